This design comes from an exercise in tuning for small area and a short achievable clock period on the open sky130 flow, not from production work.
RTL that was checked went through simulation tests only; none was proved equivalent to the original.
Runs are listed by start time; runs that overlapped did not see each other's results, and the first one shown may already differ from the original design.
Not every run is shown, and edits may drop behaviour that the tests do not exercise.
The RTL of runs 3 to 9, 13, 15, 18 to 22, 24 and 27 was laid out without a check of its function.
No activity file was given, so power comes from the tool's default toggle rates.

==> flow/design.v <==
module pc_main(clk,rst,j_sele,pc_sele,adr_in,funct,neg,zer,ovf,car,label,pc_out);
 input clk,rst,j_sele,pc_sele;
 input [8:0] adr_in,label;
 input [2:0] funct;
 input neg,zer,ovf,car;
 reg [7:0] pc;
 output [7:0] pc_out;
 wire [7:0] incr;
 always@(posedge clk, posedge rst)
 begin
 if(rst==1)
 	pc<=0;
 else if(j_sele==0 & pc_sele==0)
 	pc<=incr;
 else if(j_sele==1 & pc_sele==0)
 	pc<=pc+adr_in;
 else if(j_sele==0 & pc_sele==1)
	if (funct==1 && neg==1)
 	pc<=label;
	else if (funct==2 && zer==1)
 	pc<=label;
	else if (funct==3 && ovf==1)
 	pc<=label;
	else if (funct==4 && car==1)
 	pc<=label;
	else
 	pc<=incr;
 end
 assign incr=pc+1;
 assign pc_out=pc;
 endmodule
module intruc_memory (clk,rst,pc_in,instr_in,instruction_out);
 input clk,rst;
 input [7:0] pc_in;
 input [15:0] instr_in;
 reg [15:0] instruction;
 output [15:0] instruction_out;
 assign instruction_out=instruction;
 always @(posedge clk, posedge rst)
 begin
if(rst==1)
instruction<=0;
else
 instruction<=instr_in;
 end
 endmodule
module signextend(clk,const_in,const_out);
 input clk;
 input [5:0] const_in;
 reg [15:0] const_internal;
 output [15:0] const_out;
 always@(*)
 begin
 if(const_in[5]==0)
 const_internal=const_in|16'h0000;
 else
 const_internal=const_in|32704;
 end
 assign const_out=const_internal;
 endmodule
module data_mem(clk,rst,wr_en,read_en,data_in,address,data_out);
 input clk,rst;
 input wr_en,read_en;
 input [15:0] data_in,address;
 reg [15:0] data_internal;
 output [15:0] data_out;
 reg [15:0] ram [9:0];
 integer k;
always@(posedge clk, posedge rst)
begin
if (rst==1)
for(k=0; k<10;k=k+1)
 begin
 ram[k]<=k+16384;
 end
 else if(wr_en==1 && address<10)
 ram[address]<=data_in;
end
always@(*)
begin
if(read_en==1 && address<10)
 data_internal=ram[address];
else
 data_internal=0;
end
 assign data_out=data_internal;
 endmodule
module alu(clk,rst,var_1,rt_in,constant_in,shamtt,funct,opco,zer,neg,car,ovf,constant_en,result_out,hi_out,lo_out);
 input clk,rst;
 input [15:0] var_1,rt_in;
 input [15:0] constant_in;
 input constant_en;
 input [2:0] shamtt,funct;
 input zer,neg,car,ovf;
 input [3:0] opco;
 reg [16:0] result,hi,lo;
 output [16:0] result_out,hi_out,lo_out;
 reg [15:0] var_2;
 assign result_out=result; assign hi_out=hi; assign lo_out=lo; 
always@(*)
 begin
 if(constant_en==0)
 	var_2=rt_in;
 else
 	var_2=constant_in;
 end
 always@(*)
 begin
 result=0;
 {hi,lo}=var_1*var_2;
 if (opco==0 && funct==0)
 	result=var_1+var_2;
 else if (opco==0 && funct==1 && neg==1)
 	result=var_1+var_2;
 else if (opco==0 && funct==2 && zer==1)
 	result=var_1+var_2;
 else if(opco==1)
 	result=var_1<<shamtt;
 else if(opco==2)
 	result=var_1>>shamtt;
 else if(opco==3)
 	result=var_1|var_2;
 else if(opco==4)
 	result=var_1&var_2;
 else if(opco==5)
 	result=var_1+var_2;
 else if(opco==7)
 	result=var_1+var_2;
 else if(opco==8)
 	result=var_1+var_2;
 end
 endmodule
module decoder (clk,instruction,neg,zer,opcode_d,rs_d,rt_d,rd_d,shamt_d,funct_d,constant_d,address_d,const_en_d, write_en_d,read_en_d,write_en2_d,j_sel_d,pc_sel_d,output_sel_d,hilo_en_d);
 input clk;
 input [15:0] instruction;
 input neg,zer;
 wire [3:0] opcode; wire [3:0] opcodee;
 output [3:0] opcode_d;
 wire [2:0] rs,rd,shamt,funct;
 reg [2:0] rt;
 output [2:0] rs_d,rt_d,rd_d,shamt_d,funct_d;
 wire [5:0] constant;
 output [5:0] constant_d;
 wire [8:0] address;
 output [8:0] address_d;
 reg const_en, write_en, write_en2,j_sel,pc_sel,read_en,hilo_en;
 output const_en_d, write_en_d, write_en2_d,read_en_d,j_sel_d,pc_sel_d,hilo_en_d;
 reg [3:0] output_sel;
 output [3:0] output_sel_d;
 assign opcode_d=opcodee;
 assign rs_d=rs; assign rt_d=rt; assign rd_d=rd; assign shamt_d=shamt;
 assign constant_d=constant;
 assign address_d=address;
 assign const_en_d=const_en; assign write_en_d=write_en; assign write_en2_d=write_en2; assign j_sel_d=j_sel; assign pc_sel_d=pc_sel;
 assign output_sel_d=output_sel;
 assign read_en_d=read_en;
 assign hilo_en_d=hilo_en;
 assign funct_d=funct;
 assign opcode=instruction[3:0];
 always @(*)
 	begin 
 	output_sel=-1;
 	const_en=0;
 	write_en=0;
 	write_en2=0;
 	j_sel=0;
 	pc_sel=0;
	read_en=0;
	hilo_en=0;
 	if ((opcode==0 && funct==0) || (opcode==0 && funct==1 && neg==1) || (opcode==0 && funct==2 && zer==1))
 		begin 
 		output_sel=1;
 		write_en2=1;
 		end 
 	else if (opcode==1| opcode==2| opcode==3 |opcode==4)
 		begin 
 		output_sel=1;
 		write_en2=1;
 		end 
	else if (opcode==10)
		begin
		hilo_en=1;
		end
 	else if (opcode==11)
 		begin 
 		output_sel=3;
 		write_en2=1;
 		end
 	else if (opcode==12)
 		begin
 		output_sel=2;
 		write_en2=1;
 		end
	else if (opcode==5)
		begin
 		output_sel=1;
 		const_en=1;
 		write_en2=1;
		end
	else if (opcode==6)
		begin
 		output_sel=4;
 		write_en2=1;
		end
	else if (opcode==7)
		begin
 		output_sel=0;
 		const_en=1;
 		write_en2=1;
		read_en=1;
		end
	else if (opcode==8)
		begin
 		const_en=1;
 		write_en=1;
		end
	else if (opcode==9 && funct==0)
		begin
 		j_sel=1;
		end
	else if (opcode==9 && funct>0)
		begin
 		pc_sel=1;
		end
 end
assign opcodee=instruction[3:0];
assign rd=instruction[6:4];
assign rs=instruction[9:7];
always@(*)
begin
if (opcode==8)
 rt=rd;
else
 rt=instruction[12:10];
end
assign shamt=instruction[15:13];
assign constant=instruction[15:10];
assign address=instruction[12:4];
assign funct=instruction[15:13];
 endmodule
module regfile(clk,rst,rs_loc,rt_loc,rd_loc,alu_data,hi_data,lo_data,constant_data,ram_data,out_sel,writesignal,hilo_en,rs_out,rt_out,rd_out); 
input [2:0] rs_loc,rt_loc,rd_loc;
 input clk,rst,hilo_en;
 input [16:0] alu_data,hi_data,lo_data;
 input [15:0] constant_data,ram_data;
 input [3:0] out_sel;
 input writesignal;
 output [15:0] rs_out,rt_out,rd_out;
 reg [15:0] rs_internal,rt_internal;
 reg [15:0] hi_r,lo_r;
 reg [15:0] rd_data;
 reg [15:0] registers[7:0];
 integer i;
 always@(posedge clk,posedge rst)
 begin
 	if(rst==1)
 	for(i=0; i<8;i=i+1)
 	begin
 	registers[i]<=0;
 	end
	else if(writesignal==1)
 	registers[rd_loc]<=rd_data;
 end
 always@(posedge clk,posedge rst)
 begin
 	if(rst==1)
 	begin
	hi_r<=0;
	lo_r<=0;
	end
	else if (hilo_en==1)
	begin
	hi_r<=hi_data[15:0];
	lo_r<=lo_data[15:0];
	end
 end
always@(*)
begin
rs_internal=registers[rs_loc];
rt_internal=registers[rt_loc];
end
 assign rs_out=rs_internal;
 assign rt_out=rt_internal;
 assign rd_out=rd_data;
 always@(*)
 begin
 if(out_sel==0)
 	rd_data=ram_data;
 else if(out_sel==1)
 	rd_data=alu_data[15:0];
 else if(out_sel==2)
 	rd_data=hi_r;
 else if(out_sel==3)
 	rd_data=lo_r;
 else if(out_sel==4)
 	rd_data=constant_data;
 else
 	rd_data=0;
 end
 endmodule
module statusr(clock,reset,opc,funct,alu_ans,hi_ans,lo_ans,sr_out);
input clock,reset;
input [16:0] alu_ans,hi_ans,lo_ans;
input [3:0] opc;
input [2:0] funct;
reg [3:0] flags;
reg z_out,n_out,ca_out,of_out,upd;
output [15:0] sr_out;
assign sr_out={12'b0,flags};
always@(*)
begin
upd=0; z_out=0; n_out=0; ca_out=0; of_out=0;
if((opc==0 && (funct==0 || (funct==1 && flags[2]==1) || (funct==2 && flags[3]==1))) || opc==1 || opc==2 || opc==3 || opc==4 || opc==5)
begin
upd=1;
z_out=(alu_ans==0);
n_out=(alu_ans[16:15]==1);
ca_out=(opc==0 && alu_ans[16]==1);
of_out=alu_ans[16];
end
else if(opc==10)
begin
upd=1;
z_out=(hi_ans==0 && lo_ans==0);
n_out=(hi_ans[16:15]==1) || (hi_ans==0 && lo_ans[16:15]==1);
ca_out=0;
of_out=hi_ans[16];
end
end
always@(posedge clock,posedge reset)
begin
if(reset==1)
flags<=0;
else if(upd==1)
flags<={z_out,n_out,ca_out,of_out};
end
endmodule
module processor(clock,reset,imem_addr,imem_data,wb_en,wb_addr,wb_data,flags);
input clock,reset;
output [7:0] imem_addr;
input [15:0] imem_data;
output wb_en;
output [2:0] wb_addr;
output [15:0] wb_data;
output [3:0] flags;
wire jumpselect,pcselect; wire [8:0] adrsin; wire [7:0] counter; wire [15:0] srout; wire [2:0] functd;
pc_main progrmcountr(clock,reset,jumpselect,pcselect,adrsin,functd,srout[2],srout[3],srout[0],srout[1],adrsin,counter);
wire [15:0] instructionout;
intruc_memory instructionsmemory(clock,reset,counter,imem_data,instructionout);
wire [3:0] opc; wire [2:0] rss,rtt,rdd,shamtd; wire [5:0] cons;
wire consten,writeen,writeen2,readen,hiloen; wire [3:0] outputselect;
decoder decoding(clock,instructionout,srout[2],srout[3],opc,rss,rtt,rdd,shamtd,functd,cons,adrsin,consten,writeen,readen,writeen2,jumpselect,pcselect,outputselect,hiloen);
wire [15:0] constout;
signextend signextension(clock,cons,constout);
wire [16:0] arithlu,hid,lod; wire [15:0] memdata,oper1,oper2,rddata;
regfile registerfilee(clock,reset,rss,rtt,rdd,arithlu,hid,lod,constout,memdata,outputselect,writeen2,hiloen,oper1,oper2,rddata);
alu mathlogic(clock,reset,oper1,oper2,constout,shamtd,functd,opc,srout[3],srout[2],srout[1],srout[0],consten,arithlu,hid,lod);
data_mem datasmemory(clock,reset,writeen,readen,oper2,arithlu[15:0],memdata);
statusr statusregister(clock,reset,opc,functd,arithlu,hid,lod,srout);
assign imem_addr=counter;
assign wb_en=writeen2;
assign wb_addr=rdd;
assign wb_data=rddata;
assign flags=srout[3:0];
endmodule
==> flow/constraint.sdc <==
create_clock -name core_clock -period 11.0 [get_ports {clock}]
set_input_delay 2.2000 -clock core_clock [delete_from_list [all_inputs] [get_ports {clock}]]
set_output_delay 2.2000 -clock core_clock [all_outputs]
set_load 0.01 [all_outputs]
==> flow/run.sh <==
#!/bin/bash
# synth_recipe.tcl (not shown) runs the flow's synth.tcl, then flattens the netlist and writes it again
# the make line also repeats each setting of config.mk as NAME=value (left out here)
make -C /OpenROAD-flow-scripts/flow DESIGN_CONFIG=/design/flow/config.mk WORK_HOME=/design/flow/orfs CLKGATE_MAP_FILE= SYNTH_SCRIPT=/design/flow/synth_recipe.tcl finish
==> flow/config.mk <==
export PLATFORM = sky130hd
export DESIGN_NAME = processor
export DESIGN_NICKNAME = processor
export VERILOG_FILES = /design/flow/design.v
export SDC_FILE = /design/flow/constraint.sdc
export NUM_CORES = 4
export LEC_CHECK = 0
export CAP_MARGIN = 20
export CORE_MARGIN = 2
export CORE_UTILIZATION = 35
export SLEW_MARGIN = 20
==> results of run 1 <==
==> power breakdown <==
part           switching (W)  internal, W  total [W]
logic                0.00312      0.00170    0.00482
clock network       0.000540     0.000802    0.00134
registers           0.000160      0.00143    0.00159
total                0.00382      0.00393    0.00775
==> final cells by class <==
cell class | count | area (sq um)
inverters | 315 | 1200
clock inverters | 12 | 174
flip-flops and latches | 347 | 8720
multi-input cells | 2366 | 19300
clock buffers | 56 | 1120
well taps | 1144 | 1430
diodes | 2 | 5.00
repair buffers | 168 | 1440
fillers | 8616 | 51800
==> state kept, by name (all words and copies together), names as in the netlist <==
register	count
statusregister.flags	4
registerfilee.lo_r	16
registerfilee.hi_r	15
progrmcountr.pc	8
datasmemory.ram	160
instructionsmemory.instruction	16
registerfilee.registers	128
==> Yosys cell counts (15+ instances only) <==
library cell	instances	area (sq um)
nand2_1	371	1390
dfrtp_1	322	8060
nor2_1	303	1140
inv_1	295	1110
mux2_2	238	2680
fa_1	196	3920
a21oi_1	174	871
ha_1	144	1800
clkbuf_1	109	409
o21ai_0	107	536
mux2i_1	65	651
nand3_1	58	290
o22ai_1	46	288
nor3_1	36	180
a21o_1	35	263
buf_2	35	175
nand2b_1	28	175
xnor2_1	26	228
buf_4	25	188
dfstp_2	25	657
a22oi_1	24	180
a211oi_1	22	165
o211ai_1	21	158
a221oi_1	20	175
o31ai_1	18	135
o21a_1	17	128
o221ai_1	17	149
xor2_1	17	149
a22o_1	16	140
buf_1	16	60.1
nand4_1	16	100
a31oi_1	15	93.8
nor2b_1	15	93.8
==> what timing repair did <==
action	in CTS	in global routing
setup endpoints to repair	0	15
gates resized for setup	0	11
buffers inserted	0	3
==> worst paths after layout <==
| kind | startpoint | endpoint | slack, ps |
|---|---|---|---|
| min in group asynchronous | reset | registerfilee.registers[2][13]$_DFFE_PP0P_ | 2230 |
| hold reg to reg | registerfilee.hi_r[12]$_DFFE_PP0P_ | registerfilee.hi_r[12]$_DFFE_PP0P_ | 480 |
| max in group asynchronous | reset | datasmemory.ram[5][7]$_DFFE_PP0P_ | 7270 |
| setup / recovery | instructionsmemory.instruction[2]$_DFF_PP0_ | wb_data[10] | 340 |
| setup reg to reg | instructionsmemory.instruction[2]$_DFF_PP0_ | statusregister.flags[2]$_DFFE_PP0P_ | 390 |
| hold / removal | registerfilee.hi_r[12]$_DFFE_PP0P_ | registerfilee.hi_r[12]$_DFFE_PP0P_ | 480 |
==> logic make-up after synthesis <==
group | after synthesis | share of synthesized area, %
fa+ha+maj | 340 | 19.1
mux | 324 | 12.1
compound gates | 715 | 16.8
flops | 347 | 29.0
simple gates | 944 | 14.4
xor+xnor | 43 | 1.25
buf+inv | 515 | 7.29
==> worst max-delay path, delay by kind of cell, from the launching register on <==
family	cells	cell delay, ps
simple gates	8	2660
compound gates	10	2270
buf+inv	5	1180
fa+ha+maj	2	910
mux	1	440
flops	1	400
==> routing by layer <==
metal	global-route usage [%]	part of all wire [%]
met4	13.0	5.5
met1	35.2	42
met3	4.24	8.4
met2	40.2	44
met5	0	0.011
==> per-stage QoR <==
stage / instances / area, sq um / hold WS [ps] / setup WS [ps] / total power, W
2_1_floorplan: 3228 / 30000 / 445 / 1890 / 0.00454
3_3_place_gp: 4336 / 31900 / 462 / 436 / 0.00634
3_5_place_dp: 4336 / 31900 / 472 / 604 / 0.00632
4_1_cts: 4404 / 33200 / 485 / 90.9 / 0.00770
5_1_grt: 4408 / 33400 / 505 / 24.2 / 0.00828
6_report: 4410 / 33400 / 485 / 341 / 0.00775
==> impl_metrics.ini, run 1 <==
[setup_path]
crit_type = reg2out
critPathRequiredTime_ps = 8800
cpMaxStageDelayCell = or4_1
rr_worst_depth = 33
cp_max_fo = 19
crit_path_end_kind = output pin
start_kind = flop
cpPeakStageDelay_ps = 630
cp_data_arrival_time_ps = 8460

[final_layout]
nNetsFinal = 3593
drive_above_1_share_pct = 16.9
final_core_util_pct = 39.2
syn2layout_area_growth_pct = 11.1
final_cell_mix = 371 x nand2_1, 319 x dfrtp_1, 303 x nor2_1, 294 x inv_1, 238 x mux2_2
final_common_cell = nand2_1

[sta]
maxSlewViolCount = 0
rsz0062_at_grt = false
fmax_mhz = 93.8
setup_viol_count_final = 0
finalCriticalPeriod_ps = 10660
hold_viol = 0
tns_ps = 0
fin_crit_sh_pct = 96.9
worst_slew_pin_slew_ps = 1150
slew_headroom_pct = 23.5
fin_skew_ps = 22.5

[route]
drt_iter0_drc = 2783
wl_per_cell_microns = 26.4
num_vias = 26100
viasPerCell = 5.93
drt.antenna.violating_nets = 0
drc = 0
wl_microns = 117000
drtPass1Iterations = 8

[cts]
cts_hold_buffers = 0
clockRootBuffer = clkbuf_16
tritoncts = yes
clock_path_buffers = 3
cts-buffers-inserted = 37
htreeDepth = 2
insertion_delay_ps = 560
clk_pin_slew_ps = 60
cts_sinks = 347

[placed_design]
dp.final_hpwl_microns = 87300
io_buffers = 49
gp_congestion = 1.03

[flow_run]
max-cap-violations = 0

[power]
power.density_cell_area_nw_per_um2 = 232
ir_drop_mv = 0.438
leakagePower_nw = 15.2

[global_route]
grt-ovfl-total = 0
grt_usage_pct = 26.0
grt_max_degree = 140
first_global_vias = 26100
antenna_found_initial = 2
grt_pass1_wl_microns = 173000

[min_path]
whs_path_depth = 2
hp-class = reg2reg

[yosys]
syn_nets = 3586
synth_seq_cells = 347
syn_area_sq_um = 30000
synth_edf_count = 0
synth_cells = 3228
ys_warn_count = 10
ys.flop_type = dfrtp_1
ys_types = 119
avgSynthCellArea_sq_um = 9.30
async_reset_ff_share_pct = 100
synth-seq-area-share_pct = 29.0

[die]
ios = 50
fp.dieArea_sq_um = 88200
die_h_microns = 297
rows = 107
core_region_area_sq_um = 85100
start_util_pct = 35.3
die_width_microns = 297

[status]
status = no timing/DRC/antenna violations
==> run 2: changes to the inputs <==
==> flow/design.v (replaced) <==
module processor(clock,reset,imem_addr,imem_data,wb_en,wb_addr,wb_data,flags);
input clock,reset;
output [7:0] imem_addr;
input [15:0] imem_data;
output wb_en;
output [2:0] wb_addr;
output [15:0] wb_data;
output [3:0] flags;
reg [7:0] pc;
reg [15:0] ir;
reg [3:0] fl;             
reg [15:0] rf [0:7];
reg [7:0] rv;
reg [15:0] dm [0:9];
reg [9:0] dv;
reg [14:0] hi;
reg [15:0] lo;
reg hlv;
wire [3:0] op = ir[3:0];
wire [2:0] rd = ir[6:4];
wire [2:0] rs = ir[9:7];
wire [2:0] rt = (op == 4'd8) ? rd : ir[12:10];
wire [2:0] f  = ir[15:13];
wire [5:0] c6 = ir[15:10];
wire [15:0] sx = {1'b0, {9{c6[5]}}, c6};
wire fZ = fl[3], fN = fl[2], fC = fl[1], fV = fl[0];
wire [15:0] A  = rv[rs] ? rf[rs] : 16'd0;
wire [15:0] Bt = rv[rt] ? rf[rt] : 16'd0;
wire isimm = (op == 4'd5) | (op == 4'd7) | (op == 4'd8);
wire [15:0] B = isimm ? sx : Bt;
wire [16:0] sum = {1'b0, A} + {1'b0, B};
wire [16:0] shl = {1'b0, A} << f;
wire [15:0] shr = A >> f;
wire addok = (op == 4'd0) & ((f == 3'd0) | ((f == 3'd1) & fN) | ((f == 3'd2) & fZ));
reg [16:0] res;
always @* begin
  case (op)
    4'd1: res = shl;
    4'd2: res = {1'b0, shr};
    4'd3: res = {1'b0, A | Bt};
    4'd4: res = {1'b0, A & Bt};
    default: res = sum;
  endcase
end
wire [15:0] addr = sum[15:0];
wire inr = (addr < 16'd10);
wire [3:0] a4 = addr[3:0];
wire [15:0] mword = dv[a4] ? dm[a4] : {12'h400, a4};
wire [15:0] mdata = inr ? mword : 16'd0;
wire [31:0] P = A * Bt;
reg [15:0] wd;
always @* begin
  case (op)
    4'd6:  wd = sx;
    4'd7:  wd = mdata;
    4'd11: wd = hlv ? lo : 16'd0;
    4'd12: wd = hlv ? {1'b0, hi} : 16'd0;
    default: wd = res[15:0];
  endcase
end
wire we = addok | (op == 4'd1) | (op == 4'd2) | (op == 4'd3) | (op == 4'd4) |
          (op == 4'd5) | (op == 4'd6) | (op == 4'd7) | (op == 4'd11) | (op == 4'd12);
wire setfl = addok | (op == 4'd1) | (op == 4'd2) | (op == 4'd3) | (op == 4'd4) | (op == 4'd5);
integer k;
always @(posedge clock) begin
  if (we) rf[rd] <= wd;
  if ((op == 4'd8) & inr) dm[a4] <= Bt;
  if (op == 4'd10) begin
    hi <= P[31:17];
    lo <= P[15:0];
  end
end
always @(posedge clock, posedge reset) begin
  if (reset) begin
    rv <= 8'd0;
    dv <= 10'd0;
    hlv <= 1'b0;
  end else begin
    if (we) rv[rd] <= 1'b1;
    if ((op == 4'd8) & inr) dv[a4] <= 1'b1;
    if (op == 4'd10) hlv <= 1'b1;
  end
end
always @(posedge clock, posedge reset) begin
  if (reset)
    fl <= 4'd0;
  else if (setfl)
    fl <= {res == 17'd0, res[16:15] == 2'b01, (op == 4'd0) & res[16], res[16]};
  else if (op == 4'd10)
    fl <= {P == 32'd0, (P[31:16] == 16'd0) & P[15], 2'b00};
end
wire brc = (op == 4'd9) & (((f == 3'd1) & fN) | ((f == 3'd2) & fZ) | ((f == 3'd3) & fV) | ((f == 3'd4) & fC));
wire jmp = (op == 4'd9) & (f == 3'd0);
always @(posedge clock, posedge reset) begin
  if (reset) begin
    pc <= 8'd0;
    ir <= 16'd0;
  end else begin
    ir <= imem_data;
    if (jmp) pc <= pc + ir[11:4];
    else if (brc) pc <= ir[11:4];
    else pc <= pc + 8'd1;
  end
end
assign imem_addr = pc;
assign wb_en = we;
assign wb_addr = rd;
assign wb_data = wd;
assign flags = fl;
endmodule
==> impl_metrics.ini, run 2 <==
[setup_path]
rrSetupSlack_ps = 840
cp_data_arrival_time_ps = 8330
crit_path_end_kind = output pin
start_kind = flop
critPathRequiredTime_ps = 8800
crit_type = reg2out
cp_max_fo = 15

[sta]
fin_crit_sh_pct = 95.7
finalCriticalPeriod_ps = 10530
fin_skew_ps = 31.8
slew_headroom_pct = 27.1
hold_viol = 0
maxSlewViolCount = 0
worst_slew_pin_slew_ps = 1090
rsz0062_at_grt = false
fmax_mhz = 95.0
whs_ps = 468
tns_ps = 0
setup_viol_count_final = 0

[final_layout]
register_area_sq_um = 10800
syn2layout_area_growth_pct = 12.5
drive_above_1_share_pct = 11.1
diodes = 0
final_cell_mix = 375 x nand2_1, 319 x edfxtp_1, 265 x inv_1, 235 x nor2_1, 195 x fa_1
largest_reg_flops = 160
multi_input_area_sq_um = 15000
reg_top3 = dm (160), rf (128)
nFillCells = 7475
max_flop_register = dm
fin_cells = 3705
final_common_cell = nand2_1
nNetsFinal = 2985

[die]
rows = 102
die_width_microns = 283
ios = 50
die_h_microns = 283
fp.dieArea_sq_um = 80300
start_util_pct = 35.3
core_region_area_sq_um = 77300

[yosys]
yosysTopAreaCell = edfxtp_1
synth_top_cell_area_share_pct = 35.1
ys.flop_type = edfxtp_1
ys_warn_count = 1
ys_types = 85
synth_edf_count = 319
synth_cells = 2566
async_reset_ff_share_pct = 12.8
synth-seq-area-share_pct = 39.4
yosysMostFrequentCell = nand2_1
syn_nets = 2916
synth.area.top_cells = edfxtp_1 35%, fa_1 14%, ha_1 6.2%, nand2_1 5.2%, mux4_2 4.9%
avgSynthCellArea_sq_um = 10.6
synthTopCellsByCount = 375 x nand2_1, 319 x edfxtp_1, 266 x inv_1, 240 x nor2_1, 196 x fa_1
syn_area_sq_um = 27300
synth_seq_cells = 366

[route]
wl_per_cell_microns = 26.0
num_vias = 21000
drt_iter0_drc = 2041
drc = 0
drtPass1Iterations = 8
drt.antenna.violating_nets = 0
viasPerCell = 5.68
wl_microns = 96400

[global_route]
grt_usage_pct = 23.9
antenna_found_initial = 2
grt-ovfl-total = 0
first_global_vias = 21400
grt_pass1_wl_microns = 144000
grt_max_degree = 55

[cts]
htreeDepth = 2
tritoncts = yes
clock_path_buffers = 3
clk_pin_slew_ps = 60
insertion_delay_ps = 570
cts_sinks = 366
cts-buffers-inserted = 40
clockRootBuffer = clkbuf_16

[status]
status = no timing/DRC/antenna violations

[placed_design]
io_buffers = 49
dp.final_hpwl_microns = 71800
placed_cells = 3632
gp_congestion = 1.04

[flow_run]
max-cap-violations = 0

[min_path]
hp-class = reg2reg
run 2: cell types whose count changed after synthesis, moves of 16 or more:
cell / previous run / this run
a21oi_1: 174 / 74
a32oi_1: 6 / 27
clkbuf_1: 109 / 79
dfrtp_1: 322 / 47
dfstp_2: 25 / 0
edfxtp_1: 0 / 319
inv_1: 295 / 266
mux2_2: 238 / 23
mux4_2: 7 / 59
nand2b_1: 28 / 11
nor2_1: 303 / 240
o21ai_0: 107 / 86
o221ai_1: 17 / 1
o22ai_1: 46 / 6
run 2: critical path, stage by stage (launching register included):
cell	delay, ps
dfrtp_1	560
nor4b_4	380
buf_12	170
mux2_2	470
mux2_2	340
a211oi_2	220
buf_4	280
nand3_1	370
o21ai_0	620
ha_1	430
a21o_1	190
a22oi_1	310
a211oi_1	190
o21bai_1	240
a211o_1	160
o311ai_0	220
nor4_1	390
and4_1	400
nor2b_1	240
buf_4	240
a221oi_1	120
a21oi_1	380
buf_4	260
clkdlybuf4s50_1	560
run 2: cell type report:
type,count,area share (%)
Tap cell,1040,4.23
Clock inverter,16,0.472
Clock buffer,56,3.62
Sequential cell,366,35.0
Multi-Input combinational cell,1790,48.9
Timing Repair Buffer,157,4.31
Inverter,280,3.42
run 2: routing by layer:
layer / up-vias / GRT usage (%) / routed length, microns
met2: 999 / 37.9 / 44300
li1: 9176 / - / -
met1: 10600 / 32.2 / 39700
met4: 4 / 10.9 / 4850
met3: 226 / 4.07 / 7500
met5: - / 0 / 28
run 2: kinds of logic (layout without fill, tap and decap cells):
logic type      count (synthesis)  count (layout)  synth area share, %
mux                           149             149                 8.29
fa+ha+maj                     332             332                 20.6
buf+inv                       410             509                 5.96
simple gates                  818             818                 13.0
xor+xnor                       56              56                 1.80
compound gates                435             435                 11.0
flops                         366             366                 39.4
run 2: final timing paths:
check | start | to | cells past startpoint
max in group asynchronous | reset | ir[9]$_DFF_PP0_ | 3
worst min register to register | dv[0]$_DFFE_PP0P_ | dv[0]$_DFFE_PP0P_ | 1
min in group asynchronous | reset | ir[4]$_DFF_PP0_ | 3
worst max register to register | ir[1]$_DFF_PP0_ | fl[3]$_DFFE_PP0P_ | 32
worst min-delay path | dv[0]$_DFFE_PP0P_ | dv[0]$_DFFE_PP0P_ | 1
worst max-delay path | ir[1]$_DFF_PP0_ | wb_data[7] | 23
run 2: through the flow:
step | worst slack (ps) | util, % | area, sq um
after global placement | 867 | 38.0 | 29400
after floorplan | 1850 | - | 27300
after CTS | 77.5 | 39.7 | 30700
after detailed placement | 709 | 38.1 | 29400
final | 470 | 39.7 | 30700
after global routing | 91.2 | 39.7 | 30700
run 2: what timing repair did:
item / 4_1_cts / 5_1_grt
setup endpoints to repair: 0 / 12
buffers inserted: 0 / 1
hold buffers: 0 / 0
resized for setup: 0 / 7
Power of run 2 is not shown: the default activity estimate is doubtful for this run.
==> run 3: changes to the inputs <==
==> flow/design.v (replaced) <==
module mul16(a, b, p);
input [15:0] a, b;
output [31:0] p;
wire pp0_0 = a[0] & b[0];
wire pp0_1 = a[0] & b[1];
wire pp0_2 = a[0] & b[2];
wire pp0_3 = a[0] & b[3];
wire pp0_4 = a[0] & b[4];
wire pp0_5 = a[0] & b[5];
wire pp0_6 = a[0] & b[6];
wire pp0_7 = a[0] & b[7];
wire pp0_8 = a[0] & b[8];
wire pp0_9 = a[0] & b[9];
wire pp0_10 = a[0] & b[10];
wire pp0_11 = a[0] & b[11];
wire pp0_12 = a[0] & b[12];
wire pp0_13 = a[0] & b[13];
wire pp0_14 = a[0] & b[14];
wire pp0_15 = a[0] & b[15];
wire pp1_0 = a[1] & b[0];
wire pp1_1 = a[1] & b[1];
wire pp1_2 = a[1] & b[2];
wire pp1_3 = a[1] & b[3];
wire pp1_4 = a[1] & b[4];
wire pp1_5 = a[1] & b[5];
wire pp1_6 = a[1] & b[6];
wire pp1_7 = a[1] & b[7];
wire pp1_8 = a[1] & b[8];
wire pp1_9 = a[1] & b[9];
wire pp1_10 = a[1] & b[10];
wire pp1_11 = a[1] & b[11];
wire pp1_12 = a[1] & b[12];
wire pp1_13 = a[1] & b[13];
wire pp1_14 = a[1] & b[14];
wire pp1_15 = a[1] & b[15];
wire pp2_0 = a[2] & b[0];
wire pp2_1 = a[2] & b[1];
wire pp2_2 = a[2] & b[2];
wire pp2_3 = a[2] & b[3];
wire pp2_4 = a[2] & b[4];
wire pp2_5 = a[2] & b[5];
wire pp2_6 = a[2] & b[6];
wire pp2_7 = a[2] & b[7];
wire pp2_8 = a[2] & b[8];
wire pp2_9 = a[2] & b[9];
wire pp2_10 = a[2] & b[10];
wire pp2_11 = a[2] & b[11];
wire pp2_12 = a[2] & b[12];
wire pp2_13 = a[2] & b[13];
wire pp2_14 = a[2] & b[14];
wire pp2_15 = a[2] & b[15];
wire pp3_0 = a[3] & b[0];
wire pp3_1 = a[3] & b[1];
wire pp3_2 = a[3] & b[2];
wire pp3_3 = a[3] & b[3];
wire pp3_4 = a[3] & b[4];
wire pp3_5 = a[3] & b[5];
wire pp3_6 = a[3] & b[6];
wire pp3_7 = a[3] & b[7];
wire pp3_8 = a[3] & b[8];
wire pp3_9 = a[3] & b[9];
wire pp3_10 = a[3] & b[10];
wire pp3_11 = a[3] & b[11];
wire pp3_12 = a[3] & b[12];
wire pp3_13 = a[3] & b[13];
wire pp3_14 = a[3] & b[14];
wire pp3_15 = a[3] & b[15];
wire pp4_0 = a[4] & b[0];
wire pp4_1 = a[4] & b[1];
wire pp4_2 = a[4] & b[2];
wire pp4_3 = a[4] & b[3];
wire pp4_4 = a[4] & b[4];
wire pp4_5 = a[4] & b[5];
wire pp4_6 = a[4] & b[6];
wire pp4_7 = a[4] & b[7];
wire pp4_8 = a[4] & b[8];
wire pp4_9 = a[4] & b[9];
wire pp4_10 = a[4] & b[10];
wire pp4_11 = a[4] & b[11];
wire pp4_12 = a[4] & b[12];
wire pp4_13 = a[4] & b[13];
wire pp4_14 = a[4] & b[14];
wire pp4_15 = a[4] & b[15];
wire pp5_0 = a[5] & b[0];
wire pp5_1 = a[5] & b[1];
wire pp5_2 = a[5] & b[2];
wire pp5_3 = a[5] & b[3];
wire pp5_4 = a[5] & b[4];
wire pp5_5 = a[5] & b[5];
wire pp5_6 = a[5] & b[6];
wire pp5_7 = a[5] & b[7];
wire pp5_8 = a[5] & b[8];
wire pp5_9 = a[5] & b[9];
wire pp5_10 = a[5] & b[10];
wire pp5_11 = a[5] & b[11];
wire pp5_12 = a[5] & b[12];
wire pp5_13 = a[5] & b[13];
wire pp5_14 = a[5] & b[14];
wire pp5_15 = a[5] & b[15];
wire pp6_0 = a[6] & b[0];
wire pp6_1 = a[6] & b[1];
wire pp6_2 = a[6] & b[2];
wire pp6_3 = a[6] & b[3];
wire pp6_4 = a[6] & b[4];
wire pp6_5 = a[6] & b[5];
wire pp6_6 = a[6] & b[6];
wire pp6_7 = a[6] & b[7];
wire pp6_8 = a[6] & b[8];
wire pp6_9 = a[6] & b[9];
wire pp6_10 = a[6] & b[10];
wire pp6_11 = a[6] & b[11];
wire pp6_12 = a[6] & b[12];
wire pp6_13 = a[6] & b[13];
wire pp6_14 = a[6] & b[14];
wire pp6_15 = a[6] & b[15];
wire pp7_0 = a[7] & b[0];
wire pp7_1 = a[7] & b[1];
wire pp7_2 = a[7] & b[2];
wire pp7_3 = a[7] & b[3];
wire pp7_4 = a[7] & b[4];
wire pp7_5 = a[7] & b[5];
wire pp7_6 = a[7] & b[6];
wire pp7_7 = a[7] & b[7];
wire pp7_8 = a[7] & b[8];
wire pp7_9 = a[7] & b[9];
wire pp7_10 = a[7] & b[10];
wire pp7_11 = a[7] & b[11];
wire pp7_12 = a[7] & b[12];
wire pp7_13 = a[7] & b[13];
wire pp7_14 = a[7] & b[14];
wire pp7_15 = a[7] & b[15];
wire pp8_0 = a[8] & b[0];
wire pp8_1 = a[8] & b[1];
wire pp8_2 = a[8] & b[2];
wire pp8_3 = a[8] & b[3];
wire pp8_4 = a[8] & b[4];
wire pp8_5 = a[8] & b[5];
wire pp8_6 = a[8] & b[6];
wire pp8_7 = a[8] & b[7];
wire pp8_8 = a[8] & b[8];
wire pp8_9 = a[8] & b[9];
wire pp8_10 = a[8] & b[10];
wire pp8_11 = a[8] & b[11];
wire pp8_12 = a[8] & b[12];
wire pp8_13 = a[8] & b[13];
wire pp8_14 = a[8] & b[14];
wire pp8_15 = a[8] & b[15];
wire pp9_0 = a[9] & b[0];
wire pp9_1 = a[9] & b[1];
wire pp9_2 = a[9] & b[2];
wire pp9_3 = a[9] & b[3];
wire pp9_4 = a[9] & b[4];
wire pp9_5 = a[9] & b[5];
wire pp9_6 = a[9] & b[6];
wire pp9_7 = a[9] & b[7];
wire pp9_8 = a[9] & b[8];
wire pp9_9 = a[9] & b[9];
wire pp9_10 = a[9] & b[10];
wire pp9_11 = a[9] & b[11];
wire pp9_12 = a[9] & b[12];
wire pp9_13 = a[9] & b[13];
wire pp9_14 = a[9] & b[14];
wire pp9_15 = a[9] & b[15];
wire pp10_0 = a[10] & b[0];
wire pp10_1 = a[10] & b[1];
wire pp10_2 = a[10] & b[2];
wire pp10_3 = a[10] & b[3];
wire pp10_4 = a[10] & b[4];
wire pp10_5 = a[10] & b[5];
wire pp10_6 = a[10] & b[6];
wire pp10_7 = a[10] & b[7];
wire pp10_8 = a[10] & b[8];
wire pp10_9 = a[10] & b[9];
wire pp10_10 = a[10] & b[10];
wire pp10_11 = a[10] & b[11];
wire pp10_12 = a[10] & b[12];
wire pp10_13 = a[10] & b[13];
wire pp10_14 = a[10] & b[14];
wire pp10_15 = a[10] & b[15];
wire pp11_0 = a[11] & b[0];
wire pp11_1 = a[11] & b[1];
wire pp11_2 = a[11] & b[2];
wire pp11_3 = a[11] & b[3];
wire pp11_4 = a[11] & b[4];
wire pp11_5 = a[11] & b[5];
wire pp11_6 = a[11] & b[6];
wire pp11_7 = a[11] & b[7];
wire pp11_8 = a[11] & b[8];
wire pp11_9 = a[11] & b[9];
wire pp11_10 = a[11] & b[10];
wire pp11_11 = a[11] & b[11];
wire pp11_12 = a[11] & b[12];
wire pp11_13 = a[11] & b[13];
wire pp11_14 = a[11] & b[14];
wire pp11_15 = a[11] & b[15];
wire pp12_0 = a[12] & b[0];
wire pp12_1 = a[12] & b[1];
wire pp12_2 = a[12] & b[2];
wire pp12_3 = a[12] & b[3];
wire pp12_4 = a[12] & b[4];
wire pp12_5 = a[12] & b[5];
wire pp12_6 = a[12] & b[6];
wire pp12_7 = a[12] & b[7];
wire pp12_8 = a[12] & b[8];
wire pp12_9 = a[12] & b[9];
wire pp12_10 = a[12] & b[10];
wire pp12_11 = a[12] & b[11];
wire pp12_12 = a[12] & b[12];
wire pp12_13 = a[12] & b[13];
wire pp12_14 = a[12] & b[14];
wire pp12_15 = a[12] & b[15];
wire pp13_0 = a[13] & b[0];
wire pp13_1 = a[13] & b[1];
wire pp13_2 = a[13] & b[2];
wire pp13_3 = a[13] & b[3];
wire pp13_4 = a[13] & b[4];
wire pp13_5 = a[13] & b[5];
wire pp13_6 = a[13] & b[6];
wire pp13_7 = a[13] & b[7];
wire pp13_8 = a[13] & b[8];
wire pp13_9 = a[13] & b[9];
wire pp13_10 = a[13] & b[10];
wire pp13_11 = a[13] & b[11];
wire pp13_12 = a[13] & b[12];
wire pp13_13 = a[13] & b[13];
wire pp13_14 = a[13] & b[14];
wire pp13_15 = a[13] & b[15];
wire pp14_0 = a[14] & b[0];
wire pp14_1 = a[14] & b[1];
wire pp14_2 = a[14] & b[2];
wire pp14_3 = a[14] & b[3];
wire pp14_4 = a[14] & b[4];
wire pp14_5 = a[14] & b[5];
wire pp14_6 = a[14] & b[6];
wire pp14_7 = a[14] & b[7];
wire pp14_8 = a[14] & b[8];
wire pp14_9 = a[14] & b[9];
wire pp14_10 = a[14] & b[10];
wire pp14_11 = a[14] & b[11];
wire pp14_12 = a[14] & b[12];
wire pp14_13 = a[14] & b[13];
wire pp14_14 = a[14] & b[14];
wire pp14_15 = a[14] & b[15];
wire pp15_0 = a[15] & b[0];
wire pp15_1 = a[15] & b[1];
wire pp15_2 = a[15] & b[2];
wire pp15_3 = a[15] & b[3];
wire pp15_4 = a[15] & b[4];
wire pp15_5 = a[15] & b[5];
wire pp15_6 = a[15] & b[6];
wire pp15_7 = a[15] & b[7];
wire pp15_8 = a[15] & b[8];
wire pp15_9 = a[15] & b[9];
wire pp15_10 = a[15] & b[10];
wire pp15_11 = a[15] & b[11];
wire pp15_12 = a[15] & b[12];
wire pp15_13 = a[15] & b[13];
wire pp15_14 = a[15] & b[14];
wire pp15_15 = a[15] & b[15];
wire s0 = pp0_13 ^ pp1_12;
wire c0 = pp0_13 & pp1_12;
wire s1 = pp0_14 ^ pp1_13 ^ pp2_12;
wire c1 = (pp0_14 & pp1_13) | (pp0_14 & pp2_12) | (pp1_13 & pp2_12);
wire s2 = pp3_11 ^ pp4_10;
wire c2 = pp3_11 & pp4_10;
wire s3 = pp0_15 ^ pp1_14 ^ pp2_13;
wire c3 = (pp0_15 & pp1_14) | (pp0_15 & pp2_13) | (pp1_14 & pp2_13);
wire s4 = pp3_12 ^ pp4_11 ^ pp5_10;
wire c4 = (pp3_12 & pp4_11) | (pp3_12 & pp5_10) | (pp4_11 & pp5_10);
wire s5 = pp6_9 ^ pp7_8;
wire c5 = pp6_9 & pp7_8;
wire s6 = pp1_15 ^ pp2_14 ^ pp3_13;
wire c6 = (pp1_15 & pp2_14) | (pp1_15 & pp3_13) | (pp2_14 & pp3_13);
wire s7 = pp4_12 ^ pp5_11 ^ pp6_10;
wire c7 = (pp4_12 & pp5_11) | (pp4_12 & pp6_10) | (pp5_11 & pp6_10);
wire s8 = pp7_9 ^ pp8_8;
wire c8 = pp7_9 & pp8_8;
wire s9 = pp2_15 ^ pp3_14 ^ pp4_13;
wire c9 = (pp2_15 & pp3_14) | (pp2_15 & pp4_13) | (pp3_14 & pp4_13);
wire s10 = pp5_12 ^ pp6_11 ^ pp7_10;
wire c10 = (pp5_12 & pp6_11) | (pp5_12 & pp7_10) | (pp6_11 & pp7_10);
wire s11 = pp3_15 ^ pp4_14 ^ pp5_13;
wire c11 = (pp3_15 & pp4_14) | (pp3_15 & pp5_13) | (pp4_14 & pp5_13);
wire s12 = pp0_9 ^ pp1_8;
wire c12 = pp0_9 & pp1_8;
wire s13 = pp0_10 ^ pp1_9 ^ pp2_8;
wire c13 = (pp0_10 & pp1_9) | (pp0_10 & pp2_8) | (pp1_9 & pp2_8);
wire s14 = pp3_7 ^ pp4_6;
wire c14 = pp3_7 & pp4_6;
wire s15 = pp0_11 ^ pp1_10 ^ pp2_9;
wire c15 = (pp0_11 & pp1_10) | (pp0_11 & pp2_9) | (pp1_10 & pp2_9);
wire s16 = pp3_8 ^ pp4_7 ^ pp5_6;
wire c16 = (pp3_8 & pp4_7) | (pp3_8 & pp5_6) | (pp4_7 & pp5_6);
wire s17 = pp6_5 ^ pp7_4;
wire c17 = pp6_5 & pp7_4;
wire s18 = pp0_12 ^ pp1_11 ^ pp2_10;
wire c18 = (pp0_12 & pp1_11) | (pp0_12 & pp2_10) | (pp1_11 & pp2_10);
wire s19 = pp3_9 ^ pp4_8 ^ pp5_7;
wire c19 = (pp3_9 & pp4_8) | (pp3_9 & pp5_7) | (pp4_8 & pp5_7);
wire s20 = pp6_6 ^ pp7_5 ^ pp8_4;
wire c20 = (pp6_6 & pp7_5) | (pp6_6 & pp8_4) | (pp7_5 & pp8_4);
wire s21 = pp9_3 ^ pp10_2;
wire c21 = pp9_3 & pp10_2;
wire s22 = pp2_11 ^ pp3_10 ^ pp4_9;
wire c22 = (pp2_11 & pp3_10) | (pp2_11 & pp4_9) | (pp3_10 & pp4_9);
wire s23 = pp5_8 ^ pp6_7 ^ pp7_6;
wire c23 = (pp5_8 & pp6_7) | (pp5_8 & pp7_6) | (pp6_7 & pp7_6);
wire s24 = pp8_5 ^ pp9_4 ^ pp10_3;
wire c24 = (pp8_5 & pp9_4) | (pp8_5 & pp10_3) | (pp9_4 & pp10_3);
wire s25 = pp11_2 ^ pp12_1 ^ pp13_0;
wire c25 = (pp11_2 & pp12_1) | (pp11_2 & pp13_0) | (pp12_1 & pp13_0);
wire s26 = pp5_9 ^ pp6_8 ^ pp7_7;
wire c26 = (pp5_9 & pp6_8) | (pp5_9 & pp7_7) | (pp6_8 & pp7_7);
wire s27 = pp8_6 ^ pp9_5 ^ pp10_4;
wire c27 = (pp8_6 & pp9_5) | (pp8_6 & pp10_4) | (pp9_5 & pp10_4);
wire s28 = pp11_3 ^ pp12_2 ^ pp13_1;
wire c28 = (pp11_3 & pp12_2) | (pp11_3 & pp13_1) | (pp12_2 & pp13_1);
wire s29 = pp14_0 ^ s1 ^ s2;
wire c29 = (pp14_0 & s1) | (pp14_0 & s2) | (s1 & s2);
wire s30 = pp8_7 ^ pp9_6 ^ pp10_5;
wire c30 = (pp8_7 & pp9_6) | (pp8_7 & pp10_5) | (pp9_6 & pp10_5);
wire s31 = pp11_4 ^ pp12_3 ^ pp13_2;
wire c31 = (pp11_4 & pp12_3) | (pp11_4 & pp13_2) | (pp12_3 & pp13_2);
wire s32 = pp14_1 ^ pp15_0 ^ s3;
wire c32 = (pp14_1 & pp15_0) | (pp14_1 & s3) | (pp15_0 & s3);
wire s33 = s4 ^ s5 ^ c1;
wire c33 = (s4 & s5) | (s4 & c1) | (s5 & c1);
wire s34 = pp9_7 ^ pp10_6 ^ pp11_5;
wire c34 = (pp9_7 & pp10_6) | (pp9_7 & pp11_5) | (pp10_6 & pp11_5);
wire s35 = pp12_4 ^ pp13_3 ^ pp14_2;
wire c35 = (pp12_4 & pp13_3) | (pp12_4 & pp14_2) | (pp13_3 & pp14_2);
wire s36 = pp15_1 ^ s6 ^ s7;
wire c36 = (pp15_1 & s6) | (pp15_1 & s7) | (s6 & s7);
wire s37 = s8 ^ c3 ^ c4;
wire c37 = (s8 & c3) | (s8 & c4) | (c3 & c4);
wire s38 = pp8_9 ^ pp9_8 ^ pp10_7;
wire c38 = (pp8_9 & pp9_8) | (pp8_9 & pp10_7) | (pp9_8 & pp10_7);
wire s39 = pp11_6 ^ pp12_5 ^ pp13_4;
wire c39 = (pp11_6 & pp12_5) | (pp11_6 & pp13_4) | (pp12_5 & pp13_4);
wire s40 = pp14_3 ^ pp15_2 ^ s9;
wire c40 = (pp14_3 & pp15_2) | (pp14_3 & s9) | (pp15_2 & s9);
wire s41 = s10 ^ c6 ^ c7;
wire c41 = (s10 & c6) | (s10 & c7) | (c6 & c7);
wire s42 = pp6_12 ^ pp7_11 ^ pp8_10;
wire c42 = (pp6_12 & pp7_11) | (pp6_12 & pp8_10) | (pp7_11 & pp8_10);
wire s43 = pp9_9 ^ pp10_8 ^ pp11_7;
wire c43 = (pp9_9 & pp10_8) | (pp9_9 & pp11_7) | (pp10_8 & pp11_7);
wire s44 = pp12_6 ^ pp13_5 ^ pp14_4;
wire c44 = (pp12_6 & pp13_5) | (pp12_6 & pp14_4) | (pp13_5 & pp14_4);
wire s45 = pp15_3 ^ s11 ^ c9;
wire c45 = (pp15_3 & s11) | (pp15_3 & c9) | (s11 & c9);
wire s46 = pp4_15 ^ pp5_14 ^ pp6_13;
wire c46 = (pp4_15 & pp5_14) | (pp4_15 & pp6_13) | (pp5_14 & pp6_13);
wire s47 = pp7_12 ^ pp8_11 ^ pp9_10;
wire c47 = (pp7_12 & pp8_11) | (pp7_12 & pp9_10) | (pp8_11 & pp9_10);
wire s48 = pp10_9 ^ pp11_8 ^ pp12_7;
wire c48 = (pp10_9 & pp11_8) | (pp10_9 & pp12_7) | (pp11_8 & pp12_7);
wire s49 = pp13_6 ^ pp14_5 ^ pp15_4;
wire c49 = (pp13_6 & pp14_5) | (pp13_6 & pp15_4) | (pp14_5 & pp15_4);
wire s50 = pp5_15 ^ pp6_14 ^ pp7_13;
wire c50 = (pp5_15 & pp6_14) | (pp5_15 & pp7_13) | (pp6_14 & pp7_13);
wire s51 = pp8_12 ^ pp9_11 ^ pp10_10;
wire c51 = (pp8_12 & pp9_11) | (pp8_12 & pp10_10) | (pp9_11 & pp10_10);
wire s52 = pp11_9 ^ pp12_8 ^ pp13_7;
wire c52 = (pp11_9 & pp12_8) | (pp11_9 & pp13_7) | (pp12_8 & pp13_7);
wire s53 = pp6_15 ^ pp7_14 ^ pp8_13;
wire c53 = (pp6_15 & pp7_14) | (pp6_15 & pp8_13) | (pp7_14 & pp8_13);
wire s54 = pp9_12 ^ pp10_11 ^ pp11_10;
wire c54 = (pp9_12 & pp10_11) | (pp9_12 & pp11_10) | (pp10_11 & pp11_10);
wire s55 = pp7_15 ^ pp8_14 ^ pp9_13;
wire c55 = (pp7_15 & pp8_14) | (pp7_15 & pp9_13) | (pp8_14 & pp9_13);
wire s56 = pp0_6 ^ pp1_5;
wire c56 = pp0_6 & pp1_5;
wire s57 = pp0_7 ^ pp1_6 ^ pp2_5;
wire c57 = (pp0_7 & pp1_6) | (pp0_7 & pp2_5) | (pp1_6 & pp2_5);
wire s58 = pp3_4 ^ pp4_3;
wire c58 = pp3_4 & pp4_3;
wire s59 = pp0_8 ^ pp1_7 ^ pp2_6;
wire c59 = (pp0_8 & pp1_7) | (pp0_8 & pp2_6) | (pp1_7 & pp2_6);
wire s60 = pp3_5 ^ pp4_4 ^ pp5_3;
wire c60 = (pp3_5 & pp4_4) | (pp3_5 & pp5_3) | (pp4_4 & pp5_3);
wire s61 = pp6_2 ^ pp7_1;
wire c61 = pp6_2 & pp7_1;
wire s62 = pp2_7 ^ pp3_6 ^ pp4_5;
wire c62 = (pp2_7 & pp3_6) | (pp2_7 & pp4_5) | (pp3_6 & pp4_5);
wire s63 = pp5_4 ^ pp6_3 ^ pp7_2;
wire c63 = (pp5_4 & pp6_3) | (pp5_4 & pp7_2) | (pp6_3 & pp7_2);
wire s64 = pp8_1 ^ pp9_0 ^ s12;
wire c64 = (pp8_1 & pp9_0) | (pp8_1 & s12) | (pp9_0 & s12);
wire s65 = pp5_5 ^ pp6_4 ^ pp7_3;
wire c65 = (pp5_5 & pp6_4) | (pp5_5 & pp7_3) | (pp6_4 & pp7_3);
wire s66 = pp8_2 ^ pp9_1 ^ pp10_0;
wire c66 = (pp8_2 & pp9_1) | (pp8_2 & pp10_0) | (pp9_1 & pp10_0);
wire s67 = s13 ^ s14 ^ c12;
wire c67 = (s13 & s14) | (s13 & c12) | (s14 & c12);
wire s68 = pp8_3 ^ pp9_2 ^ pp10_1;
wire c68 = (pp8_3 & pp9_2) | (pp8_3 & pp10_1) | (pp9_2 & pp10_1);
wire s69 = pp11_0 ^ s15 ^ s16;
wire c69 = (pp11_0 & s15) | (pp11_0 & s16) | (s15 & s16);
wire s70 = s17 ^ c13 ^ c14;
wire c70 = (s17 & c13) | (s17 & c14) | (c13 & c14);
wire s71 = pp11_1 ^ pp12_0 ^ s18;
wire c71 = (pp11_1 & pp12_0) | (pp11_1 & s18) | (pp12_0 & s18);
wire s72 = s19 ^ s20 ^ s21;
wire c72 = (s19 & s20) | (s19 & s21) | (s20 & s21);
wire s73 = c15 ^ c16 ^ c17;
wire c73 = (c15 & c16) | (c15 & c17) | (c16 & c17);
wire s74 = s0 ^ s22 ^ s23;
wire c74 = (s0 & s22) | (s0 & s23) | (s22 & s23);
wire s75 = s24 ^ s25 ^ c18;
wire c75 = (s24 & s25) | (s24 & c18) | (s25 & c18);
wire s76 = c19 ^ c20 ^ c21;
wire c76 = (c19 & c20) | (c19 & c21) | (c20 & c21);
wire s77 = c0 ^ s26 ^ s27;
wire c77 = (c0 & s26) | (c0 & s27) | (s26 & s27);
wire s78 = s28 ^ s29 ^ c22;
wire c78 = (s28 & s29) | (s28 & c22) | (s29 & c22);
wire s79 = c23 ^ c24 ^ c25;
wire c79 = (c23 & c24) | (c23 & c25) | (c24 & c25);
wire s80 = c2 ^ s30 ^ s31;
wire c80 = (c2 & s30) | (c2 & s31) | (s30 & s31);
wire s81 = s32 ^ s33 ^ c26;
wire c81 = (s32 & s33) | (s32 & c26) | (s33 & c26);
wire s82 = c27 ^ c28 ^ c29;
wire c82 = (c27 & c28) | (c27 & c29) | (c28 & c29);
wire s83 = c5 ^ s34 ^ s35;
wire c83 = (c5 & s34) | (c5 & s35) | (s34 & s35);
wire s84 = s36 ^ s37 ^ c30;
wire c84 = (s36 & s37) | (s36 & c30) | (s37 & c30);
wire s85 = c31 ^ c32 ^ c33;
wire c85 = (c31 & c32) | (c31 & c33) | (c32 & c33);
wire s86 = c8 ^ s38 ^ s39;
wire c86 = (c8 & s38) | (c8 & s39) | (s38 & s39);
wire s87 = s40 ^ s41 ^ c34;
wire c87 = (s40 & s41) | (s40 & c34) | (s41 & c34);
wire s88 = c35 ^ c36 ^ c37;
wire c88 = (c35 & c36) | (c35 & c37) | (c36 & c37);
wire s89 = c10 ^ s42 ^ s43;
wire c89 = (c10 & s42) | (c10 & s43) | (s42 & s43);
wire s90 = s44 ^ s45 ^ c38;
wire c90 = (s44 & s45) | (s44 & c38) | (s45 & c38);
wire s91 = c39 ^ c40 ^ c41;
wire c91 = (c39 & c40) | (c39 & c41) | (c40 & c41);
wire s92 = c11 ^ s46 ^ s47;
wire c92 = (c11 & s46) | (c11 & s47) | (s46 & s47);
wire s93 = s48 ^ s49 ^ c42;
wire c93 = (s48 & s49) | (s48 & c42) | (s49 & c42);
wire s94 = c43 ^ c44 ^ c45;
wire c94 = (c43 & c44) | (c43 & c45) | (c44 & c45);
wire s95 = pp14_6 ^ pp15_5 ^ s50;
wire c95 = (pp14_6 & pp15_5) | (pp14_6 & s50) | (pp15_5 & s50);
wire s96 = s51 ^ s52 ^ c46;
wire c96 = (s51 & s52) | (s51 & c46) | (s52 & c46);
wire s97 = c47 ^ c48 ^ c49;
wire c97 = (c47 & c48) | (c47 & c49) | (c48 & c49);
wire s98 = pp12_9 ^ pp13_8 ^ pp14_7;
wire c98 = (pp12_9 & pp13_8) | (pp12_9 & pp14_7) | (pp13_8 & pp14_7);
wire s99 = pp15_6 ^ s53 ^ s54;
wire c99 = (pp15_6 & s53) | (pp15_6 & s54) | (s53 & s54);
wire s100 = c50 ^ c51 ^ c52;
wire c100 = (c50 & c51) | (c50 & c52) | (c51 & c52);
wire s101 = pp10_12 ^ pp11_11 ^ pp12_10;
wire c101 = (pp10_12 & pp11_11) | (pp10_12 & pp12_10) | (pp11_11 & pp12_10);
wire s102 = pp13_9 ^ pp14_8 ^ pp15_7;
wire c102 = (pp13_9 & pp14_8) | (pp13_9 & pp15_7) | (pp14_8 & pp15_7);
wire s103 = s55 ^ c53 ^ c54;
wire c103 = (s55 & c53) | (s55 & c54) | (c53 & c54);
wire s104 = pp8_15 ^ pp9_14 ^ pp10_13;
wire c104 = (pp8_15 & pp9_14) | (pp8_15 & pp10_13) | (pp9_14 & pp10_13);
wire s105 = pp11_12 ^ pp12_11 ^ pp13_10;
wire c105 = (pp11_12 & pp12_11) | (pp11_12 & pp13_10) | (pp12_11 & pp13_10);
wire s106 = pp14_9 ^ pp15_8 ^ c55;
wire c106 = (pp14_9 & pp15_8) | (pp14_9 & c55) | (pp15_8 & c55);
wire s107 = pp9_15 ^ pp10_14 ^ pp11_13;
wire c107 = (pp9_15 & pp10_14) | (pp9_15 & pp11_13) | (pp10_14 & pp11_13);
wire s108 = pp12_12 ^ pp13_11 ^ pp14_10;
wire c108 = (pp12_12 & pp13_11) | (pp12_12 & pp14_10) | (pp13_11 & pp14_10);
wire s109 = pp10_15 ^ pp11_14 ^ pp12_13;
wire c109 = (pp10_15 & pp11_14) | (pp10_15 & pp12_13) | (pp11_14 & pp12_13);
wire s110 = pp0_4 ^ pp1_3;
wire c110 = pp0_4 & pp1_3;
wire s111 = pp0_5 ^ pp1_4 ^ pp2_3;
wire c111 = (pp0_5 & pp1_4) | (pp0_5 & pp2_3) | (pp1_4 & pp2_3);
wire s112 = pp3_2 ^ pp4_1;
wire c112 = pp3_2 & pp4_1;
wire s113 = pp2_4 ^ pp3_3 ^ pp4_2;
wire c113 = (pp2_4 & pp3_3) | (pp2_4 & pp4_2) | (pp3_3 & pp4_2);
wire s114 = pp5_1 ^ pp6_0 ^ s56;
wire c114 = (pp5_1 & pp6_0) | (pp5_1 & s56) | (pp6_0 & s56);
wire s115 = pp5_2 ^ pp6_1 ^ pp7_0;
wire c115 = (pp5_2 & pp6_1) | (pp5_2 & pp7_0) | (pp6_1 & pp7_0);
wire s116 = s57 ^ s58 ^ c56;
wire c116 = (s57 & s58) | (s57 & c56) | (s58 & c56);
wire s117 = pp8_0 ^ s59 ^ s60;
wire c117 = (pp8_0 & s59) | (pp8_0 & s60) | (s59 & s60);
wire s118 = s61 ^ c57 ^ c58;
wire c118 = (s61 & c57) | (s61 & c58) | (c57 & c58);
wire s119 = s62 ^ s63 ^ s64;
wire c119 = (s62 & s63) | (s62 & s64) | (s63 & s64);
wire s120 = c59 ^ c60 ^ c61;
wire c120 = (c59 & c60) | (c59 & c61) | (c60 & c61);
wire s121 = s65 ^ s66 ^ s67;
wire c121 = (s65 & s66) | (s65 & s67) | (s66 & s67);
wire s122 = c62 ^ c63 ^ c64;
wire c122 = (c62 & c63) | (c62 & c64) | (c63 & c64);
wire s123 = s68 ^ s69 ^ s70;
wire c123 = (s68 & s69) | (s68 & s70) | (s69 & s70);
wire s124 = c65 ^ c66 ^ c67;
wire c124 = (c65 & c66) | (c65 & c67) | (c66 & c67);
wire s125 = s71 ^ s72 ^ s73;
wire c125 = (s71 & s72) | (s71 & s73) | (s72 & s73);
wire s126 = c68 ^ c69 ^ c70;
wire c126 = (c68 & c69) | (c68 & c70) | (c69 & c70);
wire s127 = s74 ^ s75 ^ s76;
wire c127 = (s74 & s75) | (s74 & s76) | (s75 & s76);
wire s128 = c71 ^ c72 ^ c73;
wire c128 = (c71 & c72) | (c71 & c73) | (c72 & c73);
wire s129 = s77 ^ s78 ^ s79;
wire c129 = (s77 & s78) | (s77 & s79) | (s78 & s79);
wire s130 = c74 ^ c75 ^ c76;
wire c130 = (c74 & c75) | (c74 & c76) | (c75 & c76);
wire s131 = s80 ^ s81 ^ s82;
wire c131 = (s80 & s81) | (s80 & s82) | (s81 & s82);
wire s132 = c77 ^ c78 ^ c79;
wire c132 = (c77 & c78) | (c77 & c79) | (c78 & c79);
wire s133 = s83 ^ s84 ^ s85;
wire c133 = (s83 & s84) | (s83 & s85) | (s84 & s85);
wire s134 = c80 ^ c81 ^ c82;
wire c134 = (c80 & c81) | (c80 & c82) | (c81 & c82);
wire s135 = s86 ^ s87 ^ s88;
wire c135 = (s86 & s87) | (s86 & s88) | (s87 & s88);
wire s136 = c83 ^ c84 ^ c85;
wire c136 = (c83 & c84) | (c83 & c85) | (c84 & c85);
wire s137 = s89 ^ s90 ^ s91;
wire c137 = (s89 & s90) | (s89 & s91) | (s90 & s91);
wire s138 = c86 ^ c87 ^ c88;
wire c138 = (c86 & c87) | (c86 & c88) | (c87 & c88);
wire s139 = s92 ^ s93 ^ s94;
wire c139 = (s92 & s93) | (s92 & s94) | (s93 & s94);
wire s140 = c89 ^ c90 ^ c91;
wire c140 = (c89 & c90) | (c89 & c91) | (c90 & c91);
wire s141 = s95 ^ s96 ^ s97;
wire c141 = (s95 & s96) | (s95 & s97) | (s96 & s97);
wire s142 = c92 ^ c93 ^ c94;
wire c142 = (c92 & c93) | (c92 & c94) | (c93 & c94);
wire s143 = s98 ^ s99 ^ s100;
wire c143 = (s98 & s99) | (s98 & s100) | (s99 & s100);
wire s144 = c95 ^ c96 ^ c97;
wire c144 = (c95 & c96) | (c95 & c97) | (c96 & c97);
wire s145 = s101 ^ s102 ^ s103;
wire c145 = (s101 & s102) | (s101 & s103) | (s102 & s103);
wire s146 = c98 ^ c99 ^ c100;
wire c146 = (c98 & c99) | (c98 & c100) | (c99 & c100);
wire s147 = s104 ^ s105 ^ s106;
wire c147 = (s104 & s105) | (s104 & s106) | (s105 & s106);
wire s148 = c101 ^ c102 ^ c103;
wire c148 = (c101 & c102) | (c101 & c103) | (c102 & c103);
wire s149 = pp15_9 ^ s107 ^ s108;
wire c149 = (pp15_9 & s107) | (pp15_9 & s108) | (s107 & s108);
wire s150 = c104 ^ c105 ^ c106;
wire c150 = (c104 & c105) | (c104 & c106) | (c105 & c106);
wire s151 = pp13_12 ^ pp14_11 ^ pp15_10;
wire c151 = (pp13_12 & pp14_11) | (pp13_12 & pp15_10) | (pp14_11 & pp15_10);
wire s152 = s109 ^ c107 ^ c108;
wire c152 = (s109 & c107) | (s109 & c108) | (c107 & c108);
wire s153 = pp11_15 ^ pp12_14 ^ pp13_13;
wire c153 = (pp11_15 & pp12_14) | (pp11_15 & pp13_13) | (pp12_14 & pp13_13);
wire s154 = pp14_12 ^ pp15_11 ^ c109;
wire c154 = (pp14_12 & pp15_11) | (pp14_12 & c109) | (pp15_11 & c109);
wire s155 = pp12_15 ^ pp13_14 ^ pp14_13;
wire c155 = (pp12_15 & pp13_14) | (pp12_15 & pp14_13) | (pp13_14 & pp14_13);
wire s156 = pp0_3 ^ pp1_2;
wire c156 = pp0_3 & pp1_2;
wire s157 = pp2_2 ^ pp3_1 ^ pp4_0;
wire c157 = (pp2_2 & pp3_1) | (pp2_2 & pp4_0) | (pp3_1 & pp4_0);
wire s158 = pp5_0 ^ s111 ^ s112;
wire c158 = (pp5_0 & s111) | (pp5_0 & s112) | (s111 & s112);
wire s159 = s113 ^ s114 ^ c111;
wire c159 = (s113 & s114) | (s113 & c111) | (s114 & c111);
wire s160 = s115 ^ s116 ^ c113;
wire c160 = (s115 & s116) | (s115 & c113) | (s116 & c113);
wire s161 = s117 ^ s118 ^ c115;
wire c161 = (s117 & s118) | (s117 & c115) | (s118 & c115);
wire s162 = s119 ^ s120 ^ c117;
wire c162 = (s119 & s120) | (s119 & c117) | (s120 & c117);
wire s163 = s121 ^ s122 ^ c119;
wire c163 = (s121 & s122) | (s121 & c119) | (s122 & c119);
wire s164 = s123 ^ s124 ^ c121;
wire c164 = (s123 & s124) | (s123 & c121) | (s124 & c121);
wire s165 = s125 ^ s126 ^ c123;
wire c165 = (s125 & s126) | (s125 & c123) | (s126 & c123);
wire s166 = s127 ^ s128 ^ c125;
wire c166 = (s127 & s128) | (s127 & c125) | (s128 & c125);
wire s167 = s129 ^ s130 ^ c127;
wire c167 = (s129 & s130) | (s129 & c127) | (s130 & c127);
wire s168 = s131 ^ s132 ^ c129;
wire c168 = (s131 & s132) | (s131 & c129) | (s132 & c129);
wire s169 = s133 ^ s134 ^ c131;
wire c169 = (s133 & s134) | (s133 & c131) | (s134 & c131);
wire s170 = s135 ^ s136 ^ c133;
wire c170 = (s135 & s136) | (s135 & c133) | (s136 & c133);
wire s171 = s137 ^ s138 ^ c135;
wire c171 = (s137 & s138) | (s137 & c135) | (s138 & c135);
wire s172 = s139 ^ s140 ^ c137;
wire c172 = (s139 & s140) | (s139 & c137) | (s140 & c137);
wire s173 = s141 ^ s142 ^ c139;
wire c173 = (s141 & s142) | (s141 & c139) | (s142 & c139);
wire s174 = s143 ^ s144 ^ c141;
wire c174 = (s143 & s144) | (s143 & c141) | (s144 & c141);
wire s175 = s145 ^ s146 ^ c143;
wire c175 = (s145 & s146) | (s145 & c143) | (s146 & c143);
wire s176 = s147 ^ s148 ^ c145;
wire c176 = (s147 & s148) | (s147 & c145) | (s148 & c145);
wire s177 = s149 ^ s150 ^ c147;
wire c177 = (s149 & s150) | (s149 & c147) | (s150 & c147);
wire s178 = s151 ^ s152 ^ c149;
wire c178 = (s151 & s152) | (s151 & c149) | (s152 & c149);
wire s179 = s153 ^ s154 ^ c151;
wire c179 = (s153 & s154) | (s153 & c151) | (s154 & c151);
wire s180 = pp15_12 ^ s155 ^ c153;
wire c180 = (pp15_12 & s155) | (pp15_12 & c153) | (s155 & c153);
wire s181 = pp13_15 ^ pp14_14 ^ pp15_13;
wire c181 = (pp13_15 & pp14_14) | (pp13_15 & pp15_13) | (pp14_14 & pp15_13);
wire s182 = pp0_2 ^ pp1_1;
wire c182 = pp0_2 & pp1_1;
wire s183 = pp2_1 ^ pp3_0 ^ s156;
wire c183 = (pp2_1 & pp3_0) | (pp2_1 & s156) | (pp3_0 & s156);
wire s184 = s110 ^ s157 ^ c156;
wire c184 = (s110 & s157) | (s110 & c156) | (s157 & c156);
wire s185 = c110 ^ s158 ^ c157;
wire c185 = (c110 & s158) | (c110 & c157) | (s158 & c157);
wire s186 = c112 ^ s159 ^ c158;
wire c186 = (c112 & s159) | (c112 & c158) | (s159 & c158);
wire s187 = c114 ^ s160 ^ c159;
wire c187 = (c114 & s160) | (c114 & c159) | (s160 & c159);
wire s188 = c116 ^ s161 ^ c160;
wire c188 = (c116 & s161) | (c116 & c160) | (s161 & c160);
wire s189 = c118 ^ s162 ^ c161;
wire c189 = (c118 & s162) | (c118 & c161) | (s162 & c161);
wire s190 = c120 ^ s163 ^ c162;
wire c190 = (c120 & s163) | (c120 & c162) | (s163 & c162);
wire s191 = c122 ^ s164 ^ c163;
wire c191 = (c122 & s164) | (c122 & c163) | (s164 & c163);
wire s192 = c124 ^ s165 ^ c164;
wire c192 = (c124 & s165) | (c124 & c164) | (s165 & c164);
wire s193 = c126 ^ s166 ^ c165;
wire c193 = (c126 & s166) | (c126 & c165) | (s166 & c165);
wire s194 = c128 ^ s167 ^ c166;
wire c194 = (c128 & s167) | (c128 & c166) | (s167 & c166);
wire s195 = c130 ^ s168 ^ c167;
wire c195 = (c130 & s168) | (c130 & c167) | (s168 & c167);
wire s196 = c132 ^ s169 ^ c168;
wire c196 = (c132 & s169) | (c132 & c168) | (s169 & c168);
wire s197 = c134 ^ s170 ^ c169;
wire c197 = (c134 & s170) | (c134 & c169) | (s170 & c169);
wire s198 = c136 ^ s171 ^ c170;
wire c198 = (c136 & s171) | (c136 & c170) | (s171 & c170);
wire s199 = c138 ^ s172 ^ c171;
wire c199 = (c138 & s172) | (c138 & c171) | (s172 & c171);
wire s200 = c140 ^ s173 ^ c172;
wire c200 = (c140 & s173) | (c140 & c172) | (s173 & c172);
wire s201 = c142 ^ s174 ^ c173;
wire c201 = (c142 & s174) | (c142 & c173) | (s174 & c173);
wire s202 = c144 ^ s175 ^ c174;
wire c202 = (c144 & s175) | (c144 & c174) | (s175 & c174);
wire s203 = c146 ^ s176 ^ c175;
wire c203 = (c146 & s176) | (c146 & c175) | (s176 & c175);
wire s204 = c148 ^ s177 ^ c176;
wire c204 = (c148 & s177) | (c148 & c176) | (s177 & c176);
wire s205 = c150 ^ s178 ^ c177;
wire c205 = (c150 & s178) | (c150 & c177) | (s178 & c177);
wire s206 = c152 ^ s179 ^ c178;
wire c206 = (c152 & s179) | (c152 & c178) | (s179 & c178);
wire s207 = c154 ^ s180 ^ c179;
wire c207 = (c154 & s180) | (c154 & c179) | (s180 & c179);
wire s208 = c155 ^ s181 ^ c180;
wire c208 = (c155 & s181) | (c155 & c180) | (s181 & c180);
wire s209 = pp14_15 ^ pp15_14 ^ c181;
wire c209 = (pp14_15 & pp15_14) | (pp14_15 & c181) | (pp15_14 & c181);
wire [31:0] x = {1'b0, pp15_15, s209, s208, s207, s206, s205, s204, s203, s202, s201, s200, s199, s198, s197, s196, s195, s194, s193, s192, s191, s190, s189, s188, s187, s186, s185, s184, s183, pp2_0, pp0_1, pp0_0};
wire [31:0] y = {1'b0, c209, c208, c207, c206, c205, c204, c203, c202, c201, c200, c199, c198, c197, c196, c195, c194, c193, c192, c191, c190, c189, c188, c187, c186, c185, c184, c183, c182, s182, pp1_0, 1'b0};
assign p = x + y;
endmodule
module processor(clock,reset,imem_addr,imem_data,wb_en,wb_addr,wb_data,flags);
input clock,reset;
output [7:0] imem_addr;
input [15:0] imem_data;
output wb_en;
output [2:0] wb_addr;
output [15:0] wb_data;
output [3:0] flags;
reg [7:0] pc;
reg [15:0] ir;
reg [3:0] fl;             
reg [15:0] rf [0:7];
reg [7:0] rv;
reg [15:0] dm [0:9];
reg [9:0] dv;
reg [14:0] hi;
reg [15:0] lo;
reg hlv;
reg [15:0] opa, opb;      
wire [3:0] op = ir[3:0];
wire [2:0] rd = ir[6:4];
wire [2:0] f  = ir[15:13];
wire [5:0] c6 = ir[15:10];
wire [15:0] sx = {1'b0, {9{c6[5]}}, c6};
wire fZ = fl[3], fN = fl[2], fC = fl[1], fV = fl[0];
wire [15:0] A  = opa;
wire [15:0] Bt = opb;
wire [15:0] B = (op == 4'd5) ? sx : Bt;
wire [16:0] sum = {1'b0, A} + {1'b0, B};
wire [16:0] shl = {1'b0, A} << f;
wire [15:0] shr = A >> f;
wire addok = (op == 4'd0) & ((f == 3'd0) | ((f == 3'd1) & fN) | ((f == 3'd2) & fZ));
reg [16:0] res;
always @* begin
  case (op)
    4'd1: res = shl;
    4'd2: res = {1'b0, shr};
    4'd3: res = {1'b0, A | Bt};
    4'd4: res = {1'b0, A & Bt};
    default: res = sum;
  endcase
end
wire [9:0] hit;
genvar k;
generate
  for (k = 0; k < 10; k = k + 1) begin : g_hit
    wire [15:0] kk = k;
    wire [15:0] t = A ^ sx ^ kk;
    wire [15:1] g = (A[14:0] & sx[14:0]) | (A[14:0] & t[14:0]) | (sx[14:0] & t[14:0]);
    assign hit[k] = ~t[0] & ~|(t[15:1] ^ g);
  end
endgenerate
reg [15:0] mdata;
integer j;
always @* begin
  mdata = 16'd0;
  for (j = 0; j < 10; j = j + 1)
    if (hit[j]) mdata = mdata | (dv[j] ? dm[j] : (16'h4000 | j));
end
wire [31:0] P;
mul16 u_mul(.a(A), .b(Bt), .p(P));
reg [15:0] wd;
always @* begin
  case (op)
    4'd6:  wd = sx;
    4'd7:  wd = mdata;
    4'd11: wd = hlv ? lo : 16'd0;
    4'd12: wd = hlv ? {1'b0, hi} : 16'd0;
    default: wd = res[15:0];
  endcase
end
wire we = addok | (op == 4'd1) | (op == 4'd2) | (op == 4'd3) | (op == 4'd4) |
          (op == 4'd5) | (op == 4'd6) | (op == 4'd7) | (op == 4'd11) | (op == 4'd12);
wire setfl = addok | (op == 4'd1) | (op == 4'd2) | (op == 4'd3) | (op == 4'd4) | (op == 4'd5);
wire st = (op == 4'd8);
always @(posedge clock) begin
  if (we) rf[rd] <= wd;
  for (j = 0; j < 10; j = j + 1)
    if (st & hit[j]) dm[j] <= Bt;
  if (op == 4'd10) begin
    hi <= P[31:17];
    lo <= P[15:0];
  end
end
always @(posedge clock, posedge reset) begin
  if (reset) begin
    rv <= 8'd0;
    dv <= 10'd0;
    hlv <= 1'b0;
  end else begin
    if (we) rv[rd] <= 1'b1;
    for (j = 0; j < 10; j = j + 1)
      if (st & hit[j]) dv[j] <= 1'b1;
    if (op == 4'd10) hlv <= 1'b1;
  end
end
always @(posedge clock, posedge reset) begin
  if (reset)
    fl <= 4'd0;
  else if (setfl)
    fl <= {res == 17'd0, res[16:15] == 2'b01, (op == 4'd0) & res[16], res[16]};
  else if (op == 4'd10)
    fl <= {(A == 16'd0) | (Bt == 16'd0), (P[31:16] == 16'd0) & P[15], 2'b00};
end
wire [3:0] nop = imem_data[3:0];
wire [2:0] nrs = imem_data[9:7];
wire [2:0] nrt = (nop == 4'd8) ? imem_data[6:4] : imem_data[12:10];
wire [15:0] rA = rv[nrs] ? rf[nrs] : 16'd0;
wire [15:0] rB = rv[nrt] ? rf[nrt] : 16'd0;
wire brc = (op == 4'd9) & (((f == 3'd1) & fN) | ((f == 3'd2) & fZ) | ((f == 3'd3) & fV) | ((f == 3'd4) & fC));
wire jmp = (op == 4'd9) & (f == 3'd0);
always @(posedge clock, posedge reset) begin
  if (reset) begin
    pc <= 8'd0;
    ir <= 16'd0;
    opa <= 16'd0;
    opb <= 16'd0;
  end else begin
    ir <= imem_data;
    opa <= (we & (rd == nrs)) ? wd : rA;
    opb <= (we & (rd == nrt)) ? wd : rB;
    if (jmp) pc <= pc + ir[11:4];
    else if (brc) pc <= ir[11:4];
    else pc <= pc + 8'd1;
  end
end
assign imem_addr = pc;
assign wb_en = we;
assign wb_addr = rd;
assign wb_data = wd;
assign flags = fl;
endmodule
==> impl_metrics.ini, run 3 <==
[cts]
tritoncts = yes
postCtsSetupBuffers = 0
cts-buffers-inserted = 44
cts_sinks = 398
insertion_delay_ps = 610
clock_path_buffers = 3
htreeDepth = 2
clockRootBuffer = clkbuf_16
cts_resized = 0
clk_pin_slew_ps = 60
cts_hold_buffers = 0

[sta]
whs_ps = 485
fmax_mhz = 118
worst_slew_pin_slew_ps = 1190
fin_skew_ps = 41.8
hold_viol = 0
setup_viol_count_final = 0
tns_ps = 0
fin_crit_sh_pct = 76.8
slew_headroom_pct = 20.1
finalCriticalPeriod_ps = 8440
maxSlewViolCount = 0
rsz0062_at_grt = false

[final_layout]
drive_above_1_share_pct = 9.56
final_common_cell = nand2_1
reg_top3 = dm (160), rf (128)
final_cell_mix = 345 x nand2_1, 319 x edfxtp_1, 253 x inv_1, 198 x fa_1, 171 x and2_1
syn2layout_area_growth_pct = 10.8
finalInstanceArea_sq_um = 31400
max_flop_register = dm
largest_reg_flops = 160
nNetsFinal = 2888

[yosys]
synth.area.mux_share_pct = 5.62
ys_warn_count = 2
yosysTopAreaCell = edfxtp_1
synth_xor_xnor_area_share_pct = 2.22
avgSynthCellArea_sq_um = 10.9
synth-compound-area-share_pct = 11.7
synth_adder_area_share_pct = 18.0
syn_nets = 2899
synth_top_cell_area_share_pct = 33.8
synth_cells = 2592
synthTopCellsByCount = 345 x nand2_1, 319 x edfxtp_1, 254 x inv_1, 198 x fa_1, 171 x and2_1
yosysMostFrequentCell = nand2_1
synth.area.top_cells = edfxtp_1 34%, fa_1 14%, dfrtp_1 7.0%, nand2_1 4.6%, mux4_2 4.3%
synth_top_family_by_area = adder cells
ys.flop_type = edfxtp_1
syn_area_sq_um = 28400
async_reset_ff_share_pct = 19.8
synth_edf_count = 319
synthSimpleGateAreaFrac_pct = 15.7
synth-seq-area-share_pct = 40.8
ys_types = 93
synth_seq_cells = 398

[setup_path]
r2r_start = opa[2]$_DFF_PP0_
crit_top_cell = nand2_1
crit_path_end_kind = output pin
start_kind = flop
rrSetupSlack_ps = 3870
crit_chain = nor2b_1 > nand2_1 > nand2_1 > o21ai_0 > ha_1 > fa_1 > a211oi_1 > o21ai_0 > nand2_1 > a21oi_1 > a31o_2 > xor2_1 > a211o_1 > o221ai_1 > inv_1 > clkdlybuf4s50_1
critPathRequiredTime_ps = 8800
r2r_end = fl[2]$_DFFE_PP0P_
cpMaxStageDelayCell = dfrtp_1
cpPeakStageDelay_ps = 700
cp_max_fo = 21
crit_type = reg2out
cp_data_arrival_time_ps = 6240
rr_worst_depth = 21

[die]
core_region_area_sq_um = 80400
ios = 50
start_util_pct = 35.3
die_h_microns = 289
die_width_microns = 289
rows = 104
fp.dieArea_sq_um = 83300

[route]
drt.antenna.violating_nets = 0
wl_microns = 91700
drtPass1Iterations = 8
wl_per_cell_microns = 24.9
drc = 0
drt_iter0_drc = 2340
num_vias = 21300
viasPerCell = 5.79

[global_route]
antenna_found_initial = 4
grt-ovfl-total = 0
first_global_vias = 21500
grt_max_degree = 70
grt_pass1_wl_microns = 137000
grt_usage_pct = 22.1

[status]
status = no timing/DRC/antenna violations

[power]
ir_drop_mv = 0.239
leakagePower_nw = 12.3
power.density_cell_area_nw_per_um2 = 247

[placed_design]
dpl_cell_area_sq_um = 30000
gp_congestion = 0.967
dp.final_hpwl_microns = 61000
io_buffers = 49

[flow_run]
max-cap-violations = 0

[min_path]
whs_path_depth = 1
holdPathEnd = hlv$_DFFE_PP0P_
hp-class = reg2reg
hold_start = hlv$_DFFE_PP0P_
[run 3: layout make-up]
| type | instances | area (sq um) |
|---|---|---|
| inverters | 256 | 977 |
| well taps | 1060 | 1330 |
| repair buffers | 109 | 935 |
| fillers | 7747 | 49000 |
| diodes | 2 | 5.00 |
| clock inverters | 22 | 267 |
| flip-flops and latches | 398 | 11600 |
| clock buffers | 59 | 1180 |
| multi-input cells | 1772 | 15200 |
[run 3: worst max path at each step]
stage / from / to / slack (ps) / cells after the start
global placement: ir[2]$_DFF_PP0_ / wb_data[14] / 3450 / 16
CTS: ir[2]$_DFF_PP0_ / wb_data[14] / 2700 / 16
global route: ir[2]$_DFF_PP0_ / wb_data[14] / 2270 / 16
detailed placement: ir[2]$_DFF_PP0_ / wb_data[14] / 3340 / 16
finish: ir[2]$_DFF_PP0_ / wb_data[14] / 2560 / 16
floorplan: opb[10]$_DFF_PP0_ / fl[2]$_DFFE_PP0P_ / 4600 / 22
[run 3: per-layer routing]
| metal | vias to the layer above | GRT usage, % | share of wire, % |
|---|---|---|---|
| met5 | - | 0 | 0.029 |
| met4 | 4 | 7.73 | 3.6 |
| met3 | 192 | 4.37 | 8.9 |
| met2 | 1063 | 35.9 | 47 |
| met1 | 10900 | 29.4 | 40 |
| li1 | 9157 | - | - |
[run 3: kinds of logic after synthesis]
logic type	Yosys count
XOR/XNOR	72
flip-flops	398
adder cells (fa/ha/maj)	289
AO/OA/AOI/OAI	463
AND/OR/NAND/NOR	857
buffers and inverters	422
multiplexers	91
[run 3: worst max-delay path: cells and delay by family (launching register included)]
family / cells / cell delay [ps]
AO/OA/AOI/OAI: 7 / 1870
XOR/XNOR: 1 / 150
adder cells (fa/ha/maj): 2 / 730
buffers and inverters: 2 / 850
flip-flops: 1 / 700
AND/OR/NAND/NOR: 4 / 1340
[run 3: metrics by stage]
| step | utilization (%) | setup slack (ps) | cells | power, W |
|---|---|---|---|---|
| floorplan | - | 4600 | 2592 | 0.00488 |
| global placement | 37.3 | 3450 | 3594 | 0.00618 |
| detailed placement | 37.3 | 3340 | 3595 | 0.00621 |
| CTS | 39.1 | 2700 | 3676 | 0.00773 |
| global route | 39.1 | 2270 | 3676 | 0.00829 |
| finish | 39.1 | 2560 | 3678 | 0.00776 |
[run 3: power breakdown]
part           internal [W]  total, W  switching, W
combinational       0.00157   0.00428       0.00271
clock              0.000856   0.00148      0.000626
sequential          0.00189   0.00199      0.000102
total               0.00432   0.00776       0.00344
==> run 4: changes to the inputs <==
--- a/flow/config.mk
+++ b/flow/config.mk
@@ -5,7 +5,9 @@
 export SDC_FILE = /design/flow/constraint.sdc
 export NUM_CORES = 4
 export LEC_CHECK = 0
+export ABC_CLOCK_PERIOD_IN_PS = 5000
 export CAP_MARGIN = 20
 export CORE_MARGIN = 2
 export CORE_UTILIZATION = 35
+export SETUP_SLACK_MARGIN = 5
 export SLEW_MARGIN = 20
==> impl_metrics.ini, run 4 <==
[yosys]
yosysMostFrequentCell = nand2_1
synth_edf_count = 319
syn_area_sq_um = 28400
ys_types = 93
async_reset_ff_share_pct = 19.8
synthTopCellsByCount = 345 x nand2_1, 319 x edfxtp_1, 254 x inv_1, 198 x fa_1, 171 x and2_1
synth-seq-area-share_pct = 40.8
synth_seq_cells = 398
ys_warn_count = 2
synth_top_cell_area_share_pct = 33.8
yosysTopAreaCell = edfxtp_1
synth_cells = 2592
avgSynthCellArea_sq_um = 10.9
ys.flop_type = edfxtp_1
syn_nets = 2899
synth.area.top_cells = edfxtp_1 34%, fa_1 14%, dfrtp_1 7.0%, nand2_1 4.6%, mux4_2 4.3%

[sta]
fin_crit_sh_pct = 57.5
slew_headroom_pct = 24.5
worst_slew_pin_slew_ps = 1130
hold_viol = 0
whs_ps = 505
finalCriticalPeriod_ps = 6330
setup_viol_count_final = 0
tns_ps = 0
maxSlewViolCount = 0
rsz0062_at_grt = true
fin_skew_ps = 25.6
fmax_mhz = 158

[route]
wl_per_cell_microns = 25.8
drt.antenna.violating_nets = 0
viasPerCell = 5.80
num_vias = 22300
drt_iter0_drc = 2516
drc = 0
drtPass1Iterations = 8
wl_microns = 99400

[setup_path]
rrSetupSlack_ps = 4920
cpMaxStageDelayCell = dfrtp_2
cp_max_fo = 10
cpPeakStageDelay_ps = 440
crit_path_end_kind = output pin
cpLargestDelayFamily = compound AO/OA/AOI/OAI gates
crit_path_start = ir[1]$_DFF_PP0_
crit_chain = nor2b_4 > buf_12 > nand2_4 > nand2_1 > o21ai_0 > ha_1 > o21ai_0 > o21ai_1 > nand2_1 > a21oi_1 > a31o_2 > xor2_1 > a211o_1 > o221ai_4 > inv_4 > buf_6
critPathRequiredTime_ps = 8800
start_kind = flop
cp_data_arrival_time_ps = 4130
crit_buf_inv = 3
r2r_start = opa[5]$_DFF_PP0_
crit_type = reg2out

[final_layout]
finalInstanceArea_sq_um = 34300
syn2layout_area_growth_pct = 21.1
final_cell_mix = 343 x nand2_1, 319 x edfxtp_1, 238 x inv_1, 192 x fa_1, 173 x buf_4
max_flop_register = dm
nNetsFinal = 3061
drive_above_1_share_pct = 21.4
final_core_util_pct = 42.7
largest_reg_flops = 160
final_common_cell = nand2_1
reg_top3 = dm (160), rf (128)

[cts]
tritoncts = yes
htreeDepth = 2
cts_sinks = 398
clock_path_buffers = 3
clk_pin_slew_ps = 70
cts-buffers-inserted = 43
insertion_delay_ps = 600
clockRootBuffer = clkbuf_16

[global_route]
grt_usage_pct = 23.5
grt-ovfl-total = 0
first_global_vias = 22700
grt_max_degree = 70
grt_pass1_wl_microns = 146000
antenna_found_initial = 4

[die]
rows = 104
ios = 50
start_util_pct = 35.3
die_width_microns = 289
core_region_area_sq_um = 80400
die_h_microns = 289
fp.dieArea_sq_um = 83300

[power]
ir_drop_mv = 0.507
power_frac_seq_pct = 22.9
p_sw_w = 0.00389
clkPwrFrac_pct = 16.5
leakagePower_nw = 13.6
pwr-share-comb_pct = 60.5
switching_share_pct = 44.4
power.density_cell_area_nw_per_um2 = 255
power_w = 0.00877
p_int_w = 0.00488

[placed_design]
dp.final_hpwl_microns = 60900
dpl_cell_area_sq_um = 30000
io_buffers = 49
gp_congestion = 0.991

[flow_run]
max-cap-violations = 0

[min_path]
hp-class = reg2reg
hold_start = hlv$_DFFE_PP0P_

[status]
status = no timing/DRC/antenna violations
## run 4: cell types whose count changed in the layout (fill, tap and decap cells not counted), sizes merged, moves of 2 or more
cell	change
buf	+177
clkdlybuf4s50	-16
bufbuf	+8
clkinvlp	+4
clkbuf	+3
bufinv	-2
inv	-2
## run 4: metal layers
| layer | up-vias | global-route usage [%] | routed length [microns] | share of wire (%) |
|---|---|---|---|---|
| li1 | 9500 | - | - | - |
| met2 | 1268 | 37.1 | 45100 | 45 |
| met1 | 11300 | 31.5 | 39400 | 40 |
| met5 | - | 0 | 27 | 0.027 |
| met4 | 4 | 10.5 | 5290 | 5.3 |
| met3 | 261 | 4.52 | 9620 | 9.7 |
## run 4: cell families (layout without fill, tap and decap cells)
kind of cell | count (synthesis) | count (layout) | share of synthesized area, %
other cells | 0 | 1 | 0
simple gates | 857 | 858 | 15.7
mux | 91 | 91 | 5.62
buf+inv | 422 | 617 | 6.05
flops | 398 | 398 | 40.8
fa+ha+maj | 289 | 289 | 18.0
xor+xnor | 72 | 72 | 2.22
compound gates | 463 | 463 | 11.7
## run 4: path summary, 6_finish.rpt
check / end / depth (start not counted)
max: wb_data[14] / 16
min: hlv$_DFFE_PP0P_ / 1
max in group asynchronous: opa[15]$_DFF_PP0_ / 3
min reg2reg: hlv$_DFFE_PP0P_ / 1
max reg2reg: fl[2]$_DFFE_PP0P_ / 20
min in group asynchronous: dv[5]$_DFFE_PP0P_ / 2
## run 4: power by group through the flow
stage                     logic [W]  registers [W]  clock network (W)
after floorplan             0.00304        0.00201                  0
after global placement      0.00424        0.00206                  0
after detailed placement    0.00428        0.00206                  0
after CTS                   0.00507        0.00201            0.00147
after global routing        0.00574        0.00202            0.00153
final                       0.00531        0.00201            0.00145
## run 4: repair_timing
| item | in CTS | in global routing |
|---|---|---|
| pin swaps | 81 | 42 |
| gates resized for setup | 293 | 81 |
| endpoints found under the hold margin | 0 | 0 |
| setup buffers | 150 | 21 |
| endpoints found under the setup margin | 30 | 22 |
| hold buffers | 0 | 0 |
| gates cloned | 10 | 2 |
## run 4: layout make-up
class                           instances  area [sq um]
Fill cell                            7463         46100
Clock inverter                         20           214
Antenna cell                            1          2.50
Multi-Input combinational cell       1773         16100
Timing Repair inverter                  1          7.51
Tap cell                             1060          1330
Sequential cell                       398         11600
Clock buffer                           59          1200
Inverter                              256          1000
Timing Repair Buffer                  281          2860
## run 4: metrics by stage
| stage | setup slack, ps | cells |
|---|---|---|
| 2_1_floorplan | 5000 | 2592 |
| 3_3_place_gp | 3340 | 3586 |
| 3_5_place_dp | 3310 | 3586 |
| 4_1_cts | 4690 | 3825 |
| 5_1_grt | 4620 | 3848 |
| 6_report | 4670 | 3849 |
==> run 5: changes to the inputs <==
--- a/flow/design.v
+++ b/flow/design.v
@@ -700,29 +700,21 @@
 reg [15:0] lo;
 reg hlv;
 reg [15:0] opa, opb;      
+reg s_sum, s_shl, s_shr, s_or, s_and, s_mem, s_lo, s_hi;
 wire [3:0] op = ir[3:0];
 wire [2:0] rd = ir[6:4];
 wire [2:0] f  = ir[15:13];
 wire [5:0] c6 = ir[15:10];
 wire [15:0] sx = {1'b0, {9{c6[5]}}, c6};
 wire fZ = fl[3], fN = fl[2], fC = fl[1], fV = fl[0];
-wire [15:0] A  = opa;
-wire [15:0] Bt = opb;
-wire [15:0] B = (op == 4'd5) ? sx : Bt;
+wire [15:0] A = opa;
+wire [15:0] B = opb;
 wire [16:0] sum = {1'b0, A} + {1'b0, B};
 wire [16:0] shl = {1'b0, A} << f;
 wire [15:0] shr = A >> f;
 wire addok = (op == 4'd0) & ((f == 3'd0) | ((f == 3'd1) & fN) | ((f == 3'd2) & fZ));
-reg [16:0] res;
-always @* begin
-  case (op)
-    4'd1: res = shl;
-    4'd2: res = {1'b0, shr};
-    4'd3: res = {1'b0, A | Bt};
-    4'd4: res = {1'b0, A & Bt};
-    default: res = sum;
-  endcase
-end
+wire [16:0] res = ({17{s_sum}} & sum) | ({17{s_shl}} & shl) | ({17{s_shr}} & {1'b0, shr}) |
+                  ({17{s_or}} & {1'b0, A | B}) | ({17{s_and}} & {1'b0, A & B});
 wire [9:0] hit;
 genvar k;
 generate
@@ -741,26 +733,19 @@
     if (hit[j]) mdata = mdata | (dv[j] ? dm[j] : (16'h4000 | j));
 end
 wire [31:0] P;
-mul16 u_mul(.a(A), .b(Bt), .p(P));
-reg [15:0] wd;
-always @* begin
-  case (op)
-    4'd6:  wd = sx;
-    4'd7:  wd = mdata;
-    4'd11: wd = hlv ? lo : 16'd0;
-    4'd12: wd = hlv ? {1'b0, hi} : 16'd0;
-    default: wd = res[15:0];
-  endcase
-end
+mul16 u_mul(.a(A), .b(B), .p(P));
+wire [15:0] wd = res[15:0] | ({16{s_mem}} & mdata) | ({16{s_lo & hlv}} & lo) |
+                 ({16{s_hi & hlv}} & {1'b0, hi});
 wire we = addok | (op == 4'd1) | (op == 4'd2) | (op == 4'd3) | (op == 4'd4) |
           (op == 4'd5) | (op == 4'd6) | (op == 4'd7) | (op == 4'd11) | (op == 4'd12);
 wire setfl = addok | (op == 4'd1) | (op == 4'd2) | (op == 4'd3) | (op == 4'd4) | (op == 4'd5);
 wire st = (op == 4'd8);
+wire mul = (op == 4'd10);
 always @(posedge clock) begin
   if (we) rf[rd] <= wd;
   for (j = 0; j < 10; j = j + 1)
-    if (st & hit[j]) dm[j] <= Bt;
-  if (op == 4'd10) begin
+    if (st & hit[j]) dm[j] <= B;
+  if (mul) begin
     hi <= P[31:17];
     lo <= P[15:0];
   end
@@ -774,7 +759,7 @@
     if (we) rv[rd] <= 1'b1;
     for (j = 0; j < 10; j = j + 1)
       if (st & hit[j]) dv[j] <= 1'b1;
-    if (op == 4'd10) hlv <= 1'b1;
+    if (mul) hlv <= 1'b1;
   end
 end
 always @(posedge clock, posedge reset) begin
@@ -782,14 +767,20 @@
     fl <= 4'd0;
   else if (setfl)
     fl <= {res == 17'd0, res[16:15] == 2'b01, (op == 4'd0) & res[16], res[16]};
-  else if (op == 4'd10)
-    fl <= {(A == 16'd0) | (Bt == 16'd0), (P[31:16] == 16'd0) & P[15], 2'b00};
+  else if (mul)
+    fl <= {(A == 16'd0) | (B == 16'd0), (P[31:16] == 16'd0) & P[15], 2'b00};
 end
 wire [3:0] nop = imem_data[3:0];
 wire [2:0] nrs = imem_data[9:7];
 wire [2:0] nrt = (nop == 4'd8) ? imem_data[6:4] : imem_data[12:10];
-wire [15:0] rA = rv[nrs] ? rf[nrs] : 16'd0;
+wire [5:0] nc6 = imem_data[15:10];
+wire [15:0] nsx = {1'b0, {9{nc6[5]}}, nc6};
+wire nimm = (nop == 4'd5) | (nop == 4'd6);
+wire nli = (nop == 4'd6);
+wire [15:0] rA = (rv[nrs] & ~nli) ? rf[nrs] : 16'd0;
 wire [15:0] rB = rv[nrt] ? rf[nrt] : 16'd0;
+wire fwa = we & (rd == nrs) & ~nli;
+wire fwb = we & (rd == nrt);
 wire brc = (op == 4'd9) & (((f == 3'd1) & fN) | ((f == 3'd2) & fZ) | ((f == 3'd3) & fV) | ((f == 3'd4) & fC));
 wire jmp = (op == 4'd9) & (f == 3'd0);
 always @(posedge clock, posedge reset) begin
@@ -798,10 +789,26 @@
     ir <= 16'd0;
     opa <= 16'd0;
     opb <= 16'd0;
+    s_sum <= 1'b1;
+    s_shl <= 1'b0;
+    s_shr <= 1'b0;
+    s_or <= 1'b0;
+    s_and <= 1'b0;
+    s_mem <= 1'b0;
+    s_lo <= 1'b0;
+    s_hi <= 1'b0;
   end else begin
     ir <= imem_data;
-    opa <= (we & (rd == nrs)) ? wd : rA;
-    opb <= (we & (rd == nrt)) ? wd : rB;
+    opa <= fwa ? wd : rA;
+    opb <= nimm ? nsx : fwb ? wd : rB;
+    s_sum <= (nop == 4'd0) | (nop == 4'd5) | (nop == 4'd6);
+    s_shl <= (nop == 4'd1);
+    s_shr <= (nop == 4'd2);
+    s_or <= (nop == 4'd3);
+    s_and <= (nop == 4'd4);
+    s_mem <= (nop == 4'd7);
+    s_lo <= (nop == 4'd11);
+    s_hi <= (nop == 4'd12);
     if (jmp) pc <= pc + ir[11:4];
     else if (brc) pc <= ir[11:4];
     else pc <= pc + 8'd1;
==> impl_metrics.ini, run 5 <==
[status]
status = no timing/DRC/antenna violations

[cts]
cts_hold_buffers = 0
htreeDepth = 2
cts-buffers-inserted = 45
tritoncts = yes
clk_pin_slew_ps = 70
clock_path_buffers = 3
insertion_delay_ps = 610
clockRootBuffer = clkbuf_16
cts_sinks = 406

[setup_path]
crit_type = reg2reg
critPathRequiredTime_ps = 11530
crit_buf_inv = 4
cpLargestDelayFamily = adder cells
crit_chain = clkinvlp_4 > buf_12 > nor2_4 > fa_1 > inv_1 > fa_1 > fa_1 > fa_2 > fa_2 > inv_2 > fa_2 > ha_4 > a21oi_4 > o211ai_1 > or4_4 > nor3_4 > nor4_2 > or4_1 > or4_4 > or4_1 > o21ai_1
cp_data_arrival_time_ps = 7330
cpPeakStageDelay_ps = 560
r2r_end = fl[2]$_DFFE_PP0P_
cpMaxStageDelayCell = or4_4
cp_max_fo = 4
start_kind = flop
r2r_start = opa[4]$_DFF_PP0_
crit_path_end_kind = flop
rrSetupSlack_ps = 4200
rr_worst_depth = 21

[sta]
worst_slew_pin_slew_ps = 1180
slew_headroom_pct = 21.1
setup_viol_count_final = 0
tns_ps = 0
fin_crit_sh_pct = 61.8
fmax_mhz = 147
rsz0062_at_grt = true
finalCriticalPeriod_ps = 6800
maxSlewViolCount = 0
setup_ws_ps = 4200
hold_viol = 0
fin_skew_ps = 31.1

[route]
num_vias = 22100
drt.antenna.violating_nets = 0
wl_per_cell_microns = 26.8
wl_microns = 101000
viasPerCell = 5.86
drt_iter0_drc = 2598
drc = 0
drtPass1Iterations = 6

[yosys]
ys_warn_count = 2
synth.area.top_cells = edfxtp_1 34%, fa_1 14%, dfrtp_1 7.6%, mux4_2 7.3%, ha_1 4.7%
synth_edf_count = 319
yosysTopAreaCell = edfxtp_1
ys_types = 96
yosysMostFrequentCell = edfxtp_1
synthTopCellsByCount = 319 x edfxtp_1, 255 x nor2_1, 250 x inv_1, 215 x nand2_1, 198 x fa_1
synth_cells = 2464
async_reset_ff_share_pct = 21.4
syn_nets = 2787
ys.flop_type = edfxtp_1
synth_seq_cells = 406
avgSynthCellArea_sq_um = 11.4
syn_area_sq_um = 28200
synth_top_cell_area_share_pct = 34.0
synth-seq-area-share_pct = 41.7

[final_layout]
final_common_cell = edfxtp_1
largest_reg_flops = 160
max_flop_register = dm
diodes = 0
reg_top3 = dm (160), rf (128)
drive_above_1_share_pct = 26.9
syn2layout_area_growth_pct = 24.0
nNetsFinal = 2992
final_cell_mix = 319 x edfxtp_1, 238 x nor2_1, 228 x inv_1, 207 x nand2_1, 191 x fa_1

[min_path]
hp-class = reg2reg
hold_start = hlv$_DFFE_PP0P_
whs_path_depth = 1
holdPathEnd = hlv$_DFFE_PP0P_

[global_route]
grt_max_degree = 69
first_global_vias = 23000
grt-ovfl-total = 0
antenna_found_initial = 3
grt_usage_pct = 24.3
grt_pass1_wl_microns = 149000

[flow_run]
max-cap-violations = 0

[placed_design]
gp_congestion = 0.961
io_buffers = 49
dp.final_hpwl_microns = 67900
place_worst_setup_slack_ps = 3030

[die]
rows = 104
die_h_microns = 288
ios = 50
core_region_area_sq_um = 80200
fp.dieArea_sq_um = 82800
die_width_microns = 288
start_util_pct = 35.2
-- run 5: cell types whose count changed after synthesis, sizes merged, moves of 19 or more --
cell    previous run  this run
and3              42        19
and2             175        10
mux4              54        91
clkbuf           115        95
nand2            346       216
nor2              69       255
a31oi             24         5
-- run 5: area by class of cell --
class	instances	area, sq um
Tap cell	1060	1330
Sequential cell	406	11800
Clock buffer	61	1240
Multi-Input combinational cell	1661	16300
Fill cell	7409	45200
Inverter	270	1200
Timing Repair Buffer	285	2710
Clock inverter	23	360
-- run 5: kinds of logic after synthesis --
kind of cell | after synthesis | share of synthesized area (%)
compound gates | 414 | 10.6
buf+inv | 398 | 5.55
fa+ha+maj | 305 | 18.8
mux | 154 | 9.62
xor+xnor | 71 | 2.21
flops | 406 | 41.7
simple gates | 716 | 11.5
-- run 5: worst max path at each step --
stage                     startpoint                 to  cells after the start
finish              opa[4]$_DFF_PP0_  fl[2]$_DFFE_PP0P_                     21
global route        opa[4]$_DFF_PP0_  fl[2]$_DFFE_PP0P_                     24
CTS                 opa[4]$_DFF_PP0_  fl[2]$_DFFE_PP0P_                     21
detailed placement  opa[2]$_DFF_PP0_  fl[2]$_DFFE_PP0P_                     20
global placement    opa[2]$_DFF_PP0_  fl[2]$_DFFE_PP0P_                     20
floorplan           opa[3]$_DFF_PP0_  fl[2]$_DFFE_PP0P_                     23
-- run 5: per-stage QoR --
step	utilization [%]	instance area [sq um]	hold slack, ps	cells
after global routing	43.6	34900	508	3766
final	43.6	34900	482	3766
after global placement	37.5	30100	459	3501
after floorplan	-	28400	440	2464
after CTS	43.0	34500	480	3734
after detailed placement	37.5	30100	465	3501
-- run 5: routing by layer --
layer	vias up	track usage, %	wire length (microns)
met4	4	12.6	5970
met5	-	0	28
met2	1203	38.2	46600
met1	11300	30.4	38300
li1	9246	-	-
met3	324	6.97	10100
-- run 5: what timing repair did --
item,CTS,global route
hold endpoints to repair,0,0
setup endpoints to repair,39,33
cloned,5,0
resized for setup,399,61
setup buffers,144,32
pin swaps,110,64
Power of run 5 is not shown: the default activity estimate is doubtful for this run.
==> run 6: changes to the inputs <==
--- a/flow/design.v
+++ b/flow/design.v
@@ -1,6 +1,6 @@
-module mul16(a, b, p);
+module mul16(a, b, x, y);
 input [15:0] a, b;
-output [31:0] p;
+output [31:0] x, y;
 wire pp0_0 = a[0] & b[0];
 wire pp0_1 = a[0] & b[1];
 wire pp0_2 = a[0] & b[2];
@@ -677,9 +677,8 @@
 wire c208 = (c155 & s181) | (c155 & c180) | (s181 & c180);
 wire s209 = pp14_15 ^ pp15_14 ^ c181;
 wire c209 = (pp14_15 & pp15_14) | (pp14_15 & c181) | (pp15_14 & c181);
-wire [31:0] x = {1'b0, pp15_15, s209, s208, s207, s206, s205, s204, s203, s202, s201, s200, s199, s198, s197, s196, s195, s194, s193, s192, s191, s190, s189, s188, s187, s186, s185, s184, s183, pp2_0, pp0_1, pp0_0};
-wire [31:0] y = {1'b0, c209, c208, c207, c206, c205, c204, c203, c202, c201, c200, c199, c198, c197, c196, c195, c194, c193, c192, c191, c190, c189, c188, c187, c186, c185, c184, c183, c182, s182, pp1_0, 1'b0};
-assign p = x + y;
+assign x = {1'b0, pp15_15, s209, s208, s207, s206, s205, s204, s203, s202, s201, s200, s199, s198, s197, s196, s195, s194, s193, s192, s191, s190, s189, s188, s187, s186, s185, s184, s183, pp2_0, pp0_1, pp0_0};
+assign y = {1'b0, c209, c208, c207, c206, c205, c204, c203, c202, c201, c200, c199, c198, c197, c196, c195, c194, c193, c192, c191, c190, c189, c188, c187, c186, c185, c184, c183, c182, s182, pp1_0, 1'b0};
 endmodule
 module processor(clock,reset,imem_addr,imem_data,wb_en,wb_addr,wb_data,flags);
 input clock,reset;
@@ -732,8 +731,10 @@
   for (j = 0; j < 10; j = j + 1)
     if (hit[j]) mdata = mdata | (dv[j] ? dm[j] : (16'h4000 | j));
 end
-wire [31:0] P;
-mul16 u_mul(.a(A), .b(B), .p(P));
+wire [31:0] mx, my;
+mul16 u_mul(.a(A), .b(B), .x(mx), .y(my));
+wire [31:0] P = mx + my;
+wire pz_hi = &((mx[31:17] ^ my[31:17]) ~^ (mx[30:16] | my[30:16])) & ~P[16];
 wire [15:0] wd = res[15:0] | ({16{s_mem}} & mdata) | ({16{s_lo & hlv}} & lo) |
                  ({16{s_hi & hlv}} & {1'b0, hi});
 wire we = addok | (op == 4'd1) | (op == 4'd2) | (op == 4'd3) | (op == 4'd4) |
@@ -768,7 +769,7 @@
   else if (setfl)
     fl <= {res == 17'd0, res[16:15] == 2'b01, (op == 4'd0) & res[16], res[16]};
   else if (mul)
-    fl <= {(A == 16'd0) | (B == 16'd0), (P[31:16] == 16'd0) & P[15], 2'b00};
+    fl <= {(A == 16'd0) | (B == 16'd0), pz_hi & P[15], 2'b00};
 end
 wire [3:0] nop = imem_data[3:0];
 wire [2:0] nrs = imem_data[9:7];
==> impl_metrics.ini, run 6 <==
[yosys]
synth_top_cell_area_share_pct = 33.2
ys.flop_type = edfxtp_1
ys_types = 97
synth_cells = 2672
yosysMostFrequentCell = edfxtp_1
synthTopCellsByCount = 319 x edfxtp_1, 306 x inv_1, 288 x nor2_1, 247 x nand2_1, 198 x fa_1
synth-seq-area-share_pct = 40.8
syn_nets = 3010
synth.area.top_cells = edfxtp_1 33%, fa_1 14%, dfrtp_1 7.5%, ha_1 5.3%, mux4_2 4.5%
syn_area_sq_um = 28800
synth_edf_count = 319
ys_warn_count = 2
async_reset_ff_share_pct = 21.4
yosysTopAreaCell = edfxtp_1
synth_seq_cells = 406
avgSynthCellArea_sq_um = 10.8

[final_layout]
reg_top3 = dm (160), rf (128)
final_common_cell = edfxtp_1
multi_input_area_sq_um = 16700
final_cell_mix = 319 x edfxtp_1, 267 x inv_1, 262 x nor2_1, 241 x nand2_1, 208 x buf_4
nFillCells = 7540
syn2layout_area_growth_pct = 23.2
diodes = 0
nNetsFinal = 3214
final_core_util_pct = 43.4
largest_reg_flops = 160
register_area_sq_um = 11800
max_flop_register = dm
drive_above_1_share_pct = 23.7

[setup_path]
crit_buf_inv = 4
r2r_start = opb[14]$_DFF_PP0_
rr_worst_depth = 19
critical_path_cell_count = 12
crit_top_cell = buf_6
cpMaxStageDelayCell = dfrtp_4
cp_max_fo = 2
critPathRequiredTime_ps = 8800
crit_chain = buf_6 > ha_4 > fa_2 > buf_6 > xor2_1 > a222oi_1 > and4_1 > nand3_2 > a221o_1 > o32ai_4 > inv_4 > buf_6
crit_path_start = opb[0]$_DFF_PP0_
cpPeakStageDelay_ps = 500
cp_data_arrival_time_ps = 3850
cpLargestDelayFamily = compound AO/OA/AOI/OAI gates
crit_type = reg2out
start_kind = flop
crit_path_end_kind = output pin

[route]
drt_iter0_drc = 2740
drtPass1Iterations = 9
routed.top_layer = met4
wl_met3_microns = 10300
drc = 0
wl_met2_microns = 46000
wl_met1_microns = 39600
wl_microns = 103000
wl_per_cell_microns = 25.8
num_vias = 23300
viasPerCell = 5.85
drt.antenna.violating_nets = 0

[global_route]
grt_pass1_wl_microns = 150000
first_global_vias = 22700
grt_max_degree = 67
grt_usage_pct = 23.6
antenna_found_initial = 0
grt-ovfl-total = 0

[cts]
cts_hold_buffers = 0
insertion_delay_ps = 630
htreeDepth = 2
cts_sinks = 406
clock_path_buffers = 3
tritoncts = yes
clockRootBuffer = clkbuf_16
clk_pin_slew_ps = 60
cts-buffers-inserted = 45

[sta]
fin_skew_ps = 31.1
fin_crit_sh_pct = 55.0
whs_ps = 496
setup_ws_ps = 4950
hold_viol = 0
fmax_mhz = 165
maxSlewViolCount = 0
finalCriticalPeriod_ps = 6050
tns_ps = 0
slew_headroom_pct = 25.5
setup_viol_count_final = 0
worst_slew_pin_slew_ps = 1120
rsz0062_at_grt = true

[power]
pwr-share-comb_pct = 66.3
leakagePower_nw = 13.7
power_frac_seq_pct = 19.3
p_int_w = 0.00591
ir_drop_mv = 0.537
p_sw_w = 0.00507
clkPwrFrac_pct = 14.4
power.density_cell_area_nw_per_um2 = 309
power_w = 0.0110
switching_share_pct = 46.1

[placed_design]
place_worst_setup_slack_ps = 3710
gp_congestion = 0.940
io_buffers = 49
dp.final_hpwl_microns = 68400

[min_path]
hp-class = reg2reg
hold_start = rv[4]$_DFFE_PP0P_
whs_path_depth = 1

[die]
die_width_microns = 291
rows = 105
ios = 50
fp.dieArea_sq_um = 84700
die_h_microns = 291
start_util_pct = 35.2
core_region_area_sq_um = 81800

[flow_run]
max-cap-violations = 0

[status]
status = no timing/DRC/antenna violations
run 6: cell types whose count changed after synthesis, sizes merged, moves of 16 or more:
cell and change:
nor2 +33, inv +52, buf +16, and3 +31
mux4 -32, a31oi +19, nand3 +30, nor3 -20
nand2 +31
run 6: what timing repair did:
action / in CTS / in global routing
cloned: 5 / 5
buffers inserted: 152 / 40
resized for setup: 317 / 126
setup endpoints to repair: 34 / 29
pin swaps: 62 / 69
run 6: worst paths after layout:
kind                                     end  slack, ps
setup / recovery                  wb_data[2]       4950
hold / removal             rv[4]$_DFFE_PP0P_        500
setup reg to reg            hi[10]$_DFFE_PP_       5030
hold reg to reg            rv[4]$_DFFE_PP0P_        500
max in group asynchronous   ir[15]$_DFF_PP0_       7710
min in group asynchronous    ir[4]$_DFF_PP0_       1970
run 6: power groups by stage:
stage | Clock [W] | Combinational (W) | Sequential (W)
after floorplan | 0 | 0.00402 | 0.00210
after global placement | 0 | 0.00563 | 0.00218
after detailed placement | 0 | 0.00568 | 0.00218
after CTS | 0.00160 | 0.00653 | 0.00212
after global routing | 0.00166 | 0.00790 | 0.00213
final | 0.00158 | 0.00728 | 0.00212
run 6: final cells by class:
type | count | area share, %
clock buffer | 53 | 3.26
clock inverter | 30 | 1.02
inverter | 309 | 3.65
multi-input combinational | 1809 | 47.1
sequential | 406 | 33.2
tap | 1070 | 3.77
timing repair buffer | 304 | 7.90
timing repair inverter | 1 | 0.0247
run 6: kinds of logic (layout without fill, tap and decap cells):
group	after synthesis	count (layout)	synth area share, %
DFF	406	406	40.8
adders and majority gates	320	320	19.0
AOI/OAI and AO/OA	429	429	10.8
buffers and inverters	458	697	6.27
and+or+nand+nor	867	868	14.1
muxes	111	111	6.52
xor gates and xnor gates	81	81	2.46
run 6: per-layer routing:
metal / global-route usage, % / vias up
met3: 4.13 / 325
li1: - / 9844
met2: 36.7 / 1493
met1: 31.6 / 11600
met4: 12.4 / 0
met5: 0 / -
run 6: metrics by stage:
| stage | instance area, sq um | instances |
|---|---|---|
| after CTS | 34500 | 3937 |
| after floorplan | 28800 | 2672 |
| final | 35500 | 3982 |
| after global routing | 35500 | 3982 |
| after detailed placement | 30500 | 3697 |
| after global placement | 30500 | 3697 |
run 6: worst reg2reg max path, cell delays in order (launching register included):
cell and delay, ps:
dfrtp_1 380, buf_12 120, clkinvlp_4 200, buf_6 200, nor2_4 100, fa_2 440
inv_1 80, fa_2 470, fa_2 590, fa_2 440, fa_1 490, inv_1 50
fa_2 560, ha_4 240, and2_1 190, o21bai_2 210, or2_4 300, a311oi_4 370
buf_4 190, xnor2_2 80
==> run 7: changes to the inputs <==
--- a/flow/design.v
+++ b/flow/design.v
@@ -710,7 +710,9 @@
 wire [15:0] B = opb;
 wire [16:0] sum = {1'b0, A} + {1'b0, B};
 wire [16:0] shl = {1'b0, A} << f;
-wire [15:0] shr = A >> f;
+reg [15:0] shr;
+integer b;
+always @* for (b = 0; b < 16; b = b + 1) shr[b] = shl[15 - b];
 wire addok = (op == 4'd0) & ((f == 3'd0) | ((f == 3'd1) & fN) | ((f == 3'd2) & fZ));
 wire [16:0] res = ({17{s_sum}} & sum) | ({17{s_shl}} & shl) | ({17{s_shr}} & {1'b0, shr}) |
                   ({17{s_or}} & {1'b0, A | B}) | ({17{s_and}} & {1'b0, A & B});
@@ -781,6 +783,10 @@
 wire [15:0] rA = (rv[nrs] & ~nli) ? rf[nrs] : 16'd0;
 wire [15:0] rB = rv[nrt] ? rf[nrt] : 16'd0;
 wire fwa = we & (rd == nrs) & ~nli;
+wire nsr = (nop == 4'd2);
+wire [15:0] ra_in = fwa ? wd : rA;
+reg [15:0] ra_rev;
+always @* for (b = 0; b < 16; b = b + 1) ra_rev[b] = ra_in[15 - b];
 wire fwb = we & (rd == nrt);
 wire brc = (op == 4'd9) & (((f == 3'd1) & fN) | ((f == 3'd2) & fZ) | ((f == 3'd3) & fV) | ((f == 3'd4) & fC));
 wire jmp = (op == 4'd9) & (f == 3'd0);
@@ -800,7 +806,7 @@
     s_hi <= 1'b0;
   end else begin
     ir <= imem_data;
-    opa <= fwa ? wd : rA;
+    opa <= nsr ? ra_rev : ra_in;
     opb <= nimm ? nsx : fwb ? wd : rB;
     s_sum <= (nop == 4'd0) | (nop == 4'd5) | (nop == 4'd6);
     s_shl <= (nop == 4'd1);
--- a/flow/config.mk
+++ b/flow/config.mk
@@ -5,9 +5,8 @@
 export SDC_FILE = /design/flow/constraint.sdc
 export NUM_CORES = 4
 export LEC_CHECK = 0
-export ABC_CLOCK_PERIOD_IN_PS = 5000
 export CAP_MARGIN = 20
 export CORE_MARGIN = 2
-export CORE_UTILIZATION = 35
+export CORE_UTILIZATION = 60
 export SETUP_SLACK_MARGIN = 5
 export SLEW_MARGIN = 20
==> impl_metrics.ini, run 7 <==
[setup_path]
cpMaxStageDelayCell = fa_1
cp_data_arrival_time_ps = 6560
critPathRequiredTime_ps = 11330
crit_path_end_kind = flop
crit_buf_inv = 5
r2r_start = opb[6]$_DFF_PP0_
cpPeakStageDelay_ps = 600
rr_worst_depth = 20
crit_top_cell = fa_1
cpLargestDelayFamily = adder cells
rrSetupSlack_ps = 4770
critical_path_cell_count = 20
crit_chain = buf_12 > clkinvlp_4 > buf_6 > nor2_2 > fa_2 > fa_1 > inv_1 > fa_1 > fa_1 > inv_1 > fa_2 > ha_4 > and4_1 > a21oi_1 > o211ai_1 > a221o_1 > a21o_1 > o221ai_4 > a21oi_1 > xor2_1
crit_type = reg2reg
critPathCapture = hi[13]$_DFFE_PP_
r2r_end = hi[13]$_DFFE_PP_
cp_max_fo = 16
crit_path_start = opb[6]$_DFF_PP0_
start_kind = flop

[yosys]
avgSynthCellArea_sq_um = 10.9
syn_area_sq_um = 28300
yosysTopAreaCell = edfxtp_1
syn_nets = 2943
ys_warn_count = 2
async_reset_ff_share_pct = 21.4
synth_seq_cells = 406
ys.flop_type = edfxtp_1
synth.area.top_cells = edfxtp_1 34%, fa_1 14%, dfrtp_1 7.6%, ha_1 5.4%, inv_1 4.0%
synth-seq-area-share_pct = 41.6
synth_edf_count = 319
synthTopCellsByCount = 319 x edfxtp_1, 300 x inv_1, 267 x nor2_1, 256 x nand2_1, 198 x fa_1
synth_top_cell_area_share_pct = 33.9
ys_types = 89
synth_cells = 2605
yosysMostFrequentCell = edfxtp_1

[status]
status = no timing/DRC/antenna violations

[sta]
rsz0062_at_grt = true
fin_crit_sh_pct = 56.6
finalCriticalPeriod_ps = 6230
slew_headroom_pct = 21.7
setup_viol_count_final = 0
maxSlewViolCount = 0
hold_viol = 0
worst_slew_pin_slew_ps = 1170
tns_ps = 0
fmax_mhz = 161
fin_skew_ps = 48.1

[global_route]
first_global_vias = 22400
antenna_found_initial = 1
grt_pass1_wl_microns = 143000
grt_usage_pct = 39.4
grt_max_degree = 70
grt-ovfl-total = 0

[route]
wl_per_cell_microns = 28.7
viasPerCell = 6.69
drt.antenna.violating_nets = 0
drtPass1Iterations = 7
num_vias = 23300
drc = 0
wl_microns = 99900
drt_iter0_drc = 3101

[final_layout]
nNetsFinal = 3174
nFillCells = 3138
syn2layout_area_growth_pct = 22.2
largest_reg_flops = 160
final_common_cell = edfxtp_1
drive_above_1_share_pct = 24.6
max_flop_register = dm
final_cell_mix = 319 x edfxtp_1, 267 x inv_1, 252 x nand2_1, 243 x nor2_1, 234 x buf_4
reg_top3 = dm (160), rf (128)
fin_cells = 3478

[cts]
clk_pin_slew_ps = 70
tritoncts = yes
cts_sinks = 406
insertion_delay_ps = 620
cts-buffers-inserted = 43
clockRootBuffer = clkbuf_16
clock_path_buffers = 3
htreeDepth = 2

[power]
p_int_w = 0.00503
ir_drop_mv = 1.20
power_frac_seq_pct = 21.7
pwr-share-comb_pct = 61.8
p_sw_w = 0.00412
clkPwrFrac_pct = 16.4
leakagePower_nw = 13.8
power.density_cell_area_nw_per_um2 = 265
switching_share_pct = 45.0

[placed_design]
gp_congestion = 1.01
io_buffers = 49
dp.final_hpwl_microns = 63300
placed_cells = 3165

[die]
fp.dieArea_sq_um = 48900
core_region_area_sq_um = 46600
start_util_pct = 60.8
die_width_microns = 221
die_h_microns = 221
ios = 50
rows = 79

[flow_run]
max-cap-violations = 0

[min_path]
hp-class = reg2reg
==> run 7: through the flow <==
stage | hold WS, ps | util, % | cell area, sq um | setup slack, ps | power (W)
2_1_floorplan | 440 | - | 28300 | 5010 | 0.00464
3_3_place_gp | 461 | 63.1 | 29400 | 3270 | 0.00601
3_5_place_dp | 464 | 63.1 | 29400 | 3110 | 0.00604
4_1_cts | 477 | 71.8 | 33400 | 4880 | 0.00838
5_1_grt | 502 | 74.3 | 34600 | 4670 | 0.00952
6_report | 474 | 74.3 | 34600 | 4770 | 0.00915
==> run 7: per-layer routing <==
metal / track usage, % / vias to the layer above / part of all wire [%]
li1: - / 9594 / -
met1: 53.9 / 11600 / 37
met2: 59.2 / 1747 / 44
met3: 10.7 / 376 / 13
met4: 18.0 / 2 / 5.9
met5: 0 / - / 0.032
==> run 7: worst min-delay path by stage <==
| stage | startpoint | endpoint | slack [ps] | depth (start not counted) |
|---|---|---|---|---|
| 5_1_grt | hlv$_DFFE_PP0P_ | hlv$_DFFE_PP0P_ | 500 | 1 |
| 3_3_place_gp | rv[2]$_DFFE_PP0P_ | rv[2]$_DFFE_PP0P_ | 460 | 2 |
| 3_5_place_dp | hlv$_DFFE_PP0P_ | hlv$_DFFE_PP0P_ | 460 | 1 |
| 4_1_cts | hlv$_DFFE_PP0P_ | hlv$_DFFE_PP0P_ | 480 | 1 |
| 2_1_floorplan | hlv$_DFFE_PP0P_ | hlv$_DFFE_PP0P_ | 440 | 1 |
| 6_report | hlv$_DFFE_PP0P_ | hlv$_DFFE_PP0P_ | 470 | 1 |
==> run 7: area by class of cell <==
cell class / count / area (sq um) / share of cell area, %
diodes: 2 / 5.00 / 0.0145
well taps: 607 / 759 / 2.20
multi-input cells: 1750 / 16300 / 47.0
clock buffers: 54 / 1190 / 3.43
inverters: 302 / 1270 / 3.66
clock inverters: 24 / 263 / 0.760
flip-flops and latches: 406 / 11800 / 34.1
repair buffers: 333 / 3040 / 8.78
==> run 7: kinds of logic (layout without fill, tap and decap cells) <==
kind of cell / after synthesis / in the layout / synth area share [%]
buf+inv: 450 / 713 / 6.27
xor+xnor: 84 / 84 / 2.60
fa+ha+maj: 320 / 320 / 19.4
compound gates: 432 / 432 / 10.9
mux: 109 / 109 / 6.02
other cells: 0 / 2 / 0
simple gates: 804 / 805 / 13.2
flops: 406 / 406 / 41.6
==> run 7: power by group through the flow <==
stage / sequential (W) / combinational [W] / clock, W
CTS: 0.00198 / 0.00489 / 0.00151
finish: 0.00199 / 0.00566 / 0.00150
global placement: 0.00203 / 0.00398 / 0
detailed placement: 0.00203 / 0.00401 / 0
global route: 0.00199 / 0.00596 / 0.00156
floorplan: 0.00199 / 0.00265 / 0
==> run 7: repair_timing <==
item,4_1_cts,5_1_grt
pin swaps,73,72
gates cloned,5,0
setup endpoints to repair,44,35
hold buffers,0,0
setup buffers,145,83
resized for setup,334,134
hold endpoints to repair,0,0
==> run 8: changes to the inputs <==
--- a/flow/config.mk
+++ b/flow/config.mk
@@ -7,6 +7,6 @@
 export LEC_CHECK = 0
 export CAP_MARGIN = 20
 export CORE_MARGIN = 2
-export CORE_UTILIZATION = 60
-export SETUP_SLACK_MARGIN = 5
+export CORE_UTILIZATION = 35
+export SETUP_SLACK_MARGIN = 4
 export SLEW_MARGIN = 20
==> impl_metrics.ini, run 8 <==
[sta]
rsz0062_at_grt = true
fin_crit_sh_pct = 63.5
slew_headroom_pct = 30.8
fin_skew_ps = 14.8
hold_viol = 0
setup_viol_count_final = 0
tns_ps = 0
worst_slew_pin_slew_ps = 1040
finalCriticalPeriod_ps = 6990
fmax_mhz = 143
maxSlewViolCount = 0

[final_layout]
nFillCells = 7665
final_core_util_pct = 39.9
drive_above_1_share_pct = 12.5
reg_top3 = dm (160), rf (128)
max_flop_register = dm
final_common_cell = edfxtp_1
final_cell_mix = 319 x edfxtp_1, 284 x inv_1, 263 x nor2_1, 256 x nand2_1, 198 x fa_1
nNetsFinal = 2983
largest_reg_flops = 160
register_area_sq_um = 11800
syn2layout_area_growth_pct = 13.4
multi_input_area_sq_um = 15100

[status]
status = no timing/DRC/antenna violations

[power]
switching_share_pct = 43.3
pwr-share-comb_pct = 53.6
p_int_w = 0.00436
leakagePower_nw = 12.6
power_frac_seq_pct = 26.1
ir_drop_mv = 0.243
clkPwrFrac_pct = 20.3
p_sw_w = 0.00332
power.density_cell_area_nw_per_um2 = 239

[route]
drtPass1Iterations = 6
drt.antenna.violating_nets = 0
num_vias = 21500
wl_per_cell_microns = 25.4
wl_microns = 94900
viasPerCell = 5.76
drc = 0
drt_iter0_drc = 2609

[yosys]
syn_area_sq_um = 28300
synth_cells = 2605
syn_nets = 2943
synth_edf_count = 319
yosysTopAreaCell = edfxtp_1
synth_top_cell_area_share_pct = 33.9
ys.flop_type = edfxtp_1
avgSynthCellArea_sq_um = 10.9
async_reset_ff_share_pct = 21.4
synth-seq-area-share_pct = 41.6
yosysMostFrequentCell = edfxtp_1
synth_seq_cells = 406
synth.area.top_cells = edfxtp_1 34%, fa_1 14%, dfrtp_1 7.6%, ha_1 5.4%, inv_1 4.0%
synthTopCellsByCount = 319 x edfxtp_1, 300 x inv_1, 267 x nor2_1, 256 x nand2_1, 198 x fa_1
ys_types = 89
ys_warn_count = 2

[placed_design]
io_buffers = 49
dp.final_hpwl_microns = 66400
gp_congestion = 0.993

[cts]
htreeDepth = 2
cts_sinks = 406
cts_hold_buffers = 0
clock_path_buffers = 3
insertion_delay_ps = 590
tritoncts = yes
clockRootBuffer = clkbuf_16
clk_pin_slew_ps = 60
cts-buffers-inserted = 45

[global_route]
use_met1_pct = 30.9
grt_usage_pct = 22.8
grt_util_met3_pct = 4.42
first_global_vias = 21800
grt_busiest_layer = met2
grt_util_met2_pct = 34.6
grt_max_degree = 70
antenna_found_initial = 1
grt_pass1_wl_microns = 141000
grt-ovfl-total = 0

[min_path]
hp-class = reg2reg

[setup_path]
crit_path_end_kind = output pin
cp_max_fo = 13
crit_type = reg2out
start_kind = flop
cp_data_arrival_time_ps = 4790
critPathRequiredTime_ps = 8800
cpMaxStageDelayCell = clkdlybuf4s50_1
crit_top_cell = a211o_1
cpLargestDelayFamily = compound AO/OA/AOI/OAI gates
rrSetupSlack_ps = 4310
cpPeakStageDelay_ps = 610
crit_buf_inv = 2
crit_chain = inv_1 > ha_1 > a211o_1 > a211o_1 > a2111o_1 > nand3_1 > a21oi_1 > o21ai_1 > nand3_2 > clkdlybuf4s50_1

[die]
ios = 50
fp.dieArea_sq_um = 83100
die_h_microns = 288
core_region_area_sq_um = 80300
start_util_pct = 35.2
die_width_microns = 288
rows = 104

[flow_run]
max-cap-violations = 0
## run 8: cell counts after synthesis
Identical to the previous run, type by type.
## run 8: worst paths after layout
path                            cells past startpoint                 to             start
worst max-delay path                               10        wb_data[15]  opb[6]$_DFF_PP0_
worst min-delay path                                1    hlv$_DFFE_PP0P_   hlv$_DFFE_PP0P_
worst max register to register                     22   hi[12]$_DFFE_PP_  opa[3]$_DFF_PP0_
worst min register to register                      1    hlv$_DFFE_PP0P_   hlv$_DFFE_PP0P_
max in group asynchronous                           3   opa[3]$_DFF_PP0_             reset
min in group asynchronous                           2  rv[2]$_DFFE_PP0P_             reset
## run 8: what timing repair did
item                                    CTS  global route
setup buffers                            28             6
pin swaps                                 2             1
endpoints found under the setup margin   18            20
gates resized for setup                  61            30
endpoints found under the hold margin     0             0
## run 8: area by class of cell
class                   count  area share [%]
diodes                      1         0.00780
inverters                 302            3.73
multi-input cells        1749            47.0
clock inverters            21           0.780
clock buffers              60            3.92
repair buffers            141            3.68
well taps                1060            4.14
flip-flops and latches    406            36.7
## run 8: per-stage QoR
stage               cells  hold WS (ps)  power, W  setup WS [ps]  instance area [sq um]
floorplan            2605           440   0.00463           4750                  28300
global placement     3624           468   0.00593           3340                  30000
detailed placement   3624           465   0.00597           3080                  30000
CTS                  3733           479   0.00762           3960                  31900
global route         3739           503   0.00814           3930                  32100
finish               3740           472   0.00768           4010                  32100
## run 8: power by group through the flow
stage / logic, W / clock network, W / registers [W]
6_report: 0.00412 / 0.00156 / 0.00201
5_1_grt: 0.00449 / 0.00164 / 0.00201
4_1_cts: 0.00404 / 0.00158 / 0.00200
3_3_place_gp: 0.00391 / 0 / 0.00202
2_1_floorplan: 0.00264 / 0 / 0.00199
3_5_place_dp: 0.00394 / 0 / 0.00203
## run 8: cells by family after synthesis
logic type	count (synthesis)	synth area share, %
multiplexers	109	6.02
adder cells (fa/ha/maj)	320	19.4
AND/OR/NAND/NOR	804	13.2
buffers and inverters	450	6.27
AO/OA/AOI/OAI	432	10.9
XOR/XNOR	84	2.60
flip-flops	406	41.6
## run 8: layer usage
layer	vias up	part of all wire, %
li1	9196	-
met1	10900	40
met2	1198	45
met3	254	9.2
met4	0	6.1
met5	-	0
## run 8: worst register-to-register path, delay by kind of cell, from the launching register on
kind | cells | cell delay (ps)
AOI/OAI and AO/OA | 6 | 1170
xor gates and xnor gates | 1 | 150
adders and majority gates | 7 | 3530
buffers and inverters | 5 | 610
DFF | 1 | 560
and+or+nand+nor | 3 | 390
==> run 9: changes to the inputs <==
--- a/flow/config.mk
+++ b/flow/config.mk
@@ -8,5 +8,7 @@
 export CAP_MARGIN = 20
 export CORE_MARGIN = 2
 export CORE_UTILIZATION = 35
-export SETUP_SLACK_MARGIN = 4
+export CTS_BUF_LIST = sky130_fd_sc_hd__clkbuf_4 sky130_fd_sc_hd__clkbuf_8
+export CTS_CLUSTER_SIZE = 30
+export SETUP_SLACK_MARGIN = 5
 export SLEW_MARGIN = 20
==> impl_metrics.ini, run 9 <==
[status]
status = no timing/DRC/antenna violations

[power]
power_frac_seq_pct = 23.5
p_int_w = 0.00474
leakagePower_nw = 13.6
pwr-share-comb_pct = 59.4
switching_share_pct = 43.9
power_w = 0.00846
p_sw_w = 0.00372
power.density_cell_area_nw_per_um2 = 244
clkPwrFrac_pct = 17.1
ir_drop_mv = 0.296

[min_path]
whs_path_depth = 1
holdPathEnd = hlv$_DFFE_PP0P_
hp-class = reg2reg
hold_start = hlv$_DFFE_PP0P_

[sta]
finalCriticalPeriod_ps = 6140
hold_viol = 0
setup_viol_count_final = 0
maxSlewViolCount = 0
setup_ws_ps = 4860
rsz0062_at_grt = true
fin_skew_ps = 38.6
tns_ps = 0
slew_headroom_pct = 23.3
fin_crit_sh_pct = 55.9
fmax_mhz = 163
worst_slew_pin_slew_ps = 1150

[global_route]
grt_pass1_wl_microns = 148000
grt_max_degree = 70
grt-ovfl-total = 0
first_global_vias = 22900
grt_usage_pct = 24.1
antenna_found_initial = 4

[cts]
clock_path_buffers = 3
cts-buffers-inserted = 72
htreeDepth = 3
cts_sinks = 406
insertion_delay_ps = 670
clockRootBuffer = clkbuf_8
tritoncts = yes
clk_pin_slew_ps = 60
cts_hold_buffers = 0

[route]
num_vias = 22600
drtPass1Iterations = 6
drt.antenna.violating_nets = 0
wl_per_cell_microns = 25.4
drt_iter0_drc = 2621
drc = 0
viasPerCell = 5.72
wl_microns = 100000

[final_layout]
syn2layout_area_growth_pct = 22.8
nFillCells = 7350
fin_cells = 3946
multi_input_area_sq_um = 16200
reg_top3 = dm (160), rf (128)
nNetsFinal = 3166
final_cell_mix = 319 x edfxtp_1, 269 x inv_1, 253 x nand2_1, 249 x nor2_1, 200 x buf_4
largest_reg_flops = 160
final_common_cell = edfxtp_1
register_area_sq_um = 11800
max_flop_register = dm
drive_above_1_share_pct = 24.5

[yosys]
ys_warn_count = 2
async_reset_ff_share_pct = 21.4
yosysTopAreaCell = edfxtp_1
synth_top_cell_area_share_pct = 33.9
synth-seq-area-share_pct = 41.6
yosysMostFrequentCell = edfxtp_1
synth.area.top_cells = edfxtp_1 34%, fa_1 14%, dfrtp_1 7.6%, ha_1 5.4%, inv_1 4.0%
avgSynthCellArea_sq_um = 10.9
synthTopCellsByCount = 319 x edfxtp_1, 300 x inv_1, 267 x nor2_1, 256 x nand2_1, 198 x fa_1
syn_nets = 2943
syn_area_sq_um = 28300
ys_types = 89
synth_cells = 2605
synth_seq_cells = 406
synth_edf_count = 319
ys.flop_type = edfxtp_1

[setup_path]
r2r_end = hi[10]$_DFFE_PP_
cp_data_arrival_time_ps = 6550
crit_top_cell = fa_1
cpLargestDelayFamily = adder cells
cp_max_fo = 6
crit_type = reg2reg
cpMaxStageDelayCell = fa_2
cpPeakStageDelay_ps = 610
critPathRequiredTime_ps = 11400
rr_worst_depth = 21
start_kind = flop
crit_buf_inv = 5
rrSetupSlack_ps = 4860
r2r_start = opb[13]$_DFF_PP0_
crit_chain = clkinvlp_4 > nor2_2 > fa_1 > fa_1 > inv_1 > fa_1 > fa_2 > fa_1 > inv_1 > fa_2 > ha_4 > a21o_1 > a21oi_2 > nor2_1 > a21oi_1 > o31a_1 > o211ai_1 > nor2_1 > buf_4 > buf_6 > xnor2_2
crit_path_end_kind = flop

[placed_design]
placed_cells = 3620
place_worst_setup_slack_ps = 3290
dp.final_hpwl_microns = 65500
gp_congestion = 0.968
io_buffers = 49

[die]
core_region_area_sq_um = 80300
rows = 104
fp.dieArea_sq_um = 83100
ios = 50
die_h_microns = 288
die_width_microns = 288
start_util_pct = 35.2

[flow_run]
max-cap-violations = 0
## run 9: cell types whose count changed in the layout (fill, tap and decap cells not counted), sizes merged
cell           before  now
bufbuf              0    2
bufinv              5    2
clkinv             13   22
and3               50   51
clkinvlp           16   29
diode               1    2
clkdlybuf4s15       0    1
buf                94  257
inv               289  279
clkdlybuf4s50      47   31
clkbuf             60  105
## run 9: area by class of cell
class                      count  share of cell area [%]
clock buffer                 100                    3.55
antenna                        2                  0.0144
sequential                   406                    34.0
clock inverter                30                   0.674
timing repair buffer         296                    7.82
tap                         1060                    3.82
multi-input combinational   1750                    46.5
inverter                     302                    3.64
## run 9: power groups by stage
stage / clock (W) / sequential, W / combinational (W)
global placement: 0 / 0.00203 / 0.00389
CTS: 0.00147 / 0.00198 / 0.00478
global route: 0.00154 / 0.00199 / 0.00545
floorplan: 0 / 0.00199 / 0.00265
finish: 0.00145 / 0.00199 / 0.00503
detailed placement: 0 / 0.00203 / 0.00397
## run 9: worst max path at each step
stage	from	endpoint	cells after the start
after floorplan	opa[3]$_DFF_PP0_	hi[14]$_DFFE_PP_	23
after global placement	ir[15]$_DFF_PP0_	wb_data[7]	11
after detailed placement	ir[15]$_DFF_PP0_	wb_data[7]	11
after CTS	opa[1]$_DFF_PP0_	wb_data[7]	13
after global routing	opa[3]$_DFF_PP0_	wb_data[7]	15
final	opb[13]$_DFF_PP0_	hi[10]$_DFFE_PP_	21
## run 9: per-stage QoR
stage / util (%) / hold WS, ps / area, sq um
detailed placement: 37.3 / 473 / 29900
finish: 43.3 / 484 / 34700
floorplan: - / 440 / 28300
global route: 43.3 / 497 / 34700
global placement: 37.3 / 462 / 29900
CTS: 42.5 / 488 / 34100
## run 9: what timing repair did
action	CTS	global route
pin swaps	75	62
gates cloned	4	2
setup buffers	152	36
resized for setup	346	99
setup endpoints to repair	34	37
hold endpoints to repair	0	0
## run 9: cells by family after synthesis
family | after synthesis | share of synthesized area, %
compound gates | 432 | 10.9
xor+xnor | 84 | 2.60
fa+ha+maj | 320 | 19.4
buf+inv | 450 | 6.27
flops | 406 | 41.6
mux | 109 | 6.02
simple gates | 804 | 13.2
## run 9: per-layer routing
metal / GRT usage (%) / part of all wire (%)
met1: 31.8 / 39
met2: 37.2 / 45
met3: 5.00 / 9.5
met4: 12.8 / 6.1
met5: 0 / 0
==> run 10: changes to the inputs <==
--- a/flow/design.v
+++ b/flow/design.v
@@ -695,7 +695,8 @@
 reg [7:0] rv;
 reg [15:0] dm [0:9];
 reg [9:0] dv;
-reg [14:0] hi;
+reg [14:0] hx, hy;       
+reg hc;
 reg [15:0] lo;
 reg hlv;
 reg [15:0] opa, opb;      
@@ -726,19 +727,33 @@
     assign hit[k] = ~t[0] & ~|(t[15:1] ^ g);
   end
 endgenerate
-reg [15:0] mdata;
-integer j;
+wire ahi0 = &((A[15:5] ^ sx[15:5]) ~^ (A[14:4] | sx[14:4])) & ~sum[4];
+reg [15:0] mword;
 always @* begin
-  mdata = 16'd0;
-  for (j = 0; j < 10; j = j + 1)
-    if (hit[j]) mdata = mdata | (dv[j] ? dm[j] : (16'h4000 | j));
+  case (sum[3:0])
+    4'd0: mword = dv[0] ? dm[0] : 16'h4000;
+    4'd1: mword = dv[1] ? dm[1] : 16'h4001;
+    4'd2: mword = dv[2] ? dm[2] : 16'h4002;
+    4'd3: mword = dv[3] ? dm[3] : 16'h4003;
+    4'd4: mword = dv[4] ? dm[4] : 16'h4004;
+    4'd5: mword = dv[5] ? dm[5] : 16'h4005;
+    4'd6: mword = dv[6] ? dm[6] : 16'h4006;
+    4'd7: mword = dv[7] ? dm[7] : 16'h4007;
+    4'd8: mword = dv[8] ? dm[8] : 16'h4008;
+    4'd9: mword = dv[9] ? dm[9] : 16'h4009;
+    default: mword = 16'd0;
+  endcase
 end
+wire [15:0] mdata = ahi0 ? mword : 16'd0;
+integer j;
 wire [31:0] mx, my;
 mul16 u_mul(.a(A), .b(B), .x(mx), .y(my));
-wire [31:0] P = mx + my;
-wire pz_hi = &((mx[31:17] ^ my[31:17]) ~^ (mx[30:16] | my[30:16])) & ~P[16];
+wire [16:0] P = {1'b0, mx[15:0]} + {1'b0, my[15:0]};    
+wire p16 = P[16] ^ mx[16] ^ my[16];                     
+wire [15:0] hsum = {1'b0, hx} + {1'b0, hy} + hc;
+wire pz_hi = &((mx[31:17] ^ my[31:17]) ~^ (mx[30:16] | my[30:16])) & ~p16;
 wire [15:0] wd = res[15:0] | ({16{s_mem}} & mdata) | ({16{s_lo & hlv}} & lo) |
-                 ({16{s_hi & hlv}} & {1'b0, hi});
+                 ({16{s_hi & hlv}} & {1'b0, hsum[15:1]});
 wire we = addok | (op == 4'd1) | (op == 4'd2) | (op == 4'd3) | (op == 4'd4) |
           (op == 4'd5) | (op == 4'd6) | (op == 4'd7) | (op == 4'd11) | (op == 4'd12);
 wire setfl = addok | (op == 4'd1) | (op == 4'd2) | (op == 4'd3) | (op == 4'd4) | (op == 4'd5);
@@ -749,7 +764,9 @@
   for (j = 0; j < 10; j = j + 1)
     if (st & hit[j]) dm[j] <= B;
   if (mul) begin
-    hi <= P[31:17];
+    hx <= mx[30:16];
+    hy <= my[30:16];
+    hc <= P[16];
     lo <= P[15:0];
   end
 end
@@ -778,7 +795,7 @@
 wire [2:0] nrt = (nop == 4'd8) ? imem_data[6:4] : imem_data[12:10];
 wire [5:0] nc6 = imem_data[15:10];
 wire [15:0] nsx = {1'b0, {9{nc6[5]}}, nc6};
-wire nimm = (nop == 4'd5) | (nop == 4'd6);
+wire nimm = (nop == 4'd5) | (nop == 4'd6) | (nop == 4'd7);
 wire nli = (nop == 4'd6);
 wire [15:0] rA = (rv[nrs] & ~nli) ? rf[nrs] : 16'd0;
 wire [15:0] rB = rv[nrt] ? rf[nrt] : 16'd0;
==> flow/config.mk (replaced) <==
export PLATFORM = sky130hd
export DESIGN_NAME = processor
export DESIGN_NICKNAME = processor
export VERILOG_FILES = /design/flow/design.v
export SDC_FILE = /design/flow/constraint.sdc
export NUM_CORES = 4
export LEC_CHECK = 0
export CAP_MARGIN = 0
export CORE_MARGIN = 2
export CORE_UTILIZATION = 35
export SETUP_SLACK_MARGIN = 5
export SLEW_MARGIN = 0
export TNS_END_PERCENT = 5
==> impl_metrics.ini, run 10 <==
[status]
status = no timing/DRC/antenna violations

[die]
ios = 50
fp.dieArea_sq_um = 83200
start_util_pct = 35.3
core_region_area_sq_um = 80300
die_h_microns = 288
rows = 104
die_width_microns = 288

[final_layout]
syn2layout_area_growth_pct = 18.5
diodes = 0
largest_reg_flops = 160
final_cell_mix = 335 x edfxtp_1, 257 x inv_1, 219 x nand2_1, 203 x nor2_1, 198 x fa_1
drive_above_1_share_pct = 19.9
reg_top3 = dm (160), rf (128)
finalInstanceArea_sq_um = 33600
max_flop_register = dm
final_common_cell = edfxtp_1
nNetsFinal = 2906

[cts]
cts-buffers-inserted = 45
cts_sinks = 422
tritoncts = yes
clock_path_buffers = 3
cts_hold_buffers = 0
clk_pin_slew_ps = 60
insertion_delay_ps = 600
clockRootBuffer = clkbuf_16
htreeDepth = 2

[yosys]
yosysTopAreaCell = edfxtp_1
synth_seq_cells = 422
synth_top_cell_area_share_pct = 35.5
ys_warn_count = 2
synth.area.top_cells = edfxtp_1 36%, fa_1 14%, dfrtp_1 7.6%, mux4_2 6.4%, ha_1 5.3%
syn_nets = 2756
synth-seq-area-share_pct = 43.2
async_reset_ff_share_pct = 20.6
synth_top_family_by_area = adder cells
ys.flop_type = edfxtp_1
synthSimpleGateAreaFrac_pct = 10.7
synth_adder_area_share_pct = 19.4
synth_xor_xnor_area_share_pct = 2.57
synth_edf_count = 335
synth_cells = 2418
synth-compound-area-share_pct = 9.56
synth.area.mux_share_pct = 8.95
ys_types = 89
yosysMostFrequentCell = edfxtp_1
avgSynthCellArea_sq_um = 11.7
synthTopCellsByCount = 335 x edfxtp_1, 273 x inv_1, 221 x nand2_1, 209 x nor2_1, 199 x fa_1
syn_area_sq_um = 28300

[sta]
fmax_mhz = 162
slew_headroom_pct = 15.9
tns_ps = 0
fin_skew_ps = 21.2
fin_crit_sh_pct = 56.1
worst_slew_pin_slew_ps = 1260
finalCriticalPeriod_ps = 6170
whs_ps = 496
hold_viol = 0
setup_viol_count_final = 0
rsz0062_at_grt = true
maxSlewViolCount = 0

[global_route]
first_global_vias = 21500
antenna_found_initial = 2
grt_pass1_wl_microns = 148000
grt_max_degree = 71
grt_usage_pct = 24.5
grt-ovfl-total = 0

[setup_path]
crit_path_end_kind = output pin
cp_max_fo = 15
cpPeakStageDelay_ps = 550
critical_path_cell_count = 13
crit_buf_inv = 6
cp_data_arrival_time_ps = 3970
rrSetupSlack_ps = 4960
rr_worst_depth = 19
crit_chain = buf_4 > clkinv_4 > ha_1 > xnor2_1 > nor3_2 > nand3_2 > buf_4 > nor4b_2 > buf_4 > nand3_1 > nand4b_1 > buf_6 > clkdlybuf4s50_1
crit_type = reg2out
crit_top_cell = buf_4
critPathRequiredTime_ps = 8800
start_kind = flop
cpLargestDelayFamily = buffers and inverters
cpMaxStageDelayCell = clkdlybuf4s50_1

[route]
wl_per_cell_microns = 27.6
viasPerCell = 5.78
num_vias = 21200
drtPass1Iterations = 6
wl_microns = 101000
drc = 0
drt.antenna.violating_nets = 0
drt_iter0_drc = 2238

[placed_design]
io_buffers = 49
gp_congestion = 0.968
dpl_cell_area_sq_um = 30200
dp.final_hpwl_microns = 71100

[min_path]
hp-class = reg2reg
whs_path_depth = 1

[flow_run]
max-cap-violations = 0

[power]
power.density_cell_area_nw_per_um2 = 229
ir_drop_mv = 0.213
leakagePower_nw = 12.7
==> run 10: cell types whose count changed after synthesis, sizes merged, moves of 17 or more <==
| cell | before | now |
|---|---|---|
| a22oi | 41 | 24 |
| inv | 301 | 281 |
| nand3 | 73 | 38 |
| a21o | 48 | 20 |
| buf | 57 | 30 |
| and3 | 50 | 15 |
| mux4 | 47 | 81 |
| nand2 | 256 | 221 |
| nor2 | 267 | 209 |
==> run 10: kinds of logic (layout without fill, tap and decap cells) <==
family / Yosys count / count (layout)
compound gates: 377 / 377
mux: 149 / 149
flops: 422 / 422
fa+ha+maj: 320 / 320
simple gates: 658 / 658
buf+inv: 409 / 596
xor+xnor: 83 / 83
==> run 10: final cells by class <==
type	instances	area, sq um
inverters	291	1200
flip-flops and latches	422	12300
well taps	1060	1330
multi-input cells	1587	15200
repair buffers	221	2000
clock buffers	65	1300
fillers	7503	46700
clock inverters	19	267
==> run 10: stage by stage <==
| stage | cells | utilization [%] | setup slack [ps] | total power, W |
|---|---|---|---|---|
| after CTS | 3652 | 41.5 | 4800 | 0.00763 |
| after global routing | 3665 | 41.8 | 4770 | 0.00816 |
| final | 3665 | 41.8 | 4830 | 0.00768 |
| after floorplan | 2418 | - | 5470 | 0.00451 |
| after global placement | 3477 | 37.6 | 3450 | 0.00567 |
| after detailed placement | 3477 | 37.6 | 3100 | 0.00572 |
==> run 10: timing repair <==
action                     4_1_cts  5_1_grt
cloned                           3        1
pin swaps                       33       14
buffers inserted                88       12
setup endpoints to repair       17       17
resized for setup              209       37
==> run 10: report_power, final <==
part / switching, W / total (W) / internal [W]
logic: 0.00241 / 0.00399 / 0.00157
registers: 0.000108 / 0.00208 / 0.00197
clock network: 0.000680 / 0.00161 / 0.000933
==> run 10: layer usage <==
metal | track usage (%) | share of wire (%)
met2 | 37.6 | 45
met4 | 11.5 | 5.5
met5 | 0 | 0.013
met1 | 33.2 | 40
met3 | 5.09 | 9.4
==> run 10: path summary, 6_finish.rpt <==
| check | to | startpoint |
|---|---|---|
| hold / removal | rv[2]$_DFFE_PP0P_ | rv[2]$_DFFE_PP0P_ |
| setup / recovery | wb_data[14] | opa[8]$_DFF_PP0_ |
| setup reg to reg | fl[2]$_DFFE_PP0P_ | opb[12]$_DFF_PP0_ |
| min in group asynchronous | rv[7]$_DFFE_PP0P_ | reset |
| hold reg to reg | rv[2]$_DFFE_PP0P_ | rv[2]$_DFFE_PP0P_ |
| max in group asynchronous | opb[0]$_DFF_PP0_ | reset |
==> run 11: changes to the inputs <==
==> flow/config.mk (replaced) <==
export PLATFORM = sky130hd
export DESIGN_NAME = processor
export DESIGN_NICKNAME = processor
export VERILOG_FILES = /design/flow/design.v
export SDC_FILE = /design/flow/constraint.sdc
export NUM_CORES = 4
export LEC_CHECK = 0
export ABC_CLOCK_PERIOD_IN_PS = 5000
export CAP_MARGIN = 20
export CORE_MARGIN = 2
export CORE_UTILIZATION = 35
export SETUP_SLACK_MARGIN = 5
export SLEW_MARGIN = 20
==> impl_metrics.ini, run 11 <==
[status]
status = no timing/DRC/antenna violations

[sta]
fin_crit_sh_pct = 54.6
setup_viol_count_final = 0
worst_slew_pin_slew_ps = 1050
fin_skew_ps = 26.8
hold_viol = 0
fmax_mhz = 166
rsz0062_at_grt = true
finalCriticalPeriod_ps = 6010
setup_ws_ps = 4990
maxSlewViolCount = 0
slew_headroom_pct = 29.3
tns_ps = 0

[global_route]
grt_max_degree = 71
grt_pass1_wl_microns = 149000
first_global_vias = 21700
antenna_found_initial = 7
grt-ovfl-total = 0
grt_usage_pct = 24.5

[die]
start_util_pct = 35.3
rows = 104
fp.dieArea_sq_um = 83200
ios = 50
die_h_microns = 288
core_region_area_sq_um = 80300
die_width_microns = 288

[placed_design]
place_worst_setup_slack_ps = 3090
io_buffers = 49
dp.final_hpwl_microns = 71100
gp_congestion = 0.968
placed_cells = 3477

[cts]
clk_pin_slew_ps = 60
clock_path_buffers = 3
clockRootBuffer = clkbuf_16
cts-buffers-inserted = 46
cts_sinks = 422
cts_hold_buffers = 0
insertion_delay_ps = 620
htreeDepth = 2
tritoncts = yes

[yosys]
ys.flop_type = edfxtp_1
async_reset_ff_share_pct = 20.6
yosysTopAreaCell = edfxtp_1
ys_warn_count = 2
synth_edf_count = 335
syn_area_sq_um = 28300
synth_top_cell_area_share_pct = 35.5
synth_cells = 2418
synth_seq_cells = 422
ys_types = 89
synth-seq-area-share_pct = 43.2
yosysMostFrequentCell = edfxtp_1
avgSynthCellArea_sq_um = 11.7
syn_nets = 2756
synthTopCellsByCount = 335 x edfxtp_1, 273 x inv_1, 221 x nand2_1, 209 x nor2_1, 199 x fa_1
synth.area.top_cells = edfxtp_1 36%, fa_1 14%, dfrtp_1 7.6%, mux4_2 6.4%, ha_1 5.3%

[setup_path]
cp_data_arrival_time_ps = 3810
critPathRequiredTime_ps = 8800
cpMaxStageDelayCell = a2111o_2
crit_path_end_kind = output pin
cp_max_fo = 11
start_kind = flop
crit_top_cell = buf_4
r2r_end = fl[2]$_DFFE_PP0P_
crit_chain = buf_4 > ha_1 > a211o_4 > nand3_4 > buf_12 > a2111oi_2 > buf_4 > buf_4 > a222oi_1 > a31oi_1 > a2111o_2 > buf_2
cpPeakStageDelay_ps = 530
rrSetupSlack_ps = 5170
r2r_start = opb[15]$_DFF_PP0_
crit_type = reg2out
rr_worst_depth = 16

[final_layout]
max_flop_register = dm
largest_reg_flops = 160
final_common_cell = edfxtp_1
syn2layout_area_growth_pct = 19.7
reg_top3 = dm (160), rf (128)
drive_above_1_share_pct = 21.3
nNetsFinal = 2925
fin_cells = 3686
final_cell_mix = 335 x edfxtp_1, 257 x inv_1, 219 x nand2_1, 202 x nor2_1, 198 x fa_1

[route]
num_vias = 21500
drtPass1Iterations = 8
wl_per_cell_microns = 27.6
drc = 0
drt.antenna.violating_nets = 0
drt_iter0_drc = 2456
wl_microns = 102000
viasPerCell = 5.84

[min_path]
holdPathEnd = rv[5]$_DFFE_PP0P_
hold_start = rv[5]$_DFFE_PP0P_
hp-class = reg2reg
whs_path_depth = 1

[flow_run]
max-cap-violations = 0

[power]
power_w = 0.00779
leakagePower_nw = 12.9
power.density_cell_area_nw_per_um2 = 230
ir_drop_mv = 0.223
==> run 11: what timing repair did <==
| action | in CTS | in global routing |
|---|---|---|
| cloned | 4 | 1 |
| gates resized for setup | 246 | 65 |
| setup buffers | 103 | 14 |
| pin swaps | 43 | 31 |
| setup endpoints to repair | 17 | 17 |
==> run 11: power by group <==
| part | internal [W] | switching [W] | total (W) |
|---|---|---|---|
| Combinational | 0.00162 | 0.00248 | 0.00411 |
| Sequential | 0.00197 | 0.000110 | 0.00208 |
| Clock | 0.000927 | 0.000675 | 0.00160 |
==> run 11: worst max path at each step <==
stage                           from           to  slack [ps]
detailed placement  opb[0]$_DFF_PP0_   wb_data[7]        3090
global route        opa[2]$_DFF_PP0_  wb_data[12]        4920
finish              opa[2]$_DFF_PP0_  wb_data[12]        4990
floorplan           opa[1]$_DFF_PP0_   wb_data[7]        5470
global placement    opb[0]$_DFF_PP0_   wb_data[7]        3450
CTS                  hx[0]$_DFFE_PP_   wb_data[7]        4800
==> run 11: kinds of logic (layout without fill, tap and decap cells) <==
logic type | Yosys count | count (layout) | share of synthesized area (%)
buf+inv | 409 | 615 | 5.59
flops | 422 | 422 | 43.2
fa+ha+maj | 320 | 320 | 19.4
other cells | 0 | 1 | 0
simple gates | 658 | 659 | 10.7
compound gates | 377 | 377 | 9.56
mux | 149 | 149 | 8.95
xor+xnor | 83 | 83 | 2.57
==> run 11: cell type report <==
cell class                      count  area, sq um
Timing Repair inverter              1         7.51
Multi-Input combinational cell   1588        15300
Antenna cell                        1         2.50
Clock buffer                       66         1300
Clock inverter                     20          274
Inverter                          291         1200
Fill cell                        7446        46400
Timing Repair Buffer              237         2200
Tap cell                         1060         1330
Sequential cell                   422        12300
==> run 11: per-layer routing <==
layer / part of all wire [%] / GRT usage [%] / wire length [microns]
met1: 41 / 33.5 / 41300
met2: 45 / 37.9 / 45700
met3: 8.6 / 4.22 / 8770
met4: 5.7 / 11.6 / 5780
met5: 0.041 / 0 / 42
==> run 11: through the flow <==
| stage | instance area, sq um | hold WS [ps] | utilization (%) |
|---|---|---|---|
| 3_3_place_gp | 30200 | 473 | 37.6 |
| 3_5_place_dp | 30200 | 479 | 37.6 |
| 2_1_floorplan | 28300 | 439 | - |
| 5_1_grt | 33900 | 517 | 42.2 |
| 6_report | 33900 | 488 | 42.2 |
| 4_1_cts | 33500 | 492 | 41.8 |
==> run 11: worst max-delay path, delay by kind of cell, from the launching register on <==
| kind | cells | cell delay [ps] |
|---|---|---|
| compound gates | 5 | 1470 |
| fa+ha+maj | 1 | 360 |
| buf+inv | 5 | 800 |
| flops | 1 | 440 |
| simple gates | 1 | 120 |
==> run 12: changes to the inputs <==
--- a/flow/config.mk
+++ b/flow/config.mk
@@ -5,9 +5,9 @@
 export SDC_FILE = /design/flow/constraint.sdc
 export NUM_CORES = 4
 export LEC_CHECK = 0
-export ABC_CLOCK_PERIOD_IN_PS = 5000
 export CAP_MARGIN = 20
 export CORE_MARGIN = 2
 export CORE_UTILIZATION = 35
+export PLACE_DENSITY = 0.8
 export SETUP_SLACK_MARGIN = 5
 export SLEW_MARGIN = 20
==> impl_metrics.ini, run 12 <==
[final_layout]
syn2layout_area_growth_pct = 18.3
nNetsFinal = 2911
finalInstanceArea_sq_um = 33500
final_cell_mix = 335 x edfxtp_1, 258 x inv_1, 218 x nand2_1, 206 x nor2_1, 198 x fa_1
final_common_cell = edfxtp_1
final_core_util_pct = 41.7
reg_top3 = dm (160), rf (128)
max_flop_register = dm
largest_reg_flops = 160
fin_cells = 3667
drive_above_1_share_pct = 20.9
diodes = 0

[route]
drt.antenna.violating_nets = 0
drt_iter0_drc = 3364
wl_microns = 94800
drtPass1Iterations = 8
wl_per_cell_microns = 25.9
num_vias = 21700
drc = 0
viasPerCell = 5.93

[yosys]
synth_top_cell_area_share_pct = 35.5
synth_seq_cells = 422
avgSynthCellArea_sq_um = 11.7
synth_edf_count = 335
synth_cells = 2418
ys.flop_type = edfxtp_1
synth-seq-area-share_pct = 43.2
async_reset_ff_share_pct = 20.6
synth.area.top_cells = edfxtp_1 36%, fa_1 14%, dfrtp_1 7.6%, mux4_2 6.4%, ha_1 5.3%
yosysTopAreaCell = edfxtp_1
synthTopCellsByCount = 335 x edfxtp_1, 273 x inv_1, 221 x nand2_1, 209 x nor2_1, 199 x fa_1
ys_types = 89
syn_area_sq_um = 28300
ys_warn_count = 2
yosysMostFrequentCell = edfxtp_1
syn_nets = 2756

[power]
power.density_cell_area_nw_per_um2 = 228
leakagePower_nw = 12.7
ir_drop_mv = 0.162

[global_route]
grt_max_degree = 73
antenna_found_initial = 3
grt-ovfl-total = 0
first_global_vias = 21900
grt_usage_pct = 22.7
grt_pass1_wl_microns = 140000

[setup_path]
cpMaxStageDelayCell = ha_1
crit_type = reg2out
crit_buf_inv = 3
crit_chain = buf_4 > clkinvlp_4 > ha_1 > nand2_1 > nor2_1 > a21oi_1 > o31ai_4 > o2111ai_1 > o211ai_1 > nand4b_1 > buf_4
cp_max_fo = 18
rr_worst_depth = 16
crit_path_end_kind = output pin
r2r_start = opb[15]$_DFF_PP0_
r2r_end = fl[2]$_DFFE_PP0P_
start_kind = flop
critPathRequiredTime_ps = 8800
cpLargestDelayFamily = compound AO/OA/AOI/OAI gates
cp_data_arrival_time_ps = 3830
rrSetupSlack_ps = 5190
cpPeakStageDelay_ps = 470
crit_top_cell = buf_4

[cts]
clk_pin_slew_ps = 70
insertion_delay_ps = 600
clockRootBuffer = clkbuf_16
cts-buffers-inserted = 42
tritoncts = yes
htreeDepth = 2
clock_path_buffers = 3
cts_sinks = 422
cts_hold_buffers = 0

[sta]
setup_ws_ps = 4970
tns_ps = 0
setup_viol_count_final = 0
fin_crit_sh_pct = 54.8
fin_skew_ps = 37.4
worst_slew_pin_slew_ps = 1050
rsz0062_at_grt = true
hold_viol = 0
fmax_mhz = 166
slew_headroom_pct = 30.1
maxSlewViolCount = 0
finalCriticalPeriod_ps = 6030

[die]
core_region_area_sq_um = 80300
start_util_pct = 35.3
fp.dieArea_sq_um = 83200
ios = 50
rows = 104
die_width_microns = 288
die_h_microns = 288

[min_path]
whs_path_depth = 1
hp-class = reg2reg
holdPathEnd = rv[5]$_DFFE_PP0P_
hold_start = rv[5]$_DFFE_PP0P_

[placed_design]
dp.final_hpwl_microns = 65000
dpl_cell_area_sq_um = 30200
gp_congestion = 0.993
io_buffers = 49
place_worst_setup_slack_ps = 3140
placed_cells = 3471

[status]
status = no timing/DRC/antenna violations

[flow_run]
max-cap-violations = 0
-- run 12: layout make-up --
class | instances | area (sq um)
Clock buffer | 53 | 1160
Clock inverter | 25 | 265
Fill cell | 7244 | 46800
Inverter | 291 | 1180
Multi-Input combinational cell | 1589 | 15300
Sequential cell | 422 | 12300
Tap cell | 1060 | 1330
Timing Repair Buffer | 226 | 1970
Timing Repair inverter | 1 | 7.51
-- run 12: where the power goes --
| part | internal (W) | switching, W | leakage [nW] |
|---|---|---|---|
| clock | 0.000834 | 0.000651 | 0.696 |
| sequential | 0.00197 | 0.000112 | 4.13 |
| combinational | 0.00160 | 0.00246 | 7.85 |
-- run 12: what timing repair did --
action                                  CTS  global route
endpoints found under the hold margin     0             0
gates resized for setup                 221            67
setup buffers                            90            21
pin swaps                                40            32
cloned                                    6             1
endpoints found under the setup margin   17            17
-- run 12: logic make-up (layout without fill, tap and decap cells) --
group	after synthesis	count (layout)	share of synthesized area [%]
xor gates and xnor gates	83	83	2.57
muxes	149	149	8.95
and+or+nand+nor	658	659	10.7
buffers and inverters	409	596	5.59
adders and majority gates	320	320	19.4
DFF	422	422	43.2
AOI/OAI and AO/OA	377	378	9.56
-- run 12: layer usage --
| layer | up-vias | wire, microns | GRT usage, % |
|---|---|---|---|
| met5 | - | 31 | 0 |
| met4 | 4 | 7190 | 14.6 |
| met3 | 425 | 11600 | 6.21 |
| met2 | 1706 | 42700 | 35.2 |
| met1 | 10700 | 33300 | 28.0 |
| li1 | 8925 | - | - |
-- run 12: how the worst max path moves through the flow --
stage	cells past startpoint	slack (ps)	startpoint	to
final	11	4970	opb[11]$_DFF_PP0_	wb_data[14]
after global routing	11	4890	opb[1]$_DFF_PP0_	wb_data[7]
after CTS	13	4920	ir[15]$_DFF_PP0_	wb_data[9]
after detailed placement	9	3140	opb[0]$_DFF_PP0_	wb_data[7]
after global placement	9	3400	opb[0]$_DFF_PP0_	wb_data[7]
after floorplan	11	5470	opa[1]$_DFF_PP0_	wb_data[7]
-- run 12: metrics by stage --
step / total power [W] / hold WS, ps
2_1_floorplan: 0.00451 / 439
3_3_place_gp: 0.00559 / 470
3_5_place_dp: 0.00571 / 481
4_1_cts: 0.00748 / 498
5_1_grt: 0.00808 / 516
6_report: 0.00763 / 508
==> run 13: changes to the inputs <==
--- a/flow/design.v
+++ b/flow/design.v
@@ -706,7 +706,9 @@
 wire [2:0] f  = ir[15:13];
 wire [5:0] c6 = ir[15:10];
 wire [15:0] sx = {1'b0, {9{c6[5]}}, c6};
-wire fZ = fl[3], fN = fl[2], fC = fl[1], fV = fl[0];
+reg nm;                   
+wire mulN;
+wire fZ = fl[3], fN = nm ? mulN : fl[2], fC = fl[1], fV = fl[0];
 wire [15:0] A = opa;
 wire [15:0] B = opb;
 wire [16:0] sum = {1'b0, A} + {1'b0, B};
@@ -749,9 +751,10 @@
 wire [31:0] mx, my;
 mul16 u_mul(.a(A), .b(B), .x(mx), .y(my));
 wire [16:0] P = {1'b0, mx[15:0]} + {1'b0, my[15:0]};    
-wire p16 = P[16] ^ mx[16] ^ my[16];                     
 wire [15:0] hsum = {1'b0, hx} + {1'b0, hy} + hc;
-wire pz_hi = &((mx[31:17] ^ my[31:17]) ~^ (mx[30:16] | my[30:16])) & ~p16;
+wire mp16 = hc ^ hx[0] ^ hy[0];                         
+wire mpz = &((hx[14:1] ^ hy[14:1]) ~^ (hx[13:0] | hy[13:0])) & ~(hx[14] | hy[14]) & ~mp16;
+assign mulN = mpz & lo[15];
 wire [15:0] wd = res[15:0] | ({16{s_mem}} & mdata) | ({16{s_lo & hlv}} & lo) |
                  ({16{s_hi & hlv}} & {1'b0, hsum[15:1]});
 wire we = addok | (op == 4'd1) | (op == 4'd2) | (op == 4'd3) | (op == 4'd4) |
@@ -783,12 +786,16 @@
   end
 end
 always @(posedge clock, posedge reset) begin
-  if (reset)
+  if (reset) begin
     fl <= 4'd0;
-  else if (setfl)
+    nm <= 1'b0;
+  end else if (setfl) begin
     fl <= {res == 17'd0, res[16:15] == 2'b01, (op == 4'd0) & res[16], res[16]};
-  else if (mul)
-    fl <= {(A == 16'd0) | (B == 16'd0), pz_hi & P[15], 2'b00};
+    nm <= 1'b0;
+  end else if (mul) begin
+    fl <= {(A == 16'd0) | (B == 16'd0), 3'b000};
+    nm <= 1'b1;
+  end
 end
 wire [3:0] nop = imem_data[3:0];
 wire [2:0] nrs = imem_data[9:7];
@@ -842,5 +849,5 @@
 assign wb_en = we;
 assign wb_addr = rd;
 assign wb_data = wd;
-assign flags = fl;
+assign flags = {fZ, fN, fC, fV};
 endmodule
--- a/flow/config.mk
+++ b/flow/config.mk
@@ -5,9 +5,9 @@
 export SDC_FILE = /design/flow/constraint.sdc
 export NUM_CORES = 4
 export LEC_CHECK = 0
+export ABC_CLOCK_PERIOD_IN_PS = 5000
 export CAP_MARGIN = 20
 export CORE_MARGIN = 2
 export CORE_UTILIZATION = 35
-export PLACE_DENSITY = 0.8
 export SETUP_SLACK_MARGIN = 5
 export SLEW_MARGIN = 20
==> impl_metrics.ini, run 13 <==
[status]
status = no timing/DRC/antenna violations

[final_layout]
diodes = 0
nFillCells = 7462
reg_top3 = dm (160), rf (128)
largest_reg_flops = 160
drive_above_1_share_pct = 22.3
multi_input_area_sq_um = 15800
register_area_sq_um = 12300
fin_cells = 3794
max_flop_register = dm
final_cell_mix = 335 x edfxtp_1, 284 x inv_1, 278 x nor2_1, 197 x fa_1, 185 x buf_4
final_common_cell = edfxtp_1
nNetsFinal = 3027
finalInstanceArea_sq_um = 34900
syn2layout_area_growth_pct = 20.7

[setup_path]
critPathRequiredTime_ps = 8800
crit_type = reg2out
cp_max_fo = 5
start_kind = flop
crit_path_end_kind = output pin
cp_data_arrival_time_ps = 4040

[yosys]
synthTopCellsByCount = 335 x edfxtp_1, 312 x inv_1, 281 x nor2_1, 200 x fa_1, 163 x nand2_1
synth_top_cell_area_share_pct = 34.8
synth_cells = 2510
syn_nets = 2849
ys.flop_type = edfxtp_1
synth_top_family_by_area = adder cells
synthSimpleGateAreaFrac_pct = 11.2
syn_area_sq_um = 28900
synth-compound-area-share_pct = 9.76
synth.area.top_cells = edfxtp_1 35%, fa_1 14%, dfrtp_1 7.5%, mux4_2 6.3%, ha_1 5.2%
yosysMostFrequentCell = edfxtp_1
synth_seq_cells = 423
synth_xor_xnor_area_share_pct = 2.39
synth_adder_area_share_pct = 19.1
synth.area.mux_share_pct = 8.86
avgSynthCellArea_sq_um = 11.5
ys_warn_count = 2
synth-seq-area-share_pct = 42.4
ys_types = 87
yosysTopAreaCell = edfxtp_1
async_reset_ff_share_pct = 20.8
synth_edf_count = 335

[sta]
hold_viol = 0
fmax_mhz = 160
setup_ws_ps = 4760
worst_slew_pin_slew_ps = 1040
finalCriticalPeriod_ps = 6240
fin_skew_ps = 41.5
setup_viol_count_final = 0
fin_crit_sh_pct = 56.7
rsz0062_at_grt = true
tns_ps = 0
slew_headroom_pct = 30.6
maxSlewViolCount = 0

[global_route]
grt_max_degree = 62
first_global_vias = 22100
antenna_found_initial = 0
grt_busiest_layer = met2
use_met1_pct = 30.2
grt_usage_pct = 23.1
grt_pass1_wl_microns = 146000
grt-ovfl-total = 0
grt_util_met2_pct = 37.5
grt_util_met3_pct = 3.70

[flow_run]
max-cap-violations = 0

[die]
fp.dieArea_sq_um = 84900
rows = 105
die_width_microns = 291
die_h_microns = 291
start_util_pct = 35.3
ios = 50
core_region_area_sq_um = 81800

[power]
leakagePower_nw = 13.5
ir_drop_mv = 0.297
power.density_cell_area_nw_per_um2 = 242

[placed_design]
gp_congestion = 0.979
io_buffers = 49
place_worst_setup_slack_ps = 3080
dpl_cell_area_sq_um = 30700
placed_cells = 3557
dp.final_hpwl_microns = 69300

[route]
drt_iter0_drc = 2481
wl_per_cell_microns = 26.1
drc = 0
viasPerCell = 5.79
drtPass1Iterations = 6
wl_microns = 98900
num_vias = 22000
drt.antenna.violating_nets = 0

[cts]
tritoncts = yes
clk_pin_slew_ps = 70
clockRootBuffer = clkbuf_16
htreeDepth = 2
cts_sinks = 423
insertion_delay_ps = 610
cts-buffers-inserted = 47
clock_path_buffers = 3

[min_path]
hp-class = reg2reg
run 13: cell count changes after synthesis, moves of 10 or more:
cell       previous run  this run
nor2_1              209       281
a31oi_1               7        35
or3_1                 7        27
nand2_1             221       163
buf_2                12        22
inv_1               273       312
xnor2_1              51        39
a21oi_1              67        49
o211ai_1             23        35
o2111ai_1             9        26
run 13: worst paths after layout:
check	endpoint	from	cells after the start	slack, ps
min in group asynchronous	pc[0]$_DFF_PP0_	reset	2	1930
setup reg to reg	lo[14]$_DFFE_PN_	opb[10]$_DFF_PP0_	15	5260
hold / removal	fl[2]$_DFFE_PP0P_	fl[2]$_DFFE_PP0P_	2	500
max in group asynchronous	opb[3]$_DFF_PP0_	reset	3	7700
setup / recovery	wb_data[8]	opb[0]$_DFF_PP0_	12	4760
hold reg to reg	fl[2]$_DFFE_PP0P_	fl[2]$_DFFE_PP0P_	2	500
run 13: where the power goes:
part / internal (W) / total (W) / switching, W
registers: 0.00206 / 0.00219 / 0.000130
clock network: 0.000961 / 0.00164 / 0.000676
logic: 0.00186 / 0.00460 / 0.00274
total: 0.00488 / 0.00843 / 0.00354
run 13: cell families after synthesis:
kind of cell | after synthesis
and+or+nand+nor | 689
buffers and inverters | 461
DFF | 423
AOI/OAI and AO/OA | 387
adders and majority gates | 321
muxes | 151
xor gates and xnor gates | 78
run 13: metal layers:
metal,vias to the layer above,wire [microns]
met4,0,5430
met5,-,0
met2,1197,46000
met3,264,8180
li1,9254,-
met1,11300,39300
run 13: metrics by stage:
step / total power [W] / utilization [%] / hold slack [ps]
after floorplan: 0.00483 / - / 449
after global placement: 0.00613 / 37.5 / 469
after detailed placement: 0.00619 / 37.5 / 483
after CTS: 0.00838 / 42.2 / 497
after global routing: 0.00898 / 42.6 / 540
final: 0.00843 / 42.6 / 496
run 13: repair_timing:
item                       in CTS  in global routing
setup endpoints to repair      19                 22
resized for setup             291                 38
setup buffers                 123                 21
hold buffers                    0                  0
cloned                          7                  0
pin swaps                      71                 49
run 13: cell type report:
type	count	share of cell area, %
Clock buffer	62	3.86
Clock inverter	23	0.743
Inverter	315	3.67
Multi-Input combinational cell	1626	45.3
Sequential cell	423	35.2
Tap cell	1070	3.84
Timing Repair Buffer	275	7.34
run 13: worst max-delay path: stages (launching register included):
cell and delay [ps]:
dfrtp_4 520, ha_4 180, fa_2 490, buf_12 170, nor2b_4 130, and3_4 200
buf_6 110, a222oi_1 610, mux2_4 300, a31o_4 180, nand3_4 100, or2_4 300
buf_6 130
==> run 14: changes to the inputs <==
--- a/flow/design.v
+++ b/flow/design.v
@@ -697,6 +697,8 @@
 reg [9:0] dv;
 reg [14:0] hx, hy;       
 reg hc;
+reg [3:0] alo;            
+reg ac4;                  
 reg [15:0] lo;
 reg hlv;
 reg [15:0] opa, opb;      
@@ -729,10 +731,10 @@
     assign hit[k] = ~t[0] & ~|(t[15:1] ^ g);
   end
 endgenerate
-wire ahi0 = &((A[15:5] ^ sx[15:5]) ~^ (A[14:4] | sx[14:4])) & ~sum[4];
+wire ahi0 = &((A[15:5] ^ sx[15:5]) ~^ (A[14:4] | sx[14:4])) & ~(A[4] ^ sx[4] ^ ac4);
 reg [15:0] mword;
 always @* begin
-  case (sum[3:0])
+  case (alo)
     4'd0: mword = dv[0] ? dm[0] : 16'h4000;
     4'd1: mword = dv[1] ? dm[1] : 16'h4001;
     4'd2: mword = dv[2] ? dm[2] : 16'h4002;
@@ -802,7 +804,7 @@
 wire [2:0] nrt = (nop == 4'd8) ? imem_data[6:4] : imem_data[12:10];
 wire [5:0] nc6 = imem_data[15:10];
 wire [15:0] nsx = {1'b0, {9{nc6[5]}}, nc6};
-wire nimm = (nop == 4'd5) | (nop == 4'd6) | (nop == 4'd7);
+wire nimm = (nop == 4'd5) | (nop == 4'd6);
 wire nli = (nop == 4'd6);
 wire [15:0] rA = (rv[nrs] & ~nli) ? rf[nrs] : 16'd0;
 wire [15:0] rB = rv[nrt] ? rf[nrt] : 16'd0;
@@ -845,6 +847,8 @@
     else pc <= pc + 8'd1;
   end
 end
+always @(posedge clock)
+  {ac4, alo} <= ra_in[3:0] + nsx[3:0];
 assign imem_addr = pc;
 assign wb_en = we;
 assign wb_addr = rd;
==> impl_metrics.ini, run 14 <==
[sta]
rsz0062_at_grt = true
tns_ps = 0
worst_slew_pin_slew_ps = 1010
fmax_mhz = 167
setup_viol_count_final = 0
finalCriticalPeriod_ps = 5970
hold_viol = 0
slew_headroom_pct = 32.8
fin_skew_ps = 47.4
maxSlewViolCount = 0
fin_crit_sh_pct = 54.3
setup_ws_ps = 5030

[die]
ios = 50
die_width_microns = 291
core_region_area_sq_um = 81700
rows = 105
start_util_pct = 35.2
die_h_microns = 291
fp.dieArea_sq_um = 84400

[route]
routed.top_layer = met5
drt_iter0_drc = 2062
wl_microns = 99600
num_vias = 21200
drt.antenna.violating_nets = 0
wl_per_cell_microns = 26.8
wl_met2_microns = 46000
drc = 0
viasPerCell = 5.72
drtPass1Iterations = 7
wl_met3_microns = 9050
wl_met1_microns = 39900

[cts]
tritoncts = yes
clockRootBuffer = clkbuf_16
insertion_delay_ps = 640
cts-buffers-inserted = 48
htreeDepth = 2
cts_sinks = 428
clock_path_buffers = 3
clk_pin_slew_ps = 70

[yosys]
syn_area_sq_um = 28700
avgSynthCellArea_sq_um = 11.7
async_reset_ff_share_pct = 20.6
ys_warn_count = 2
synth_seq_cells = 428
synth-seq-area-share_pct = 43.0
synth_cells = 2464
synth.area.top_cells = edfxtp_1 35%, fa_1 14%, dfrtp_1 7.6%, mux4_2 6.3%, ha_1 5.4%
syn_nets = 2808
ys_types = 92
synth_edf_count = 335
synth_top_cell_area_share_pct = 35.0
ys.flop_type = edfxtp_1
synthTopCellsByCount = 335 x edfxtp_1, 301 x inv_1, 283 x nor2_1, 201 x fa_1, 136 x nand2_1
yosysTopAreaCell = edfxtp_1
yosysMostFrequentCell = edfxtp_1

[global_route]
first_global_vias = 21500
grt_max_degree = 65
grt-ovfl-total = 0
grt_pass1_wl_microns = 146000
antenna_found_initial = 3
grt_usage_pct = 23.4

[final_layout]
nNetsFinal = 2944
final_common_cell = edfxtp_1
fin_cells = 3710
largest_reg_flops = 160
drive_above_1_share_pct = 20.7
syn2layout_area_growth_pct = 17.9
nFillCells = 7695
reg_top3 = dm (160), rf (128)
diodes = 0
final_cell_mix = 335 x edfxtp_1, 281 x nor2_1, 272 x inv_1, 198 x fa_1, 145 x buf_4
max_flop_register = dm
final_core_util_pct = 41.5

[setup_path]
crit_type = reg2out
cp_data_arrival_time_ps = 3770
crit_path_end_kind = output pin
critPathRequiredTime_ps = 8800
cpPeakStageDelay_ps = 510
start_kind = flop
crit_chain = buf_4 > mux4_2 > mux2_4 > a221o_1 > a221o_1 > a2111oi_4 > buf_6 > inv_2 > clkdlybuf4s50_1
cp_max_fo = 8
crit_top_cell = a221o_1
cpMaxStageDelayCell = mux4_2

[power]
power_w = 0.00792
ir_drop_mv = 0.207
power.density_cell_area_nw_per_um2 = 234
leakagePower_nw = 13.0

[placed_design]
gp_congestion = 0.962
placed_cells = 3511
dp.final_hpwl_microns = 70600
place_worst_setup_slack_ps = 3980
io_buffers = 49

[flow_run]
max-cap-violations = 0

[min_path]
hp-class = reg2reg

[status]
status = no timing/DRC/antenna violations
-- run 14: changes by cell type after synthesis, moves of 15 or more --
cell       change
a21oi_1       +20
a22oi_1       +30
a31oi_1       -31
clkbuf_1      -15
mux2i_1       -25
nand2_1       -27
o2111ai_1     -21
o211ai_1      -24
o21ai_0       +24
-- run 14: power breakdown --
part	total [W]	switching (W)	internal [W]
registers	0.00230	0.000204	0.00209
logic	0.00396	0.00235	0.00161
clock network	0.00167	0.000717	0.000948
-- run 14: what timing repair did --
action	CTS	global route
hold buffers	0	0
cloned	3	1
gates resized for setup	210	40
setup buffers	88	17
pin swaps	34	24
setup endpoints to repair	18	15
-- run 14: area by class of cell --
cell class                      count  area (sq um)  area share [%]
Multi-Input combinational cell   1608         15400            45.6
Sequential cell                   428         12400            36.7
Timing Repair Buffer              210          1790            5.29
Tap cell                         1070          1340            3.95
Clock buffer                       63          1310            3.86
Inverter                          303          1230            3.62
Clock inverter                     27           323           0.953
Timing Repair inverter              1          5.00          0.0148
-- run 14: kinds of logic (layout without fill, tap and decap cells) --
family	after synthesis	in the layout	share of synthesized area, %
fa+ha+maj	326	326	19.4
xor+xnor	76	76	2.32
flops	428	428	43.0
compound gates	398	398	9.80
simple gates	666	668	10.9
buf+inv	430	604	5.91
mux	140	140	8.59
-- run 14: per-layer routing --
metal | vias to the layer above | track usage [%]
li1 | 8990 | -
met1 | 11000 | 31.0
met2 | 1044 | 37.2
met3 | 201 | 4.93
met4 | 2 | 9.67
met5 | - | 0
-- run 14: worst max-delay path: cells and delay by family (launching register included) --
kind | cells | cell delay (ps)
AOI/OAI and AO/OA | 3 | 950
buffers and inverters | 4 | 880
DFF | 1 | 490
muxes | 2 | 810
-- run 14: per-stage QoR --
step,area [sq um],hold slack [ps]
finish,33900,479
global route,33900,495
CTS,33500,481
detailed placement,30500,467
global placement,30400,460
floorplan,28700,439
-- run 14: worst paths after layout --
kind	to	startpoint	cells past startpoint	slack, ps
max in group asynchronous	opb[0]$_DFF_PP0_	reset	3	7780
hold reg to reg	rv[2]$_DFFE_PP0P_	rv[2]$_DFFE_PP0P_	1	480
setup / recovery	wb_data[4]	opa[6]$_DFF_PP0_	9	5030
setup reg to reg	lo[15]$_DFFE_PN_	opb[12]$_DFF_PP0_	16	5600
hold / removal	rv[2]$_DFFE_PP0P_	rv[2]$_DFFE_PP0P_	1	480
min in group asynchronous	pc[4]$_DFF_PP0_	reset	2	1910
==> run 15: changes to the inputs <==
--- a/flow/design.v
+++ b/flow/design.v
@@ -721,17 +721,8 @@
 wire addok = (op == 4'd0) & ((f == 3'd0) | ((f == 3'd1) & fN) | ((f == 3'd2) & fZ));
 wire [16:0] res = ({17{s_sum}} & sum) | ({17{s_shl}} & shl) | ({17{s_shr}} & {1'b0, shr}) |
                   ({17{s_or}} & {1'b0, A | B}) | ({17{s_and}} & {1'b0, A & B});
-wire [9:0] hit;
-genvar k;
-generate
-  for (k = 0; k < 10; k = k + 1) begin : g_hit
-    wire [15:0] kk = k;
-    wire [15:0] t = A ^ sx ^ kk;
-    wire [15:1] g = (A[14:0] & sx[14:0]) | (A[14:0] & t[14:0]) | (sx[14:0] & t[14:0]);
-    assign hit[k] = ~t[0] & ~|(t[15:1] ^ g);
-  end
-endgenerate
 wire ahi0 = &((A[15:5] ^ sx[15:5]) ~^ (A[14:4] | sx[14:4])) & ~(A[4] ^ sx[4] ^ ac4);
+wire [9:0] hit = {10{ahi0}} & (10'd1 << alo);
 reg [15:0] mword;
 always @* begin
   case (alo)
@@ -820,9 +811,7 @@
   if (reset) begin
     pc <= 8'd0;
     ir <= 16'd0;
-    opa <= 16'd0;
-    opb <= 16'd0;
-    s_sum <= 1'b1;
+    s_sum <= 1'b0;            
     s_shl <= 1'b0;
     s_shr <= 1'b0;
     s_or <= 1'b0;
@@ -832,8 +821,6 @@
     s_hi <= 1'b0;
   end else begin
     ir <= imem_data;
-    opa <= nsr ? ra_rev : ra_in;
-    opb <= nimm ? nsx : fwb ? wd : rB;
     s_sum <= (nop == 4'd0) | (nop == 4'd5) | (nop == 4'd6);
     s_shl <= (nop == 4'd1);
     s_shr <= (nop == 4'd2);
@@ -847,8 +834,11 @@
     else pc <= pc + 8'd1;
   end
 end
-always @(posedge clock)
+always @(posedge clock) begin
+  opa <= nsr ? ra_rev : ra_in;
+  opb <= nimm ? nsx : fwb ? wd : rB;
   {ac4, alo} <= ra_in[3:0] + nsx[3:0];
+end
 assign imem_addr = pc;
 assign wb_en = we;
 assign wb_addr = rd;
==> impl_metrics.ini, run 15 <==
[status]
status = no timing/DRC/antenna violations

[setup_path]
critPathRequiredTime_ps = 8800
cp_data_arrival_time_ps = 3940
cpPeakStageDelay_ps = 460
cp_max_fo = 9
start_kind = flop
rrSetupSlack_ps = 5400
crit_type = reg2out
r2r_start = opa[0]$_DFF_P_
crit_chain = clkinvlp_4 > ha_1 > o21a_1 > o22a_1 > a32o_2 > o21ai_0 > o31ai_1 > a221o_1 > a211oi_4 > inv_2 > dlygate4sd2_1
r2r_end = hc$_DFFE_PP_
cpMaxStageDelayCell = a211oi_4
rr_worst_depth = 16
crit_path_end_kind = output pin

[min_path]
whs_path_depth = 1
holdPathEnd = rv[0]$_DFFE_PP0P_
hp-class = reg2reg
hold_start = rv[0]$_DFFE_PP0P_

[placed_design]
io_buffers = 49
dp.final_hpwl_microns = 68600
dpl_cell_area_sq_um = 29900
gp_congestion = 0.998
place_worst_setup_slack_ps = 3940

[final_layout]
nNetsFinal = 2834
syn2layout_area_growth_pct = 16.0
drive_above_1_share_pct = 20.0
reg_top3 = dm (160), rf (128)
max_flop_register = dm
final_common_cell = edfxtp_1
nFillCells = 7472
final_core_util_pct = 40.9
final_cell_mix = 335 x edfxtp_1, 263 x inv_1, 262 x nor2_1, 198 x fa_1, 122 x nand2_1
finalInstanceArea_sq_um = 32800
largest_reg_flops = 160

[cts]
htreeDepth = 2
clockRootBuffer = clkbuf_16
tritoncts = yes
clock_path_buffers = 3
cts-buffers-inserted = 48
cts_sinks = 427
clk_pin_slew_ps = 60
insertion_delay_ps = 630

[yosys]
avgSynthCellArea_sq_um = 11.8
syn_area_sq_um = 28300
synthTopCellsByCount = 335 x edfxtp_1, 304 x inv_1, 262 x nor2_1, 201 x fa_1, 122 x nand2_1
synth_cells = 2397
synth.area.mux_share_pct = 9.52
synthSimpleGateAreaFrac_pct = 10.8
syn_nets = 2733
synth_edf_count = 335
synth_xor_xnor_area_share_pct = 2.20
ys.flop_type = edfxtp_1
synth_seq_cells = 427
ys_warn_count = 2
ys_types = 88
async_reset_ff_share_pct = 12.9
synth.area.top_cells = edfxtp_1 36%, fa_1 14%, mux4_2 6.1%, ha_1 5.2%, dfrtp_1 4.9%
synth-compound-area-share_pct = 8.94
yosysTopAreaCell = edfxtp_1
synth_top_cell_area_share_pct = 35.6
yosysMostFrequentCell = edfxtp_1
synth_top_family_by_area = adder cells
synth-seq-area-share_pct = 43.1
synth_adder_area_share_pct = 19.4

[global_route]
first_global_vias = 20600
grt_usage_pct = 23.0
grt-ovfl-total = 0
grt_pass1_wl_microns = 141000
antenna_found_initial = 4
grt_max_degree = 56

[power]
p_int_w = 0.00472
p_sw_w = 0.00339
pwr-share-comb_pct = 51.8
leakagePower_nw = 12.5
ir_drop_mv = 0.185
power.density_cell_area_nw_per_um2 = 247
power_frac_seq_pct = 28.8
clkPwrFrac_pct = 19.4
switching_share_pct = 41.8

[route]
drtPass1Iterations = 6
wl_microns = 95100
drt.antenna.violating_nets = 0
wl_per_cell_microns = 26.4
drt_iter0_drc = 2313
num_vias = 20400
viasPerCell = 5.68
drc = 0

[flow_run]
max-cap-violations = 0

[sta]
maxSlewViolCount = 0
fin_crit_sh_pct = 55.8
hold_viol = 0
setup_viol_count_final = 0
tns_ps = 0
slew_headroom_pct = 24.3
fin_skew_ps = 55.5
setup_ws_ps = 4860
rsz0062_at_grt = true
finalCriticalPeriod_ps = 6140
fmax_mhz = 163
worst_slew_pin_slew_ps = 1140

[die]
fp.dieArea_sq_um = 83100
ios = 50
core_region_area_sq_um = 80300
rows = 104
die_h_microns = 288
start_util_pct = 35.2
die_width_microns = 288
==> run 15: changes by cell type in the layout (fill, tap and decap cells not counted), moves of 14 or more <==
cell     delta
a22o_1     +16
or3_1      -14
a22oi_1    -26
dfxtp_4    +22
nand3_1    +30
a21oi_1    -14
mux2_2     +16
buf_4      -31
dfrtp_2    -18
nor2_1     -19
==> run 15: worst max-delay path: cells and delay by family (launching register included) <==
family / cells / cell delay [ps]
AO/OA/AOI/OAI: 7 / 1930
buffers and inverters: 3 / 570
flip-flops: 1 / 430
adder cells (fa/ha/maj): 1 / 390
==> run 15: worst max path at each step <==
| stage | from | to | slack [ps] | cells after the start |
|---|---|---|---|---|
| 4_1_cts | opb[8]$_DFF_P_ | wb_data[13] | 4830 | 11 |
| 5_1_grt | opb[1]$_DFF_P_ | wb_data[13] | 4780 | 12 |
| 3_3_place_gp | opb[9]$_DFF_P_ | wb_data[13] | 4140 | 11 |
| 6_report | opa[5]$_DFF_P_ | wb_data[13] | 4860 | 11 |
| 3_5_place_dp | opb[10]$_DFF_P_ | wb_data[13] | 3940 | 11 |
| 2_1_floorplan | opa[10]$_DFF_P_ | wb_data[13] | 5820 | 12 |
==> run 15: routing by layer <==
metal	GRT usage, %	vias up	part of all wire, %
li1	-	8657	-
met1	31.4	10600	41
met2	35.6	1003	45
met3	4.91	196	9.4
met4	9.17	4	4.3
met5	0	-	0.028
==> run 15: cell type report <==
cell class	instances	area, sq um	area share [%]
tap	1060	1330	4.04
inverter	308	1260	3.84
clock buffer	61	1270	3.87
sequential	427	12300	37.4
antenna	2	5.00	0.0153
clock inverter	28	264	0.805
timing repair buffer	174	1480	4.52
multi-input combinational	1539	14900	45.5
==> run 15: cell families (layout without fill, tap and decap cells) <==
kind of cell,count (synthesis),in the layout
buffers and inverters,431,571
muxes,157,157
AOI/OAI and AO/OA,351,351
and+or+nand+nor,642,642
adders and majority gates,318,318
xor gates and xnor gates,71,71
other,0,2
DFF,427,427
==> run 15: power by group through the flow <==
| stage | clock network (W) | logic [W] | registers (W) |
|---|---|---|---|
| after global routing | 0.00166 | 0.00473 | 0.00235 |
| after detailed placement | 0 | 0.00393 | 0.00235 |
| after global placement | 0 | 0.00388 | 0.00233 |
| final | 0.00157 | 0.00420 | 0.00234 |
| after CTS | 0.00159 | 0.00414 | 0.00234 |
| after floorplan | 0 | 0.00271 | 0.00224 |
==> run 15: repair_timing <==
action,in CTS,in global routing
endpoints found under the setup margin,17,18
setup buffers,49,31
gates cloned,0,2
gates resized for setup,158,57
hold endpoints to repair,0,0
pin swaps,18,19
hold buffers,0,0
==> run 15: per-stage QoR <==
stage	std cells	power, W	hold WS (ps)
6_report	3599	0.00811	502
5_1_grt	3597	0.00874	502
4_1_cts	3564	0.00807	496
2_1_floorplan	2397	0.00495	439
3_5_place_dp	3426	0.00628	474
3_3_place_gp	3426	0.00622	473
==> run 16: changes to the inputs <==
--- a/flow/design.v
+++ b/flow/design.v
@@ -701,6 +701,7 @@
 reg ac4;                  
 reg [15:0] lo;
 reg hlv;
+integer j;
 reg [15:0] opa, opb;      
 reg s_sum, s_shl, s_shr, s_or, s_and, s_mem, s_lo, s_hi;
 wire [3:0] op = ir[3:0];
@@ -716,31 +717,21 @@
 wire [16:0] sum = {1'b0, A} + {1'b0, B};
 wire [16:0] shl = {1'b0, A} << f;
 reg [15:0] shr;
-integer b;
-always @* for (b = 0; b < 16; b = b + 1) shr[b] = shl[15 - b];
+integer bi;
+always @* for (bi = 0; bi < 16; bi = bi + 1) shr[bi] = shl[15 - bi];
 wire addok = (op == 4'd0) & ((f == 3'd0) | ((f == 3'd1) & fN) | ((f == 3'd2) & fZ));
 wire [16:0] res = ({17{s_sum}} & sum) | ({17{s_shl}} & shl) | ({17{s_shr}} & {1'b0, shr}) |
                   ({17{s_or}} & {1'b0, A | B}) | ({17{s_and}} & {1'b0, A & B});
 wire ahi0 = &((A[15:5] ^ sx[15:5]) ~^ (A[14:4] | sx[14:4])) & ~(A[4] ^ sx[4] ^ ac4);
 wire [9:0] hit = {10{ahi0}} & (10'd1 << alo);
+wire [9:0] msel = 10'd1 << alo;
 reg [15:0] mword;
 always @* begin
-  case (alo)
-    4'd0: mword = dv[0] ? dm[0] : 16'h4000;
-    4'd1: mword = dv[1] ? dm[1] : 16'h4001;
-    4'd2: mword = dv[2] ? dm[2] : 16'h4002;
-    4'd3: mword = dv[3] ? dm[3] : 16'h4003;
-    4'd4: mword = dv[4] ? dm[4] : 16'h4004;
-    4'd5: mword = dv[5] ? dm[5] : 16'h4005;
-    4'd6: mword = dv[6] ? dm[6] : 16'h4006;
-    4'd7: mword = dv[7] ? dm[7] : 16'h4007;
-    4'd8: mword = dv[8] ? dm[8] : 16'h4008;
-    4'd9: mword = dv[9] ? dm[9] : 16'h4009;
-    default: mword = 16'd0;
-  endcase
+  mword = 16'd0;
+  for (j = 0; j < 10; j = j + 1)
+    mword = mword | ({16{msel[j] & dv[j]}} & dm[j]) | ({16{msel[j] & ~dv[j]}} & (16'h4000 | j));
 end
 wire [15:0] mdata = ahi0 ? mword : 16'd0;
-integer j;
 wire [31:0] mx, my;
 mul16 u_mul(.a(A), .b(B), .x(mx), .y(my));
 wire [16:0] P = {1'b0, mx[15:0]} + {1'b0, my[15:0]};    
@@ -797,13 +788,22 @@
 wire [15:0] nsx = {1'b0, {9{nc6[5]}}, nc6};
 wire nimm = (nop == 4'd5) | (nop == 4'd6);
 wire nli = (nop == 4'd6);
-wire [15:0] rA = (rv[nrs] & ~nli) ? rf[nrs] : 16'd0;
-wire [15:0] rB = rv[nrt] ? rf[nrt] : 16'd0;
+wire [7:0] sela = {8{~nli}} & rv & (8'd1 << nrs);
+wire [7:0] selb = rv & (8'd1 << nrt);
+reg [15:0] rA, rB;
+always @* begin
+  rA = 16'd0;
+  rB = 16'd0;
+  for (j = 0; j < 8; j = j + 1) begin
+    rA = rA | ({16{sela[j]}} & rf[j]);
+    rB = rB | ({16{selb[j]}} & rf[j]);
+  end
+end
 wire fwa = we & (rd == nrs) & ~nli;
 wire nsr = (nop == 4'd2);
 wire [15:0] ra_in = fwa ? wd : rA;
 reg [15:0] ra_rev;
-always @* for (b = 0; b < 16; b = b + 1) ra_rev[b] = ra_in[15 - b];
+always @* for (bi = 0; bi < 16; bi = bi + 1) ra_rev[bi] = ra_in[15 - bi];
 wire fwb = we & (rd == nrt);
 wire brc = (op == 4'd9) & (((f == 3'd1) & fN) | ((f == 3'd2) & fZ) | ((f == 3'd3) & fV) | ((f == 3'd4) & fC));
 wire jmp = (op == 4'd9) & (f == 3'd0);
--- a/flow/config.mk
+++ b/flow/config.mk
@@ -9,5 +9,5 @@
 export CAP_MARGIN = 20
 export CORE_MARGIN = 2
 export CORE_UTILIZATION = 35
-export SETUP_SLACK_MARGIN = 5
+export SETUP_SLACK_MARGIN = 4.5
 export SLEW_MARGIN = 20
==> impl_metrics.ini, run 16 <==
[die]
rows = 103
die_width_microns = 286
die_h_microns = 286
fp.dieArea_sq_um = 81900
ios = 50
core_region_area_sq_um = 78900
start_util_pct = 35.3

[final_layout]
reg_top3 = dm (160), rf (128)
syn2layout_area_growth_pct = 14.3
final_common_cell = edfxtp_1
drive_above_1_share_pct = 14.0
largest_reg_flops = 160
nNetsFinal = 2861
final_cell_mix = 335 x edfxtp_1, 264 x inv_1, 247 x nor2_1, 200 x fa_1, 137 x a22oi_1
nFillCells = 7529
max_flop_register = dm

[sta]
worst_slew_pin_slew_ps = 1080
rsz0062_at_grt = true
hold_viol = 0
finalCriticalPeriod_ps = 6430
fin_crit_sh_pct = 58.5
fin_skew_ps = 27.4
maxSlewViolCount = 0
setup_viol_count_final = 0
tns_ps = 0
fmax_mhz = 155
slew_headroom_pct = 27.7

[route]
num_vias = 20900
viasPerCell = 5.79
wl_per_cell_microns = 26.2
drtPass1Iterations = 6
drt.antenna.violating_nets = 0
drc = 0
wl_microns = 94600
drt_iter0_drc = 2602

[cts]
tritoncts = yes
cts_hold_buffers = 0
clock_path_buffers = 3
htreeDepth = 2
cts-buffers-inserted = 46
clockRootBuffer = clkbuf_16
cts_sinks = 427
clk_pin_slew_ps = 70
insertion_delay_ps = 600

[setup_path]
start_kind = flop
crit_type = reg2out
cp_max_fo = 26
critPathRequiredTime_ps = 8800
cpMaxStageDelayCell = a221oi_1
cp_data_arrival_time_ps = 4230
crit_path_end_kind = output pin
crit_chain = buf_4 > mux4_2 > mux2_2 > a221oi_1 > nand3_1 > clkdlybuf4s50_1
cpPeakStageDelay_ps = 840

[global_route]
grt_pass1_wl_microns = 139000
first_global_vias = 21200
grt_max_degree = 56
antenna_found_initial = 1
grt-ovfl-total = 0
grt_usage_pct = 22.8

[power]
ir_drop_mv = 0.150
power.density_cell_area_nw_per_um2 = 209
power_w = 0.00665
leakagePower_nw = 12.1

[yosys]
syn_nets = 2813
synth_edf_count = 335
avgSynthCellArea_sq_um = 11.2
yosysTopAreaCell = edfxtp_1
synth_cells = 2477
yosysMostFrequentCell = edfxtp_1
synth.area.top_cells = edfxtp_1 36%, fa_1 14%, ha_1 5.3%, dfrtp_1 4.9%, inv_1 3.9%
synth_top_cell_area_share_pct = 36.1
async_reset_ff_share_pct = 12.9
synth-seq-area-share_pct = 43.7
synth_seq_cells = 427
ys_types = 96
syn_area_sq_um = 27900
ys_warn_count = 2
ys.flop_type = edfxtp_1
synthTopCellsByCount = 335 x edfxtp_1, 290 x inv_1, 247 x nor2_1, 201 x fa_1, 137 x a22oi_1

[placed_design]
dp.final_hpwl_microns = 67200
gp_congestion = 0.947
io_buffers = 49

[flow_run]
max-cap-violations = 0

[status]
status = no timing/DRC/antenna violations

[min_path]
hp-class = reg2reg
-- run 16: per-layer routing --
layer / track usage [%] / part of all wire (%) / vias to the layer above
met5: 0 / 0.014 / -
met4: 11.2 / 5.2 / 2
met3: 4.24 / 8.9 / 234
met2: 35.0 / 45 / 1141
met1: 31.2 / 41 / 10600
li1: - / - / 8920
-- run 16: report_power, final --
group          leakage, nW  switching [W]  total, W  internal [W]
registers             4.06       0.000185   0.00219       0.00200
logic                 7.30        0.00170   0.00282       0.00112
clock network        0.779       0.000694   0.00165      0.000957
total                 12.1        0.00257   0.00665       0.00408
-- run 16: final cells by class --
type / count / area, sq um / area share (%)
tap: 1050 / 1310 / 4.12
multi-input combinational: 1614 / 14300 / 45.0
antenna: 1 / 2.50 / 0.00786
inverter: 295 / 1190 / 3.75
clock inverter: 32 / 385 / 1.21
timing repair buffer: 141 / 1180 / 3.72
sequential: 427 / 12200 / 38.3
clock buffer: 54 / 1230 / 3.87
-- run 16: repair_timing --
action,4_1_cts,5_1_grt
resized for setup,74,40
pin swaps,8,5
setup buffers,40,2
setup endpoints to repair,17,14
-- run 16: worst paths after layout --
check	cells past startpoint	endpoint	slack (ps)	from
min in group asynchronous	3	dv[9]$_DFFE_PP0P_	2150	reset
max in group asynchronous	3	ir[15]$_DFF_PP0_	8190	reset
min	1	rv[5]$_DFFE_PP0P_	490	rv[5]$_DFFE_PP0P_
min reg2reg	1	rv[5]$_DFFE_PP0P_	490	rv[5]$_DFFE_PP0P_
max reg2reg	16	lo[15]$_DFFE_PP_	5610	opb[8]$_DFF_P_
max	6	wb_data[3]	4570	ir[14]$_DFF_PP0_
-- run 16: logic make-up (layout without fill, tap and decap cells) --
kind of cell	Yosys count	after routing	synth area share, %
and+or+nand+nor	667	667	11.9
buffers and inverters	436	522	6.15
other	0	1	0
AOI/OAI and AO/OA	497	497	13.3
xor gates and xnor gates	71	71	2.23
adders and majority gates	318	318	19.7
muxes	61	61	3.08
DFF	427	427	43.7
-- run 16: worst max-delay path, delay by kind of cell (launching register included) --
kind | cells | cell delay [ps]
muxes | 2 | 920
DFF | 1 | 320
and+or+nand+nor | 1 | 530
AOI/OAI and AO/OA | 1 | 840
buffers and inverters | 2 | 1000
-- run 16: metrics by stage --
| stage | worst slack [ps] | instances | util (%) | area [sq um] | hold slack (ps) |
|---|---|---|---|---|---|
| 4_1_cts | 4490 | 3611 | 40.1 | 31700 | 487 |
| 5_1_grt | 4470 | 3613 | 40.4 | 31800 | 515 |
| 2_1_floorplan | 5860 | 2477 | - | 27900 | 433 |
| 6_report | 4570 | 3614 | 40.4 | 31900 | 493 |
| 3_3_place_gp | 3830 | 3485 | 37.4 | 29500 | 457 |
| 3_5_place_dp | 3760 | 3485 | 37.4 | 29500 | 465 |
==> run 17: changes to the inputs <==
--- a/flow/config.mk
+++ b/flow/config.mk
@@ -9,5 +9,5 @@
 export CAP_MARGIN = 20
 export CORE_MARGIN = 2
 export CORE_UTILIZATION = 35
-export SETUP_SLACK_MARGIN = 4.5
+export SETUP_SLACK_MARGIN = 5
 export SLEW_MARGIN = 20
==> impl_metrics.ini, run 17 <==
[status]
status = no timing/DRC/antenna violations

[global_route]
first_global_vias = 21400
grt-ovfl-total = 0
grt_pass1_wl_microns = 141000
antenna_found_initial = 3
grt_usage_pct = 23.1
grt_max_degree = 56

[power]
power_frac_seq_pct = 32.5
switching_share_pct = 38.8
ir_drop_mv = 0.150
p_sw_w = 0.00261
pwr-share-comb_pct = 43.0
leakagePower_nw = 12.5
p_int_w = 0.00413
power.density_cell_area_nw_per_um2 = 207
clkPwrFrac_pct = 24.5

[yosys]
avgSynthCellArea_sq_um = 11.2
yosysTopAreaCell = edfxtp_1
yosysMostFrequentCell = edfxtp_1
async_reset_ff_share_pct = 12.9
synth_top_cell_area_share_pct = 36.1
synth.area.top_cells = edfxtp_1 36%, fa_1 14%, ha_1 5.3%, dfrtp_1 4.9%, inv_1 3.9%
syn_nets = 2813
synth_seq_cells = 427
synthTopCellsByCount = 335 x edfxtp_1, 290 x inv_1, 247 x nor2_1, 201 x fa_1, 137 x a22oi_1
syn_area_sq_um = 27900
ys_types = 96
ys_warn_count = 2
synth_edf_count = 335
ys.flop_type = edfxtp_1
synth_cells = 2477
synth-seq-area-share_pct = 43.7

[die]
ios = 50
start_util_pct = 35.3
core_region_area_sq_um = 78900
die_width_microns = 286
rows = 103
die_h_microns = 286
fp.dieArea_sq_um = 81900

[min_path]
holdPathEnd = rv[5]$_DFFE_PP0P_
hold_start = rv[5]$_DFFE_PP0P_
whs_path_depth = 1
hp-class = reg2reg

[sta]
worst_slew_pin_slew_ps = 1120
finalCriticalPeriod_ps = 5960
tns_ps = 0
whs_ps = 493
hold_viol = 0
fin_skew_ps = 27.8
setup_viol_count_final = 0
slew_headroom_pct = 25.4
fmax_mhz = 168
rsz0062_at_grt = true
fin_crit_sh_pct = 54.2
maxSlewViolCount = 0

[cts]
clockRootBuffer = clkbuf_16
tritoncts = yes
cts_hold_buffers = 0
htreeDepth = 2
clk_pin_slew_ps = 70
cts_sinks = 427
insertion_delay_ps = 610
clock_path_buffers = 3
cts-buffers-inserted = 46

[placed_design]
dp.final_hpwl_microns = 67200
placed_cells = 3485
gp_congestion = 0.947
dpl_cell_area_sq_um = 29500
io_buffers = 49

[route]
viasPerCell = 5.81
wl_microns = 95800
drt.antenna.violating_nets = 0
num_vias = 21200
wl_per_cell_microns = 26.2
drc = 0
drtPass1Iterations = 6
drt_iter0_drc = 2863

[setup_path]
crit_chain = inv_1 > fa_1 > fa_2 > nor2b_2 > o31a_1 > o31a_1 > o21ai_1 > xnor2_2 > a211oi_2 > buf_4 > clkinvlp_4 > dlygate4sd2_1
crit_type = reg2out
cpMaxStageDelayCell = fa_1
r2r_end = hc$_DFFE_PP_
crit_path_end_kind = output pin
rr_worst_depth = 15
start_kind = flop
critPathRequiredTime_ps = 8800
cp_data_arrival_time_ps = 3760
r2r_start = opb[13]$_DFF_P_
crit_top_cell = o31a_1
rrSetupSlack_ps = 5660
cp_max_fo = 3
cpPeakStageDelay_ps = 470

[final_layout]
syn2layout_area_growth_pct = 16.6
nFillCells = 7492
max_flop_register = dm
largest_reg_flops = 160
reg_top3 = dm (160), rf (128)
fin_cells = 3653
drive_above_1_share_pct = 17.3
finalInstanceArea_sq_um = 32500
nNetsFinal = 2898
final_common_cell = edfxtp_1
final_cell_mix = 335 x edfxtp_1, 257 x inv_1, 247 x nor2_1, 199 x fa_1, 137 x a22oi_1

[flow_run]
max-cap-violations = 0
-- run 17: cell count changes in the layout (fill, tap and decap cells not counted), sizes merged --
cell	before	now
buf	92	127
clkdlybuf4s50	49	37
dlygate4sd2	0	5
dlymetal6s2s	0	5
clkinvlp	27	30
diode	1	3
inv	275	273
clkbuf	54	55
clkdlybuf4s15	0	1
nand2	136	137
-- run 17: logic make-up (layout without fill, tap and decap cells) --
logic type | Yosys count | after routing | synth area share, %
muxes | 61 | 61 | 3.08
and+or+nand+nor | 667 | 668 | 11.9
adders and majority gates | 318 | 318 | 19.7
buffers and inverters | 436 | 558 | 6.15
xor gates and xnor gates | 71 | 71 | 2.23
AOI/OAI and AO/OA | 497 | 497 | 13.3
DFF | 427 | 427 | 43.7
other | 0 | 3 | 0
-- run 17: metrics by stage --
| step | setup WS, ps | power (W) | utilization [%] |
|---|---|---|---|
| finish | 5040 | 0.00674 | 41.2 |
| global route | 4980 | 0.00716 | 41.2 |
| CTS | 4850 | 0.00672 | 40.8 |
| detailed placement | 3760 | 0.00490 | 37.4 |
| global placement | 3830 | 0.00483 | 37.4 |
| floorplan | 5860 | 0.00399 | - |
-- run 17: routing by layer --
layer	wire (microns)	global-route usage (%)
met5	41	0
met4	4980	10.9
met3	8430	4.16
met1	39700	31.5
met2	42700	35.9
-- run 17: final cells by class --
type,count,area (sq um),area share [%]
Multi-Input combinational cell,1615,14600,44.9
Sequential cell,427,12200,37.7
Timing Repair Buffer,176,1510,4.65
Tap cell,1050,1310,4.04
Clock buffer,54,1230,3.79
Inverter,295,1200,3.70
Clock inverter,32,385,1.19
Antenna cell,3,7.51,0.0231
Timing Repair inverter,1,5.00,0.0154
-- run 17: how the worst max path moves through the flow --
stage,start,to,slack [ps],cells past startpoint
2_1_floorplan,opb[1]$_DFF_P_,wb_data[11],5860,10
3_3_place_gp,ir[15]$_DFF_PP0_,wb_data[1],3830,8
3_5_place_dp,ir[15]$_DFF_PP0_,wb_data[1],3760,8
4_1_cts,opb[0]$_DFF_P_,wb_data[1],4850,9
5_1_grt,hy[1]$_DFFE_PP_,wb_data[2],4980,9
6_report,hx[0]$_DFFE_PP_,wb_data[11],5040,12
-- run 17: power groups by stage --
stage / sequential (W) / combinational [W] / clock (W)
CTS: 0.00218 / 0.00286 / 0.00168
floorplan: 0.00212 / 0.00187 / 0
finish: 0.00219 / 0.00290 / 0.00165
detailed placement: 0.00220 / 0.00270 / 0
global placement: 0.00219 / 0.00264 / 0
global route: 0.00220 / 0.00323 / 0.00174
-- run 17: repair_timing --
action / in CTS / in global routing
cloned: 1 / 2
gates resized for setup: 174 / 43
buffers inserted: 63 / 13
setup endpoints to repair: 18 / 15
pin swaps: 27 / 18
-- run 17: critical path, delay by kind of cell (launching register included) --
family / cells / cell delay, ps
compound gates: 4 / 940
fa+ha+maj: 2 / 850
buf+inv: 4 / 670
flops: 1 / 320
xor+xnor: 1 / 230
simple gates: 1 / 150
==> run 18: changes to the inputs <==
--- a/flow/design.v
+++ b/flow/design.v
@@ -735,12 +735,12 @@
 wire [31:0] mx, my;
 mul16 u_mul(.a(A), .b(B), .x(mx), .y(my));
 wire [16:0] P = {1'b0, mx[15:0]} + {1'b0, my[15:0]};    
-wire [15:0] hsum = {1'b0, hx} + {1'b0, hy} + hc;
+wire [16:0] hsum2 = {1'b0, hx, hc} + {1'b0, hy, hc};
 wire mp16 = hc ^ hx[0] ^ hy[0];                         
 wire mpz = &((hx[14:1] ^ hy[14:1]) ~^ (hx[13:0] | hy[13:0])) & ~(hx[14] | hy[14]) & ~mp16;
 assign mulN = mpz & lo[15];
 wire [15:0] wd = res[15:0] | ({16{s_mem}} & mdata) | ({16{s_lo & hlv}} & lo) |
-                 ({16{s_hi & hlv}} & {1'b0, hsum[15:1]});
+                 ({16{s_hi & hlv}} & {1'b0, hsum2[16:2]});
 wire we = addok | (op == 4'd1) | (op == 4'd2) | (op == 4'd3) | (op == 4'd4) |
           (op == 4'd5) | (op == 4'd6) | (op == 4'd7) | (op == 4'd11) | (op == 4'd12);
 wire setfl = addok | (op == 4'd1) | (op == 4'd2) | (op == 4'd3) | (op == 4'd4) | (op == 4'd5);
--- a/flow/config.mk
+++ b/flow/config.mk
@@ -9,5 +9,8 @@
 export CAP_MARGIN = 20
 export CORE_MARGIN = 2
 export CORE_UTILIZATION = 35
+export CTS_BUF_LIST = sky130_fd_sc_hd__clkbuf_8 sky130_fd_sc_hd__clkbuf_16
+export CTS_CLUSTER_DIAMETER = 80
+export CTS_CLUSTER_SIZE = 25
 export SETUP_SLACK_MARGIN = 5
 export SLEW_MARGIN = 20
==> impl_metrics.ini, run 18 <==
[status]
status = no timing/DRC/antenna violations

[final_layout]
finalInstanceArea_sq_um = 31900
final_common_cell = edfxtp_1
max_flop_register = dm
final_cell_mix = 335 x edfxtp_1, 271 x inv_1, 252 x nor2_1, 199 x fa_1, 137 x nand2_1
reg_top3 = dm (160), rf (128)
fin_cells = 3617
diodes = 0
nNetsFinal = 2882
drive_above_1_share_pct = 14.8
largest_reg_flops = 160
syn2layout_area_growth_pct = 14.8
final_core_util_pct = 40.5

[yosys]
yosysTopAreaCell = edfxtp_1
synthSimpleGateAreaFrac_pct = 12.0
ys_types = 93
avgSynthCellArea_sq_um = 11.2
syn_area_sq_um = 27800
synth.area.top_cells = edfxtp_1 36%, fa_1 14%, ha_1 5.3%, dfrtp_1 5.0%, inv_1 4.0%
ys.flop_type = edfxtp_1
synthTopCellsByCount = 335 x edfxtp_1, 295 x inv_1, 252 x nor2_1, 200 x fa_1, 140 x nand2_1
synth_top_family_by_area = adder cells
syn_nets = 2808
synth_seq_cells = 427
yosysMostFrequentCell = edfxtp_1
synth.area.mux_share_pct = 2.87
synth_adder_area_share_pct = 19.7
synth_edf_count = 335
synth_xor_xnor_area_share_pct = 2.21
synth_top_cell_area_share_pct = 36.2
async_reset_ff_share_pct = 12.9
synth-compound-area-share_pct = 13.2
ys_warn_count = 2
synth_cells = 2472
synth-seq-area-share_pct = 43.9

[sta]
rsz0062_at_grt = true
fin_crit_sh_pct = 55.2
setup_viol_count_final = 0
tns_ps = 0
fmax_mhz = 165
fin_skew_ps = 30.2
finalCriticalPeriod_ps = 6070
slew_headroom_pct = 23.8
worst_slew_pin_slew_ps = 1140
hold_viol = 0
maxSlewViolCount = 0

[cts]
insertion_delay_ps = 630
clock_path_buffers = 3
tritoncts = yes
cts-buffers-inserted = 27
clockRootBuffer = clkbuf_16
cts_sinks = 427
htreeDepth = 1
clk_pin_slew_ps = 100

[die]
die_width_microns = 286
start_util_pct = 35.3
fp.dieArea_sq_um = 81600
rows = 103
ios = 50
die_h_microns = 286
core_region_area_sq_um = 78700

[setup_path]
cpPeakStageDelay_ps = 350
rrSetupSlack_ps = 5460
crit_type = reg2out
start_kind = flop
crit_buf_inv = 4
cpMaxStageDelayCell = fa_2
cpLargestDelayFamily = compound AO/OA/AOI/OAI gates
cp_max_fo = 7
crit_top_cell = buf_4
cp_data_arrival_time_ps = 3870
critPathRequiredTime_ps = 8800
crit_path_end_kind = output pin
crit_chain = buf_12 > ha_4 > fa_2 > a211o_1 > a21o_1 > buf_4 > a32oi_4 > buf_6 > mux2i_1 > a221oi_2 > nand3_2 > or2_4 > buf_4

[placed_design]
io_buffers = 49
gp_congestion = 0.914
placed_cells = 3492
dp.final_hpwl_microns = 66500
dpl_cell_area_sq_um = 29500

[route]
wl_microns = 94800
drt.antenna.violating_nets = 0
drt_iter0_drc = 2604
wl_per_cell_microns = 26.2
drtPass1Iterations = 5
num_vias = 20900
viasPerCell = 5.77
drc = 0

[power]
switching_share_pct = 40.8
power_w = 0.00626
power.density_cell_area_nw_per_um2 = 196
ir_drop_mv = 0.143
clkPwrFrac_pct = 18.3
pwr-share-comb_pct = 47.2
leakagePower_nw = 12.1
power_frac_seq_pct = 34.6
p_int_w = 0.00370
p_sw_w = 0.00256

[min_path]
hp-class = reg2reg

[flow_run]
max-cap-violations = 0

[global_route]
grt_pass1_wl_microns = 140000
grt-ovfl-total = 0
antenna_found_initial = 1
grt_usage_pct = 22.9
grt_max_degree = 56
first_global_vias = 21300
## run 18: repair_timing
item	CTS	global route
resized for setup	164	49
setup endpoints to repair	18	18
pin swaps	15	13
hold buffers	0	0
gates cloned	1	1
hold endpoints to repair	0	0
setup buffers	52	21
## run 18: area by class of cell
class	count	area, sq um
repair inverters	1	5.00
flip-flops and latches	427	12200
inverters	299	1230
clock buffers	29	714
repair buffers	183	1640
multi-input cells	1607	14500
fillers	7447	46900
clock inverters	21	254
well taps	1050	1310
## run 18: layer usage
layer  part of all wire, %  global-route usage [%]  up-vias
met5                     0                       0        -
met4                   4.4                    9.31        0
met3                   8.1                    3.03      199
met2                    46                    36.9     1073
met1                    41                    31.2    10700
li1                      -                       -     8941
## run 18: through the flow
stage / setup slack, ps / hold WS (ps)
3_3_place_gp: 4280 / 468
6_report: 4930 / 501
4_1_cts: 4760 / 497
3_5_place_dp: 4210 / 475
2_1_floorplan: 5900 / 433
5_1_grt: 4810 / 516
## run 18: worst reg2reg max path: cells and delay by family (launching register included)
family	cells	cell delay (ps)
buffers and inverters	5	840
AO/OA/AOI/OAI	2	220
adder cells (fa/ha/maj)	7	3350
flip-flops	1	330
AND/OR/NAND/NOR	2	510
## run 18: power by group through the flow
stage | sequential (W) | combinational (W) | clock, W
after detailed placement | 0.00218 | 0.00276 | 0
final | 0.00216 | 0.00295 | 0.00114
after CTS | 0.00216 | 0.00292 | 0.00117
after global placement | 0.00217 | 0.00271 | 0
after floorplan | 0.00213 | 0.00190 | 0
after global routing | 0.00218 | 0.00333 | 0.00122
## run 18: path summary, 6_finish.rpt
| path | from | end | cells past startpoint |
|---|---|---|---|
| worst max register to register | opb[13]$_DFF_P_ | hc$_DFFE_PP_ | 16 |
| worst max-delay path | opb[0]$_DFF_P_ | wb_data[12] | 13 |
| worst min register to register | fl[2]$_DFFE_PP0P_ | fl[2]$_DFFE_PP0P_ | 1 |
| worst min-delay path | fl[2]$_DFFE_PP0P_ | fl[2]$_DFFE_PP0P_ | 1 |
| min in group asynchronous | reset | dv[2]$_DFFE_PP0P_ | 3 |
| max in group asynchronous | reset | ir[1]$_DFF_PP0_ | 3 |
## run 18: cell families (layout without fill, tap and decap cells)
family,count (synthesis),count (layout)
mux,54,54
fa+ha+maj,318,318
buf+inv,438,533
xor+xnor,70,70
flops,427,427
compound gates,492,492
simple gates,673,673
==> run 19: changes to the inputs <==
--- a/flow/config.mk
+++ b/flow/config.mk
@@ -9,8 +9,8 @@
 export CAP_MARGIN = 20
 export CORE_MARGIN = 2
 export CORE_UTILIZATION = 35
-export CTS_BUF_LIST = sky130_fd_sc_hd__clkbuf_8 sky130_fd_sc_hd__clkbuf_16
-export CTS_CLUSTER_DIAMETER = 80
-export CTS_CLUSTER_SIZE = 25
+export CTS_BUF_LIST = sky130_fd_sc_hd__clkbuf_8
+export CTS_CLUSTER_DIAMETER = 60
+export CTS_CLUSTER_SIZE = 16
 export SETUP_SLACK_MARGIN = 5
 export SLEW_MARGIN = 20
==> impl_metrics.ini, run 19 <==
[status]
status = no timing/DRC/antenna violations

[setup_path]
r2r_end = hc$_DFFE_PP_
r2r_start = opb[13]$_DFF_P_
cpLargestDelayFamily = compound AO/OA/AOI/OAI gates
start_kind = flop
cpMaxStageDelayCell = a211o_1
cp_data_arrival_time_ps = 3850
rr_worst_depth = 16
critPathRequiredTime_ps = 8800
crit_path_end_kind = output pin
rrSetupSlack_ps = 5450
crit_chain = buf_12 > clkinvlp_4 > ha_4 > a211o_1 > a21o_1 > buf_6 > a32oi_4 > buf_6 > buf_6 > mux2i_4 > a221oi_4 > nand3_2 > or2_4 > buf_6
crit_top_cell = buf_6
cpPeakStageDelay_ps = 380
crit_type = reg2out
crit_buf_inv = 6
cp_max_fo = 15

[yosys]
ys_types = 93
synth_top_cell_area_share_pct = 36.2
syn_area_sq_um = 27800
yosysTopAreaCell = edfxtp_1
yosysMostFrequentCell = edfxtp_1
ys_warn_count = 2
ys.flop_type = edfxtp_1
syn_nets = 2808
synth_cells = 2472
synth_seq_cells = 427
async_reset_ff_share_pct = 12.9
synth.area.top_cells = edfxtp_1 36%, fa_1 14%, ha_1 5.3%, dfrtp_1 5.0%, inv_1 4.0%
synthTopCellsByCount = 335 x edfxtp_1, 295 x inv_1, 252 x nor2_1, 200 x fa_1, 140 x nand2_1
avgSynthCellArea_sq_um = 11.2
synth_edf_count = 335
synth-seq-area-share_pct = 43.9

[global_route]
first_global_vias = 21400
grt-ovfl-total = 0
grt_pass1_wl_microns = 142000
grt_max_degree = 56
grt_usage_pct = 23.2
antenna_found_initial = 2

[final_layout]
final_core_util_pct = 40.8
reg_top3 = dm (160), rf (128)
final_cell_mix = 335 x edfxtp_1, 275 x inv_1, 252 x nor2_1, 199 x fa_1, 136 x nand2_1
nNetsFinal = 2910
finalInstanceArea_sq_um = 32100
nFillCells = 7431
multi_input_area_sq_um = 14700
register_area_sq_um = 12200
max_flop_register = dm
drive_above_1_share_pct = 16.7
final_common_cell = edfxtp_1
syn2layout_area_growth_pct = 15.7
largest_reg_flops = 160

[flow_run]
max-cap-violations = 0

[route]
viasPerCell = 5.74
drt.antenna.violating_nets = 0
num_vias = 21000
wl_microns = 95800
wl_met2_microns = 44600
drt_iter0_drc = 2621
wl_met3_microns = 7590
wl_per_cell_microns = 26.2
drtPass1Iterations = 6
drc = 0
routed.top_layer = met4
wl_met1_microns = 39400

[power]
ir_drop_mv = 0.145
power.density_cell_area_nw_per_um2 = 195
power_w = 0.00627
leakagePower_nw = 12.3

[cts]
cts-buffers-inserted = 41
htreeDepth = 2
cts_sinks = 427
clk_pin_slew_ps = 110
insertion_delay_ps = 700
tritoncts = yes
clock_path_buffers = 3
clockRootBuffer = clkbuf_8

[sta]
fin_crit_sh_pct = 55.0
worst_slew_pin_slew_ps = 1150
whs_ps = 493
fin_skew_ps = 60.1
rsz0062_at_grt = true
slew_headroom_pct = 23.2
maxSlewViolCount = 0
tns_ps = 0
hold_viol = 0
setup_viol_count_final = 0
fmax_mhz = 165
finalCriticalPeriod_ps = 6050

[die]
ios = 50
rows = 103
core_region_area_sq_um = 78700
die_width_microns = 286
die_h_microns = 286
start_util_pct = 35.3
fp.dieArea_sq_um = 81600

[min_path]
hold_start = fl[2]$_DFFE_PP0P_
holdPathEnd = fl[2]$_DFFE_PP0P_
whs_path_depth = 1
hp-class = reg2reg

[placed_design]
dpl_cell_area_sq_um = 29500
dp.final_hpwl_microns = 66500
gp_congestion = 0.914
io_buffers = 49
-- run 19: cell type report --
type | instances | share of cell area [%]
clock buffer | 41 | 1.76
timing repair inverter | 1 | 0.0156
inverter | 299 | 3.87
sequential | 427 | 38.0
antenna | 1 | 0.00779
tap | 1050 | 4.09
clock inverter | 35 | 1.00
timing repair buffer | 197 | 5.60
multi-input combinational | 1607 | 45.6
-- run 19: worst register-to-register path, stage by stage, from the launching register on --
cell        delay, ps
dfxtp_1           330
buf_4             310
clkinvlp_4        200
buf_4             210
nor2_1            160
fa_1              460
fa_1              530
inv_1              50
fa_1              470
fa_1              550
fa_1              470
fa_1              530
inv_1              40
ha_1              330
or3_1             360
o21ai_0            90
a21oi_1           130
-- run 19: repair_timing --
action | CTS | global route
cloned | 1 | 1
buffers inserted | 64 | 23
hold buffers | 0 | 0
pin swaps | 17 | 15
endpoints found under the setup margin | 18 | 15
resized for setup | 182 | 75
-- run 19: metal layers --
| metal | GRT usage, % | vias to the layer above |
|---|---|---|
| met5 | 0 | - |
| met4 | 9.53 | 0 |
| met3 | 3.46 | 203 |
| met2 | 37.5 | 1064 |
| met1 | 31.3 | 10700 |
| li1 | - | 9007 |
-- run 19: cell families after synthesis --
kind of cell	after synthesis	synth area share [%]
DFF	427	43.9
AOI/OAI and AO/OA	492	13.2
adders and majority gates	318	19.7
xor gates and xnor gates	70	2.21
buffers and inverters	438	6.16
muxes	54	2.87
and+or+nand+nor	673	12.0
-- run 19: per-stage QoR --
stage | cells | worst slack (ps)
after detailed placement | 3492 | 4210
after global routing | 3658 | 4910
after floorplan | 2472 | 5900
final | 3658 | 4950
after global placement | 3492 | 4280
after CTS | 3633 | 4650
-- run 19: power by group --
part	leakage [nW]	switching (W)	internal [W]	total [W]
Combinational	7.70	0.00179	0.00123	0.00303
Clock	0.490	0.000632	0.000450	0.00108
Sequential	4.07	0.000162	0.00200	0.00217
-- run 19: worst max path at each step --
stage / cells past startpoint / startpoint / to / slack, ps
2_1_floorplan: 11 / opa[2]$_DFF_P_ / wb_data[12] / 5900
3_3_place_gp: 11 / opb[6]$_DFF_P_ / wb_data[9] / 4280
3_5_place_dp: 11 / opb[6]$_DFF_P_ / wb_data[9] / 4210
4_1_cts: 13 / opb[3]$_DFF_P_ / wb_data[9] / 4650
5_1_grt: 14 / opb[0]$_DFF_P_ / wb_data[14] / 4910
6_report: 14 / opb[2]$_DFF_P_ / wb_data[12] / 4950
==> run 20: changes to the inputs <==
--- a/flow/config.mk
+++ b/flow/config.mk
@@ -9,8 +9,5 @@
 export CAP_MARGIN = 20
 export CORE_MARGIN = 2
 export CORE_UTILIZATION = 35
-export CTS_BUF_LIST = sky130_fd_sc_hd__clkbuf_8
-export CTS_CLUSTER_DIAMETER = 60
-export CTS_CLUSTER_SIZE = 16
 export SETUP_SLACK_MARGIN = 5
 export SLEW_MARGIN = 20
==> impl_metrics.ini, run 20 <==
[min_path]
hp-class = reg2reg

[sta]
fin_crit_sh_pct = 55.2
tns_ps = 0
setup_viol_count_final = 0
fmax_mhz = 165
hold_viol = 0
rsz0062_at_grt = true
finalCriticalPeriod_ps = 6070
fin_skew_ps = 35.9
worst_slew_pin_slew_ps = 1150
slew_headroom_pct = 23.4
maxSlewViolCount = 0

[power]
power.density_cell_area_nw_per_um2 = 207
leakagePower_nw = 12.4
ir_drop_mv = 0.146
power_w = 0.00670

[route]
drt_iter0_drc = 2637
wl_microns = 95500
viasPerCell = 5.72
drc = 0
num_vias = 20900
drt.antenna.violating_nets = 0
wl_per_cell_microns = 26.1
drtPass1Iterations = 6

[cts]
cts_sinks = 427
tritoncts = yes
cts-buffers-inserted = 46
htreeDepth = 2
clock_path_buffers = 3
cts_hold_buffers = 0
clockRootBuffer = clkbuf_16
insertion_delay_ps = 610
clk_pin_slew_ps = 60

[global_route]
grt_max_degree = 56
antenna_found_initial = 1
use_met1_pct = 31.2
grt-ovfl-total = 0
grt_usage_pct = 23.1
grt_util_met2_pct = 37.5
grt_pass1_wl_microns = 141000
first_global_vias = 21400
grt_util_met3_pct = 3.52
grt_busiest_layer = met2

[setup_path]
start_kind = flop
crit_path_end_kind = output pin
crit_type = reg2out
critPathRequiredTime_ps = 8800
cp_max_fo = 16
cp_data_arrival_time_ps = 3870

[final_layout]
final_cell_mix = 335 x edfxtp_1, 261 x inv_1, 252 x nor2_1, 199 x fa_1, 137 x nand2_1
syn2layout_area_growth_pct = 16.8
final_common_cell = edfxtp_1
max_flop_register = dm
final_core_util_pct = 41.2
reg_top3 = dm (160), rf (128)
diodes = 0
drive_above_1_share_pct = 15.9
finalInstanceArea_sq_um = 32400
nNetsFinal = 2903
largest_reg_flops = 160

[placed_design]
io_buffers = 49
dpl_cell_area_sq_um = 29500
gp_congestion = 0.914
dp.final_hpwl_microns = 66500

[flow_run]
max-cap-violations = 0

[yosys]
ys.flop_type = edfxtp_1
syn_area_sq_um = 27800
ys_warn_count = 2
ys_types = 93
synth.area.top_cells = edfxtp_1 36%, fa_1 14%, ha_1 5.3%, dfrtp_1 5.0%, inv_1 4.0%
synth_edf_count = 335
avgSynthCellArea_sq_um = 11.2
yosysTopAreaCell = edfxtp_1
synth_cells = 2472
synthTopCellsByCount = 335 x edfxtp_1, 295 x inv_1, 252 x nor2_1, 200 x fa_1, 140 x nand2_1
synth_top_cell_area_share_pct = 36.2
synth_seq_cells = 427
async_reset_ff_share_pct = 12.9
synth-seq-area-share_pct = 43.9
syn_nets = 2808
yosysMostFrequentCell = edfxtp_1

[status]
status = no timing/DRC/antenna violations

[die]
die_width_microns = 286
core_region_area_sq_um = 78700
rows = 103
die_h_microns = 286
fp.dieArea_sq_um = 81600
ios = 50
start_util_pct = 35.3
run 20: path summary, 6_finish.rpt:
| check | startpoint | to | slack, ps | cells after the start |
|---|---|---|---|---|
| setup / recovery | opb[3]$_DFF_P_ | wb_data[9] | 4930 | 13 |
| hold / removal | rv[5]$_DFFE_PP0P_ | rv[5]$_DFFE_PP0P_ | 500 | 1 |
| setup reg to reg | opb[13]$_DFF_P_ | hc$_DFFE_PP_ | 5490 | 16 |
| hold reg to reg | rv[5]$_DFFE_PP0P_ | rv[5]$_DFFE_PP0P_ | 500 | 1 |
| max in group asynchronous | reset | ir[14]$_DFF_PP0_ | 8280 | 3 |
| min in group asynchronous | reset | dv[2]$_DFFE_PP0P_ | 2130 | 3 |
run 20: layout make-up:
type                    instances  area [sq um]
multi-input cells            1607         14500
repair buffers                186          1660
inverters                     299          1240
fillers                      7398         46300
clock buffers                  63          1270
clock inverters                22           236
flip-flops and latches        427         12200
well taps                    1050          1310
run 20: repair_timing:
| action | in CTS | in global routing |
|---|---|---|
| setup buffers | 55 | 21 |
| setup endpoints to repair | 18 | 16 |
| hold endpoints to repair | 0 | 0 |
| pin swaps | 14 | 12 |
| gates cloned | 0 | 1 |
| resized for setup | 151 | 64 |
run 20: per-stage QoR:
stage | setup WS (ps) | hold slack (ps) | cells
detailed placement | 4210 | 475 | 3492
floorplan | 5900 | 433 | 2472
CTS | 4770 | 489 | 3632
finish | 4930 | 496 | 3654
global route | 4780 | 508 | 3654
global placement | 4280 | 468 | 3492
run 20: logic make-up after synthesis:
| logic type | synth area share, % |
|---|---|
| simple gates | 12.0 |
| compound gates | 13.2 |
| flops | 43.9 |
| fa+ha+maj | 19.7 |
| mux | 2.87 |
| buf+inv | 6.16 |
| xor+xnor | 2.21 |
run 20: per-layer routing:
metal	vias up	share of wire, %
li1	9009	-
met1	10700	41
met2	1018	46
met3	195	7.9
met4	0	4.3
met5	-	0
run 20: critical path, stage by stage (launching register included):
cell,delay [ps]
dfxtp_1,320
buf_6,210
clkinvlp_4,170
ha_2,420
nand3_1,150
o22ai_4,240
o21ai_2,100
mux2_1,310
o211a_1,250
o21ai_0,120
a221oi_2,60
buf_4,220
clkinvlp_4,140
clkdlybuf4s50_1,560
run 20: power breakdown:
group | total, W | switching, W | internal, W | leakage, nW
Clock | 0.00156 | 0.000677 | 0.000886 | 0.733
Combinational | 0.00297 | 0.00177 | 0.00120 | 7.58
Sequential | 0.00217 | 0.000162 | 0.00201 | 4.07
==> run 21: changes to the inputs <==
--- a/flow/config.mk
+++ b/flow/config.mk
@@ -8,6 +8,9 @@
 export ABC_CLOCK_PERIOD_IN_PS = 5000
 export CAP_MARGIN = 20
 export CORE_MARGIN = 2
-export CORE_UTILIZATION = 35
+export CORE_UTILIZATION = 50
+export CTS_BUF_LIST = sky130_fd_sc_hd__clkbuf_8
+export CTS_CLUSTER_DIAMETER = 60
+export CTS_CLUSTER_SIZE = 16
 export SETUP_SLACK_MARGIN = 5
 export SLEW_MARGIN = 20
==> impl_metrics.ini, run 21 <==
[status]
status = no timing/DRC/antenna violations

[final_layout]
fin_cells = 3366
syn2layout_area_growth_pct = 14.6
largest_reg_flops = 160
final_cell_mix = 335 x edfxtp_1, 269 x inv_1, 251 x nor2_1, 199 x fa_1, 139 x buf_4
max_flop_register = dm
finalInstanceArea_sq_um = 31800
final_core_util_pct = 57.9
nNetsFinal = 2920
final_common_cell = edfxtp_1
nFillCells = 4650
drive_above_1_share_pct = 17.3
reg_top3 = dm (160), rf (128)

[cts]
cts-buffers-inserted = 42
tritoncts = yes
htreeDepth = 2
clockRootBuffer = clkbuf_8
insertion_delay_ps = 700
clk_pin_slew_ps = 90
cts_sinks = 427
clock_path_buffers = 3

[placed_design]
dpl_cell_area_sq_um = 29100
placed_cells = 3183
place_worst_setup_slack_ps = 4280
dp.final_hpwl_microns = 67100
gp_congestion = 0.989
io_buffers = 49

[power]
leakagePower_nw = 12.3
ir_drop_mv = 0.240
power.density_cell_area_nw_per_um2 = 200

[setup_path]
crit_type = reg2out
critPathRequiredTime_ps = 8800
crit_path_end_kind = output pin
cp_data_arrival_time_ps = 3800
start_kind = flop
cp_max_fo = 4
rr_worst_depth = 15

[route]
num_vias = 21200
drt_iter0_drc = 2575
viasPerCell = 6.31
wl_per_cell_microns = 28.5
drtPass1Iterations = 6
drc = 0
drt.antenna.violating_nets = 0
wl_microns = 95900

[yosys]
synth.area.top_cells = edfxtp_1 36%, fa_1 14%, ha_1 5.3%, dfrtp_1 5.0%, inv_1 4.0%
ys.flop_type = edfxtp_1
ys_warn_count = 2
async_reset_ff_share_pct = 12.9
synthTopCellsByCount = 335 x edfxtp_1, 295 x inv_1, 252 x nor2_1, 200 x fa_1, 140 x nand2_1
synth-seq-area-share_pct = 43.9
ys_types = 93
avgSynthCellArea_sq_um = 11.2
yosysMostFrequentCell = edfxtp_1
yosysTopAreaCell = edfxtp_1
synth_top_cell_area_share_pct = 36.2
syn_nets = 2808
synth_cells = 2472
synth_edf_count = 335
synth_seq_cells = 427
syn_area_sq_um = 27800

[sta]
worst_slew_pin_slew_ps = 1180
finalCriticalPeriod_ps = 6000
rsz0062_at_grt = true
fin_crit_sh_pct = 54.5
hold_viol = 0
maxSlewViolCount = 0
setup_ws_ps = 5000
fin_skew_ps = 62.7
tns_ps = 0
slew_headroom_pct = 21.5
setup_viol_count_final = 0
fmax_mhz = 167

[global_route]
grt-ovfl-total = 0
antenna_found_initial = 2
grt_max_degree = 56
grt_usage_pct = 33.9
first_global_vias = 21100
grt_pass1_wl_microns = 141000

[die]
rows = 86
start_util_pct = 50.5
ios = 50
core_region_area_sq_um = 55000
die_width_microns = 240
die_h_microns = 240
fp.dieArea_sq_um = 57400

[min_path]
hp-class = reg2reg
whs_path_depth = 1

[flow_run]
max-cap-violations = 0
[run 21: cell counts after synthesis]
No cell type changed its count.
[run 21: path summary, 6_finish.rpt]
| kind | end | from | slack [ps] |
|---|---|---|---|
| min in group asynchronous | pc[7]$_DFF_PP0_ | reset | 2050 |
| worst min register to register | rv[0]$_DFFE_PP0P_ | rv[0]$_DFFE_PP0P_ | 490 |
| worst max-delay path | wb_en | hc$_DFFE_PP_ | 5000 |
| worst min-delay path | rv[0]$_DFFE_PP0P_ | rv[0]$_DFFE_PP0P_ | 490 |
| max in group asynchronous | ir[15]$_DFF_PP0_ | reset | 8360 |
| worst max register to register | hc$_DFFE_PP_ | opb[12]$_DFF_P_ | 5560 |
[run 21: logic make-up after synthesis]
logic type      after synthesis  share of synthesized area [%]
buf+inv                     438                           6.16
mux                          54                           2.87
fa+ha+maj                   318                           19.7
xor+xnor                     70                           2.21
flops                       427                           43.9
compound gates              492                           13.2
simple gates                673                           12.0
[run 21: through the flow]
| step | power [W] | hold slack [ps] |
|---|---|---|
| floorplan | 0.00402 | 433 |
| global placement | 0.00494 | 462 |
| detailed placement | 0.00497 | 468 |
| CTS | 0.00629 | 492 |
| global route | 0.00678 | 516 |
| finish | 0.00635 | 495 |
[run 21: worst max-delay path: stages (launching register included)]
cell and delay [ps]:
edfxtp_1 560, inv_1 110, fa_1 520, nand4_1 110, or4_1 540, nor4_2 200
buf_4 230, o2111ai_4 160, nand2_2 150, clkdlybuf4s50_1 540
[run 21: cell type report]
class,count,area (sq um),share of cell area (%)
inverter,299,1250,3.94
sequential,427,12300,38.5
clock buffer,44,606,1.90
timing repair buffer,207,1810,5.69
antenna,1,2.50,0.00787
tap,748,936,2.94
clock inverter,33,309,0.971
multi-input combinational,1607,14600,46.0
[run 21: power by group]
part,internal [W],switching (W)
sequential,0.00201,0.000183
combinational,0.00126,0.00181
clock,0.000451,0.000639
total,0.00372,0.00263
[run 21: what timing repair did]
action / in CTS / in global routing
setup buffers: 78 / 26
pin swaps: 21 / 13
setup endpoints to repair: 18 / 17
gates cloned: 0 / 1
hold buffers: 0 / 0
resized for setup: 200 / 54
[run 21: layer usage]
metal,part of all wire (%),up-vias,wire length (microns),global-route usage (%)
li1,-,9036,-,-
met1,43,10800,41000,49.4
met2,43,1208,41400,49.7
met3,10,222,9540,7.03
met4,4.1,2,3930,13.1
met5,0.014,-,13,0
==> run 22: changes to the inputs <==
--- a/flow/config.mk
+++ b/flow/config.mk
@@ -8,7 +8,7 @@
 export ABC_CLOCK_PERIOD_IN_PS = 5000
 export CAP_MARGIN = 20
 export CORE_MARGIN = 2
-export CORE_UTILIZATION = 50
+export CORE_UTILIZATION = 65
 export CTS_BUF_LIST = sky130_fd_sc_hd__clkbuf_8
 export CTS_CLUSTER_DIAMETER = 60
 export CTS_CLUSTER_SIZE = 16
==> impl_metrics.ini, run 22 <==
[final_layout]
nNetsFinal = 2887
drive_above_1_share_pct = 15.6
reg_top3 = dm (160), rf (128)
syn2layout_area_growth_pct = 11.7
nFillCells = 2916
final_cell_mix = 335 x edfxtp_1, 278 x inv_1, 251 x nor2_1, 199 x fa_1, 137 x nand2_1
largest_reg_flops = 160
max_flop_register = dm
final_common_cell = edfxtp_1
fin_cells = 3121

[sta]
worst_slew_pin_slew_ps = 1170
rsz0062_at_grt = true
fin_crit_sh_pct = 55.4
fin_skew_ps = 56.1
setup_viol_count_final = 0
maxSlewViolCount = 0
tns_ps = 0
fmax_mhz = 164
hold_viol = 0
finalCriticalPeriod_ps = 6090
slew_headroom_pct = 21.7

[cts]
clk_pin_slew_ps = 100
cts-buffers-inserted = 36
tritoncts = yes
htreeDepth = 2
insertion_delay_ps = 660
clockRootBuffer = clkbuf_8
clock_path_buffers = 3
cts_sinks = 427

[yosys]
ys.flop_type = edfxtp_1
syn_area_sq_um = 27800
synth-compound-area-share_pct = 13.2
avgSynthCellArea_sq_um = 11.2
ys_warn_count = 2
synth_edf_count = 335
synth_adder_area_share_pct = 19.7
synth_top_family_by_area = adder cells
synth-seq-area-share_pct = 43.9
synthTopCellsByCount = 335 x edfxtp_1, 295 x inv_1, 252 x nor2_1, 200 x fa_1, 140 x nand2_1
syn_nets = 2808
synthSimpleGateAreaFrac_pct = 12.0
synth.area.mux_share_pct = 2.87
synth_seq_cells = 427
synth_xor_xnor_area_share_pct = 2.21
async_reset_ff_share_pct = 12.9
synth_top_cell_area_share_pct = 36.2
synth.area.top_cells = edfxtp_1 36%, fa_1 14%, ha_1 5.3%, dfrtp_1 5.0%, inv_1 4.0%
yosysTopAreaCell = edfxtp_1
yosysMostFrequentCell = edfxtp_1
ys_types = 93
synth_cells = 2472

[setup_path]
cp_max_fo = 16
cp_data_arrival_time_ps = 3890
rr_worst_depth = 15
start_kind = flop
crit_type = reg2out
critPathRequiredTime_ps = 8800
crit_path_end_kind = output pin
rrSetupSlack_ps = 5540

[status]
status = no timing/DRC/antenna violations

[route]
drt_iter0_drc = 3308
drtPass1Iterations = 7
num_vias = 21600
drc = 0
drt.antenna.violating_nets = 0
wl_microns = 90200
viasPerCell = 6.93
wl_per_cell_microns = 28.9

[placed_design]
io_buffers = 49
placed_cells = 2965
gp_congestion = 1.04
dp.final_hpwl_microns = 62800

[flow_run]
max-cap-violations = 0

[die]
start_util_pct = 66.1
die_width_microns = 211
ios = 50
fp.dieArea_sq_um = 44400
core_region_area_sq_um = 42000
die_h_microns = 211
rows = 75

[global_route]
grt-ovfl-total = 0
grt_max_degree = 56
first_global_vias = 21300
antenna_found_initial = 4
grt_pass1_wl_microns = 133000
grt_usage_pct = 41.1

[min_path]
hp-class = reg2reg
whs_path_depth = 1

[power]
ir_drop_mv = 0.347
leakagePower_nw = 12.1
power.density_cell_area_nw_per_um2 = 196
## run 22: cell counts after synthesis
No cell type changed its count.
## run 22: path summary, 6_finish.rpt
kind | start | endpoint
worst max-delay path | opb[3]$_DFF_P_ | wb_data[9]
worst min-delay path | rv[0]$_DFFE_PP0P_ | rv[0]$_DFFE_PP0P_
worst max register to register | opb[12]$_DFF_P_ | hc$_DFFE_PP_
worst min register to register | rv[0]$_DFFE_PP0P_ | rv[0]$_DFFE_PP0P_
max in group asynchronous | reset | ir[15]$_DFF_PP0_
min in group asynchronous | reset | dv[5]$_DFFE_PP0P_
## run 22: cell families after synthesis
| group | after synthesis |
|---|---|
| AND/OR/NAND/NOR | 673 |
| AO/OA/AOI/OAI | 492 |
| buffers and inverters | 438 |
| flip-flops | 427 |
| adder cells (fa/ha/maj) | 318 |
| XOR/XNOR | 70 |
| multiplexers | 54 |
## run 22: layout make-up
class                      count  area [sq um]  area share, %
inverter                     299          1240           3.99
sequential                   427         12300           39.6
antenna                        3          7.51         0.0242
clock buffer                  37           509           1.64
multi-input combinational   1607         14600           46.9
tap                          539           674           2.17
timing repair buffer         180          1570           5.06
clock inverter                29           180          0.581
## run 22: per-layer routing
| layer | share of wire, % | track usage, % | routed length [microns] | vias to the layer above |
|---|---|---|---|---|
| met2 | 43 | 59.9 | 38500 | 1629 |
| met4 | 5.4 | 17.4 | 4840 | 4 |
| li1 | - | - | - | 8983 |
| met1 | 37 | 56.0 | 33600 | 10700 |
| met5 | 0.031 | 0 | 28 | - |
| met3 | 15 | 15.1 | 13200 | 329 |
## run 22: stage by stage
stage / total power [W] / utilization (%) / worst slack, ps / area [sq um] / hold slack (ps)
5_1_grt: 0.00647 / 73.8 / 4790 / 31000 / 517
4_1_cts: 0.00596 / 72.7 / 4750 / 30600 / 496
6_report: 0.00609 / 73.8 / 4910 / 31000 / 498
3_3_place_gp: 0.00484 / 68.4 / 4460 / 28800 / 465
3_5_place_dp: 0.00490 / 68.4 / 4270 / 28800 / 463
2_1_floorplan: 0.00402 / - / 5900 / 27800 / 433
## run 22: power breakdown
part / internal [W] / leakage [nW] / total [W] / switching [W]
combinational: 0.00122 / 7.57 / 0.00297 / 0.00175
clock: 0.000333 / 0.414 / 0.000896 / 0.000563
sequential: 0.00201 / 4.07 / 0.00222 / 0.000212
## run 22: what timing repair did
action / in CTS / in global routing
gates cloned: 0 / 1
hold buffers: 0 / 0
pin swaps: 18 / 12
setup buffers: 63 / 21
resized for setup: 180 / 55
setup endpoints to repair: 18 / 14
## run 22: critical path: stages (launching register included)
cell and delay (ps):
dfxtp_1 390, buf_12 200, clkinvlp_4 140, ha_1 350, a21oi_1 190, o22ai_2 140, o21ai_1 200, mux2_1 350
o211a_1 220, o21ai_0 170, a221oi_4 120, inv_2 190, clkdlybuf4s50_1 560
==> run 23: changes to the inputs <==
--- a/flow/design.v
+++ b/flow/design.v
@@ -722,7 +722,10 @@
 wire addok = (op == 4'd0) & ((f == 3'd0) | ((f == 3'd1) & fN) | ((f == 3'd2) & fZ));
 wire [16:0] res = ({17{s_sum}} & sum) | ({17{s_shl}} & shl) | ({17{s_shr}} & {1'b0, shr}) |
                   ({17{s_or}} & {1'b0, A | B}) | ({17{s_and}} & {1'b0, A & B});
-wire ahi0 = &((A[15:5] ^ sx[15:5]) ~^ (A[14:4] | sx[14:4])) & ~(A[4] ^ sx[4] ^ ac4);
+wire ahi_p = (A[15:5] == 11'h7ff) | (A[15:5] == 11'h000);
+wire ahi_n = A[15] & (A[14:6] == 9'h000);
+wire a5ok = (A[5] ^ c6[5]) == (A[4] | c6[4]);
+wire ahi0 = (c6[5] ? ahi_n : ahi_p) & a5ok & ~(A[4] ^ c6[4] ^ ac4);
 wire [9:0] hit = {10{ahi0}} & (10'd1 << alo);
 wire [9:0] msel = 10'd1 << alo;
 reg [15:0] mword;
--- a/flow/config.mk
+++ b/flow/config.mk
@@ -8,7 +8,7 @@
 export ABC_CLOCK_PERIOD_IN_PS = 5000
 export CAP_MARGIN = 20
 export CORE_MARGIN = 2
-export CORE_UTILIZATION = 65
+export CORE_UTILIZATION = 35
 export CTS_BUF_LIST = sky130_fd_sc_hd__clkbuf_8
 export CTS_CLUSTER_DIAMETER = 60
 export CTS_CLUSTER_SIZE = 16
==> impl_metrics.ini, run 23 <==
[status]
status = no timing/DRC/antenna violations

[setup_path]
crit_type = reg2out
critPathRequiredTime_ps = 8800
start_kind = flop
cp_max_fo = 16
cp_data_arrival_time_ps = 3760
crit_path_end_kind = output pin

[die]
die_width_microns = 284
rows = 102
ios = 50
die_h_microns = 284
core_region_area_sq_um = 77600
fp.dieArea_sq_um = 80600
start_util_pct = 35.4

[yosys]
avgSynthCellArea_sq_um = 11.0
yosysMostFrequentCell = edfxtp_1
synth_xor_xnor_area_share_pct = 1.98
synth_top_family_by_area = adder cells
synth.area.top_cells = edfxtp_1 37%, fa_1 15%, dfrtp_1 5.0%, ha_1 4.9%, inv_1 4.1%
ys_types = 77
synth_adder_area_share_pct = 19.5
ys.flop_type = edfxtp_1
syn_area_sq_um = 27400
synth-compound-area-share_pct = 12.9
synthTopCellsByCount = 335 x edfxtp_1, 298 x inv_1, 255 x nor2_1, 200 x fa_1, 147 x nand2_1
synth.area.mux_share_pct = 3.41
ys_warn_count = 2
synth-seq-area-share_pct = 44.4
syn_nets = 2812
synth_seq_cells = 427
synth_top_cell_area_share_pct = 36.7
synthSimpleGateAreaFrac_pct = 11.4
yosysTopAreaCell = edfxtp_1
synth_edf_count = 335
async_reset_ff_share_pct = 12.9
synth_cells = 2486

[sta]
fin_crit_sh_pct = 54.1
rsz0062_at_grt = true
finalCriticalPeriod_ps = 5960
maxSlewViolCount = 0
tns_ps = 0
worst_slew_pin_slew_ps = 1060
hold_viol = 0
fmax_mhz = 168
slew_headroom_pct = 27.4
setup_viol_count_final = 0
fin_skew_ps = 58.1

[placed_design]
dp.final_hpwl_microns = 64000
dpl_cell_area_sq_um = 29100
io_buffers = 49
gp_congestion = 0.971
placed_cells = 3482

[final_layout]
finalInstanceArea_sq_um = 31600
drive_above_1_share_pct = 15.4
reg_top3 = dm (160), rf (128)
nNetsFinal = 2895
largest_reg_flops = 160
syn2layout_area_growth_pct = 15.1
fin_cells = 3641
max_flop_register = dm
final_cell_mix = 335 x edfxtp_1, 272 x inv_1, 255 x nor2_1, 199 x fa_1, 146 x nand2_1
final_common_cell = edfxtp_1

[route]
viasPerCell = 5.74
drt_iter0_drc = 2214
num_vias = 20900
wl_microns = 91800
wl_per_cell_microns = 25.2
drtPass1Iterations = 5
drt.antenna.violating_nets = 0
drc = 0

[global_route]
grt_usage_pct = 22.4
antenna_found_initial = 3
grt_pass1_wl_microns = 136000
grt-ovfl-total = 0
first_global_vias = 20900
grt_max_degree = 56

[power]
switching_share_pct = 40.4
power.density_cell_area_nw_per_um2 = 189
pwr-share-comb_pct = 45.9
clkPwrFrac_pct = 17.9
p_sw_w = 0.00241
p_int_w = 0.00356
power_w = 0.00597
power_frac_seq_pct = 36.3
leakagePower_nw = 11.9
ir_drop_mv = 0.144

[cts]
htreeDepth = 2
clk_pin_slew_ps = 100
clock_path_buffers = 3
tritoncts = yes
insertion_delay_ps = 680
clockRootBuffer = clkbuf_8
cts_sinks = 427
cts-buffers-inserted = 39

[min_path]
hp-class = reg2reg

[flow_run]
max-cap-violations = 0
-- run 23: cell types whose count changed after synthesis, sizes merged, moves of 11 or more --
| cell | delta |
|---|---|
| a21o | -11 |
| and3 | -12 |
| clkbuf | +13 |
| mux2i | +42 |
| nand3 | +15 |
| o21ai | +21 |
| xor2 | -17 |
-- run 23: cell type report --
class / instances / area, sq um
clock inverter: 33 / 342
multi-input combinational: 1611 / 14200
inverter: 301 / 1260
tap: 1040 / 1300
clock buffer: 39 / 537
antenna: 1 / 2.50
fill: 7426 / 46000
timing repair buffer: 189 / 1710
sequential: 427 / 12200
-- run 23: routing by layer --
layer / vias up / wire, microns / global-route usage [%]
met5: - / 0 / 0
met3: 193 / 7730 / 3.69
met4: 0 / 4380 / 9.79
met2: 1130 / 41600 / 35.1
met1: 10600 / 38100 / 30.5
li1: 8943 / - / -
-- run 23: what timing repair did --
action	in CTS	in global routing
gates resized for setup	182	67
setup buffers	60	24
setup endpoints to repair	17	17
pin swaps	26	18
gates cloned	1	1
hold buffers	0	0
-- run 23: cells by family after synthesis --
logic type,after synthesis
multiplexers,83
AND/OR/NAND/NOR,663
AO/OA/AOI/OAI,494
adder cells (fa/ha/maj),308
XOR/XNOR,62
flip-flops,427
buffers and inverters,449
-- run 23: final timing paths --
path | slack [ps] | cells past startpoint | end | startpoint
setup / recovery | 5040 | 14 | wb_data[12] | opb[3]$_DFF_P_
hold / removal | 500 | 1 | dv[0]$_DFFE_PP0P_ | dv[0]$_DFFE_PP0P_
setup reg to reg | 5540 | 15 | hc$_DFFE_PP_ | opb[13]$_DFF_P_
hold reg to reg | 500 | 1 | dv[0]$_DFFE_PP0P_ | dv[0]$_DFFE_PP0P_
max in group asynchronous | 8260 | 3 | ir[14]$_DFF_PP0_ | reset
min in group asynchronous | 2090 | 3 | pc[4]$_DFF_PP0_ | reset
-- run 23: critical path, stage by stage, from the launching register on --
cell,delay [ps]
dfxtp_2,360
buf_12,160
clkinvlp_4,160
ha_4,320
o21ai_1,120
o21ai_2,200
a21oi_2,80
buf_4,160
buf_4,130
buf_4,120
o2111a_1,250
a311oi_2,340
and3_1,270
o311ai_4,200
buf_6,200
-- run 23: stage by stage --
| stage | worst slack [ps] | hold slack [ps] | utilization [%] |
|---|---|---|---|
| floorplan | 5850 | 431 | - |
| detailed placement | 4110 | 469 | 37.5 |
| global route | 4980 | 522 | 40.7 |
| CTS | 4830 | 497 | 40.1 |
| global placement | 4240 | 450 | 37.5 |
| finish | 5040 | 495 | 40.7 |
-- run 23: power by group through the flow --
stage	Sequential (W)	Combinational, W	Clock (W)
after floorplan	0.00211	0.00170	0
after global placement	0.00218	0.00245	0
after detailed placement	0.00218	0.00248	0
after CTS	0.00216	0.00267	0.00109
after global routing	0.00217	0.00307	0.00114
final	0.00216	0.00274	0.00107
==> run 24: changes to the inputs <==
--- a/flow/design.v
+++ b/flow/design.v
@@ -704,6 +704,7 @@
 integer j;
 reg [15:0] opa, opb;      
 reg s_sum, s_shl, s_shr, s_or, s_and, s_mem, s_lo, s_hi;
+reg d_we, d_fl, d_an, d_az;
 wire [3:0] op = ir[3:0];
 wire [2:0] rd = ir[6:4];
 wire [2:0] f  = ir[15:13];
@@ -719,7 +720,6 @@
 reg [15:0] shr;
 integer bi;
 always @* for (bi = 0; bi < 16; bi = bi + 1) shr[bi] = shl[15 - bi];
-wire addok = (op == 4'd0) & ((f == 3'd0) | ((f == 3'd1) & fN) | ((f == 3'd2) & fZ));
 wire [16:0] res = ({17{s_sum}} & sum) | ({17{s_shl}} & shl) | ({17{s_shr}} & {1'b0, shr}) |
                   ({17{s_or}} & {1'b0, A | B}) | ({17{s_and}} & {1'b0, A & B});
 wire ahi_p = (A[15:5] == 11'h7ff) | (A[15:5] == 11'h000);
@@ -739,14 +739,14 @@
 mul16 u_mul(.a(A), .b(B), .x(mx), .y(my));
 wire [16:0] P = {1'b0, mx[15:0]} + {1'b0, my[15:0]};    
 wire [16:0] hsum2 = {1'b0, hx, hc} + {1'b0, hy, hc};
-wire mp16 = hc ^ hx[0] ^ hy[0];                         
-wire mpz = &((hx[14:1] ^ hy[14:1]) ~^ (hx[13:0] | hy[13:0])) & ~(hx[14] | hy[14]) & ~mp16;
+wire mpz_d = &((mx[31:17] ^ my[31:17]) ~^ (mx[30:16] | my[30:16])) & ~(P[16] ^ mx[16] ^ my[16]);
+reg mpz;
 assign mulN = mpz & lo[15];
 wire [15:0] wd = res[15:0] | ({16{s_mem}} & mdata) | ({16{s_lo & hlv}} & lo) |
                  ({16{s_hi & hlv}} & {1'b0, hsum2[16:2]});
-wire we = addok | (op == 4'd1) | (op == 4'd2) | (op == 4'd3) | (op == 4'd4) |
-          (op == 4'd5) | (op == 4'd6) | (op == 4'd7) | (op == 4'd11) | (op == 4'd12);
-wire setfl = addok | (op == 4'd1) | (op == 4'd2) | (op == 4'd3) | (op == 4'd4) | (op == 4'd5);
+wire cadd = (d_an & fN) | (d_az & fZ);
+wire we = d_we | cadd;
+wire setfl = d_fl | cadd;
 wire st = (op == 4'd8);
 wire mul = (op == 4'd10);
 always @(posedge clock) begin
@@ -757,6 +757,7 @@
     hx <= mx[30:16];
     hy <= my[30:16];
     hc <= P[16];
+    mpz <= mpz_d;
     lo <= P[15:0];
   end
 end
@@ -788,6 +789,7 @@
 wire [2:0] nrs = imem_data[9:7];
 wire [2:0] nrt = (nop == 4'd8) ? imem_data[6:4] : imem_data[12:10];
 wire [5:0] nc6 = imem_data[15:10];
+wire [2:0] nf = imem_data[15:13];
 wire [15:0] nsx = {1'b0, {9{nc6[5]}}, nc6};
 wire nimm = (nop == 4'd5) | (nop == 4'd6);
 wire nli = (nop == 4'd6);
@@ -822,6 +824,10 @@
     s_mem <= 1'b0;
     s_lo <= 1'b0;
     s_hi <= 1'b0;
+    d_we <= 1'b1;             
+    d_fl <= 1'b1;
+    d_an <= 1'b0;
+    d_az <= 1'b0;
   end else begin
     ir <= imem_data;
     s_sum <= (nop == 4'd0) | (nop == 4'd5) | (nop == 4'd6);
@@ -832,6 +838,13 @@
     s_mem <= (nop == 4'd7);
     s_lo <= (nop == 4'd11);
     s_hi <= (nop == 4'd12);
+    d_we <= ((nop == 4'd0) & (nf == 3'd0)) | (nop == 4'd1) | (nop == 4'd2) | (nop == 4'd3) |
+            (nop == 4'd4) | (nop == 4'd5) | (nop == 4'd6) | (nop == 4'd7) | (nop == 4'd11) |
+            (nop == 4'd12);
+    d_fl <= ((nop == 4'd0) & (nf == 3'd0)) | (nop == 4'd1) | (nop == 4'd2) | (nop == 4'd3) |
+            (nop == 4'd4) | (nop == 4'd5);
+    d_an <= (nop == 4'd0) & (nf == 3'd1);
+    d_az <= (nop == 4'd0) & (nf == 3'd2);
     if (jmp) pc <= pc + ir[11:4];
     else if (brc) pc <= ir[11:4];
     else pc <= pc + 8'd1;
==> impl_metrics.ini, run 24 <==
[status]
status = no timing/DRC/antenna violations

[setup_path]
cpPeakStageDelay_ps = 570
cp_data_arrival_time_ps = 3810
cpMaxStageDelayCell = clkdlybuf4s50_1
crit_buf_inv = 4
cp_max_fo = 15
crit_top_cell = buf_4
cpLargestDelayFamily = buffers and inverters
critPathRequiredTime_ps = 8800
crit_type = reg2out
crit_path_end_kind = output pin
start_kind = flop
crit_chain = buf_4 > clkinv_2 > ha_4 > nand2_1 > o21ai_0 > nor2_1 > a21oi_1 > nand4b_1 > nor3b_2 > buf_4 > nand2_4 > clkdlybuf4s50_1

[placed_design]
dp.final_hpwl_microns = 66200
gp_congestion = 0.960
placed_cells = 3471
io_buffers = 49

[sta]
fin_crit_sh_pct = 54.6
tns_ps = 0
hold_viol = 0
slew_headroom_pct = 25.8
finalCriticalPeriod_ps = 6010
setup_viol_count_final = 0
fin_skew_ps = 64.4
fmax_mhz = 166
worst_slew_pin_slew_ps = 1110
rsz0062_at_grt = true
maxSlewViolCount = 0

[power]
power_w = 0.00748
p_int_w = 0.00418
pwr-share-comb_pct = 55.6
power.density_cell_area_nw_per_um2 = 235
clkPwrFrac_pct = 14.5
ir_drop_mv = 0.182
leakagePower_nw = 12.2
p_sw_w = 0.00330
power_frac_seq_pct = 29.9
switching_share_pct = 44.1

[route]
drt.antenna.violating_nets = 0
drtPass1Iterations = 8
wl_microns = 94600
viasPerCell = 5.75
num_vias = 21000
wl_per_cell_microns = 26.0
drt_iter0_drc = 2780
drc = 0

[die]
die_h_microns = 285
start_util_pct = 35.2
die_width_microns = 285
ios = 50
core_region_area_sq_um = 78700
fp.dieArea_sq_um = 81500
rows = 103

[cts]
insertion_delay_ps = 710
clk_pin_slew_ps = 110
clockRootBuffer = clkbuf_8
clock_path_buffers = 3
cts-buffers-inserted = 43
htreeDepth = 2
tritoncts = yes
cts_hold_buffers = 0
cts_sinks = 432

[final_layout]
reg_top3 = dm (160), rf (128)
fin_cells = 3646
final_common_cell = edfxtp_1
largest_reg_flops = 160
register_area_sq_um = 12400
max_flop_register = dm
nFillCells = 7526
nNetsFinal = 2884
final_cell_mix = 336 x edfxtp_1, 274 x inv_1, 233 x nor2_1, 198 x fa_1, 152 x nand2_1
multi_input_area_sq_um = 14400
syn2layout_area_growth_pct = 14.8
drive_above_1_share_pct = 17.1

[global_route]
grt_usage_pct = 23.0
grt-ovfl-total = 0
grt_pass1_wl_microns = 140000
grt_max_degree = 60
first_global_vias = 21300
antenna_found_initial = 2

[yosys]
avgSynthCellArea_sq_um = 11.3
ys.flop_type = edfxtp_1
synth_cells = 2463
yosysTopAreaCell = edfxtp_1
synth_seq_cells = 432
syn_nets = 2787
synth.area.top_cells = edfxtp_1 36%, fa_1 14%, dfrtp_1 5.1%, ha_1 4.8%, inv_1 4.0%
synth_edf_count = 336
synth-seq-area-share_pct = 44.4
yosysMostFrequentCell = edfxtp_1
ys_types = 86
synth_top_cell_area_share_pct = 36.4
ys_warn_count = 2
async_reset_ff_share_pct = 13.7
syn_area_sq_um = 27700
synthTopCellsByCount = 336 x edfxtp_1, 297 x inv_1, 233 x nor2_1, 199 x fa_1, 157 x nand2_1

[flow_run]
max-cap-violations = 0

[min_path]
hp-class = reg2reg
==> run 24: cell count changes in the layout (fill, tap and decap cells not counted), sizes merged, moves of 12 or more <==
cell	delta
a22oi	+15
and2	+12
nor2b	-15
nand3	-12
nor2	-22
and3	-14
o21ai	-31
mux2	+12
mux2i	-31
==> run 24: per-layer routing <==
metal / part of all wire (%) / vias up / global-route usage, %
met1: 41 / 10700 / 30.9
met3: 9.4 / 205 / 4.66
met2: 46 / 1165 / 36.7
li1: - / 8932 / -
met5: 0.013 / - / 0
met4: 4.1 / 2 / 8.53
==> run 24: power by group through the flow <==
stage	clock network (W)	registers (W)	logic, W
CTS	0.00111	0.00223	0.00413
global route	0.00116	0.00225	0.00466
finish	0.00108	0.00224	0.00416
detailed placement	0	0.00226	0.00390
global placement	0	0.00225	0.00387
floorplan	0	0.00217	0.00275
==> run 24: area by class of cell <==
cell class	instances	area share [%]
tap	1050	4.13
multi-input combinational	1584	45.1
clock inverter	37	0.947
inverter	302	3.92
clock buffer	43	1.86
antenna	1	0.00786
timing repair buffer	197	5.13
sequential	432	38.9
==> run 24: cell families after synthesis <==
group	Yosys count	synth area share [%]
xor gates and xnor gates	67	2.12
muxes	70	3.30
adders and majority gates	306	19.2
AOI/OAI and AO/OA	490	13.1
buffers and inverters	447	6.37
DFF	432	44.4
and+or+nand+nor	651	11.6
==> run 24: repair_timing <==
item	CTS	global route
gates resized for setup	180	40
hold endpoints to repair	0	0
pin swaps	23	19
endpoints found under the setup margin	17	17
setup buffers	63	31
==> run 24: final timing paths <==
check	start	to	slack [ps]	depth (start not counted)
max in group asynchronous	reset	ir[13]$_DFF_PP0_	8330	3
min reg2reg	dv[0]$_DFFE_PP0P_	dv[0]$_DFFE_PP0P_	470	1
min in group asynchronous	reset	pc[7]$_DFF_PP0_	2050	3
min	dv[0]$_DFFE_PP0P_	dv[0]$_DFFE_PP0P_	470	1
max reg2reg	opb[15]$_SDFF_PP0_	mpz$_DFFE_PN_	5300	17
max	opa[12]$_DFF_P_	wb_data[15]	4990	12
==> run 24: worst register-to-register path, stage by stage, from the launching register on <==
cell and delay, ps:
dfxtp_1 330, buf_4 280, nand2_1 150, fa_1 590
inv_1 70, fa_1 500, inv_1 60, fa_1 570
fa_1 460, fa_1 550, inv_1 50, fa_1 510
inv_1 40, ha_1 290, xnor2_1 150, nor4_1 280
nand4_1 240, nor4_2 330
==> run 24: through the flow <==
step           hold WS, ps  setup WS, ps  utilization, %  area [sq um]
5_1_grt                505          4870            40.4         31800
3_3_place_gp           457          4260            37.4         29400
4_1_cts                475          4920            40.0         31500
6_report               471          4990            40.4         31800
3_5_place_dp           451          4040            37.4         29400
2_1_floorplan          425          5800               -         27700
==> run 25: changes to the inputs <==
--- a/flow/design.v
+++ b/flow/design.v
@@ -704,7 +704,6 @@
 integer j;
 reg [15:0] opa, opb;      
 reg s_sum, s_shl, s_shr, s_or, s_and, s_mem, s_lo, s_hi;
-reg d_we, d_fl, d_an, d_az;
 wire [3:0] op = ir[3:0];
 wire [2:0] rd = ir[6:4];
 wire [2:0] f  = ir[15:13];
@@ -720,6 +719,7 @@
 reg [15:0] shr;
 integer bi;
 always @* for (bi = 0; bi < 16; bi = bi + 1) shr[bi] = shl[15 - bi];
+wire addok = (op == 4'd0) & ((f == 3'd0) | ((f == 3'd1) & fN) | ((f == 3'd2) & fZ));
 wire [16:0] res = ({17{s_sum}} & sum) | ({17{s_shl}} & shl) | ({17{s_shr}} & {1'b0, shr}) |
                   ({17{s_or}} & {1'b0, A | B}) | ({17{s_and}} & {1'b0, A & B});
 wire ahi_p = (A[15:5] == 11'h7ff) | (A[15:5] == 11'h000);
@@ -744,9 +744,9 @@
 assign mulN = mpz & lo[15];
 wire [15:0] wd = res[15:0] | ({16{s_mem}} & mdata) | ({16{s_lo & hlv}} & lo) |
                  ({16{s_hi & hlv}} & {1'b0, hsum2[16:2]});
-wire cadd = (d_an & fN) | (d_az & fZ);
-wire we = d_we | cadd;
-wire setfl = d_fl | cadd;
+wire we = addok | (op == 4'd1) | (op == 4'd2) | (op == 4'd3) | (op == 4'd4) |
+          (op == 4'd5) | (op == 4'd6) | (op == 4'd7) | (op == 4'd11) | (op == 4'd12);
+wire setfl = addok | (op == 4'd1) | (op == 4'd2) | (op == 4'd3) | (op == 4'd4) | (op == 4'd5);
 wire st = (op == 4'd8);
 wire mul = (op == 4'd10);
 always @(posedge clock) begin
@@ -789,7 +789,6 @@
 wire [2:0] nrs = imem_data[9:7];
 wire [2:0] nrt = (nop == 4'd8) ? imem_data[6:4] : imem_data[12:10];
 wire [5:0] nc6 = imem_data[15:10];
-wire [2:0] nf = imem_data[15:13];
 wire [15:0] nsx = {1'b0, {9{nc6[5]}}, nc6};
 wire nimm = (nop == 4'd5) | (nop == 4'd6);
 wire nli = (nop == 4'd6);
@@ -824,10 +823,6 @@
     s_mem <= 1'b0;
     s_lo <= 1'b0;
     s_hi <= 1'b0;
-    d_we <= 1'b1;             
-    d_fl <= 1'b1;
-    d_an <= 1'b0;
-    d_az <= 1'b0;
   end else begin
     ir <= imem_data;
     s_sum <= (nop == 4'd0) | (nop == 4'd5) | (nop == 4'd6);
@@ -838,13 +833,6 @@
     s_mem <= (nop == 4'd7);
     s_lo <= (nop == 4'd11);
     s_hi <= (nop == 4'd12);
-    d_we <= ((nop == 4'd0) & (nf == 3'd0)) | (nop == 4'd1) | (nop == 4'd2) | (nop == 4'd3) |
-            (nop == 4'd4) | (nop == 4'd5) | (nop == 4'd6) | (nop == 4'd7) | (nop == 4'd11) |
-            (nop == 4'd12);
-    d_fl <= ((nop == 4'd0) & (nf == 3'd0)) | (nop == 4'd1) | (nop == 4'd2) | (nop == 4'd3) |
-            (nop == 4'd4) | (nop == 4'd5);
-    d_an <= (nop == 4'd0) & (nf == 3'd1);
-    d_az <= (nop == 4'd0) & (nf == 3'd2);
     if (jmp) pc <= pc + ir[11:4];
     else if (brc) pc <= ir[11:4];
     else pc <= pc + 8'd1;
--- a/flow/config.mk
+++ b/flow/config.mk
@@ -8,7 +8,7 @@
 export ABC_CLOCK_PERIOD_IN_PS = 5000
 export CAP_MARGIN = 20
 export CORE_MARGIN = 2
-export CORE_UTILIZATION = 35
+export CORE_UTILIZATION = 50
 export CTS_BUF_LIST = sky130_fd_sc_hd__clkbuf_8
 export CTS_CLUSTER_DIAMETER = 60
 export CTS_CLUSTER_SIZE = 16
==> impl_metrics.ini, run 25 <==
[status]
status = no timing/DRC/antenna violations

[placed_design]
dp.final_hpwl_microns = 63900
placed_cells = 3114
io_buffers = 49
gp_congestion = 0.964

[die]
ios = 50
start_util_pct = 50.7
fp.dieArea_sq_um = 56700
die_width_microns = 238
rows = 85
die_h_microns = 238
core_region_area_sq_um = 54000

[yosys]
avgSynthCellArea_sq_um = 11.2
yosysTopAreaCell = edfxtp_1
synth_cells = 2445
synthTopCellsByCount = 336 x edfxtp_1, 284 x inv_1, 247 x nor2_1, 199 x fa_1, 142 x nand2_1
synth_xor_xnor_area_share_pct = 2.14
synth_top_cell_area_share_pct = 36.8
yosysMostFrequentCell = edfxtp_1
ys.flop_type = edfxtp_1
synth_seq_cells = 428
ys_types = 86
ys_warn_count = 2
synth.area.top_cells = edfxtp_1 37%, fa_1 15%, dfrtp_1 5.0%, ha_1 4.9%, inv_1 3.9%
async_reset_ff_share_pct = 12.9
synth_adder_area_share_pct = 19.4
syn_nets = 2769
synth-seq-area-share_pct = 44.6
synth_top_family_by_area = adder cells
synthSimpleGateAreaFrac_pct = 11.7
syn_area_sq_um = 27400
synth_edf_count = 336
synth-compound-area-share_pct = 13.3
synth.area.mux_share_pct = 2.73

[sta]
setup_viol_count_final = 0
slew_headroom_pct = 17.4
fmax_mhz = 167
whs_ps = 521
fin_crit_sh_pct = 54.5
worst_slew_pin_slew_ps = 1240
finalCriticalPeriod_ps = 5990
tns_ps = 0
rsz0062_at_grt = true
hold_viol = 0
fin_skew_ps = 34.5
maxSlewViolCount = 0

[power]
leakagePower_nw = 12.1
power_frac_seq_pct = 29.9
power_w = 0.00752
power.density_cell_area_nw_per_um2 = 242
p_int_w = 0.00424
switching_share_pct = 43.6
pwr-share-comb_pct = 55.6
p_sw_w = 0.00328
clkPwrFrac_pct = 14.5
ir_drop_mv = 0.387

[route]
viasPerCell = 6.38
wl_per_cell_microns = 28.3
drc = 0
drt_iter0_drc = 2285
drtPass1Iterations = 6
wl_microns = 92600
num_vias = 20900
drt.antenna.violating_nets = 0

[setup_path]
cp_data_arrival_time_ps = 3790
crit_path_start = opb[1]$_DFF_P_
cp_max_fo = 18
rr_worst_depth = 19
crit_type = reg2out
start_kind = flop
r2r_start = opa[2]$_DFF_P_
critPathRequiredTime_ps = 8800
crit_path_end_kind = output pin

[min_path]
hp-class = reg2reg
hold_start = rv[4]$_DFFE_PP0P_
whs_path_depth = 1

[cts]
clock_path_buffers = 3
htreeDepth = 2
cts-buffers-inserted = 42
tritoncts = yes
clockRootBuffer = clkbuf_8
cts_sinks = 428
insertion_delay_ps = 660
clk_pin_slew_ps = 90

[final_layout]
syn2layout_area_growth_pct = 13.4
final_cell_mix = 336 x edfxtp_1, 266 x inv_1, 242 x nor2_1, 198 x fa_1, 142 x nand2_1
final_common_cell = edfxtp_1
diodes = 0
drive_above_1_share_pct = 15.5
final_core_util_pct = 57.5
nNetsFinal = 2867
reg_top3 = dm (160), rf (128)
largest_reg_flops = 160
max_flop_register = dm
fin_cells = 3272

[global_route]
antenna_found_initial = 2
grt-ovfl-total = 0
grt_pass1_wl_microns = 136000
first_global_vias = 20900
grt_usage_pct = 32.8
grt_max_degree = 56

[flow_run]
max-cap-violations = 0
[run 25: changes by cell type after synthesis, moves of 14 or more]
cell	previous run	this run
o21ai_0	35	86
a22oi_1	148	104
nand2_1	157	142
a221oi_1	36	50
nor2_1	233	247
[run 25: path summary, 6_finish.rpt]
path	end	slack (ps)
worst max-delay path	wb_data[9]	5010
worst max register to register	mpz$_DFFE_PP_	5160
max in group asynchronous	ir[13]$_DFF_PP0_	8430
worst min register to register	rv[4]$_DFFE_PP0P_	520
worst min-delay path	rv[4]$_DFFE_PP0P_	520
min in group asynchronous	ir[8]$_DFF_PP0_	2060
[run 25: per-layer routing]
metal  GRT usage, %  vias up  routed length (microns)
li1               -     8957                        -
met1           45.5    10600                    37700
met2           50.6     1122                    41500
met3           6.59      218                     9100
met4           13.4        2                     4240
met5              0        -                       13
[run 25: logic make-up (layout without fill, tap and decap cells)]
family,count (synthesis),after routing
fa+ha+maj,306,306
simple gates,657,657
buf+inv,427,556
mux,57,57
xor+xnor,67,67
compound gates,503,505
flops,428,428
[run 25: per-stage QoR]
step	setup WS [ps]	cell area [sq um]
2_1_floorplan	5670	27400
3_3_place_gp	4400	28800
3_5_place_dp	4140	28800
4_1_cts	4850	30500
5_1_grt	4900	31000
6_report	5010	31000
[run 25: power groups by stage]
| stage | Clock, W | Combinational [W] | Sequential (W) |
|---|---|---|---|
| after floorplan | 0 | 0.00274 | 0.00217 |
| after global placement | 0 | 0.00386 | 0.00227 |
| after detailed placement | 0 | 0.00389 | 0.00227 |
| after CTS | 0.00111 | 0.00409 | 0.00225 |
| after global routing | 0.00117 | 0.00467 | 0.00226 |
| final | 0.00109 | 0.00418 | 0.00225 |
[run 25: what timing repair did]
action | in CTS | in global routing
setup buffers | 46 | 33
resized for setup | 149 | 53
endpoints found under the setup margin | 18 | 18
cloned | 1 | 1
hold buffers | 0 | 0
pin swaps | 14 | 15
[run 25: critical path: stages (launching register included)]
cell and delay, ps:
dfxtp_1 370, buf_12 190, clkinvlp_4 120, ha_1 340
a21oi_4 230, o2111ai_4 210, a31oi_4 240, xor2_1 240
o21ai_2 160, a2111o_2 500, clkdlybuf4s50_1 530
[run 25: layout make-up]
cell class / count / area (sq um)
Multi-Input combinational cell: 1592 / 14100
Inverter: 289 / 1210
Clock inverter: 33 / 292
Clock buffer: 44 / 606
Fill cell: 4573 / 23000
Timing Repair Buffer: 190 / 1670
Sequential cell: 428 / 12300
Tap cell: 696 / 871
==> run 26: changes to the inputs <==
--- a/flow/config.mk
+++ b/flow/config.mk
@@ -8,9 +8,10 @@
 export ABC_CLOCK_PERIOD_IN_PS = 5000
 export CAP_MARGIN = 20
 export CORE_MARGIN = 2
-export CORE_UTILIZATION = 50
+export CORE_UTILIZATION = 35
 export CTS_BUF_LIST = sky130_fd_sc_hd__clkbuf_8
 export CTS_CLUSTER_DIAMETER = 60
 export CTS_CLUSTER_SIZE = 16
+export GPL_TIMING_DRIVEN = 0
 export SETUP_SLACK_MARGIN = 5
 export SLEW_MARGIN = 20
==> impl_metrics.ini, run 26 <==
[final_layout]
nFillCells = 7341
largest_reg_flops = 160
max_flop_register = dm
nNetsFinal = 2953
final_common_cell = edfxtp_1
multi_input_area_sq_um = 14300
finalInstanceArea_sq_um = 32000
register_area_sq_um = 12300
reg_top3 = dm (160), rf (128)
drive_above_1_share_pct = 16.5
syn2layout_area_growth_pct = 17.0
fin_cells = 3701
final_cell_mix = 336 x edfxtp_1, 282 x inv_1, 233 x nor2_1, 199 x fa_1, 141 x nand2_1

[yosys]
synth-seq-area-share_pct = 44.6
synth.area.top_cells = edfxtp_1 37%, fa_1 15%, dfrtp_1 5.0%, ha_1 4.9%, inv_1 3.9%
avgSynthCellArea_sq_um = 11.2
syn_nets = 2769
ys_warn_count = 2
synth_cells = 2445
async_reset_ff_share_pct = 12.9
ys.flop_type = edfxtp_1
ys_types = 86
synthTopCellsByCount = 336 x edfxtp_1, 284 x inv_1, 247 x nor2_1, 199 x fa_1, 142 x nand2_1
yosysTopAreaCell = edfxtp_1
synth_edf_count = 336
synth_top_cell_area_share_pct = 36.8
syn_area_sq_um = 27400
yosysMostFrequentCell = edfxtp_1
synth_seq_cells = 428

[setup_path]
crit_path_end_kind = output pin
crit_path_start = opa[2]$_DFF_P_
start_kind = flop
crit_type = reg2out
critPathRequiredTime_ps = 8800
r2r_start = opa[2]$_DFF_P_
cp_max_fo = 10
cp_data_arrival_time_ps = 3760

[sta]
setup_ws_ps = 5040
fin_crit_sh_pct = 54.2
setup_viol_count_final = 0
fin_skew_ps = 78.5
finalCriticalPeriod_ps = 5960
rsz0062_at_grt = true
tns_ps = 0
hold_viol = 0
worst_slew_pin_slew_ps = 1090
slew_headroom_pct = 27.5
fmax_mhz = 168
maxSlewViolCount = 0

[min_path]
hp-class = reg2reg
hold_start = rv[3]$_DFFE_PP0P_

[power]
leakagePower_nw = 12.3
power.density_cell_area_nw_per_um2 = 243
power_w = 0.00780
ir_drop_mv = 0.174

[cts]
cts-buffers-inserted = 40
insertion_delay_ps = 710
cts_sinks = 428
htreeDepth = 2
clk_pin_slew_ps = 100
clockRootBuffer = clkbuf_8
tritoncts = yes
clock_path_buffers = 3

[route]
drt.antenna.violating_nets = 0
wl_per_cell_microns = 27.3
num_vias = 21600
drc = 0
drtPass1Iterations = 9
viasPerCell = 5.83
drt_iter0_drc = 2638
wl_microns = 101000

[die]
start_util_pct = 35.3
die_width_microns = 284
rows = 102
core_region_area_sq_um = 77500
fp.dieArea_sq_um = 80500
ios = 50
die_h_microns = 284

[placed_design]
dpl_cell_area_sq_um = 29600
gp_congestion = 0.987
io_buffers = 49
placed_cells = 3559
place_worst_setup_slack_ps = 2930
dp.final_hpwl_microns = 72300

[global_route]
first_global_vias = 21900
grt_usage_pct = 24.7
antenna_found_initial = 6
grt_pass1_wl_microns = 147000
grt_max_degree = 53
grt-ovfl-total = 0

[flow_run]
max-cap-violations = 0

[status]
status = no timing/DRC/antenna violations
==> run 26: cell counts after synthesis <==
No cell type changed its count.
==> run 26: layout make-up <==
type                    instances  area share [%]
well taps                    1040            4.06
clock inverters                31           0.902
diodes                          2          0.0156
repair buffers                142            3.93
plain buffers                 138            2.82
inverters                     289            3.51
multi-input cells            1590            44.6
flip-flops and latches        428            38.4
clock buffers                  41            1.76
==> run 26: layer usage <==
metal,global-route usage (%),up-vias,wire length [microns]
met4,13.4,4,6500
met2,39.0,1241,45500
li1,-,9122,-
met1,32.2,10900,39900
met3,4.69,321,9090
met5,0,-,27
==> run 26: repair_timing <==
item,in CTS,in global routing
resized for setup,290,52
hold buffers,0,0
endpoints found under the setup margin,22,17
pin swaps,29,17
setup buffers,59,9
==> run 26: path summary, 6_finish.rpt <==
path | to | slack, ps | cells after the start
hold / removal | rv[3]$_DFFE_PP0P_ | 520 | 1
setup reg to reg | mpz$_DFFE_PP_ | 5190 | 20
setup / recovery | wb_data[6] | 5040 | 13
max in group asynchronous | ir[14]$_DFF_PP0_ | 8780 | 3
min in group asynchronous | dv[9]$_DFFE_PP0P_ | 1720 | 2
hold reg to reg | rv[3]$_DFFE_PP0P_ | 520 | 1
==> run 26: power breakdown <==
part	total, W	switching (W)	internal (W)
combinational	0.00451	0.00271	0.00179
clock	0.00107	0.000642	0.000429
sequential	0.00222	0.000169	0.00205
==> run 26: metrics by stage <==
| stage | hold slack [ps] | utilization [%] |
|---|---|---|
| global route | 544 | 41.4 |
| floorplan | 448 | - |
| detailed placement | 494 | 38.2 |
| global placement | 481 | 37.7 |
| CTS | 517 | 41.1 |
| finish | 521 | 41.4 |
==> run 26: kinds of logic after synthesis <==
group,count (synthesis),synth area share (%)
XOR/XNOR,67,2.14
buffers and inverters,427,6.05
adder cells (fa/ha/maj),306,19.4
multiplexers,57,2.73
AND/OR/NAND/NOR,657,11.7
AO/OA/AOI/OAI,503,13.3
flip-flops,428,44.6
==> run 26: worst max-delay path, stage by stage, from the launching register on <==
cell,delay [ps]
dfxtp_4,400
clkbuf_8,200
clkinvlp_4,100
buf_4,190
ha_4,280
a211oi_1,370
or4b_2,220
a21oi_2,60
a21oi_1,180
nand3_2,110
a2111oi_2,390
buf_4,240
inv_4,70
clkdlybuf4s15_2,220
==> run 27: changes to the inputs <==
--- a/flow/design.v
+++ b/flow/design.v
@@ -695,8 +695,7 @@
 reg [7:0] rv;
 reg [15:0] dm [0:9];
 reg [9:0] dv;
-reg [14:0] hx, hy;       
-reg hc;
+reg [14:0] hi;
 reg [3:0] alo;            
 reg ac4;                  
 reg [15:0] lo;
@@ -737,13 +736,12 @@
 wire [15:0] mdata = ahi0 ? mword : 16'd0;
 wire [31:0] mx, my;
 mul16 u_mul(.a(A), .b(B), .x(mx), .y(my));
-wire [16:0] P = {1'b0, mx[15:0]} + {1'b0, my[15:0]};    
-wire [16:0] hsum2 = {1'b0, hx, hc} + {1'b0, hy, hc};
-wire mpz_d = &((mx[31:17] ^ my[31:17]) ~^ (mx[30:16] | my[30:16])) & ~(P[16] ^ mx[16] ^ my[16]);
+wire [31:0] P = mx + my;
+wire mpz_d = &((mx[31:17] ^ my[31:17]) ~^ (mx[30:16] | my[30:16])) & ~P[16];
 reg mpz;
 assign mulN = mpz & lo[15];
 wire [15:0] wd = res[15:0] | ({16{s_mem}} & mdata) | ({16{s_lo & hlv}} & lo) |
-                 ({16{s_hi & hlv}} & {1'b0, hsum2[16:2]});
+                 ({16{s_hi & hlv}} & {1'b0, hi});
 wire we = addok | (op == 4'd1) | (op == 4'd2) | (op == 4'd3) | (op == 4'd4) |
           (op == 4'd5) | (op == 4'd6) | (op == 4'd7) | (op == 4'd11) | (op == 4'd12);
 wire setfl = addok | (op == 4'd1) | (op == 4'd2) | (op == 4'd3) | (op == 4'd4) | (op == 4'd5);
@@ -754,9 +752,7 @@
   for (j = 0; j < 10; j = j + 1)
     if (st & hit[j]) dm[j] <= B;
   if (mul) begin
-    hx <= mx[30:16];
-    hy <= my[30:16];
-    hc <= P[16];
+    hi <= P[31:17];
     mpz <= mpz_d;
     lo <= P[15:0];
   end
--- a/flow/config.mk
+++ b/flow/config.mk
@@ -12,6 +12,5 @@
 export CTS_BUF_LIST = sky130_fd_sc_hd__clkbuf_8
 export CTS_CLUSTER_DIAMETER = 60
 export CTS_CLUSTER_SIZE = 16
-export GPL_TIMING_DRIVEN = 0
 export SETUP_SLACK_MARGIN = 5
 export SLEW_MARGIN = 20
==> impl_metrics.ini, run 27 <==
[yosys]
synth_seq_cells = 412
synth-seq-area-share_pct = 43.1
avgSynthCellArea_sq_um = 11.0
ys_types = 91
syn_nets = 2794
synthTopCellsByCount = 320 x edfxtp_1, 289 x inv_1, 240 x nor2_1, 199 x fa_1, 164 x nand2_1
syn_area_sq_um = 27200
synth_top_cell_area_share_pct = 35.3
yosysTopAreaCell = edfxtp_1
synth_cells = 2469
synth.area.top_cells = edfxtp_1 35%, fa_1 15%, dfrtp_1 5.1%, ha_1 5.0%, inv_1 4.0%
async_reset_ff_share_pct = 13.3
ys_warn_count = 2
yosysMostFrequentCell = edfxtp_1
synth_edf_count = 320
ys.flop_type = edfxtp_1

[placed_design]
io_buffers = 49
dp.final_hpwl_microns = 64800
placed_cells = 3457
gp_congestion = 0.963

[route]
viasPerCell = 5.77
drt.antenna.violating_nets = 0
drt_iter0_drc = 2627
drc = 0
drtPass1Iterations = 6
wl_per_cell_microns = 25.9
wl_microns = 94800
num_vias = 21100

[final_layout]
diodes = 0
drive_above_1_share_pct = 18.8
reg_top3 = dm (160), rf (128)
fin_cells = 3657
largest_reg_flops = 160
nNetsFinal = 2911
final_cell_mix = 320 x edfxtp_1, 267 x inv_1, 228 x nor2_1, 183 x fa_1, 161 x nand2_1
final_common_cell = edfxtp_1
syn2layout_area_growth_pct = 15.8
nFillCells = 7286
max_flop_register = dm
final_core_util_pct = 40.8

[sta]
fin_skew_ps = 61.2
worst_slew_pin_slew_ps = 1180
tns_ps = 0
setup_viol_count_final = 0
slew_headroom_pct = 21.5
fin_crit_sh_pct = 54.0
fmax_mhz = 168
rsz0062_at_grt = true
hold_viol = 0
finalCriticalPeriod_ps = 5940
maxSlewViolCount = 0

[cts]
clockRootBuffer = clkbuf_8
cts-buffers-inserted = 40
cts_sinks = 412
htreeDepth = 2
insertion_delay_ps = 670
clk_pin_slew_ps = 100
clock_path_buffers = 3
tritoncts = yes

[power]
ir_drop_mv = 0.304
power.density_cell_area_nw_per_um2 = 259
leakagePower_nw = 12.0

[setup_path]
crit_path_end_kind = flop
start_kind = flop
rrSetupSlack_ps = 5060
r2r_end = hi[13]$_DFFE_PP_
critPathRequiredTime_ps = 11370
rr_worst_depth = 20
crit_type = reg2reg
cp_max_fo = 10
cp_data_arrival_time_ps = 6320
r2r_start = opa[5]$_DFF_P_

[status]
status = no timing/DRC/antenna violations

[global_route]
grt-ovfl-total = 0
antenna_found_initial = 1
first_global_vias = 21200
grt_max_degree = 56
grt_pass1_wl_microns = 140000
grt_usage_pct = 23.8

[min_path]
hold_start = rv[3]$_DFFE_PP0P_
hp-class = reg2reg
holdPathEnd = rv[3]$_DFFE_PP0P_
whs_path_depth = 1

[die]
fp.dieArea_sq_um = 79900
core_region_area_sq_um = 77200
start_util_pct = 35.2
ios = 50
die_h_microns = 283
rows = 102
die_width_microns = 283

[flow_run]
max-cap-violations = 0
==> run 27: cell types whose count changed after synthesis, moves of 9 or more <==
cell / previous run / this run
a22oi_1: 104 / 128
nand2_1: 142 / 164
edfxtp_1: 336 / 320
mux2i_1: 32 / 19
and3_1: 26 / 38
mux2_2: 13 / 25
buf_2: 17 / 28
nand4_1: 45 / 35
o21ai_0: 86 / 77
==> run 27: power by group <==
| group | leakage [nW] | switching, W | internal (W) | total [W] |
|---|---|---|---|---|
| sequential | 3.93 | 0.000161 | 0.00196 | 0.00212 |
| clock | 0.468 | 0.000575 | 0.000418 | 0.000993 |
| combinational | 7.64 | 0.00296 | 0.00209 | 0.00505 |
| total | 12.0 | 0.00370 | 0.00447 | 0.00816 |
==> run 27: critical path, stage by stage (launching register included) <==
cell,delay (ps)
dfxtp_4,390
buf_4,150
inv_2,210
nor2_2,70
fa_2,390
fa_2,580
inv_1,60
fa_1,590
fa_2,440
fa_1,500
inv_1,60
fa_2,560
ha_4,240
a21o_1,190
a221o_1,300
a21oi_2,180
o22ai_2,100
a211oi_2,280
o41ai_2,120
a21oi_1,160
xnor2_1,80
==> run 27: worst max path at each step <==
stage | from | endpoint | slack (ps) | cells after the start
5_1_grt | opa[5]$_DFF_P_ | hi[13]$_DFFE_PP_ | 4870 | 20
3_3_place_gp | opb[15]$_SDFF_PP0_ | hi[13]$_DFFE_PP_ | 4180 | 19
6_report | opa[5]$_DFF_P_ | hi[13]$_DFFE_PP_ | 5060 | 20
2_1_floorplan | opb[11]$_DFF_P_ | hi[13]$_DFFE_PP_ | 5000 | 21
3_5_place_dp | opb[10]$_DFF_P_ | hi[12]$_DFFE_PP_ | 4030 | 18
4_1_cts | opa[3]$_DFF_P_ | wb_data[9] | 4940 | 13
==> run 27: per-layer routing <==
metal | up-vias | part of all wire, % | track usage [%]
li1 | 8988 | - | -
met1 | 10700 | 40 | 31.6
met3 | 290 | 9.3 | 4.73
met2 | 1183 | 45 | 37.9
met5 | - | 0 | 0
met4 | 0 | 5.1 | 10.0
==> run 27: layout make-up <==
type                            instances  area, sq um  area share (%)
Clock buffer                           45          619            1.97
Clock inverter                         28          200           0.636
Inverter                              297         1240            3.93
Multi-Input combinational cell       1613        14400            45.7
Sequential cell                       412        11800            37.5
Tap cell                             1040         1300            4.13
Timing Repair Buffer                  222         1930            6.13
==> run 27: through the flow <==
step / area (sq um) / setup slack, ps / hold slack, ps / power, W
global placement: 28700 / 4180 / 463 / 0.00640
finish: 31500 / 5060 / 501 / 0.00816
CTS: 30900 / 4940 / 501 / 0.00787
floorplan: 27200 / 5000 / 433 / 0.00510
detailed placement: 28700 / 4030 / 468 / 0.00643
global route: 31500 / 4870 / 517 / 0.00873
==> run 27: what timing repair did <==
item / CTS / global route
endpoints found under the setup margin: 33 / 29
endpoints found under the hold margin: 0 / 0
resized for setup: 186 / 99
pin swaps: 31 / 35
buffers inserted: 91 / 33
hold buffers: 0 / 0
cloned: 3 / 0
==> run 27: cells by family after synthesis <==
logic type,Yosys count,synth area share [%]
compound gates,527,14.1
xor+xnor,64,2.06
mux,61,2.94
simple gates,651,11.5
fa+ha+maj,307,19.6
flops,412,43.1
buf+inv,447,6.67
==> run 28: changes to the inputs <==
--- a/flow/design.v
+++ b/flow/design.v
@@ -695,7 +695,8 @@
 reg [7:0] rv;
 reg [15:0] dm [0:9];
 reg [9:0] dv;
-reg [14:0] hi;
+reg [14:0] hx, hy;       
+reg hc;
 reg [3:0] alo;            
 reg ac4;                  
 reg [15:0] lo;
@@ -736,12 +737,13 @@
 wire [15:0] mdata = ahi0 ? mword : 16'd0;
 wire [31:0] mx, my;
 mul16 u_mul(.a(A), .b(B), .x(mx), .y(my));
-wire [31:0] P = mx + my;
-wire mpz_d = &((mx[31:17] ^ my[31:17]) ~^ (mx[30:16] | my[30:16])) & ~P[16];
+wire [16:0] P = {1'b0, mx[15:0]} + {1'b0, my[15:0]};    
+wire [16:0] hsum2 = {1'b0, hx, hc} + {1'b0, hy, hc};
+wire mpz_d = &((mx[31:17] ^ my[31:17]) ~^ (mx[30:16] | my[30:16])) & ~(P[16] ^ mx[16] ^ my[16]);
 reg mpz;
 assign mulN = mpz & lo[15];
 wire [15:0] wd = res[15:0] | ({16{s_mem}} & mdata) | ({16{s_lo & hlv}} & lo) |
-                 ({16{s_hi & hlv}} & {1'b0, hi});
+                 ({16{s_hi & hlv}} & {1'b0, hsum2[16:2]});
 wire we = addok | (op == 4'd1) | (op == 4'd2) | (op == 4'd3) | (op == 4'd4) |
           (op == 4'd5) | (op == 4'd6) | (op == 4'd7) | (op == 4'd11) | (op == 4'd12);
 wire setfl = addok | (op == 4'd1) | (op == 4'd2) | (op == 4'd3) | (op == 4'd4) | (op == 4'd5);
@@ -752,7 +754,9 @@
   for (j = 0; j < 10; j = j + 1)
     if (st & hit[j]) dm[j] <= B;
   if (mul) begin
-    hi <= P[31:17];
+    hx <= mx[30:16];
+    hy <= my[30:16];
+    hc <= P[16];
     mpz <= mpz_d;
     lo <= P[15:0];
   end
==> impl_metrics.ini, run 28 <==
[cts]
cts-buffers-inserted = 39
htreeDepth = 2
clockRootBuffer = clkbuf_8
insertion_delay_ps = 680
clk_pin_slew_ps = 100
cts_hold_buffers = 0
clock_path_buffers = 3
cts_sinks = 428
tritoncts = yes

[route]
wl_met2_microns = 43200
wl_microns = 96800
num_vias = 20800
drc = 0
wl_met3_microns = 8990
drt.antenna.violating_nets = 0
viasPerCell = 5.76
routed.top_layer = met4
wl_per_cell_microns = 26.9
drtPass1Iterations = 6
drt_iter0_drc = 2301
wl_met1_microns = 40000

[sta]
worst_slew_pin_slew_ps = 1220
fin_crit_sh_pct = 54.6
finalCriticalPeriod_ps = 6010
maxSlewViolCount = 0
fmax_mhz = 166
tns_ps = 0
hold_viol = 0
slew_headroom_pct = 18.4
rsz0062_at_grt = true
setup_viol_count_final = 0
fin_skew_ps = 50.2
whs_ps = 517

[final_layout]
nFillCells = 7414
drive_above_1_share_pct = 15.7
max_flop_register = dm
largest_reg_flops = 160
reg_top3 = dm (160), rf (128)
nNetsFinal = 2857
final_common_cell = edfxtp_1
syn2layout_area_growth_pct = 14.7
final_cell_mix = 336 x edfxtp_1, 267 x inv_1, 241 x nor2_1, 198 x fa_1, 142 x nand2_1

[die]
ios = 50
die_h_microns = 284
fp.dieArea_sq_um = 80500
die_width_microns = 284
start_util_pct = 35.3
rows = 102
core_region_area_sq_um = 77500

[setup_path]
critPathCapture = wb_data[3]
crit_path_end_kind = output pin
r2r_end = mpz$_DFFE_PP_
rrSetupSlack_ps = 5160
crit_path_start = opb[1]$_DFF_P_
cp_max_fo = 18
critPathRequiredTime_ps = 8800
rr_worst_depth = 19
r2r_start = opb[14]$_DFF_P_
start_kind = flop
crit_type = reg2out
cp_data_arrival_time_ps = 3810

[yosys]
synth-compound-area-share_pct = 13.3
synthTopCellsByCount = 336 x edfxtp_1, 284 x inv_1, 247 x nor2_1, 199 x fa_1, 142 x nand2_1
synth_cells = 2445
synthSimpleGateAreaFrac_pct = 11.7
synth.area.top_cells = edfxtp_1 37%, fa_1 15%, dfrtp_1 5.0%, ha_1 4.9%, inv_1 3.9%
synth_top_family_by_area = adder cells
yosysTopAreaCell = edfxtp_1
synth_seq_cells = 428
ys.flop_type = edfxtp_1
synth.area.mux_share_pct = 2.73
synth_xor_xnor_area_share_pct = 2.14
synth-seq-area-share_pct = 44.6
ys_warn_count = 2
yosysMostFrequentCell = edfxtp_1
synth_top_cell_area_share_pct = 36.8
avgSynthCellArea_sq_um = 11.2
ys_types = 86
syn_area_sq_um = 27400
synth_adder_area_share_pct = 19.4
synth_edf_count = 336
syn_nets = 2769
async_reset_ff_share_pct = 12.9

[power]
ir_drop_mv = 0.249
power.density_cell_area_nw_per_um2 = 238
leakagePower_nw = 11.9

[global_route]
antenna_found_initial = 1
grt_max_degree = 56
first_global_vias = 21000
grt-ovfl-total = 0
grt_usage_pct = 23.8
grt_pass1_wl_microns = 143000

[placed_design]
io_buffers = 49
dp.final_hpwl_microns = 67200
gp_congestion = 1.04

[min_path]
hp-class = reg2reg
hold_start = fl[2]$_DFFE_PP0P_

[status]
status = no timing/DRC/antenna violations

[flow_run]
max-cap-violations = 0
## run 28: cell type report
cell class	count	area [sq um]	share of cell area, %
Inverter	289	1210	3.85
Clock buffer	41	564	1.80
Timing Repair Buffer	185	1640	5.21
Sequential cell	428	12300	39.2
Multi-Input combinational cell	1590	14100	45.0
Clock inverter	30	267	0.849
Antenna cell	1	2.50	0.00797
Tap cell	1040	1300	4.14
## run 28: where the power goes
group	total, W	internal [W]	switching (W)	leakage, nW
Sequential	0.00227	0.00205	0.000216	4.07
Clock	0.00104	0.000418	0.000625	0.470
Combinational	0.00416	0.00171	0.00245	7.37
## run 28: repair_timing
item / CTS / global route
pin swaps: 18 / 13
cloned: 1 / 0
setup endpoints to repair: 20 / 11
setup buffers: 62 / 19
gates resized for setup: 184 / 47
## run 28: per-stage QoR
stage          setup WS (ps)  utilization (%)  power, W  cell area (sq um)  cells
2_1_floorplan           5670                -   0.00491              27400   2445
3_3_place_gp            4010             37.5   0.00614              29100   3449
3_5_place_dp            3810             37.6   0.00620              29100   3450
4_1_cts                 4940             40.1   0.00747              31100   3584
5_1_grt                 4910             40.5   0.00802              31400   3604
6_report                4990             40.5   0.00747              31400   3604
## run 28: worst min-delay path by stage
stage / end / depth (start not counted)
CTS: fl[2]$_DFFE_PP0P_ / 2
floorplan: rv[6]$_DFFE_PP0P_ / 1
detailed placement: fl[2]$_DFFE_PP0P_ / 2
global route: dv[4]$_DFFE_PP0P_ / 1
finish: fl[2]$_DFFE_PP0P_ / 2
global placement: dv[4]$_DFFE_PP0P_ / 1
## run 28: critical path: stages (launching register included)
cell	delay, ps
dfxtp_1	350
buf_8	200
clkinvlp_4	180
ha_1	380
a211oi_2	100
o31ai_1	310
o221ai_1	270
a221oi_4	440
o21ai_1	170
buf_4	220
clkdlybuf4s50_1	490
## run 28: cell families (layout without fill, tap and decap cells)
group	after synthesis	after routing
buf+inv	427	545
xor+xnor	67	67
fa+ha+maj	306	306
mux	57	57
simple gates	657	657
flops	428	428
compound gates	503	503
other cells	0	1
## run 28: routing by layer
layer	GRT usage [%]	up-vias
met3	4.52	220
met1	32.6	10600
met4	10.3	0
li1	-	8920
met5	0	-
met2	36.8	1059
==> run 29: changes to the inputs <==
==> flow/flow/run.sh (new file) <==
#!/bin/bash
set -e
export SETUP_SLACK_MARGIN=6.0
bash standard.sh > standard.log 2>&1
==> flow/standard.sh (new file) <==
#!/bin/bash
# synth_recipe.tcl (not shown) runs the flow's synth.tcl, then flattens the netlist and writes it again
# the make line also repeats each setting of config.mk as NAME=value (left out here)
make -C /OpenROAD-flow-scripts/flow DESIGN_CONFIG=/design/flow/config.mk WORK_HOME=/design/flow/orfs CLKGATE_MAP_FILE= SYNTH_SCRIPT=/design/flow/synth_recipe.tcl "${@:-finish}"
--- a/flow/config.mk
+++ b/flow/config.mk
@@ -12,5 +12,4 @@
 export CTS_BUF_LIST = sky130_fd_sc_hd__clkbuf_8
 export CTS_CLUSTER_DIAMETER = 60
 export CTS_CLUSTER_SIZE = 16
-export SETUP_SLACK_MARGIN = 5
 export SLEW_MARGIN = 20
removed: flow/run.sh
==> impl_metrics.ini, run 29 <==
[status]
status = no timing/DRC/antenna violations

[sta]
slew_headroom_pct = 17.1
finalCriticalPeriod_ps = 5560
tns_ps = 0
worst_slew_pin_slew_ps = 1240
fin_crit_sh_pct = 50.5
setup_ws_ps = 5440
fmax_mhz = 180
fin_skew_ps = 49.2
maxSlewViolCount = 0
hold_viol = 0
setup_viol_count_final = 0
rsz0062_at_grt = true

[yosys]
synth_top_cell_area_share_pct = 36.8
synth_cells = 2445
synth.area.top_cells = edfxtp_1 37%, fa_1 15%, dfrtp_1 5.0%, ha_1 4.9%, inv_1 3.9%
ys_warn_count = 2
synthTopCellsByCount = 336 x edfxtp_1, 284 x inv_1, 247 x nor2_1, 199 x fa_1, 142 x nand2_1
syn_nets = 2769
yosysTopAreaCell = edfxtp_1
ys.flop_type = edfxtp_1
synth_seq_cells = 428
ys_types = 86
yosysMostFrequentCell = edfxtp_1
synth-seq-area-share_pct = 44.6
synth_edf_count = 336
async_reset_ff_share_pct = 12.9
avgSynthCellArea_sq_um = 11.2
syn_area_sq_um = 27400

[final_layout]
drive_above_1_share_pct = 24.7
nFillCells = 7184
nNetsFinal = 2996
final_cell_mix = 336 x edfxtp_1, 266 x inv_1, 237 x buf_4, 226 x nor2_1, 197 x fa_1
largest_reg_flops = 160
max_flop_register = dm
final_common_cell = edfxtp_1
syn2layout_area_growth_pct = 22.1
reg_top3 = dm (160), rf (128)

[setup_path]
cp_max_fo = 6
start_kind = flop
critPathRequiredTime_ps = 8800
cp_data_arrival_time_ps = 3360
r2r_end = rf[1][4]$_DFFE_PP_
crit_path_end_kind = output pin
crit_type = reg2out
crit_path_start = opb[1]$_DFF_P_
rr_worst_depth = 34
rrSetupSlack_ps = 5560
critPathCapture = wb_data[7]
r2r_start = opb[1]$_DFF_P_

[route]
wl_microns = 98200
wl_per_cell_microns = 26.2
drc = 0
drt_iter0_drc = 2514
drtPass1Iterations = 6
viasPerCell = 5.76
num_vias = 21600
drt.antenna.violating_nets = 0

[placed_design]
io_buffers = 49
gp_congestion = 0.959
place_worst_setup_slack_ps = 4460
dp.final_hpwl_microns = 65200

[die]
core_region_area_sq_um = 77500
fp.dieArea_sq_um = 80500
rows = 102
die_width_microns = 284
ios = 50
die_h_microns = 284
start_util_pct = 35.3

[power]
leakagePower_nw = 12.7
power.density_cell_area_nw_per_um2 = 242
ir_drop_mv = 0.212

[flow_run]
max-cap-violations = 0

[cts]
clockRootBuffer = clkbuf_8
tritoncts = yes
clock_path_buffers = 3
clk_pin_slew_ps = 100
htreeDepth = 2
cts-buffers-inserted = 40
cts_sinks = 428
insertion_delay_ps = 700

[global_route]
grt_pass1_wl_microns = 145000
first_global_vias = 21900
grt_max_degree = 56
grt-ovfl-total = 0
antenna_found_initial = 2
grt_usage_pct = 24.0

[min_path]
hp-class = reg2reg
## run 29: cell counts after synthesis
No cell type changed its count.
## run 29: worst min-delay path by stage
| stage | endpoint | slack [ps] | depth (start not counted) | start |
|---|---|---|---|---|
| 2_1_floorplan | rv[6]$_DFFE_PP0P_ | 450 | 1 | rv[6]$_DFFE_PP0P_ |
| 3_3_place_gp | rv[6]$_DFFE_PP0P_ | 490 | 1 | rv[6]$_DFFE_PP0P_ |
| 3_5_place_dp | rv[6]$_DFFE_PP0P_ | 480 | 1 | rv[6]$_DFFE_PP0P_ |
| 4_1_cts | rv[6]$_DFFE_PP0P_ | 500 | 1 | rv[6]$_DFFE_PP0P_ |
| 5_1_grt | rv[6]$_DFFE_PP0P_ | 520 | 1 | rv[6]$_DFFE_PP0P_ |
| 6_report | rv[6]$_DFFE_PP0P_ | 500 | 1 | rv[6]$_DFFE_PP0P_ |
## run 29: report_power, final
group,switching (W),internal [W],total [W],leakage [nW]
logic,0.00269,0.00211,0.00480,8.19
registers,0.000186,0.00205,0.00224,4.08
clock network,0.000632,0.000416,0.00105,0.483
total,0.00351,0.00458,0.00809,12.7
## run 29: layer usage
metal | GRT usage, % | wire length (microns) | vias up | part of all wire [%]
li1 | - | - | 9220 | -
met1 | 32.3 | 39900 | 10900 | 41
met2 | 37.2 | 44100 | 1246 | 45
met3 | 5.31 | 9770 | 204 | 9.9
met4 | 10.5 | 4430 | 2 | 4.5
met5 | 0 | 13 | - | 0.013
## run 29: repair_timing
item | 4_1_cts | 5_1_grt
hold buffers | 0 | 0
pin swaps | 78 | 54
gates resized for setup | 433 | 83
buffers inserted | 182 | 38
endpoints found under the setup margin | 44 | 39
gates cloned | 2 | 0
## run 29: metrics by stage
step	total power (W)	utilization (%)	cells	hold slack, ps	instance area, sq um
global route	0.00870	43.2	3744	524	33400
CTS	0.00781	42.3	3705	504	32800
detailed placement	0.00612	37.5	3448	482	29100
floorplan	0.00492	-	2445	448	27400
finish	0.00809	43.2	3745	503	33400
global placement	0.00606	37.5	3448	490	29100
## run 29: cells by family after synthesis
family                     count (synthesis)  synth area share [%]
DFF                                      428                  44.6
AOI/OAI and AO/OA                        503                  13.3
and+or+nand+nor                          657                  11.7
xor gates and xnor gates                  67                  2.14
buffers and inverters                    427                  6.05
adders and majority gates                306                  19.4
muxes                                     57                  2.73
## run 29: worst max-delay path: stages (launching register included)
cell and delay [ps]:
dfxtp_2 350, buf_12 140, clkinvlp_4 160, ha_4 290
a21oi_4 160, o2111ai_4 150, a31oi_1 220, xor2_1 240
o221ai_2 160, or4_4 630, buf_6 160
## run 29: area by class of cell
cell class	instances	area, sq um	share of cell area (%)
Clock inverter	33	289	0.864
Antenna cell	2	5.00	0.0150
Inverter	289	1220	3.64
Timing Repair Buffer	323	2840	8.51
Sequential cell	428	12300	36.9
Multi-Input combinational cell	1590	14900	44.6
Tap cell	1040	1300	3.89
Clock buffer	40	551	1.65
==> run 30: changes to the inputs <==
==> flow/flow/run.sh (replaced) <==
#!/bin/bash
set -e
export SETUP_SLACK_MARGIN=5.5
bash standard.sh > standard.log 2>&1
==> impl_metrics.ini, run 30 <==
[setup_path]
crit_chain = ha_4 > fa_2 > buf_4 > a211oi_2 > or4b_2 > a21oi_2 > a21oi_2 > nand3_4 > a2111oi_4 > buf_4 > clkinvlp_4 > buf_4
cpMaxStageDelayCell = dfxtp_4
cp_max_fo = 3
cp_data_arrival_time_ps = 3370
crit_buf_inv = 4
crit_top_cell = buf_4
cpPeakStageDelay_ps = 400
crit_type = reg2out
cpLargestDelayFamily = compound AO/OA/AOI/OAI gates
critPathRequiredTime_ps = 8800
crit_path_end_kind = output pin
start_kind = flop

[die]
ios = 50
die_h_microns = 284
rows = 102
fp.dieArea_sq_um = 80500
core_region_area_sq_um = 77500
die_width_microns = 284
start_util_pct = 35.3

[cts]
htreeDepth = 2
clockRootBuffer = clkbuf_8
clk_pin_slew_ps = 90
insertion_delay_ps = 690
clock_path_buffers = 3
cts-buffers-inserted = 39
tritoncts = yes
cts_hold_buffers = 0
cts_sinks = 428

[placed_design]
dp.final_hpwl_microns = 67200
io_buffers = 49
gp_congestion = 1.04

[final_layout]
nFillCells = 7289
register_area_sq_um = 12300
final_core_util_pct = 42.2
final_cell_mix = 336 x edfxtp_1, 266 x inv_1, 234 x nor2_1, 198 x fa_1, 189 x buf_4
drive_above_1_share_pct = 21.6
multi_input_area_sq_um = 14600
final_common_cell = edfxtp_1
max_flop_register = dm
reg_top3 = dm (160), rf (128)
largest_reg_flops = 160
nNetsFinal = 2941
syn2layout_area_growth_pct = 19.3

[yosys]
synth.area.top_cells = edfxtp_1 37%, fa_1 15%, dfrtp_1 5.0%, ha_1 4.9%, inv_1 3.9%
synthTopCellsByCount = 336 x edfxtp_1, 284 x inv_1, 247 x nor2_1, 199 x fa_1, 142 x nand2_1
synth_top_cell_area_share_pct = 36.8
yosysMostFrequentCell = edfxtp_1
async_reset_ff_share_pct = 12.9
synth-seq-area-share_pct = 44.6
synth_seq_cells = 428
synth_cells = 2445
synth_edf_count = 336
syn_area_sq_um = 27400
yosysTopAreaCell = edfxtp_1
syn_nets = 2769
ys_types = 86
ys.flop_type = edfxtp_1
ys_warn_count = 2
avgSynthCellArea_sq_um = 11.2

[sta]
fin_skew_ps = 52.4
fmax_mhz = 179
maxSlewViolCount = 0
tns_ps = 0
slew_headroom_pct = 30.2
finalCriticalPeriod_ps = 5570
fin_crit_sh_pct = 50.7
rsz0062_at_grt = true
setup_viol_count_final = 0
hold_viol = 0
worst_slew_pin_slew_ps = 1040

[global_route]
grt_usage_pct = 24.7
grt_pass1_wl_microns = 147000
grt-ovfl-total = 0
first_global_vias = 21600
grt_max_degree = 56
antenna_found_initial = 1

[route]
drc = 0
viasPerCell = 5.81
drtPass1Iterations = 8
num_vias = 21400
drt_iter0_drc = 2555
wl_microns = 101000
wl_per_cell_microns = 27.3
drt.antenna.violating_nets = 0

[min_path]
hp-class = reg2reg

[power]
power.density_cell_area_nw_per_um2 = 241
ir_drop_mv = 0.254
leakagePower_nw = 12.4

[status]
status = no timing/DRC/antenna violations

[flow_run]
max-cap-violations = 0
## run 30: area by class of cell
cell class                 instances  share of cell area [%]
antenna                            1                 0.00766
clock buffer                      41                    1.73
clock inverter                    30                   0.815
inverter                         289                    3.72
multi-input combinational       1590                    44.6
sequential                       428                    37.7
tap                             1040                    3.98
timing repair buffer             268                    7.42
timing repair inverter             1                  0.0153
## run 30: path summary, 6_finish.rpt
path | end | startpoint | cells past startpoint | slack (ps)
worst max-delay path | wb_data[6] | opb[0]$_DFF_P_ | 12 | 5430
min in group asynchronous | rv[6]$_DFFE_PP0P_ | reset | 3 | 2060
worst max register to register | mpz$_DFFE_PP_ | opa[3]$_DFF_P_ | 18 | 5480
worst min-delay path | dv[4]$_DFFE_PP0P_ | dv[4]$_DFFE_PP0P_ | 1 | 520
worst min register to register | dv[4]$_DFFE_PP0P_ | dv[4]$_DFFE_PP0P_ | 1 | 520
max in group asynchronous | ir[13]$_DFF_PP0_ | reset | 3 | 8360
## run 30: per-stage QoR
step / cells / power (W) / cell area, sq um / setup slack [ps] / hold WS (ps)
2_1_floorplan: 2445 / 0.00491 / 27400 / 5670 / 448
6_report: 3688 / 0.00787 / 32700 / 5430 / 517
3_3_place_gp: 3449 / 0.00614 / 29100 / 4010 / 486
5_1_grt: 3688 / 0.00842 / 32700 / 5340 / 539
4_1_cts: 3674 / 0.00779 / 32400 / 5430 / 514
3_5_place_dp: 3450 / 0.00620 / 29100 / 3810 / 493
## run 30: worst reg2reg max path, stage by stage (launching register included)
cell and delay, ps:
dfxtp_4 430, buf_4 170, buf_4 130, nand2_1 70, fa_1 540, inv_1 50, fa_1 550, inv_1 80
fa_1 520, fa_1 440, fa_1 540, inv_1 50, fa_1 490, inv_1 50, ha_1 290, xnor2_1 140
nor4_1 300, nand4_1 180, nor4_2 290
## run 30: logic make-up (layout without fill, tap and decap cells)
kind of cell,after synthesis,in the layout,share of synthesized area (%)
AO/OA/AOI/OAI,503,503,13.3
flip-flops,428,428,44.6
buffers and inverters,427,629,6.05
adder cells (fa/ha/maj),306,306,19.4
multiplexers,57,57,2.73
other,0,1,0
AND/OR/NAND/NOR,657,657,11.7
XOR/XNOR,67,67,2.14
## run 30: timing repair
item	in CTS	in global routing
pin swaps	61	36
cloned	4	0
setup endpoints to repair	22	33
setup buffers	149	12
resized for setup	376	39
## run 30: routing by layer
layer | GRT usage [%] | vias to the layer above | share of wire [%] | routed length [microns]
met5 | 0 | - | 0 | 0
met2 | 38.2 | 1191 | 45 | 45000
met1 | 33.0 | 10900 | 40 | 40700
met3 | 4.73 | 267 | 9.1 | 9160
li1 | - | 9085 | - | -
met4 | 12.6 | 0 | 5.9 | 5920
## run 30: where the power goes
group          leakage (nW)  switching [W]  total, W  internal [W]
sequential             4.08       0.000179   0.00223       0.00205
clock                 0.470       0.000629   0.00105      0.000418
combinational          7.85        0.00267   0.00460       0.00192
==> run 31: changes to the inputs <==
--- a/flow/config.mk
+++ b/flow/config.mk
@@ -8,7 +8,7 @@
 export ABC_CLOCK_PERIOD_IN_PS = 5000
 export CAP_MARGIN = 20
 export CORE_MARGIN = 2
-export CORE_UTILIZATION = 35
+export CORE_UTILIZATION = 50
 export CTS_BUF_LIST = sky130_fd_sc_hd__clkbuf_8
 export CTS_CLUSTER_DIAMETER = 60
 export CTS_CLUSTER_SIZE = 16
==> impl_metrics.ini, run 31 <==
[status]
status = no timing/DRC/antenna violations

[yosys]
async_reset_ff_share_pct = 12.9
synthTopCellsByCount = 336 x edfxtp_1, 284 x inv_1, 247 x nor2_1, 199 x fa_1, 142 x nand2_1
synth_seq_cells = 428
synth_cells = 2445
ys_warn_count = 2
synth_top_cell_area_share_pct = 36.8
synth_edf_count = 336
yosysMostFrequentCell = edfxtp_1
avgSynthCellArea_sq_um = 11.2
syn_area_sq_um = 27400
ys.flop_type = edfxtp_1
syn_nets = 2769
yosysTopAreaCell = edfxtp_1
synth-seq-area-share_pct = 44.6
synth.area.top_cells = edfxtp_1 37%, fa_1 15%, dfrtp_1 5.0%, ha_1 4.9%, inv_1 3.9%
ys_types = 86

[sta]
fin_skew_ps = 38.1
fin_crit_sh_pct = 51.4
hold_viol = 0
finalCriticalPeriod_ps = 5660
setup_viol_count_final = 0
worst_slew_pin_slew_ps = 929
fmax_mhz = 177
tns_ps = 0
maxSlewViolCount = 0
slew_headroom_pct = 37.9
rsz0062_at_grt = true
whs_ps = 518

[final_layout]
diodes = 0
nNetsFinal = 2973
syn2layout_area_growth_pct = 18.9
max_flop_register = dm
nFillCells = 4402
final_common_cell = edfxtp_1
reg_top3 = dm (160), rf (128)
drive_above_1_share_pct = 22.0
largest_reg_flops = 160
register_area_sq_um = 12300
multi_input_area_sq_um = 14600
final_cell_mix = 336 x edfxtp_1, 263 x inv_1, 238 x nor2_1, 199 x buf_4, 194 x fa_1

[power]
ir_drop_mv = 0.427
power.density_cell_area_nw_per_um2 = 247
leakagePower_nw = 12.7

[cts]
cts_sinks = 428
htreeDepth = 2
tritoncts = yes
insertion_delay_ps = 660
clockRootBuffer = clkbuf_8
cts_hold_buffers = 0
clk_pin_slew_ps = 90
cts-buffers-inserted = 42
clock_path_buffers = 3

[setup_path]
crit_path_end_kind = output pin
critPathRequiredTime_ps = 8800
cpMaxStageDelayCell = a2111oi_4
start_kind = flop
crit_type = reg2out
rr_worst_depth = 39
r2r_start = opb[0]$_DFF_P_
crit_chain = buf_6 > buf_12 > clkinvlp_4 > ha_4 > xnor2_2 > nor2_1 > a41o_1 > nand4_1 > buf_12 > a31oi_4 > a2111oi_4 > buf_4 > clkinvlp_4 > buf_6
cp_max_fo = 7
cp_data_arrival_time_ps = 3460
rrSetupSlack_ps = 5400
crit_path_start = ir[14]$_DFF_PP0_
cpPeakStageDelay_ps = 450

[global_route]
antenna_found_initial = 2
grt-ovfl-total = 0
first_global_vias = 21600
grt_pass1_wl_microns = 140000
grt_max_degree = 56
grt_usage_pct = 33.8

[die]
fp.dieArea_sq_um = 56700
ios = 50
core_region_area_sq_um = 54000
rows = 85
start_util_pct = 50.7
die_h_microns = 238
die_width_microns = 238

[route]
num_vias = 21500
drt.antenna.violating_nets = 0
drt_iter0_drc = 2390
wl_per_cell_microns = 28.2
wl_microns = 95300
drc = 0
viasPerCell = 6.37
drtPass1Iterations = 8

[min_path]
hp-class = reg2reg
whs_path_depth = 1
hold_start = rv[4]$_DFFE_PP0P_

[placed_design]
io_buffers = 49
dp.final_hpwl_microns = 63900
gp_congestion = 0.964

[flow_run]
max-cap-violations = 0
run 31: cell counts after synthesis:
No cell type changed its count.
run 31: worst paths after layout:
kind | end
min reg2reg | rv[4]$_DFFE_PP0P_
min | rv[4]$_DFFE_PP0P_
min in group asynchronous | pc[2]$_DFF_PP0_
max | wb_data[6]
max reg2reg | fl[3]$_DFFE_PP0P_
max in group asynchronous | ir[14]$_DFF_PP0_
run 31: area by class of cell:
class                   count  share of cell area (%)
clock inverters            33                   0.896
multi-input cells        1591                    44.8
repair buffers            297                    8.18
flip-flops and latches    428                    37.8
clock buffers              44                    1.86
inverters                 289                    3.76
well taps                 696                    2.68
run 31: power by group:
part / switching (W) / internal, W
Combinational: 0.00268 / 0.00204
Sequential: 0.000166 / 0.00205
Clock: 0.000622 / 0.000467
run 31: kinds of logic after synthesis:
kind of cell | share of synthesized area (%)
simple gates | 11.7
compound gates | 13.3
flops | 44.6
buf+inv | 6.05
fa+ha+maj | 19.4
xor+xnor | 2.14
mux | 2.73
run 31: per-layer routing:
metal / up-vias / share of wire, % / global-route usage (%)
met5: - / 0.022 / 0
met4: 4 / 5.3 / 15.8
met3: 267 / 10 / 8.31
met2: 1222 / 45 / 51.6
met1: 10900 / 40 / 45.9
li1: 9167 / - / -
run 31: through the flow:
| step | power, W | cell area [sq um] | util [%] | instances | setup slack, ps |
|---|---|---|---|---|---|
| 2_1_floorplan | 0.00491 | 27400 | - | 2445 | 5670 |
| 3_3_place_gp | 0.00613 | 28800 | 53.2 | 3114 | 4400 |
| 3_5_place_dp | 0.00616 | 28800 | 53.2 | 3114 | 4140 |
| 4_1_cts | 0.00774 | 31900 | 59.1 | 3350 | 5330 |
| 5_1_grt | 0.00860 | 32600 | 60.2 | 3378 | 5230 |
| 6_report | 0.00803 | 32600 | 60.2 | 3378 | 5340 |
run 31: timing repair:
item | CTS | global route
endpoints found under the setup margin | 29 | 21
cloned | 3 | 0
endpoints found under the hold margin | 0 | 0
pin swaps | 47 | 45
setup buffers | 156 | 28
resized for setup | 313 | 101
run 31: worst max-delay path, delay by kind of cell (launching register included):
family                   cells  cell delay [ps]
flip-flops                   1              420
AO/OA/AOI/OAI                3              780
buffers and inverters        7              990
XOR/XNOR                     1              160
AND/OR/NAND/NOR              2              230
adder cells (fa/ha/maj)      1              200
==> run 32: changes to the inputs <==
==> flow/flow/run.sh (replaced) <==
#!/bin/bash
set -e
export SETUP_SLACK_MARGIN=5.5
export BUFFER_PORTS_ARGS="-buffer_cell sky130_fd_sc_hd__buf_2"
bash standard.sh > standard.log 2>&1
--- a/flow/config.mk
+++ b/flow/config.mk
@@ -8,7 +8,7 @@
 export ABC_CLOCK_PERIOD_IN_PS = 5000
 export CAP_MARGIN = 20
 export CORE_MARGIN = 2
-export CORE_UTILIZATION = 50
+export CORE_UTILIZATION = 35
 export CTS_BUF_LIST = sky130_fd_sc_hd__clkbuf_8
 export CTS_CLUSTER_DIAMETER = 60
 export CTS_CLUSTER_SIZE = 16
==> impl_metrics.ini, run 32 <==
[flow_run]
max-cap-violations = 0

[sta]
hold_viol = 0
maxSlewViolCount = 0
worst_slew_pin_slew_ps = 1120
fmax_mhz = 177
fin_crit_sh_pct = 51.2
setup_viol_count_final = 0
slew_headroom_pct = 25.1
fin_skew_ps = 76.9
tns_ps = 0
rsz0062_at_grt = true
finalCriticalPeriod_ps = 5640

[yosys]
ys_warn_count = 2
synthTopCellsByCount = 336 x edfxtp_1, 284 x inv_1, 247 x nor2_1, 199 x fa_1, 142 x nand2_1
ys.flop_type = edfxtp_1
synth.area.top_cells = edfxtp_1 37%, fa_1 15%, dfrtp_1 5.0%, ha_1 4.9%, inv_1 3.9%
syn_nets = 2769
avgSynthCellArea_sq_um = 11.2
synth_seq_cells = 428
ys_types = 86
synth_top_cell_area_share_pct = 36.8
synth-seq-area-share_pct = 44.6
yosysMostFrequentCell = edfxtp_1
syn_area_sq_um = 27400
yosysTopAreaCell = edfxtp_1
synth_cells = 2445
synth_edf_count = 336
async_reset_ff_share_pct = 12.9

[final_layout]
largest_reg_flops = 160
register_area_sq_um = 12300
fin_cells = 3704
nNetsFinal = 2956
final_cell_mix = 336 x edfxtp_1, 262 x inv_1, 231 x nor2_1, 199 x buf_4, 189 x fa_1
syn2layout_area_growth_pct = 19.7
final_core_util_pct = 42.3
max_flop_register = dm
multi_input_area_sq_um = 14800
nFillCells = 7262
reg_top3 = dm (160), rf (128)
drive_above_1_share_pct = 24.0
final_common_cell = edfxtp_1

[cts]
clk_pin_slew_ps = 100
clock_path_buffers = 3
cts-buffers-inserted = 41
insertion_delay_ps = 710
cts_sinks = 428
tritoncts = yes
htreeDepth = 2
clockRootBuffer = clkbuf_8

[route]
num_vias = 21600
drt.antenna.violating_nets = 0
wl_per_cell_microns = 27.3
wl_microns = 101000
drtPass1Iterations = 6
viasPerCell = 5.83
drc = 0
drt_iter0_drc = 2897

[power]
clkPwrFrac_pct = 13.0
power.density_cell_area_nw_per_um2 = 244
pwr-share-comb_pct = 59.0
leakagePower_nw = 12.5
p_sw_w = 0.00353
switching_share_pct = 44.1
p_int_w = 0.00447
ir_drop_mv = 0.213
power_frac_seq_pct = 28.0

[global_route]
first_global_vias = 21500
antenna_found_initial = 5
grt-ovfl-total = 0
grt_usage_pct = 24.7
grt_pass1_wl_microns = 147000
grt_max_degree = 56

[die]
die_width_microns = 284
start_util_pct = 35.3
ios = 50
rows = 102
fp.dieArea_sq_um = 80500
core_region_area_sq_um = 77500
die_h_microns = 284

[setup_path]
cp_max_fo = 8
rr_worst_depth = 18
crit_path_start = ir[15]$_DFF_PP0_
r2r_end = mpz$_DFFE_PP_
start_kind = flop
crit_path_end_kind = output pin
critPathCapture = wb_data[15]
critPathRequiredTime_ps = 8800
cp_data_arrival_time_ps = 3440
crit_type = reg2out
rrSetupSlack_ps = 5670
r2r_start = opa[2]$_DFF_P_

[min_path]
whs_path_depth = 1
hp-class = reg2reg

[placed_design]
placed_cells = 3449
gp_congestion = 0.966
io_buffers = 49
dp.final_hpwl_microns = 66500

[status]
status = no timing/DRC/antenna violations
-- run 32: kinds of logic (layout without fill, tap and decap cells) --
family | Yosys count | after routing | synth area share [%]
other | 0 | 2 | 0
multiplexers | 57 | 57 | 2.73
flip-flops | 428 | 428 | 44.6
adder cells (fa/ha/maj) | 306 | 306 | 19.4
AO/OA/AOI/OAI | 503 | 503 | 13.3
AND/OR/NAND/NOR | 657 | 657 | 11.7
XOR/XNOR | 67 | 67 | 2.14
buffers and inverters | 427 | 644 | 6.05
-- run 32: power groups by stage --
stage / combinational [W] / clock (W) / sequential, W
6_report: 0.00472 / 0.00104 / 0.00224
4_1_cts: 0.00440 / 0.00106 / 0.00224
3_3_place_gp: 0.00376 / 0 / 0.00229
2_1_floorplan: 0.00274 / 0 / 0.00217
5_1_grt: 0.00523 / 0.00112 / 0.00225
3_5_place_dp: 0.00381 / 0 / 0.00230
-- run 32: critical path, stage by stage (launching register included) --
cell	delay (ps)
dfrtp_4	550
buf_4	210
mux4_2	340
mux2_4	340
a2111oi_4	370
nor2b_2	210
mux2i_2	70
buf_4	170
a211o_4	320
buf_6	140
-- run 32: worst min-delay path by stage --
stage,from,to,slack (ps)
after floorplan,rv[6]$_DFFE_PP0P_,rv[6]$_DFFE_PP0P_,450
after global placement,rv[6]$_DFFE_PP0P_,rv[6]$_DFFE_PP0P_,480
after detailed placement,rv[5]$_DFFE_PP0P_,rv[5]$_DFFE_PP0P_,490
after CTS,rv[4]$_DFFE_PP0P_,rv[4]$_DFFE_PP0P_,520
after global routing,rv[4]$_DFFE_PP0P_,rv[4]$_DFFE_PP0P_,540
final,dv[4]$_DFFE_PP0P_,dv[4]$_DFFE_PP0P_,520
-- run 32: through the flow --
stage | worst slack (ps) | hold WS (ps) | total power, W | cell area, sq um
after CTS | 5380 | 517 | 0.00769 | 32100
after detailed placement | 3680 | 487 | 0.00611 | 28800
final | 5360 | 522 | 0.00800 | 32800
after floorplan | 5670 | 448 | 0.00491 | 27400
after global placement | 3730 | 478 | 0.00606 | 28800
after global routing | 5290 | 539 | 0.00859 | 32800
-- run 32: layout make-up --
class,count,share of cell area [%]
multi-input combinational,1590,45.0
sequential,428,37.6
timing repair buffer,282,7.14
tap,1040,3.97
inverter,289,3.69
clock buffer,43,1.81
clock inverter,30,0.752
antenna,2,0.0153
-- run 32: routing by layer --
metal	global-route usage, %	wire length [microns]	up-vias
li1	-	-	9128
met1	33.8	41300	10900
met2	38.2	44900	1278
met3	4.70	9330	270
met4	11.2	5350	4
met5	0	51	-
-- run 32: timing repair --
item	in CTS	in global routing
hold endpoints to repair	0	0
endpoints found under the setup margin	24	17
hold buffers	0	0
setup buffers	143	35
pin swaps	52	47
gates cloned	2	0
resized for setup	301	96
==> run 33: changes to the inputs <==
==> flow/flow/run.sh (replaced) <==
#!/bin/bash
set -e
export SETUP_SLACK_MARGIN=5.5
export BUFFER_PORTS_ARGS="-buffer_cell sky130_fd_sc_hd__buf_4"
bash standard.sh > standard.log 2>&1
==> impl_metrics.ini, run 33 <==
[final_layout]
nNetsFinal = 2945
max_flop_register = dm
final_common_cell = edfxtp_1
largest_reg_flops = 160
multi_input_area_sq_um = 14500
final_cell_mix = 336 x edfxtp_1, 262 x inv_1, 237 x nor2_1, 224 x buf_4, 198 x fa_1
reg_top3 = dm (160), rf (128)
nFillCells = 7323
finalInstanceArea_sq_um = 32600
drive_above_1_share_pct = 22.4
syn2layout_area_growth_pct = 19.0
register_area_sq_um = 12300

[yosys]
synth_top_family_by_area = adder cells
ys_types = 86
synth.area.top_cells = edfxtp_1 37%, fa_1 15%, dfrtp_1 5.0%, ha_1 4.9%, inv_1 3.9%
syn_nets = 2769
synth_cells = 2445
yosysMostFrequentCell = edfxtp_1
async_reset_ff_share_pct = 12.9
avgSynthCellArea_sq_um = 11.2
synth_xor_xnor_area_share_pct = 2.14
synth_top_cell_area_share_pct = 36.8
ys_warn_count = 2
synth-compound-area-share_pct = 13.3
synth-seq-area-share_pct = 44.6
syn_area_sq_um = 27400
synthTopCellsByCount = 336 x edfxtp_1, 284 x inv_1, 247 x nor2_1, 199 x fa_1, 142 x nand2_1
synth_adder_area_share_pct = 19.4
yosysTopAreaCell = edfxtp_1
ys.flop_type = edfxtp_1
synth.area.mux_share_pct = 2.73
synth_edf_count = 336
synth_seq_cells = 428
synthSimpleGateAreaFrac_pct = 11.7

[sta]
slew_headroom_pct = 25.0
worst_slew_pin_slew_ps = 1120
setup_viol_count_final = 0
fmax_mhz = 175
fin_skew_ps = 83.7
maxSlewViolCount = 0
finalCriticalPeriod_ps = 5700
hold_viol = 0
fin_crit_sh_pct = 51.8
rsz0062_at_grt = true
tns_ps = 0

[die]
die_width_microns = 284
start_util_pct = 35.3
ios = 50
die_h_microns = 284
fp.dieArea_sq_um = 80500
core_region_area_sq_um = 77500
rows = 102

[setup_path]
start_kind = flop
cp_data_arrival_time_ps = 3500
crit_type = reg2out
cpPeakStageDelay_ps = 470
rrSetupSlack_ps = 5520
critPathRequiredTime_ps = 8800
cpLargestDelayFamily = compound AO/OA/AOI/OAI gates
cp_max_fo = 7
crit_chain = clkinvlp_4 > buf_4 > ha_1 > and3_2 > and4b_1 > o211ai_1 > mux2i_2 > a211o_2 > buf_4
cpMaxStageDelayCell = mux2i_2
crit_buf_inv = 3
crit_path_end_kind = output pin
crit_top_cell = buf_4

[power]
power_frac_seq_pct = 28.6
power.density_cell_area_nw_per_um2 = 240
ir_drop_mv = 0.183
p_int_w = 0.00442
leakagePower_nw = 12.5
switching_share_pct = 43.6
p_sw_w = 0.00342
clkPwrFrac_pct = 13.7
pwr-share-comb_pct = 57.7

[cts]
clockRootBuffer = clkbuf_8
cts_sinks = 428
tritoncts = yes
htreeDepth = 2
insertion_delay_ps = 700
clock_path_buffers = 3
cts-buffers-inserted = 41
clk_pin_slew_ps = 100
cts_hold_buffers = 0

[route]
drt_iter0_drc = 2763
viasPerCell = 5.83
num_vias = 21500
routed.top_layer = met4
wl_per_cell_microns = 27.2
wl_met3_microns = 9750
drtPass1Iterations = 8
wl_microns = 100000
drc = 0
wl_met2_microns = 44700
drt.antenna.violating_nets = 0
wl_met1_microns = 40900

[global_route]
grt_usage_pct = 24.4
first_global_vias = 21600
grt-ovfl-total = 0
grt_pass1_wl_microns = 146000
grt_max_degree = 56
antenna_found_initial = 2

[min_path]
hp-class = reg2reg

[placed_design]
dp.final_hpwl_microns = 66700
dpl_cell_area_sq_um = 29000
io_buffers = 49
gp_congestion = 0.983

[flow_run]
max-cap-violations = 0

[status]
status = no timing/DRC/antenna violations
run 33: what timing repair did:
action / in CTS / in global routing
setup buffers: 125 / 35
cloned: 2 / 1
resized for setup: 253 / 76
pin swaps: 43 / 38
setup endpoints to repair: 21 / 18
run 33: layout make-up:
class / count / share of cell area (%)
multi-input combinational: 1590 / 44.4
sequential: 428 / 37.8
timing repair buffer: 271 / 7.33
tap: 1040 / 3.99
inverter: 289 / 3.73
clock buffer: 46 / 1.94
clock inverter: 30 / 0.791
antenna: 2 / 0.0154
run 33: path summary, 6_finish.rpt:
kind	start	endpoint	cells past startpoint
setup / recovery	opb[8]$_DFF_P_	wb_data[15]	9
hold / removal	dv[4]$_DFFE_PP0P_	dv[4]$_DFFE_PP0P_	1
setup reg to reg	opb[8]$_DFF_P_	mpz$_DFFE_PP_	19
hold reg to reg	dv[4]$_DFFE_PP0P_	dv[4]$_DFFE_PP0P_	1
max in group asynchronous	reset	ir[13]$_DFF_PP0_	3
min in group asynchronous	reset	s_sum$_DFF_PP0_	3
run 33: metal layers:
layer  vias up  GRT usage (%)
li1       9108              -
met1     10900           33.3
met2      1270           37.8
met3       267           4.85
met4         0           10.6
met5         -              0
run 33: power by group through the flow:
| stage | clock (W) | sequential [W] | combinational (W) |
|---|---|---|---|
| floorplan | 0 | 0.00217 | 0.00274 |
| global placement | 0 | 0.00227 | 0.00380 |
| detailed placement | 0 | 0.00228 | 0.00385 |
| CTS | 0.00109 | 0.00223 | 0.00430 |
| global route | 0.00115 | 0.00225 | 0.00502 |
| finish | 0.00108 | 0.00224 | 0.00452 |
run 33: stage by stage:
step	setup WS [ps]	utilization, %	total power (W)	hold WS, ps	cells
after floorplan	5670	-	0.00491	448	2445
after global placement	4230	37.5	0.00607	483	3455
after detailed placement	4070	37.5	0.00613	501	3455
after CTS	5450	41.2	0.00761	524	3658
after global routing	5260	42.1	0.00841	542	3696
final	5300	42.1	0.00783	520	3696
run 33: kinds of logic (layout without fill, tap and decap cells):
family | Yosys count | after routing
buffers and inverters | 427 | 636
and+or+nand+nor | 657 | 657
muxes | 57 | 57
DFF | 428 | 428
xor gates and xnor gates | 67 | 67
adders and majority gates | 306 | 306
AOI/OAI and AO/OA | 503 | 503
other | 0 | 2
run 33: worst register-to-register path, stage by stage, from the launching register on:
cell        delay, ps
dfxtp_4           440
clkinvlp_4        120
buf_4             170
buf_4             150
nor2_2            110
fa_1              440
fa_1              550
inv_1              50
fa_1              480
fa_1              510
inv_1              60
fa_1              560
ha_4              230
inv_2              70
o21ai_0           100
a41o_1            260
o41ai_4           410
o21ai_2           170
xnor2_2           170
nor4_2            180

## afterwards: timing with drivers on the ports
The flow's constraints put no driver on any port. The routed layouts listed below were extracted and timed again, unchanged, in two steps. Step 1 sets driving cells, clkbuf_16 on the clock port and buf_2 on the other inputs (assumed; they add their load-dependent delay and slew). Step 2 adds t to the input delays and takes it off the output delays; t is the mean of the earliest and latest rising clock arrival at the registers after step 1. Input paths then give back, and output paths get back, about the clock's delay inside the block. Slacks: ideal ports / drivers / drivers and shift; pairs: ideal ports / drivers.
run | t, ns | slack for setup (ns) | pins driven straight from the clock port
run 1 | 0.611 | 0.341 / 0.283 / 0.387 | 1
run 2 | 0.621 | 0.470 / 0.404 / 0.843 | 1
run 3 | 0.652 | 2.555 / 2.495 / 3.147 | 1
run 4 | 0.648 | 4.671 / 4.613 / 4.532 | 1
run 5 | 0.659 | 4.202 / 4.202 / 4.202 | 1
run 6 | 0.680 | 4.947 / 4.879 / 4.744 | 1
run 7 | 0.658 | 4.774 / 4.726 / 4.519 | 1
run 8 | 0.643 | 4.013 / 3.949 / 4.308 | 1
run 9 | 0.710 | 4.856 / 4.832 / 4.697 | 1
run 10 | 0.651 | 4.828 / 4.770 / 4.905 | 1
run 11 | 0.661 | 4.993 / 4.934 / 4.943 | 1
run 12 | 0.640 | 4.967 / 4.907 / 4.897 | 1
run 13 | 0.655 | 4.760 / 4.697 / 4.772 | 1
run 14 | 0.680 | 5.029 / 4.961 / 4.635 | 1
run 15 | 0.673 | 4.857 / 4.791 / 4.701 | 1
run 16 | 0.655 | 4.565 / 4.500 / 4.780 | 1
run 17 | 0.667 | 5.037 / 4.964 / 4.811 | 1
run 18 | 0.674 | 4.929 / 4.865 / 4.674 | 1
run 19 | 0.733 | 4.954 / 4.893 / 4.597 | 1
run 20 | 0.661 | 4.931 / 4.865 / 4.607 | 1
run 21 | 0.723 | 5.003 / 4.952 / 4.572 | 1
run 22 | 0.689 | 4.909 / 4.856 / 4.571 | 1
run 23 | 0.715 | 5.044 / 4.981 / 4.514 | 1
run 24 | 0.732 | 4.993 / 4.936 / 4.559 | 1
run 25 | 0.698 | 5.010 / 4.955 / 4.546 | 1
run 26 | 0.738 | 5.036 / 4.972 / 4.364 | 1
run 27 | 0.703 | 5.057 / 5.031 / 4.547 | 1
run 28 | 0.718 | 4.992 / 4.929 / 4.580 | 1
run 29 | 0.737 | 5.442 / 5.378 / 5.457 | 1
run 30 | 0.723 | 5.426 / 5.366 / 4.895 | 1
run 31 | 0.701 | 5.341 / 5.284 / 4.860 | 1
run 32 | 0.736 | 5.365 / 5.302 / 4.975 | 1
run 33 | 0.718 | 5.299 / 5.241 / 5.002 | 1
After both steps setup and hold are still met in every run listed. The setup slack of run 26, which loses most, moves by -0.064 ns with the drivers and by -0.672 ns with both steps.
